What follows belongs to an exercise in optimizing a design on an open flow for small area and a short achievable clock period; a production flow would make more cautious choices. Where RTL was checked, it was by simulation tests only, not by an equivalence proof against the original. Runs are listed by start time; runs that overlapped did not see each other's results, and the first one shown may already differ from the original design. The series may have gaps, and a smaller design here may also do less where the tests do not look. The RTL of runs 4 to 12, 18, 28 to 31, 38, 40 to 43 and 45 was laid out without a check of its function. In runs 35 to 45 and 47 the design's own scripts or RTL, not TritonCTS, make the clock network. No driver is modelled on the clock port, so clock power and skew are understated where the tree is cut down; a real chip needs a root buffer or a tree. Power and IR drop assume default switching activity.

==> design.v <==
module FSM_out
(
    input clk,
    input reset_n,
    input [63:0] fifo_data,
    input fifo_empty,
    input req,
    output reg data_end,
    output reg read_enable,
    output reg strobe_out,
    output reg [7:0] data_out
);
reg [3:0] state;
always @(posedge clk)
begin
    if(!reset_n)
    begin
      read_enable <= 0;
      state <= 0;
      strobe_out <= 0;
      data_out <= 0;
      data_end <= 0; 
    end
    else
    begin
        case(state)
            0: begin
                if(req && !fifo_empty)
                begin
                    state <= 1;
                    read_enable <= 1;
                end
                else state <= 0;
            end
            1: begin
               read_enable <= 0;
               state <= 2; 
            end
            2: begin
               strobe_out <= 1;
               data_out <= fifo_data[7:0];
               state <= 3; 
            end
            3: begin
                data_out <= fifo_data[15:8];
                state <= 4;
            end
            4: begin
                data_out <= fifo_data[23:16];
                state <= 5;
            end
            5: begin
                data_out <= fifo_data[31:24];
                state <= 6;
            end
            6: begin
               data_out <= fifo_data[39:32];
               state <= 7;
            end
            7: begin
                data_out <= fifo_data[47:40];
                state <= 8;
            end
            8: begin
                data_out <= fifo_data[55:48];
                state <= 9;
            end
            9: begin
                data_out <= fifo_data[63:56];
                data_end <= 1;
                state <= 10;
            end
            10: begin
                strobe_out <= 0;
                data_end <= 0;
                state <= 0;
            end
            default: state <= 0;
        endcase
    end
end
endmodule
module module_64_8
#(parameter width = 64, parameter depth = 8)
(
    input   clk,                                 
    input   reset_n,                             
    input   strobe_in,                           
    input   [width-1:0] input_data,              
    input   req_data,                            
    output  ready,                               
    output data_end,                             
    output  strobe_out,                          
    output  [7:0] data_out,                      
    output [$clog2(depth)-1:0]  write_counter
);
reg [width-1:0] mem [depth-1:0];
reg [$clog2(depth):0] wr_adr;
reg [$clog2(depth):0] rd_adr;
wire read_enable;
wire full = (wr_adr[$clog2(depth)-1:0] == rd_adr[$clog2(depth)-1:0]) && (wr_adr[$clog2(depth)]!= rd_adr[$clog2(depth)]);
wire empty = wr_adr == rd_adr;
assign write_counter = wr_adr - rd_adr;
assign ready = empty;
always @(posedge clk)
begin
    if(!reset_n)  
    begin
       wr_adr <= 0; 
    end
    else
    begin
        if(strobe_in && !full)
        begin
          wr_adr <= wr_adr + 1;  
        end
    end
end
always @(posedge clk)
begin
    if(strobe_in && !full)
    begin
        mem[wr_adr[$clog2(depth)-1:0]] <= input_data;  
    end
end
always @(posedge clk)
begin
    if(!reset_n)
    begin
       rd_adr <= 0; 
    end
    else
    begin
        if(read_enable)
        begin
           rd_adr <= rd_adr + 1;  
        end
    end
end
reg [width-1:0] data_out_fifo;
always @(posedge clk)
begin
    if(!reset_n)
    begin
        data_out_fifo <= 0;
    end
    else
    begin
        if(read_enable)
        begin
           data_out_fifo <=  mem[rd_adr[$clog2(depth)-1:0]];  
        end
    end
end
FSM_out FSM_out_1
(
    .clk            (clk),
    .reset_n        (reset_n),
    .fifo_data      (data_out_fifo),
    .fifo_empty     (empty),
    .req            (req_data),
    .data_end       (data_end),
    .read_enable    (read_enable),
    .strobe_out     (strobe_out),
    .data_out       (data_out)
);
endmodule
==> run.sh <==
#!/bin/bash
# synth_recipe.tcl (not shown) runs the flow's synth.tcl, then flattens the netlist and writes it again
# the make line also repeats each setting of config.mk as NAME=value (left out here)
make -C /OpenROAD-flow-scripts/flow DESIGN_CONFIG=/design/flow/config.mk WORK_HOME=/design/flow/orfs CLKGATE_MAP_FILE= SYNTH_SCRIPT=/design/flow/synth_recipe.tcl finish
==> config.mk <==
export PLATFORM = sky130hd
export DESIGN_NAME = module_64_8
export DESIGN_NICKNAME = module_64_8
export VERILOG_FILES = /design/flow/design.v
export SDC_FILE = /design/flow/constraint.sdc
export NUM_CORES = 4
export LEC_CHECK = 0
export CAP_MARGIN = 20
export CORE_MARGIN = 2
export CORE_UTILIZATION = 50
export SLEW_MARGIN = 20
==> constraint.sdc <==
create_clock -name core_clock -period 5.0 [get_ports {clk}]
set_input_delay 1.0000 -clock core_clock [delete_from_list [all_inputs] [get_ports {clk}]]
set_output_delay 1.0000 -clock core_clock [all_outputs]
set_load 0.01 [all_outputs]
==> flow_summary.json, run 1 <==
{
  "status": "finished clean",
  "synth_cell_type_count": 47,
  "first_iter_violations": 1020,
  "crit_type": "reg -> out",
  "die_h_um": 217,
  "rsz0062_at_grt": "no",
  "grt_usage_pct": 21.6,
  "htree_levels": 2,
  "use_met3_pct": 4.01,
  "synth_cells": 1230,
  "io-pin-count": 82,
  "diodes": 0,
  "num_rows": 78,
  "synth_edf_count": 512,
  "detail-route-antenna-nets": 0,
  "drive_gt1_share_pct": 19.1,
  "instances_no_fill": 1965,
  "synth-seq-cells": 599,
  "die-width_um": 217,
  "async_flop_share_pct": 0,
  "drc": 0,
  "max_cap_viol_count": 0,
  "required_ns": 4.00,
  "layout.nets": 1389,
  "critPathArrivalTime_ns": 2.90,
  "clk_latency_ns": 0.60,
  "yosysWarnings": 2,
  "netlist_area_um2": 22700,
  "fp.dieArea_um2": 47100,
  "crit_fanout": 57,
  "hold_viol_final": 0,
  "core_um2": 45100,
  "worstMarginPinSlew_ns": 1.00,
  "grt_pass1_vias": 11801,
  "cp_cell_sequence": "xnor2_1 > nand4_1 > inv_1 > clkdlybuf4s50_1",
  "gp_congestion": 0.770,
  "grt_most_used_layer": "met2",
  "grt_max_degree": 93,
  "hp-class": "reg -> reg",
  "drt-total-wl_mm": 49.5,
  "cts_max_path_buffers": 3,
  "met2_usage_pct": 34.0,
  "grt_pass1_wl_mm": 74.3,
  "wl_per_cell_um": 25.2,
  "setup_viol": 0,
  "worstSetupEndpointType": "output pin",
  "area_growth_pct": 14.8,
  "synthFlopType": "edfxtp_1",
  "yosysSeqAreaShare_pct": 75.4,
  "clock_sinks": 599,
  "clk_pin_slew_ns": 0.06,
  "finalClockSkew_ns": 0.0139,
  "fillCellCount": 3437,
  "cp_slowest_cell": "dfxtp_4",
  "cts_buffers": 59,
  "post_cts_buffers": 0,
  "cts_resized": 0,
  "worst_setup_path_start_kind": "register",
  "grt_overflow": 0,
  "drt-pass1-iter-count": 5,
  "start_util_pct": 50.3,
  "postCtsHoldBufs": 0,
  "hpwl_mm": 27.2,
  "antenna_found_initial": 1,
  "numPortBuffers": 81,
  "cts-root-buf": "clkbuf_16",
  "clock.fmax_ghz": 0.257,
  "slew_headroom_pct": 33.0,
  "tns_ns": 0,
  "p_per_area_nw_per_um2": 436,
  "vdd_drop_max_mv": 0.311,
  "dpl.cell_count": 1854,
  "use_met1_pct": 31.2,
  "syn_area_per_cell_um2": 18.5,
  "vias_per_cell": 5.88,
  "min_period_ns": 3.90,
  "p_leak_uw": 0.00818,
  "worst_path_largest_cell_delay_ns": 0.95,
  "final_max_slew_viol_count": 0,
  "vias": 11557,
  "period_share_pct": 77.9,
  "cts_tree": "yes"
}
final timing paths:
path | start | end | slack [ns] | cells past startpoint
min reg2reg | rd_adr[3] | rd_adr[3] | 0.55 | 2
min | rd_adr[3] | rd_adr[3] | 0.55 | 2
max reg2reg | rd_adr[2] | mem[7][22] | 1.44 | 4
max | rd_adr[2] | ready | 1.10 | 4
cell families after synthesis:
family,count (synthesis),share of synthesized area (%)
flops,599,75.4
compound gates,204,5.45
simple gates,187,3.39
mux,136,13.1
buf+inv,89,2.01
xor+xnor,10,0.386
fa+ha+maj,5,0.309
Yosys cell counts (2+ instances only):
cell type    n  share of area, %
edfxtp_1   512                68
nand2_1    142               2.3
mux4_2     128                13
dfxtp_1     87               7.7
o21ai_0     82               1.8
a31oi_1     67               1.8
clkbuf_1    38              0.63
a21oi_1     21              0.46
buf_2       20              0.44
nor2_1      19              0.31
buf_6       11              0.55
a22oi_1     10              0.33
inv_1        8              0.13
nand3_1      8              0.18
o221ai_1     8              0.31
xnor2_1      8              0.31
mux2i_1      7              0.31
buf_1        6             0.099
buf_4        4              0.13
ha_1         4              0.22
nor3_1       4             0.088
o221a_2      4              0.20
and2_1       2             0.055
inv_2        2             0.033
nand2b_1     2             0.055
nand4_1      2             0.055
o221a_1      2             0.099
o22ai_1      2             0.055
xor2_1       2             0.077
area by class of cell:
cell class | count | area, µm² | share of cell area [%]
sequential | 599 | 17100 | 65.7
multi-input combinational | 542 | 5190 | 19.9
clock buffer | 94 | 1760 | 6.76
timing repair buffer | 104 | 1010 | 3.87
tap | 600 | 751 | 2.88
clock inverter | 16 | 178 | 0.682
inverter | 10 | 37.5 | 0.144
stage by stage:
stage	hold slack [ns]	utilization, %	setup WS, ns	power [µW]	area, µm²
after floorplan	0.495	-	0.0419	6670	22700
after global placement	0.520	53.4	1.21	7080	24100
after detailed placement	0.528	53.4	1.15	7100	24100
after CTS	0.546	57.7	1.09	11500	26000
after global routing	0.585	57.8	0.997	11800	26100
final	0.545	57.8	1.10	11400	26100
placed cells by master (no fill, tap or decap), types with 7 or more instances in the layout:
master,instances
nor2_1,13
clkdlybuf4s50_1,80
xnor2_1,8
nand3_1,8
mux2i_1,7
dfxtp_1,83
clkbuf_8,11
edfxtp_1,512
o221ai_1,8
mux4_2,128
buf_4,21
a21oi_1,21
clkbuf_16,61
a31oi_1,67
clkinv_2,10
a22oi_1,10
o21ai_0,82
inv_1,8
nand2_1,142
clkbuf_1,22
power by group:
group | internal, µW | switching, µW
Combinational | 528 | 587
Sequential | 5660 | 209
Clock | 2600 | 1770
Total | 8790 | 2570
layer usage:
metal	up-vias	part of all wire, %
met2	343	48
met5	-	0.026
li1	5112	-
met1	6019	44
met4	2	2.3
met3	81	6.4
sequential cells by signal, summed over array words and instances, names as in the netlist:
name	flops
mem	512
data_out_fifo	64
FSM_out_1.data_out	8
FSM_out_1.state	4
rd_adr	4
wr_adr	4
FSM_out_1.data_end	1
FSM_out_1.read_enable	1
FSM_out_1.strobe_out	1
worst max-delay path, delay by kind of cell, from the launching register on:
family | cells | cell delay (ns)
flip-flops | 1 | 0.95
buffers and inverters | 2 | 0.68
AND/OR/NAND/NOR | 1 | 0.39
XOR/XNOR | 1 | 0.26
==> run 2: changes to the inputs <==
==> design.v (replaced) <==
module FSM_out
(
    input             clk,
    input             reset_n,
    input             req,
    input             fifo_empty,
    input      [63:0] fifo_data,    
    output            remove,       
    output            load,         
    output reg        strobe_out,
    output reg        data_end,
    output reg  [7:0] data_out
);
reg [3:0] state;
reg [55:0] buf_q;
wire idle  = (state == 4'd0);
assign remove = (state == 4'd1);
assign load   = (state == 4'd2);
wire shift = (state >= 4'd3) && (state <= 4'd9);
always @(posedge clk)
begin
    if (!reset_n)
        state <= 4'd0;
    else if (idle)
        state <= (req && !fifo_empty) ? 4'd1 : 4'd0;
    else if (state == 4'd10)
        state <= 4'd0;
    else
        state <= state + 4'd1;
end
always @(posedge clk)
    buf_q <= fifo_data[63:8] | ({56{!load}} & {8'd0, buf_q[55:8]});
always @(posedge clk)
begin
    if (!reset_n)
    begin
        strobe_out <= 1'b0;
        data_end   <= 1'b0;
        data_out   <= 8'd0;
    end
    else
    begin
        if (load)
        begin
            strobe_out <= 1'b1;
            data_out   <= fifo_data[7:0];
        end
        else if (shift)
            data_out <= buf_q[7:0];
        if (state == 4'd9)
            data_end <= 1'b1;
        else if (state == 4'd10)
        begin
            strobe_out <= 1'b0;
            data_end   <= 1'b0;
        end
    end
end
endmodule
module module_64_8
#(parameter width = 64, parameter depth = 8)
(
    input   clk,
    input   reset_n,
    input   strobe_in,
    input   [width-1:0] input_data,
    input   req_data,
    output  ready,
    output  data_end,
    output  strobe_out,
    output  [7:0] data_out,
    output  [$clog2(depth)-1:0] write_counter
);
reg [width-1:0] mem [depth-1:0];
reg [depth-1:0] wr_ptr;
reg [depth-1:0] rd_ptr;
reg [$clog2(depth):0] count;
reg                   empty;
wire full = count[$clog2(depth)];
wire write = strobe_in && !full;
wire remove;
wire load;
wire [$clog2(depth):0] count_next = count + {{$clog2(depth){1'b0}}, write} - {{$clog2(depth){1'b0}}, remove};
assign write_counter = count[$clog2(depth)-1:0];
assign ready = empty;
always @(posedge clk)
begin
    if (!reset_n)
    begin
        count <= 0;
        empty <= 1'b1;
        wr_ptr <= 1;
    end
    else
    begin
        count <= count_next;
        empty <= (count_next == 0);
        if (write)
            wr_ptr <= {wr_ptr[depth-2:0], wr_ptr[depth-1]};
    end
end
always @(posedge clk)
begin
    if (!reset_n)
        rd_ptr <= 1;
    else if (load)
        rd_ptr <= {rd_ptr[depth-2:0], rd_ptr[depth-1]};
end
integer i;
always @(posedge clk)
begin
    for (i = 0; i < depth; i = i + 1)
        if (write && wr_ptr[i])
            mem[i] <= input_data;
end
reg [width-1:0] rd_data;
always @*
begin
    rd_data = 0;
    for (i = 0; i < depth; i = i + 1)
        rd_data = rd_data | ({width{load && rd_ptr[i]}} & mem[i]);
end
FSM_out FSM_out_1
(
    .clk        (clk),
    .reset_n    (reset_n),
    .req        (req_data),
    .fifo_empty (empty),
    .fifo_data  (rd_data),
    .remove     (remove),
    .load       (load),
    .strobe_out (strobe_out),
    .data_end   (data_end),
    .data_out   (data_out)
);
endmodule
--- a/config.mk
+++ b/config.mk
@@ -10,2 +10,4 @@
 export CORE_UTILIZATION = 50
+export CTS_BUF_LIST = sky130_fd_sc_hd__clkbuf_4 sky130_fd_sc_hd__clkbuf_8
+export SETUP_SLACK_MARGIN = 2.5
 export SLEW_MARGIN = 20
==> run 2 against run 1 <==
Against the previous run: sequential cell count is 4 higher; non-clock buffer count rose by 9; first-iteration DRC count rose by 0.20%; cell count fell by 1.8%; die area is 6.6% lower; area after synthesis decreased by 6.8%; critical path depth increased by 5; sequential share of layout area is 4.2 points higher; highest routed layer is now met4.
==> flow_summary.json, run 2 <==
{
  "final_cell_mix": "edfxtp_1, clkbuf_8, a22o_1, a221oi_1, dfxtp_1",
  "synth_cell_type_count": 36,
  "power_frac_comb_pct": 7.3,
  "worstSetupEndpointType": "register",
  "timing.rr.start": "rd_ptr[4]",
  "slew_headroom_pct": 31.6,
  "crit_fanout": 9,
  "grt_pass1_wl_mm": 73.4,
  "largest_reg_flops": 512,
  "hold_viol_final": 0,
  "wl_per_cell_um": 25.7,
  "status": "finished clean",
  "p_leak_uw": 0.00798,
  "grt_max_degree": 74,
  "ys_top_cells_by_count": "edfxtp_1, a221oi_1, a22o_1",
  "finalClockSkew_ns": 0.0308,
  "cts_tree": "yes",
  "fp.dieArea_um2": 44000,
  "die_h_um": 210,
  "clk_latency_ns": 0.64,
  "clockPowerShare_pct": 38.6,
  "p_int_uw": 8430,
  "syn_area_per_cell_um2": 18.1,
  "async_flop_share_pct": 0,
  "htree_levels": 3,
  "die-width_um": 210,
  "yosysWarnings": 3,
  "num_rows": 75,
  "final_max_slew_viol_count": 0,
  "critPathArrivalTime_ns": 3.13,
  "grt_overflow": 0,
  "crit_type": "in -> reg",
  "min_period_ns": 2.60,
  "place_ws_ns": 1.68,
  "worst_setup_path_start_kind": "input port",
  "drc": 0,
  "rsz0062_at_grt": "yes",
  "p_switching_uw": 2410,
  "clock_sinks": 603,
  "power_frac_seq_pct": 54.0,
  "path_buf_inv": 3,
  "critPathMostFrequentCell": "ha_4",
  "final_common_cell": "edfxtp_1",
  "holdPathStages": 2,
  "cts_max_path_buffers": 3,
  "period_share_pct": 52.0,
  "first_iter_violations": 1022,
  "synth.most_common_cell": "edfxtp_1",
  "yosysTopAreaCellShare_pct": 72.6,
  "grt_usage_pct": 22.5,
  "hold_end": "FSM_out_1.buf_q[6]",
  "io-pin-count": 82,
  "detail-route-antenna-nets": 0,
  "hp-class": "reg -> reg",
  "p_per_area_nw_per_um2": 441,
  "min-delay-start": "FSM_out_1.buf_q[14]",
  "cp_cell_sequence": "clkdlybuf4s50_1 > nor2b_4 > inv_4 > ha_4 > inv_2 > ha_4 > fa_2 > xor2_1 > o41ai_2",
  "reg2reg_setup_slack_ns": 2.68,
  "synthFlopType": "edfxtp_1",
  "gp_congestion": 0.741,
  "antenna_found_initial": 0,
  "tns_ns": 0,
  "cts-root-buf": "clkbuf_8",
  "vias": 11519,
  "drt-total-wl_mm": 49.5,
  "synth_edf_count": 512,
  "start_util_pct": 50.6,
  "synth_top_area_cell": "edfxtp_1",
  "synth-seq-cells": 603,
  "area_growth_pct": 16.2,
  "cp_top_family": "adder cells",
  "grt_pass1_vias": 11893,
  "cts_buffers": 95,
  "layout.nets": 1387,
  "required_ns": 5.52,
  "vias_per_cell": 5.97,
  "setup_ws_ns": 2.40,
  "r2r_cells": 4,
  "worst_path_largest_cell_delay_ns": 0.45,
  "postCtsHoldBufs": 0,
  "yosysSeqAreaShare_pct": 81.3,
  "drt-pass1-iter-count": 4,
  "core_um2": 41900,
  "numPortBuffers": 81,
  "r2r_end": "FSM_out_1.buf_q[23]",
  "clk_pin_slew_ns": 0.06,
  "cp_slowest_cell": "clkdlybuf4s50_1",
  "worstMarginPinSlew_ns": 1.03,
  "setup_viol": 0,
  "diodes": 0,
  "clock.fmax_ghz": 0.384,
  "synth.area.top_cells": "edfxtp_1, dfxtp_1, a221oi_1, a22o_1, a22oi_1",
  "vdd_drop_max_mv": 0.245,
  "max_cap_viol_count": 0,
  "netlist_area_um2": 21200,
  "hpwl_mm": 25.5,
  "p_sw_share_pct": 22.2,
  "drive_gt1_share_pct": 16.8,
  "synth_cells": 1171
}
-- run 2: cell count changes after synthesis, sizes merged, moves of 19 or more --
cell and change:
mux4 -128, nand2 -122, a221oi +104, a22o +103, o21ai -73, a22oi +39, nor2 +34, and2 +19
-- run 2: area by class of cell --
cell class              count  area (µm²)
multi-input cells         488        3650
clock buffers             153        1820
well taps                 539         674
fillers                  3152       17300
inverters                   9        36.3
flip-flops and latches    603       17200
repair buffers            113        1050
clock inverters            24         148
-- run 2: cells by family (layout without fill, tap and decap cells) --
family,Yosys count,count (layout),share of synthesized area (%)
simple gates,112,115,2.46
mux,9,9,0.426
flops,603,603,81.3
compound gates,350,350,13.2
xor+xnor,5,5,0.207
buf+inv,83,299,1.89
fa+ha+maj,9,9,0.568
-- run 2: metal layers --
metal  track usage, %  routed length (µm)  vias to the layer above
li1                 -                   -                     5131
met4             6.60                 881                        0
met1             31.2               21900                     5956
met5                0                   0                        -
met3             3.56                2730                       77
met2             37.1               24000                      355
-- run 2: per-stage QoR --
step	area [µm²]	utilization (%)	power [µW]	hold slack [ns]	instances
after detailed placement	22600	53.9	6750	0.463	1746
after global routing	24600	58.7	11200	0.486	1929
after global placement	22600	53.9	6730	0.458	1746
after CTS	24500	58.6	10900	0.473	1925
final	24600	58.7	10800	0.469	1929
after floorplan	21200	-	6370	0.430	1171
-- run 2: worst max-delay path by stage --
| stage | slack (ns) | start | depth (start not counted) | endpoint |
|---|---|---|---|---|
| detailed placement | 1.68 | strobe_in | 9 | empty |
| global route | 2.31 | strobe_in | 4 | mem[3][30] |
| finish | 2.40 | strobe_in | 9 | empty |
| CTS | 2.38 | strobe_in | 9 | empty |
| global placement | 1.74 | strobe_in | 4 | mem[1][19] |
| floorplan | 2.43 | strobe_in | 8 | empty |
-- run 2: power groups by stage --
stage	registers [µW]	clock network (µW)	logic (µW)
final	5860	4190	795
after global routing	5880	4490	876
after CTS	5860	4270	775
after detailed placement	5960	0	781
after global placement	5960	0	767
after floorplan	5910	0	454
-- run 2: what timing repair did --
item                       4_1_cts  5_1_grt
setup endpoints to repair       58      146
pin swaps                        3        3
buffers inserted                 2        1
gates resized for setup         14        3
cloned                           0        3
-- run 2: worst register-to-register path, delay by kind of cell (launching register included) --
kind	cells	cell delay, ns
flip-flops	1	0.97
buffers and inverters	1	0.63
AO/OA/AOI/OAI	3	0.61
==> run 3: changes to the inputs <==
--- a/config.mk
+++ b/config.mk
@@ -10,4 +10,2 @@
 export CORE_UTILIZATION = 50
-export CTS_BUF_LIST = sky130_fd_sc_hd__clkbuf_4 sky130_fd_sc_hd__clkbuf_8
-export SETUP_SLACK_MARGIN = 2.5
 export SLEW_MARGIN = 20
==> run 3 against run 2 <==
Against the previous run: register-to-register slack got worse by 0.51 ns; cell count decreased by 3.8%; utilization decreased by 0.29 points; sequential cell count is the same; cell area fell by 0.49%; setup slack got worse by 0.77 ns; sequential share of layout area is 0.34 points higher; clock power increased by 4%; via count down 2.2%; fmax shrank 23%; area after synthesis is the same; critical endpoint unchanged.
==> flow_summary.json, run 3 <==
{
  "status": "finished clean",
  "largest_reg_flops": 512,
  "required_ns": 5.49,
  "post_cts_buffers": 0,
  "cts-root-buf": "clkbuf_16",
  "tns_ns": 0,
  "synth-seq-cells": 603,
  "clk_latency_ns": 0.61,
  "detail-route-antenna-nets": 0,
  "r2r_cells": 8,
  "synth.most_common_cell": "edfxtp_1",
  "setup_ws_ns": 1.63,
  "period_share_pct": 67.5,
  "cts_buffers": 58,
  "drt-total-wl_mm": 48.3,
  "vdd_drop_max_mv": 0.282,
  "timing.rr.start": "count[3]",
  "slew_headroom_pct": 29.6,
  "p_per_area_nw_per_um2": 448,
  "first_iter_violations": 1051,
  "cp_slowest_cell": "nor2b_1",
  "yosysWarnings": 3,
  "crit_fanout": 9,
  "drc": 0,
  "worstSetupEndpointType": "register",
  "grt_usage_pct": 22.4,
  "fp.dieArea_um2": 44000,
  "worst_setup_path_start_kind": "input port",
  "hold_viol_final": 0,
  "drt-pass1-iter-count": 7,
  "grt_pass1_vias": 11476,
  "rsz0062_at_grt": "no",
  "cts_tree": "yes",
  "ys_top_cells_by_count": "edfxtp_1, a221oi_1, a22o_1",
  "holdPathStages": 2,
  "synthFlopType": "edfxtp_1",
  "hp-class": "reg -> reg",
  "worstMarginPinSlew_ns": 1.06,
  "final_common_cell": "edfxtp_1",
  "numPortBuffers": 81,
  "layout.nets": 1343,
  "synth_top_area_cell": "edfxtp_1",
  "finalClockSkew_ns": 0.0196,
  "grt_pass1_wl_mm": 72.7,
  "place_ws_ns": 0.995,
  "wl_per_cell_um": 26.1,
  "hold_end": "FSM_out_1.buf_q[3]",
  "synth.area.top_cells": "edfxtp_1, dfxtp_1, a221oi_1, a22o_1, a22oi_1",
  "crit_type": "in -> reg",
  "cp_cell_sequence": "clkdlybuf4s50_1 > nor2b_1 > inv_1 > ha_1 > inv_1 > ha_1 > fa_1 > xor2_1 > o41ai_1",
  "final_max_slew_viol_count": 0,
  "syn_area_per_cell_um2": 18.1,
  "grt_max_degree": 54,
  "final_cell_mix": "edfxtp_1, a22o_1, a221oi_1, dfxtp_1, clkdlybuf4s50_1",
  "cts_resized": 0,
  "critPathArrivalTime_ns": 3.86,
  "die_h_um": 210,
  "clk_pin_slew_ns": 0.06,
  "async_flop_share_pct": 0,
  "min_period_ns": 3.37,
  "core_um2": 41900,
  "grt_overflow": 0,
  "start_util_pct": 50.6,
  "cp_top_family": "adder cells",
  "drive_gt1_share_pct": 9.89,
  "r2r_end": "empty",
  "yosysSeqAreaShare_pct": 81.3,
  "vias_per_cell": 6.08,
  "clock_sinks": 603,
  "min-delay-start": "FSM_out_1.buf_q[11]",
  "setup_viol": 0,
  "clock.fmax_ghz": 0.296,
  "max_cap_viol_count": 0,
  "io-pin-count": 82,
  "gp_congestion": 0.758,
  "synth_cell_type_count": 36,
  "path_buf_inv": 3,
  "netlist_area_um2": 21200,
  "die-width_um": 210,
  "postCtsHoldBufs": 0,
  "antenna_found_initial": 1,
  "synth_cells": 1171,
  "worst_path_largest_cell_delay_ns": 0.59,
  "cts_max_path_buffers": 3,
  "finalPower_uw": 11000,
  "p_leak_uw": 0.00777,
  "area_growth_pct": 15.6,
  "vias": 11271,
  "yosysTopAreaCellShare_pct": 72.6,
  "hpwl_mm": 26.2,
  "htree_levels": 2,
  "synth_edf_count": 512,
  "reg2reg_setup_slack_ns": 2.17,
  "num_rows": 75
}
-- run 3: worst reg2reg max path: stages (launching register included) --
cell     delay, ns
dfxtp_1       0.32
nor2b_1       0.57
inv_1         0.31
ha_1          0.36
inv_1         0.04
ha_1          0.20
fa_1          0.42
xor2_1        0.19
o41ai_1       0.32
-- run 3: per-stage QoR --
| step | std cells | hold WS, ns | util [%] | instance area [µm²] |
|---|---|---|---|---|
| floorplan | 1171 | 0.431 | - | 21200 |
| global placement | 1745 | 0.455 | 53.9 | 22500 |
| detailed placement | 1745 | 0.459 | 53.9 | 22500 |
| CTS | 1854 | 0.486 | 58.4 | 24500 |
| global route | 1854 | 0.483 | 58.4 | 24500 |
| finish | 1855 | 0.478 | 58.5 | 24500 |
-- run 3: cell type report --
cell class,count,area [µm²]
Tap cell,539,674
Clock buffer,81,1610
Timing Repair Buffer,109,1050
Fill cell,3177,17400
Inverter,9,33.8
Antenna cell,1,2.50
Sequential cell,603,17200
Multi-Input combinational cell,485,3590
Clock inverter,28,305
-- run 3: how the worst max path moves through the flow --
stage	from	endpoint	slack (ns)	cells past startpoint
4_1_cts	strobe_in	empty	1.62	9
3_3_place_gp	strobe_in	empty	1.10	9
5_1_grt	strobe_in	empty	1.43	9
3_5_place_dp	strobe_in	empty	0.99	9
2_1_floorplan	strobe_in	mem[0][0]	1.70	2
6_report	strobe_in	empty	1.63	9
-- run 3: cells by family (layout without fill, tap and decap cells) --
logic type | Yosys count | in the layout | share of synthesized area, %
fa+ha+maj | 9 | 9 | 0.568
flops | 603 | 603 | 81.3
other cells | 0 | 1 | 0
compound gates | 350 | 350 | 13.2
xor+xnor | 5 | 5 | 0.207
mux | 9 | 9 | 0.426
simple gates | 112 | 112 | 2.46
buf+inv | 83 | 227 | 1.89
-- run 3: report_power, final --
| group | switching [µW] | internal, µW | leakage [µW] |
|---|---|---|---|
| clock | 1780 | 2590 | 0.000939 |
| sequential | 102 | 5740 | 0.00538 |
| combinational | 436 | 319 | 0.00145 |
| total | 2320 | 8650 | 0.00777 |
-- run 3: layer usage --
metal / wire length, µm / GRT usage [%] / vias to the layer above / part of all wire [%]
met4: 903 / 5.65 / 0 / 1.9
li1: - / - / 5015 / -
met5: 0 / 0 / - / 0
met3: 2670 / 3.80 / 64 / 5.5
met2: 23500 / 36.8 / 326 / 49
met1: 21300 / 31.4 / 5866 / 44
==> run 4: changes to the inputs <==
--- a/design.v
+++ b/design.v
@@ -73,2 +73,3 @@
 );
+localparam aw = $clog2(depth);
 reg [width-1:0] mem [depth-1:0];
@@ -76,5 +77,6 @@
 reg [depth-1:0] rd_ptr;
-reg [$clog2(depth):0] count;
-reg                   empty;
-wire full = count[$clog2(depth)];
+reg [depth-1:0] wr_en;
+reg [aw:0] count;
+reg        empty;
+wire full = count[aw];
 wire write = strobe_in && !full;
@@ -82,4 +84,9 @@
 wire load;
-wire [$clog2(depth):0] count_next = count + {{$clog2(depth){1'b0}}, write} - {{$clog2(depth){1'b0}}, remove};
-assign write_counter = count[$clog2(depth)-1:0];
+wire [aw:0]    count_w  = remove ? count : count + 1'b1;
+wire [aw:0]    count_nw = remove ? count - 1'b1 : count;
+wire [depth-1:0] wr_ptr_w = {wr_ptr[depth-2:0], wr_ptr[depth-1]};
+wire           full_w   = (count_w == depth);
+wire           full_nw  = (count_nw == depth);
+wire           empty_nw = (count_nw == 0);
+assign write_counter = count[aw-1:0];
 assign ready = empty;
@@ -89,5 +96,13 @@
     begin
-        count <= 0;
-        empty <= 1'b1;
+        count  <= 0;
+        empty  <= 1'b1;
         wr_ptr <= 1;
+        wr_en  <= 1;
+    end
+    else if (write)
+    begin
+        count  <= count_w;
+        empty  <= 1'b0;
+        wr_ptr <= wr_ptr_w;
+        wr_en  <= full_w ? {depth{1'b0}} : wr_ptr_w;
     end
@@ -95,6 +110,5 @@
     begin
-        count <= count_next;
-        empty <= (count_next == 0);
-        if (write)
-            wr_ptr <= {wr_ptr[depth-2:0], wr_ptr[depth-1]};
+        count  <= count_nw;
+        empty  <= empty_nw;
+        wr_en  <= full_nw ? {depth{1'b0}} : wr_ptr;
     end
@@ -112,3 +126,3 @@
     for (i = 0; i < depth; i = i + 1)
-        if (write && wr_ptr[i])
+        if (wr_en[i])
             mem[i] <= input_data;
==> flow/run.sh (new file) <==
#!/bin/bash
# The standard ORFS layout, with the port buffers made of buf_2 cells (instead of the
# delay cells buffer_ports picks by default) and timing repair free to change a cell's
# footprint.
set -euo pipefail
bash standard.sh MATCH_CELL_FOOTPRINT=0 "BUFFER_PORTS_ARGS=-buffer_cell sky130_fd_sc_hd__buf_2" finish > standard_flow.log 2>&1
==> standard.sh (new file) <==
#!/bin/bash
# synth_recipe.tcl (not shown) runs the flow's synth.tcl, then flattens the netlist and writes it again
# the make line also repeats each setting of config.mk as NAME=value (left out here)
make -C /OpenROAD-flow-scripts/flow DESIGN_CONFIG=/design/flow/config.mk WORK_HOME=/design/flow/orfs CLKGATE_MAP_FILE= SYNTH_SCRIPT=/design/flow/synth_recipe.tcl "${@:-finish}"
--- a/config.mk
+++ b/config.mk
@@ -10,2 +10,4 @@
 export CORE_UTILIZATION = 50
+export CTS_BUF_LIST = sky130_fd_sc_hd__clkbuf_4 sky130_fd_sc_hd__clkbuf_8
+export SETUP_SLACK_MARGIN = 2.5
 export SLEW_MARGIN = 20
removed: run.sh
==> run 4 against run 3 <==
Against the previous run: synthesized cell count increased by 3.1%; non-clock buffer count shrank 7; total power down 5.3%; clock skew is 0.0069 ns higher; worst hold slack got worse by 0.0046 ns; area after synthesis rose by 0.84%; clock power decreased by 3%; register-to-register slack improved by 0.53 ns; combinational power down 52%; die area up 0.83%; sequential share of layout area up 1.3 points; critical path type is now reg -> reg; largest power group unchanged.
==> flow_summary.json, run 4 <==
{
  "status": "finished clean",
  "setup_viol": 0,
  "drt-total-wl_mm": 50.2,
  "htree_levels": 3,
  "grt_pass1_vias": 11735,
  "worst_path_largest_cell_delay_ns": 0.80,
  "setup_ws_ns": 2.70,
  "hold_viol_final": 0,
  "numPortBuffers": 81,
  "cp_slowest_cell": "and2_4",
  "r2r_end": "FSM_out_1.buf_q[45]",
  "start_util_pct": 50.8,
  "layout.nets": 1399,
  "holdPathStages": 2,
  "vias_per_cell": 6.06,
  "gp_congestion": 0.772,
  "min_period_ns": 2.30,
  "io-pin-count": 82,
  "drive_gt1_share_pct": 20.8,
  "post_cts_buffers": 0,
  "hp-class": "reg -> reg",
  "synth-seq-cells": 611,
  "synth.most_common_cell": "edfxtp_1",
  "async_flop_share_pct": 0,
  "cts_buffers": 94,
  "clk_latency_ns": 0.65,
  "synth.area.top_cells": "edfxtp_1, dfxtp_1, a221oi_1, a22o_1, a22oi_1",
  "cts_resized": 0,
  "final_max_slew_viol_count": 0,
  "finalCoreUtilization_pct": 57.7,
  "final_cell_mix": "edfxtp_1, clkbuf_8, a22o_1, a221oi_1, dfxtp_1",
  "fillCellCount": 3315,
  "crit_fanout": 83,
  "drc": 0,
  "yosysSeqAreaShare_pct": 81.3,
  "first_iter_violations": 983,
  "yosysTopAreaCellShare_pct": 72.0,
  "grt_max_degree": 84,
  "cts_max_path_buffers": 3,
  "worstMarginPinSlew_ns": 1.10,
  "area_growth_pct": 13.7,
  "yosysWarnings": 3,
  "cp_cell_sequence": "inv_1 > ha_1 > and2_4 > buf_4 > nor2_1 > a31oi_1",
  "worstSetupEndpointType": "register",
  "synth_top_area_cell": "edfxtp_1",
  "core_um2": 42000,
  "timing.rr.start": "FSM_out_1.state[0]",
  "p_per_area_nw_per_um2": 428,
  "num_rows": 75,
  "crit_type": "reg -> reg",
  "multi_input_area_um2": 3640,
  "tns_ns": 0,
  "period_share_pct": 46.0,
  "clock_sinks": 611,
  "largest_reg_flops": 512,
  "grt_pass1_wl_mm": 74.8,
  "syn_area_per_cell_um2": 17.7,
  "cts-root-buf": "clkbuf_8",
  "worst_setup_path_start_kind": "register",
  "ys_top_cells_by_count": "edfxtp_1, a221oi_1, a22o_1",
  "drt-pass1-iter-count": 4,
  "p_leak_uw": 0.00795,
  "clk_pin_slew_ns": 0.06,
  "hpwl_mm": 25.0,
  "rsz0062_at_grt": "no",
  "postCtsHoldBufs": 0,
  "clock.fmax_ghz": 0.434,
  "grt_usage_pct": 23.0,
  "r2r_cells": 6,
  "grt_overflow": 0,
  "detail-route-antenna-nets": 0,
  "min-delay-start": "FSM_out_1.buf_q[23]",
  "synth_cells": 1207,
  "finalPower_uw": 10400,
  "fp.dieArea_um2": 44400,
  "hold_end": "FSM_out_1.buf_q[15]",
  "netlist_area_um2": 21300,
  "max_cap_viol_count": 0,
  "reg2reg_setup_slack_ns": 2.70,
  "instances_no_fill": 1946,
  "finalClockSkew_ns": 0.0265,
  "required_ns": 5.57,
  "seqCellArea_um2": 17400,
  "vdd_drop_max_mv": 0.302,
  "synth_cell_type_count": 40,
  "final_common_cell": "edfxtp_1",
  "vias": 11801,
  "slew_headroom_pct": 26.9,
  "dpl.cell_count": 1768,
  "synthFlopType": "edfxtp_1",
  "die_h_um": 211,
  "place_ws_ns": 2.56,
  "synth_edf_count": 512,
  "antenna_found_initial": 6,
  "cts_tree": "yes",
  "wl_per_cell_um": 25.8,
  "die-width_um": 211,
  "critPathArrivalTime_ns": 2.87
}
-- run 4: cell count changes in the layout (fill, tap and decap cells not counted), moves of 8 or more --
cell,delta
clkbuf_8,+100
buf_2,+81
clkdlybuf4s50_1,-81
clkbuf_16,-59
clkbuf_4,+52
nand2_1,+18
clkbuf_1,-17
nor2_1,+13
and2_1,-11
a211oi_1,+8
and2_4,-8
dfxtp_4,+8
-- run 4: power breakdown --
part | total, µW | switching, µW | internal, µW
sequential | 5800 | 102 | 5700
combinational | 366 | 225 | 141
clock | 4220 | 1850 | 2370
-- run 4: routing by layer --
layer  track usage [%]  part of all wire, %
met5                 0                0.066
met3              4.31                  5.2
met2              37.2                   49
met1              32.2                   44
met4              6.73                  1.7
-- run 4: cells by family after synthesis --
logic type | share of synthesized area, %
AOI/OAI and AO/OA | 13.3
xor gates and xnor gates | 0.205
DFF | 81.3
muxes | 0.422
adders and majority gates | 0.352
and+or+nand+nor | 2.74
buffers and inverters | 1.64
-- run 4: worst max path at each step --
stage,start,end,slack (ns),cells past startpoint
floorplan,wr_en[0],mem[0][0],2.90,0
global placement,strobe_in,wr_en[6],2.59,4
detailed placement,strobe_in,wr_en[2],2.56,4
CTS,FSM_out_1.state[0],FSM_out_1.buf_q[45],2.67,6
global route,FSM_out_1.state[0],FSM_out_1.buf_q[37],2.55,6
finish,FSM_out_1.state[0],FSM_out_1.buf_q[45],2.70,6
-- run 4: cell type report --
class	count	share of cell area (%)
Timing Repair Buffer	102	2.32
Clock inverter	18	0.562
Clock buffer	157	7.56
Sequential cell	611	71.7
Inverter	6	0.0928
Multi-Input combinational cell	510	15.0
Antenna cell	3	0.0309
Tap cell	539	2.78
-- run 4: critical path: cells and delay by family, from the launching register on --
kind,cells,cell delay (ns)
AOI/OAI and AO/OA,1,0.16
adders and majority gates,1,0.26
buffers and inverters,2,0.50
DFF,1,0.34
and+or+nand+nor,2,0.87
-- run 4: through the flow --
step | hold WS (ns) | instance area (µm²)
finish | 0.474 | 24300
global route | 0.503 | 24300
CTS | 0.477 | 24300
detailed placement | 0.469 | 22300
global placement | 0.470 | 22300
floorplan | 0.445 | 21300
==> run 5: changes to the inputs <==
==> run.sh (new file) <==
#!/bin/bash
# synth_recipe.tcl (not shown) runs the flow's synth.tcl, then flattens the netlist and writes it again
# the make line also repeats each setting of config.mk as NAME=value (left out here)
make -C /OpenROAD-flow-scripts/flow DESIGN_CONFIG=/design/flow/config.mk WORK_HOME=/design/flow/orfs CLKGATE_MAP_FILE= SYNTH_SCRIPT=/design/flow/synth_recipe.tcl finish
removed: flow/run.sh
removed: standard.sh
==> run 5 against run 4 <==
Against the previous run: via count decreased by 0.10%; clock skew is 0.0011 ns lower; largest cell class unchanged; non-clock buffer count is 1 lower; sequential cell count did not move; combinational power rose by 7.1%; count of clock-buffer cells in the layout down 10; worst hold slack gained 0.0066 ns.
==> flow_summary.json, run 5 <==
{
  "required_ns": 4.00,
  "clock_sinks": 611,
  "grt_max_degree": 70,
  "die-width_um": 211,
  "first_iter_violations": 1186,
  "yosysTopAreaCellShare_pct": 72.0,
  "crit_fanout": 2,
  "max_cap_viol_count": 0,
  "area_growth_pct": 15.4,
  "final_common_cell": "edfxtp_1",
  "rsz0062_at_grt": "no",
  "synth.most_common_cell": "edfxtp_1",
  "synth.area.top_cells": "edfxtp_1, dfxtp_1, a221oi_1, a22o_1, a22oi_1",
  "core_um2": 42000,
  "syn_area_per_cell_um2": 17.7,
  "hold_viol_final": 0,
  "drt-total-wl_mm": 51.3,
  "p_leak_uw": 0.00797,
  "hpwl_mm": 24.5,
  "numPortBuffers": 81,
  "drc": 0,
  "cts_max_path_buffers": 3,
  "worstSetupEndpointType": "output pin",
  "wl_per_cell_um": 26.3,
  "gp_congestion": 0.764,
  "drt-pass1-iter-count": 5,
  "clk_latency_ns": 0.66,
  "yosysSeqAreaShare_pct": 81.3,
  "layout.nets": 1402,
  "vias": 11789,
  "yosysWarnings": 3,
  "grt_overflow": 0,
  "vias_per_cell": 6.05,
  "setup_viol": 0,
  "seqCellArea_um2": 17400,
  "path_depth": 1,
  "finalClockSkew_ns": 0.0253,
  "detail-route-antenna-nets": 0,
  "die_h_um": 211,
  "cp_slowest_cell": "dfxtp_1",
  "finalPower_uw": 10300,
  "crit_type": "reg -> out",
  "hp-class": "reg -> reg",
  "synth-seq-cells": 611,
  "critPathArrivalTime_ns": 1.32,
  "slew_headroom_pct": 30.0,
  "grt_pass1_wl_mm": 75.3,
  "fillCellCount": 3198,
  "synthFlopType": "edfxtp_1",
  "synth_cell_type_count": 40,
  "clk_pin_slew_ns": 0.06,
  "grt_pass1_vias": 11819,
  "io-pin-count": 82,
  "htree_levels": 3,
  "final_max_slew_viol_count": 0,
  "worstMarginPinSlew_ns": 1.05,
  "num_rows": 75,
  "async_flop_share_pct": 0,
  "worst_setup_path_start_kind": "register",
  "min_period_ns": 2.32,
  "period_share_pct": 46.3,
  "fp.dieArea_um2": 44400,
  "cp_cell_sequence": "dlygate4sd2_1",
  "tns_ns": 0,
  "synth_edf_count": 512,
  "path_buf_inv": 1,
  "cts_tree": "yes",
  "synth_top_area_cell": "edfxtp_1",
  "grt_usage_pct": 23.0,
  "ys_top_cells_by_count": "edfxtp_1, a221oi_1, a22o_1",
  "status": "finished clean",
  "drive_gt1_share_pct": 14.7,
  "r2r_cells": 5,
  "vdd_drop_max_mv": 0.227,
  "antenna_found_initial": 3,
  "cts-root-buf": "clkbuf_8",
  "start_util_pct": 50.8,
  "clock.fmax_ghz": 0.432,
  "final_cell_mix": "edfxtp_1, clkbuf_8, a22o_1, a221oi_1, dfxtp_1",
  "synth_cells": 1207,
  "worst_path_largest_cell_delay_ns": 0.37,
  "p_per_area_nw_per_um2": 419,
  "cts_buffers": 96,
  "finalCoreUtilization_pct": 58.6,
  "largest_reg_flops": 512,
  "multi_input_area_um2": 3650,
  "netlist_area_um2": 21300,
  "holdPathStages": 2,
  "cp_top_family": "flip-flops"
}
run 5: cell count changes in the layout (fill, tap and decap cells not counted), sizes merged:
| cell | previous run | this run |
|---|---|---|
| dlymetal6s2s | 0 | 1 |
| clkinv | 10 | 25 |
| buf | 102 | 20 |
| dlygate4sd2 | 0 | 13 |
| clkbuf | 157 | 147 |
| diode | 3 | 2 |
| clkdlybuf4s50 | 0 | 67 |
| clkinvlp | 4 | 3 |
| inv | 9 | 7 |
| and2 | 2 | 4 |
| bufinv | 1 | 0 |
run 5: what timing repair did:
action,4_1_cts,5_1_grt
cloned,0,2
setup endpoints to repair,14,19
pin swaps,0,1
gates resized for setup,16,1
hold buffers,0,0
setup buffers,0,0
run 5: cell type report:
| type | instances | share of cell area [%] |
|---|---|---|
| timing repair buffer | 101 | 3.85 |
| sequential | 611 | 70.7 |
| clock inverter | 29 | 0.554 |
| multi-input combinational | 512 | 14.8 |
| antenna | 2 | 0.0203 |
| inverter | 6 | 0.0915 |
| tap | 539 | 2.74 |
| clock buffer | 147 | 7.25 |
run 5: final timing paths:
check / startpoint / endpoint / slack (ns)
min reg2reg: FSM_out_1.buf_q[48] / FSM_out_1.buf_q[40] / 0.48
max: FSM_out_1.data_out[1] / data_out[1] / 2.68
max reg2reg: rd_ptr[0] / FSM_out_1.data_out[3] / 2.69
min: FSM_out_1.buf_q[48] / FSM_out_1.buf_q[40] / 0.48
run 5: power breakdown:
part           internal, µW  total [µW]  switching, µW  leakage [µW]
Sequential             5700        5810            112       0.00551
Combinational           171         392            220       0.00144
Clock                  2270        4120           1850       0.00102
Total                  8150       10300           2180       0.00797
run 5: kinds of logic after synthesis:
kind of cell             Yosys count  share of synthesized area, %
XOR/XNOR                           5                         0.205
flip-flops                       611                          81.3
multiplexers                       9                         0.422
AO/OA/AOI/OAI                    356                          13.3
buffers and inverters             86                          1.64
AND/OR/NAND/NOR                  134                          2.74
adder cells (fa/ha/maj)            6                         0.352
run 5: per-stage QoR:
stage	std cells	hold WS [ns]	area [µm²]	worst slack, ns
6_report	1947	0.480	24600	2.68
5_1_grt	1947	0.503	24600	2.53
4_1_cts	1943	0.482	24600	2.38
3_5_place_dp	1767	0.472	22700	2.14
3_3_place_gp	1767	0.468	22700	2.15
2_1_floorplan	1207	0.445	21300	2.90
run 5: layer usage:
| metal | vias up | GRT usage, % | routed length [µm] |
|---|---|---|---|
| met5 | - | 0 | 16 |
| met4 | 2 | 6.22 | 807 |
| met3 | 72 | 4.23 | 2720 |
| met2 | 340 | 37.0 | 24700 |
| met1 | 6128 | 32.8 | 23000 |
| li1 | 5247 | - | - |
==> run 6: changes to the inputs <==
--- a/design.v
+++ b/design.v
@@ -7,4 +7,4 @@
     input      [63:0] fifo_data,    
-    output            remove,       
-    output            load,         
+    output reg        remove,       
+    output reg        load,         
     output reg        strobe_out,
@@ -14,7 +14,6 @@
 reg [3:0] state;
+reg       shift;
 reg [55:0] buf_q;
-wire idle  = (state == 4'd0);
-assign remove = (state == 4'd1);
-assign load   = (state == 4'd2);
-wire shift = (state >= 4'd3) && (state <= 4'd9);
+wire idle = (state == 4'd0);
+wire start = idle && req && !fifo_empty;
 always @(posedge clk)
@@ -22,12 +21,23 @@
     if (!reset_n)
-        state <= 4'd0;
-    else if (idle)
-        state <= (req && !fifo_empty) ? 4'd1 : 4'd0;
-    else if (state == 4'd10)
-        state <= 4'd0;
+    begin
+        state  <= 4'd0;
+        remove <= 1'b0;
+        load   <= 1'b0;
+        shift  <= 1'b0;
+    end
     else
-        state <= state + 4'd1;
+    begin
+        if (idle)
+            state <= start ? 4'd1 : 4'd0;
+        else if (state == 4'd10)
+            state <= 4'd0;
+        else
+            state <= state + 4'd1;
+        remove <= start;
+        load   <= (state == 4'd1);
+        shift  <= (state >= 4'd2) && (state <= 4'd8);
+    end
 end
 always @(posedge clk)
-    buf_q <= fifo_data[63:8] | ({56{!load}} & {8'd0, buf_q[55:8]});
+    buf_q <= fifo_data[63:8] | ({56{shift}} & {8'd0, buf_q[55:8]});
 always @(posedge clk)
@@ -115,2 +125,3 @@
 end
+reg [depth-1:0] rd_sel;
 always @(posedge clk)
@@ -118,5 +129,12 @@
     if (!reset_n)
+    begin
         rd_ptr <= 1;
-    else if (load)
-        rd_ptr <= {rd_ptr[depth-2:0], rd_ptr[depth-1]};
+        rd_sel <= 0;
+    end
+    else
+    begin
+        if (load)
+            rd_ptr <= {rd_ptr[depth-2:0], rd_ptr[depth-1]};
+        rd_sel <= remove ? rd_ptr : {depth{1'b0}};
+    end
 end
@@ -134,3 +152,3 @@
     for (i = 0; i < depth; i = i + 1)
-        rd_data = rd_data | ({width{load && rd_ptr[i]}} & mem[i]);
+        rd_data = rd_data | ({width{rd_sel[i]}} & mem[i]);
 end
==> flow/run.sh (new file) <==
#!/bin/bash
# The standard ORFS layout, with the port buffers made of buf_2 cells (instead of the
# delay cells buffer_ports picks by default) and timing repair free to change a cell's
# footprint.
set -euo pipefail
bash standard.sh MATCH_CELL_FOOTPRINT=0 "BUFFER_PORTS_ARGS=-buffer_cell sky130_fd_sc_hd__buf_2" finish > standard_flow.log 2>&1
==> standard.sh (new file) <==
#!/bin/bash
# synth_recipe.tcl (not shown) runs the flow's synth.tcl, then flattens the netlist and writes it again
# the make line also repeats each setting of config.mk as NAME=value (left out here)
make -C /OpenROAD-flow-scripts/flow DESIGN_CONFIG=/design/flow/config.mk WORK_HOME=/design/flow/orfs CLKGATE_MAP_FILE= SYNTH_SCRIPT=/design/flow/synth_recipe.tcl "${@:-finish}"
--- a/config.mk
+++ b/config.mk
@@ -11,3 +11,3 @@
 export CTS_BUF_LIST = sky130_fd_sc_hd__clkbuf_4 sky130_fd_sc_hd__clkbuf_8
-export SETUP_SLACK_MARGIN = 2.5
+export SETUP_SLACK_MARGIN = 3.0
 export SLEW_MARGIN = 20
removed: run.sh
==> run 6 against run 5 <==
Against the previous run: still clean on timing, DRC and antenna; utilization is 0.32 points lower; area after synthesis is 0.59% higher; register-to-register slack better by 0.45 ns; combinational power is 32% lower; setup slack better by 0.21 ns; wire length is 4.0% lower; clock skew is 0.00088 ns lower; cell area is 0.33% lower; total power is 0.18% lower; die area is 0.58% higher; clock power is 2% higher; cell count is 2.3% lower; critical endpoint is now data_out[5]; largest cell class unchanged; largest power group unchanged.
==> flow_summary.json, run 6 <==
{
  "status": "finished clean",
  "reg2reg_setup_slack_ns": 3.14,
  "detail-route-antenna-nets": 0,
  "synth_top_area_cell": "edfxtp_1",
  "fp.dieArea_um2": 44600,
  "r2r_cells": 4,
  "finalPower_uw": 10300,
  "path_buf_inv": 1,
  "area_growth_pct": 14.3,
  "clk_latency_ns": 0.65,
  "synthFlopType": "edfxtp_1",
  "min_period_ns": 2.11,
  "start_util_pct": 51.0,
  "final_max_slew_viol_count": 0,
  "syn_area_per_cell_um2": 18.5,
  "drt-total-wl_mm": 49.2,
  "crit_fanout": 2,
  "min-delay-start": "empty",
  "postCtsHoldBufs": 0,
  "worst_setup_path_start_kind": "register",
  "required_ns": 4.00,
  "hpwl_mm": 24.2,
  "cp_slowest_cell": "dfxtp_2",
  "num_rows": 75,
  "yosysWarnings": 3,
  "period_share_pct": 42.1,
  "grt_usage_pct": 22.3,
  "hold_end": "FSM_out_1.remove",
  "io-pin-count": 82,
  "max_cap_viol_count": 0,
  "cts_buffers": 96,
  "vias_per_cell": 6.08,
  "tns_ns": 0,
  "grt_pass1_vias": 11680,
  "rsz0062_at_grt": "yes",
  "p_per_area_nw_per_um2": 420,
  "worst_path_largest_cell_delay_ns": 0.36,
  "vias": 11557,
  "hp-class": "reg -> reg",
  "critPathArrivalTime_ns": 1.11,
  "synth_cell_type_count": 47,
  "netlist_area_um2": 21500,
  "layout.nets": 1355,
  "vdd_drop_max_mv": 0.222,
  "r2r_end": "FSM_out_1.data_out[5]",
  "cts-root-buf": "clkbuf_8",
  "timing.rr.start": "rd_sel[6]",
  "synth.area.top_cells": "edfxtp_1, dfxtp_1, a22oi_1, a222oi_1, a22o_1",
  "yosysTopAreaCellShare_pct": 71.6,
  "final_cell_mix": "edfxtp_1, clkbuf_8, a22oi_1, dfxtp_1, buf_2",
  "grt_pass1_wl_mm": 73.2,
  "yosysSeqAreaShare_pct": 81.9,
  "p_leak_uw": 0.00820,
  "wl_per_cell_um": 25.9,
  "async_flop_share_pct": 0,
  "ys_top_cells_by_count": "edfxtp_1, dfxtp_1, a22oi_1",
  "first_iter_violations": 1156,
  "die_h_um": 211,
  "hold_viol_final": 0,
  "worstMarginPinSlew_ns": 1.05,
  "synth_cells": 1158,
  "synth_edf_count": 512,
  "cp_cell_sequence": "buf_6",
  "finalClockSkew_ns": 0.0245,
  "cp_top_family": "flip-flops",
  "setup_viol": 0,
  "numPortBuffers": 81,
  "cts_max_path_buffers": 3,
  "clk_pin_slew_ns": 0.06,
  "drive_gt1_share_pct": 22.8,
  "largest_reg_flops": 512,
  "cts_tree": "yes",
  "crit_type": "reg -> out",
  "htree_levels": 3,
  "die-width_um": 211,
  "drt-pass1-iter-count": 8,
  "worstSetupEndpointType": "output pin",
  "gp_congestion": 0.748,
  "holdPathStages": 1,
  "antenna_found_initial": 7,
  "clock_sinks": 622,
  "grt_max_degree": 56,
  "slew_headroom_pct": 29.8,
  "synth.most_common_cell": "edfxtp_1",
  "grt_overflow": 0,
  "clock.fmax_ghz": 0.475,
  "core_um2": 42100,
  "synth-seq-cells": 622,
  "drc": 0,
  "final_common_cell": "edfxtp_1"
}
run 6: metal layers:
metal  wire length, µm  global-route usage [%]  share of wire (%)
met2             23600                    35.5                 48
met4               569                    6.05                1.2
met3              3740                    4.48                7.6
met5                63                       0               0.13
met1             21200                    31.6                 43
run 6: kinds of logic after synthesis:
group,after synthesis,share of synthesized area (%)
buffers and inverters,83,1.70
and+or+nand+nor,130,3.35
DFF,622,81.9
xor gates and xnor gates,6,0.245
adders and majority gates,6,0.350
AOI/OAI and AO/OA,294,11.7
muxes,17,0.839
run 6: worst max path at each step:
stage | startpoint | to | slack (ns) | cells after the start
after floorplan | strobe_in | wr_en[7] | 3.18 | 5
after global placement | FSM_out_1.shift | FSM_out_1.data_out[1] | 2.73 | 4
after detailed placement | FSM_out_1.shift | FSM_out_1.data_out[6] | 2.72 | 4
after CTS | FSM_out_1.data_out[1] | data_out[1] | 2.84 | 1
after global routing | FSM_out_1.data_out[6] | data_out[6] | 2.84 | 1
final | FSM_out_1.data_out[5] | data_out[5] | 2.89 | 1
run 6: stage by stage:
step	hold slack [ns]	utilization, %	setup WS (ns)	instances	area (µm²)
final	0.440	58.2	2.89	1902	24500
after CTS	0.435	58.1	2.84	1899	24500
after global routing	0.466	58.2	2.84	1900	24500
after detailed placement	0.441	53.1	2.72	1718	22400
after floorplan	0.437	-	3.18	1158	21500
after global placement	0.431	53.1	2.73	1718	22400
run 6: area by class of cell:
class / instances / area [µm²]
inverters: 6 / 22.5
diodes: 2 / 5.00
flip-flops and latches: 622 / 17700
clock inverters: 36 / 191
repair buffers: 102 / 674
well taps: 539 / 674
fillers: 3141 / 17600
multi-input cells: 453 / 3530
clock buffers: 142 / 1780
run 6: repair_timing:
action                                  CTS  global route
endpoints found under the hold margin     0             0
endpoints found under the setup margin   67            21
buffers inserted                          3             1
pin swaps                                 0             0
resized for setup                        39             5
run 6: worst reg2reg max path, cell delays in order, from the launching register on:
cell      delay [ns]
dfxtp_2         0.72
buf_6           0.54
a22o_1          0.23
a221oi_1        0.06
a41oi_1         0.24
run 6: report_power, final:
group          leakage, µW  internal (µW)  switching [µW]
clock network      0.00104           2330            1870
logic              0.00154           94.5             173
registers          0.00561           5760            84.8
total              0.00820           8180            2130
==> run 7: changes to the inputs <==
==> flow/run.sh (replaced) <==
#!/bin/bash
# The standard ORFS layout, with the port buffers made of buf_1 cells (instead of the
# delay cells buffer_ports picks by default), timing repair free to change a cell's
# footprint, and a clock tree of fewer, larger leaf clusters.
set -euo pipefail
bash standard.sh MATCH_CELL_FOOTPRINT=0 \
  "BUFFER_PORTS_ARGS=-buffer_cell sky130_fd_sc_hd__buf_1" \
  "CTS_ARGS=-sink_clustering_enable -repair_clock_nets -buf_list {sky130_fd_sc_hd__clkbuf_8 sky130_fd_sc_hd__clkbuf_16} -sink_clustering_size 20 -sink_clustering_max_diameter 60" \
  finish > standard_flow.log 2>&1
--- a/config.mk
+++ b/config.mk
@@ -9,4 +9,3 @@
 export CORE_MARGIN = 2
-export CORE_UTILIZATION = 50
-export CTS_BUF_LIST = sky130_fd_sc_hd__clkbuf_4 sky130_fd_sc_hd__clkbuf_8
+export CORE_UTILIZATION = 60
 export SETUP_SLACK_MARGIN = 3.0
==> run 7 against run 6 <==
Against the previous run: still clean on timing, DRC and antenna; cell count down 9.7%; sequential cell count unchanged; combinational power down 2%; die area down 16%; worst hold slack worse by 0.032 ns; area after synthesis unchanged; count of clock-buffer cells in the layout down 99; via count down 3.1%; wire length down 4.5%; sequential power about the same; sequential share of layout area up 2.6 points; setup slack better by 0.086 ns.
==> flow_summary.json, run 7 <==
{
  "r2r_cells": 4,
  "grt_pass1_vias": 10954,
  "clock_sinks": 622,
  "period_share_pct": 40.4,
  "setup_viol": 0,
  "vdd_drop_max_mv": 0.347,
  "async_flop_share_pct": 0,
  "num_rows": 69,
  "crit_fanout": 2,
  "first_iter_violations": 1097,
  "cts_tree": "yes",
  "worst_path_largest_cell_delay_ns": 0.37,
  "synth_edf_count": 512,
  "ys_top_cells_by_count": "edfxtp_1, dfxtp_1, a22oi_1",
  "cts_buffers": 40,
  "detail-route-antenna-nets": 0,
  "numPortBuffers": 81,
  "worstSetupEndpointType": "output pin",
  "cp_top_family": "flip-flops",
  "synth.most_common_cell": "edfxtp_1",
  "gp_congestion": 0.746,
  "grt_usage_pct": 25.3,
  "netlist_area_um2": 21500,
  "critPathArrivalTime_ns": 1.02,
  "yosysTopAreaCellShare_pct": 71.6,
  "synth_cells": 1158,
  "path_buf_inv": 1,
  "min_period_ns": 2.02,
  "area_growth_pct": 10.2,
  "final_max_slew_viol_count": 0,
  "rsz0062_at_grt": "yes",
  "p_leak_uw": 0.00767,
  "htree_levels": 2,
  "tns_ns": 0,
  "fp.dieArea_um2": 37300,
  "yosysSeqAreaShare_pct": 81.9,
  "cts-root-buf": "clkbuf_16",
  "holdPathStages": 1,
  "synth_top_area_cell": "edfxtp_1",
  "finalClockSkew_ns": 0.0153,
  "max_cap_viol_count": 0,
  "wl_per_cell_um": 27.4,
  "reg2reg_setup_slack_ns": 3.02,
  "place_ws_ns": 2.74,
  "timing.rr.start": "rd_sel[3]",
  "yosysWarnings": 3,
  "syn_area_per_cell_um2": 18.5,
  "status": "finished clean",
  "io-pin-count": 82,
  "hp-class": "reg -> reg",
  "worstMarginPinSlew_ns": 1.04,
  "vias_per_cell": 6.52,
  "clock.fmax_ghz": 0.495,
  "required_ns": 4.00,
  "synth_cell_type_count": 47,
  "final_cell_mix": "edfxtp_1, a22oi_1, dfxtp_1, buf_1, a22o_1",
  "hold_viol_final": 0,
  "finalPower_uw": 9420,
  "die_h_um": 193,
  "cp_slowest_cell": "dfxtp_2",
  "largest_reg_flops": 512,
  "hold_end": "FSM_out_1.remove",
  "crit_type": "reg -> out",
  "worst_setup_path_start_kind": "register",
  "vias": 11201,
  "grt_max_degree": 55,
  "antenna_found_initial": 2,
  "fillCellCount": 2421,
  "die-width_um": 193,
  "drive_gt1_share_pct": 11.4,
  "synth.area.top_cells": "edfxtp_1, dfxtp_1, a22oi_1, a222oi_1, a22o_1",
  "slew_headroom_pct": 30.5,
  "min-delay-start": "empty",
  "drt-pass1-iter-count": 7,
  "clk_latency_ns": 0.54,
  "layout.nets": 1302,
  "setup_ws_ns": 2.98,
  "final_common_cell": "edfxtp_1",
  "multi_input_area_um2": 3530,
  "core_um2": 35400,
  "r2r_end": "FSM_out_1.buf_q[37]",
  "grt_pass1_wl_mm": 68.9,
  "finalCoreUtilization_pct": 66.9,
  "start_util_pct": 60.7,
  "synthFlopType": "edfxtp_1",
  "p_per_area_nw_per_um2": 398,
  "cp_cell_sequence": "buf_6",
  "clk_pin_slew_ns": 0.08,
  "whs_ns": 0.408,
  "synth-seq-cells": 622,
  "drc": 0,
  "seqCellArea_um2": 17700,
  "drt-total-wl_mm": 47.0,
  "hpwl_mm": 23.5,
  "cts_max_path_buffers": 3,
  "grt_overflow": 0
}
-- run 7: cell types whose count changed in the layout (fill, tap and decap cells not counted), sizes merged --
cell	previous run	this run
diode	2	1
clkbuf	142	44
inv	7	24
clkinvlp	3	0
buf	102	104
clkinv	31	6
bufinv	1	3
-- run 7: cell type report --
cell class                      instances  area share [%]
Antenna cell                            1          0.0106
Clock inverter                         27           0.973
Tap cell                              461            2.44
Timing Repair Buffer                  105            2.52
Clock buffer                           43            4.45
Inverter                                6          0.0952
Sequential cell                       622            74.6
Multi-Input combinational cell        453            14.9
-- run 7: kinds of logic (layout without fill, tap and decap cells) --
kind of cell / count (synthesis) / count (layout) / share of synthesized area [%]
flops: 622 / 622 / 81.9
compound gates: 294 / 294 / 11.7
simple gates: 130 / 130 / 3.35
buf+inv: 83 / 181 / 1.70
mux: 17 / 17 / 0.839
fa+ha+maj: 6 / 6 / 0.350
xor+xnor: 6 / 6 / 0.245
other cells: 0 / 1 / 0
-- run 7: routing by layer --
| layer | track usage (%) | up-vias | share of wire [%] |
|---|---|---|---|
| met5 | 0 | - | 0.028 |
| met3 | 3.40 | 57 | 6.4 |
| met2 | 41.1 | 368 | 48 |
| met1 | 37.4 | 5800 | 44 |
| li1 | - | 4974 | - |
| met4 | 4.95 | 2 | 1.6 |
-- run 7: report_power, final --
group / switching [µW] / total [µW] / internal (µW)
logic: 174 / 261 / 86.9
registers: 82.1 / 5830 / 5750
clock network: 1630 / 3330 / 1700
total: 1890 / 9420 / 7540
-- run 7: metrics by stage --
step	instance area, µm²	std cells
after CTS	23600	1714
after global placement	22200	1642
final	23700	1718
after global routing	23700	1717
after floorplan	21500	1158
after detailed placement	22200	1642
-- run 7: repair_timing --
item,CTS,global route
buffers inserted,2,3
gates resized for setup,64,5
hold endpoints to repair,0,0
hold buffers,0,0
endpoints found under the setup margin,65,22
-- run 7: worst max-delay path by stage --
stage	slack (ns)	depth (start not counted)	start	to
after CTS	2.86	1	count[0]	write_counter[0]
after global routing	2.96	1	count[0]	write_counter[0]
after floorplan	3.18	5	strobe_in	wr_en[7]
final	2.98	1	FSM_out_1.data_out[4]	data_out[4]
after detailed placement	2.74	5	strobe_in	count[1]
after global placement	2.78	5	strobe_in	count[1]
==> run 8: changes to the inputs <==
==> flow/run.sh (replaced) <==
#!/bin/bash
# The standard ORFS layout, with the port buffers made of buf_1 cells (instead of the
# delay cells buffer_ports picks by default), timing repair free to change a cell's
# footprint, and a clock tree with custom clustering.
set -euo pipefail
bash standard.sh MATCH_CELL_FOOTPRINT=0 \
  "BUFFER_PORTS_ARGS=-buffer_cell sky130_fd_sc_hd__buf_1" \
  "CTS_ARGS=-sink_clustering_enable -repair_clock_nets -buf_list {sky130_fd_sc_hd__clkbuf_8 sky130_fd_sc_hd__clkbuf_16} -sink_clustering_size 20 -sink_clustering_max_diameter 60 -dont_use_dummy_load" \
  finish > standard_flow.log 2>&1
==> run 8 against run 7 <==
Against the previous run: count of clock-buffer cells in the layout is 3 lower; first-iteration DRC count is 1.5% lower; largest cell class unchanged; combinational power hardly changed; critical path depth stayed put; synthesized cell count stayed put; highest routed layer unchanged.
==> flow_summary.json, run 8 <==
{
  "synth_cells": 1158,
  "drc": 0,
  "grt_usage_pct": 25.2,
  "p_switching_uw": 1760,
  "power_frac_comb_pct": 2.9,
  "worstSetupEndpointType": "output pin",
  "gp_congestion": 0.746,
  "drive_gt1_share_pct": 10.3,
  "reg2reg_setup_slack_ns": 3.05,
  "die-width_um": 193,
  "fin_area_um2": 23400,
  "worstMarginPinSlew_ns": 1.03,
  "synth.most_common_cell": "edfxtp_1",
  "wl_per_cell_um": 27.7,
  "synth_top_area_cell": "edfxtp_1",
  "r2r_end": "FSM_out_1.buf_q[37]",
  "synth_cell_type_count": 47,
  "grt_pass1_wl_mm": 68.7,
  "placed_area_um2": 22200,
  "power_frac_seq_pct": 64.7,
  "worst_setup_path_start_kind": "register",
  "r2r_cells": 4,
  "hpwl_mm": 23.5,
  "fillCellCount": 2452,
  "netlist_area_um2": 21500,
  "clockPowerShare_pct": 32.4,
  "clk_pin_slew_ns": 0.08,
  "p_sw_share_pct": 19.5,
  "max_cap_viol_count": 0,
  "critPathArrivalTime_ns": 1.01,
  "tns_ns": 0,
  "io-pin-count": 82,
  "layout.nets": 1302,
  "cts_buffers": 40,
  "endpoint": "data_out[4]",
  "final_cell_mix": "edfxtp_1, a22oi_1, dfxtp_1, buf_1, a22o_1",
  "yosysSeqAreaShare_pct": 81.9,
  "area_growth_pct": 8.86,
  "crit_path_start": "FSM_out_1.data_out[4]",
  "cts_max_path_buffers": 3,
  "fp.dieArea_um2": 37300,
  "slew_headroom_pct": 31.1,
  "status": "finished clean",
  "vias_per_cell": 6.56,
  "cp_cell_sequence": "buf_6",
  "hold_viol_final": 0,
  "grt_max_degree": 55,
  "clock_sinks": 622,
  "crit_type": "reg -> out",
  "clk_latency_ns": 0.53,
  "numPortBuffers": 81,
  "syn_area_per_cell_um2": 18.5,
  "rsz0062_at_grt": "yes",
  "p_leak_uw": 0.00747,
  "seqCellArea_um2": 17700,
  "cts-root-buf": "clkbuf_16",
  "yosysWarnings": 3,
  "drt-pass1-iter-count": 6,
  "setup_viol": 0,
  "drt-total-wl_mm": 46.8,
  "htree_levels": 2,
  "yosysTopAreaCellShare_pct": 71.6,
  "clock.fmax_ghz": 0.498,
  "grt_pass1_vias": 10891,
  "first_iter_violations": 1080,
  "crit_fanout": 2,
  "timing.rr.start": "rd_sel[3]",
  "synthFlopType": "edfxtp_1",
  "largest_reg_flops": 512,
  "ys_top_cells_by_count": "edfxtp_1, dfxtp_1, a22oi_1",
  "path_buf_inv": 1,
  "synth_edf_count": 512,
  "p_per_area_nw_per_um2": 386,
  "detail-route-antenna-nets": 0,
  "required_ns": 4.00,
  "cp_top_family": "flip-flops",
  "synth.area.top_cells": "edfxtp_1, dfxtp_1, a22oi_1, a222oi_1, a22o_1",
  "finalCoreUtilization_pct": 66.0,
  "finalClockSkew_ns": 0.0324,
  "postCtsHoldBufs": 0,
  "synth-seq-cells": 622,
  "final_common_cell": "edfxtp_1",
  "core_um2": 35400,
  "vdd_drop_max_mv": 0.343,
  "final_max_slew_viol_count": 0,
  "hp-class": "reg -> reg",
  "cp_slowest_cell": "dfxtp_2",
  "async_flop_share_pct": 0,
  "num_rows": 69,
  "die_h_um": 193,
  "p_int_uw": 7250,
  "antenna_found_initial": 3,
  "cts_tree": "yes",
  "worst_path_largest_cell_delay_ns": 0.37,
  "start_util_pct": 60.7,
  "grt_overflow": 0,
  "path_depth": 1,
  "whs_ns": 0.404,
  "period_share_pct": 40.2,
  "multi_input_area_um2": 3530,
  "vias": 11080,
  "min_period_ns": 2.01
}
## run 8: cell count changes in the layout (fill, tap and decap cells not counted), moves of 2 or more
cell / change
buf_6: -2
clkinv_4: -3
clkbuf_2: +2
clkbuf_8: -2
bufinv_16: -3
inv_1: -15
clkinv_2: -2
## run 8: layout make-up
cell class,count,share of cell area [%]
diodes,2,0.0214
clock buffers,40,4.28
inverters,6,0.0964
multi-input cells,453,15.1
flip-flops and latches,622,75.5
well taps,461,2.47
repair buffers,105,2.49
## run 8: cells by family after synthesis
| logic type | share of synthesized area [%] |
|---|---|
| buffers and inverters | 1.70 |
| adder cells (fa/ha/maj) | 0.350 |
| AND/OR/NAND/NOR | 3.35 |
| AO/OA/AOI/OAI | 11.7 |
| XOR/XNOR | 0.245 |
| flip-flops | 81.9 |
| multiplexers | 0.839 |
## run 8: worst min-delay path by stage
stage               slack (ns)                 end  cells after the start          startpoint
floorplan                 0.44  FSM_out_1.buf_q[0]                      2  FSM_out_1.buf_q[8]
global route              0.42    FSM_out_1.remove                      1               empty
detailed placement        0.43    FSM_out_1.remove                      1               empty
global placement          0.42    FSM_out_1.remove                      1               empty
CTS                       0.41    FSM_out_1.remove                      1               empty
finish                    0.40    FSM_out_1.remove                      1               empty
## run 8: repair_timing
| action | 4_1_cts | 5_1_grt |
|---|---|---|
| setup endpoints to repair | 54 | 18 |
| endpoints found under the hold margin | 0 | 0 |
| pin swaps | 0 | 0 |
| gates resized for setup | 55 | 7 |
| buffers inserted | 2 | 3 |
## run 8: power by group through the flow
stage | combinational, µW | clock (µW) | sequential [µW]
after floorplan | 105 | 0 | 5940
after global placement | 229 | 0 | 5950
after detailed placement | 236 | 0 | 5960
after CTS | 251 | 2990 | 5840
after global routing | 285 | 3140 | 5840
final | 259 | 2920 | 5830
## run 8: metal layers
layer / routed length [µm] / track usage (%) / up-vias
met5: 13 / 0 / -
li1: - / - / 4940
met1: 20200 / 37.3 / 5691
met4: 757 / 5.22 / 2
met3: 3260 / 3.40 / 58
met2: 22600 / 40.9 / 389
## run 8: stage by stage
stage | cells | worst slack [ns] | power (µW)
detailed placement | 1642 | 2.74 | 6190
floorplan | 1158 | 3.18 | 6050
finish | 1689 | 2.99 | 9010
CTS | 1684 | 2.85 | 9070
global route | 1688 | 2.97 | 9270
global placement | 1642 | 2.78 | 6180
==> run 9: changes to the inputs <==
--- a/flow/run.sh
+++ b/flow/run.sh
@@ -7,3 +7,3 @@
   "BUFFER_PORTS_ARGS=-buffer_cell sky130_fd_sc_hd__buf_1" \
-  "CTS_ARGS=-sink_clustering_enable -repair_clock_nets -buf_list {sky130_fd_sc_hd__clkbuf_8 sky130_fd_sc_hd__clkbuf_16} -sink_clustering_size 20 -sink_clustering_max_diameter 60 -dont_use_dummy_load" \
+  "CTS_ARGS=-sink_clustering_enable -repair_clock_nets -buf_list {sky130_fd_sc_hd__clkbuf_16} -sink_clustering_size 30 -sink_clustering_max_diameter 80 -dont_use_dummy_load" \
   finish > standard_flow.log 2>&1
==> run 9 against run 8 <==
Against the previous run: still clean on timing, DRC and antenna; cell area decreased by 1.5%; sequential power about the same; area after synthesis unchanged; via count decreased by 0.36%; cell count decreased by 0.89%; critical path type unchanged.
==> flow_summary.json, run 9 <==
{
  "status": "finished clean",
  "synth_top_area_cell": "edfxtp_1",
  "route.layer.met1.wl_mm": 20.4,
  "io-pin-count": 82,
  "max_cap_viol_count": 0,
  "cts-root-buf": "clkbuf_16",
  "worst_path_largest_cell_delay_ns": 0.37,
  "vias_per_cell": 6.59,
  "synth_cell_type_count": 47,
  "synthFlopType": "edfxtp_1",
  "vdd_drop_max_mv": 0.293,
  "cts_buffers": 25,
  "final_common_cell": "edfxtp_1",
  "p_int_uw": 6740,
  "p_sw_share_pct": 19.7,
  "clock.fmax_ghz": 0.485,
  "cp_top_family": "flip-flops",
  "drt-total-wl_mm": 46.5,
  "r2r_cells": 7,
  "drt-pass1-iter-count": 6,
  "antenna_found_initial": 3,
  "multi_input_area_um2": 3530,
  "finalClockSkew_ns": 0.0226,
  "min_period_ns": 2.06,
  "drc": 0,
  "holdPathStages": 1,
  "hpwl_mm": 23.5,
  "place_ws_ns": 2.74,
  "cp_cell_sequence": "buf_6",
  "path_depth": 1,
  "power_frac_comb_pct": 3.1,
  "setup_viol": 0,
  "critPathArrivalTime_ns": 1.06,
  "required_ns": 4.00,
  "async_flop_share_pct": 0,
  "p_leak_uw": 0.00729,
  "synth-seq-cells": 622,
  "cts_max_path_buffers": 3,
  "grt_max_degree": 55,
  "cts_tree": "yes",
  "hold_viol_final": 0,
  "core_um2": 35400,
  "slew_headroom_pct": 30.7,
  "synth.area.top_cells": "edfxtp_1, dfxtp_1, a22oi_1, a222oi_1, a22o_1",
  "synth_edf_count": 512,
  "grt_pass1_wl_mm": 68.3,
  "die-width_um": 193,
  "crit_type": "reg -> out",
  "setup_ws_ns": 2.94,
  "fp.dieArea_um2": 37300,
  "p_switching_uw": 1660,
  "period_share_pct": 41.2,
  "syn_area_per_cell_um2": 18.5,
  "yosysWarnings": 3,
  "clk_pin_slew_ns": 0.11,
  "fillCellCount": 2478,
  "worstMarginPinSlew_ns": 1.04,
  "htree_levels": 1,
  "clockPowerShare_pct": 27.4,
  "seqCellArea_um2": 17700,
  "final_cell_mix": "edfxtp_1, a22oi_1, dfxtp_1, buf_1, a22o_1",
  "grt_pass1_vias": 10797,
  "die_h_um": 193,
  "yosysTopAreaCellShare_pct": 71.6,
  "hp-class": "reg -> reg",
  "synth.most_common_cell": "edfxtp_1",
  "synth_cells": 1158,
  "grt_overflow": 0,
  "detail-route-antenna-nets": 0,
  "gp_congestion": 0.746,
  "numPortBuffers": 81,
  "tns_ns": 0,
  "final_max_slew_viol_count": 0,
  "yosysSeqAreaShare_pct": 81.9,
  "wl_per_cell_um": 27.8,
  "cp_slowest_cell": "dfxtp_4",
  "num_rows": 69,
  "ys_top_cells_by_count": "edfxtp_1, dfxtp_1, a22oi_1",
  "first_iter_violations": 1134,
  "grt_usage_pct": 25.0,
  "dr_wl_met3_mm": 2.93,
  "clock_sinks": 622,
  "met2_length_mm": 22.6,
  "crit_fanout": 2,
  "start_util_pct": 60.7,
  "p_per_area_nw_per_um2": 365,
  "area_growth_pct": 7.27,
  "clk_latency_ns": 0.58,
  "whs_ns": 0.440,
  "layout.nets": 1287,
  "highest_layer": "met5",
  "netlist_area_um2": 21500,
  "worst_setup_path_start_kind": "register",
  "path_buf_inv": 1,
  "worstSetupEndpointType": "output pin",
  "drive_gt1_share_pct": 9.33,
  "largest_reg_flops": 512,
  "postCtsHoldBufs": 0,
  "vias": 11040,
  "power_frac_seq_pct": 69.5,
  "rsz0062_at_grt": "yes"
}
run 9: cell counts after synthesis:
Identical to the previous run, type by type.
run 9: power groups by stage:
| stage | combinational (µW) | clock [µW] | sequential, µW |
|---|---|---|---|
| floorplan | 105 | 0 | 5940 |
| global placement | 229 | 0 | 5950 |
| detailed placement | 236 | 0 | 5960 |
| CTS | 254 | 2350 | 5840 |
| global route | 290 | 2490 | 5850 |
| finish | 264 | 2300 | 5830 |
run 9: kinds of logic after synthesis:
group                      after synthesis  synth area share [%]
adders and majority gates                6                 0.350
muxes                                   17                 0.839
DFF                                    622                  81.9
AOI/OAI and AO/OA                      294                  11.7
xor gates and xnor gates                 6                 0.245
buffers and inverters                   83                  1.70
and+or+nand+nor                        130                  3.35
run 9: metrics by stage:
step / utilization (%) / instances / power (µW) / instance area (µm²)
3_5_place_dp: 62.7 / 1642 / 6190 / 22200
4_1_cts: 64.9 / 1669 / 8440 / 23000
3_3_place_gp: 62.7 / 1642 / 6180 / 22200
6_report: 65.1 / 1674 / 8390 / 23000
5_1_grt: 65.1 / 1673 / 8630 / 23000
2_1_floorplan: - / 1158 / 6050 / 21500
run 9: path summary, 6_finish.rpt:
| kind | startpoint | to | slack, ns |
|---|---|---|---|
| max | FSM_out_1.data_out[7] | data_out[7] | 2.94 |
| min | empty | FSM_out_1.remove | 0.44 |
| max reg2reg | count[1] | wr_en[1] | 3.11 |
| min reg2reg | empty | FSM_out_1.remove | 0.44 |
run 9: cell type report:
type                    count  area share [%]
flip-flops and latches    622            76.7
multi-input cells         453            15.3
clock buffers              25            2.72
repair buffers            105            2.66
well taps                 461            2.50
inverters                   6          0.0978
diodes                      2          0.0217
run 9: timing repair:
item                       4_1_cts  5_1_grt
setup endpoints to repair       65       28
buffers inserted                 2        3
resized for setup               65        9
run 9: worst reg2reg max path, delay by kind of cell, from the launching register on:
family | cells | cell delay, ns
AOI/OAI and AO/OA | 1 | 0.23
DFF | 1 | 0.37
adders and majority gates | 1 | 0.33
buffers and inverters | 2 | 0.21
and+or+nand+nor | 3 | 0.64
run 9: per-layer routing:
metal	global-route usage, %	vias to the layer above
li1	-	4893
met1	37.4	5754
met2	40.9	352
met3	2.81	39
met4	4.31	2
met5	0	-
==> run 10: changes to the inputs <==
--- a/config.mk
+++ b/config.mk
@@ -10,3 +10,3 @@
 export CORE_UTILIZATION = 60
-export SETUP_SLACK_MARGIN = 3.0
+export SETUP_SLACK_MARGIN = 3.4
 export SLEW_MARGIN = 20
==> run 10 against run 9 <==
Against the previous run: sequential power hardly changed; via count increased by 1.5%; setup slack better by 0.0071 ns; non-clock buffer count up 18; synthesized cell count stayed put; cell count rose by 1.1%; combinational power grew 19%; sequential share of layout area down 1.4 points; die area unchanged; clock power hardly changed; sequential cell count unchanged; critical path type unchanged; largest power group unchanged.
==> flow_summary.json, run 10 <==
{
  "clk_latency_ns": 0.58,
  "tns_ns": 0,
  "p_per_area_nw_per_um2": 360,
  "final_cell_mix": "edfxtp_1, a22oi_1, dfxtp_1, buf_1, a22o_1",
  "synth-seq-cells": 622,
  "cts_buffers": 25,
  "yosysWarnings": 3,
  "syn_area_per_cell_um2": 18.5,
  "start_util_pct": 60.7,
  "area_growth_pct": 9.37,
  "min_period_ns": 2.05,
  "finalPower_uw": 8450,
  "ys_top_cells_by_count": "edfxtp_1, dfxtp_1, a22oi_1",
  "grt_pass1_vias": 10903,
  "fin_area_um2": 23500,
  "grt_overflow": 0,
  "drc": 0,
  "critPathArrivalTime_ns": 1.05,
  "vdd_drop_max_mv": 0.304,
  "max_cap_viol_count": 0,
  "vias_per_cell": 6.62,
  "cts-root-buf": "clkbuf_16",
  "worstSetupEndpointType": "output pin",
  "hold_viol_final": 0,
  "dpl.cell_count": 1642,
  "fillCellCount": 2466,
  "cts_max_path_buffers": 3,
  "setup_viol": 0,
  "met2_length_mm": 23.8,
  "crit_type": "reg -> out",
  "postCtsHoldBufs": 0,
  "cts_tree": "yes",
  "finalClockSkew_ns": 0.0451,
  "hpwl_mm": 23.2,
  "worst_setup_path_start_kind": "register",
  "die-width_um": 193,
  "rsz0062_at_grt": "yes",
  "synthFlopType": "edfxtp_1",
  "route.layer.met1.wl_mm": 20.6,
  "synth_cell_type_count": 47,
  "gp_congestion": 0.743,
  "fp.dieArea_um2": 37300,
  "clk_pin_slew_ns": 0.11,
  "slew_headroom_pct": 51.6,
  "grt_pass1_wl_mm": 69.6,
  "drt-pass1-iter-count": 8,
  "grt_max_degree": 56,
  "path_buf_inv": 1,
  "io-pin-count": 82,
  "cp_cell_sequence": "buf_6",
  "finalCoreUtilization_pct": 66.3,
  "synth_cells": 1158,
  "async_flop_share_pct": 0,
  "dr_wl_met3_mm": 3.51,
  "placed_area_um2": 22200,
  "hp-class": "reg -> reg",
  "drt-total-wl_mm": 48.5,
  "netlist_area_um2": 21500,
  "required_ns": 4.00,
  "clock_sinks": 622,
  "antenna_found_initial": 3,
  "synth_edf_count": 512,
  "numPortBuffers": 81,
  "wl_per_cell_um": 28.7,
  "cp_top_family": "flip-flops",
  "crit_fanout": 2,
  "detail-route-antenna-nets": 0,
  "grt_usage_pct": 25.6,
  "worst_path_largest_cell_delay_ns": 0.37,
  "highest_layer": "met5",
  "synth.area.top_cells": "edfxtp_1, dfxtp_1, a22oi_1, a222oi_1, a22o_1",
  "synth.most_common_cell": "edfxtp_1",
  "layout.nets": 1305,
  "yosysSeqAreaShare_pct": 81.9,
  "largest_reg_flops": 512,
  "period_share_pct": 41.1,
  "yosysTopAreaCellShare_pct": 71.6,
  "instances_no_fill": 1692,
  "vias": 11209,
  "first_iter_violations": 1317,
  "worstMarginPinSlew_ns": 0.725,
  "synth_top_area_cell": "edfxtp_1",
  "final_max_slew_viol_count": 0,
  "cp_slowest_cell": "dfxtp_4",
  "die_h_um": 193,
  "num_rows": 69,
  "drive_gt1_share_pct": 11.6,
  "final_common_cell": "edfxtp_1",
  "status": "finished clean",
  "core_um2": 35400,
  "p_leak_uw": 0.00746,
  "htree_levels": 1,
  "clock.fmax_ghz": 0.487
}
==> run 10: logic make-up (layout without fill, tap and decap cells) <==
kind of cell | count (synthesis) | in the layout | share of synthesized area [%]
flops | 622 | 622 | 81.9
compound gates | 294 | 294 | 11.7
simple gates | 130 | 130 | 3.35
buf+inv | 83 | 154 | 1.70
mux | 17 | 17 | 0.839
fa+ha+maj | 6 | 6 | 0.350
xor+xnor | 6 | 6 | 0.245
other cells | 0 | 2 | 0
==> run 10: repair_timing <==
item,CTS,global route
setup buffers,12,11
pin swaps,3,7
resized for setup,105,23
endpoints found under the setup margin,456,96
==> run 10: worst paths after layout <==
| path | startpoint | to | slack (ns) | depth (start not counted) |
|---|---|---|---|---|
| setup / recovery | FSM_out_1.data_out[7] | data_out[7] | 2.95 | 1 |
| setup reg to reg | count[1] | wr_en[2] | 3.25 | 8 |
| hold / removal | empty | FSM_out_1.remove | 0.44 | 1 |
| hold reg to reg | empty | FSM_out_1.remove | 0.44 | 1 |
==> run 10: layer usage <==
layer | global-route usage (%) | vias to the layer above
li1 | - | 4942
met1 | 37.3 | 5832
met2 | 42.5 | 390
met3 | 3.35 | 43
met4 | 4.75 | 2
met5 | 0 | -
==> run 10: cell type report <==
| cell class | instances | area (µm²) | share of cell area [%] |
|---|---|---|---|
| repair buffers | 123 | 977 | 4.16 |
| diodes | 2 | 5.00 | 0.0213 |
| well taps | 461 | 577 | 2.46 |
| clock buffers | 25 | 626 | 2.66 |
| multi-input cells | 453 | 3600 | 15.3 |
| flip-flops and latches | 622 | 17700 | 75.3 |
| inverters | 6 | 27.5 | 0.117 |
==> run 10: through the flow <==
stage          hold slack (ns)  worst slack, ns
2_1_floorplan            0.437             3.18
3_3_place_gp             0.418             2.42
3_5_place_dp             0.417             2.37
4_1_cts                  0.431             2.92
5_1_grt                  0.441             2.91
6_report                 0.435             2.95
==> run 10: report_power, final <==
| part | switching (µW) | leakage [µW] | internal [µW] | total (µW) |
|---|---|---|---|---|
| Combinational | 196 | 0.00154 | 119 | 315 |
| Clock | 1410 | 0.000308 | 901 | 2310 |
| Sequential | 75.9 | 0.00561 | 5750 | 5820 |
| Total | 1680 | 0.00746 | 6770 | 8450 |
==> run 11: changes to the inputs <==
--- a/flow/run.sh
+++ b/flow/run.sh
@@ -7,3 +7,3 @@
   "BUFFER_PORTS_ARGS=-buffer_cell sky130_fd_sc_hd__buf_1" \
-  "CTS_ARGS=-sink_clustering_enable -repair_clock_nets -buf_list {sky130_fd_sc_hd__clkbuf_16} -sink_clustering_size 30 -sink_clustering_max_diameter 80 -dont_use_dummy_load" \
+  "CTS_ARGS=-sink_clustering_enable -repair_clock_nets -buf_list {sky130_fd_sc_hd__clkbuf_8 sky130_fd_sc_hd__clkbuf_16} -sink_clustering_size 20 -sink_clustering_max_diameter 60 -dont_use_dummy_load" \
   finish > standard_flow.log 2>&1
==> run 11 against run 10 <==
Against the previous run: fmax increased by 1.4%; largest cell class unchanged; die area unchanged; worst hold slack got worse by 0.0072 ns; clock skew decreased by 0.0097 ns; total power increased by 6.4%; combinational power about the same; via count decreased by 0.17%; first-iteration DRC count increased by 2.9%; cell count increased by 0.71%.
==> flow_summary.json, run 11 <==
{
  "async_flop_share_pct": 0,
  "cts_tree": "yes",
  "hpwl_mm": 23.2,
  "yosysTopAreaCellShare_pct": 71.6,
  "synth.area.top_cells": "edfxtp_1, dfxtp_1, a22oi_1, a222oi_1, a22o_1",
  "detail-route-antenna-nets": 0,
  "max_cap_viol_count": 0,
  "slew_headroom_pct": 51.3,
  "syn_area_per_cell_um2": 18.5,
  "grt_usage_pct": 26.0,
  "placed_area_um2": 22200,
  "hold_viol_final": 0,
  "drt-pass1-iter-count": 5,
  "crit_type": "reg -> out",
  "p_leak_uw": 0.00761,
  "critPathArrivalTime_ns": 1.03,
  "netlist_area_um2": 21500,
  "core_um2": 35400,
  "grt_overflow": 0,
  "grt_max_degree": 56,
  "worst_setup_path_start_kind": "register",
  "drt-total-wl_mm": 48.3,
  "yosysSeqAreaShare_pct": 81.9,
  "clock_sinks": 622,
  "largest_reg_flops": 512,
  "status": "finished clean",
  "fillCellCount": 2435,
  "fp.dieArea_um2": 37300,
  "rsz0062_at_grt": "yes",
  "drc": 0,
  "post_synth_xor_area_fraction_pct": 0.245,
  "num_rows": 69,
  "vias": 11190,
  "synth_edf_count": 512,
  "vias_per_cell": 6.57,
  "worstSetupEndpointType": "output pin",
  "drive_gt1_share_pct": 12.7,
  "die_h_um": 193,
  "fin_area_um2": 23800,
  "path_buf_inv": 1,
  "layout.nets": 1317,
  "synth_cells": 1158,
  "required_ns": 4.00,
  "synth_cell_type_count": 47,
  "synth_mux_area_share_pct": 0.839,
  "cts_max_path_buffers": 3,
  "cp_top_family": "flip-flops",
  "first_iter_violations": 1355,
  "numPortBuffers": 81,
  "vdd_drop_max_mv": 0.296,
  "start_util_pct": 60.7,
  "synth_top_area_cell": "edfxtp_1",
  "grt_pass1_vias": 11005,
  "period_share_pct": 40.5,
  "area_growth_pct": 10.8,
  "final_cell_mix": "edfxtp_1, a22oi_1, dfxtp_1, buf_1, a22o_1",
  "clock.fmax_ghz": 0.493,
  "cts_buffers": 38,
  "yosysWarnings": 3,
  "grt_pass1_wl_mm": 70.2,
  "htree_levels": 2,
  "synth-seq-cells": 622,
  "yosys.area_share.simple_pct": 3.35,
  "synth.most_common_cell": "edfxtp_1",
  "setup_viol": 0,
  "final_max_slew_viol_count": 0,
  "die-width_um": 193,
  "synth_top_family_by_area": "compound AO/OA/AOI/OAI gates",
  "io-pin-count": 82,
  "antenna_found_initial": 3,
  "finalClockSkew_ns": 0.0355,
  "synth_compound_gate_area_share_pct": 11.7,
  "clk_latency_ns": 0.54,
  "gp_congestion": 0.743,
  "ys_top_cells_by_count": "edfxtp_1, dfxtp_1, a22oi_1",
  "p_per_area_nw_per_um2": 378,
  "cp_slowest_cell": "dfxtp_4",
  "crit_fanout": 2,
  "worstMarginPinSlew_ns": 0.731,
  "tns_ns": 0,
  "cp_cell_sequence": "buf_6",
  "worst_path_largest_cell_delay_ns": 0.36,
  "cts-root-buf": "clkbuf_16",
  "min_period_ns": 2.03,
  "hp-class": "reg -> reg",
  "finalPower_uw": 8980,
  "postCtsHoldBufs": 0,
  "synth_fa_ha_area_share_pct": 0.350,
  "clk_pin_slew_ns": 0.08,
  "final_common_cell": "edfxtp_1",
  "synthFlopType": "edfxtp_1",
  "wl_per_cell_um": 28.3
}
run 11: logic make-up after synthesis:
| group | count (synthesis) |
|---|---|
| AO/OA/AOI/OAI | 294 |
| XOR/XNOR | 6 |
| adder cells (fa/ha/maj) | 6 |
| buffers and inverters | 83 |
| flip-flops | 622 |
| multiplexers | 17 |
| AND/OR/NAND/NOR | 130 |
run 11: power breakdown:
| group | switching (µW) | internal, µW | total [µW] |
|---|---|---|---|
| logic | 195 | 119 | 314 |
| registers | 78.0 | 5750 | 5820 |
| clock network | 1490 | 1350 | 2850 |
| total | 1770 | 7220 | 8980 |
run 11: what timing repair did:
action,CTS,global route
gates resized for setup,108,27
pin swaps,6,12
setup endpoints to repair,458,90
setup buffers,16,6
run 11: cell type report:
| type | count | area, µm² | area share, % |
|---|---|---|---|
| Sequential cell | 622 | 17700 | 74.3 |
| Multi-Input combinational cell | 453 | 3610 | 15.2 |
| Timing Repair Buffer | 122 | 956 | 4.02 |
| Clock buffer | 38 | 951 | 4.00 |
| Tap cell | 461 | 577 | 2.42 |
| Inverter | 6 | 27.5 | 0.116 |
| Antenna cell | 2 | 5.00 | 0.0210 |
run 11: stage by stage:
| stage | instances | util (%) | worst slack [ns] | hold WS [ns] |
|---|---|---|---|---|
| 6_report | 1704 | 67.2 | 2.97 | 0.428 |
| 5_1_grt | 1703 | 67.2 | 2.95 | 0.435 |
| 4_1_cts | 1696 | 66.7 | 2.95 | 0.427 |
| 3_5_place_dp | 1642 | 62.7 | 2.37 | 0.417 |
| 3_3_place_gp | 1642 | 62.7 | 2.42 | 0.418 |
| 2_1_floorplan | 1158 | - | 3.18 | 0.437 |
run 11: final timing paths:
check / slack (ns) / depth (start not counted) / end / start
setup / recovery: 2.97 / 1 / data_out[4] / FSM_out_1.data_out[4]
hold reg to reg: 0.43 / 1 / FSM_out_1.remove / empty
hold / removal: 0.43 / 1 / FSM_out_1.remove / empty
setup reg to reg: 3.29 / 8 / wr_en[4] / count[1]
run 11: layer usage:
layer | share of wire, % | vias up | GRT usage, % | wire (µm)
met3 | 6.4 | 58 | 3.29 | 3090
met5 | 0.027 | - | 0 | 13
met4 | 1.7 | 2 | 5.33 | 813
met1 | 43 | 5769 | 37.5 | 20600
met2 | 49 | 396 | 43.2 | 23700
li1 | - | 4965 | - | -
==> run 12: changes to the inputs <==
==> flow/run.sh (replaced) <==
#!/bin/bash
# The standard ORFS layout, with the port buffers made of buf_1 cells (instead of the
# delay cells buffer_ports picks by default), timing repair free to change a cell's
# footprint, a clock tree of about 30 flip-flops per leaf buffer, and the clock
# tree's root buffer taken out after CTS (flow/bypass_root.tcl).
set -euo pipefail
W=$(pwd)
bash standard.sh MATCH_CELL_FOOTPRINT=0 \
  "BUFFER_PORTS_ARGS=-buffer_cell sky130_fd_sc_hd__buf_1" \
  "CTS_ARGS=-sink_clustering_enable -repair_clock_nets -buf_list {sky130_fd_sc_hd__clkbuf_16} -sink_clustering_size 30 -sink_clustering_max_diameter 80 -dont_use_dummy_load" \
  "POST_CTS_TCL=$W/flow/bypass_root.tcl" \
  finish > standard_flow.log 2>&1
==> flow/bypass_root.tcl (new file) <==
# After clock tree synthesis: take out the tree's root buffer, so that the clock port
# drives the root's few loads (the first level of clock buffers) directly.
set block [ord::get_db_block]
set clk_net [[$block findBTerm clk] getNet]
set roots {}
foreach it [$clk_net getITerms] {
  lappend roots [$it getInst]
}
if {[llength $roots] != 1} {
  puts "bypass_root: clock port drives [llength $roots] cells, leaving the tree as it is"
  return
}
set root [lindex $roots 0]
set out_net {}
foreach it [$root getITerms] {
  if {[$it isOutputSignal]} { set out_net [$it getNet] }
}
set loads {}
foreach it [$out_net getITerms] {
  if {[$it getInst] ne $root} { lappend loads $it }
}
if {[llength $loads] > 4 || [llength [$out_net getBTerms]] > 0} {
  puts "bypass_root: root drives [llength $loads] pins, leaving the tree as it is"
  return
}
puts "bypass_root: removing [$root getName] ([[$root getMaster] getName]), clock port now drives [llength $loads] pins"
foreach it $loads { $it disconnect }
foreach it [$root getITerms] { $it disconnect }
odb::dbInst_destroy $root
odb::dbNet_destroy $out_net
foreach it $loads { $it connect $clk_net }
--- a/config.mk
+++ b/config.mk
@@ -10,3 +10,3 @@
 export CORE_UTILIZATION = 60
-export SETUP_SLACK_MARGIN = 3.4
+export SETUP_SLACK_MARGIN = 3.0
 export SLEW_MARGIN = 20
==> run 12 against run 11 <==
Against the previous run: still clean on timing, DRC and antenna; sequential share of layout area increased by 2.5 points; global-route usage decreased by 1.0 points; count of clock-buffer cells in the layout decreased by 14; first-iteration DRC count decreased by 15%; worst hold slack improved by 0.012 ns; clock power decreased by 21%; area after synthesis unchanged; utilization decreased by 2.3 points; fmax increased by 3.8%; register-to-register slack got worse by 0.18 ns; sequential power about the same; critical path type unchanged; critical endpoint is now write_counter[0].
==> flow_summary.json, run 12 <==
{
  "grt_pass1_wl_mm": 68.2,
  "synth_top_area_cell": "edfxtp_1",
  "whs_ns": 0.440,
  "numPortBuffers": 81,
  "slew_headroom_pct": 31.1,
  "num_rows": 69,
  "syn_area_per_cell_um2": 18.5,
  "start_util_pct": 60.7,
  "grt_overflow": 0,
  "finalClockSkew_ns": 0.0235,
  "synth.most_common_cell": "edfxtp_1",
  "detail-route-antenna-nets": 0,
  "fillCellCount": 2480,
  "area_growth_pct": 7.13,
  "yosysWarnings": 3,
  "instances_no_fill": 1674,
  "dpl.cell_count": 1642,
  "synth.area.top_cells": "edfxtp_1, dfxtp_1, a22oi_1, a222oi_1, a22o_1",
  "grt_pass1_vias": 10794,
  "drc": 0,
  "cp_top_family": "flip-flops",
  "r2r_end": "wr_en[1]",
  "cp_slowest_cell": "dfxtp_4",
  "setup_viol": 0,
  "worst_path_largest_cell_delay_ns": 0.37,
  "min-delay-start": "empty",
  "hold_end": "FSM_out_1.remove",
  "status": "finished clean",
  "p_per_area_nw_per_um2": 363,
  "clock.fmax_ghz": 0.512,
  "clock_sinks": 622,
  "synth_cell_type_count": 47,
  "vias": 10968,
  "period_share_pct": 39.1,
  "final_max_slew_viol_count": 0,
  "final_cell_mix": "edfxtp_1, a22oi_1, dfxtp_1, buf_1, a22o_1",
  "gp_congestion": 0.746,
  "first_iter_violations": 1153,
  "io-pin-count": 82,
  "worstMarginPinSlew_ns": 1.03,
  "synth_edf_count": 512,
  "min_period_ns": 1.95,
  "worst_setup_path_start_kind": "register",
  "vias_per_cell": 6.55,
  "drive_gt1_share_pct": 9.25,
  "cp_cell_sequence": "buf_1",
  "p_leak_uw": 0.00728,
  "synthFlopType": "edfxtp_1",
  "clk_latency_ns": 0.45,
  "synth-seq-cells": 622,
  "die_h_um": 193,
  "r2r_cells": 7,
  "place_ws_ns": 2.74,
  "yosysTopAreaCellShare_pct": 71.6,
  "rsz0062_at_grt": "yes",
  "synth_cells": 1158,
  "layout.nets": 1287,
  "final_common_cell": "edfxtp_1",
  "netlist_area_um2": 21500,
  "drt-pass1-iter-count": 6,
  "crit_fanout": 4,
  "worstSetupEndpointType": "output pin",
  "crit_path_start": "count[0]",
  "yosysSeqAreaShare_pct": 81.9,
  "max_cap_viol_count": 0,
  "reg2reg_setup_slack_ns": 3.11,
  "timing.rr.start": "count[1]",
  "core_um2": 35400,
  "holdPathStages": 1,
  "hpwl_mm": 23.5,
  "ys_top_cells_by_count": "edfxtp_1, dfxtp_1, a22oi_1",
  "async_flop_share_pct": 0,
  "largest_reg_flops": 512,
  "critPathArrivalTime_ns": 0.95,
  "hp-class": "reg -> reg",
  "drt-total-wl_mm": 46.5,
  "clk_pin_slew_ns": 0.11,
  "hold_viol_final": 0,
  "required_ns": 4.00,
  "fp.dieArea_um2": 37300,
  "grt_max_degree": 55,
  "grt_usage_pct": 24.9,
  "antenna_found_initial": 3,
  "wl_per_cell_um": 27.8,
  "vdd_drop_max_mv": 0.294,
  "tns_ns": 0,
  "path_buf_inv": 1,
  "die-width_um": 193,
  "crit_type": "reg -> out",
  "setup_ws_ns": 3.05
}
## run 12: cell counts after synthesis
Identical to the previous run, type by type.
## run 12: worst max-delay path by stage
stage                       endpoint  cells past startpoint
2_1_floorplan               wr_en[7]                      5
3_3_place_gp                count[1]                      5
3_5_place_dp                count[1]                      5
5_1_grt        FSM_out_1.data_out[0]                      4
6_report            write_counter[0]                      1
## run 12: cells by family after synthesis
| family | count (synthesis) | synth area share, % |
|---|---|---|
| buf+inv | 83 | 1.70 |
| mux | 17 | 0.839 |
| flops | 622 | 81.9 |
| compound gates | 294 | 11.7 |
| fa+ha+maj | 6 | 0.350 |
| simple gates | 130 | 3.35 |
| xor+xnor | 6 | 0.245 |
## run 12: area by class of cell
class / instances / area, µm² / share of cell area [%]
Antenna cell: 2 / 5.00 / 0.0218
Clock buffer: 24 / 601 / 2.61
Inverter: 6 / 22.5 / 0.0979
Multi-Input combinational cell: 453 / 3530 / 15.3
Sequential cell: 622 / 17700 / 76.8
Tap cell: 461 / 577 / 2.51
Timing Repair Buffer: 106 / 612 / 2.66
## run 12: layer usage
metal | global-route usage (%) | up-vias | share of wire (%)
met3 | 2.64 | 42 | 6.2
met2 | 40.7 | 367 | 48
met4 | 4.52 | 2 | 1.5
li1 | - | 4891 | -
met5 | 0 | - | 0.024
met1 | 37.4 | 5666 | 44
## run 12: where the power goes
part	internal [µW]	switching [µW]
clock network	865	1380
registers	5750	82.9
logic	89.5	175
## run 12: per-stage QoR
stage | utilization (%) | total power [µW] | area, µm²
2_1_floorplan | - | 6050 | 21500
3_5_place_dp | 62.7 | 6190 | 22200
3_3_place_gp | 62.7 | 6180 | 22200
6_report | 65.0 | 8340 | 23000
5_1_grt | 65.0 | 8580 | 23000
==> run 13: changes to the inputs <==
--- a/design.v
+++ b/design.v
@@ -85,4 +85,4 @@
 reg [width-1:0] mem [depth-1:0];
-reg [depth-1:0] wr_ptr;
 reg [depth-1:0] rd_ptr;
+reg [depth-1:0] rd_sel;
 reg [depth-1:0] wr_en;
@@ -94,8 +94,9 @@
 wire load;
-wire [aw:0]    count_w  = remove ? count : count + 1'b1;
-wire [aw:0]    count_nw = remove ? count - 1'b1 : count;
+wire [depth-1:0] wr_ptr   = full ? rd_ptr : wr_en;
 wire [depth-1:0] wr_ptr_w = {wr_ptr[depth-2:0], wr_ptr[depth-1]};
-wire           full_w   = (count_w == depth);
-wire           full_nw  = (count_nw == depth);
-wire           empty_nw = (count_nw == 0);
+wire [aw:0] count_w  = remove ? count : count + 1'b1;
+wire [aw:0] count_nw = remove ? count - 1'b1 : count;
+wire        full_w   = (count_w == depth);
+wire        full_nw  = (count_nw == depth);
+wire        empty_nw = (count_nw == 0);
 assign write_counter = count[aw-1:0];
@@ -106,6 +107,5 @@
     begin
-        count  <= 0;
-        empty  <= 1'b1;
-        wr_ptr <= 1;
-        wr_en  <= 1;
+        count <= 0;
+        empty <= 1'b1;
+        wr_en <= 1;
     end
@@ -113,6 +113,5 @@
     begin
-        count  <= count_w;
-        empty  <= 1'b0;
-        wr_ptr <= wr_ptr_w;
-        wr_en  <= full_w ? {depth{1'b0}} : wr_ptr_w;
+        count <= count_w;
+        empty <= 1'b0;
+        wr_en <= full_w ? {depth{1'b0}} : wr_ptr_w;
     end
@@ -120,8 +119,7 @@
     begin
-        count  <= count_nw;
-        empty  <= empty_nw;
-        wr_en  <= full_nw ? {depth{1'b0}} : wr_ptr;
+        count <= count_nw;
+        empty <= empty_nw;
+        wr_en <= full_nw ? {depth{1'b0}} : wr_ptr;
     end
 end
-reg [depth-1:0] rd_sel;
 always @(posedge clk)
--- a/config.mk
+++ b/config.mk
@@ -10,3 +10,3 @@
 export CORE_UTILIZATION = 60
-export SETUP_SLACK_MARGIN = 3.0
+export SETUP_SLACK_MARGIN = 3.6
 export SLEW_MARGIN = 20
==> run 13 against run 12 <==
Against the previous run: die area down 1.3%; setup slack improved by 0.0018 ns; sequential power decreased by 1%; worst hold slack improved by 0.0012 ns; synthesized cell count fell by 2.3%; wire length increased by 10%.
==> flow_summary.json, run 13 <==
{
  "die_h_um": 192,
  "synth-seq-cells": 614,
  "yosysSeqAreaShare_pct": 82.2,
  "io-pin-count": 82,
  "synth_cells": 1131,
  "synth_edf_count": 512,
  "drt-total-wl_mm": 51.3,
  "worstMarginPinSlew_ns": 0.734,
  "met2_usage_pct": 45.5,
  "hp-class": "reg -> reg",
  "p_per_area_nw_per_um2": 350,
  "fin_area_um2": 24000,
  "grt_usage_pct": 27.8,
  "hpwl_mm": 23.3,
  "worst_path_largest_cell_delay_ns": 0.38,
  "worstSetupEndpointType": "output pin",
  "path_buf_inv": 1,
  "grt_pass1_wl_mm": 73.5,
  "syn_area_per_cell_um2": 18.7,
  "wl_per_cell_um": 30.2,
  "core_um2": 34600,
  "final_common_cell": "edfxtp_1",
  "antenna_found_initial": 6,
  "grt_max_degree": 65,
  "netlist_area_um2": 21200,
  "grt_overflow": 0,
  "drc": 0,
  "largest_reg_flops": 512,
  "area_growth_pct": 13.3,
  "cp_slowest_cell": "dfxtp_4",
  "vias": 11482,
  "clk_latency_ns": 0.45,
  "yosysWarnings": 3,
  "cp_cell_sequence": "buf_6",
  "placed_area_um2": 22000,
  "period_share_pct": 39.0,
  "required_ns": 4.00,
  "finalClockSkew_ns": 0.0535,
  "yosysTopAreaCellShare_pct": 72.6,
  "first_iter_violations": 1233,
  "final_cell_mix": "edfxtp_1, a22oi_1, dfxtp_1, buf_1, a222oi_1",
  "grt_pass1_vias": 11184,
  "p_leak_uw": 0.00768,
  "finalCoreUtilization_pct": 69.3,
  "fp.dieArea_um2": 36800,
  "crit_type": "reg -> out",
  "synth_top_area_cell": "edfxtp_1",
  "final_max_slew_viol_count": 0,
  "async_flop_share_pct": 0,
  "use_met1_pct": 40.7,
  "min_period_ns": 1.95,
  "clock_sinks": 614,
  "numPortBuffers": 81,
  "crit_fanout": 2,
  "num_rows": 68,
  "start_util_pct": 61.2,
  "hold_viol_final": 0,
  "clock.fmax_ghz": 0.513,
  "slew_headroom_pct": 51.1,
  "vdd_drop_max_mv": 0.306,
  "die-width_um": 192,
  "clk_pin_slew_ns": 0.11,
  "grt_most_used_layer": "met2",
  "use_met3_pct": 3.67,
  "tns_ns": 0,
  "layout.nets": 1313,
  "synthFlopType": "edfxtp_1",
  "setup_viol": 0,
  "cp_top_family": "flip-flops",
  "drive_gt1_share_pct": 16.5,
  "vias_per_cell": 6.77,
  "max_cap_viol_count": 0,
  "drt-pass1-iter-count": 7,
  "rsz0062_at_grt": "yes",
  "critPathArrivalTime_ns": 0.95,
  "synth_cell_type_count": 46,
  "gp_congestion": 0.736,
  "worst_setup_path_start_kind": "register",
  "status": "finished clean",
  "ys_top_cells_by_count": "edfxtp_1, dfxtp_1, a22oi_1",
  "detail-route-antenna-nets": 0,
  "synth.area.top_cells": "edfxtp_1, dfxtp_1, a22oi_1, a222oi_1, a221oi_1",
  "synth.most_common_cell": "edfxtp_1"
}
==> run 13: final timing paths <==
| path | startpoint | to | slack [ns] | cells past startpoint |
|---|---|---|---|---|
| max | FSM_out_1.data_out[7] | data_out[7] | 3.05 | 1 |
| min reg2reg | empty | FSM_out_1.remove | 0.44 | 1 |
| max reg2reg | count[1] | wr_en[7] | 3.22 | 9 |
| min | empty | FSM_out_1.remove | 0.44 | 1 |
==> run 13: area by class of cell <==
type | instances | area [µm²]
repair buffers | 156 | 1540
multi-input cells | 437 | 3720
diodes | 3 | 7.51
inverters | 5 | 21.3
fillers | 2222 | 10600
well taps | 455 | 569
clock buffers | 25 | 626
flip-flops and latches | 614 | 17500
==> run 13: logic make-up after synthesis <==
kind of cell	share of synthesized area, %
XOR/XNOR	0.289
multiplexers	0.850
adder cells (fa/ha/maj)	0.354
AO/OA/AOI/OAI	11.8
buffers and inverters	1.55
flip-flops	82.2
AND/OR/NAND/NOR	2.92
==> run 13: routing by layer <==
layer  up-vias  share of wire (%)
met3        58                7.4
li1       4953                  -
met5         -              0.080
met2       436                 49
met1      6029                 42
met4         6                1.9
==> run 13: through the flow <==
stage / cells / power [µW] / hold WS (ns) / setup WS, ns
2_1_floorplan: 1131 / 5980 / 0.437 / 3.30
5_1_grt: 1693 / 8620 / 0.449 / 3.03
3_5_place_dp: 1610 / 6120 / 0.447 / 2.66
6_report: 1695 / 8400 / 0.441 / 3.05
3_3_place_gp: 1610 / 6110 / 0.437 / 2.63
==> run 13: power by group <==
group	internal (µW)	leakage [µW]	switching, µW
registers	5680	0.00555	78.0
logic	142	0.00183	216
clock network	900	0.000308	1390
==> run 14: changes to the inputs <==
--- a/config.mk
+++ b/config.mk
@@ -10,3 +10,3 @@
 export CORE_UTILIZATION = 60
-export SETUP_SLACK_MARGIN = 3.6
+export SETUP_SLACK_MARGIN = 3.3
 export SLEW_MARGIN = 20
==> run 14 against run 13 <==
Against the previous run: still clean on timing, DRC and antenna; clock skew up 0.017 ns; critical path depth unchanged; sequential share of layout area up 3.3 points; critical endpoint is now data_out[1]; largest power group unchanged; highest routed layer unchanged.
==> flow_summary.json, run 14 <==
{
  "min_period_ns": 1.92,
  "async_flop_share_pct": 0,
  "final_max_slew_viol_count": 0,
  "power_frac_comb_pct": 3.2,
  "tns_ns": 0,
  "finalPower_uw": 8310,
  "grt_max_degree": 65,
  "required_ns": 4.00,
  "layout.nets": 1265,
  "hp-class": "reg -> reg",
  "clk_pin_slew_ns": 0.11,
  "numPortBuffers": 81,
  "synth.most_common_cell": "edfxtp_1",
  "synth.area.top_cells": "edfxtp_1, dfxtp_1, a22oi_1, a222oi_1, a221oi_1",
  "largest_reg_flops": 512,
  "fin_area_um2": 23000,
  "p_switching_uw": 1640,
  "grt_pass1_vias": 10792,
  "p_int_uw": 6670,
  "yosysTopAreaCellShare_pct": 72.6,
  "clockPowerShare_pct": 27.4,
  "finalClockSkew_ns": 0.0700,
  "die_h_um": 192,
  "power_frac_seq_pct": 69.4,
  "worst_setup_path_start_kind": "register",
  "p_leak_uw": 0.00723,
  "worstMarginPinSlew_ns": 0.744,
  "netlist_area_um2": 21200,
  "fp.dieArea_um2": 36800,
  "drt-pass1-iter-count": 7,
  "cp_slowest_cell": "dfxtp_4",
  "synth-seq-cells": 614,
  "gp_congestion": 0.744,
  "slew_headroom_pct": 50.4,
  "placed_area_um2": 21900,
  "vias_per_cell": 6.75,
  "cp_cell_sequence": "buf_6",
  "worstSetupEndpointType": "output pin",
  "path_buf_inv": 1,
  "ys_top_cells_by_count": "edfxtp_1, dfxtp_1, a22oi_1",
  "hold_viol_final": 0,
  "area_growth_pct": 8.32,
  "clock_sinks": 614,
  "grt_pass1_wl_mm": 70.0,
  "detail-route-antenna-nets": 0,
  "min-delay-start": "empty",
  "crit_fanout": 2,
  "drive_gt1_share_pct": 9.92,
  "clk_latency_ns": 0.46,
  "finalCoreUtilization_pct": 66.3,
  "first_iter_violations": 1280,
  "io-pin-count": 82,
  "grt_overflow": 0,
  "die-width_um": 192,
  "num_rows": 68,
  "syn_area_per_cell_um2": 18.7,
  "yosysWarnings": 3,
  "crit_type": "reg -> out",
  "grt_usage_pct": 26.0,
  "drc": 0,
  "setup_viol": 0,
  "synth_top_area_cell": "edfxtp_1",
  "antenna_found_initial": 5,
  "status": "finished clean",
  "hpwl_mm": 23.8,
  "clock.fmax_ghz": 0.520,
  "synth_edf_count": 512,
  "final_common_cell": "edfxtp_1",
  "vias": 11104,
  "start_util_pct": 61.2,
  "rsz0062_at_grt": "yes",
  "core_um2": 34600,
  "max_cap_viol_count": 0,
  "synth_cells": 1131,
  "timing.rr.start": "count[0]",
  "p_per_area_nw_per_um2": 362,
  "place_ws_ns": 2.90,
  "synth_cell_type_count": 46,
  "crit_path_start": "FSM_out_1.data_out[1]",
  "drt-total-wl_mm": 47.8,
  "period_share_pct": 38.5,
  "synthFlopType": "edfxtp_1",
  "worst_path_largest_cell_delay_ns": 0.38,
  "setup_ws_ns": 3.08,
  "wl_per_cell_um": 29.1,
  "critPathArrivalTime_ns": 0.92,
  "final_cell_mix": "edfxtp_1, a22oi_1, dfxtp_1, buf_1",
  "yosysSeqAreaShare_pct": 82.2,
  "vdd_drop_max_mv": 0.276,
  "cp_top_family": "flip-flops",
  "p_sw_share_pct": 19.7
}
-- run 14: final timing paths --
path,to,depth (start not counted),slack [ns]
max,data_out[1],1,3.08
min,FSM_out_1.remove,1,0.43
max reg2reg,wr_en[5],7,3.35
min reg2reg,FSM_out_1.remove,1,0.43
-- run 14: metrics by stage --
step | cells | hold slack (ns)
3_5_place_dp | 1611 | 0.423
3_3_place_gp | 1611 | 0.420
6_report | 1646 | 0.431
5_1_grt | 1645 | 0.462
2_1_floorplan | 1131 | 0.437
-- run 14: cell families (layout without fill, tap and decap cells) --
group | after synthesis | in the layout | share of synthesized area (%)
flops | 614 | 614 | 82.2
compound gates | 294 | 294 | 11.8
simple gates | 113 | 113 | 2.92
buf+inv | 80 | 138 | 1.55
mux | 17 | 17 | 0.850
xor+xnor | 7 | 7 | 0.289
fa+ha+maj | 6 | 6 | 0.354
other cells | 0 | 2 | 0
-- run 14: area by class of cell --
class | count | area, µm²
clock buffers | 25 | 626
diodes | 2 | 5.00
well taps | 455 | 569
multi-input cells | 437 | 3480
inverters | 5 | 18.8
flip-flops and latches | 614 | 17500
repair buffers | 108 | 743
fillers | 2350 | 11700
-- run 14: power groups by stage --
stage               clock network, µW  registers, µW  logic, µW
floorplan                           0           5870        100
global placement                    0           5880        223
detailed placement                  0           5890        227
global route                     2470           5780        294
finish                           2280           5760        268
-- run 14: layer usage --
layer | routed length, µm | part of all wire [%] | up-vias | GRT usage [%]
met5 | 35 | 0.073 | - | 0
met4 | 661 | 1.4 | 6 | 3.96
met3 | 3850 | 8.0 | 46 | 3.01
met2 | 22700 | 47 | 477 | 41.5
met1 | 20600 | 43 | 5734 | 39.9
li1 | - | - | 4841 | -
-- run 14: worst reg2reg max path: stages (launching register included) --
cell and delay (ns):
dfxtp_4 0.35, buf_6 0.14, inv_1 0.05, ha_1 0.24, xnor2_2 0.20, a41oi_4 0.17, o21ai_4 0.28, o2bb2ai_1 0.09
==> run 15: changes to the inputs <==
--- a/config.mk
+++ b/config.mk
@@ -9,3 +9,3 @@
 export CORE_MARGIN = 2
-export CORE_UTILIZATION = 60
+export CORE_UTILIZATION = 70
 export SETUP_SLACK_MARGIN = 3.3
==> run 15 against run 14 <==
Against the previous run: sequential power barely moved; cell area fell by 0.33%; global-route usage rose by 3.2 points; total power fell by 1.0%; synthesized cell count did not move; first-iteration DRC count rose by 41%; setup slack got worse by 0.0028 ns; critical path type unchanged; largest power group unchanged; highest routed layer unchanged.
==> flow_summary.json, run 15 <==
{
  "status": "finished clean",
  "worst_setup_path_start_kind": "register",
  "gp_congestion": 0.787,
  "core_um2": 29700,
  "final_max_slew_viol_count": 0,
  "netlist_area_um2": 21200,
  "cp_cell_sequence": "buf_6",
  "yosysSeqAreaShare_pct": 82.2,
  "finalClockSkew_ns": 0.0300,
  "hpwl_mm": 23.3,
  "syn_area_per_cell_um2": 18.7,
  "fin_area_um2": 22900,
  "numPortBuffers": 81,
  "min_period_ns": 1.93,
  "synthFlopType": "edfxtp_1",
  "drive_gt1_share_pct": 10.5,
  "slew_headroom_pct": 51.4,
  "layout.nets": 1268,
  "synth_top_area_cell": "edfxtp_1",
  "p_per_area_nw_per_um2": 359,
  "drt-pass1-iter-count": 5,
  "worstSetupEndpointType": "output pin",
  "num_rows": 63,
  "antenna_found_initial": 1,
  "cp_slowest_cell": "dfxtp_4",
  "vias_per_cell": 7.08,
  "critPathArrivalTime_ns": 0.93,
  "worst_path_largest_cell_delay_ns": 0.38,
  "vdd_drop_max_mv": 0.307,
  "dr_wl_met3_mm": 4.57,
  "required_ns": 4.00,
  "clock_sinks": 614,
  "period_share_pct": 38.5,
  "highest_layer": "met5",
  "clk_latency_ns": 0.43,
  "yosysWarnings": 3,
  "setup_viol": 0,
  "final_cell_mix": "edfxtp_1, a22oi_1, dfxtp_1, buf_1",
  "grt_max_degree": 58,
  "largest_reg_flops": 512,
  "p_leak_uw": 0.00724,
  "yosysTopAreaCellShare_pct": 72.6,
  "clk_pin_slew_ns": 0.10,
  "ys_top_cells_by_count": "edfxtp_1, dfxtp_1, a22oi_1",
  "die-width_um": 178,
  "diodes": 0,
  "whs_ns": 0.445,
  "synth-seq-cells": 614,
  "io-pin-count": 82,
  "rsz0062_at_grt": "yes",
  "placed_area_um2": 21900,
  "drt-total-wl_mm": 45.9,
  "synth_edf_count": 512,
  "vias": 11207,
  "final_common_cell": "edfxtp_1",
  "synth_cells": 1131,
  "die_h_um": 178,
  "max_cap_viol_count": 0,
  "detail-route-antenna-nets": 0,
  "grt_pass1_vias": 11058,
  "first_iter_violations": 1806,
  "fp.dieArea_um2": 31700,
  "clock.fmax_ghz": 0.519,
  "async_flop_share_pct": 0,
  "drc": 0,
  "synth_cell_type_count": 46,
  "area_growth_pct": 7.96,
  "wl_per_cell_um": 29.0,
  "hp-class": "reg -> reg",
  "crit_type": "reg -> out",
  "route.layer.met1.wl_mm": 18.4,
  "cp_top_family": "flip-flops",
  "synth.area.top_cells": "edfxtp_1, dfxtp_1, a22oi_1, a222oi_1, a221oi_1",
  "tns_ns": 0,
  "synth.most_common_cell": "edfxtp_1",
  "crit_fanout": 2,
  "start_util_pct": 71.3,
  "hold_viol_final": 0,
  "grt_usage_pct": 29.2,
  "grt_pass1_wl_mm": 67.6,
  "grt_overflow": 0,
  "met2_length_mm": 22.2,
  "path_buf_inv": 1,
  "worstMarginPinSlew_ns": 0.728
}
-- run 15: cell types whose count changed in the layout (fill, tap and decap cells not counted), moves of 2 or more --
cell	previous run	this run
buf_8	2	6
buf_12	4	1
o2bb2ai_1	6	3
o2bb2ai_2	1	4
buf_4	8	10
clkbuf_16	25	23
diode_2	2	0
-- run 15: area by class of cell --
| class | instances | area (µm²) |
|---|---|---|
| sequential | 614 | 17500 |
| fill | 1617 | 6840 |
| multi-input combinational | 437 | 3490 |
| timing repair buffer | 113 | 797 |
| clock buffer | 23 | 576 |
| tap | 390 | 488 |
| inverter | 5 | 18.8 |
-- run 15: through the flow --
| stage | std cells | total power [µW] | worst slack (ns) | util, % |
|---|---|---|---|---|
| after floorplan | 1131 | 5970 | 3.30 | - |
| after global placement | 1545 | 6100 | 2.92 | 73.6 |
| after detailed placement | 1545 | 6110 | 2.88 | 73.6 |
| after global routing | 1582 | 8440 | 3.05 | 77.0 |
| final | 1582 | 8220 | 3.07 | 77.0 |
-- run 15: path summary, 6_finish.rpt --
path                          from                to  slack, ns  cells after the start
max          FSM_out_1.data_out[1]       data_out[1]       3.07                      1
min reg2reg                  empty  FSM_out_1.remove       0.44                      1
min                          empty  FSM_out_1.remove       0.44                      1
max reg2reg               count[1]          wr_en[1]       3.32                      7
-- run 15: where the power goes --
part | switching, µW | total [µW] | internal [µW] | leakage [µW]
combinational | 182 | 284 | 102 | 0.00141
sequential | 79.2 | 5760 | 5680 | 0.00554
clock | 1350 | 2180 | 833 | 0.000283
total | 1610 | 8220 | 6610 | 0.00724
-- run 15: layer usage --
metal / global-route usage (%) / vias to the layer above
li1: - / 4849
met3: 4.13 / 46
met4: 6.32 / 2
met5: 0 / -
met2: 46.7 / 609
met1: 44.1 / 5701
-- run 15: cells by family after synthesis --
group | share of synthesized area [%]
flip-flops | 82.2
AO/OA/AOI/OAI | 11.8
multiplexers | 0.850
adder cells (fa/ha/maj) | 0.354
buffers and inverters | 1.55
AND/OR/NAND/NOR | 2.92
XOR/XNOR | 0.289
==> run 16: changes to the inputs <==
==> flow/run.sh (replaced) <==
#!/bin/bash
# The standard ORFS layout, with the port buffers made of buf_1 cells (instead of the
# delay cells buffer_ports picks by default), timing repair free to change a cell's
# footprint, a clock tree of about 20 flip-flops per leaf buffer, and the top of the
# clock tree reshaped after CTS (flow/clock_top.tcl).
set -euo pipefail
W=$(pwd)
bash standard.sh MATCH_CELL_FOOTPRINT=0 \
  "BUFFER_PORTS_ARGS=-buffer_cell sky130_fd_sc_hd__buf_1" \
  "CTS_ARGS=-sink_clustering_enable -repair_clock_nets -buf_list {sky130_fd_sc_hd__clkbuf_16} -sink_clustering_size 20 -sink_clustering_max_diameter 60 -dont_use_dummy_load" \
  "POST_CTS_TCL=$W/flow/clock_top.tcl" \
  finish > standard_flow.log 2>&1
==> flow/clock_top.tcl (new file) <==
set block [ord::get_db_block]
set clk_net [[$block findBTerm clk] getNet]

proc loads_of {net drv} {
  set loads {}
  foreach it [$net getITerms] {
    if {[$it getInst] ne $drv} { lappend loads $it }
  }
  return $loads
}
proc out_net_of {inst} {
  foreach it [$inst getITerms] {
    if {[$it isOutputSignal]} { return [$it getNet] }
  }
  return {}
}

set roots {}
foreach it [$clk_net getITerms] { lappend roots [$it getInst] }
if {[llength $roots] != 1} {
  puts "clock_top: clock port drives [llength $roots] cells, leaving the tree as it is"
  return
}
set root [lindex $roots 0]
set root_net [out_net_of $root]
set level1 [loads_of $root_net $root]
if {[llength $level1] > 4 || [llength [$root_net getBTerms]] > 0} {
  puts "clock_top: root drives [llength $level1] pins, leaving the tree as it is"
  return
}
puts "clock_top: removing root [$root getName], clock port now drives [llength $level1] pins"
foreach it $level1 { $it disconnect }
foreach it [$root getITerms] { $it disconnect }
odb::dbInst_destroy $root
odb::dbNet_destroy $root_net
foreach it $level1 { $it connect $clk_net }

# split first-level buffers while the clock port has room
set n_clk [llength $level1]
set k 0
foreach it $level1 {
  if {$n_clk >= 4} { break }
  set buf [$it getInst]
  set net [out_net_of $buf]
  set loads [loads_of $net $buf]
  if {[llength $loads] < 4} { continue }
  # positions of the loads
  set pts {}
  set xs {}
  set ys {}
  foreach l $loads {
    set b [[$l getInst] getBBox]
    set x [expr {([$b xMin] + [$b xMax]) / 2}]
    set y [expr {([$b yMin] + [$b yMax]) / 2}]
    lappend pts [list $l $x $y]
    lappend xs $x
    lappend ys $y
  }
  set dx [expr {[tcl::mathfunc::max {*}$xs] - [tcl::mathfunc::min {*}$xs]}]
  set dy [expr {[tcl::mathfunc::max {*}$ys] - [tcl::mathfunc::min {*}$ys]}]
  set idx [expr {$dx >= $dy ? 1 : 2}]
  set pts [lsort -integer -index $idx $pts]
  set half [expr {[llength $pts] / 2}]
  set keep [lrange $pts 0 [expr {$half - 1}]]
  set move [lrange $pts $half end]
  set master [$buf getMaster]
  set nb [odb::dbInst_create $block $master "clkbuf_split_${k}_clk"]
  set nn [odb::dbNet_create $block "clknet_split_${k}_clk"]
  $nn setSigType CLOCK
  foreach p $move {
    set l [lindex $p 0]
    $l disconnect
    $l connect $nn
  }
  # place each buffer at the centre of its loads
  foreach {b group} [list $buf $keep $nb $move] {
    set sx 0
    set sy 0
    foreach p $group {
      incr sx [lindex $p 1]
      incr sy [lindex $p 2]
    }
    set n [llength $group]
    $b setLocation [expr {$sx / $n}] [expr {$sy / $n}]
    $b setPlacementStatus PLACED
  }
  [$nb findITerm A] connect $clk_net
  [$nb findITerm X] connect $nn
  puts "clock_top: split [$buf getName]: [llength $keep] loads kept, [llength $move] moved to [$nb getName]"
  incr n_clk
  incr k
}
global_connect
detailed_placement
check_placement -verbose
--- a/config.mk
+++ b/config.mk
@@ -9,3 +9,3 @@
 export CORE_MARGIN = 2
-export CORE_UTILIZATION = 70
+export CORE_UTILIZATION = 60
 export SETUP_SLACK_MARGIN = 3.3
removed: flow/bypass_root.tcl
==> run 16 against run 15 <==
Against the previous run: still clean; critical path depth unchanged; area after synthesis stayed put; first-iteration DRC count is 32% lower; wire length grew 4.4%; critical endpoint unchanged; largest cell class unchanged; largest power group unchanged; highest routed layer unchanged.
==> flow_summary.json, run 16 <==
{
  "status": "finished clean",
  "r2r_cells": 6,
  "rsz0062_at_grt": "yes",
  "crit_type": "reg -> out",
  "vdd_drop_max_mv": 0.268,
  "synthFlopType": "edfxtp_1",
  "yosysSeqAreaShare_pct": 82.2,
  "r2r_end": "wr_en[1]",
  "clockPowerShare_pct": 31.3,
  "largest_reg_flops": 512,
  "finalCoreUtilization_pct": 67.1,
  "first_iter_violations": 1224,
  "p_int_uw": 7090,
  "hpwl_mm": 23.8,
  "layout.nets": 1277,
  "period_share_pct": 37.2,
  "io-pin-count": 82,
  "drt-pass1-iter-count": 5,
  "num_rows": 68,
  "final_common_cell": "edfxtp_1",
  "reg2reg_setup_slack_ns": 3.35,
  "core_um2": 34600,
  "synth_cell_type_count": 46,
  "vias": 11212,
  "path_depth": 1,
  "grt_pass1_wl_mm": 70.4,
  "tns_ns": 0,
  "drc": 0,
  "endpoint": "data_out[1]",
  "synth.most_common_cell": "edfxtp_1",
  "grt_usage_pct": 26.3,
  "yosysWarnings": 3,
  "clk_latency_ns": 0.37,
  "p_switching_uw": 1690,
  "worstSetupEndpointType": "output pin",
  "setup_ws_ns": 3.14,
  "async_flop_share_pct": 0,
  "fillCellCount": 2309,
  "ys_top_cells_by_count": "edfxtp_1, dfxtp_1, a22oi_1",
  "power_frac_comb_pct": 3.0,
  "antenna_found_initial": 5,
  "slew_headroom_pct": 51.9,
  "max_cap_viol_count": 0,
  "hp-class": "reg -> reg",
  "die-width_um": 192,
  "synth_top_area_cell": "edfxtp_1",
  "gp_congestion": 0.744,
  "setup_viol": 0,
  "finalClockSkew_ns": 0.0345,
  "clk_pin_slew_ns": 0.08,
  "worst_path_largest_cell_delay_ns": 0.37,
  "numPortBuffers": 81,
  "critPathArrivalTime_ns": 0.86,
  "worstMarginPinSlew_ns": 0.722,
  "required_ns": 4.00,
  "netlist_area_um2": 21200,
  "cp_top_family": "flip-flops",
  "crit_path_start": "FSM_out_1.data_out[1]",
  "path_buf_inv": 1,
  "placed_area_um2": 21900,
  "crit_fanout": 2,
  "cp_slowest_cell": "dfxtp_4",
  "area_growth_pct": 9.71,
  "hold_viol_final": 0,
  "die_h_um": 192,
  "p_leak_uw": 0.00737,
  "syn_area_per_cell_um2": 18.7,
  "fin_area_um2": 23200,
  "vias_per_cell": 6.76,
  "place_ws_ns": 2.90,
  "clock_sinks": 614,
  "synth_edf_count": 512,
  "grt_overflow": 0,
  "finalPower_uw": 8780,
  "synth.area.top_cells": "edfxtp_1, dfxtp_1, a22oi_1, a222oi_1, a221oi_1",
  "synth_cells": 1131,
  "fp.dieArea_um2": 36800,
  "grt_pass1_vias": 10873,
  "yosysTopAreaCellShare_pct": 72.6,
  "drive_gt1_share_pct": 10.9,
  "start_util_pct": 61.2,
  "cp_cell_sequence": "buf_6",
  "power_frac_seq_pct": 65.7,
  "detail-route-antenna-nets": 0,
  "synth-seq-cells": 614,
  "drt-total-wl_mm": 48.0,
  "p_per_area_nw_per_um2": 378,
  "p_sw_share_pct": 19.3,
  "grt_max_degree": 65,
  "min_period_ns": 1.86,
  "wl_per_cell_um": 28.9,
  "worst_setup_path_start_kind": "register",
  "clock.fmax_ghz": 0.538,
  "final_cell_mix": "edfxtp_1, a22oi_1, dfxtp_1, buf_1",
  "timing.rr.start": "count[0]",
  "final_max_slew_viol_count": 0
}
run 16: worst min-delay path by stage:
stage	cells past startpoint	slack, ns	to	from
floorplan	2	0.44	FSM_out_1.buf_q[0]	FSM_out_1.buf_q[8]
global placement	1	0.42	FSM_out_1.remove	empty
detailed placement	1	0.42	FSM_out_1.remove	empty
global route	1	0.40	FSM_out_1.remove	empty
finish	1	0.38	FSM_out_1.remove	empty
run 16: cell families (layout without fill, tap and decap cells):
family                     after synthesis  count (layout)  synth area share [%]
adders and majority gates                6               6                 0.354
other                                    0               2                     0
and+or+nand+nor                        113             113                  2.92
xor gates and xnor gates                 7               7                 0.289
AOI/OAI and AO/OA                      294             294                  11.8
buffers and inverters                   80             150                  1.55
muxes                                   17              17                 0.850
DFF                                    614             614                  82.2
run 16: power by group through the flow:
stage / Combinational [µW] / Sequential [µW] / Clock, µW
floorplan: 100 / 5870 / 0
detailed placement: 227 / 5890 / 0
global placement: 223 / 5880 / 0
finish: 267 / 5760 / 2750
global route: 293 / 5780 / 2960
run 16: final cells by class, without the clock buffers:
cell class	instances	area, µm²	share of cell area, %
diodes	2	5.00	0.0215
repair buffers	108	732	3.15
multi-input cells	437	3490	15.0
well taps	455	569	2.45
inverters	5	18.8	0.0807
flip-flops and latches	614	17500	75.3
run 16: stage by stage:
step                cells  hold WS, ns
finish               1658        0.382
detailed placement   1611        0.423
floorplan            1131        0.437
global placement     1611        0.420
global route         1657        0.403
run 16: metal layers:
layer	part of all wire [%]	global-route usage, %
met3	8.1	3.51
met1	43	40.2
met2	47	41.8
met5	0.069	0
met4	1.3	3.96
==> run 17: changes to the inputs <==
==> flow/run.sh (replaced) <==
#!/bin/bash
# The standard ORFS layout, with the port buffers made of buf_1 cells (instead of the
# delay cells buffer_ports picks by default), timing repair free to change a cell's
# footprint, a clock tree of about 30 flip-flops per leaf buffer, and the top of the
# clock tree reshaped after CTS (flow/clock_top.tcl).
set -euo pipefail
W=$(pwd)
bash standard.sh MATCH_CELL_FOOTPRINT=0 \
  "BUFFER_PORTS_ARGS=-buffer_cell sky130_fd_sc_hd__buf_1" \
  "CTS_ARGS=-sink_clustering_enable -repair_clock_nets -buf_list {sky130_fd_sc_hd__clkbuf_16} -sink_clustering_size 30 -sink_clustering_max_diameter 80 -dont_use_dummy_load" \
  "POST_CTS_TCL=$W/flow/clock_top.tcl" \
  finish > standard_flow.log 2>&1
==> run 17 against run 16 <==
Against the previous run: wire length up 0.20%; utilization down 0.70 points; cell count down 0.54%; area after synthesis unchanged; sequential power about the same; clock skew up 0.036 ns; total power down 4.5%; die area unchanged.
==> flow_summary.json, run 17 <==
{
  "yosysWarnings": 3,
  "synthFlopType": "edfxtp_1",
  "crit_path_start": "FSM_out_1.data_out[1]",
  "grt_usage_pct": 26.2,
  "netlist_area_um2": 21200,
  "place_ws_ns": 2.90,
  "num_rows": 68,
  "synth_edf_count": 512,
  "clock_sinks": 614,
  "use_met3_pct": 3.95,
  "finalCoreUtilization_pct": 66.4,
  "path_depth": 1,
  "min_period_ns": 1.84,
  "drt-total-wl_mm": 48.1,
  "tns_ns": 0,
  "status": "finished clean",
  "numPortBuffers": 81,
  "async_flop_share_pct": 0,
  "reg2reg_setup_slack_ns": 3.35,
  "final_cell_mix": "edfxtp_1, a22oi_1, dfxtp_1, buf_1",
  "detail-route-antenna-nets": 0,
  "cp_slowest_cell": "dfxtp_4",
  "drc": 0,
  "final_max_slew_viol_count": 0,
  "vias_per_cell": 6.74,
  "clk_pin_slew_ns": 0.11,
  "antenna_found_initial": 6,
  "timing.rr.start": "count[0]",
  "final_common_cell": "edfxtp_1",
  "grt_overflow": 0,
  "syn_area_per_cell_um2": 18.7,
  "layout.nets": 1267,
  "hp-class": "reg -> reg",
  "wl_per_cell_um": 29.1,
  "rsz0062_at_grt": "yes",
  "synth-seq-cells": 614,
  "die_h_um": 192,
  "vias": 11119,
  "clk_latency_ns": 0.37,
  "met2_usage_pct": 41.3,
  "hold_viol_final": 0,
  "grt_pass1_wl_mm": 70.0,
  "finalClockSkew_ns": 0.0701,
  "setup_viol": 0,
  "grt_pass1_vias": 10822,
  "first_iter_violations": 1332,
  "worstSetupEndpointType": "output pin",
  "clock.fmax_ghz": 0.543,
  "start_util_pct": 61.2,
  "finalPower_uw": 8380,
  "crit_type": "reg -> out",
  "p_leak_uw": 0.00725,
  "die-width_um": 192,
  "ys_top_cells_by_count": "edfxtp_1, dfxtp_1, a22oi_1",
  "p_per_area_nw_per_um2": 364,
  "worst_path_largest_cell_delay_ns": 0.38,
  "vdd_drop_max_mv": 0.279,
  "largest_reg_flops": 512,
  "use_met1_pct": 40.1,
  "endpoint": "data_out[1]",
  "synth_cell_type_count": 46,
  "grt_most_used_layer": "met2",
  "worst_setup_path_start_kind": "register",
  "period_share_pct": 36.8,
  "synth.area.top_cells": "edfxtp_1, dfxtp_1, a22oi_1, a222oi_1, a221oi_1",
  "path_buf_inv": 1,
  "area_growth_pct": 8.57,
  "r2r_end": "wr_en[5]",
  "cp_cell_sequence": "buf_6",
  "critPathArrivalTime_ns": 0.84,
  "crit_fanout": 2,
  "hpwl_mm": 23.8,
  "gp_congestion": 0.744,
  "io-pin-count": 82,
  "worstMarginPinSlew_ns": 0.732,
  "core_um2": 34600,
  "synth.most_common_cell": "edfxtp_1",
  "slew_headroom_pct": 51.2,
  "setup_ws_ns": 3.16,
  "fp.dieArea_um2": 36800,
  "r2r_cells": 7,
  "yosysTopAreaCellShare_pct": 72.6,
  "drive_gt1_share_pct": 10.1,
  "grt_max_degree": 65,
  "synth_cells": 1131,
  "required_ns": 4.00,
  "yosysSeqAreaShare_pct": 82.2,
  "cp_top_family": "flip-flops",
  "synth_top_area_cell": "edfxtp_1",
  "drt-pass1-iter-count": 5,
  "max_cap_viol_count": 0
}
==> run 17: stage by stage <==
stage | hold WS (ns) | cells | area, µm²
6_report | 0.431 | 1649 | 23000
5_1_grt | 0.462 | 1648 | 23000
2_1_floorplan | 0.437 | 1131 | 21200
3_5_place_dp | 0.423 | 1611 | 21900
3_3_place_gp | 0.420 | 1611 | 21900
==> run 17: cell type report, without the clock buffers <==
| type | instances | area, µm² |
|---|---|---|
| Fill cell | 2338 | 11600 |
| Inverter | 5 | 18.8 |
| Multi-Input combinational cell | 437 | 3480 |
| Sequential cell | 614 | 17500 |
| Antenna cell | 3 | 7.51 |
| Tap cell | 455 | 569 |
| Timing Repair Buffer | 108 | 743 |
| Buffer | 2 | 50.0 |
==> run 17: where the power goes <==
group | switching (µW) | leakage, µW | internal [µW]
Clock | 1370 | 0.000333 | 980
Combinational | 178 | 0.00138 | 91.7
Sequential | 84.0 | 0.00554 | 5680
==> run 17: worst min path at each step <==
stage                               to          startpoint  slack [ns]  cells past startpoint
floorplan           FSM_out_1.buf_q[0]  FSM_out_1.buf_q[8]        0.44                      2
global placement      FSM_out_1.remove               empty        0.42                      1
detailed placement    FSM_out_1.remove               empty        0.42                      1
global route          FSM_out_1.remove               empty        0.46                      1
finish                FSM_out_1.remove               empty        0.43                      1
==> run 17: kinds of logic after synthesis <==
family                   count (synthesis)  share of synthesized area, %
XOR/XNOR                                 7                         0.289
flip-flops                             614                          82.2
multiplexers                            17                         0.850
AO/OA/AOI/OAI                          294                          11.8
adder cells (fa/ha/maj)                  6                         0.354
buffers and inverters                   80                          1.55
AND/OR/NAND/NOR                        113                          2.92
==> run 17: per-layer routing <==
layer,wire [µm],part of all wire [%],vias up
li1,-,-,4847
met1,20900,43,5773
met2,22700,47,445
met3,3870,8.0,48
met4,591,1.2,6
met5,37,0.077,-
==> run 17: worst reg2reg max path: cells and delay by family, from the launching register on <==
family	cells	cell delay (ns)
DFF	1	0.35
xor gates and xnor gates	1	0.20
AOI/OAI and AO/OA	3	0.55
buffers and inverters	2	0.19
adders and majority gates	1	0.24
==> run 18: changes to the inputs <==
--- a/design.v
+++ b/design.v
@@ -16,2 +16,3 @@
 reg [55:0] buf_q;
+reg  [7:0] data_out_n;
 wire idle = (state == 4'd0);
@@ -22,6 +23,8 @@
     begin
-        state  <= 4'd0;
-        remove <= 1'b0;
-        load   <= 1'b0;
-        shift  <= 1'b0;
+        state      <= 4'd0;
+        remove     <= 1'b0;
+        load       <= 1'b0;
+        shift      <= 1'b0;
+        strobe_out <= 1'b0;
+        data_end   <= 1'b0;
     end
@@ -35,5 +38,7 @@
             state <= state + 4'd1;
-        remove <= start;
-        load   <= (state == 4'd1);
-        shift  <= (state >= 4'd2) && (state <= 4'd8);
+        remove     <= start;
+        load       <= (state == 4'd1);
+        shift      <= (state >= 4'd2) && (state <= 4'd8);
+        strobe_out <= (state >= 4'd2) && (state <= 4'd9);
+        data_end   <= (state == 4'd9);
     end
@@ -42,2 +47,5 @@
     buf_q <= fifo_data[63:8] | ({56{shift}} & {8'd0, buf_q[55:8]});
+wire [7:0] data_next = load  ? fifo_data[7:0] :
+                       shift ? buf_q[7:0] :
+                               ~data_out_n;
 always @(posedge clk)
@@ -46,5 +54,4 @@
     begin
-        strobe_out <= 1'b0;
-        data_end   <= 1'b0;
         data_out   <= 8'd0;
+        data_out_n <= 8'hff;
     end
@@ -52,16 +59,4 @@
     begin
-        if (load)
-        begin
-            strobe_out <= 1'b1;
-            data_out   <= fifo_data[7:0];
-        end
-        else if (shift)
-            data_out <= buf_q[7:0];
-        if (state == 4'd9)
-            data_end <= 1'b1;
-        else if (state == 4'd10)
-        begin
-            strobe_out <= 1'b0;
-            data_end   <= 1'b0;
-        end
+        data_out   <= data_next;
+        data_out_n <= ~data_next;
     end
@@ -88,4 +83,7 @@
 reg [depth-1:0] wr_en;
-reg [aw:0] count;
-reg        empty;
+reg [aw:0]   count_n;
+reg          nonempty;
+reg [aw-1:0] write_counter_q;
+reg          ready_q;
+wire [aw:0] count = ~count_n;
 wire full = count[aw];
@@ -101,4 +99,6 @@
 wire        empty_nw = (count_nw == 0);
-assign write_counter = count[aw-1:0];
-assign ready = empty;
+wire [aw:0] count_next = write ? count_w : count_nw;
+wire        empty_next = write ? 1'b0 : empty_nw;
+assign write_counter = write_counter_q;
+assign ready = ready_q;
 always @(posedge clk)
@@ -107,11 +107,7 @@
     begin
-        count <= 0;
-        empty <= 1'b1;
-        wr_en <= 1;
-    end
-    else if (write)
-    begin
-        count <= count_w;
-        empty <= 1'b0;
-        wr_en <= full_w ? {depth{1'b0}} : wr_ptr_w;
+        count_n         <= {(aw+1){1'b1}};
+        nonempty        <= 1'b0;
+        write_counter_q <= 0;
+        ready_q         <= 1'b1;
+        wr_en           <= 1;
     end
@@ -119,5 +115,10 @@
     begin
-        count <= count_nw;
-        empty <= empty_nw;
-        wr_en <= full_nw ? {depth{1'b0}} : wr_ptr;
+        count_n         <= ~count_next;
+        nonempty        <= !empty_next;
+        write_counter_q <= count_next[aw-1:0];
+        ready_q         <= empty_next;
+        if (write)
+            wr_en <= full_w ? {depth{1'b0}} : wr_ptr_w;
+        else
+            wr_en <= full_nw ? {depth{1'b0}} : wr_ptr;
     end
@@ -157,3 +158,3 @@
     .req        (req_data),
-    .fifo_empty (empty),
+    .fifo_empty (!nonempty),
     .fifo_data  (rd_data),
==> run 18 against run 17 <==
Against the previous run: sequential cell count rose by 12; first-iteration DRC count fell by 5.6%; utilization rose by 0.40 points; clock skew fell by 0.036 ns; sequential share of layout area fell by 1.3 points; register-to-register slack barely moved; die area rose by 1.8%; via count rose by 4.2%; cell area rose by 3.1%; synthesized cell count rose by 4.2%; combinational power rose by 33%; critical path type unchanged; critical endpoint is now write_counter[1]; largest cell class unchanged.
==> flow_summary.json, run 18 <==
{
  "synth.area.top_cells": "edfxtp_1, dfxtp_1, a22oi_1, a222oi_1, a221oi_1",
  "largest_reg_flops": 512,
  "start_util_pct": 60.8,
  "clk_latency_ns": 0.37,
  "netlist_area_um2": 21600,
  "syn_area_per_cell_um2": 18.3,
  "drt-pass1-iter-count": 8,
  "hold_viol_final": 0,
  "highest_layer": "met5",
  "synth.most_common_cell": "edfxtp_1",
  "hpwl_mm": 24.0,
  "vdd_drop_max_mv": 0.308,
  "grt_usage_pct": 26.7,
  "vias_per_cell": 6.74,
  "fillCellCount": 2373,
  "fp.dieArea_um2": 37500,
  "worstMarginPinSlew_ns": 1.12,
  "setup_viol": 0,
  "cp_slowest_cell": "dfxtp_2",
  "synth_cell_type_count": 49,
  "synth_fa_ha_area_share_pct": 0.452,
  "yosysWarnings": 3,
  "grt_pass1_vias": 11265,
  "grt_pass1_wl_mm": 74.1,
  "post_synth_xor_area_fraction_pct": 0.244,
  "clk_pin_slew_ns": 0.11,
  "clock_sinks": 626,
  "die-width_um": 194,
  "first_iter_violations": 1257,
  "hp-class": "reg -> reg",
  "cp_cell_sequence": "buf_6",
  "crit_fanout": 1,
  "worst_setup_path_start_kind": "register",
  "cp_top_family": "flip-flops",
  "path_buf_inv": 1,
  "yosys.area_share.simple_pct": 3.65,
  "tns_ns": 0,
  "grt_max_degree": 65,
  "layout.nets": 1333,
  "synth-seq-cells": 626,
  "wl_per_cell_um": 29.9,
  "ys_top_cells_by_count": "edfxtp_1, dfxtp_1, a22oi_1",
  "finalClockSkew_ns": 0.0345,
  "crit_type": "reg -> out",
  "p_per_area_nw_per_um2": 367,
  "worstSetupEndpointType": "output pin",
  "synth_cells": 1178,
  "instances_no_fill": 1719,
  "synth_top_area_cell": "edfxtp_1",
  "synth_compound_gate_area_share_pct": 10.9,
  "route.layer.met1.wl_mm": 22.3,
  "synthFlopType": "edfxtp_1",
  "final_max_slew_viol_count": 0,
  "antenna_found_initial": 6,
  "dpl.cell_count": 1663,
  "drc": 0,
  "core_um2": 35500,
  "detail-route-antenna-nets": 0,
  "required_ns": 4.00,
  "final_common_cell": "edfxtp_1",
  "yosysTopAreaCellShare_pct": 71.3,
  "clock.fmax_ghz": 0.550,
  "synth_mux_area_share_pct": 1.02,
  "slew_headroom_pct": 25.0,
  "num_rows": 69,
  "yosysSeqAreaShare_pct": 81.8,
  "p_leak_uw": 0.00763,
  "synth_edf_count": 512,
  "die_h_um": 194,
  "dr_wl_met3_mm": 4.30,
  "rsz0062_at_grt": "yes",
  "synth_top_family_by_area": "compound AO/OA/AOI/OAI gates",
  "max_cap_viol_count": 0,
  "worst_path_largest_cell_delay_ns": 0.34,
  "io-pin-count": 82,
  "area_growth_pct": 9.90,
  "met2_length_mm": 24.1,
  "vias": 11581,
  "drive_gt1_share_pct": 10.7,
  "status": "finished clean",
  "critPathArrivalTime_ns": 0.82,
  "grt_overflow": 0,
  "async_flop_share_pct": 0,
  "gp_congestion": 0.732,
  "final_cell_mix": "edfxtp_1, dfxtp_1, a22oi_1, buf_1",
  "min_period_ns": 1.82,
  "numPortBuffers": 81,
  "period_share_pct": 36.4,
  "drt-total-wl_mm": 51.5
}
==> run 18: final cells by class, without the clock buffers <==
| cell class | instances | area, µm² | area share, % |
|---|---|---|---|
| Sequential cell | 626 | 17700 | 74.8 |
| Multi-Input combinational cell | 459 | 3560 | 15.0 |
| Timing Repair Buffer | 125 | 1050 | 4.45 |
| Tap cell | 461 | 577 | 2.43 |
| Inverter | 17 | 67.6 | 0.285 |
| Buffer | 2 | 50.0 | 0.211 |
| Timing Repair inverter | 1 | 7.51 | 0.0317 |
| Antenna cell | 2 | 5.00 | 0.0211 |
==> run 18: routing by layer <==
layer	vias to the layer above	track usage, %
met5	-	0
met4	6	4.30
met3	55	4.52
met2	490	41.6
met1	6024	41.1
li1	5006	-
==> run 18: path summary, 6_finish.rpt <==
path                                          from             endpoint  slack [ns]  cells after the start
worst max-delay path            write_counter_q[1]     write_counter[1]        3.18                      1
worst min-delay path                    mem[6][63]  FSM_out_1.buf_q[55]        0.45                      2
worst max register to register            wr_en[2]            mem[2][1]        3.35                      1
worst min register to register          mem[6][63]  FSM_out_1.buf_q[55]        0.45                      2
==> run 18: cell families after synthesis <==
| logic type | count (synthesis) |
|---|---|
| adders and majority gates | 8 |
| DFF | 626 |
| xor gates and xnor gates | 6 |
| muxes | 22 |
| AOI/OAI and AO/OA | 276 |
| buffers and inverters | 93 |
| and+or+nand+nor | 147 |
==> run 18: power breakdown <==
part	switching (µW)	internal (µW)
sequential	101	5810
clock	1410	1020
combinational	234	126
==> run 18: through the flow <==
step	utilization [%]	hold WS, ns	total power, µW	instance area (µm²)	worst slack (ns)
final	66.8	0.454	8700	23700	3.18
after detailed placement	62.8	0.453	6330	22300	2.39
after global placement	62.8	0.442	6320	22300	2.41
after global routing	66.8	0.482	8950	23700	3.15
after floorplan	-	0.437	6160	21600	3.33
==> run 19: changes to the inputs <==
==> design.v: back to that of run 13 <==
--- a/config.mk
+++ b/config.mk
@@ -10,3 +10,3 @@
 export CORE_UTILIZATION = 60
-export SETUP_SLACK_MARGIN = 3.3
+export SETUP_SLACK_MARGIN = 3.1
 export SLEW_MARGIN = 20
==> run 19 against run 18 <==
Against the previous run: die area is 1.8% lower; sequential power is 3% lower; synthesized cell count is 4.0% lower; critical endpoint is now data_out[7]; via count is 4.4% lower; global-route usage is 0.12 points lower.
==> flow_summary.json, run 19 <==
{
  "synth_edf_count": 512,
  "async_flop_share_pct": 0,
  "vdd_drop_max_mv": 0.275,
  "timing.rr.start": "wr_en[4]",
  "max_cap_viol_count": 0,
  "p_per_area_nw_per_um2": 367,
  "finalClockSkew_ns": 0.0462,
  "drt-total-wl_mm": 47.8,
  "min-delay-start": "mem[1][19]",
  "final_max_slew_viol_count": 0,
  "grt_pass1_wl_mm": 70.7,
  "synth-seq-cells": 614,
  "rsz0062_at_grt": "no",
  "grt_usage_pct": 26.6,
  "worstSetupEndpointType": "output pin",
  "path_depth": 1,
  "fp.dieArea_um2": 36800,
  "start_util_pct": 61.2,
  "core_um2": 34600,
  "worst_path_largest_cell_delay_ns": 0.39,
  "grt_max_degree": 65,
  "clk_latency_ns": 0.37,
  "syn_area_per_cell_um2": 18.7,
  "slew_headroom_pct": 30.4,
  "synth.most_common_cell": "edfxtp_1",
  "io-pin-count": 82,
  "r2r_cells": 1,
  "cp_top_family": "flip-flops",
  "netlist_area_um2": 21200,
  "die_h_um": 192,
  "synthFlopType": "edfxtp_1",
  "holdPathStages": 2,
  "grt_pass1_vias": 10937,
  "wl_per_cell_um": 29.1,
  "drive_gt1_share_pct": 9.27,
  "clk_pin_slew_ns": 0.11,
  "crit_path_start": "FSM_out_1.data_out[7]",
  "place_ws_ns": 2.88,
  "setup_viol": 0,
  "min_period_ns": 1.85,
  "clock.fmax_ghz": 0.542,
  "synth_cell_type_count": 46,
  "ys_top_cells_by_count": "edfxtp_1, dfxtp_1, a22oi_1",
  "period_share_pct": 36.9,
  "fillCellCount": 2377,
  "clock_sinks": 614,
  "cp_slowest_cell": "dfxtp_2",
  "whs_ns": 0.431,
  "drc": 0,
  "final_common_cell": "edfxtp_1",
  "tns_ns": 0,
  "synth_cells": 1131,
  "detail-route-antenna-nets": 0,
  "hold_viol_final": 0,
  "synth.area.top_cells": "edfxtp_1, dfxtp_1, a22oi_1, a222oi_1, a221oi_1",
  "critPathArrivalTime_ns": 0.85,
  "hp-class": "reg -> reg",
  "die-width_um": 192,
  "worst_setup_path_start_kind": "register",
  "path_buf_inv": 1,
  "area_growth_pct": 7.72,
  "gp_congestion": 0.728,
  "cp_cell_sequence": "buf_6",
  "crit_type": "reg -> out",
  "required_ns": 4.00,
  "layout.nets": 1263,
  "synth_top_area_cell": "edfxtp_1",
  "crit_fanout": 2,
  "setup_ws_ns": 3.15,
  "yosysWarnings": 3,
  "hpwl_mm": 23.6,
  "vias": 11071,
  "status": "finished clean",
  "antenna_found_initial": 1,
  "numPortBuffers": 81,
  "first_iter_violations": 1202,
  "num_rows": 68,
  "yosysSeqAreaShare_pct": 82.2,
  "largest_reg_flops": 512,
  "yosysTopAreaCellShare_pct": 72.6,
  "worstMarginPinSlew_ns": 1.04,
  "final_cell_mix": "edfxtp_1, a22oi_1, dfxtp_1, buf_1",
  "p_leak_uw": 0.00719,
  "vias_per_cell": 6.73,
  "grt_overflow": 0,
  "drt-pass1-iter-count": 5
}
run 19: cell types whose count changed in the layout (fill, tap and decap cells not counted), sizes merged, moves of 9 or more:
| cell | previous run | this run |
|---|---|---|
| buf | 120 | 103 |
| inv | 16 | 5 |
| mux2i | 22 | 9 |
| nor2b | 1 | 13 |
| nor2 | 26 | 7 |
| dfxtp | 114 | 102 |
| nand4 | 17 | 8 |
run 19: power by group:
part           switching [µW]  total (µW)  internal (µW)
Sequential               82.3        5760           5680
Combinational             177         258           81.4
Clock                    1380        2360            980
run 19: worst paths after layout:
check | end | slack (ns)
min | FSM_out_1.buf_q[11] | 0.43
min reg2reg | FSM_out_1.buf_q[11] | 0.43
max reg2reg | mem[4][3] | 3.18
max | data_out[7] | 3.15
run 19: final cells by class, without the clock buffers:
class	instances	area, µm²	share of cell area [%]
diodes	2	5.00	0.0219
plain buffers	2	50.0	0.219
inverters	5	18.8	0.0822
multi-input cells	437	3440	15.1
flip-flops and latches	614	17500	76.7
well taps	455	569	2.49
repair buffers	104	614	2.69
run 19: metrics by stage:
stage | util (%) | power [µW] | instance area, µm² | cells
global route | 65.9 | 8620 | 22800 | 1643
floorplan | - | 5970 | 21200 | 1131
global placement | 63.3 | 6110 | 21900 | 1611
detailed placement | 63.3 | 6120 | 21900 | 1611
finish | 65.9 | 8380 | 22800 | 1644
run 19: kinds of logic (layout without fill, tap and decap cells):
group	Yosys count	in the layout	synth area share, %
xor+xnor	7	7	0.289
buf+inv	80	136	1.55
compound gates	294	294	11.8
flops	614	614	82.2
other cells	0	2	0
fa+ha+maj	6	6	0.354
mux	17	17	0.850
simple gates	113	113	2.92
run 19: routing by layer:
layer  track usage [%]  vias to the layer above  routed length, µm
met5                 0                        -                  0
met4              4.35                        0                655
met3              3.80                       46               3640
met2              43.3                      408              23200
met1              39.4                     5785              20400
li1                  -                     4832                  -
==> run 20: changes to the inputs <==
--- a/config.mk
+++ b/config.mk
@@ -10,3 +10,3 @@
 export CORE_UTILIZATION = 60
-export SETUP_SLACK_MARGIN = 3.1
+export SETUP_SLACK_MARGIN = 3.2
 export SLEW_MARGIN = 20
==> run 20 against run 19 <==
Against the previous run: highest routed layer unchanged; combinational power rose by 2%; sequential power barely moved; critical path type unchanged; global-route usage rose by 0.10 points; cell area rose by 0.36%; die area did not move; sequential cell count did not move; sequential share of layout area fell by 0.25 points; clock power barely moved; area after synthesis did not move; utilization rose by 0.23 points; still clean on timing, DRC and antenna.
==> flow_summary.json, run 20 <==
{
  "status": "finished clean",
  "synth_cells": 1131,
  "antenna_found_initial": 1,
  "setup_viol": 0,
  "placed_area_um2": 21900,
  "synth.area.top_cells": "edfxtp_1, dfxtp_1, a22oi_1, a222oi_1, a221oi_1",
  "max_cap_viol_count": 0,
  "async_flop_share_pct": 0,
  "worst_setup_path_start_kind": "register",
  "synthFlopType": "edfxtp_1",
  "whs_ns": 0.431,
  "cp_cell_sequence": "buf_6",
  "setup_ws_ns": 3.16,
  "rsz0062_at_grt": "yes",
  "grt_max_degree": 65,
  "vias_per_cell": 6.74,
  "p_per_area_nw_per_um2": 366,
  "vias": 11103,
  "gp_congestion": 0.728,
  "r2r_cells": 4,
  "grt_pass1_wl_mm": 70.9,
  "worstSetupEndpointType": "output pin",
  "grt_overflow": 0,
  "die_h_um": 192,
  "finalCoreUtilization_pct": 66.1,
  "crit_type": "reg -> out",
  "netlist_area_um2": 21200,
  "holdPathStages": 2,
  "place_ws_ns": 2.88,
  "synth_cell_type_count": 46,
  "synth_top_area_cell": "edfxtp_1",
  "min_period_ns": 1.84,
  "crit_fanout": 2,
  "period_share_pct": 36.8,
  "hp-class": "reg -> reg",
  "fillCellCount": 2371,
  "syn_area_per_cell_um2": 18.7,
  "clk_pin_slew_ns": 0.11,
  "tns_ns": 0,
  "worst_path_largest_cell_delay_ns": 0.38,
  "fin_area_um2": 22900,
  "cp_slowest_cell": "dfxtp_4",
  "cp_top_family": "flip-flops",
  "hpwl_mm": 23.6,
  "hold_viol_final": 0,
  "clock.fmax_ghz": 0.544,
  "worstMarginPinSlew_ns": 0.977,
  "io-pin-count": 82,
  "grt_usage_pct": 26.7,
  "yosysWarnings": 3,
  "drc": 0,
  "synth.most_common_cell": "edfxtp_1",
  "start_util_pct": 61.2,
  "reg2reg_setup_slack_ns": 3.27,
  "yosysTopAreaCellShare_pct": 72.6,
  "drt-pass1-iter-count": 5,
  "layout.nets": 1266,
  "area_growth_pct": 8.11,
  "core_um2": 34600,
  "final_common_cell": "edfxtp_1",
  "largest_reg_flops": 512,
  "clock_sinks": 614,
  "drt-total-wl_mm": 48.2,
  "fp.dieArea_um2": 36800,
  "final_max_slew_viol_count": 0,
  "drive_gt1_share_pct": 9.92,
  "grt_pass1_vias": 10966,
  "synth_edf_count": 512,
  "p_leak_uw": 0.00722,
  "clk_latency_ns": 0.37,
  "path_depth": 1,
  "slew_headroom_pct": 34.9,
  "die-width_um": 192,
  "vdd_drop_max_mv": 0.275,
  "yosysSeqAreaShare_pct": 82.2,
  "ys_top_cells_by_count": "edfxtp_1, dfxtp_1, a22oi_1",
  "first_iter_violations": 1170,
  "required_ns": 4.00,
  "wl_per_cell_um": 29.3,
  "finalClockSkew_ns": 0.0499,
  "detail-route-antenna-nets": 0,
  "numPortBuffers": 81,
  "synth-seq-cells": 614,
  "num_rows": 68,
  "critPathArrivalTime_ns": 0.84,
  "path_buf_inv": 1,
  "final_cell_mix": "edfxtp_1, a22oi_1, dfxtp_1, buf_1"
}
[run 20: area by class of cell, without the clock buffers]
class	count	area, µm²	share of cell area, %
Sequential cell	614	17500	76.4
Multi-Input combinational cell	437	3450	15.1
Timing Repair Buffer	107	679	2.97
Tap cell	455	569	2.49
Buffer	2	50.0	0.218
Inverter	5	18.8	0.0819
Antenna cell	2	5.00	0.0218
[run 20: path summary, 6_finish.rpt]
path                              start                     to
hold / removal               mem[1][19]    FSM_out_1.buf_q[11]
hold reg to reg              mem[1][19]    FSM_out_1.buf_q[11]
setup / recovery  FSM_out_1.data_out[7]            data_out[7]
setup reg to reg        FSM_out_1.shift  FSM_out_1.data_out[3]
[run 20: cell families after synthesis]
group / synth area share [%]
AOI/OAI and AO/OA: 11.8
xor gates and xnor gates: 0.289
adders and majority gates: 0.354
buffers and inverters: 1.55
DFF: 82.2
muxes: 0.850
and+or+nand+nor: 2.92
[run 20: report_power, final]
| part | switching (µW) | internal, µW | leakage (µW) |
|---|---|---|---|
| Clock | 1380 | 980 | 0.000333 |
| Sequential | 82.4 | 5680 | 0.00554 |
| Combinational | 177 | 85.0 | 0.00134 |
[run 20: routing by layer]
metal / global-route usage [%] / share of wire [%] / vias to the layer above
met2: 43.3 / 49 / 364
met5: 0 / 0 / -
met3: 3.86 / 6.3 / 51
li1: - / - / 4837
met4: 4.64 / 1.5 / 0
met1: 39.6 / 44 / 5851
[run 20: stage by stage]
step                      power [µW]  std cells
after floorplan                 5970       1131
after global placement          6110       1611
after detailed placement        6120       1611
after global routing            8630       1646
final                           8380       1647
==> run 21: changes to the inputs <==
--- a/design.v
+++ b/design.v
@@ -15,2 +15,3 @@
 reg       shift;
+reg       hold;
 reg [55:0] buf_q;
@@ -26,2 +27,3 @@
         shift  <= 1'b0;
+        hold   <= 1'b1;
     end
@@ -38,2 +40,3 @@
         shift  <= (state >= 4'd2) && (state <= 4'd8);
+        hold   <= !((state >= 4'd1) && (state <= 4'd8));
     end
@@ -42,2 +45,3 @@
     buf_q <= fifo_data[63:8] | ({56{shift}} & {8'd0, buf_q[55:8]});
+wire [7:0] data_next = fifo_data[7:0] | ({8{shift}} & buf_q[7:0]) | ({8{hold}} & data_out);
 always @(posedge clk)
@@ -52,9 +56,5 @@
     begin
+        data_out <= data_next;
         if (load)
-        begin
             strobe_out <= 1'b1;
-            data_out   <= fifo_data[7:0];
-        end
-        else if (shift)
-            data_out <= buf_q[7:0];
         if (state == 4'd9)
--- a/config.mk
+++ b/config.mk
@@ -10,2 +10,3 @@
 export CORE_UTILIZATION = 60
+export PLACE_DENSITY = 0.7
 export SETUP_SLACK_MARGIN = 3.2
==> run 21 against run 20 <==
Against the previous run: wire length down 4.4%; register-to-register slack worse by 0.05 ns; first-iteration DRC count up 12%; area after synthesis down 0.54%; setup slack worse by 0.014 ns; clock power down 5%; cell count about the same; via count down 0.54%; fmax down 0.74%; total power down 0.21%; sequential cell count up 1; critical path type unchanged.
==> flow_summary.json, run 21 <==
{
  "p_per_area_nw_per_um2": 367,
  "synth.most_common_cell": "edfxtp_1",
  "synth_edf_count": 512,
  "io-pin-count": 82,
  "gp_congestion": 0.733,
  "p_leak_uw": 0.00725,
  "largest_reg_flops": 512,
  "core_um2": 34500,
  "final_common_cell": "edfxtp_1",
  "final_cell_mix": "edfxtp_1, a22oi_1, dfxtp_1, buf_1",
  "tns_ns": 0,
  "finalPower_uw": 8360,
  "worst_setup_path_start_kind": "register",
  "path_buf_inv": 1,
  "p_int_uw": 6730,
  "vias_per_cell": 6.71,
  "vdd_drop_max_mv": 0.210,
  "crit_type": "reg -> out",
  "min_period_ns": 1.85,
  "hold_viol_final": 0,
  "drt-pass1-iter-count": 6,
  "synth_top_area_cell": "edfxtp_1",
  "whs_ns": 0.467,
  "grt_pass1_wl_mm": 67.8,
  "area_growth_pct": 8.23,
  "cp_top_family": "flip-flops",
  "die_h_um": 191,
  "r2r_end": "wr_en[2]",
  "p_sw_share_pct": 19.5,
  "period_share_pct": 37.0,
  "netlist_area_um2": 21100,
  "grt_usage_pct": 25.2,
  "hp-class": "reg -> reg",
  "worstMarginPinSlew_ns": 1.10,
  "num_rows": 68,
  "crit_fanout": 2,
  "p_switching_uw": 1630,
  "power_frac_seq_pct": 69.1,
  "grt_pass1_vias": 10842,
  "worst_path_largest_cell_delay_ns": 0.38,
  "fp.dieArea_um2": 36600,
  "critPathArrivalTime_ns": 0.85,
  "synth_cell_type_count": 40,
  "r2r_cells": 6,
  "yosysTopAreaCellShare_pct": 73.0,
  "first_iter_violations": 1310,
  "numPortBuffers": 81,
  "holdPathStages": 2,
  "async_flop_share_pct": 0,
  "required_ns": 4.00,
  "clk_pin_slew_ns": 0.11,
  "synth-seq-cells": 615,
  "ys_top_cells_by_count": "edfxtp_1, dfxtp_1, a22oi_1",
  "timing.rr.start": "count[0]",
  "reg2reg_setup_slack_ns": 3.22,
  "setup_viol": 0,
  "layout.nets": 1266,
  "cp_cell_sequence": "buf_6",
  "clockPowerShare_pct": 26.9,
  "yosysWarnings": 3,
  "clock_sinks": 615,
  "wl_per_cell_um": 28.0,
  "drc": 0,
  "slew_headroom_pct": 26.8,
  "clk_latency_ns": 0.36,
  "status": "finished clean",
  "cp_slowest_cell": "dfxtp_4",
  "synthFlopType": "edfxtp_1",
  "grt_overflow": 0,
  "antenna_found_initial": 2,
  "final_max_slew_viol_count": 0,
  "worstSetupEndpointType": "output pin",
  "start_util_pct": 61.0,
  "vias": 11043,
  "max_cap_viol_count": 0,
  "hpwl_mm": 23.1,
  "detail-route-antenna-nets": 0,
  "synth_cells": 1125,
  "syn_area_per_cell_um2": 18.7,
  "yosysSeqAreaShare_pct": 82.7,
  "drive_gt1_share_pct": 9.66,
  "clock.fmax_ghz": 0.540,
  "grt_max_degree": 65,
  "finalClockSkew_ns": 0.0353,
  "min-delay-start": "mem[1][17]",
  "die-width_um": 191,
  "hold_end": "FSM_out_1.buf_q[9]",
  "drt-total-wl_mm": 46.1,
  "rsz0062_at_grt": "yes",
  "synth.area.top_cells": "edfxtp_1, dfxtp_1, a22oi_1, a221oi_1, a22o_1",
  "power_frac_comb_pct": 3.9
}
-- run 21: cell count changes in the layout (fill, tap and decap cells not counted), sizes merged, moves of 9 or more --
cell / delta
a222oi: -9
nor2: +12
a31oi: +9
nor2b: -11
-- run 21: cells by family after synthesis --
kind of cell | synth area share [%]
xor+xnor | 0.249
compound gates | 11.9
flops | 82.7
mux | 0.427
simple gates | 2.78
buf+inv | 1.52
fa+ha+maj | 0.404
-- run 21: worst max path at each step --
stage                               start     endpoint  slack (ns)  cells after the start
global route                      reset_n     wr_en[0]        3.11                      5
global placement                  reset_n     wr_en[0]        2.78                      5
finish              FSM_out_1.data_out[0]  data_out[0]        3.15                      1
floorplan                       strobe_in     wr_en[1]        3.22                      5
detailed placement                reset_n     wr_en[0]        2.79                      5
-- run 21: power groups by stage --
| stage | sequential [µW] | clock, µW | combinational [µW] |
|---|---|---|---|
| 3_5_place_dp | 5910 | 0 | 256 |
| 3_3_place_gp | 5900 | 0 | 244 |
| 6_report | 5780 | 2250 | 330 |
| 5_1_grt | 5790 | 2430 | 359 |
| 2_1_floorplan | 5900 | 0 | 112 |
-- run 21: final cells by class, without the clock buffers --
type                       instances  area, µm²
sequential                       615      17500
fill                            2371      11700
multi-input combinational        430       3350
timing repair buffer             112        689
tap                              455        569
buffer                             2       50.0
inverter                           7       30.0
timing repair inverter             1       7.51
antenna                            1       2.50
-- run 21: per-stage QoR --
stage	util, %	worst slack, ns	cells	cell area (µm²)
after detailed placement	63.3	2.79	1607	21900
final	66.0	3.15	1646	22800
after global routing	66.0	3.11	1645	22800
after global placement	63.3	2.78	1607	21900
after floorplan	-	3.22	1125	21100
-- run 21: per-layer routing --
metal  share of wire (%)  global-route usage, %  up-vias
met2                  48                   40.9      482
li1                    -                      -     4823
met1                  42                   37.2     5682
met4                 1.5                   4.47        2
met3                 8.2                   3.93       54
met5               0.026                      0        -
==> run 22: changes to the inputs <==
--- a/config.mk
+++ b/config.mk
@@ -10,4 +10,4 @@
 export CORE_UTILIZATION = 60
-export PLACE_DENSITY = 0.7
 export SETUP_SLACK_MARGIN = 3.2
 export SLEW_MARGIN = 20
+export TNS_END_PERCENT = 5
==> run 22 against run 21 <==
Against the previous run: sequential power about the same; cell count unchanged; synthesized cell count unchanged; area after synthesis unchanged; fmax increased by 0.66%; critical path type unchanged; critical endpoint unchanged.
==> flow_summary.json, run 22 <==
{
  "drc": 0,
  "layout.nets": 1266,
  "use_met1_pct": 39.7,
  "area_growth_pct": 8.11,
  "first_iter_violations": 1275,
  "r2r_end": "FSM_out_1.data_out[7]",
  "worstSetupEndpointType": "output pin",
  "min-delay-start": "empty",
  "die_h_um": 191,
  "grt_pass1_vias": 10770,
  "path_buf_inv": 1,
  "numPortBuffers": 81,
  "synth.most_common_cell": "edfxtp_1",
  "vias": 11128,
  "critPathArrivalTime_ns": 0.84,
  "tns_ns": 0,
  "wl_per_cell_um": 29.1,
  "syn_area_per_cell_um2": 18.7,
  "clk_latency_ns": 0.36,
  "timing.rr.start": "rd_sel[0]",
  "clk_pin_slew_ns": 0.09,
  "cp_slowest_cell": "dfxtp_2",
  "worstMarginPinSlew_ns": 0.854,
  "cp_top_family": "flip-flops",
  "required_ns": 4.00,
  "reg2reg_setup_slack_ns": 3.19,
  "rsz0062_at_grt": "yes",
  "max_cap_viol_count": 0,
  "hp-class": "reg -> reg",
  "drt-pass1-iter-count": 5,
  "die-width_um": 191,
  "ys_top_cells_by_count": "edfxtp_1, dfxtp_1, a22oi_1",
  "num_rows": 68,
  "crit_path_start": "FSM_out_1.data_out[0]",
  "drt-total-wl_mm": 47.9,
  "yosysTopAreaCellShare_pct": 73.0,
  "start_util_pct": 61.0,
  "grt_max_degree": 55,
  "hold_viol_final": 0,
  "core_um2": 34500,
  "hold_end": "FSM_out_1.remove",
  "min_period_ns": 1.84,
  "detail-route-antenna-nets": 0,
  "holdPathStages": 1,
  "clock.fmax_ghz": 0.544,
  "final_common_cell": "edfxtp_1",
  "worst_path_largest_cell_delay_ns": 0.37,
  "grt_most_used_layer": "met2",
  "async_flop_share_pct": 0,
  "setup_viol": 0,
  "synth_cells": 1125,
  "period_share_pct": 36.8,
  "worst_setup_path_start_kind": "register",
  "p_leak_uw": 0.00725,
  "hpwl_mm": 23.7,
  "final_max_slew_viol_count": 0,
  "met2_usage_pct": 42.0,
  "drive_gt1_share_pct": 9.24,
  "largest_reg_flops": 512,
  "fp.dieArea_um2": 36600,
  "grt_overflow": 0,
  "vdd_drop_max_mv": 0.284,
  "clock_sinks": 615,
  "final_cell_mix": "edfxtp_1, a22oi_1, dfxtp_1, buf_1",
  "synth_cell_type_count": 40,
  "crit_type": "reg -> out",
  "synth.area.top_cells": "edfxtp_1, dfxtp_1, a22oi_1, a221oi_1, a22o_1",
  "netlist_area_um2": 21100,
  "status": "finished clean",
  "p_per_area_nw_per_um2": 371,
  "yosysWarnings": 3,
  "synth_edf_count": 512,
  "slew_headroom_pct": 43.0,
  "io-pin-count": 82,
  "antenna_found_initial": 2,
  "use_met3_pct": 3.69,
  "synth-seq-cells": 615,
  "grt_usage_pct": 26.2,
  "gp_congestion": 0.757,
  "r2r_cells": 4,
  "synthFlopType": "edfxtp_1",
  "grt_pass1_wl_mm": 69.5,
  "crit_fanout": 2,
  "vias_per_cell": 6.76,
  "synth_top_area_cell": "edfxtp_1",
  "cp_cell_sequence": "buf_2",
  "finalPower_uw": 8440,
  "finalClockSkew_ns": 0.0289,
  "yosysSeqAreaShare_pct": 82.7
}
run 22: cell types whose count changed in the layout (fill, tap and decap cells not counted), sizes merged:
cell	before	now
buf	111	102
clkbuf	26	35
run 22: layer usage:
metal | up-vias | part of all wire [%] | wire length [µm]
met4 | 0 | 1.1 | 546
met2 | 408 | 48 | 23000
met3 | 41 | 6.9 | 3330
li1 | 4839 | - | -
met1 | 5840 | 44 | 21000
met5 | - | 0 | 0
run 22: area by class of cell, without the clock buffers:
cell class	instances	area, µm²
antenna	1	2.50
buffer	2	50.0
tap	455	569
timing repair buffer	110	633
inverter	7	30.0
timing repair inverter	1	5.00
fill	2414	11800
sequential	615	17500
multi-input combinational	430	3350
run 22: cell families after synthesis:
group / after synthesis / share of synthesized area (%)
compound gates: 297 / 11.9
flops: 615 / 82.7
xor+xnor: 6 / 0.249
mux: 9 / 0.427
buf+inv: 80 / 1.52
simple gates: 111 / 2.78
fa+ha+maj: 7 / 0.404
run 22: worst max-delay path by stage:
stage                             end  slack, ns  cells after the start
after floorplan              wr_en[1]       3.22                      5
final                     data_out[0]       3.16                      1
after global routing       mem[7][17]       3.13                      1
after detailed placement     wr_en[0]       2.77                      5
after global placement       wr_en[0]       2.79                      5
run 22: power by group:
group | switching (µW) | internal [µW] | total, µW
Clock | 1370 | 980 | 2350
Sequential | 96.1 | 5700 | 5790
Combinational | 192 | 109 | 301
Total | 1660 | 6790 | 8440
run 22: metrics by stage:
stage	setup WS [ns]	cells	util, %	cell area (µm²)	hold WS [ns]
after floorplan	3.22	1125	-	21100	0.437
final	3.16	1646	66.0	22800	0.425
after detailed placement	2.77	1606	63.2	21800	0.447
after global routing	3.13	1645	65.9	22800	0.446
after global placement	2.79	1606	63.2	21800	0.442
==> run 23: changes to the inputs <==
--- a/config.mk
+++ b/config.mk
@@ -12,2 +12,2 @@
 export SLEW_MARGIN = 20
-export TNS_END_PERCENT = 5
+export TNS_END_PERCENT = 30
==> run 23 against run 22 <==
Against the previous run: utilization up 0.29 points; sequential cell count unchanged; clock power about the same; critical path depth unchanged; combinational power up 2%; total power up 0.11%; fmax up 0.40%; sequential power about the same; first-iteration DRC count down 1.8%; setup slack better by 0.0074 ns; highest routed layer unchanged.
==> flow_summary.json, run 23 <==
{
  "layout.nets": 1268,
  "synth-seq-cells": 615,
  "ys_top_cells_by_count": "edfxtp_1, dfxtp_1, a22oi_1",
  "p_sw_share_pct": 19.6,
  "hp-class": "reg -> reg",
  "period_share_pct": 36.6,
  "worst_path_largest_cell_delay_ns": 0.38,
  "clock_sinks": 615,
  "first_iter_violations": 1252,
  "drc": 0,
  "grt_pass1_wl_mm": 69.5,
  "crit_type": "reg -> out",
  "tns_ns": 0,
  "synth.most_common_cell": "edfxtp_1",
  "vias_per_cell": 6.70,
  "required_ns": 4.00,
  "instances_no_fill": 1648,
  "clockPowerShare_pct": 27.8,
  "finalClockSkew_ns": 0.0291,
  "synth.area.top_cells": "edfxtp_1, dfxtp_1, a22oi_1, a221oi_1, a22o_1",
  "clock.fmax_ghz": 0.546,
  "worstMarginPinSlew_ns": 0.850,
  "critPathArrivalTime_ns": 0.83,
  "netlist_area_um2": 21100,
  "max_cap_viol_count": 0,
  "largest_reg_flops": 512,
  "timing.rr.start": "wr_en[3]",
  "r2r_end": "mem[3][45]",
  "drive_gt1_share_pct": 9.65,
  "grt_usage_pct": 26.2,
  "vias": 11036,
  "reg2reg_setup_slack_ns": 3.22,
  "cp_cell_sequence": "buf_6",
  "syn_area_per_cell_um2": 18.7,
  "final_cell_mix": "edfxtp_1, a22oi_1, dfxtp_1, buf_1",
  "hold_end": "FSM_out_1.remove",
  "grt_overflow": 0,
  "grt_pass1_vias": 10771,
  "power_frac_seq_pct": 68.5,
  "area_growth_pct": 8.59,
  "worstSetupEndpointType": "output pin",
  "gp_congestion": 0.757,
  "fillCellCount": 2404,
  "final_common_cell": "edfxtp_1",
  "antenna_found_initial": 1,
  "wl_per_cell_um": 29.0,
  "min_period_ns": 1.83,
  "synth_cell_type_count": 40,
  "worst_setup_path_start_kind": "register",
  "io-pin-count": 82,
  "hpwl_mm": 23.7,
  "finalCoreUtilization_pct": 66.2,
  "r2r_cells": 1,
  "num_rows": 68,
  "die_h_um": 191,
  "holdPathStages": 1,
  "status": "finished clean",
  "power_frac_comb_pct": 3.6,
  "grt_max_degree": 55,
  "clk_pin_slew_ns": 0.10,
  "hold_viol_final": 0,
  "p_leak_uw": 0.00728,
  "drt-pass1-iter-count": 6,
  "core_um2": 34500,
  "path_buf_inv": 1,
  "cp_slowest_cell": "dfxtp_2",
  "p_switching_uw": 1660,
  "synth_top_area_cell": "edfxtp_1",
  "dpl.cell_count": 1606,
  "yosysWarnings": 3,
  "clk_latency_ns": 0.36,
  "min-delay-start": "empty",
  "rsz0062_at_grt": "yes",
  "synth_cells": 1125,
  "slew_headroom_pct": 43.3,
  "p_int_uw": 6790,
  "setup_viol": 0,
  "cp_top_family": "flip-flops",
  "yosysSeqAreaShare_pct": 82.7,
  "drt-total-wl_mm": 47.9,
  "crit_fanout": 2,
  "synth_edf_count": 512,
  "start_util_pct": 61.0,
  "async_flop_share_pct": 0,
  "synthFlopType": "edfxtp_1",
  "yosysTopAreaCellShare_pct": 73.0,
  "vdd_drop_max_mv": 0.284,
  "final_max_slew_viol_count": 0,
  "detail-route-antenna-nets": 0,
  "p_per_area_nw_per_um2": 369,
  "die-width_um": 191,
  "fp.dieArea_um2": 36600,
  "path_depth": 1,
  "numPortBuffers": 81
}
[run 23: cell types whose count changed in the layout (fill, tap and decap cells not counted)]
cell        change
dfxtp_1         -3
buf_2           -1
buf_6           +9
buf_12          +1
dfxtp_2         +2
clkinvlp_2      -1
buf_8           +1
dfxtp_4         +1
clkinvlp_4      +1
clkbuf_2        -8
[run 23: worst max path at each step]
| stage | endpoint | from | slack (ns) |
|---|---|---|---|
| floorplan | wr_en[1] | strobe_in | 3.22 |
| global placement | wr_en[0] | reset_n | 2.79 |
| detailed placement | wr_en[0] | reset_n | 2.77 |
| global route | data_out[4] | FSM_out_1.data_out[4] | 3.14 |
| finish | data_out[5] | FSM_out_1.data_out[5] | 3.17 |
[run 23: power by group through the flow]
stage	registers [µW]	clock network (µW)	logic [µW]
2_1_floorplan	5900	0	112
3_3_place_gp	5910	0	241
3_5_place_dp	5920	0	245
5_1_grt	5810	2550	337
6_report	5790	2350	308
[run 23: area by class of cell, without the clock buffers]
type | instances | area [µm²] | share of cell area (%)
Timing Repair Buffer | 112 | 724 | 3.17
Timing Repair inverter | 1 | 7.51 | 0.0328
Antenna cell | 1 | 2.50 | 0.0109
Sequential cell | 615 | 17500 | 76.6
Multi-Input combinational cell | 430 | 3350 | 14.7
Buffer | 2 | 50.0 | 0.219
Inverter | 7 | 30.0 | 0.131
Tap cell | 455 | 569 | 2.49
[run 23: cell families after synthesis]
group,after synthesis,synth area share (%)
DFF,615,82.7
AOI/OAI and AO/OA,297,11.9
and+or+nand+nor,111,2.78
buffers and inverters,80,1.52
muxes,9,0.427
adders and majority gates,7,0.404
xor gates and xnor gates,6,0.249
[run 23: through the flow]
step | area (µm²) | hold WS (ns) | total power [µW] | setup slack (ns)
finish | 22900 | 0.439 | 8450 | 3.17
global route | 22900 | 0.460 | 8700 | 3.14
detailed placement | 21800 | 0.447 | 6160 | 2.77
global placement | 21800 | 0.442 | 6150 | 2.79
floorplan | 21100 | 0.437 | 6010 | 3.22
[run 23: per-layer routing]
| metal | routed length, µm | up-vias | GRT usage, % |
|---|---|---|---|
| met5 | 0 | - | 0 |
| met2 | 23000 | 434 | 42.0 |
| met4 | 546 | 0 | 3.67 |
| met3 | 3550 | 40 | 3.71 |
| li1 | - | 4838 | - |
| met1 | 20800 | 5724 | 39.8 |
==> run 24: changes to the inputs <==
--- a/config.mk
+++ b/config.mk
@@ -12,2 +12 @@
 export SLEW_MARGIN = 20
-export TNS_END_PERCENT = 30
==> run 24 against run 23 <==
Against the previous run: clock power hardly changed; combinational power decreased by 1%; fmax barely moved; cell area decreased by 0.10%; sequential power is essentially flat; global-route usage grew 0.21 points; critical path depth is the same; setup slack is essentially flat; sequential cell count did not move; clock skew shrank 0.00087 ns; still clean; worst hold slack about the same; utilization decreased by 0.069 points.
==> flow_summary.json, run 24 <==
{
  "netlist_area_um2": 21100,
  "vdd_drop_max_mv": 0.283,
  "worst_path_largest_cell_delay_ns": 0.38,
  "die_h_um": 191,
  "power_frac_comb_pct": 3.6,
  "area_growth_pct": 8.47,
  "antenna_found_initial": 3,
  "grt_pass1_wl_mm": 69.8,
  "synthFlopType": "edfxtp_1",
  "gp_congestion": 0.757,
  "worstSetupEndpointType": "output pin",
  "max_cap_viol_count": 0,
  "critPathArrivalTime_ns": 0.83,
  "cp_cell_sequence": "buf_6",
  "yosysWarnings": 3,
  "drt-pass1-iter-count": 5,
  "layout.nets": 1265,
  "p_per_area_nw_per_um2": 369,
  "clk_pin_slew_ns": 0.10,
  "fp.dieArea_um2": 36600,
  "p_int_uw": 6790,
  "synth_edf_count": 512,
  "synth_cell_type_count": 40,
  "final_max_slew_viol_count": 0,
  "hpwl_mm": 23.7,
  "die-width_um": 191,
  "p_sw_share_pct": 19.6,
  "ys_top_cells_by_count": "edfxtp_1, dfxtp_1, a22oi_1",
  "numPortBuffers": 81,
  "p_leak_uw": 0.00726,
  "required_ns": 4.00,
  "p_switching_uw": 1650,
  "multi_input_area_um2": 3350,
  "synth_cells": 1125,
  "grt_overflow": 0,
  "yosysTopAreaCellShare_pct": 73.0,
  "grt_max_degree": 55,
  "synth.most_common_cell": "edfxtp_1",
  "syn_area_per_cell_um2": 18.7,
  "first_iter_violations": 1261,
  "core_um2": 34500,
  "clockPowerShare_pct": 27.8,
  "fillCellCount": 2409,
  "crit_fanout": 2,
  "yosysSeqAreaShare_pct": 82.7,
  "drt-total-wl_mm": 47.9,
  "worst_setup_path_start_kind": "register",
  "synth_top_area_cell": "edfxtp_1",
  "async_flop_share_pct": 0,
  "synth-seq-cells": 615,
  "final_common_cell": "edfxtp_1",
  "tns_ns": 0,
  "io-pin-count": 82,
  "vias_per_cell": 6.70,
  "period_share_pct": 36.7,
  "path_buf_inv": 1,
  "clock_sinks": 615,
  "finalPower_uw": 8440,
  "grt_pass1_vias": 10756,
  "drive_gt1_share_pct": 9.42,
  "num_rows": 68,
  "vias": 11029,
  "finalClockSkew_ns": 0.0283,
  "wl_per_cell_um": 29.1,
  "largest_reg_flops": 512,
  "final_cell_mix": "edfxtp_1, a22oi_1, dfxtp_1, buf_1",
  "setup_viol": 0,
  "worstMarginPinSlew_ns": 0.859,
  "start_util_pct": 61.0,
  "grt_usage_pct": 26.4,
  "synth.area.top_cells": "edfxtp_1, dfxtp_1, a22oi_1, a221oi_1, a22o_1",
  "hp-class": "reg -> reg",
  "finalCoreUtilization_pct": 66.2,
  "crit_type": "reg -> out",
  "drc": 0,
  "cp_top_family": "flip-flops",
  "min_period_ns": 1.83,
  "status": "finished clean",
  "clk_latency_ns": 0.36,
  "cp_slowest_cell": "dfxtp_2",
  "seqCellArea_um2": 17500,
  "detail-route-antenna-nets": 0,
  "hold_viol_final": 0,
  "clock.fmax_ghz": 0.546,
  "power_frac_seq_pct": 68.6,
  "slew_headroom_pct": 42.7,
  "rsz0062_at_grt": "yes"
}
-- run 24: cell counts after synthesis --
No cell type changed its count.
-- run 24: routing by layer --
layer | vias up | track usage (%) | share of wire, % | wire, µm
li1 | 4837 | - | - | -
met1 | 5723 | 40.1 | 44 | 20900
met2 | 430 | 42.2 | 48 | 23000
met3 | 39 | 3.71 | 7.3 | 3500
met4 | 0 | 3.88 | 1.2 | 557
met5 | - | 0 | 0 | 0
-- run 24: path summary, 6_finish.rpt --
path	slack [ns]	from	cells after the start	end
setup / recovery	3.17	FSM_out_1.data_out[5]	1	data_out[5]
hold / removal	0.44	empty	1	FSM_out_1.remove
setup reg to reg	3.23	rd_sel[4]	4	FSM_out_1.data_out[0]
hold reg to reg	0.44	empty	1	FSM_out_1.remove
-- run 24: kinds of logic (layout without fill, tap and decap cells) --
family	Yosys count	after routing	share of synthesized area (%)
buffers and inverters	80	144	1.52
other	0	2	0
adder cells (fa/ha/maj)	7	7	0.404
flip-flops	615	615	82.7
XOR/XNOR	6	6	0.249
AO/OA/AOI/OAI	297	297	11.9
multiplexers	9	9	0.427
AND/OR/NAND/NOR	111	111	2.78
-- run 24: power groups by stage --
stage	clock network, µW	logic [µW]	registers [µW]
3_5_place_dp	0	245	5920
2_1_floorplan	0	112	5900
3_3_place_gp	0	241	5910
6_report	2340	304	5790
5_1_grt	2550	333	5810
-- run 24: area by class of cell, without the clock buffers --
cell class                      instances  share of cell area, %
Antenna cell                            2                 0.0219
Buffer                                  2                  0.219
Inverter                                7                  0.131
Multi-Input combinational cell        430                   14.7
Sequential cell                       615                   76.6
Tap cell                              455                   2.49
Timing Repair Buffer                  109                   3.07
Timing Repair inverter                  1                 0.0219
-- run 24: per-stage QoR --
step | cells | hold WS, ns | cell area [µm²] | setup WS (ns)
2_1_floorplan | 1125 | 0.437 | 21100 | 3.22
3_3_place_gp | 1606 | 0.442 | 21800 | 2.79
3_5_place_dp | 1606 | 0.447 | 21800 | 2.77
5_1_grt | 1645 | 0.460 | 22900 | 3.13
6_report | 1646 | 0.439 | 22900 | 3.17
==> run 25: changes to the inputs <==
==> flow/run.sh (replaced) <==
#!/bin/bash
# The standard ORFS layout with these changes:
# - synthesis maps the logic with an area-oriented ABC script (flow/abc_area.script);
#   everything else in synthesis is the standard synthesis, so the registers are
#   the same cells with the same names;
# - the port buffers are buf_1 cells (instead of the delay cells buffer_ports picks),
#   and timing repair is free to change a cell's footprint;
# - a clock tree of about 30 flip-flops per leaf buffer, whose top is reshaped after
#   CTS (flow/clock_top.tcl) so the clock port drives four first-level buffers.
set -euo pipefail
W=$(pwd)
# ORFS's synth.tcl, with its ABC script replaced by flow/abc_area.script
sed '/^source \$::env(SCRIPTS_DIR)\/synth_preamble.tcl/a set abc_args [lreplace $abc_args 1 1 $::env(MY_ABC_SCRIPT)]\nputs "ABC script: $::env(MY_ABC_SCRIPT)"' \
  "$FLOW_HOME/scripts/synth.tcl" > "$W/area_synth.tcl"
grep -q MY_ABC_SCRIPT "$W/area_synth.tcl"
# The standard flow's synthesis script, sourcing that copy
sed "s#source \$::env(SCRIPTS_DIR)/synth.tcl#source $W/area_synth.tcl#" synth_recipe.tcl > "$W/area_synth_recipe.tcl"
grep -q area_synth.tcl "$W/area_synth_recipe.tcl"
export MY_ABC_SCRIPT="$W/flow/abc_area.script"
bash standard.sh "SYNTH_SCRIPT=$W/area_synth_recipe.tcl" MATCH_CELL_FOOTPRINT=0 \
  "BUFFER_PORTS_ARGS=-buffer_cell sky130_fd_sc_hd__buf_1" \
  "CTS_ARGS=-sink_clustering_enable -repair_clock_nets -buf_list {sky130_fd_sc_hd__clkbuf_16} -sink_clustering_size 30 -sink_clustering_max_diameter 80 -dont_use_dummy_load" \
  "POST_CTS_TCL=$W/flow/clock_top.tcl" \
  finish > standard_flow.log 2>&1
==> flow/abc_area.script (new file) <==
&get -n
&st
&dch
&nf -R 1000
&put
topo
stime -c
==> run 25 against run 24 <==
Against the previous run: fmax is 5.8% lower; utilization is 1.2 points higher; total power is 3.5% higher; still clean on timing, DRC and antenna; clock skew is 0.018 ns higher; global-route usage is 1.2 points lower; setup slack worse by 0.11 ns.
==> flow_summary.json, run 25 <==
{
  "grt_pass1_wl_mm": 66.5,
  "clock_sinks": 615,
  "hp-class": "reg -> reg",
  "netlist_area_um2": 20500,
  "die-width_um": 189,
  "synth_edf_count": 512,
  "synth_top_area_cell": "edfxtp_1",
  "fin_area_um2": 22700,
  "synth_fa_ha_area_share_pct": 0.366,
  "numPortBuffers": 81,
  "synth_cells": 1016,
  "worstMarginPinSlew_ns": 0.769,
  "instances_no_fill": 1602,
  "final_common_cell": "edfxtp_1",
  "synth-seq-cells": 615,
  "yosysSeqAreaShare_pct": 85.1,
  "clock.fmax_ghz": 0.514,
  "setup_viol": 0,
  "grt_max_degree": 52,
  "grt_usage_pct": 25.2,
  "antenna_found_initial": 4,
  "yosysTopAreaCellShare_pct": 75.0,
  "finalCoreUtilization_pct": 67.4,
  "drc": 0,
  "timing.rr.start": "count[0]",
  "final_max_slew_viol_count": 0,
  "fillCellCount": 2237,
  "worst_setup_path_start_kind": "register",
  "status": "finished clean",
  "clk_pin_slew_ns": 0.11,
  "largest_reg_flops": 512,
  "min_period_ns": 1.94,
  "slew_headroom_pct": 48.8,
  "area_growth_pct": 10.6,
  "first_iter_violations": 1602,
  "use_met3_pct": 3.99,
  "drt-pass1-iter-count": 9,
  "min-delay-start": "mem[6][46]",
  "post_synth_xor_area_fraction_pct": 0.256,
  "crit_fanout": 8,
  "synth_top_family_by_area": "compound AO/OA/AOI/OAI gates",
  "met2_usage_pct": 41.8,
  "vias_per_cell": 6.75,
  "dpl.cell_count": 1563,
  "final_cell_mix": "edfxtp_1, a222oi_1, dfxtp_1, buf_1, nand3_1",
  "finalPower_uw": 8740,
  "synth_compound_gate_area_share_pct": 10.9,
  "grt_most_used_layer": "met2",
  "period_share_pct": 38.9,
  "drt-total-wl_mm": 44.7,
  "layout.nets": 1229,
  "crit_path_start": "count[0]",
  "yosys.area_share.simple_pct": 2.94,
  "rsz0062_at_grt": "yes",
  "required_ns": 5.24,
  "start_util_pct": 61.0,
  "grt_overflow": 0,
  "synth.most_common_cell": "edfxtp_1",
  "fp.dieArea_um2": 35600,
  "synth_cell_type_count": 35,
  "detail-route-antenna-nets": 0,
  "p_per_area_nw_per_um2": 386,
  "num_rows": 67,
  "synth_mux_area_share_pct": 0.153,
  "drive_gt1_share_pct": 10.6,
  "crit_type": "reg -> reg",
  "p_leak_uw": 0.00722,
  "core_um2": 33600,
  "async_flop_share_pct": 0,
  "hold_viol_final": 0,
  "placed_area_um2": 21600,
  "ys_top_cells_by_count": "edfxtp_1, a222oi_1, dfxtp_1",
  "grt_pass1_vias": 10922,
  "die_h_um": 189,
  "vias": 10820,
  "synthFlopType": "edfxtp_1",
  "finalClockSkew_ns": 0.0464,
  "use_met1_pct": 36.3,
  "hpwl_mm": 21.8,
  "vdd_drop_max_mv": 0.292,
  "gp_congestion": 0.731,
  "synth.area.top_cells": "edfxtp_1, dfxtp_1, a222oi_1, nand3_1, and3_1",
  "clk_latency_ns": 0.36,
  "wl_per_cell_um": 27.9,
  "syn_area_per_cell_um2": 20.2,
  "critPathArrivalTime_ns": 2.18,
  "max_cap_viol_count": 0,
  "tns_ns": 0,
  "yosysWarnings": 3,
  "io-pin-count": 82,
  "worstSetupEndpointType": "register"
}
run 25: cell families (layout without fill, tap and decap cells):
kind of cell	after synthesis	count (layout)
xor gates and xnor gates	6	6
adders and majority gates	6	6
other	0	1
and+or+nand+nor	124	125
DFF	615	615
muxes	3	3
buffers and inverters	17	153
AOI/OAI and AO/OA	245	245
run 25: stage by stage:
stage / setup WS (ns) / hold WS [ns]
final: 3.06 / 0.447
after global routing: 2.96 / 0.475
after global placement: 2.57 / 0.433
after detailed placement: 2.53 / 0.437
after floorplan: 3.20 / 0.422
run 25: final timing paths:
kind / end / slack [ns] / cells after the start
max reg2reg: wr_en[0] / 3.06 / 9
min reg2reg: FSM_out_1.buf_q[38] / 0.45 / 2
max: wr_en[0] / 3.06 / 9
min: FSM_out_1.buf_q[38] / 0.45 / 2
run 25: final cells by class, without the clock buffers:
| class | count | area (µm²) | area share [%] |
|---|---|---|---|
| diodes | 1 | 2.50 | 0.0110 |
| plain buffers | 2 | 50.0 | 0.221 |
| inverters | 17 | 66.3 | 0.293 |
| multi-input cells | 385 | 3130 | 13.8 |
| flip-flops and latches | 615 | 17500 | 77.3 |
| well taps | 448 | 561 | 2.47 |
| repair buffers | 109 | 701 | 3.09 |
run 25: critical path, cell delays in order, from the launching register on:
cell       delay [ns]
dfxtp_4          0.36
buf_6            0.11
buf_6            0.12
inv_4            0.05
ha_4             0.12
mux2_4           0.30
nor3_2           0.13
and2_4           0.28
a2111oi_4        0.05
a311o_1          0.33
run 25: per-layer routing:
layer | part of all wire, % | wire, µm | vias to the layer above
li1 | - | - | 4782
met1 | 41 | 18400 | 5490
met2 | 49 | 21800 | 480
met3 | 8.4 | 3740 | 62
met4 | 1.6 | 693 | 6
met5 | 0.098 | 44 | -
run 25: power breakdown:
part,internal [µW],switching [µW],total [µW],leakage (µW)
logic,115,249,364,0.00131
clock network,979,1360,2340,0.000333
registers,5860,176,6030,0.00558
total,6950,1780,8740,0.00722
==> run 26: changes to the inputs <==
==> flow/abc_area.script (replaced) <==
&get -n
&st
&dch
&nf -R 0
&put
topo
stime -c
--- a/config.mk
+++ b/config.mk
@@ -10,3 +10,3 @@
 export CORE_UTILIZATION = 60
-export SETUP_SLACK_MARGIN = 3.2
+export SETUP_SLACK_MARGIN = 3.35
 export SLEW_MARGIN = 20
==> run 26 against run 25 <==
Against the previous run: clock power decreased by 2%; highest routed layer unchanged; sequential cell count unchanged; worst hold slack improved by 0.0020 ns; largest cell class unchanged; wire length increased by 2.9%.
==> flow_summary.json, run 26 <==
{
  "detail-route-antenna-nets": 0,
  "drt-total-wl_mm": 46.0,
  "grt_usage_pct": 25.3,
  "antenna_found_initial": 6,
  "grt_max_degree": 65,
  "slew_headroom_pct": 47.0,
  "dpl.cell_count": 1560,
  "hp-class": "reg -> reg",
  "gp_congestion": 0.728,
  "fp.dieArea_um2": 35800,
  "hold_viol_final": 0,
  "worst_setup_path_start_kind": "register",
  "synth.most_common_cell": "edfxtp_1",
  "synth.area.top_cells": "edfxtp_1, dfxtp_1, a222oi_1, nand3_1, a21boi_0",
  "p_per_area_nw_per_um2": 382,
  "clock_sinks": 615,
  "clock.fmax_ghz": 0.542,
  "vias": 11076,
  "async_flop_share_pct": 0,
  "yosysTopAreaCellShare_pct": 74.8,
  "status": "finished clean",
  "wl_per_cell_um": 28.5,
  "grt_pass1_wl_mm": 67.1,
  "synth_cells": 1016,
  "clk_pin_slew_ns": 0.10,
  "ys_top_cells_by_count": "edfxtp_1, a222oi_1, dfxtp_1",
  "finalClockSkew_ns": 0.0621,
  "crit_type": "reg -> out",
  "setup_viol": 0,
  "worstMarginPinSlew_ns": 0.795,
  "finalCoreUtilization_pct": 67.9,
  "cp_top_family": "flip-flops",
  "synth-seq-cells": 615,
  "largest_reg_flops": 512,
  "layout.nets": 1235,
  "synth_top_area_cell": "edfxtp_1",
  "synth_cell_type_count": 35,
  "final_common_cell": "edfxtp_1",
  "final_max_slew_viol_count": 0,
  "grt_pass1_vias": 10793,
  "max_cap_viol_count": 0,
  "vdd_drop_max_mv": 0.258,
  "synth_edf_count": 512,
  "critPathArrivalTime_ns": 0.84,
  "start_util_pct": 61.2,
  "clk_latency_ns": 0.36,
  "die-width_um": 189,
  "period_share_pct": 36.9,
  "cp_slowest_cell": "dfxtp_4",
  "rsz0062_at_grt": "yes",
  "worstSetupEndpointType": "output pin",
  "cp_cell_sequence": "buf_6",
  "drc": 0,
  "fillCellCount": 2248,
  "synthFlopType": "edfxtp_1",
  "finalPower_uw": 8720,
  "core_um2": 33600,
  "required_ns": 4.00,
  "worst_path_largest_cell_delay_ns": 0.37,
  "path_buf_inv": 1,
  "crit_fanout": 2,
  "whs_ns": 0.449,
  "yosysSeqAreaShare_pct": 84.8,
  "netlist_area_um2": 20600,
  "die_h_um": 189,
  "io-pin-count": 82,
  "vias_per_cell": 6.88,
  "hpwl_mm": 20.8,
  "tns_ns": 0,
  "numPortBuffers": 81,
  "grt_overflow": 0,
  "first_iter_violations": 1696,
  "instances_no_fill": 1611,
  "syn_area_per_cell_um2": 20.2,
  "final_cell_mix": "edfxtp_1, a222oi_1, dfxtp_1, buf_1, nand3_1",
  "area_growth_pct": 11.1,
  "yosysWarnings": 3,
  "p_leak_uw": 0.00730,
  "drive_gt1_share_pct": 10.3,
  "num_rows": 67,
  "drt-pass1-iter-count": 6,
  "min_period_ns": 1.84
}
run 26: changes by cell type after synthesis, sizes merged, moves of 2 or more:
cell,previous run,this run
a2111o,0,7
a2111oi,7,0
a21boi,3,18
a21oi,19,12
a31oi,7,0
clkinv,17,14
nand2,20,18
nand3,57,66
nor2,22,16
run 26: cell type report, without the clock buffers:
| class | instances | area, µm² | share of cell area, % |
|---|---|---|---|
| repair buffers | 117 | 893 | 3.91 |
| inverters | 14 | 55.1 | 0.241 |
| plain buffers | 2 | 50.0 | 0.219 |
| flip-flops and latches | 615 | 17500 | 76.7 |
| multi-input cells | 387 | 3140 | 13.8 |
| diodes | 4 | 10.0 | 0.0438 |
| well taps | 448 | 561 | 2.45 |
run 26: worst paths after layout:
path                    from             endpoint  slack [ns]  cells after the start
setup / recovery    count[1]     write_counter[1]        3.16                      1
hold / removal    mem[4][58]  FSM_out_1.buf_q[50]        0.45                      2
setup reg to reg    count[0]             wr_en[1]        3.23                      9
hold reg to reg   mem[4][58]  FSM_out_1.buf_q[50]        0.45                      2
run 26: metal layers:
| metal | GRT usage, % | wire length (µm) |
|---|---|---|
| met5 | 0 | 27 |
| met4 | 7.18 | 792 |
| met3 | 3.67 | 4080 |
| met2 | 39.6 | 21800 |
| met1 | 37.9 | 19300 |
run 26: logic make-up after synthesis:
group                      count (synthesis)  share of synthesized area (%)
buffers and inverters                     14                          0.256
DFF                                      615                           84.8
xor gates and xnor gates                   6                          0.256
adders and majority gates                  6                          0.365
and+or+nand+nor                          127                           3.09
muxes                                      3                          0.146
AOI/OAI and AO/OA                        245                           11.1
run 26: worst reg2reg max path, cell delays in order (launching register included):
cell and delay [ns]:
dfxtp_4 0.37, buf_6 0.13, inv_4 0.04, ha_4 0.23, and2_4 0.14, o21bai_4 0.14, nor3b_4 0.06, buf_6 0.14
a2111o_1 0.33, a21boi_1 0.12
run 26: power by group:
group	switching, µW	total, µW	internal (µW)
registers	142	6000	5860
logic	287	415	128
clock network	1350	2300	945
run 26: stage by stage:
stage | instance area [µm²] | setup WS (ns)
floorplan | 20600 | 3.23
global placement | 21600 | 3.04
detailed placement | 21600 | 3.02
global route | 22800 | 3.12
finish | 22800 | 3.16
==> run 27: changes to the inputs <==
--- a/config.mk
+++ b/config.mk
@@ -10,3 +10,3 @@
 export CORE_UTILIZATION = 60
-export SETUP_SLACK_MARGIN = 3.35
+export SETUP_SLACK_MARGIN = 3.2
 export SLEW_MARGIN = 20
==> run 27 against run 26 <==
Against the previous run: clock power barely moved; fmax rose by 0.38%; area after synthesis unchanged; clock skew decreased by 0.028 ns; register-to-register slack worse by 0.02 ns; setup slack improved by 0.0070 ns; largest cell class unchanged; critical endpoint is now data_out[2]; critical path depth unchanged; wire length is 1.3% lower; worst hold slack better by 0.0031 ns; largest power group unchanged; utilization is 0.12 points lower.
==> flow_summary.json, run 27 <==
{
  "tns_ns": 0,
  "grt_pass1_vias": 10749,
  "drc": 0,
  "period_share_pct": 36.7,
  "final_common_cell": "edfxtp_1",
  "min_period_ns": 1.84,
  "vias": 10969,
  "synthFlopType": "edfxtp_1",
  "clock.fmax_ghz": 0.544,
  "crit_type": "reg -> out",
  "worst_path_largest_cell_delay_ns": 0.38,
  "grt_max_degree": 47,
  "cp_slowest_cell": "dfxtp_4",
  "detail-route-antenna-nets": 0,
  "place_ws_ns": 2.70,
  "p_leak_uw": 0.00729,
  "clockPowerShare_pct": 26.3,
  "synth_cells": 1016,
  "crit_path_start": "FSM_out_1.data_out[2]",
  "fillCellCount": 2251,
  "final_max_slew_viol_count": 0,
  "clk_latency_ns": 0.36,
  "gp_congestion": 0.740,
  "synth_cell_type_count": 35,
  "crit_fanout": 2,
  "worstMarginPinSlew_ns": 0.727,
  "clk_pin_slew_ns": 0.11,
  "p_sw_share_pct": 20.4,
  "yosysTopAreaCellShare_pct": 74.8,
  "p_switching_uw": 1780,
  "setup_ws_ns": 3.16,
  "power_frac_comb_pct": 4.5,
  "endpoint": "data_out[2]",
  "path_buf_inv": 1,
  "timing.rr.start": "count[1]",
  "drive_gt1_share_pct": 10.4,
  "worst_setup_path_start_kind": "register",
  "synth.most_common_cell": "edfxtp_1",
  "die_h_um": 189,
  "worstSetupEndpointType": "output pin",
  "required_ns": 4.00,
  "instances_no_fill": 1609,
  "layout.nets": 1235,
  "wl_per_cell_um": 28.2,
  "critPathArrivalTime_ns": 0.84,
  "start_util_pct": 61.2,
  "hpwl_mm": 21.3,
  "die-width_um": 189,
  "max_cap_viol_count": 0,
  "slew_headroom_pct": 51.5,
  "r2r_cells": 9,
  "path_depth": 1,
  "grt_overflow": 0,
  "drt-pass1-iter-count": 9,
  "area_growth_pct": 10.9,
  "numPortBuffers": 81,
  "ys_top_cells_by_count": "edfxtp_1, a222oi_1, dfxtp_1",
  "async_flop_share_pct": 0,
  "r2r_end": "wr_en[0]",
  "dpl.cell_count": 1561,
  "first_iter_violations": 1509,
  "final_cell_mix": "edfxtp_1, a222oi_1, dfxtp_1, nand3_1, buf_1",
  "core_um2": 33600,
  "synth.area.top_cells": "edfxtp_1, dfxtp_1, a222oi_1, nand3_1, a21boi_0",
  "yosysSeqAreaShare_pct": 84.8,
  "finalClockSkew_ns": 0.0345,
  "reg2reg_setup_slack_ns": 3.21,
  "io-pin-count": 82,
  "cp_cell_sequence": "buf_6",
  "p_per_area_nw_per_um2": 382,
  "vias_per_cell": 6.82,
  "clock_sinks": 615,
  "grt_usage_pct": 25.2,
  "rsz0062_at_grt": "yes",
  "cp_top_family": "flip-flops",
  "hold_viol_final": 0,
  "netlist_area_um2": 20600,
  "largest_reg_flops": 512,
  "syn_area_per_cell_um2": 20.2,
  "synth-seq-cells": 615,
  "yosysWarnings": 3,
  "status": "finished clean",
  "p_int_uw": 6930,
  "vdd_drop_max_mv": 0.264,
  "setup_viol": 0,
  "power_frac_seq_pct": 69.2,
  "synth_edf_count": 512,
  "hp-class": "reg -> reg",
  "drt-total-wl_mm": 45.4,
  "fp.dieArea_um2": 35800,
  "antenna_found_initial": 3,
  "grt_pass1_wl_mm": 66.3,
  "num_rows": 67,
  "synth_top_area_cell": "edfxtp_1"
}
-- run 27: cell types whose count changed in the layout (fill, tap and decap cells not counted), moves of 2 or more --
cell     previous run  this run
dfxtp_4            19        21
o21ai_1             2         0
buf_12              7         3
buf_4              11        15
diode_2             4         2
dfxtp_2            14        12
buf_6              23        25
o21ai_0             9        11
buf_8               7         4
-- run 27: area by class of cell, without the clock buffers --
class / count / area [µm²] / share of cell area [%]
Buffer: 2 / 50.0 / 0.220
Sequential cell: 615 / 17500 / 76.9
Inverter: 14 / 55.1 / 0.241
Multi-Input combinational cell: 387 / 3140 / 13.8
Antenna cell: 2 / 5.00 / 0.0220
Timing Repair Buffer: 117 / 852 / 3.74
Tap cell: 448 / 561 / 2.46
-- run 27: worst min-delay path by stage --
| stage | start | end | slack [ns] | depth (start not counted) |
|---|---|---|---|---|
| global route | mem[2][19] | FSM_out_1.buf_q[11] | 0.47 | 2 |
| finish | mem[4][58] | FSM_out_1.buf_q[50] | 0.45 | 2 |
| detailed placement | mem[4][63] | FSM_out_1.buf_q[55] | 0.45 | 2 |
| global placement | mem[4][63] | FSM_out_1.buf_q[55] | 0.44 | 2 |
| floorplan | mem[4][58] | FSM_out_1.buf_q[50] | 0.42 | 2 |
-- run 27: logic make-up (layout without fill, tap and decap cells) --
kind of cell / count (synthesis) / count (layout) / synth area share [%]
flops: 615 / 615 / 84.8
compound gates: 245 / 245 / 11.1
simple gates: 127 / 127 / 3.09
buf+inv: 14 / 157 / 0.256
fa+ha+maj: 6 / 6 / 0.365
xor+xnor: 6 / 6 / 0.256
mux: 3 / 3 / 0.146
other cells: 0 / 2 / 0
-- run 27: metal layers --
metal / track usage (%) / vias up / wire length, µm
li1: - / 4789 / -
met1: 37.7 / 5613 / 18500
met2: 40.4 / 518 / 21800
met3: 4.26 / 47 / 4550
met4: 4.09 / 2 / 571
met5: 0 / - / 9
-- run 27: power groups by stage --
stage	registers [µW]	logic [µW]	clock network, µW
after floorplan	6150	94.5	0
after global placement	6160	292	0
after detailed placement	6180	299	0
after global routing	6050	430	2500
final	6030	394	2290
-- run 27: metrics by stage --
step                utilization, %  power (µW)  cell area [µm²]  hold slack, ns
floorplan                        -        6240            20600           0.422
global placement              64.3        6460            21600           0.440
detailed placement            64.3        6470            21600           0.447
global route                  67.8        8980            22800           0.470
finish                        67.8        8710            22800           0.452
==> run 28: changes to the inputs <==
--- a/design.v
+++ b/design.v
@@ -94,9 +94,11 @@
 wire load;
-wire [depth-1:0] wr_ptr   = full ? rd_ptr : wr_en;
-wire [depth-1:0] wr_ptr_w = {wr_ptr[depth-2:0], wr_ptr[depth-1]};
-wire [aw:0] count_w  = remove ? count : count + 1'b1;
-wire [aw:0] count_nw = remove ? count - 1'b1 : count;
-wire        full_w   = (count_w == depth);
-wire        full_nw  = (count_nw == depth);
-wire        empty_nw = (count_nw == 0);
+wire [aw:0] count_inc = count + 1'b1;
+wire [aw:0] count_dec = count - 1'b1;
+wire        count_is1 = (count == 1);
+wire        count_is7 = (count == depth - 1);
+wire [aw:0] count_w  = remove ? count : count_inc;
+wire [aw:0] count_nw = remove ? count_dec : count;
+wire        empty_nw = remove ? count_is1 : empty;
+wire [depth-1:0] wr_en_w  = (count_is7 && !remove) ? {depth{1'b0}} : {wr_en[depth-2:0], wr_en[depth-1]};
+wire [depth-1:0] wr_en_nw = wr_en | ({depth{full && remove}} & rd_ptr);
 assign write_counter = count[aw-1:0];
@@ -115,3 +117,3 @@
         empty <= 1'b0;
-        wr_en <= full_w ? {depth{1'b0}} : wr_ptr_w;
+        wr_en <= wr_en_w;
     end
@@ -121,3 +123,3 @@
         empty <= empty_nw;
-        wr_en <= full_nw ? {depth{1'b0}} : wr_ptr;
+        wr_en <= wr_en_nw;
     end
==> flow/run.sh (replaced) <==
#!/bin/bash
# The standard ORFS layout, with the port buffers made of buf_1 cells (instead of the
# delay cells buffer_ports picks by default), timing repair free to change a cell's
# footprint, a clock tree of about 30 flip-flops per leaf buffer, and the top of the
# clock tree reshaped after CTS (flow/clock_top.tcl).
set -euo pipefail
W=$(pwd)
bash standard.sh MATCH_CELL_FOOTPRINT=0 \
  "BUFFER_PORTS_ARGS=-buffer_cell sky130_fd_sc_hd__buf_1" \
  "CTS_ARGS=-sink_clustering_enable -repair_clock_nets -buf_list {sky130_fd_sc_hd__clkbuf_16} -sink_clustering_size 30 -sink_clustering_max_diameter 80 -dont_use_dummy_load" \
  "POST_CTS_TCL=$W/flow/clock_top.tcl" \
  finish > standard_flow.log 2>&1
removed: flow/abc_area.script
==> run 28 against run 27 <==
Against the previous run: still clean; sequential cell count unchanged; cell area increased by 1.0%; total power decreased by 1.3%; via count increased by 0.21%; clock skew increased by 0.012 ns; global-route usage increased by 0.57 points; cell count increased by 2.8%; critical path type unchanged.
==> flow_summary.json, run 28 <==
{
  "path_buf_inv": 1,
  "drt-total-wl_mm": 47.9,
  "p_leak_uw": 0.00738,
  "drt-pass1-iter-count": 6,
  "yosysTopAreaCellShare_pct": 71.9,
  "yosysWarnings": 3,
  "clock.fmax_ghz": 0.546,
  "area_growth_pct": 7.71,
  "final_common_cell": "edfxtp_1",
  "post_synth_xor_area_fraction_pct": 0.164,
  "grt_usage_pct": 25.8,
  "synth_top_area_cell": "edfxtp_1",
  "drc": 0,
  "final_cell_mix": "edfxtp_1, a22oi_1, dfxtp_1, a22o_1, buf_1",
  "tns_ns": 0,
  "die_h_um": 193,
  "async_flop_share_pct": 0,
  "synth_mux_area_share_pct": 0.568,
  "antenna_found_initial": 2,
  "syn_area_per_cell_um2": 19.0,
  "vias_per_cell": 6.65,
  "min-delay-start": "mem[7][52]",
  "final_max_slew_viol_count": 0,
  "core_um2": 35300,
  "cp_slowest_cell": "dfxtp_2",
  "yosysSeqAreaShare_pct": 81.5,
  "synth_fa_ha_area_share_pct": 0.468,
  "drive_gt1_share_pct": 10.9,
  "detail-route-antenna-nets": 0,
  "first_iter_violations": 1212,
  "period_share_pct": 36.6,
  "synth.area.top_cells": "edfxtp_1, dfxtp_1, a22oi_1, a22o_1, a222oi_1",
  "fillCellCount": 2409,
  "hpwl_mm": 22.9,
  "setup_viol": 0,
  "clk_pin_slew_ns": 0.10,
  "grt_overflow": 0,
  "whs_ns": 0.453,
  "synth_cells": 1128,
  "p_per_area_nw_per_um2": 373,
  "hold_viol_final": 0,
  "gp_congestion": 0.731,
  "ys_top_cells_by_count": "edfxtp_1, dfxtp_1, a22oi_1",
  "slew_headroom_pct": 22.5,
  "synth_edf_count": 512,
  "fp.dieArea_um2": 37200,
  "start_util_pct": 60.6,
  "worst_path_largest_cell_delay_ns": 0.37,
  "instances_no_fill": 1654,
  "finalClockSkew_ns": 0.0462,
  "vias": 10992,
  "timing.rr.start": "rd_sel[4]",
  "grt_pass1_wl_mm": 69.2,
  "num_rows": 69,
  "wl_per_cell_um": 28.9,
  "worstMarginPinSlew_ns": 1.16,
  "die-width_um": 193,
  "largest_reg_flops": 512,
  "crit_path_start": "FSM_out_1.data_out[1]",
  "synthFlopType": "edfxtp_1",
  "max_cap_viol_count": 0,
  "finalPower_uw": 8600,
  "worstSetupEndpointType": "output pin",
  "layout.nets": 1270,
  "crit_fanout": 2,
  "vdd_drop_max_mv": 0.366,
  "clk_latency_ns": 0.37,
  "required_ns": 4.00,
  "worst_setup_path_start_kind": "register",
  "cp_cell_sequence": "buf_6",
  "cp_top_family": "flip-flops",
  "synth_compound_gate_area_share_pct": 12.6,
  "grt_pass1_vias": 10760,
  "critPathArrivalTime_ns": 0.83,
  "synth-seq-cells": 615,
  "status": "finished clean",
  "synth_top_family_by_area": "compound AO/OA/AOI/OAI gates",
  "synth.most_common_cell": "edfxtp_1",
  "synth_cell_type_count": 41,
  "clock_sinks": 615,
  "rsz0062_at_grt": "yes",
  "crit_type": "reg -> out",
  "hp-class": "reg -> reg",
  "netlist_area_um2": 21400,
  "io-pin-count": 82,
  "yosys.area_share.simple_pct": 2.49,
  "min_period_ns": 1.83,
  "grt_max_degree": 65,
  "numPortBuffers": 81,
  "dpl.cell_count": 1613
}
run 28: layout make-up, without the clock buffers:
class	instances	area, µm²	share of cell area [%]
Sequential cell	615	17500	76.1
Multi-Input combinational cell	433	3500	15.2
Timing Repair Buffer	106	686	2.98
Tap cell	461	577	2.50
Buffer	2	50.0	0.217
Inverter	9	37.5	0.163
Timing Repair inverter	1	7.51	0.0326
Antenna cell	1	2.50	0.0109
run 28: where the power goes:
| part | switching (µW) | internal [µW] | total (µW) |
|---|---|---|---|
| registers | 124 | 5760 | 5880 |
| clock network | 1380 | 1010 | 2400 |
| logic | 212 | 106 | 318 |
| total | 1720 | 6880 | 8600 |
run 28: path summary, 6_finish.rpt:
check,to,slack (ns),cells past startpoint
max,data_out[1],3.17,1
min,FSM_out_1.buf_q[44],0.45,2
max reg2reg,FSM_out_1.data_out[1],3.26,3
min reg2reg,FSM_out_1.buf_q[44],0.45,2
run 28: metrics by stage:
step,util (%),cell area [µm²],setup WS [ns]
floorplan,-,21400,3.16
global placement,62.3,22000,2.02
detailed placement,62.3,22000,1.92
global route,65.2,23000,3.13
finish,65.2,23000,3.17
run 28: cells by family (layout without fill, tap and decap cells):
kind of cell	after synthesis	count (layout)
flops	615	615
compound gates	302	302
simple gates	107	107
buf+inv	80	144
mux	12	12
fa+ha+maj	8	8
xor+xnor	4	4
other cells	0	1
run 28: layer usage:
metal  track usage [%]  vias up  wire length, µm
met5                 0        -                9
met4              4.96        2              608
met3              2.89       36             3200
met2              42.3      364            23400
met1              38.1     5746            20600
li1                  -     4844                -
==> run 29: changes to the inputs <==
==> flow/run.sh (replaced) <==
#!/bin/bash
# The standard ORFS layout with these changes:
# - synthesis maps the logic with an area-oriented ABC script (flow/abc_area.script);
#   everything else in synthesis is the standard synthesis, so the registers are
#   the same cells with the same names;
# - the port buffers are buf_1 cells (instead of the delay cells buffer_ports picks),
#   and timing repair is free to change a cell's footprint;
# - a clock tree of about 30 flip-flops per leaf buffer, whose top is reshaped after
#   CTS (flow/clock_top.tcl) so the clock port drives four first-level buffers.
set -euo pipefail
W=$(pwd)
# ORFS's synth.tcl, with its ABC script replaced by flow/abc_area.script
sed '/^source \$::env(SCRIPTS_DIR)\/synth_preamble.tcl/a set abc_args [lreplace $abc_args 1 1 $::env(MY_ABC_SCRIPT)]\nputs "ABC script: $::env(MY_ABC_SCRIPT)"' \
  "$FLOW_HOME/scripts/synth.tcl" > "$W/area_synth.tcl"
grep -q MY_ABC_SCRIPT "$W/area_synth.tcl"
# The standard flow's synthesis script, sourcing that copy
sed "s#source \$::env(SCRIPTS_DIR)/synth.tcl#source $W/area_synth.tcl#" synth_recipe.tcl > "$W/area_synth_recipe.tcl"
grep -q area_synth.tcl "$W/area_synth_recipe.tcl"
export MY_ABC_SCRIPT="$W/flow/abc_area.script"
bash standard.sh "SYNTH_SCRIPT=$W/area_synth_recipe.tcl" MATCH_CELL_FOOTPRINT=0 \
  "BUFFER_PORTS_ARGS=-buffer_cell sky130_fd_sc_hd__buf_1" \
  "CTS_ARGS=-sink_clustering_enable -repair_clock_nets -buf_list {sky130_fd_sc_hd__clkbuf_16} -sink_clustering_size 30 -sink_clustering_max_diameter 80 -dont_use_dummy_load" \
  "POST_CTS_TCL=$W/flow/clock_top.tcl" \
  finish > standard_flow.log 2>&1
==> flow/abc_area.script (new file) <==
&get -n
&st
&dch
&nf -R 0
&put
topo
stime -c
==> run 29 against run 28 <==
Against the previous run: still clean on timing, DRC and antenna; register-to-register slack improved by 0.02 ns; utilization rose by 2.1 points; fmax fell by 1.4%; critical endpoint is now data_out[2]; largest cell class unchanged; highest routed layer unchanged.
==> flow_summary.json, run 29 <==
{
  "min_period_ns": 1.86,
  "finalCoreUtilization_pct": 67.4,
  "reg2reg_setup_slack_ns": 3.28,
  "rsz0062_at_grt": "yes",
  "worst_path_largest_cell_delay_ns": 0.37,
  "cp_cell_sequence": "buf_6",
  "slew_headroom_pct": 53.6,
  "instances_no_fill": 1603,
  "worst_setup_path_start_kind": "register",
  "status": "finished clean",
  "async_flop_share_pct": 0,
  "max_cap_viol_count": 0,
  "critPathArrivalTime_ns": 0.86,
  "start_util_pct": 61.0,
  "synth_cell_type_count": 33,
  "detail-route-antenna-nets": 0,
  "synthFlopType": "edfxtp_1",
  "hp-class": "reg -> reg",
  "min-delay-start": "mem[6][40]",
  "vdd_drop_max_mv": 0.424,
  "period_share_pct": 37.2,
  "yosysWarnings": 3,
  "finalClockSkew_ns": 0.0592,
  "vias": 10899,
  "p_leak_uw": 0.00732,
  "tns_ns": 0,
  "drt-total-wl_mm": 45.9,
  "hold_viol_final": 0,
  "worstMarginPinSlew_ns": 0.696,
  "layout.nets": 1233,
  "place_ws_ns": 2.59,
  "setup_ws_ns": 3.14,
  "num_rows": 67,
  "ys_top_cells_by_count": "edfxtp_1, a222oi_1, dfxtp_1",
  "path_buf_inv": 1,
  "grt_pass1_vias": 10808,
  "clock.fmax_ghz": 0.538,
  "timing.rr.start": "FSM_out_1.shift",
  "largest_reg_flops": 512,
  "grt_pass1_wl_mm": 67.8,
  "grt_overflow": 0,
  "gp_congestion": 0.736,
  "yosysTopAreaCellShare_pct": 75.0,
  "diodes": 0,
  "io-pin-count": 82,
  "highest_layer": "met5",
  "antenna_found_initial": 2,
  "synth.area.top_cells": "edfxtp_1, dfxtp_1, a222oi_1, nand3_1, and3_1",
  "met2_length_mm": 22.5,
  "route.layer.met1.wl_mm": 19.1,
  "final_cell_mix": "edfxtp_1, a222oi_1, dfxtp_1, buf_1, nand3_1",
  "crit_fanout": 2,
  "crit_type": "reg -> out",
  "grt_usage_pct": 25.7,
  "clk_pin_slew_ns": 0.11,
  "dr_wl_met3_mm": 3.69,
  "area_growth_pct": 10.5,
  "first_iter_violations": 1559,
  "drc": 0,
  "core_um2": 33600,
  "setup_viol": 0,
  "synth_edf_count": 512,
  "whs_ns": 0.448,
  "p_per_area_nw_per_um2": 398,
  "r2r_cells": 4,
  "clk_latency_ns": 0.38,
  "syn_area_per_cell_um2": 20.3,
  "synth_cells": 1012,
  "worstSetupEndpointType": "output pin",
  "die-width_um": 189,
  "hold_end": "FSM_out_1.buf_q[32]",
  "fp.dieArea_um2": 35600,
  "cp_slowest_cell": "dfxtp_4",
  "clock_sinks": 615,
  "hpwl_mm": 21.7,
  "netlist_area_um2": 20500,
  "r2r_end": "FSM_out_1.data_out[1]",
  "drive_gt1_share_pct": 9.61,
  "cp_top_family": "flip-flops",
  "grt_max_degree": 51,
  "dpl.cell_count": 1563,
  "vias_per_cell": 6.80,
  "required_ns": 4.00,
  "numPortBuffers": 81,
  "yosysSeqAreaShare_pct": 85.1,
  "synth-seq-cells": 615,
  "final_common_cell": "edfxtp_1",
  "holdPathStages": 2,
  "wl_per_cell_um": 28.6,
  "final_max_slew_viol_count": 0,
  "synth_top_area_cell": "edfxtp_1",
  "die_h_um": 189,
  "drt-pass1-iter-count": 7,
  "synth.most_common_cell": "edfxtp_1"
}
==> run 29: kinds of logic (layout without fill, tap and decap cells) <==
| logic type | after synthesis | after routing | share of synthesized area (%) |
|---|---|---|---|
| compound gates | 244 | 244 | 10.8 |
| xor+xnor | 3 | 3 | 0.128 |
| fa+ha+maj | 8 | 8 | 0.488 |
| buf+inv | 16 | 159 | 0.293 |
| flops | 615 | 615 | 85.1 |
| mux | 1 | 1 | 0.0488 |
| simple gates | 125 | 125 | 3.11 |
==> run 29: worst max-delay path by stage <==
stage / start / endpoint / slack, ns / depth (start not counted)
6_report: FSM_out_1.data_out[2] / data_out[2] / 3.14 / 1
5_1_grt: FSM_out_1.data_out[2] / data_out[2] / 3.12 / 1
3_5_place_dp: strobe_in / count[2] / 2.59 / 7
2_1_floorplan: strobe_in / count[2] / 2.87 / 6
3_3_place_gp: reset_n / rd_ptr[7] / 2.44 / 4
==> run 29: per-stage QoR <==
stage	power [µW]	instance area, µm²
floorplan	6420	20500
global placement	6680	21600
detailed placement	6700	21600
global route	9280	22600
finish	9000	22600
==> run 29: power by group <==
group	internal, µW	switching, µW
combinational	113	294
sequential	5990	220
clock	1010	1370
total	7120	1880
==> run 29: per-layer routing <==
metal,global-route usage (%),vias to the layer above
li1,-,4768
met1,37.3,5624
met2,42.7,461
met3,3.82,42
met4,4.48,4
met5,0,-
==> run 29: final cells by class, without the clock buffers <==
class / count / area, µm²
Timing Repair Buffer: 115 / 786
Fill cell: 2272 / 11000
Inverter: 16 / 62.6
Multi-Input combinational cell: 381 / 3020
Tap cell: 448 / 561
Sequential cell: 615 / 17500
Buffer: 2 / 50.0
==> run 30: changes to the inputs <==
--- a/config.mk
+++ b/config.mk
@@ -10,3 +10,3 @@
 export CORE_UTILIZATION = 60
-export SETUP_SLACK_MARGIN = 3.2
+export SETUP_SLACK_MARGIN = 3.0
 export SLEW_MARGIN = 20
==> run 30 against run 29 <==
Against the previous run: wire length fell by 3.4%; first-iteration DRC count fell by 3.8%; cell count rose by 0.12%; area after synthesis did not move; sequential cell count did not move; synthesized cell count did not move; largest power group unchanged; setup slack got worse by 0.023 ns.
==> flow_summary.json, run 30 <==
{
  "p_sw_share_pct": 20.7,
  "gp_congestion": 0.732,
  "grt_usage_pct": 25.1,
  "vias_per_cell": 6.81,
  "hpwl_mm": 21.8,
  "holdPathStages": 2,
  "synthFlopType": "edfxtp_1",
  "timing.rr.start": "FSM_out_1.shift",
  "synth_cells": 1012,
  "tns_ns": 0,
  "min_period_ns": 1.88,
  "max_cap_viol_count": 0,
  "required_ns": 5.26,
  "final_max_slew_viol_count": 0,
  "drive_gt1_share_pct": 9.69,
  "synth_cell_type_count": 33,
  "yosysWarnings": 3,
  "clk_pin_slew_ns": 0.10,
  "numPortBuffers": 81,
  "finalClockSkew_ns": 0.0738,
  "synth_top_area_cell": "edfxtp_1",
  "die_h_um": 189,
  "start_util_pct": 61.0,
  "die-width_um": 189,
  "fp.dieArea_um2": 35600,
  "worstSetupEndpointType": "register",
  "setup_viol": 0,
  "hp-class": "reg -> reg",
  "first_iter_violations": 1500,
  "synth.area.top_cells": "edfxtp_1, dfxtp_1, a222oi_1, nand3_1, and3_1",
  "power_frac_comb_pct": 4.3,
  "critPathArrivalTime_ns": 2.14,
  "worstMarginPinSlew_ns": 0.962,
  "hold_viol_final": 0,
  "endpoint": "count[2]",
  "p_switching_uw": 1850,
  "r2r_cells": 3,
  "detail-route-antenna-nets": 0,
  "core_um2": 33600,
  "reg2reg_setup_slack_ns": 3.15,
  "min-delay-start": "mem[7][40]",
  "slew_headroom_pct": 35.8,
  "drc": 0,
  "grt_pass1_vias": 10817,
  "antenna_found_initial": 4,
  "grt_pass1_wl_mm": 66.4,
  "power_frac_seq_pct": 69.6,
  "final_common_cell": "edfxtp_1",
  "clock_sinks": 615,
  "largest_reg_flops": 512,
  "async_flop_share_pct": 0,
  "vdd_drop_max_mv": 0.321,
  "ys_top_cells_by_count": "edfxtp_1, a222oi_1, dfxtp_1",
  "instances_no_fill": 1605,
  "placed_area_um2": 21600,
  "finalPower_uw": 8930,
  "num_rows": 67,
  "clk_latency_ns": 0.36,
  "yosysTopAreaCellShare_pct": 75.0,
  "grt_overflow": 0,
  "grt_max_degree": 49,
  "final_cell_mix": "edfxtp_1, a222oi_1, dfxtp_1, buf_1, nand3_1",
  "p_int_uw": 7080,
  "io-pin-count": 82,
  "r2r_end": "FSM_out_1.buf_q[16]",
  "finalCoreUtilization_pct": 67.0,
  "area_growth_pct": 9.88,
  "drt-total-wl_mm": 44.3,
  "yosysSeqAreaShare_pct": 85.1,
  "synth.most_common_cell": "edfxtp_1",
  "netlist_area_um2": 20500,
  "p_per_area_nw_per_um2": 397,
  "crit_type": "in -> reg",
  "syn_area_per_cell_um2": 20.3,
  "clock.fmax_ghz": 0.532,
  "status": "finished clean",
  "period_share_pct": 37.6,
  "fin_area_um2": 22500,
  "crit_path_start": "strobe_in",
  "clockPowerShare_pct": 26.0,
  "crit_fanout": 10,
  "synth_edf_count": 512,
  "worst_setup_path_start_kind": "input port",
  "drt-pass1-iter-count": 6,
  "synth-seq-cells": 615,
  "dpl.cell_count": 1563,
  "wl_per_cell_um": 27.6,
  "layout.nets": 1234,
  "rsz0062_at_grt": "no",
  "p_leak_uw": 0.00729,
  "vias": 10936
}
-- run 30: cell families (layout without fill, tap and decap cells) --
kind of cell / count (synthesis) / in the layout / synth area share, %
flops: 615 / 615 / 85.1
mux: 1 / 1 / 0.0488
compound gates: 244 / 244 / 10.8
fa+ha+maj: 8 / 8 / 0.488
buf+inv: 16 / 160 / 0.293
other cells: 0 / 1 / 0
xor+xnor: 3 / 3 / 0.128
simple gates: 125 / 125 / 3.11
-- run 30: layer usage --
layer | part of all wire [%] | global-route usage [%] | up-vias
met5 | 0.077 | 0 | -
met4 | 1.4 | 5.17 | 6
met3 | 8.3 | 3.82 | 45
met2 | 48 | 41.2 | 435
met1 | 42 | 36.4 | 5684
li1 | - | - | 4766
-- run 30: power by group through the flow --
stage / Sequential, µW / Combinational [µW] / Clock (µW)
after floorplan: 6330 / 91.0 / 0
after global placement: 6330 / 353 / 0
after detailed placement: 6340 / 359 / 0
after global routing: 6260 / 423 / 2540
final: 6220 / 386 / 2330
-- run 30: metrics by stage --
step	setup slack, ns	hold WS (ns)
after floorplan	2.87	0.422
after global placement	2.59	0.431
after detailed placement	2.55	0.433
after global routing	3.05	0.431
final	3.12	0.416
-- run 30: cell type report, without the clock buffers --
type | count | area, µm²
diodes | 1 | 2.50
well taps | 448 | 561
fillers | 2303 | 11100
flip-flops and latches | 615 | 17500
multi-input cells | 381 | 3020
repair buffers | 117 | 689
inverters | 16 | 62.6
plain buffers | 2 | 50.0
-- run 30: how the worst min path moves through the flow --
stage / end
2_1_floorplan: FSM_out_1.buf_q[48]
3_3_place_gp: FSM_out_1.buf_q[51]
3_5_place_dp: FSM_out_1.buf_q[52]
5_1_grt: FSM_out_1.buf_q[32]
6_report: FSM_out_1.buf_q[32]
-- run 30: worst max-delay path: stages --
cell and delay [ns]:
buf_1 0.09, nor2b_4 0.23, inv_4 0.10, ha_4 0.30, o21ai_0 0.11, nor3_1 0.13
and3b_1 0.19
==> run 31: changes to the inputs <==
--- a/config.mk
+++ b/config.mk
@@ -10,3 +10,3 @@
 export CORE_UTILIZATION = 60
-export SETUP_SLACK_MARGIN = 3.0
+export SETUP_SLACK_MARGIN = 3.1
 export SLEW_MARGIN = 20
==> run 31 against run 30 <==
Against the previous run: still clean on timing, DRC and antenna; cell count about the same; register-to-register slack about the same; critical path depth unchanged; critical endpoint unchanged; largest cell class unchanged.
==> flow_summary.json, run 31 <==
{
  "status": "finished clean",
  "clock_sinks": 615,
  "grt_overflow": 0,
  "yosysTopAreaCellShare_pct": 75.0,
  "drive_gt1_share_pct": 9.69,
  "synth.area.top_cells": "edfxtp_1, dfxtp_1, a222oi_1, nand3_1, and3_1",
  "drt-pass1-iter-count": 7,
  "worst_path_largest_cell_delay_ns": 0.29,
  "syn_area_per_cell_um2": 20.3,
  "final_max_slew_viol_count": 0,
  "async_flop_share_pct": 0,
  "drc": 0,
  "final_common_cell": "edfxtp_1",
  "worst_setup_path_start_kind": "input port",
  "io-pin-count": 82,
  "clk_latency_ns": 0.36,
  "min_period_ns": 1.94,
  "drt-total-wl_mm": 44.9,
  "ys_top_cells_by_count": "edfxtp_1, a222oi_1, dfxtp_1",
  "path_buf_inv": 2,
  "hpwl_mm": 21.8,
  "area_growth_pct": 10.0,
  "worstMarginPinSlew_ns": 0.929,
  "hold_viol_final": 0,
  "antenna_found_initial": 3,
  "synthFlopType": "edfxtp_1",
  "largest_reg_flops": 512,
  "crit_type": "in -> reg",
  "synth_cells": 1012,
  "instances_no_fill": 1606,
  "synth-seq-cells": 615,
  "numPortBuffers": 81,
  "grt_usage_pct": 25.3,
  "cp_top_family": "simple AND/OR/NAND/NOR gates",
  "fp.dieArea_um2": 35600,
  "grt_max_degree": 58,
  "grt_pass1_vias": 10555,
  "rsz0062_at_grt": "yes",
  "cp_cell_sequence": "clkbuf_2 > nor2b_4 > clkinv_4 > ha_4 > o21ai_1 > nor3_1 > and3b_1",
  "wl_per_cell_um": 27.9,
  "detail-route-antenna-nets": 0,
  "synth.most_common_cell": "edfxtp_1",
  "clock.fmax_ghz": 0.515,
  "yosysSeqAreaShare_pct": 85.1,
  "num_rows": 67,
  "required_ns": 5.26,
  "slew_headroom_pct": 38.1,
  "grt_pass1_wl_mm": 66.5,
  "die_h_um": 189,
  "crit_fanout": 8,
  "synth_cell_type_count": 33,
  "clk_pin_slew_ns": 0.10,
  "p_leak_uw": 0.00729,
  "p_per_area_nw_per_um2": 397,
  "setup_viol": 0,
  "final_cell_mix": "edfxtp_1, a222oi_1, dfxtp_1, buf_1, nand3_1",
  "core_um2": 33600,
  "first_iter_violations": 1460,
  "vdd_drop_max_mv": 0.340,
  "synth_top_area_cell": "edfxtp_1",
  "max_cap_viol_count": 0,
  "vias_per_cell": 6.70,
  "critPathArrivalTime_ns": 2.20,
  "synth_edf_count": 512,
  "dpl.cell_count": 1563,
  "netlist_area_um2": 20500,
  "worstSetupEndpointType": "register",
  "yosysWarnings": 3,
  "tns_ns": 0,
  "vias": 10758,
  "start_util_pct": 61.0,
  "gp_congestion": 0.741,
  "hp-class": "reg -> reg",
  "layout.nets": 1234,
  "die-width_um": 189,
  "period_share_pct": 38.8,
  "finalClockSkew_ns": 0.0328,
  "cp_slowest_cell": "ha_4"
}
-- run 31: changes by cell type in the layout (fill, tap and decap cells not counted) --
cell,previous run,this run
buf_4,32,28
buf_6,17,20
o21ai_0,12,10
o21ai_1,0,2
buf_12,0,1
clkinv_4,0,1
dfxtp_2,17,16
dfxtp_4,14,15
diode_2,1,2
inv_4,1,0
-- run 31: routing by layer --
layer	wire (µm)	part of all wire, %	GRT usage, %
met5	13	0.029	0
met4	576	1.3	3.97
met3	3560	7.9	3.87
met2	21800	48	42.3
met1	19000	42	36.6
-- run 31: logic make-up (layout without fill, tap and decap cells) --
logic type / after synthesis / after routing / synth area share (%)
other cells: 0 / 2 / 0
flops: 615 / 615 / 85.1
compound gates: 244 / 244 / 10.8
buf+inv: 16 / 160 / 0.293
fa+ha+maj: 8 / 8 / 0.488
simple gates: 125 / 125 / 3.11
xor+xnor: 3 / 3 / 0.128
mux: 1 / 1 / 0.0488
-- run 31: path summary, 6_finish.rpt --
kind                   start             endpoint  slack [ns]  cells past startpoint
setup reg to reg   rd_sel[0]  FSM_out_1.buf_q[51]        3.14                      4
hold reg to reg   mem[4][62]  FSM_out_1.buf_q[54]        0.45                      2
hold / removal    mem[4][62]  FSM_out_1.buf_q[54]        0.45                      2
setup / recovery   strobe_in             count[2]        3.06                      7
-- run 31: layout make-up, without the clock buffers --
type	count	area, µm²
Sequential cell	615	17500
Fill cell	2219	11100
Multi-Input combinational cell	381	3020
Timing Repair Buffer	117	713
Tap cell	448	561
Inverter	16	65.1
Buffer	2	50.0
Antenna cell	2	5.00
-- run 31: metrics by stage --
| stage | hold slack [ns] | utilization [%] | cell area [µm²] | setup slack, ns | power, µW |
|---|---|---|---|---|---|
| after global placement | 0.433 | 64.2 | 21600 | 2.63 | 6680 |
| after global routing | 0.457 | 67.1 | 22500 | 3.02 | 9220 |
| after floorplan | 0.422 | - | 20500 | 2.87 | 6420 |
| after detailed placement | 0.431 | 64.2 | 21600 | 2.58 | 6700 |
| final | 0.445 | 67.1 | 22500 | 3.06 | 8940 |
-- run 31: tightest hold or removal path, stage by stage, from the launching register on --
cell	delay, ns
edfxtp_1	0.33
nand2_1	0.05
nand3_1	0.05
-- run 31: power by group --
| group | leakage (µW) | total (µW) | switching [µW] | internal, µW |
|---|---|---|---|---|
| combinational | 0.00130 | 383 | 273 | 110 |
| clock | 0.000333 | 2340 | 1360 | 979 |
| sequential | 0.00566 | 6230 | 231 | 5990 |
==> run 32: changes to the inputs <==
--- a/design.v
+++ b/design.v
@@ -94,11 +94,9 @@
 wire load;
-wire [aw:0] count_inc = count + 1'b1;
-wire [aw:0] count_dec = count - 1'b1;
-wire        count_is1 = (count == 1);
-wire        count_is7 = (count == depth - 1);
-wire [aw:0] count_w  = remove ? count : count_inc;
-wire [aw:0] count_nw = remove ? count_dec : count;
-wire        empty_nw = remove ? count_is1 : empty;
-wire [depth-1:0] wr_en_w  = (count_is7 && !remove) ? {depth{1'b0}} : {wr_en[depth-2:0], wr_en[depth-1]};
-wire [depth-1:0] wr_en_nw = wr_en | ({depth{full && remove}} & rd_ptr);
+wire [depth-1:0] wr_ptr   = full ? rd_ptr : wr_en;
+wire [depth-1:0] wr_ptr_w = {wr_ptr[depth-2:0], wr_ptr[depth-1]};
+wire [aw:0] count_w  = remove ? count : count + 1'b1;
+wire [aw:0] count_nw = remove ? count - 1'b1 : count;
+wire        full_w   = (count_w == depth);
+wire        full_nw  = (count_nw == depth);
+wire        empty_nw = (count_nw == 0);
 assign write_counter = count[aw-1:0];
@@ -117,3 +115,3 @@
         empty <= 1'b0;
-        wr_en <= wr_en_w;
+        wr_en <= full_w ? {depth{1'b0}} : wr_ptr_w;
     end
@@ -123,3 +121,3 @@
         empty <= empty_nw;
-        wr_en <= wr_en_nw;
+        wr_en <= full_nw ? {depth{1'b0}} : wr_ptr;
     end
==> flow/run.sh (replaced) <==
#!/bin/bash
# The standard ORFS layout, with the port buffers made of buf_1 cells (instead of the
# delay cells buffer_ports picks by default), timing repair free to change a cell's
# footprint, a clock tree of about 30 flip-flops per leaf buffer, and the top of the
# clock tree reshaped after CTS (flow/clock_top.tcl).
set -euo pipefail
W=$(pwd)
bash standard.sh MATCH_CELL_FOOTPRINT=0 \
  "BUFFER_PORTS_ARGS=-buffer_cell sky130_fd_sc_hd__buf_1" \
  "CTS_ARGS=-sink_clustering_enable -repair_clock_nets -buf_list {sky130_fd_sc_hd__clkbuf_16} -sink_clustering_size 30 -sink_clustering_max_diameter 50 -dont_use_dummy_load" \
  "POST_CTS_TCL=$W/flow/clock_top.tcl" \
  finish > standard_flow.log 2>&1
--- a/config.mk
+++ b/config.mk
@@ -10,3 +10,3 @@
 export CORE_UTILIZATION = 60
-export SETUP_SLACK_MARGIN = 3.1
+export SETUP_SLACK_MARGIN = 3.2
 export SLEW_MARGIN = 20
removed: flow/abc_area.script
==> run 32 against run 31 <==
Against the previous run: sequential power decreased by 6.9%; die area grew 2.8%; worst hold slack got worse by 0.011 ns; total power grew 1.3%; via count up 3.9%; combinational power down 22%; wire length rose by 7.5%; synthesized cell count grew 11%; critical path type is now reg -> out.
==> flow_summary.json, run 32 <==
{
  "setup_viol": 0,
  "fp.dieArea_um2": 36600,
  "vdd_drop_max_mv": 0.275,
  "cp_cell_sequence": "buf_6",
  "critPathArrivalTime_ns": 0.88,
  "final_cell_mix": "edfxtp_1, a22oi_1, dfxtp_1, buf_1",
  "tns_ns": 0,
  "drt-total-wl_mm": 48.2,
  "grt_overflow": 0,
  "slew_headroom_pct": 55.9,
  "synth.most_common_cell": "edfxtp_1",
  "crit_path_start": "FSM_out_1.data_out[0]",
  "status": "finished clean",
  "gp_congestion": 0.757,
  "hpwl_mm": 23.7,
  "hold_viol_final": 0,
  "r2r_cells": 6,
  "synth_edf_count": 512,
  "seqCellArea_um2": 17500,
  "first_iter_violations": 1227,
  "path_depth": 1,
  "p_per_area_nw_per_um2": 390,
  "die_h_um": 191,
  "final_max_slew_viol_count": 0,
  "synth_cell_type_count": 40,
  "drc": 0,
  "wl_per_cell_um": 29.1,
  "rsz0062_at_grt": "yes",
  "io-pin-count": 82,
  "period_share_pct": 37.6,
  "r2r_end": "wr_en[5]",
  "antenna_found_initial": 3,
  "clock_sinks": 615,
  "required_ns": 4.00,
  "hp-class": "reg -> reg",
  "yosysWarnings": 3,
  "multi_input_area_um2": 3350,
  "worst_path_largest_cell_delay_ns": 0.37,
  "cp_slowest_cell": "dfxtp_4",
  "clk_pin_slew_ns": 0.08,
  "synth_cells": 1125,
  "crit_fanout": 2,
  "layout.nets": 1277,
  "whs_ns": 0.434,
  "netlist_area_um2": 21100,
  "grt_pass1_wl_mm": 70.5,
  "core_um2": 34500,
  "placed_area_um2": 21800,
  "cp_top_family": "flip-flops",
  "ys_top_cells_by_count": "edfxtp_1, dfxtp_1, a22oi_1",
  "worst_setup_path_start_kind": "register",
  "yosysTopAreaCellShare_pct": 73.0,
  "worstMarginPinSlew_ns": 0.662,
  "grt_max_degree": 55,
  "num_rows": 68,
  "start_util_pct": 61.0,
  "min_period_ns": 1.88,
  "synthFlopType": "edfxtp_1",
  "drive_gt1_share_pct": 10.2,
  "crit_type": "reg -> out",
  "vias": 11182,
  "numPortBuffers": 81,
  "synth-seq-cells": 615,
  "grt_pass1_vias": 10969,
  "detail-route-antenna-nets": 0,
  "path_buf_inv": 1,
  "timing.rr.start": "count[0]",
  "final_common_cell": "edfxtp_1",
  "vias_per_cell": 6.74,
  "clock.fmax_ghz": 0.532,
  "synth.area.top_cells": "edfxtp_1, dfxtp_1, a22oi_1, a221oi_1, a22o_1",
  "async_flop_share_pct": 0,
  "finalCoreUtilization_pct": 67.2,
  "die-width_um": 191,
  "max_cap_viol_count": 0,
  "endpoint": "data_out[0]",
  "reg2reg_setup_slack_ns": 3.26,
  "fillCellCount": 2363,
  "clk_latency_ns": 0.39,
  "grt_usage_pct": 26.6,
  "syn_area_per_cell_um2": 18.7,
  "synth_top_area_cell": "edfxtp_1",
  "area_growth_pct": 10.2,
  "worstSetupEndpointType": "output pin",
  "finalClockSkew_ns": 0.0402,
  "yosysSeqAreaShare_pct": 82.7,
  "fin_area_um2": 23200,
  "drt-pass1-iter-count": 6,
  "p_leak_uw": 0.00743,
  "largest_reg_flops": 512
}
[run 32: cell types whose count changed after synthesis, moves of 12 or more]
cell      previous run  this run
a21boi_0            12         0
a21oi_1             17         4
a221oi_1             1        64
a222oi_1           184        48
a22o_1               0        64
a22oi_1              3        89
buf_1                0        15
clkbuf_1             0        52
clkinv_1            16         0
nand2_1             20         5
[run 32: final cells by class, without the clock buffers]
class / instances / share of cell area, %
well taps: 455 / 2.45
repair buffers: 106 / 2.94
repair inverters: 1 / 0.0323
diodes: 2 / 0.0216
flip-flops and latches: 615 / 75.5
multi-input cells: 430 / 14.4
inverters: 7 / 0.129
[run 32: report_power, final]
group | internal, µW | leakage (µW) | total, µW | switching (µW)
combinational | 109 | 0.00136 | 298 | 189
sequential | 5700 | 0.00555 | 5800 | 96.6
clock | 1490 | 0.000518 | 2960 | 1480
[run 32: how the worst min path moves through the flow]
stage                     depth (start not counted)  slack, ns                   to                 from
after floorplan                                   2       0.44  FSM_out_1.buf_q[10]  FSM_out_1.buf_q[18]
after global placement                            1       0.44     FSM_out_1.remove                empty
after detailed placement                          1       0.45     FSM_out_1.remove                empty
after global routing                              1       0.45     FSM_out_1.remove                empty
final                                             1       0.43     FSM_out_1.remove                empty
[run 32: routing by layer]
layer,part of all wire [%],vias to the layer above,GRT usage [%]
met5,0,-,0
met4,1.4,0,4.88
met3,7.9,57,4.02
met2,48,459,42.4
met1,43,5801,40.1
li1,-,4865,-
[run 32: cell families (layout without fill, tap and decap cells)]
family,Yosys count,in the layout,synth area share [%]
flip-flops,615,615,82.7
XOR/XNOR,6,6,0.249
AND/OR/NAND/NOR,111,111,2.78
AO/OA/AOI/OAI,297,297,11.9
adder cells (fa/ha/maj),7,7,0.404
multiplexers,9,9,0.427
buffers and inverters,80,156,1.52
other,0,2,0
[run 32: per-stage QoR]
stage / std cells / setup WS (ns) / power (µW)
2_1_floorplan: 1125 / 3.22 / 6010
5_1_grt: 1657 / 3.10 / 9310
6_report: 1658 / 3.12 / 9060
3_3_place_gp: 1606 / 2.79 / 6150
3_5_place_dp: 1606 / 2.77 / 6160
==> run 33: changes to the inputs <==
==> flow/run.sh (replaced) <==
#!/bin/bash
# The standard ORFS layout, with the port buffers made of buf_1 cells (instead of the
# delay cells buffer_ports picks by default), timing repair free to change a cell's
# footprint, a clock tree of about 25 flip-flops per leaf buffer, and the top of the
# clock tree reshaped after CTS (flow/clock_top.tcl).
set -euo pipefail
W=$(pwd)
bash standard.sh MATCH_CELL_FOOTPRINT=0 \
  "BUFFER_PORTS_ARGS=-buffer_cell sky130_fd_sc_hd__buf_1" \
  "CTS_ARGS=-sink_clustering_enable -repair_clock_nets -buf_list {sky130_fd_sc_hd__clkbuf_16} -sink_clustering_size 25 -sink_clustering_max_diameter 60 -dont_use_dummy_load" \
  "POST_CTS_TCL=$W/flow/clock_top.tcl" \
  finish > standard_flow.log 2>&1
==> run 33 against run 32 <==
Against the previous run: still clean on timing, DRC and antenna; via count is 1.4% lower; worst hold slack improved by 0.011 ns; setup slack better by 0.026 ns; combinational power about the same; first-iteration DRC count rose by 10%; total power shrank 2.6%; critical path depth did not move; fmax grew 1.4%; sequential power about the same; sequential share of layout area grew 0.56 points; utilization down 0.50 points; die area did not move; largest power group unchanged.
==> flow_summary.json, run 33 <==
{
  "synth_edf_count": 512,
  "worstMarginPinSlew_ns": 0.852,
  "netlist_area_um2": 21100,
  "synth-seq-cells": 615,
  "first_iter_violations": 1353,
  "final_common_cell": "edfxtp_1",
  "clk_pin_slew_ns": 0.09,
  "wl_per_cell_um": 29.2,
  "hpwl_mm": 23.7,
  "reg2reg_setup_slack_ns": 3.24,
  "holdPathStages": 1,
  "critPathArrivalTime_ns": 0.85,
  "area_growth_pct": 9.34,
  "fp.dieArea_um2": 36600,
  "grt_overflow": 0,
  "crit_fanout": 2,
  "timing.rr.start": "count[1]",
  "r2r_cells": 6,
  "detail-route-antenna-nets": 0,
  "vdd_drop_max_mv": 0.398,
  "synth_cells": 1125,
  "clock.fmax_ghz": 0.540,
  "grt_pass1_vias": 10850,
  "clk_latency_ns": 0.37,
  "worst_path_largest_cell_delay_ns": 0.37,
  "vias": 11031,
  "grt_pass1_wl_mm": 70.1,
  "start_util_pct": 61.0,
  "grt_max_degree": 55,
  "core_um2": 34500,
  "tns_ns": 0,
  "cp_slowest_cell": "dfxtp_2",
  "async_flop_share_pct": 0,
  "synth.area.top_cells": "edfxtp_1, dfxtp_1, a22oi_1, a221oi_1, a22o_1",
  "drc": 0,
  "p_per_area_nw_per_um2": 383,
  "die-width_um": 191,
  "synth_top_area_cell": "edfxtp_1",
  "drt-pass1-iter-count": 5,
  "yosysSeqAreaShare_pct": 82.7,
  "slew_headroom_pct": 43.2,
  "worst_setup_path_start_kind": "register",
  "period_share_pct": 37.0,
  "ys_top_cells_by_count": "edfxtp_1, dfxtp_1, a22oi_1",
  "largest_reg_flops": 512,
  "whs_ns": 0.445,
  "max_cap_viol_count": 0,
  "cp_cell_sequence": "buf_6",
  "vias_per_cell": 6.69,
  "min-delay-start": "empty",
  "hold_end": "FSM_out_1.remove",
  "rsz0062_at_grt": "yes",
  "yosysTopAreaCellShare_pct": 73.0,
  "required_ns": 4.00,
  "layout.nets": 1270,
  "finalCoreUtilization_pct": 66.7,
  "worstSetupEndpointType": "output pin",
  "yosysWarnings": 3,
  "drive_gt1_share_pct": 9.80,
  "crit_type": "reg -> out",
  "die_h_um": 191,
  "status": "finished clean",
  "clock_sinks": 615,
  "p_leak_uw": 0.00735,
  "hp-class": "reg -> reg",
  "antenna_found_initial": 1,
  "hold_viol_final": 0,
  "setup_viol": 0,
  "numPortBuffers": 81,
  "grt_usage_pct": 26.5,
  "cp_top_family": "flip-flops",
  "gp_congestion": 0.757,
  "min_period_ns": 1.85,
  "synth.most_common_cell": "edfxtp_1",
  "finalClockSkew_ns": 0.0393,
  "io-pin-count": 82,
  "num_rows": 68,
  "r2r_end": "wr_en[7]",
  "final_cell_mix": "edfxtp_1, a22oi_1, dfxtp_1, buf_1",
  "path_buf_inv": 1,
  "synthFlopType": "edfxtp_1",
  "drt-total-wl_mm": 48.2,
  "synth_cell_type_count": 40,
  "syn_area_per_cell_um2": 18.7,
  "final_max_slew_viol_count": 0
}
==> run 33: cell types whose count changed in the layout (fill, tap and decap cells not counted) <==
cell | previous run | this run
buf_12 | 2 | 1
buf_4 | 8 | 9
buf_6 | 28 | 27
clkbuf_16 | 42 | 36
diode_2 | 2 | 1
or3_1 | 1 | 0
or3_4 | 0 | 1
==> run 33: cell type report, without the clock buffers <==
cell class | count | area, µm²
Timing Repair inverter | 1 | 7.51
Tap cell | 455 | 569
Timing Repair Buffer | 105 | 658
Antenna cell | 1 | 2.50
Fill cell | 2386 | 11500
Multi-Input combinational cell | 430 | 3350
Sequential cell | 615 | 17500
Inverter | 7 | 30.0
==> run 33: worst max-delay path by stage <==
stage                                     start           to  slack [ns]  cells after the start
after floorplan                       strobe_in     wr_en[1]        3.22                      5
after global placement                  reset_n     wr_en[0]        2.79                      5
after detailed placement                reset_n     wr_en[0]        2.77                      5
after global routing                    reset_n     wr_en[0]        3.12                      5
final                     FSM_out_1.data_out[5]  data_out[5]        3.15                      1
==> run 33: logic make-up after synthesis <==
logic type | Yosys count | share of synthesized area (%)
AO/OA/AOI/OAI | 297 | 11.9
XOR/XNOR | 6 | 0.249
adder cells (fa/ha/maj) | 7 | 0.404
buffers and inverters | 80 | 1.52
flip-flops | 615 | 82.7
multiplexers | 9 | 0.427
AND/OR/NAND/NOR | 111 | 2.78
==> run 33: routing by layer <==
metal  GRT usage [%]  up-vias  part of all wire (%)
li1                -     4852                     -
met1            40.1     5692                    43
met2            42.0      436                    48
met3            3.52       51                   7.8
met4            5.09        0                   1.5
met5               0        -                     0
==> run 33: through the flow <==
step,worst slack [ns],instance area (µm²),power [µW],cells
finish,3.15,23000,8820,1650
floorplan,3.22,21100,6010,1125
global route,3.12,23000,9080,1649
detailed placement,2.77,21800,6160,1606
global placement,2.79,21800,6150,1606
==> run 33: power by group <==
group,switching [µW],internal (µW)
Sequential,97.6,5700
Combinational,189,109
Clock,1440,1290
==> run 34: changes to the inputs <==
==> flow/run.sh (replaced) <==
#!/bin/bash
# The standard ORFS layout, with the port buffers made of buf_1 cells (instead of the
# delay cells buffer_ports picks by default), timing repair free to change a cell's
# footprint, a clock tree of about 30 flip-flops per leaf buffer, and the top of the
# clock tree reshaped after CTS (flow/clock_top.tcl).
set -euo pipefail
W=$(pwd)
bash standard.sh MATCH_CELL_FOOTPRINT=0 \
  "BUFFER_PORTS_ARGS=-buffer_cell sky130_fd_sc_hd__buf_1" \
  "CTS_ARGS=-sink_clustering_enable -repair_clock_nets -buf_list {sky130_fd_sc_hd__clkbuf_16} -sink_clustering_size 30 -sink_clustering_max_diameter 80 -dont_use_dummy_load" \
  "PRE_DETAIL_PLACE_TCL=$W/flow/output_flops.tcl" \
  "POST_CTS_TCL=$W/flow/clock_top.tcl" \
  finish > standard_flow.log 2>&1
==> flow/output_flops.tcl (new file) <==
# Before detailed placement: put each flip-flop that drives an output port's buffer
# right next to that buffer, so the wire between them is short. Detailed placement
# then legalizes the moved cells.
set block [ord::get_db_block]
set moved 0
foreach bt [$block getBTerms] {
  if {[$bt getIoType] ne "OUTPUT"} { continue }
  foreach it [[$bt getNet] getITerms] {
    set buf [$it getInst]
    foreach in [$buf getITerms] {
      if {![$in isInputSignal] || [$in getNet] eq "NULL"} { continue }
      foreach drv [[$in getNet] getITerms] {
        if {![$drv isOutputSignal]} { continue }
        set ff [$drv getInst]
        if {![string match "*__df*" [[$ff getMaster] getName]]} { continue }
        set bb [$buf getBBox]
        set ffb [$ff getBBox]
        # step from the buffer towards the flip-flop's current place by one buffer width
        set bx [$bb xMin]
        set by [$bb yMin]
        set dx [expr {[$ffb xMin] - $bx}]
        set dy [expr {[$ffb yMin] - $by}]
        set len [expr {sqrt(double($dx) * $dx + double($dy) * $dy)}]
        set step [expr {2.0 * ([$bb xMax] - [$bb xMin])}]
        if {$len > $step} {
          set nx [expr {int($bx + $dx * $step / $len)}]
          set ny [expr {int($by + $dy * $step / $len)}]
          $ff setLocation $nx $ny
          incr moved
        }
      }
    }
  }
}
puts "output_flops: moved $moved flip-flops next to their output buffers"
==> run 34 against run 33 <==
Against the previous run: combinational power up 8.7%; worst hold slack worse by 0.0071 ns; setup slack improved by 0.022 ns; largest power group unchanged.
==> flow_summary.json, run 34 <==
{
  "hpwl_mm": 23.8,
  "synth_edf_count": 512,
  "tns_ns": 0,
  "yosysWarnings": 3,
  "synth_top_area_cell": "edfxtp_1",
  "finalCoreUtilization_pct": 66.5,
  "async_flop_share_pct": 0,
  "slew_headroom_pct": 56.4,
  "clock.fmax_ghz": 0.546,
  "grt_pass1_vias": 11057,
  "whs_ns": 0.438,
  "first_iter_violations": 1064,
  "drc": 0,
  "crit_fanout": 2,
  "grt_max_degree": 55,
  "period_share_pct": 36.6,
  "clock_sinks": 615,
  "gp_congestion": 0.757,
  "cp_cell_sequence": "buf_6",
  "min_period_ns": 1.83,
  "num_rows": 68,
  "largest_reg_flops": 512,
  "vias": 11156,
  "clk_latency_ns": 0.36,
  "yosysTopAreaCellShare_pct": 73.0,
  "final_max_slew_viol_count": 0,
  "setup_viol": 0,
  "numPortBuffers": 81,
  "synth_top_family_by_area": "compound AO/OA/AOI/OAI gates",
  "drive_gt1_share_pct": 10.4,
  "cp_top_family": "flip-flops",
  "vias_per_cell": 6.73,
  "io-pin-count": 82,
  "netlist_area_um2": 21100,
  "path_buf_inv": 1,
  "die_h_um": 191,
  "grt_usage_pct": 27.1,
  "yosysSeqAreaShare_pct": 82.7,
  "fin_area_um2": 23000,
  "worstSetupEndpointType": "output pin",
  "fillCellCount": 2381,
  "synthFlopType": "edfxtp_1",
  "synth_fa_ha_area_share_pct": 0.404,
  "synth_cell_type_count": 40,
  "start_util_pct": 61.0,
  "post_synth_xor_area_fraction_pct": 0.249,
  "synth_mux_area_share_pct": 0.427,
  "grt_overflow": 0,
  "area_growth_pct": 9.08,
  "synth.most_common_cell": "edfxtp_1",
  "final_common_cell": "edfxtp_1",
  "finalClockSkew_ns": 0.0469,
  "vdd_drop_max_mv": 0.313,
  "ys_top_cells_by_count": "edfxtp_1, dfxtp_1, a22oi_1",
  "hp-class": "reg -> reg",
  "synth_compound_gate_area_share_pct": 11.9,
  "reg2reg_setup_slack_ns": 3.22,
  "drt-total-wl_mm": 49.2,
  "detail-route-antenna-nets": 0,
  "p_per_area_nw_per_um2": 367,
  "synth_cells": 1125,
  "crit_type": "reg -> out",
  "hold_viol_final": 0,
  "p_leak_uw": 0.00733,
  "core_um2": 34500,
  "die-width_um": 191,
  "cp_slowest_cell": "dfxtp_4",
  "required_ns": 4.00,
  "layout.nets": 1276,
  "worst_path_largest_cell_delay_ns": 0.37,
  "final_cell_mix": "edfxtp_1, a22oi_1, dfxtp_1, buf_1",
  "critPathArrivalTime_ns": 0.83,
  "max_cap_viol_count": 0,
  "antenna_found_initial": 2,
  "drt-pass1-iter-count": 8,
  "status": "finished clean",
  "worst_setup_path_start_kind": "register",
  "synth-seq-cells": 615,
  "wl_per_cell_um": 29.7,
  "clk_pin_slew_ns": 0.11,
  "rsz0062_at_grt": "yes",
  "fp.dieArea_um2": 36600,
  "worstMarginPinSlew_ns": 0.653,
  "syn_area_per_cell_um2": 18.7,
  "grt_pass1_wl_mm": 71.8,
  "yosys.area_share.simple_pct": 2.78,
  "synth.area.top_cells": "edfxtp_1, dfxtp_1, a22oi_1, a221oi_1, a22o_1",
  "placed_area_um2": 21800
}
## run 34: final cells by class, without the clock buffers
| cell class | count | area (µm²) | area share [%] |
|---|---|---|---|
| diodes | 2 | 5.00 | 0.0218 |
| repair buffers | 121 | 846 | 3.68 |
| multi-input cells | 430 | 3360 | 14.6 |
| repair inverters | 1 | 7.51 | 0.0327 |
| inverters | 7 | 30.0 | 0.131 |
| flip-flops and latches | 615 | 17500 | 76.2 |
| plain buffers | 2 | 50.0 | 0.218 |
| well taps | 455 | 569 | 2.48 |
## run 34: through the flow
stage               worst slack, ns  instances  power, µW
floorplan                      3.22       1125       6010
global placement               2.79       1606       6150
detailed placement             2.72       1606       6160
global route                   3.13       1656       8680
finish                         3.17       1657       8440
## run 34: cells by family (layout without fill, tap and decap cells)
family,Yosys count,after routing
multiplexers,9,9
flip-flops,615,615
AND/OR/NAND/NOR,111,111
buffers and inverters,80,155
XOR/XNOR,6,6
AO/OA/AOI/OAI,297,297
other,0,2
adder cells (fa/ha/maj),7,7
## run 34: path summary, 6_finish.rpt
check / from / end / cells after the start
min reg2reg: empty / FSM_out_1.remove / 1
max reg2reg: count[1] / wr_en[4] / 7
min: empty / FSM_out_1.remove / 1
max: count[2] / write_counter[2] / 1
## run 34: power by group
group          internal [µW]  switching, µW
logic                    124            199
registers               5700           95.9
clock network            946           1380
## run 34: routing by layer
layer	GRT usage, %	up-vias	share of wire (%)
met5	0	-	0
met4	4.88	0	1.3
met3	4.64	46	7.7
met2	43.4	446	48
met1	40.1	5801	43
li1	-	4863	-
==> run 35: changes to the inputs <==
--- a/flow/run.sh
+++ b/flow/run.sh
@@ -10,3 +10,2 @@
   "CTS_ARGS=-sink_clustering_enable -repair_clock_nets -buf_list {sky130_fd_sc_hd__clkbuf_16} -sink_clustering_size 30 -sink_clustering_max_diameter 80 -dont_use_dummy_load" \
-  "PRE_DETAIL_PLACE_TCL=$W/flow/output_flops.tcl" \
   "POST_CTS_TCL=$W/flow/clock_top.tcl" \
--- a/flow/clock_top.tcl
+++ b/flow/clock_top.tcl
@@ -92,2 +92,45 @@
 }
+# Make every buffer of the tree (two levels: first level and leaves) an inverter:
+# two inversions on every path keep the flip-flops' clock polarity, and an inverter
+# is one stage where a buffer is two.
+set inv_master [[ord::get_db] findMaster sky130_fd_sc_hd__clkinv_16]
+set tree {}
+foreach it [$clk_net getITerms] { lappend tree [$it getInst] }
+set level1 $tree
+foreach b $level1 {
+  foreach it [loads_of [out_net_of $b] $b] { lappend tree [$it getInst] }
+}
+set n_inv 0
+set all_bufs 1
+foreach b $tree {
+  if {![string match "sky130_fd_sc_hd__clkbuf_*" [[$b getMaster] getName]]} { set all_bufs 0 }
+}
+# every path must go through exactly two tree cells
+foreach b $level1 {
+  foreach it [loads_of [out_net_of $b] $b] {
+    set leaf [$it getInst]
+    foreach it2 [loads_of [out_net_of $leaf] $leaf] {
+      if {[string match "sky130_fd_sc_hd__clkbuf_*" [[[$it2 getInst] getMaster] getName]]} { set all_bufs 0 }
+    }
+  }
+}
+if {$all_bufs} {
+  foreach b $tree {
+    set in_net [[$b findITerm A] getNet]
+    set out_net [out_net_of $b]
+    set loc [$b getLocation]
+    set name [$b getName]
+    foreach it [$b getITerms] { $it disconnect }
+    odb::dbInst_destroy $b
+    set inv [odb::dbInst_create $block $inv_master $name]
+    $inv setLocation [lindex $loc 0] [lindex $loc 1]
+    $inv setPlacementStatus PLACED
+    [$inv findITerm A] connect $in_net
+    [$inv findITerm Y] connect $out_net
+    incr n_inv
+  }
+  puts "clock_top: made $n_inv clock tree cells inverters"
+} else {
+  puts "clock_top: the tree is not two levels of buffers, leaving its cells as they are"
+}
 global_connect
removed: flow/output_flops.tcl
==> run 35 against run 34 <==
Against the previous run: still clean; clock skew down 0.0087 ns; die area unchanged; combinational power down 5%; register-to-register slack better by 0.03 ns; total power down 1.2%; sequential power about the same; first-iteration DRC count up 17%; setup slack better by 0.079 ns; sequential share of layout area down 0.14 points; sequential cell count unchanged; critical endpoint is now wr_en[4].
==> flow_summary.json, run 35 <==
{
  "status": "finished clean",
  "r2r_end": "wr_en[4]",
  "p_sw_share_pct": 25.5,
  "syn_area_per_cell_um2": 18.7,
  "min_period_ns": 1.75,
  "instances_no_fill": 1649,
  "first_iter_violations": 1242,
  "clock_sinks": 615,
  "layout.nets": 1268,
  "start_util_pct": 61.0,
  "cp_cell_sequence": "buf_1 > buf_4 > and3_4 > a221o_1",
  "worstMarginPinSlew_ns": 0.840,
  "drc": 0,
  "final_common_cell": "edfxtp_1",
  "cp_slowest_cell": "a221o_1",
  "ys_top_cells_by_count": "edfxtp_1, dfxtp_1, a22oi_1",
  "gp_congestion": 0.757,
  "synth_top_area_cell": "edfxtp_1",
  "p_leak_uw": 0.00726,
  "final_cell_mix": "edfxtp_1, a22oi_1, dfxtp_1, buf_1",
  "worst_path_largest_cell_delay_ns": 0.35,
  "r2r_cells": 6,
  "io-pin-count": 82,
  "placed_area_um2": 21800,
  "period_share_pct": 35.0,
  "grt_overflow": 0,
  "p_int_uw": 6210,
  "worstSetupEndpointType": "register",
  "yosysTopAreaCellShare_pct": 73.0,
  "crit_fanout": 26,
  "hp-class": "reg -> reg",
  "antenna_found_initial": 3,
  "rsz0062_at_grt": "no",
  "largest_reg_flops": 512,
  "yosysSeqAreaShare_pct": 82.7,
  "synth_cell_type_count": 40,
  "vdd_drop_max_mv": 0.319,
  "critPathArrivalTime_ns": 1.87,
  "vias_per_cell": 6.71,
  "wl_per_cell_um": 29.1,
  "crit_type": "in -> reg",
  "p_per_area_nw_per_um2": 362,
  "crit_path_start": "reset_n",
  "endpoint": "wr_en[4]",
  "slew_headroom_pct": 44.0,
  "synth_cells": 1125,
  "grt_max_degree": 55,
  "netlist_area_um2": 21100,
  "die_h_um": 191,
  "timing.rr.start": "count[1]",
  "synth-seq-cells": 615,
  "synth_edf_count": 512,
  "die-width_um": 191,
  "tns_ns": 0,
  "synth.area.top_cells": "edfxtp_1, dfxtp_1, a22oi_1, a221oi_1, a22o_1",
  "detail-route-antenna-nets": 0,
  "worst_setup_path_start_kind": "input port",
  "fp.dieArea_um2": 36600,
  "clk_latency_ns": 0.27,
  "hold_viol_final": 0,
  "max_cap_viol_count": 0,
  "numPortBuffers": 81,
  "final_max_slew_viol_count": 0,
  "area_growth_pct": 9.28,
  "power_frac_seq_pct": 69.5,
  "required_ns": 5.12,
  "power_frac_comb_pct": 3.7,
  "synthFlopType": "edfxtp_1",
  "grt_pass1_wl_mm": 70.2,
  "drive_gt1_share_pct": 9.73,
  "reg2reg_setup_slack_ns": 3.25,
  "finalPower_uw": 8340,
  "yosysWarnings": 3,
  "grt_usage_pct": 26.5,
  "dpl.cell_count": 1606,
  "core_um2": 34500,
  "p_switching_uw": 2130,
  "drt-total-wl_mm": 47.9,
  "synth.most_common_cell": "edfxtp_1",
  "vias": 11073,
  "clock.fmax_ghz": 0.571,
  "finalClockSkew_ns": 0.0382,
  "clk_pin_slew_ns": 0.07,
  "fin_area_um2": 23000,
  "setup_viol": 0,
  "clockPowerShare_pct": 26.8,
  "hpwl_mm": 23.7,
  "drt-pass1-iter-count": 8,
  "async_flop_share_pct": 0,
  "grt_pass1_vias": 10757,
  "num_rows": 68
}
## run 35: final cells by class
class,instances,area (µm²)
diodes,2,5.00
fillers,2393,11500
inverters,34,841
multi-input cells,430,3350
flip-flops and latches,615,17500
well taps,455,569
repair buffers,112,733
repair inverters,1,7.51
## run 35: through the flow
stage / setup WS, ns / hold WS [ns] / util, %
2_1_floorplan: 3.22 / 0.437 / -
3_3_place_gp: 2.79 / 0.442 / 63.2
3_5_place_dp: 2.77 / 0.447 / 63.2
5_1_grt: 3.20 / 0.456 / 66.7
6_report: 3.25 / 0.436 / 66.7
## run 35: power groups by stage
stage,Combinational (µW),Sequential (µW),Clock [µW]
final,309,5790,2230
after global routing,337,5810,2490
after detailed placement,245,5920,0
after global placement,241,5910,0
after floorplan,112,5900,0
## run 35: worst min-delay path by stage
stage / from / endpoint / cells after the start
2_1_floorplan: FSM_out_1.buf_q[18] / FSM_out_1.buf_q[10] / 2
3_3_place_gp: empty / FSM_out_1.remove / 1
3_5_place_dp: empty / FSM_out_1.remove / 1
5_1_grt: empty / FSM_out_1.remove / 1
6_report: empty / FSM_out_1.remove / 1
## run 35: worst max-delay path: cells and delay by family
family / cells / cell delay (ns)
AOI/OAI and AO/OA: 1 / 0.35
and+or+nand+nor: 1 / 0.24
buffers and inverters: 2 / 0.28
## run 35: per-layer routing
| layer | routed length, µm | global-route usage, % |
|---|---|---|
| met1 | 21200 | 40.3 |
| met2 | 23300 | 42.6 |
| met4 | 565 | 4.62 |
| met3 | 2830 | 3.05 |
| met5 | 0 | 0 |
## run 35: cell families after synthesis
kind of cell,count (synthesis),share of synthesized area (%)
flops,615,82.7
compound gates,297,11.9
simple gates,111,2.78
buf+inv,80,1.52
mux,9,0.427
fa+ha+maj,7,0.404
xor+xnor,6,0.249
==> run 36: changes to the inputs <==
--- a/config.mk
+++ b/config.mk
@@ -10,3 +10,3 @@
 export CORE_UTILIZATION = 60
-export SETUP_SLACK_MARGIN = 3.2
+export SETUP_SLACK_MARGIN = 3.4
 export SLEW_MARGIN = 20
==> run 36 against run 35 <==
Against the previous run: setup slack lost 0.0016 ns; highest routed layer unchanged; still clean; global-route usage up 0.45 points; via count grew 0.91%; combinational power increased by 6.8%.
==> flow_summary.json, run 36 <==
{
  "vias": 11174,
  "vdd_drop_max_mv": 0.334,
  "die-width_um": 191,
  "antenna_found_initial": 4,
  "hp-class": "reg -> reg",
  "netlist_area_um2": 21100,
  "yosysSeqAreaShare_pct": 82.7,
  "place_ws_ns": 2.81,
  "grt_pass1_wl_mm": 71.0,
  "drt-pass1-iter-count": 9,
  "ys_top_cells_by_count": "edfxtp_1, dfxtp_1, a22oi_1",
  "setup_viol": 0,
  "numPortBuffers": 81,
  "required_ns": 5.14,
  "gp_congestion": 0.712,
  "clock.fmax_ghz": 0.570,
  "synth_edf_count": 512,
  "grt_usage_pct": 27.0,
  "hpwl_mm": 23.6,
  "num_rows": 68,
  "drc": 0,
  "layout.nets": 1268,
  "p_leak_uw": 0.00729,
  "worst_setup_path_start_kind": "register",
  "clk_pin_slew_ns": 0.08,
  "use_met3_pct": 3.95,
  "fin_area_um2": 23200,
  "use_met1_pct": 41.2,
  "tns_ns": 0,
  "setup_ws_ns": 3.25,
  "p_per_area_nw_per_um2": 360,
  "detail-route-antenna-nets": 0,
  "grt_pass1_vias": 10960,
  "min_period_ns": 1.75,
  "synth-seq-cells": 615,
  "start_util_pct": 61.0,
  "status": "finished clean",
  "synth.most_common_cell": "edfxtp_1",
  "clk_latency_ns": 0.27,
  "finalPower_uw": 8350,
  "placed_area_um2": 21900,
  "drive_gt1_share_pct": 10.2,
  "period_share_pct": 35.1,
  "io-pin-count": 82,
  "final_cell_mix": "edfxtp_1, a22oi_1, dfxtp_1, buf_1",
  "final_common_cell": "edfxtp_1",
  "synthFlopType": "edfxtp_1",
  "hold_viol_final": 0,
  "core_um2": 34500,
  "synth.area.top_cells": "edfxtp_1, dfxtp_1, a22oi_1, a221oi_1, a22o_1",
  "max_cap_viol_count": 0,
  "vias_per_cell": 6.77,
  "clock_sinks": 615,
  "synth_cell_type_count": 40,
  "synth_top_area_cell": "edfxtp_1",
  "met2_usage_pct": 42.4,
  "cp_top_family": "simple AND/OR/NAND/NOR gates",
  "worst_path_largest_cell_delay_ns": 0.37,
  "grt_max_degree": 65,
  "slew_headroom_pct": 50.6,
  "path_buf_inv": 2,
  "grt_most_used_layer": "met2",
  "die_h_um": 191,
  "async_flop_share_pct": 0,
  "worstSetupEndpointType": "register",
  "crit_type": "reg -> reg",
  "grt_overflow": 0,
  "final_max_slew_viol_count": 0,
  "largest_reg_flops": 512,
  "worstMarginPinSlew_ns": 0.741,
  "rsz0062_at_grt": "yes",
  "fp.dieArea_um2": 36600,
  "syn_area_per_cell_um2": 18.7,
  "first_iter_violations": 1126,
  "critPathArrivalTime_ns": 1.89,
  "wl_per_cell_um": 29.2,
  "yosysWarnings": 3,
  "finalClockSkew_ns": 0.0428,
  "crit_fanout": 8,
  "cp_slowest_cell": "dfxtp_4",
  "yosysTopAreaCellShare_pct": 73.0,
  "synth_cells": 1125,
  "drt-total-wl_mm": 48.2,
  "area_growth_pct": 10.0,
  "cp_cell_sequence": "buf_8 > inv_2 > ha_4 > or3_4 > and3_4 > a221o_1"
}
==> run 36: changes by cell type in the layout (fill, tap and decap cells not counted), moves of 2 or more <==
cell	before	now
buf_8	1	5
buf_6	26	22
dfxtp_4	17	21
inv_1	5	3
diode_2	2	4
buf_4	15	8
dfxtp_2	15	11
buf_12	3	9
==> run 36: path summary, 6_finish.rpt <==
path / start / endpoint / slack (ns) / cells after the start
setup / recovery: count[0] / wr_en[1] / 3.25 / 6
hold / removal: empty / FSM_out_1.remove / 0.43 / 1
setup reg to reg: count[0] / wr_en[1] / 3.25 / 6
hold reg to reg: empty / FSM_out_1.remove / 0.43 / 1
==> run 36: per-stage QoR <==
stage | util [%] | hold WS [ns] | cells
2_1_floorplan | - | 0.437 | 1125
3_3_place_gp | 63.3 | 0.420 | 1606
3_5_place_dp | 63.3 | 0.424 | 1606
5_1_grt | 67.1 | 0.441 | 1650
6_report | 67.1 | 0.425 | 1651
==> run 36: power by group <==
part / switching (µW) / internal, µW
clock: 1840 / 397
sequential: 89.1 / 5690
combinational: 207 / 124
total: 2130 / 6210
==> run 36: final cells by class <==
cell class              instances  area (µm²)
inverters                      34         843
fillers                      2362       11400
multi-input cells             430        3370
diodes                          4        10.0
flip-flops and latches        615       17500
well taps                     455         569
repair inverters                1        7.51
repair buffers                112         852
==> run 36: logic make-up (layout without fill, tap and decap cells) <==
| kind of cell | Yosys count | count (layout) | synth area share (%) |
|---|---|---|---|
| AND/OR/NAND/NOR | 111 | 111 | 2.78 |
| AO/OA/AOI/OAI | 297 | 297 | 11.9 |
| flip-flops | 615 | 615 | 82.7 |
| buffers and inverters | 80 | 147 | 1.52 |
| other | 0 | 4 | 0 |
| adder cells (fa/ha/maj) | 7 | 7 | 0.404 |
| multiplexers | 9 | 9 | 0.427 |
| XOR/XNOR | 6 | 6 | 0.249 |
==> run 36: metal layers <==
layer | up-vias | wire [µm]
met3 | 38 | 3770
li1 | 4831 | -
met4 | 0 | 525
met1 | 5862 | 20700
met5 | - | 0
met2 | 443 | 23200
==> run 37: changes to the inputs <==
--- a/config.mk
+++ b/config.mk
@@ -10,3 +10,3 @@
 export CORE_UTILIZATION = 60
-export SETUP_SLACK_MARGIN = 3.4
+export SETUP_SLACK_MARGIN = 3.5
 export SLEW_MARGIN = 20
==> run 37 against run 36 <==
Against the previous run: still clean on timing, DRC and antenna; via count is 0.56% higher; sequential share of layout area fell by 0.80 points; die area unchanged; synthesized cell count did not move; largest cell class unchanged.
==> flow_summary.json, run 37 <==
{
  "status": "finished clean",
  "vias_per_cell": 6.77,
  "max_cap_viol_count": 0,
  "grt_usage_pct": 26.9,
  "final_cell_mix": "edfxtp_1, a22oi_1, dfxtp_1, buf_1, a22o_1",
  "gp_congestion": 0.761,
  "use_met3_pct": 4.30,
  "worstMarginPinSlew_ns": 0.659,
  "core_um2": 34500,
  "clk_pin_slew_ns": 0.07,
  "met2_usage_pct": 43.5,
  "place_ws_ns": 2.84,
  "largest_reg_flops": 512,
  "crit_type": "reg -> reg",
  "period_share_pct": 35.8,
  "drive_gt1_share_pct": 11.6,
  "ys_top_cells_by_count": "edfxtp_1, dfxtp_1, a22oi_1",
  "yosysTopAreaCellShare_pct": 73.0,
  "yosysSeqAreaShare_pct": 82.7,
  "grt_overflow": 0,
  "critPathArrivalTime_ns": 1.94,
  "synthFlopType": "edfxtp_1",
  "tns_ns": 0,
  "min_period_ns": 1.79,
  "finalClockSkew_ns": 0.0664,
  "clock.fmax_ghz": 0.558,
  "reg2reg_setup_slack_ns": 3.21,
  "async_flop_share_pct": 0,
  "rsz0062_at_grt": "yes",
  "crit_fanout": 7,
  "vias": 11237,
  "setup_viol": 0,
  "hp-class": "reg -> reg",
  "drt-pass1-iter-count": 6,
  "layout.nets": 1280,
  "drt-total-wl_mm": 49.3,
  "num_rows": 68,
  "hold_viol_final": 0,
  "slew_headroom_pct": 56.1,
  "grt_pass1_wl_mm": 71.2,
  "p_per_area_nw_per_um2": 359,
  "numPortBuffers": 81,
  "wl_per_cell_um": 29.7,
  "grt_most_used_layer": "met2",
  "worstSetupEndpointType": "register",
  "area_growth_pct": 11.1,
  "final_max_slew_viol_count": 0,
  "start_util_pct": 61.0,
  "die-width_um": 191,
  "syn_area_per_cell_um2": 18.7,
  "hpwl_mm": 23.1,
  "antenna_found_initial": 1,
  "required_ns": 5.15,
  "vdd_drop_max_mv": 0.280,
  "detail-route-antenna-nets": 0,
  "yosysWarnings": 3,
  "io-pin-count": 82,
  "grt_max_degree": 65,
  "synth_cell_type_count": 40,
  "synth_cells": 1125,
  "netlist_area_um2": 21100,
  "grt_pass1_vias": 11059,
  "fillCellCount": 2308,
  "synth.most_common_cell": "edfxtp_1",
  "synth_top_area_cell": "edfxtp_1",
  "die_h_um": 191,
  "p_leak_uw": 0.00741,
  "clk_latency_ns": 0.28,
  "fp.dieArea_um2": 36600,
  "use_met1_pct": 39.8,
  "synth-seq-cells": 615,
  "worst_setup_path_start_kind": "register",
  "first_iter_violations": 1242,
  "synth_edf_count": 512,
  "setup_ws_ns": 3.21,
  "synth.area.top_cells": "edfxtp_1, dfxtp_1, a22oi_1, a221oi_1, a22o_1",
  "drc": 0,
  "final_common_cell": "edfxtp_1",
  "clock_sinks": 615
}
run 37: cell counts after synthesis:
No cell type changed its count.
run 37: routing by layer:
metal | vias to the layer above | wire length, µm
met5 | - | 0
met4 | 0 | 624
met3 | 48 | 3990
met2 | 490 | 23900
met1 | 5842 | 20800
li1 | 4857 | -
run 37: logic make-up (layout without fill, tap and decap cells):
family | Yosys count | in the layout | share of synthesized area [%]
compound gates | 297 | 297 | 11.9
xor+xnor | 6 | 6 | 0.249
fa+ha+maj | 7 | 7 | 0.404
buf+inv | 80 | 159 | 1.52
flops | 615 | 615 | 82.7
mux | 9 | 9 | 0.427
other cells | 0 | 1 | 0
simple gates | 111 | 111 | 2.78
run 37: final cells by class:
class,count,area (µm²),area share (%)
Timing Repair Buffer,125,1070,4.56
Sequential cell,615,17500,74.8
Antenna cell,1,2.50,0.0107
Tap cell,455,569,2.43
Inverter,34,847,3.62
Multi-Input combinational cell,430,3410,14.6
run 37: per-stage QoR:
stage / instance area (µm²) / utilization, % / power (µW) / hold slack [ns] / cells
floorplan: 21200 / - / 6020 / 0.437 / 1125
global placement: 21900 / 63.4 / 6170 / 0.423 / 1606
detailed placement: 21900 / 63.4 / 6180 / 0.429 / 1606
global route: 23400 / 67.8 / 8700 / 0.439 / 1659
finish: 23400 / 67.8 / 8400 / 0.425 / 1660
run 37: path summary, 6_finish.rpt:
| path | cells past startpoint | to | from |
|---|---|---|---|
| min reg2reg | 1 | FSM_out_1.remove | empty |
| max | 7 | wr_en[5] | count[1] |
| max reg2reg | 7 | wr_en[5] | count[1] |
| min | 1 | FSM_out_1.remove | empty |
run 37: power by group:
group          switching, µW  leakage [µW]  internal, µW
clock network           1840      0.000308           396
logic                    233       0.00155           157
registers               80.0       0.00555          5700
run 37: critical path, cell delays in order, from the launching register on:
cell     delay (ns)
dfxtp_4        0.36
buf_6          0.11
buf_6          0.13
inv_4          0.06
ha_4           0.20
or3_4          0.33
and3_4         0.20
a221o_1        0.29
==> run 38: changes to the inputs <==
--- a/design.v
+++ b/design.v
@@ -90,2 +90,4 @@
 reg        empty;
+reg        count_is1;
+reg        count_is7;
 wire full = count[aw];
@@ -94,9 +96,13 @@
 wire load;
-wire [depth-1:0] wr_ptr   = full ? rd_ptr : wr_en;
-wire [depth-1:0] wr_ptr_w = {wr_ptr[depth-2:0], wr_ptr[depth-1]};
+wire count_is6 = (count == depth - 2);
+wire count_is2 = (count == 2);
 wire [aw:0] count_w  = remove ? count : count + 1'b1;
 wire [aw:0] count_nw = remove ? count - 1'b1 : count;
-wire        full_w   = (count_w == depth);
-wire        full_nw  = (count_nw == depth);
-wire        empty_nw = (count_nw == 0);
+wire        empty_nw = remove ? count_is1 : empty;
+wire        is1_w    = remove ? count_is1 : empty;
+wire        is1_nw   = remove ? count_is2 : count_is1;
+wire        is7_w    = remove ? count_is7 : count_is6;
+wire        is7_nw   = remove ? full : count_is7;
+wire [depth-1:0] wr_en_w  = (count_is7 && !remove) ? {depth{1'b0}} : {wr_en[depth-2:0], wr_en[depth-1]};
+wire [depth-1:0] wr_en_nw = wr_en | ({depth{full && remove}} & rd_ptr);
 assign write_counter = count[aw-1:0];
@@ -107,5 +113,7 @@
     begin
-        count <= 0;
-        empty <= 1'b1;
-        wr_en <= 1;
+        count     <= 0;
+        empty     <= 1'b1;
+        count_is1 <= 1'b0;
+        count_is7 <= 1'b0;
+        wr_en     <= 1;
     end
@@ -113,5 +121,7 @@
     begin
-        count <= count_w;
-        empty <= 1'b0;
-        wr_en <= full_w ? {depth{1'b0}} : wr_ptr_w;
+        count     <= count_w;
+        empty     <= 1'b0;
+        count_is1 <= is1_w;
+        count_is7 <= is7_w;
+        wr_en     <= wr_en_w;
     end
@@ -119,5 +129,7 @@
     begin
-        count <= count_nw;
-        empty <= empty_nw;
-        wr_en <= full_nw ? {depth{1'b0}} : wr_ptr;
+        count     <= count_nw;
+        empty     <= empty_nw;
+        count_is1 <= is1_nw;
+        count_is7 <= is7_nw;
+        wr_en     <= wr_en_nw;
     end
--- a/config.mk
+++ b/config.mk
@@ -10,3 +10,3 @@
 export CORE_UTILIZATION = 60
-export SETUP_SLACK_MARGIN = 3.5
+export SETUP_SLACK_MARGIN = 3.4
 export SLEW_MARGIN = 20
==> run 38 against run 37 <==
Against the previous run: still clean; cell area up 0.83%; cell count up 1.0%; first-iteration DRC count up 9.4%; synthesized cell count up 1.4%; utilization down 1.1 points; clock power down 2%; sequential cell count up 2; combinational power up 4%; setup slack worse by 0.092 ns; die area up 1.8%; largest cell class unchanged.
==> flow_summary.json, run 38 <==
{
  "synth.area.top_cells": "edfxtp_1, dfxtp_1, a22oi_1, a22o_1, a222oi_1",
  "multi_input_area_um2": 3570,
  "drt-pass1-iter-count": 8,
  "worstSetupEndpointType": "register",
  "ys_top_cells_by_count": "edfxtp_1, dfxtp_1, a22oi_1",
  "io-pin-count": 82,
  "p_per_area_nw_per_um2": 360,
  "clockPowerShare_pct": 25.9,
  "p_sw_share_pct": 25.8,
  "grt_overflow": 0,
  "final_common_cell": "edfxtp_1",
  "synthFlopType": "edfxtp_1",
  "crit_path_start": "strobe_in",
  "required_ns": 5.18,
  "core_um2": 35400,
  "max_cap_viol_count": 0,
  "numPortBuffers": 81,
  "gp_congestion": 0.725,
  "grt_max_degree": 57,
  "synth_edf_count": 512,
  "drive_gt1_share_pct": 12.3,
  "clk_latency_ns": 0.27,
  "crit_fanout": 5,
  "first_iter_violations": 1359,
  "grt_pass1_wl_mm": 72.8,
  "clock.fmax_ghz": 0.531,
  "rsz0062_at_grt": "yes",
  "syn_area_per_cell_um2": 18.8,
  "yosysTopAreaCellShare_pct": 71.6,
  "finalPower_uw": 8510,
  "antenna_found_initial": 3,
  "synth.most_common_cell": "edfxtp_1",
  "detail-route-antenna-nets": 0,
  "yosysWarnings": 3,
  "num_rows": 69,
  "worst_path_largest_cell_delay_ns": 0.28,
  "clk_pin_slew_ns": 0.08,
  "layout.nets": 1293,
  "status": "finished clean",
  "p_leak_uw": 0.00748,
  "fillCellCount": 2366,
  "critPathArrivalTime_ns": 2.06,
  "worstMarginPinSlew_ns": 0.685,
  "slew_headroom_pct": 54.4,
  "synth_top_area_cell": "edfxtp_1",
  "clock_sinks": 617,
  "worst_setup_path_start_kind": "input port",
  "final_cell_mix": "edfxtp_1, a22oi_1, dfxtp_1, buf_1, a22o_1",
  "cp_cell_sequence": "buf_8 > nor2b_4 > inv_4 > ha_4 > nand3_1 > and3b_1 > nor4_1",
  "power_frac_comb_pct": 4.8,
  "setup_ws_ns": 3.12,
  "vias_per_cell": 6.74,
  "synth-seq-cells": 617,
  "netlist_area_um2": 21500,
  "yosysSeqAreaShare_pct": 81.4,
  "grt_usage_pct": 27.2,
  "largest_reg_flops": 512,
  "drt-total-wl_mm": 50.6,
  "vdd_drop_max_mv": 0.350,
  "wl_per_cell_um": 30.2,
  "hp-class": "reg -> reg",
  "finalCoreUtilization_pct": 66.7,
  "synth_cell_type_count": 45,
  "final_max_slew_viol_count": 0,
  "power_frac_seq_pct": 69.4,
  "seqCellArea_um2": 17600,
  "min-delay-start": "mem[7][37]",
  "grt_pass1_vias": 11307,
  "cp_slowest_cell": "ha_4",
  "async_flop_share_pct": 0,
  "fp.dieArea_um2": 37300,
  "p_int_uw": 6310,
  "period_share_pct": 37.7,
  "area_growth_pct": 10.0,
  "timing.rr.start": "count[3]",
  "place_ws_ns": 2.09,
  "hpwl_mm": 23.7,
  "die_h_um": 193,
  "hold_viol_final": 0,
  "finalClockSkew_ns": 0.0422,
  "min_period_ns": 1.88,
  "drc": 0,
  "tns_ns": 0,
  "vias": 11301,
  "synth_cells": 1141,
  "setup_viol": 0,
  "start_util_pct": 60.7,
  "p_switching_uw": 2190,
  "die-width_um": 193,
  "crit_type": "in -> reg"
}
## run 38: cell count changes after synthesis, moves of 7 or more
cell and change:
buf_2 +28, clkbuf_1 -27, a221oi_1 -24, a221oi_2 +24
buf_6 +11, buf_1 -10, and3_1 -9, a21oi_1 +8
a32oi_1 +8, a21o_1 +7, a221o_1 -7
## run 38: metrics by stage
| step | cell area (µm²) | hold slack (ns) | instances |
|---|---|---|---|
| 3_5_place_dp | 22100 | 0.454 | 1622 |
| 5_1_grt | 23600 | 0.477 | 1676 |
| 3_3_place_gp | 22100 | 0.445 | 1622 |
| 2_1_floorplan | 21500 | 0.438 | 1141 |
| 6_report | 23600 | 0.448 | 1677 |
## run 38: metal layers
layer | routed length, µm | GRT usage, % | up-vias
met3 | 3450 | 3.80 | 45
met4 | 833 | 5.97 | 4
li1 | - | - | 4900
met1 | 21600 | 40.1 | 5914
met2 | 24600 | 44.2 | 438
met5 | 27 | 0 | -
## run 38: final timing paths
path	endpoint	slack (ns)	cells after the start
worst max-delay path	count[3]	3.12	7
worst min register to register	FSM_out_1.buf_q[29]	0.45	2
worst max register to register	count[3]	3.33	6
worst min-delay path	FSM_out_1.buf_q[29]	0.45	2
## run 38: logic make-up after synthesis
group | count (synthesis) | synth area share, %
AOI/OAI and AO/OA | 315 | 12.8
xor gates and xnor gates | 4 | 0.163
adders and majority gates | 8 | 0.501
buffers and inverters | 86 | 2.16
DFF | 617 | 81.4
muxes | 11 | 0.513
and+or+nand+nor | 100 | 2.41
## run 38: layout make-up
type	count	share of cell area, %
timing repair buffer	124	4.55
antenna	1	0.0106
sequential	617	74.4
multi-input combinational	438	15.1
tap	461	2.44
inverter	36	3.50
## run 38: worst max-delay path, delay by kind of cell
family / cells / cell delay [ns]
simple gates: 4 / 0.63
fa+ha+maj: 1 / 0.28
buf+inv: 2 / 0.16
## run 38: power groups by stage
stage	logic [µW]	clock network [µW]	registers, µW
floorplan	139	0	6020
global placement	279	0	6040
detailed placement	286	0	6050
global route	439	2450	5920
finish	405	2200	5900
==> run 39: changes to the inputs <==
--- a/design.v
+++ b/design.v
@@ -90,4 +90,2 @@
 reg        empty;
-reg        count_is1;
-reg        count_is7;
 wire full = count[aw];
@@ -96,13 +94,9 @@
 wire load;
-wire count_is6 = (count == depth - 2);
-wire count_is2 = (count == 2);
+wire [depth-1:0] wr_ptr   = full ? rd_ptr : wr_en;
+wire [depth-1:0] wr_ptr_w = {wr_ptr[depth-2:0], wr_ptr[depth-1]};
 wire [aw:0] count_w  = remove ? count : count + 1'b1;
 wire [aw:0] count_nw = remove ? count - 1'b1 : count;
-wire        empty_nw = remove ? count_is1 : empty;
-wire        is1_w    = remove ? count_is1 : empty;
-wire        is1_nw   = remove ? count_is2 : count_is1;
-wire        is7_w    = remove ? count_is7 : count_is6;
-wire        is7_nw   = remove ? full : count_is7;
-wire [depth-1:0] wr_en_w  = (count_is7 && !remove) ? {depth{1'b0}} : {wr_en[depth-2:0], wr_en[depth-1]};
-wire [depth-1:0] wr_en_nw = wr_en | ({depth{full && remove}} & rd_ptr);
+wire        full_w   = (count_w == depth);
+wire        full_nw  = (count_nw == depth);
+wire        empty_nw = (count_nw == 0);
 assign write_counter = count[aw-1:0];
@@ -113,7 +107,5 @@
     begin
-        count     <= 0;
-        empty     <= 1'b1;
-        count_is1 <= 1'b0;
-        count_is7 <= 1'b0;
-        wr_en     <= 1;
+        count <= 0;
+        empty <= 1'b1;
+        wr_en <= 1;
     end
@@ -121,7 +113,5 @@
     begin
-        count     <= count_w;
-        empty     <= 1'b0;
-        count_is1 <= is1_w;
-        count_is7 <= is7_w;
-        wr_en     <= wr_en_w;
+        count <= count_w;
+        empty <= 1'b0;
+        wr_en <= full_w ? {depth{1'b0}} : wr_ptr_w;
     end
@@ -129,7 +119,5 @@
     begin
-        count     <= count_nw;
-        empty     <= empty_nw;
-        count_is1 <= is1_nw;
-        count_is7 <= is7_nw;
-        wr_en     <= wr_en_nw;
+        count <= count_nw;
+        empty <= empty_nw;
+        wr_en <= full_nw ? {depth{1'b0}} : wr_ptr;
     end
==> flow/run.sh (replaced) <==
#!/bin/bash
# The standard ORFS layout, with the port buffers made of buf_1 cells (instead of the
# delay cells buffer_ports picks by default), timing repair free to change a cell's
# footprint, a clock tree of about 20 flip-flops per leaf buffer, and the top of the
# clock tree reshaped after CTS (flow/clock_top.tcl).
set -euo pipefail
W=$(pwd)
bash standard.sh MATCH_CELL_FOOTPRINT=0 \
  "BUFFER_PORTS_ARGS=-buffer_cell sky130_fd_sc_hd__buf_1" \
  "CTS_ARGS=-sink_clustering_enable -repair_clock_nets -buf_list {sky130_fd_sc_hd__clkbuf_16} -sink_clustering_size 20 -sink_clustering_max_diameter 60 -dont_use_dummy_load" \
  "POST_CTS_TCL=$W/flow/clock_top.tcl" \
  finish > standard_flow.log 2>&1
--- a/flow/clock_top.tcl
+++ b/flow/clock_top.tcl
@@ -96,2 +96,3 @@
 set inv_master [[ord::get_db] findMaster sky130_fd_sc_hd__clkinv_16]
+set leaf_master [[ord::get_db] findMaster sky130_fd_sc_hd__clkinv_8]
 set tree {}
@@ -124,3 +125,4 @@
     odb::dbInst_destroy $b
-    set inv [odb::dbInst_create $block $inv_master $name]
+    set m [expr {[lsearch -exact $level1 $b] >= 0 ? $inv_master : $leaf_master}]
+    set inv [odb::dbInst_create $block $m $name]
     $inv setLocation [lindex $loc 0] [lindex $loc 1]
==> run 39 against run 38 <==
Against the previous run: sequential power decreased by 2%; first-iteration DRC count decreased by 11%; fmax increased by 9.1%; cell count decreased by 0.30%; area after synthesis decreased by 1.8%; total power decreased by 3.4%; via count decreased by 0.39%; highest routed layer is now met4; register-to-register slack got worse by 0.03 ns; clock skew increased by 0.0016 ns; clock power decreased by 6%; wire length decreased by 2.7%.
==> flow_summary.json, run 39 <==
{
  "status": "finished clean",
  "hold_end": "FSM_out_1.remove",
  "r2r_end": "wr_en[6]",
  "drt-pass1-iter-count": 8,
  "clk_pin_slew_ns": 0.08,
  "synth_cells": 1125,
  "drt-total-wl_mm": 49.2,
  "holdPathStages": 1,
  "timing.rr.start": "count[1]",
  "hpwl_mm": 23.6,
  "period_share_pct": 34.5,
  "grt_overflow": 0,
  "tns_ns": 0,
  "cp_slowest_cell": "dfxtp_4",
  "area_growth_pct": 10.2,
  "worst_path_largest_cell_delay_ns": 0.37,
  "reg2reg_setup_slack_ns": 3.30,
  "detail-route-antenna-nets": 0,
  "p_leak_uw": 0.00735,
  "cp_cell_sequence": "buf_6",
  "crit_fanout": 2,
  "syn_area_per_cell_um2": 18.7,
  "worstMarginPinSlew_ns": 0.741,
  "drc": 0,
  "final_max_slew_viol_count": 0,
  "crit_type": "reg -> out",
  "yosysWarnings": 3,
  "synth.most_common_cell": "edfxtp_1",
  "grt_pass1_wl_mm": 71.1,
  "io-pin-count": 82,
  "required_ns": 4.00,
  "wl_per_cell_um": 29.4,
  "grt_pass1_vias": 11123,
  "hp-class": "reg -> reg",
  "worstSetupEndpointType": "output pin",
  "yosysSeqAreaShare_pct": 82.7,
  "netlist_area_um2": 21100,
  "slew_headroom_pct": 50.6,
  "path_buf_inv": 1,
  "p_per_area_nw_per_um2": 354,
  "ys_top_cells_by_count": "edfxtp_1, dfxtp_1, a22oi_1",
  "rsz0062_at_grt": "yes",
  "synth_top_area_cell": "edfxtp_1",
  "largest_reg_flops": 512,
  "synthFlopType": "edfxtp_1",
  "antenna_found_initial": 3,
  "first_iter_violations": 1212,
  "layout.nets": 1290,
  "grt_max_degree": 65,
  "final_common_cell": "edfxtp_1",
  "finalPower_uw": 8220,
  "multi_input_area_um2": 3400,
  "vdd_drop_max_mv": 0.279,
  "worst_setup_path_start_kind": "register",
  "start_util_pct": 61.0,
  "finalClockSkew_ns": 0.0438,
  "synth-seq-cells": 615,
  "synth_cell_type_count": 40,
  "fillCellCount": 2386,
  "clock_sinks": 615,
  "die_h_um": 191,
  "clk_latency_ns": 0.25,
  "async_flop_share_pct": 0,
  "gp_congestion": 0.712,
  "vias_per_cell": 6.73,
  "vias": 11257,
  "max_cap_viol_count": 0,
  "fp.dieArea_um2": 36600,
  "setup_viol": 0,
  "core_um2": 34500,
  "final_cell_mix": "edfxtp_1, a22oi_1, dfxtp_1, buf_1",
  "hold_viol_final": 0,
  "die-width_um": 191,
  "critPathArrivalTime_ns": 0.73,
  "r2r_cells": 6,
  "grt_usage_pct": 26.9,
  "min_period_ns": 1.73,
  "synth_edf_count": 512,
  "synth.area.top_cells": "edfxtp_1, dfxtp_1, a22oi_1, a221oi_1, a22o_1",
  "whs_ns": 0.423,
  "clock.fmax_ghz": 0.579,
  "drive_gt1_share_pct": 12.4,
  "cp_top_family": "flip-flops",
  "num_rows": 68,
  "yosysTopAreaCellShare_pct": 73.0,
  "min-delay-start": "empty",
  "numPortBuffers": 81,
  "seqCellArea_um2": 17500
}
[run 39: per-layer routing]
| layer | global-route usage [%] | routed length (µm) | vias to the layer above |
|---|---|---|---|
| met2 | 42.8 | 23700 | 466 |
| met5 | 0 | 0 | - |
| met1 | 40.6 | 21200 | 5856 |
| li1 | - | - | 4889 |
| met3 | 3.82 | 3670 | 46 |
| met4 | 5.36 | 675 | 0 |
[run 39: through the flow]
step | instances | utilization, % | area (µm²) | worst slack, ns
6_report | 1672 | 67.2 | 23200 | 3.27
3_3_place_gp | 1606 | 63.3 | 21900 | 2.79
5_1_grt | 1671 | 67.2 | 23200 | 3.25
2_1_floorplan | 1125 | - | 21100 | 3.27
3_5_place_dp | 1606 | 63.3 | 21900 | 2.81
[run 39: cell type report]
| cell class | instances | share of cell area (%) |
|---|---|---|
| inverters | 45 | 3.05 |
| repair buffers | 122 | 4.32 |
| diodes | 3 | 0.0323 |
| multi-input cells | 430 | 14.6 |
| well taps | 455 | 2.45 |
| repair inverters | 2 | 0.0539 |
| flip-flops and latches | 615 | 75.5 |
[run 39: worst max-delay path by stage]
stage	slack [ns]	from	depth (start not counted)	to
final	3.27	FSM_out_1.data_out[3]	1	data_out[3]
after global routing	3.25	FSM_out_1.data_out[3]	1	data_out[3]
after detailed placement	2.81	reset_n	5	wr_en[0]
after global placement	2.79	reset_n	5	wr_en[0]
after floorplan	3.27	count[0]	7	wr_en[1]
[run 39: logic make-up after synthesis]
family | Yosys count | share of synthesized area, %
flip-flops | 615 | 82.7
AO/OA/AOI/OAI | 297 | 11.9
AND/OR/NAND/NOR | 111 | 2.78
buffers and inverters | 80 | 1.52
multiplexers | 9 | 0.427
adder cells (fa/ha/maj) | 7 | 0.404
XOR/XNOR | 6 | 0.249
[run 39: report_power, final]
group / switching, µW / internal, µW / total, µW
Clock: 1730 / 331 / 2070
Combinational: 223 / 149 / 372
Sequential: 90.0 / 5690 / 5780
==> run 40: changes to the inputs <==
--- a/design.v
+++ b/design.v
@@ -90,2 +90,3 @@
 reg        empty;
+reg        count_is7;
 wire full = count[aw];
@@ -98,5 +99,7 @@
 wire [aw:0] count_nw = remove ? count - 1'b1 : count;
-wire        full_w   = (count_w == depth);
 wire        full_nw  = (count_nw == depth);
 wire        empty_nw = (count_nw == 0);
+wire        count_is6 = (count == depth - 2);
+wire        is7_w    = remove ? count_is7 : count_is6;
+wire        is7_nw   = remove ? full : count_is7;
 assign write_counter = count[aw-1:0];
@@ -109,2 +112,3 @@
         empty <= 1'b1;
+        count_is7 <= 1'b0;
         wr_en <= 1;
@@ -115,3 +119,4 @@
         empty <= 1'b0;
-        wr_en <= full_w ? {depth{1'b0}} : wr_ptr_w;
+        count_is7 <= is7_w;
+        wr_en <= (count_is7 && !remove) ? {depth{1'b0}} : wr_ptr_w;
     end
@@ -121,2 +126,3 @@
         empty <= empty_nw;
+        count_is7 <= is7_nw;
         wr_en <= full_nw ? {depth{1'b0}} : wr_ptr;
==> run 40 against run 39 <==
Against the previous run: still clean on timing, DRC and antenna; wire length decreased by 0.20%; die area increased by 0.33%; setup slack got worse by 0.14 ns; highest routed layer is now met5.
==> flow_summary.json, run 40 <==
{
  "layout.nets": 1304,
  "netlist_area_um2": 21100,
  "area_growth_pct": 10.5,
  "synthFlopType": "edfxtp_1",
  "clock.fmax_ghz": 0.536,
  "grt_pass1_wl_mm": 71.3,
  "yosysTopAreaCellShare_pct": 72.7,
  "start_util_pct": 61.1,
  "grt_max_degree": 65,
  "antenna_found_initial": 2,
  "drt-pass1-iter-count": 8,
  "p_per_area_nw_per_um2": 351,
  "yosysSeqAreaShare_pct": 82.6,
  "clockPowerShare_pct": 25.2,
  "drc": 0,
  "worstSetupEndpointType": "register",
  "vdd_drop_max_mv": 0.280,
  "rsz0062_at_grt": "yes",
  "syn_area_per_cell_um2": 18.7,
  "hp-class": "reg -> reg",
  "power_frac_comb_pct": 3.8,
  "wl_per_cell_um": 29.2,
  "place_ws_ns": 2.68,
  "drive_gt1_share_pct": 13.5,
  "period_share_pct": 37.3,
  "worst_setup_path_start_kind": "register",
  "tns_ns": 0,
  "core_um2": 34600,
  "synth_cell_type_count": 41,
  "clk_latency_ns": 0.25,
  "numPortBuffers": 81,
  "hpwl_mm": 23.1,
  "synth.most_common_cell": "edfxtp_1",
  "status": "finished clean",
  "vias": 11294,
  "final_cell_mix": "edfxtp_1, a22oi_1, dfxtp_1, buf_1, a22o_1",
  "cp_cell_sequence": "buf_6 > or4b_4 > a221o_2 > a221o_1",
  "vias_per_cell": 6.71,
  "fp.dieArea_um2": 36800,
  "clock_sinks": 616,
  "worst_path_largest_cell_delay_ns": 0.54,
  "grt_overflow": 0,
  "max_cap_viol_count": 0,
  "min_period_ns": 1.87,
  "p_int_uw": 6160,
  "setup_ws_ns": 3.13,
  "required_ns": 5.13,
  "p_switching_uw": 2030,
  "synth_top_area_cell": "edfxtp_1",
  "yosysWarnings": 3,
  "async_flop_share_pct": 0,
  "p_leak_uw": 0.00740,
  "grt_usage_pct": 26.7,
  "finalCoreUtilization_pct": 67.5,
  "finalClockSkew_ns": 0.0338,
  "detail-route-antenna-nets": 0,
  "crit_fanout": 8,
  "largest_reg_flops": 512,
  "drt-total-wl_mm": 49.1,
  "first_iter_violations": 1213,
  "synth_cells": 1130,
  "setup_viol": 0,
  "worstMarginPinSlew_ns": 0.756,
  "die-width_um": 192,
  "synth_edf_count": 512,
  "ys_top_cells_by_count": "edfxtp_1, dfxtp_1, a22oi_1",
  "power_frac_seq_pct": 70.9,
  "critPathArrivalTime_ns": 2.00,
  "gp_congestion": 0.789,
  "slew_headroom_pct": 49.6,
  "cp_slowest_cell": "or4b_4",
  "fillCellCount": 2301,
  "synth-seq-cells": 616,
  "p_sw_share_pct": 24.7,
  "crit_type": "reg -> reg",
  "grt_pass1_vias": 11289,
  "num_rows": 68,
  "final_common_cell": "edfxtp_1",
  "io-pin-count": 82,
  "die_h_um": 192,
  "finalPower_uw": 8190,
  "hold_viol_final": 0,
  "synth.area.top_cells": "edfxtp_1, dfxtp_1, a22oi_1, a221oi_1, a22o_1",
  "clk_pin_slew_ns": 0.08,
  "final_max_slew_viol_count": 0
}
==> run 40: critical path: cells and delay by family, from the launching register on <==
family	cells	cell delay (ns)
AND/OR/NAND/NOR	1	0.54
buffers and inverters	1	0.13
flip-flops	1	0.35
AO/OA/AOI/OAI	2	0.73
==> run 40: metrics by stage <==
step	cell area [µm²]	std cells	hold WS, ns
2_1_floorplan	21200	1130	0.438
3_3_place_gp	21900	1612	0.446
3_5_place_dp	21900	1612	0.450
5_1_grt	23400	1682	0.472
6_report	23400	1682	0.448
==> run 40: logic make-up after synthesis <==
family,Yosys count,share of synthesized area (%)
adder cells (fa/ha/maj),8,0.473
XOR/XNOR,4,0.166
AO/OA/AOI/OAI,301,12.0
AND/OR/NAND/NOR,103,2.53
flip-flops,616,82.6
buffers and inverters,81,1.44
multiplexers,17,0.852
==> run 40: path summary, 6_finish.rpt <==
| kind | startpoint | end | slack [ns] | cells past startpoint |
|---|---|---|---|---|
| setup / recovery | count[1] | wr_en[0] | 3.13 | 4 |
| setup reg to reg | count[1] | wr_en[0] | 3.13 | 4 |
| hold reg to reg | mem[7][51] | FSM_out_1.buf_q[43] | 0.45 | 2 |
| hold / removal | mem[7][51] | FSM_out_1.buf_q[43] | 0.45 | 2 |
==> run 40: area by class of cell <==
type	count	area (µm²)	area share [%]
diodes	1	2.50	0.0107
repair inverters	1	7.51	0.0321
flip-flops and latches	616	17500	75.1
well taps	455	569	2.44
inverters	47	713	3.05
multi-input cells	433	3480	14.9
repair buffers	129	1050	4.50
==> run 40: power by group through the flow <==
stage	clock network, µW	logic [µW]	registers (µW)
after detailed placement	0	232	5940
after floorplan	0	84.9	5930
after global placement	0	228	5930
final	2070	313	5810
after global routing	2290	338	5830
==> run 40: routing by layer <==
| metal | up-vias | GRT usage [%] | wire, µm |
|---|---|---|---|
| li1 | 4932 | - | - |
| met1 | 5860 | 39.3 | 21000 |
| met2 | 446 | 43.2 | 23900 |
| met3 | 54 | 3.89 | 3410 |
| met4 | 2 | 5.56 | 820 |
| met5 | - | 0 | 13 |
==> run 41: changes to the inputs <==
--- a/design.v
+++ b/design.v
@@ -90,2 +90,3 @@
 reg        empty;
+reg        count_is1;
 reg        count_is7;
@@ -95,11 +96,30 @@
 wire load;
-wire [depth-1:0] wr_ptr   = full ? rd_ptr : wr_en;
-wire [depth-1:0] wr_ptr_w = {wr_ptr[depth-2:0], wr_ptr[depth-1]};
-wire [aw:0] count_w  = remove ? count : count + 1'b1;
-wire [aw:0] count_nw = remove ? count - 1'b1 : count;
-wire        full_nw  = (count_nw == depth);
-wire        empty_nw = (count_nw == 0);
-wire        count_is6 = (count == depth - 2);
+wire count_is6 = (count == depth - 2);
+wire count_is2 = (count == 2);
+reg [aw:0] count_inc;
+reg [aw:0] count_dec;
+reg        carry;
+reg        borrow;
+integer k;
+always @*
+begin
+    carry  = 1'b1;
+    borrow = 1'b1;
+    for (k = 0; k <= aw; k = k + 1)
+    begin
+        count_inc[k] = count[k] ^ carry;
+        count_dec[k] = count[k] ^ borrow;
+        carry  = carry & count[k];
+        borrow = borrow & ~count[k];
+    end
+end
+wire [aw:0] count_w  = remove ? count : count_inc;
+wire [aw:0] count_nw = remove ? count_dec : count;
+wire        empty_nw = remove ? count_is1 : empty;
+wire        is1_w    = remove ? count_is1 : empty;
+wire        is1_nw   = remove ? count_is2 : count_is1;
 wire        is7_w    = remove ? count_is7 : count_is6;
 wire        is7_nw   = remove ? full : count_is7;
+wire [depth-1:0] wr_en_w  = (count_is7 && !remove) ? {depth{1'b0}} : {wr_en[depth-2:0], wr_en[depth-1]};
+wire [depth-1:0] wr_en_nw = wr_en | ({depth{full && remove}} & rd_ptr);
 assign write_counter = count[aw-1:0];
@@ -110,6 +130,7 @@
     begin
-        count <= 0;
-        empty <= 1'b1;
+        count     <= 0;
+        empty     <= 1'b1;
+        count_is1 <= 1'b0;
         count_is7 <= 1'b0;
-        wr_en <= 1;
+        wr_en     <= 1;
     end
@@ -117,6 +138,7 @@
     begin
-        count <= count_w;
-        empty <= 1'b0;
+        count     <= count_w;
+        empty     <= 1'b0;
+        count_is1 <= is1_w;
         count_is7 <= is7_w;
-        wr_en <= (count_is7 && !remove) ? {depth{1'b0}} : wr_ptr_w;
+        wr_en     <= wr_en_w;
     end
@@ -124,6 +146,7 @@
     begin
-        count <= count_nw;
-        empty <= empty_nw;
+        count     <= count_nw;
+        empty     <= empty_nw;
+        count_is1 <= is1_nw;
         count_is7 <= is7_nw;
-        wr_en <= full_nw ? {depth{1'b0}} : wr_ptr;
+        wr_en     <= wr_en_nw;
     end
==> run 41 against run 40 <==
Against the previous run: combinational power grew 6%; clock power about the same; die area up 0.55%.
==> flow_summary.json, run 41 <==
{
  "core_um2": 34700,
  "hold_viol_final": 0,
  "num_rows": 68,
  "clk_latency_ns": 0.26,
  "period_share_pct": 36.9,
  "syn_area_per_cell_um2": 18.7,
  "drc": 0,
  "clock.fmax_ghz": 0.541,
  "vias": 11320,
  "p_leak_uw": 0.00744,
  "drt-total-wl_mm": 49.3,
  "grt_max_degree": 48,
  "drt-pass1-iter-count": 7,
  "tns_ns": 0,
  "crit_path_start": "strobe_in",
  "setup_viol": 0,
  "required_ns": 5.17,
  "async_flop_share_pct": 0,
  "vias_per_cell": 6.70,
  "place_ws_ns": 2.27,
  "gp_congestion": 0.730,
  "area_growth_pct": 9.82,
  "synth_cells": 1138,
  "hp-class": "reg -> reg",
  "worst_path_largest_cell_delay_ns": 0.24,
  "vdd_drop_max_mv": 0.301,
  "ys_top_cells_by_count": "edfxtp_1, dfxtp_1, a22oi_1",
  "grt_pass1_vias": 11207,
  "start_util_pct": 61.3,
  "yosysTopAreaCellShare_pct": 72.3,
  "die_h_um": 192,
  "synth-seq-cells": 617,
  "crit_type": "in -> reg",
  "synth.area.top_cells": "edfxtp_1, dfxtp_1, a22oi_1, a22o_1, a221oi_1",
  "grt_pass1_wl_mm": 72.1,
  "critPathArrivalTime_ns": 2.02,
  "synth_top_area_cell": "edfxtp_1",
  "die-width_um": 192,
  "hpwl_mm": 24.0,
  "clk_pin_slew_ns": 0.08,
  "first_iter_violations": 1274,
  "numPortBuffers": 81,
  "fp.dieArea_um2": 37000,
  "detail-route-antenna-nets": 0,
  "wl_per_cell_um": 29.2,
  "max_cap_viol_count": 0,
  "fillCellCount": 2401,
  "layout.nets": 1308,
  "synth_edf_count": 512,
  "synthFlopType": "edfxtp_1",
  "cp_cell_sequence": "buf_8 > nor2b_4 > inv_4 > ha_4 > buf_4 > buf_6 > nand2_2 > nand3_1 > o21ai_1",
  "final_max_slew_viol_count": 0,
  "p_per_area_nw_per_um2": 354,
  "setup_ws_ns": 3.15,
  "worstSetupEndpointType": "register",
  "status": "finished clean",
  "synth_cell_type_count": 42,
  "crit_fanout": 5,
  "io-pin-count": 82,
  "final_cell_mix": "edfxtp_1, a22oi_1, dfxtp_1, buf_1, a22o_1",
  "cp_slowest_cell": "ha_4",
  "antenna_found_initial": 3,
  "worst_setup_path_start_kind": "input port",
  "netlist_area_um2": 21300,
  "yosysSeqAreaShare_pct": 82.2,
  "rsz0062_at_grt": "yes",
  "min_period_ns": 1.85,
  "synth.most_common_cell": "edfxtp_1",
  "grt_overflow": 0,
  "worstMarginPinSlew_ns": 0.612,
  "grt_usage_pct": 27.0,
  "clock_sinks": 617,
  "finalClockSkew_ns": 0.0485,
  "reg2reg_setup_slack_ns": 3.44,
  "min-delay-start": "mem[7][29]",
  "slew_headroom_pct": 59.2,
  "drive_gt1_share_pct": 12.5,
  "largest_reg_flops": 512,
  "yosysWarnings": 3,
  "final_common_cell": "edfxtp_1",
  "timing.rr.start": "count[3]"
}
run 41: cell type report:
class	count	area [µm²]	area share (%)
antenna	1	2.50	0.0107
inverter	46	709	3.04
multi-input combinational	440	3430	14.7
sequential	617	17600	75.3
tap	455	569	2.44
timing repair buffer	129	1060	4.55
timing repair inverter	1	7.51	0.0322
run 41: critical path: cells and delay by family:
family,cells,cell delay (ns)
fa+ha+maj,1,0.24
simple gates,3,0.29
compound gates,1,0.10
buf+inv,4,0.38
run 41: where the power goes:
group          internal [µW]  total (µW)  switching [µW]
Sequential              5740        5840             101
Clock                    331        2100            1770
Combinational            124         331             207
Total                   6190        8260            2070
run 41: metal layers:
layer  track usage [%]  share of wire (%)
met4              6.14                2.1
met5                 0              0.055
met1              39.5                 42
met3              4.33                7.3
met2              43.6                 48
run 41: worst paths after layout:
kind	to	cells after the start
setup / recovery	count[3]	9
hold / removal	FSM_out_1.buf_q[21]	2
setup reg to reg	count[3]	8
hold reg to reg	FSM_out_1.buf_q[21]	2
run 41: logic make-up (layout without fill, tap and decap cells):
| logic type | Yosys count | in the layout | synth area share, % |
|---|---|---|---|
| DFF | 617 | 617 | 82.2 |
| AOI/OAI and AO/OA | 303 | 303 | 12.1 |
| and+or+nand+nor | 116 | 116 | 2.71 |
| buffers and inverters | 81 | 176 | 1.96 |
| muxes | 12 | 12 | 0.571 |
| adders and majority gates | 5 | 5 | 0.294 |
| xor gates and xnor gates | 4 | 4 | 0.165 |
| other | 0 | 1 | 0 |
run 41: per-stage QoR:
stage               utilization (%)  hold WS [ns]  cell area (µm²)  power (µW)  cells
floorplan                         -         0.435            21300        6060   1138
global placement               63.2         0.446            21900        6210   1619
finish                         67.3         0.453            23300        8260   1689
global route                   67.3         0.471            23300        8540   1689
detailed placement             63.2         0.450            21900        6220   1619
==> run 42: changes to the inputs <==
--- a/design.v
+++ b/design.v
@@ -90,3 +90,2 @@
 reg        empty;
-reg        count_is1;
 reg        count_is7;
@@ -96,30 +95,11 @@
 wire load;
-wire count_is6 = (count == depth - 2);
-wire count_is2 = (count == 2);
-reg [aw:0] count_inc;
-reg [aw:0] count_dec;
-reg        carry;
-reg        borrow;
-integer k;
-always @*
-begin
-    carry  = 1'b1;
-    borrow = 1'b1;
-    for (k = 0; k <= aw; k = k + 1)
-    begin
-        count_inc[k] = count[k] ^ carry;
-        count_dec[k] = count[k] ^ borrow;
-        carry  = carry & count[k];
-        borrow = borrow & ~count[k];
-    end
-end
-wire [aw:0] count_w  = remove ? count : count_inc;
-wire [aw:0] count_nw = remove ? count_dec : count;
-wire        empty_nw = remove ? count_is1 : empty;
-wire        is1_w    = remove ? count_is1 : empty;
-wire        is1_nw   = remove ? count_is2 : count_is1;
+wire [depth-1:0] wr_ptr   = full ? rd_ptr : wr_en;
+wire [depth-1:0] wr_ptr_w = {wr_ptr[depth-2:0], wr_ptr[depth-1]};
+wire [aw:0] count_w  = remove ? count : count + 1'b1;
+wire [aw:0] count_nw = remove ? count - 1'b1 : count;
+wire        full_nw  = (count_nw == depth);
+wire        empty_nw = (count_nw == 0);
+wire        count_is6 = (count == depth - 2);
 wire        is7_w    = remove ? count_is7 : count_is6;
 wire        is7_nw   = remove ? full : count_is7;
-wire [depth-1:0] wr_en_w  = (count_is7 && !remove) ? {depth{1'b0}} : {wr_en[depth-2:0], wr_en[depth-1]};
-wire [depth-1:0] wr_en_nw = wr_en | ({depth{full && remove}} & rd_ptr);
 assign write_counter = count[aw-1:0];
@@ -130,7 +110,6 @@
     begin
-        count     <= 0;
-        empty     <= 1'b1;
-        count_is1 <= 1'b0;
+        count <= 0;
+        empty <= 1'b1;
         count_is7 <= 1'b0;
-        wr_en     <= 1;
+        wr_en <= 1;
     end
@@ -138,7 +117,6 @@
     begin
-        count     <= count_w;
-        empty     <= 1'b0;
-        count_is1 <= is1_w;
+        count <= count_w;
+        empty <= 1'b0;
         count_is7 <= is7_w;
-        wr_en     <= wr_en_w;
+        wr_en <= (count_is7 && !remove) ? {depth{1'b0}} : wr_ptr_w;
     end
@@ -146,7 +124,6 @@
     begin
-        count     <= count_nw;
-        empty     <= empty_nw;
-        count_is1 <= is1_nw;
+        count <= count_nw;
+        empty <= empty_nw;
         count_is7 <= is7_nw;
-        wr_en     <= wr_en_nw;
+        wr_en <= wr_en | ({depth{full && remove}} & rd_ptr);
     end
==> run 42 against run 41 <==
Against the previous run: critical path depth fell by 1; sequential share of layout area fell by 0.12 points; synthesized cell count fell by 0.26%; first-iteration DRC count rose by 17%; global-route usage rose by 0.44 points; worst hold slack improved by 0.0037 ns; critical path type unchanged; largest cell class unchanged.
==> flow_summary.json, run 42 <==
{
  "min_period_ns": 1.94,
  "critPathArrivalTime_ns": 2.05,
  "first_iter_violations": 1496,
  "die_h_um": 192,
  "grt_pass1_vias": 11203,
  "clock_sinks": 616,
  "holdPathStages": 2,
  "vias": 11331,
  "r2r_end": "count[1]",
  "max_cap_viol_count": 0,
  "finalClockSkew_ns": 0.0427,
  "antenna_found_initial": 3,
  "gp_congestion": 0.733,
  "clk_latency_ns": 0.26,
  "synth-seq-cells": 616,
  "syn_area_per_cell_um2": 18.7,
  "p_leak_uw": 0.00744,
  "detail-route-antenna-nets": 0,
  "hold_end": "FSM_out_1.buf_q[29]",
  "die-width_um": 192,
  "worst_path_largest_cell_delay_ns": 0.40,
  "min-delay-start": "FSM_out_1.buf_q[37]",
  "synthFlopType": "edfxtp_1",
  "fp.dieArea_um2": 37000,
  "hpwl_mm": 23.5,
  "grt_overflow": 0,
  "ys_top_cells_by_count": "edfxtp_1, dfxtp_1, a22oi_1",
  "area_growth_pct": 9.82,
  "rsz0062_at_grt": "yes",
  "layout.nets": 1306,
  "period_share_pct": 38.8,
  "final_max_slew_viol_count": 0,
  "timing.rr.start": "count[0]",
  "io-pin-count": 82,
  "tns_ns": 0,
  "final_common_cell": "edfxtp_1",
  "required_ns": 5.11,
  "hold_viol_final": 0,
  "grt_pass1_wl_mm": 72.9,
  "synth_cell_type_count": 47,
  "cp_slowest_cell": "a2111oi_1",
  "crit_fanout": 4,
  "worst_setup_path_start_kind": "input port",
  "worstMarginPinSlew_ns": 0.729,
  "hp-class": "reg -> reg",
  "vdd_drop_max_mv": 0.323,
  "drt-total-wl_mm": 49.8,
  "vias_per_cell": 6.72,
  "status": "finished clean",
  "drc": 0,
  "synth.most_common_cell": "edfxtp_1",
  "r2r_cells": 6,
  "num_rows": 68,
  "drive_gt1_share_pct": 12.8,
  "grt_usage_pct": 27.5,
  "largest_reg_flops": 512,
  "final_cell_mix": "edfxtp_1, a22oi_1, dfxtp_1, buf_1, a22o_1",
  "drt-pass1-iter-count": 8,
  "synth_top_area_cell": "edfxtp_1",
  "yosysTopAreaCellShare_pct": 72.3,
  "netlist_area_um2": 21300,
  "core_um2": 34700,
  "crit_type": "in -> reg",
  "clk_pin_slew_ns": 0.08,
  "start_util_pct": 61.3,
  "synth_cells": 1135,
  "slew_headroom_pct": 51.4,
  "numPortBuffers": 81,
  "critPathMostFrequentCell": "nand2b_4",
  "instances_no_fill": 1685,
  "yosysSeqAreaShare_pct": 82.1,
  "wl_per_cell_um": 29.5,
  "p_per_area_nw_per_um2": 347,
  "synth.area.top_cells": "edfxtp_1, dfxtp_1, a22oi_1, a22o_1, a222oi_1",
  "dpl.cell_count": 1618,
  "synth_edf_count": 512,
  "async_flop_share_pct": 0,
  "reg2reg_setup_slack_ns": 3.36,
  "grt_max_degree": 65,
  "setup_viol": 0,
  "clock.fmax_ghz": 0.515,
  "worstSetupEndpointType": "register",
  "cp_cell_sequence": "buf_12 > nand2b_4 > inv_4 > ha_4 > nand2b_4 > nor3_1 > a2111oi_1 > nor2_1",
  "yosysWarnings": 3
}
run 42: cell count changes after synthesis, moves of 3 or more:
cell,previous run,this run
buf_2,24,31
a221oi_2,2,7
a221oi_1,63,57
clkbuf_1,34,31
ha_1,5,8
buf_6,10,3
o21ai_0,3,0
nand2_1,13,7
run 42: area by class of cell:
type / instances / area (µm²)
Antenna cell: 2 / 5.00
Fill cell: 2361 / 11400
Inverter: 47 / 722
Multi-Input combinational cell: 439 / 3500
Sequential cell: 616 / 17600
Tap cell: 455 / 569
Timing Repair Buffer: 126 / 1020
run 42: power breakdown:
part	internal, µW	leakage, µW	switching, µW
combinational	92.9	0.00161	174
sequential	5670	0.00555	77.4
clock	331	0.000280	1750
run 42: logic make-up (layout without fill, tap and decap cells):
| kind of cell | after synthesis | in the layout | synth area share (%) |
|---|---|---|---|
| DFF | 616 | 616 | 82.1 |
| xor gates and xnor gates | 4 | 4 | 0.165 |
| buffers and inverters | 80 | 173 | 1.79 |
| and+or+nand+nor | 112 | 112 | 2.70 |
| adders and majority gates | 8 | 8 | 0.471 |
| muxes | 10 | 10 | 0.471 |
| AOI/OAI and AO/OA | 305 | 305 | 12.3 |
| other | 0 | 2 | 0 |
run 42: metrics by stage:
step	utilization (%)	area [µm²]	power (µW)	hold slack, ns	setup slack (ns)
floorplan	-	21300	5950	0.438	3.03
global placement	63.4	22000	6080	0.435	2.44
detailed placement	63.4	22000	6090	0.434	2.42
global route	67.3	23400	8370	0.492	3.01
finish	67.3	23400	8100	0.457	3.06
run 42: worst max-delay path by stage:
stage,startpoint,to,slack (ns),depth (start not counted)
2_1_floorplan,strobe_in,count[1],3.03,7
3_3_place_gp,strobe_in,count[1],2.44,8
3_5_place_dp,strobe_in,count[1],2.42,8
5_1_grt,strobe_in,count[1],3.01,8
6_report,strobe_in,count[1],3.06,8
run 42: worst max-delay path: cells and delay by family:
family | cells | cell delay, ns
adder cells (fa/ha/maj) | 1 | 0.14
AO/OA/AOI/OAI | 1 | 0.40
buffers and inverters | 2 | 0.18
AND/OR/NAND/NOR | 4 | 0.33
run 42: layer usage:
layer	GRT usage [%]	wire length (µm)	vias to the layer above
li1	-	-	4939
met1	41.2	21100	5821
met2	43.0	23400	510
met3	4.31	4300	59
met4	6.84	904	2
met5	0	18	-
==> run 43: changes to the inputs <==
--- a/design.v
+++ b/design.v
@@ -88,6 +88,6 @@
 reg [depth-1:0] wr_en;
-reg [aw:0] count;
-reg        empty;
-reg        count_is7;
-wire full = count[aw];
+reg [depth:0]  level;
+reg [aw-1:0]   count_q;
+wire full  = level[depth];
+wire empty = level[0];
 wire write = strobe_in && !full;
@@ -95,12 +95,16 @@
 wire load;
-wire [depth-1:0] wr_ptr   = full ? rd_ptr : wr_en;
-wire [depth-1:0] wr_ptr_w = {wr_ptr[depth-2:0], wr_ptr[depth-1]};
-wire [aw:0] count_w  = remove ? count : count + 1'b1;
-wire [aw:0] count_nw = remove ? count - 1'b1 : count;
-wire        full_nw  = (count_nw == depth);
-wire        empty_nw = (count_nw == 0);
-wire        count_is6 = (count == depth - 2);
-wire        is7_w    = remove ? count_is7 : count_is6;
-wire        is7_nw   = remove ? full : count_is7;
-assign write_counter = count[aw-1:0];
+function [aw-1:0] level_count;
+    input [depth:0] l;
+    integer k;
+    begin
+        level_count = 0;
+        for (k = 0; k <= depth; k = k + 1)
+            level_count = level_count | ({aw{l[k]}} & k[aw-1:0]);
+    end
+endfunction
+wire [depth:0] level_w  = remove ? level : {level[depth-1:0], 1'b0};
+wire [depth:0] level_nw = remove ? {1'b0, level[depth:1]} : level;
+wire [depth-1:0] wr_en_w  = (level[depth-1] && !remove) ? {depth{1'b0}} : {wr_en[depth-2:0], wr_en[depth-1]};
+wire [depth-1:0] wr_en_nw = wr_en | ({depth{full && remove}} & rd_ptr);
+assign write_counter = count_q;
 assign ready = empty;
@@ -110,6 +114,5 @@
     begin
-        count <= 0;
-        empty <= 1'b1;
-        count_is7 <= 1'b0;
-        wr_en <= 1;
+        level   <= 1;
+        count_q <= 0;
+        wr_en   <= 1;
     end
@@ -117,6 +120,5 @@
     begin
-        count <= count_w;
-        empty <= 1'b0;
-        count_is7 <= is7_w;
-        wr_en <= (count_is7 && !remove) ? {depth{1'b0}} : wr_ptr_w;
+        level   <= level_w;
+        count_q <= level_count(level_w);
+        wr_en   <= wr_en_w;
     end
@@ -124,6 +126,5 @@
     begin
-        count <= count_nw;
-        empty <= empty_nw;
-        count_is7 <= is7_nw;
-        wr_en <= wr_en | ({depth{full && remove}} & rd_ptr);
+        level   <= level_nw;
+        count_q <= level_count(level_nw);
+        wr_en   <= wr_en_nw;
     end
==> run 43 against run 42 <==
Against the previous run: area after synthesis grew 0.68%; setup slack gained 0.10 ns; die area increased by 0.67%; sequential share of layout area shrank 0.22 points; sequential cell count up 6; still clean; critical endpoint is now count_q[2]; largest cell class unchanged.
==> flow_summary.json, run 43 <==
{
  "status": "finished clean",
  "clk_pin_slew_ns": 0.08,
  "yosysWarnings": 3,
  "cp_cell_sequence": "buf_8 > nor2b_4 > buf_6 > a221oi_2 > a21oi_1 > o41a_1",
  "wl_per_cell_um": 29.2,
  "yosysTopAreaCellShare_pct": 71.8,
  "r2r_cells": 4,
  "period_share_pct": 36.8,
  "synthFlopType": "edfxtp_1",
  "fin_area_um2": 23600,
  "timing.rr.start": "rd_sel[5]",
  "grt_usage_pct": 27.3,
  "crit_type": "in -> reg",
  "drc": 0,
  "io-pin-count": 82,
  "fillCellCount": 2450,
  "hpwl_mm": 23.5,
  "crit_fanout": 6,
  "crit_path_start": "strobe_in",
  "worst_path_largest_cell_delay_ns": 0.31,
  "r2r_end": "FSM_out_1.data_out[1]",
  "synth.most_common_cell": "edfxtp_1",
  "vdd_drop_max_mv": 0.323,
  "async_flop_share_pct": 0,
  "antenna_found_initial": 2,
  "required_ns": 5.11,
  "grt_overflow": 0,
  "numPortBuffers": 81,
  "rsz0062_at_grt": "yes",
  "cp_slowest_cell": "o41a_1",
  "tns_ns": 0,
  "max_cap_viol_count": 0,
  "synth_cell_type_count": 46,
  "placed_area_um2": 22200,
  "seqCellArea_um2": 17700,
  "finalCoreUtilization_pct": 66.6,
  "path_buf_inv": 2,
  "area_growth_pct": 10.1,
  "synth_edf_count": 512,
  "min-delay-start": "mem[2][38]",
  "reg2reg_setup_slack_ns": 3.42,
  "setup_ws_ns": 3.16,
  "worst_setup_path_start_kind": "input port",
  "min_period_ns": 1.84,
  "start_util_pct": 60.5,
  "synth_cells": 1173,
  "place_ws_ns": 2.55,
  "synth-seq-cells": 622,
  "detail-route-antenna-nets": 0,
  "final_max_slew_viol_count": 0,
  "grt_pass1_vias": 11168,
  "yosysSeqAreaShare_pct": 82.1,
  "final_cell_mix": "edfxtp_1, a22oi_1, dfxtp_1, buf_1, a22o_1",
  "hold_end": "FSM_out_1.buf_q[30]",
  "syn_area_per_cell_um2": 18.3,
  "die_h_um": 193,
  "clk_latency_ns": 0.25,
  "netlist_area_um2": 21400,
  "layout.nets": 1340,
  "largest_reg_flops": 512,
  "setup_viol": 0,
  "num_rows": 69,
  "critPathArrivalTime_ns": 1.95,
  "finalClockSkew_ns": 0.0243,
  "core_um2": 35400,
  "holdPathStages": 2,
  "worstSetupEndpointType": "register",
  "die-width_um": 193,
  "worstMarginPinSlew_ns": 0.715,
  "ys_top_cells_by_count": "edfxtp_1, dfxtp_1, a22oi_1",
  "fp.dieArea_um2": 37200,
  "multi_input_area_um2": 3610,
  "vias_per_cell": 6.68,
  "drive_gt1_share_pct": 12.2,
  "synth_top_area_cell": "edfxtp_1",
  "clock_sinks": 622,
  "hold_viol_final": 0,
  "drt-total-wl_mm": 50.5,
  "cp_top_family": "compound AO/OA/AOI/OAI gates",
  "slew_headroom_pct": 52.3,
  "p_leak_uw": 0.00760,
  "hp-class": "reg -> reg",
  "drt-pass1-iter-count": 6,
  "vias": 11555,
  "grt_pass1_wl_mm": 72.6,
  "synth.area.top_cells": "edfxtp_1, dfxtp_1, a22oi_1, a221oi_1, a22o_1",
  "p_per_area_nw_per_um2": 357,
  "first_iter_violations": 1244,
  "grt_max_degree": 56,
  "final_common_cell": "edfxtp_1",
  "gp_congestion": 0.758,
  "clock.fmax_ghz": 0.543
}
-- run 43: per-stage QoR --
step	hold WS (ns)	std cells	power, µW
6_report	0.463	1729	8420
5_1_grt	0.478	1727	8700
3_5_place_dp	0.456	1657	6390
3_3_place_gp	0.445	1657	6380
2_1_floorplan	0.437	1173	6210
-- run 43: per-layer routing --
| metal | track usage (%) | vias to the layer above | share of wire (%) |
|---|---|---|---|
| met5 | 0 | - | 0.028 |
| met4 | 5.36 | 2 | 1.6 |
| met3 | 4.47 | 52 | 8.3 |
| met2 | 44.0 | 462 | 48 |
| met1 | 40.2 | 5978 | 43 |
| li1 | - | 5061 | - |
-- run 43: kinds of logic after synthesis --
family	count (synthesis)	synth area share, %
flops	622	82.1
compound gates	310	12.1
simple gates	136	3.17
buf+inv	83	1.59
mux	14	0.684
xor+xnor	4	0.164
fa+ha+maj	4	0.234
-- run 43: worst register-to-register path, delay by kind of cell, from the launching register on --
family | cells | cell delay, ns
AOI/OAI and AO/OA | 3 | 0.48
DFF | 1 | 0.62
buffers and inverters | 1 | 0.41
-- run 43: how the worst max path moves through the flow --
stage,slack [ns],cells past startpoint,to
final,3.16,6,count_q[2]
after global routing,3.13,6,count_q[2]
after detailed placement,2.55,5,level[1]
after global placement,2.57,5,level[3]
after floorplan,3.08,5,count_q[2]
-- run 43: power breakdown --
group          internal, µW  switching (µW)  leakage [µW]  total, µW
logic                  88.7             231       0.00160        320
registers              5880             126       0.00572       6000
clock network           331            1770      0.000280       2100
-- run 43: cell type report --
class	instances	area share, %
Antenna cell	2	0.0212
Timing Repair inverter	1	0.0318
Timing Repair Buffer	130	4.30
Inverter	44	2.97
Multi-Input combinational cell	469	15.3
Sequential cell	622	74.9
Tap cell	461	2.45
==> run 44: changes to the inputs <==
--- a/design.v
+++ b/design.v
@@ -88,6 +88,5 @@
 reg [depth-1:0] wr_en;
-reg [depth:0]  level;
-reg [aw-1:0]   count_q;
-wire full  = level[depth];
-wire empty = level[0];
+reg [aw:0] count;
+reg        empty;
+wire full = count[aw];
 wire write = strobe_in && !full;
@@ -95,16 +94,10 @@
 wire load;
-function [aw-1:0] level_count;
-    input [depth:0] l;
-    integer k;
-    begin
-        level_count = 0;
-        for (k = 0; k <= depth; k = k + 1)
-            level_count = level_count | ({aw{l[k]}} & k[aw-1:0]);
-    end
-endfunction
-wire [depth:0] level_w  = remove ? level : {level[depth-1:0], 1'b0};
-wire [depth:0] level_nw = remove ? {1'b0, level[depth:1]} : level;
-wire [depth-1:0] wr_en_w  = (level[depth-1] && !remove) ? {depth{1'b0}} : {wr_en[depth-2:0], wr_en[depth-1]};
-wire [depth-1:0] wr_en_nw = wr_en | ({depth{full && remove}} & rd_ptr);
-assign write_counter = count_q;
+wire [depth-1:0] wr_ptr   = full ? rd_ptr : wr_en;
+wire [depth-1:0] wr_ptr_w = {wr_ptr[depth-2:0], wr_ptr[depth-1]};
+wire [aw:0] count_w  = remove ? count : count + 1'b1;
+wire [aw:0] count_nw = remove ? count - 1'b1 : count;
+wire        full_w   = (count_w == depth);
+wire        full_nw  = (count_nw == depth);
+wire        empty_nw = (count_nw == 0);
+assign write_counter = count[aw-1:0];
 assign ready = empty;
@@ -114,5 +107,5 @@
     begin
-        level   <= 1;
-        count_q <= 0;
-        wr_en   <= 1;
+        count <= 0;
+        empty <= 1'b1;
+        wr_en <= 1;
     end
@@ -120,5 +113,5 @@
     begin
-        level   <= level_w;
-        count_q <= level_count(level_w);
-        wr_en   <= wr_en_w;
+        count <= count_w;
+        empty <= 1'b0;
+        wr_en <= full_w ? {depth{1'b0}} : wr_ptr_w;
     end
@@ -126,5 +119,5 @@
     begin
-        level   <= level_nw;
-        count_q <= level_count(level_nw);
-        wr_en   <= wr_en_nw;
+        count <= count_nw;
+        empty <= empty_nw;
+        wr_en <= full_nw ? {depth{1'b0}} : wr_ptr;
     end
--- a/config.mk
+++ b/config.mk
@@ -10,3 +10,3 @@
 export CORE_UTILIZATION = 60
-export SETUP_SLACK_MARGIN = 3.4
+export SETUP_SLACK_MARGIN = 3.3
 export SLEW_MARGIN = 20
==> run 44 against run 43 <==
Against the previous run: setup slack gained 0.12 ns; register-to-register slack got worse by 0.11 ns; worst hold slack got worse by 0.042 ns; highest routed layer is now met4; synthesized cell count shrank 4.1%; cell count fell by 3.8%; combinational power rose by 5%; wire length fell by 3.0%; area after synthesis decreased by 1.6%; cell area down 2.2%; largest cell class unchanged; global-route usage down 0.60 points; total power decreased by 2.9%.
==> flow_summary.json, run 44 <==
{
  "gp_congestion": 0.766,
  "first_iter_violations": 1153,
  "status": "finished clean",
  "worst_path_largest_cell_delay_ns": 0.37,
  "ys_top_cells_by_count": "edfxtp_1, dfxtp_1, a22oi_1",
  "path_depth": 1,
  "largest_reg_flops": 512,
  "vias_per_cell": 6.70,
  "hold_viol_final": 0,
  "fillCellCount": 2370,
  "netlist_area_um2": 21100,
  "rsz0062_at_grt": "yes",
  "crit_type": "reg -> out",
  "grt_usage_pct": 26.7,
  "power_frac_seq_pct": 70.7,
  "synth_edf_count": 512,
  "start_util_pct": 61.0,
  "grt_max_degree": 57,
  "worst_setup_path_start_kind": "register",
  "required_ns": 4.00,
  "reg2reg_setup_slack_ns": 3.31,
  "yosys.area_share.simple_pct": 2.78,
  "grt_pass1_vias": 11069,
  "yosysTopAreaCellShare_pct": 73.0,
  "r2r_end": "wr_en[1]",
  "p_per_area_nw_per_um2": 355,
  "synth_fa_ha_area_share_pct": 0.404,
  "synth_mux_area_share_pct": 0.427,
  "post_synth_xor_area_fraction_pct": 0.249,
  "num_rows": 68,
  "r2r_cells": 6,
  "synth-seq-cells": 615,
  "numPortBuffers": 81,
  "synth_top_family_by_area": "compound AO/OA/AOI/OAI gates",
  "die-width_um": 191,
  "hp-class": "reg -> reg",
  "synthFlopType": "edfxtp_1",
  "clock_sinks": 615,
  "layout.nets": 1284,
  "timing.rr.start": "count[1]",
  "slew_headroom_pct": 40.9,
  "grt_overflow": 0,
  "async_flop_share_pct": 0,
  "syn_area_per_cell_um2": 18.7,
  "drive_gt1_share_pct": 11.5,
  "path_buf_inv": 1,
  "fp.dieArea_um2": 36600,
  "tns_ns": 0,
  "detail-route-antenna-nets": 0,
  "place_ws_ns": 2.81,
  "p_switching_uw": 2030,
  "antenna_found_initial": 1,
  "critPathArrivalTime_ns": 0.72,
  "io-pin-count": 82,
  "final_cell_mix": "edfxtp_1, a22oi_1, dfxtp_1, buf_1",
  "vias": 11153,
  "endpoint": "data_out[5]",
  "synth.area.top_cells": "edfxtp_1, dfxtp_1, a22oi_1, a221oi_1, a22o_1",
  "drc": 0,
  "max_cap_viol_count": 0,
  "synth.most_common_cell": "edfxtp_1",
  "worstMarginPinSlew_ns": 0.886,
  "p_int_uw": 6150,
  "crit_fanout": 2,
  "yosysWarnings": 3,
  "clockPowerShare_pct": 25.2,
  "finalCoreUtilization_pct": 66.8,
  "clock.fmax_ghz": 0.580,
  "synth_cell_type_count": 40,
  "drt-total-wl_mm": 49.0,
  "final_common_cell": "edfxtp_1",
  "clk_latency_ns": 0.24,
  "synth_top_area_cell": "edfxtp_1",
  "area_growth_pct": 9.45,
  "hpwl_mm": 23.8,
  "clk_pin_slew_ns": 0.08,
  "die_h_um": 191,
  "min_period_ns": 1.72,
  "period_share_pct": 34.5,
  "synth_cells": 1125,
  "vdd_drop_max_mv": 0.274,
  "core_um2": 34500,
  "cp_slowest_cell": "dfxtp_2",
  "synth_compound_gate_area_share_pct": 11.9,
  "setup_viol": 0,
  "cp_cell_sequence": "buf_6",
  "drt-pass1-iter-count": 8,
  "worstSetupEndpointType": "output pin",
  "crit_path_start": "FSM_out_1.data_out[5]",
  "power_frac_comb_pct": 4.1,
  "cp_top_family": "flip-flops",
  "final_max_slew_viol_count": 0,
  "wl_per_cell_um": 29.4,
  "yosysSeqAreaShare_pct": 82.7,
  "setup_ws_ns": 3.28,
  "grt_pass1_wl_mm": 70.9,
  "p_leak_uw": 0.00730,
  "p_sw_share_pct": 24.9,
  "finalClockSkew_ns": 0.0375
}
[run 44: power by group through the flow]
| stage | combinational (µW) | clock, µW | sequential (µW) |
|---|---|---|---|
| 2_1_floorplan | 122 | 0 | 5900 |
| 3_3_place_gp | 258 | 0 | 5910 |
| 3_5_place_dp | 263 | 0 | 5920 |
| 5_1_grt | 365 | 2280 | 5800 |
| 6_report | 337 | 2060 | 5790 |
[run 44: area by class of cell]
class | instances | area, µm² | area share, %
flip-flops and latches | 615 | 17500 | 76.0
inverters | 44 | 689 | 2.99
multi-input cells | 430 | 3370 | 14.6
diodes | 1 | 2.50 | 0.0108
repair buffers | 118 | 902 | 3.91
repair inverters | 1 | 7.51 | 0.0325
well taps | 455 | 569 | 2.47
[run 44: metrics by stage]
step           hold WS, ns  power (µW)  cell area, µm²  std cells
2_1_floorplan        0.437        6020           21100       1125
3_3_place_gp         0.424        6170           21900       1607
3_5_place_dp         0.424        6180           21900       1608
5_1_grt              0.436        8450           23100       1663
6_report             0.421        8180           23100       1664
[run 44: logic make-up after synthesis]
| logic type | count (synthesis) |
|---|---|
| AND/OR/NAND/NOR | 111 |
| XOR/XNOR | 6 |
| multiplexers | 9 |
| flip-flops | 615 |
| AO/OA/AOI/OAI | 297 |
| adder cells (fa/ha/maj) | 7 |
| buffers and inverters | 80 |
[run 44: worst min-delay path by stage]
stage	endpoint	startpoint	cells after the start	slack (ns)
finish	FSM_out_1.remove	empty	1	0.42
global route	FSM_out_1.remove	empty	1	0.44
detailed placement	FSM_out_1.remove	empty	1	0.42
global placement	FSM_out_1.remove	empty	1	0.42
floorplan	FSM_out_1.buf_q[10]	FSM_out_1.buf_q[18]	2	0.44
[run 44: layer usage]
layer	GRT usage [%]	vias to the layer above	wire length, µm
met3	3.76	64	3270
met1	40.0	5801	21500
met4	6.33	0	1030
li1	-	4885	-
met2	42.1	403	23200
met5	0	-	0
[run 44: worst register-to-register path, cell delays in order, from the launching register on]
cell     delay (ns)
dfxtp_4        0.36
buf_6          0.11
inv_2          0.05
ha_4           0.25
or3_4          0.33
and3_4         0.21
a221o_1        0.30
==> run 45: changes to the inputs <==
==> design.v (replaced) <==
module FSM_out
#(parameter W = 1)
(
    input          reset_n,
    input          strobe_in,
    input          full,
    input  [W-1:0] reset_value,
    input  [W-1:0] with_write,
    input  [W-1:0] without_write,
    output [W-1:0] next
);
assign next = !reset_n              ? reset_value :
              (strobe_in && !full)  ? with_write  :
                                      without_write;
endmodule
module module_64_8
#(parameter width = 64, parameter depth = 8)
(
    input   clk,
    input   reset_n,
    input   strobe_in,
    input   [width-1:0] input_data,
    input   req_data,
    output  ready,
    output  reg data_end,
    output  reg strobe_out,
    output  reg [7:0] data_out,
    output  [$clog2(depth)-1:0] write_counter
);
localparam aw = $clog2(depth);
reg [width-1:0] mem [depth-1:0];
reg [depth-1:0] rd_ptr;
reg [depth-1:0] rd_sel;
reg [depth-1:0] wr_en;
reg [aw:0] count;
reg        empty;
wire full = count[aw];
wire write = strobe_in && !full;
reg  remove;       
reg  load;         
wire [depth-1:0] wr_ptr   = full ? rd_ptr : wr_en;
wire [depth-1:0] wr_ptr_w = {wr_ptr[depth-2:0], wr_ptr[depth-1]};
wire [aw:0] count_w  = remove ? count : count + 1'b1;
wire [aw:0] count_nw = remove ? count - 1'b1 : count;
wire        full_w   = (count_w == depth);
wire        full_nw  = (count_nw == depth);
wire        empty_nw = (count_nw == 0);
assign write_counter = count[aw-1:0];
assign ready = empty;
wire [aw:0]       count_next;
wire              empty_next;
wire [depth-1:0]  wr_en_next;
FSM_out #(.W(aw + 2 + depth)) write_select
(
    .reset_n       (reset_n),
    .strobe_in     (strobe_in),
    .full          (full),
    .reset_value   ({{(aw+1){1'b0}}, 1'b1, {{(depth-1){1'b0}}, 1'b1}}),
    .with_write    ({count_w, 1'b0, full_w ? {depth{1'b0}} : wr_ptr_w}),
    .without_write ({count_nw, empty_nw, full_nw ? {depth{1'b0}} : wr_ptr}),
    .next          ({count_next, empty_next, wr_en_next})
);
always @(posedge clk)
begin
    count <= count_next;
    empty <= empty_next;
    wr_en <= wr_en_next;
end
always @(posedge clk)
begin
    if (!reset_n)
    begin
        rd_ptr <= 1;
        rd_sel <= 0;
    end
    else
    begin
        if (load)
            rd_ptr <= {rd_ptr[depth-2:0], rd_ptr[depth-1]};
        rd_sel <= remove ? rd_ptr : {depth{1'b0}};
    end
end
integer i;
always @(posedge clk)
begin
    for (i = 0; i < depth; i = i + 1)
        if (wr_en[i])
            mem[i] <= input_data;
end
reg [width-1:0] rd_data;
always @*
begin
    rd_data = 0;
    for (i = 0; i < depth; i = i + 1)
        rd_data = rd_data | ({width{rd_sel[i]}} & mem[i]);
end
reg [3:0] state;
reg       shift;
reg       hold;
reg [55:0] buf_q;
wire idle = (state == 4'd0);
wire start = idle && req_data && !empty;
always @(posedge clk)
begin
    if (!reset_n)
    begin
        state  <= 4'd0;
        remove <= 1'b0;
        load   <= 1'b0;
        shift  <= 1'b0;
        hold   <= 1'b1;
    end
    else
    begin
        if (idle)
            state <= start ? 4'd1 : 4'd0;
        else if (state == 4'd10)
            state <= 4'd0;
        else
            state <= state + 4'd1;
        remove <= start;
        load   <= (state == 4'd1);
        shift  <= (state >= 4'd2) && (state <= 4'd8);
        hold   <= !((state >= 4'd1) && (state <= 4'd8));
    end
end
always @(posedge clk)
    buf_q <= rd_data[63:8] | ({56{shift}} & {8'd0, buf_q[55:8]});
wire [7:0] data_next = rd_data[7:0] | ({8{shift}} & buf_q[7:0]) | ({8{hold}} & data_out);
always @(posedge clk)
begin
    if (!reset_n)
    begin
        strobe_out <= 1'b0;
        data_end   <= 1'b0;
        data_out   <= 8'd0;
    end
    else
    begin
        data_out <= data_next;
        if (load)
            strobe_out <= 1'b1;
        if (state == 4'd9)
            data_end <= 1'b1;
        else if (state == 4'd10)
        begin
            strobe_out <= 1'b0;
            data_end   <= 1'b0;
        end
    end
end
endmodule
--- a/config.mk
+++ b/config.mk
@@ -12 +12,3 @@
 export SLEW_MARGIN = 20
+export SYNTH_HIERARCHICAL = 1
+export SYNTH_MINIMUM_KEEP_SIZE = 0
==> run 45 against run 44 <==
Against the previous run: still clean on timing, DRC and antenna; critical path depth increased by 1; sequential power increased by 8.8%; fmax decreased by 3.9%; total power increased by 11%; combinational power increased by 110%; critical path type unchanged; largest cell class unchanged.
==> flow_summary.json, run 45 <==
{
  "status": "finished clean",
  "gp_congestion": 0.739,
  "vdd_drop_max_mv": 0.330,
  "p_int_uw": 6650,
  "async_flop_share_pct": 0,
  "drc": 0,
  "min_period_ns": 1.79,
  "area_growth_pct": 9.78,
  "yosysSeqAreaShare_pct": 80.6,
  "vias": 11552,
  "synth_top_area_cell": "edfxtp_1",
  "r2r_end": "wr_en[2]",
  "min-delay-start": "buf_q[47]",
  "fp.dieArea_um2": 37600,
  "drt-total-wl_mm": 48.6,
  "num_rows": 69,
  "largest_reg_flops": 512,
  "clock.fmax_ghz": 0.558,
  "holdPathStages": 2,
  "wl_per_cell_um": 27.9,
  "start_util_pct": 60.9,
  "grt_max_degree": 65,
  "detail-route-antenna-nets": 0,
  "clockPowerShare_pct": 22.8,
  "layout.nets": 1359,
  "clk_latency_ns": 0.26,
  "synth.area.top_cells": "edfxtp_1, dfxtp_1, a22oi_1, a221oi_1, a22o_1",
  "grt_usage_pct": 25.7,
  "r2r_cells": 9,
  "synth_cells": 1186,
  "antenna_found_initial": 2,
  "power_frac_comb_pct": 7.8,
  "critPathArrivalTime_ns": 0.79,
  "die_h_um": 194,
  "clock_sinks": 615,
  "setup_ws_ns": 3.21,
  "final_common_cell": "edfxtp_1",
  "final_max_slew_viol_count": 0,
  "syn_area_per_cell_um2": 18.3,
  "grt_pass1_vias": 11522,
  "core_um2": 35600,
  "hold_end": "buf_q[39]",
  "tns_ns": 0,
  "io-pin-count": 82,
  "synth_cell_type_count": 49,
  "fin_area_um2": 23800,
  "netlist_area_um2": 21600,
  "slew_headroom_pct": 32.2,
  "rsz0062_at_grt": "yes",
  "placed_area_um2": 22400,
  "yosysTopAreaCellShare_pct": 71.0,
  "synth_edf_count": 512,
  "finalClockSkew_ns": 0.0737,
  "power_frac_seq_pct": 69.4,
  "worstMarginPinSlew_ns": 1.02,
  "p_sw_share_pct": 26.8,
  "clk_pin_slew_ns": 0.08,
  "grt_overflow": 0,
  "worst_setup_path_start_kind": "register",
  "crit_fanout": 2,
  "max_cap_viol_count": 0,
  "yosysWarnings": 8,
  "timing.rr.start": "count[0]",
  "first_iter_violations": 1116,
  "die-width_um": 194,
  "ys_top_cells_by_count": "edfxtp_1, dfxtp_1, a22oi_1",
  "p_leak_uw": 0.00774,
  "setup_viol": 0,
  "reg2reg_setup_slack_ns": 3.22,
  "hold_viol_final": 0,
  "p_per_area_nw_per_um2": 382,
  "vias_per_cell": 6.62,
  "drt-pass1-iter-count": 5,
  "required_ns": 4.00,
  "crit_type": "reg -> out",
  "hpwl_mm": 23.2,
  "synthFlopType": "edfxtp_1",
  "hp-class": "reg -> reg",
  "period_share_pct": 35.9,
  "p_switching_uw": 2430,
  "drive_gt1_share_pct": 12.9,
  "final_cell_mix": "edfxtp_1, a22oi_1, dfxtp_1, buf_1",
  "synth.most_common_cell": "edfxtp_1",
  "worstSetupEndpointType": "output pin",
  "grt_pass1_wl_mm": 72.3,
  "numPortBuffers": 81,
  "synth-seq-cells": 615,
  "place_ws_ns": 1.87
}
-- run 45: layout make-up --
cell class | instances | area [µm²]
timing repair buffer | 126 | 941
multi-input combinational | 494 | 4000
tap | 461 | 577
antenna | 2 | 5.00
fill | 2473 | 11800
sequential | 615 | 17500
inverter | 47 | 716
-- run 45: logic make-up after synthesis --
group                    Yosys count  synth area share [%]
buffers and inverters             90                  1.88
multiplexers                      19                 0.884
XOR/XNOR                           8                 0.358
AND/OR/NAND/NOR                  134                  3.60
flip-flops                       615                  80.6
other                              2                0.0347
AO/OA/AOI/OAI                    311                  12.3
adder cells (fa/ha/maj)            7                 0.405
-- run 45: worst max path at each step --
| stage | from | endpoint | slack [ns] |
|---|---|---|---|
| floorplan | count[0] | wr_en[5] | 3.33 |
| detailed placement | reset_n | hold | 1.87 |
| global route | count[0] | wr_en[5] | 3.15 |
| global placement | reset_n | hold | 1.94 |
| finish | count[0] | write_counter[0] | 3.21 |
-- run 45: power groups by stage --
stage	Combinational (µW)	Clock, µW	Sequential, µW
after floorplan	241	0	6430
final	707	2070	6300
after detailed placement	555	0	6430
after global routing	763	2290	6340
after global placement	548	0	6420
-- run 45: metrics by stage --
step	cells	util (%)	total power [µW]	hold WS [ns]
2_1_floorplan	1198	-	6670	0.438
3_3_place_gp	1677	63.0	6960	0.445
3_5_place_dp	1677	63.0	6990	0.449
5_1_grt	1744	66.8	9400	0.484
6_report	1745	66.8	9080	0.462
-- run 45: critical path, cell delays in order (launching register included) --
cell and delay (ns):
dfxtp_4 0.34, buf_4 0.14, buf_6 0.11
-- run 45: metal layers --
layer / wire length, µm / global-route usage (%)
met5: 0 / 0
met4: 779 / 5.22
met3: 3100 / 2.92
met2: 23800 / 42.3
met1: 21000 / 37.8
==> run 46: changes to the inputs <==
==> design.v: back to that of run 21 <==
==> flow/run.sh (replaced) <==
#!/bin/bash
# The standard ORFS layout, with the port buffers made of buf_1 cells (instead of the
# delay cells buffer_ports picks by default), timing repair free to change a cell's
# footprint, a clock tree of about 10 flip-flops per leaf buffer, and the top of the
# clock tree reshaped after CTS (flow/clock_top.tcl).
set -euo pipefail
W=$(pwd)
bash standard.sh MATCH_CELL_FOOTPRINT=0 \
  "BUFFER_PORTS_ARGS=-buffer_cell sky130_fd_sc_hd__buf_1" \
  "CTS_ARGS=-sink_clustering_enable -repair_clock_nets -buf_list {sky130_fd_sc_hd__clkbuf_16} -sink_clustering_size 10 -sink_clustering_max_diameter 40 -dont_use_dummy_load" \
  "POST_CTS_TCL=$W/flow/clock_top.tcl" \
  finish > standard_flow.log 2>&1
--- a/flow/clock_top.tcl
+++ b/flow/clock_top.tcl
@@ -96,3 +96,3 @@
 set inv_master [[ord::get_db] findMaster sky130_fd_sc_hd__clkinv_16]
-set leaf_master [[ord::get_db] findMaster sky130_fd_sc_hd__clkinv_8]
+set leaf_master [[ord::get_db] findMaster sky130_fd_sc_hd__clkinv_4]
 set tree {}
--- a/config.mk
+++ b/config.mk
@@ -12,3 +12 @@
 export SLEW_MARGIN = 20
-export SYNTH_HIERARCHICAL = 1
-export SYNTH_MINIMUM_KEEP_SIZE = 0
==> run 46 against run 45 <==
Against the previous run: still clean on timing, DRC and antenna; global-route usage is 1.4 points higher; synthesized cell count is 5.1% lower; sequential power is 7.8% lower; first-iteration DRC count decreased by 0.72%; worst hold slack got worse by 0.037 ns; total power grew 16%; critical path type unchanged; largest cell class unchanged.
==> flow_summary.json, run 46 <==
{
  "tns_ns": 0,
  "synth_cells": 1125,
  "setup_viol": 0,
  "cp_slowest_cell": "dfxtp_4",
  "dpl.cell_count": 1608,
  "core_um2": 34500,
  "io-pin-count": 82,
  "antenna_found_initial": 2,
  "synth.area.top_cells": "edfxtp_1, dfxtp_1, a22oi_1, a221oi_1, a22o_1",
  "worst_setup_path_start_kind": "register",
  "grt_overflow": 0,
  "gp_congestion": 0.766,
  "clock.fmax_ghz": 0.490,
  "yosysTopAreaCellShare_pct": 73.0,
  "critPathArrivalTime_ns": 1.04,
  "synth_mux_area_share_pct": 0.427,
  "synth.most_common_cell": "edfxtp_1",
  "grt_pass1_vias": 11422,
  "synthFlopType": "edfxtp_1",
  "crit_fanout": 2,
  "cp_top_family": "flip-flops",
  "drt-total-wl_mm": 49.1,
  "hpwl_mm": 23.8,
  "worstSetupEndpointType": "output pin",
  "vias": 11339,
  "wl_per_cell_um": 28.9,
  "required_ns": 4.00,
  "first_iter_violations": 1108,
  "fp.dieArea_um2": 36600,
  "synth-seq-cells": 615,
  "clk_latency_ns": 0.56,
  "worst_path_largest_cell_delay_ns": 0.36,
  "min_period_ns": 2.04,
  "drc": 0,
  "grt_max_degree": 57,
  "start_util_pct": 61.0,
  "crit_type": "reg -> out",
  "yosys.area_share.simple_pct": 2.78,
  "finalClockSkew_ns": 0.0280,
  "async_flop_share_pct": 0,
  "vdd_drop_max_mv": 0.325,
  "fillCellCount": 2210,
  "rsz0062_at_grt": "yes",
  "status": "finished clean",
  "synth_fa_ha_area_share_pct": 0.404,
  "vias_per_cell": 6.66,
  "cts_tree": "yes",
  "finalCoreUtilization_pct": 70.1,
  "grt_usage_pct": 27.0,
  "synth_top_family_by_area": "compound AO/OA/AOI/OAI gates",
  "drive_gt1_share_pct": 14.0,
  "syn_area_per_cell_um2": 18.7,
  "slew_headroom_pct": 39.9,
  "layout.nets": 1321,
  "clock_sinks": 615,
  "ys_top_cells_by_count": "edfxtp_1, dfxtp_1, a22oi_1",
  "instances_no_fill": 1702,
  "clk_pin_slew_ns": 0.05,
  "largest_reg_flops": 512,
  "die_h_um": 191,
  "p_leak_uw": 0.00792,
  "numPortBuffers": 81,
  "final_max_slew_viol_count": 0,
  "hp-class": "reg -> reg",
  "grt_pass1_wl_mm": 71.8,
  "drt-pass1-iter-count": 8,
  "num_rows": 68,
  "synth_cell_type_count": 40,
  "detail-route-antenna-nets": 0,
  "die-width_um": 191,
  "p_per_area_nw_per_um2": 433,
  "netlist_area_um2": 21100,
  "yosysSeqAreaShare_pct": 82.7,
  "cp_cell_sequence": "buf_6",
  "final_common_cell": "edfxtp_1",
  "yosysWarnings": 3,
  "final_cell_mix": "edfxtp_1, a22oi_1, clkbuf_16, dfxtp_1, buf_1",
  "synth_top_area_cell": "edfxtp_1",
  "post_synth_xor_area_fraction_pct": 0.249,
  "worstMarginPinSlew_ns": 0.901,
  "area_growth_pct": 15.0,
  "path_buf_inv": 1,
  "synth_edf_count": 512,
  "max_cap_viol_count": 0,
  "hold_viol_final": 0,
  "synth_compound_gate_area_share_pct": 11.9,
  "period_share_pct": 40.8
}
run 46: changes by cell type after synthesis, sizes merged, moves of 8 or more:
cell    before  now
a311oi       8    0
and3         9   18
buf         41   21
clkbuf      40   52
mux2i       18    9
nand2       17    5
nand2b      15    1
nand4b      14    0
o211ai      13    0
run 46: power breakdown:
group / switching, µW / total (µW) / internal (µW)
Combinational: 210 / 349 / 139
Sequential: 94.3 / 5810 / 5710
Clock: 1730 / 4340 / 2620
Total: 2030 / 10500 / 8470
run 46: final timing paths:
kind	start	to	slack (ns)	cells after the start
max	FSM_out_1.data_out[7]	data_out[7]	2.96	1
min	empty	FSM_out_1.remove	0.42	1
max reg2reg	count[1]	wr_en[3]	3.19	7
min reg2reg	empty	FSM_out_1.remove	0.42	1
run 46: kinds of logic (layout without fill, tap and decap cells):
| logic type | after synthesis | after routing |
|---|---|---|
| mux | 9 | 9 |
| xor+xnor | 6 | 6 |
| compound gates | 297 | 297 |
| fa+ha+maj | 7 | 7 |
| flops | 615 | 615 |
| other cells | 0 | 2 |
| simple gates | 111 | 111 |
| buf+inv | 80 | 200 |
run 46: layout make-up, without the clock buffers:
cell class	instances	area [µm²]	area share (%)
timing repair buffer	117	837	3.45
inverter	7	37.5	0.155
tap	455	569	2.35
timing repair inverter	1	5.00	0.0207
antenna	2	5.00	0.0207
multi-input combinational	430	3380	13.9
sequential	615	17500	72.3
run 46: per-stage QoR:
| step | setup WS, ns | hold slack [ns] | total power [µW] | area [µm²] |
|---|---|---|---|---|
| floorplan | 3.27 | 0.437 | 6020 | 21100 |
| global placement | 2.79 | 0.424 | 6170 | 21900 |
| detailed placement | 2.81 | 0.424 | 6180 | 21900 |
| global route | 2.93 | 0.437 | 10800 | 24200 |
| finish | 2.96 | 0.425 | 10500 | 24200 |
run 46: metal layers:
metal,up-vias,wire (µm),global-route usage (%)
li1,4967,-,-
met1,5803,21000,39.8
met2,497,23400,41.9
met3,72,3780,4.81
met4,0,969,7.96
met5,-,0,0
==> run 47: changes to the inputs <==
==> flow/run.sh (replaced) <==
#!/bin/bash
# The standard ORFS layout with these changes:
# - synthesis maps the logic with an area-oriented ABC script (flow/abc_area.script);
#   everything else in synthesis is the standard synthesis, so the registers are
#   the same cells with the same names;
# - the port buffers are buf_1 cells (instead of the delay cells buffer_ports picks),
#   and timing repair is free to change a cell's footprint;
# - a clock tree of about 20 flip-flops per leaf, whose top is reshaped after
#   CTS (flow/clock_top.tcl) so the clock port drives four first-level buffers.
set -euo pipefail
W=$(pwd)
# ORFS's synth.tcl, with its ABC script replaced by flow/abc_area.script
sed '/^source \$::env(SCRIPTS_DIR)\/synth_preamble.tcl/a set abc_args [lreplace $abc_args 1 1 $::env(MY_ABC_SCRIPT)]\nputs "ABC script: $::env(MY_ABC_SCRIPT)"' \
  "$FLOW_HOME/scripts/synth.tcl" > "$W/area_synth.tcl"
grep -q MY_ABC_SCRIPT "$W/area_synth.tcl"
# The standard flow's synthesis script, sourcing that copy
sed "s#source \$::env(SCRIPTS_DIR)/synth.tcl#source $W/area_synth.tcl#" synth_recipe.tcl > "$W/area_synth_recipe.tcl"
grep -q area_synth.tcl "$W/area_synth_recipe.tcl"
export MY_ABC_SCRIPT="$W/flow/abc_area.script"
bash standard.sh "SYNTH_SCRIPT=$W/area_synth_recipe.tcl" MATCH_CELL_FOOTPRINT=0 \
  "BUFFER_PORTS_ARGS=-buffer_cell sky130_fd_sc_hd__buf_1" \
  "CTS_ARGS=-sink_clustering_enable -repair_clock_nets -buf_list {sky130_fd_sc_hd__clkbuf_16} -sink_clustering_size 20 -sink_clustering_max_diameter 60 -dont_use_dummy_load" \
  "POST_CTS_TCL=$W/flow/clock_top.tcl" \
  finish > standard_flow.log 2>&1
==> flow/abc_area.script (new file) <==
&get -n
&st
&dch
&nf -R 0
&put
topo
stime -c
--- a/flow/clock_top.tcl
+++ b/flow/clock_top.tcl
@@ -96,3 +96,3 @@
 set inv_master [[ord::get_db] findMaster sky130_fd_sc_hd__clkinv_16]
-set leaf_master [[ord::get_db] findMaster sky130_fd_sc_hd__clkinv_4]
+set leaf_master [[ord::get_db] findMaster sky130_fd_sc_hd__clkinv_8]
 set tree {}
==> run 47 against run 46 <==
Against the previous run: area after synthesis down 2.4%; setup slack better by 0.23 ns; die area down 2.4%; utilization down 2.3 points; cell area down 5.8%; synthesized cell count down 9.7%; fmax up 13%; total power down 20%; clock power down 53%; critical path depth up 1; first-iteration DRC count up 33%; sequential share of layout area up 4.5 points; critical endpoint is now write_counter[1]; highest routed layer is now met5.
==> flow_summary.json, run 47 <==
{
  "final_common_cell": "edfxtp_1",
  "yosysWarnings": 3,
  "rsz0062_at_grt": "yes",
  "clk_latency_ns": 0.24,
  "synth_cell_type_count": 35,
  "hpwl_mm": 21.3,
  "met2_length_mm": 22.0,
  "crit_type": "reg -> out",
  "slew_headroom_pct": 49.5,
  "highest_layer": "met5",
  "reg2reg_setup_slack_ns": 3.21,
  "synth_compound_gate_area_share_pct": 11.1,
  "syn_area_per_cell_um2": 20.2,
  "clockPowerShare_pct": 24.0,
  "drt-pass1-iter-count": 6,
  "timing.rr.start": "count[0]",
  "tns_ns": 0,
  "async_flop_share_pct": 0,
  "final_cell_mix": "edfxtp_1, a222oi_1, dfxtp_1, nand3_1, buf_1",
  "p_switching_uw": 2130,
  "p_sw_share_pct": 25.2,
  "whs_ns": 0.438,
  "drive_gt1_share_pct": 11.2,
  "period_share_pct": 36.2,
  "hold_viol_final": 0,
  "setup_viol": 0,
  "largest_reg_flops": 512,
  "drt-total-wl_mm": 45.4,
  "gp_congestion": 0.724,
  "grt_max_degree": 65,
  "worst_setup_path_start_kind": "register",
  "yosysSeqAreaShare_pct": 84.8,
  "grt_usage_pct": 25.2,
  "p_int_uw": 6310,
  "layout.nets": 1250,
  "antenna_found_initial": 3,
  "synth_edf_count": 512,
  "cp_slowest_cell": "dfxtp_4",
  "netlist_area_um2": 20600,
  "route.layer.met1.wl_mm": 18.3,
  "grt_overflow": 0,
  "cp_cell_sequence": "buf_4 > buf_6",
  "clock_sinks": 615,
  "finalClockSkew_ns": 0.0295,
  "fillCellCount": 2194,
  "p_per_area_nw_per_um2": 370,
  "area_growth_pct": 11.0,
  "max_cap_viol_count": 0,
  "multi_input_area_um2": 3140,
  "synth_top_area_cell": "edfxtp_1",
  "synth.most_common_cell": "edfxtp_1",
  "power_frac_comb_pct": 4.7,
  "die_h_um": 189,
  "vias": 10994,
  "start_util_pct": 61.2,
  "hp-class": "reg -> reg",
  "path_buf_inv": 2,
  "r2r_end": "wr_en[4]",
  "r2r_cells": 8,
  "clock.fmax_ghz": 0.552,
  "detail-route-antenna-nets": 0,
  "yosys.area_share.simple_pct": 3.09,
  "numPortBuffers": 81,
  "required_ns": 4.00,
  "crit_fanout": 2,
  "clk_pin_slew_ns": 0.08,
  "power_frac_seq_pct": 71.3,
  "path_depth": 2,
  "io-pin-count": 82,
  "endpoint": "write_counter[1]",
  "critPathArrivalTime_ns": 0.81,
  "p_leak_uw": 0.00725,
  "synth_top_family_by_area": "compound AO/OA/AOI/OAI gates",
  "vdd_drop_max_mv": 0.270,
  "die-width_um": 189,
  "dr_wl_met3_mm": 4.39,
  "fp.dieArea_um2": 35800,
  "setup_ws_ns": 3.19,
  "core_um2": 33600,
  "seqCellArea_um2": 17500,
  "worstMarginPinSlew_ns": 0.757,
  "num_rows": 67,
  "yosysTopAreaCellShare_pct": 74.8,
  "worst_path_largest_cell_delay_ns": 0.35,
  "cp_top_family": "flip-flops",
  "first_iter_violations": 1479,
  "vias_per_cell": 6.77,
  "min_period_ns": 1.81,
  "grt_pass1_vias": 10912,
  "wl_per_cell_um": 27.9,
  "final_max_slew_viol_count": 0,
  "grt_pass1_wl_mm": 66.7,
  "place_ws_ns": 2.74,
  "post_synth_xor_area_fraction_pct": 0.256,
  "synth-seq-cells": 615,
  "worstSetupEndpointType": "output pin",
  "synth_fa_ha_area_share_pct": 0.365,
  "synth_cells": 1016,
  "synthFlopType": "edfxtp_1",
  "ys_top_cells_by_count": "edfxtp_1, a222oi_1, dfxtp_1",
  "crit_path_start": "count[1]",
  "synth_mux_area_share_pct": 0.146,
  "status": "finished clean",
  "synth.area.top_cells": "edfxtp_1, dfxtp_1, a222oi_1, nand3_1, a21boi_0",
  "drc": 0
}
==> run 47: changes by cell type in the layout (fill, tap and decap cells not counted), sizes merged, moves of 11 or more <==
cell,delta
a22o,-64
a21boi,+18
nand3,+16
a31oi,-11
clkbuf,-76
a221oi,-62
a22oi,-86
a222oi,+136
clkinv,+51
nand2,+13
==> run 47: how the worst min path moves through the flow <==
stage | end | slack (ns) | depth (start not counted) | startpoint
after floorplan | FSM_out_1.buf_q[50] | 0.42 | 2 | mem[4][58]
after global placement | FSM_out_1.buf_q[50] | 0.44 | 2 | mem[4][58]
after detailed placement | FSM_out_1.buf_q[50] | 0.44 | 2 | mem[4][58]
after global routing | FSM_out_1.buf_q[45] | 0.47 | 2 | FSM_out_1.buf_q[53]
final | FSM_out_1.buf_q[50] | 0.44 | 2 | mem[4][58]
==> run 47: layout make-up <==
class | count | share of cell area, %
inverter | 51 | 3.11
tap | 448 | 2.46
timing repair buffer | 120 | 3.83
sequential | 615 | 76.8
antenna | 2 | 0.0219
multi-input combinational | 388 | 13.8
==> run 47: cells by family (layout without fill, tap and decap cells) <==
group | count (synthesis) | after routing
AOI/OAI and AO/OA | 245 | 245
xor gates and xnor gates | 6 | 6
adders and majority gates | 6 | 6
buffers and inverters | 14 | 171
DFF | 615 | 615
muxes | 3 | 3
other | 0 | 2
and+or+nand+nor | 127 | 128
==> run 47: metal layers <==
layer  up-vias  global-route usage, %
li1       4836                      -
met1      5588                   36.8
met2       510                   41.2
met3        58                   4.32
met4         2                   4.63
met5         -                      0
==> run 47: power groups by stage <==
stage          registers [µW]  clock network, µW  logic [µW]
5_1_grt                  6050               2280         431
2_1_floorplan            6140                  0        98.9
6_report                 6020               2030         394
3_5_place_dp             6150                  0         325
3_3_place_gp             6140                  0         320
==> run 47: through the flow <==
step                      std cells  power (µW)  util, %  cell area, µm²
after floorplan                1016        6240        -           20600
after detailed placement       1563        6480     64.3           21600
after global routing           1622        8760     67.9           22800
final                          1624        8440     67.9           22800
after global placement         1563        6460     64.3           21600
==> run 47: worst reg2reg max path: stages, from the launching register on <==
cell and delay (ns):
dfxtp_4 0.36, buf_6 0.12, clkinv_1 0.10, ha_4 0.25, and2_4 0.14, o21bai_4 0.14, nor3b_4 0.09, a2111o_1 0.40
a21boi_1 0.12

what the ideal ports hide:
How much do the figures lean on ideal ports? The routed layouts below were timed once more, with nothing changed but the port constraints. Step 1 (the two cells are an assumption about what drives the block):
set clk [get_ports {clk}]
set_driving_cell -lib_cell sky130_fd_sc_hd__clkbuf_16 $clk
set_driving_cell -lib_cell sky130_fd_sc_hd__buf_2 [delete_from_list [all_inputs] $clk]
Step 2 also shifts input and output timing later by t, the mid clock arrival at the registers, as if the neighbouring blocks saw the same clock. Slacks: ideal / step 1 / step 2; pairs: ideal / step 1.
run	t, ns	setup slack, ns	worst hold slack (ns)	worst setup path at the end	latest minus earliest clock arrival (ns)
run 1	0.653	1.103 / 1.047 / 1.122	0.545 / 0.545 / 0.545	input to register	0.016 / 0.015
run 2	0.682	2.398 / 2.421 / 1.738	0.469 / 0.469 / 0.469	input to register	0.035 / 0.035
run 3	0.655	1.627 / 1.653 / 0.998	0.478 / 0.478 / 0.478	input to register	0.020 / 0.020
run 4	0.689	2.698 / 2.698 / 2.557	0.474 / 0.474 / 0.474	input to register	0.027 / 0.027
run 5	0.695	2.685 / 2.634 / 2.070	0.480 / 0.480 / 0.480	input to register	0.026 / 0.025
run 6	0.683	2.893 / 2.842 / 2.764	0.440 / 0.440 / 0.440	input to register	0.027 / 0.027
run 7	0.587	2.978 / 2.924 / 2.707	0.408 / 0.408 / 0.408	input to register	0.017 / 0.017
run 8	0.569	2.990 / 2.937 / 2.680	0.404 / 0.404 / 0.404	input to register	0.043 / 0.043
run 9	0.623	2.938 / 2.878 / 2.716	0.440 / 0.440 / 0.440	input to register	0.026 / 0.025
run 10	0.610	2.945 / 2.890 / 2.878	0.435 / 0.435 / 0.435	input to register	0.048 / 0.048
run 11	0.571	2.973 / 2.917 / 2.885	0.428 / 0.428 / 0.428	input to register	0.055 / 0.054
run 12	0.504	3.047 / 2.977 / 2.745	0.440 / 0.440 / 0.440	input to register	0.027 / 0.027
run 13	0.495	3.049 / 2.979 / 2.994	0.441 / 0.441 / 0.441	input to register	0.055 / 0.055
run 14	0.485	3.076 / 3.011 / 3.009	0.431 / 0.431 / 0.431	input to register	0.071 / 0.070
run 15	0.486	3.073 / 3.003 / 2.965	0.445 / 0.445 / 0.445	input to register	0.031 / 0.030
run 16	0.448	3.142 / 3.047 / 3.005	0.382 / 0.382 / 0.382	input to register	0.035 / 0.036
run 17	0.448	3.159 / 3.045 / 3.009	0.431 / 0.431 / 0.431	input to register	0.071 / 0.071
run 18	0.465	3.181 / 3.068 / 2.875	0.454 / 0.454 / 0.454	input to register	0.035 / 0.035
run 19	0.459	3.154 / 3.042 / 2.891	0.431 / 0.431 / 0.431	input to register	0.050 / 0.050
run 20	0.458	3.162 / 3.049 / 3.000	0.431 / 0.431 / 0.431	input to register	0.050 / 0.050
run 21	0.456	3.148 / 3.036 / 2.861	0.467 / 0.467 / 0.467	input to register	0.036 / 0.035
run 22	0.460	3.160 / 3.044 / 2.873	0.425 / 0.425 / 0.425	input to register	0.031 / 0.030
run 23	0.461	3.168 / 3.051 / 2.890	0.439 / 0.439 / 0.439	input to register	0.031 / 0.031
run 24	0.461	3.167 / 3.049 / 2.843	0.439 / 0.439 / 0.439	input to register	0.029 / 0.029
run 25	0.453	3.055 / 3.046 / 2.878	0.447 / 0.447 / 0.447	input to register	0.050 / 0.050
run 26	0.447	3.156 / 3.043 / 3.075	0.449 / 0.449 / 0.449	input to register	0.068 / 0.067
run 27	0.457	3.163 / 3.052 / 3.010	0.452 / 0.452 / 0.452	input to register	0.037 / 0.036
run 28	0.460	3.168 / 3.054 / 2.897	0.453 / 0.453 / 0.453	input to register	0.050 / 0.051
run 29	0.466	3.142 / 3.025 / 2.851	0.448 / 0.448 / 0.448	input to register	0.061 / 0.061
run 30	0.444	3.119 / 3.058 / 2.766	0.416 / 0.416 / 0.416	input to register	0.087 / 0.087
run 31	0.458	3.060 / 3.061 / 2.691	0.445 / 0.445 / 0.445	input to register	0.034 / 0.034
run 32	0.472	3.122 / 3.022 / 2.869	0.434 / 0.434 / 0.434	input to register	0.045 / 0.045
run 33	0.458	3.148 / 3.044 / 2.812	0.445 / 0.445 / 0.445	input to register	0.041 / 0.042
run 34	0.453	3.170 / 3.058 / 2.859	0.438 / 0.438 / 0.438	input to register	0.047 / 0.046
run 35	0.494	3.248 / 3.021 / 2.981	0.436 / 0.437 / 0.437	input to register	0.039 / 0.039
run 36	0.488	3.247 / 3.013 / 3.069	0.425 / 0.426 / 0.426	input to register	0.045 / 0.045
run 37	0.482	3.208 / 3.005 / 3.073	0.425 / 0.425 / 0.425	input to register	0.066 / 0.070
run 38	0.493	3.116 / 3.006 / 2.815	0.448 / 0.449 / 0.449	input to register	0.043 / 0.044
run 39	0.461	3.273 / 3.036 / 3.079	0.423 / 0.423 / 0.423	input to register	0.049 / 0.051
run 40	0.461	3.135 / 2.925 / 2.892	0.448 / 0.449 / 0.449	input to register	0.037 / 0.037
run 41	0.450	3.153 / 3.039 / 2.886	0.453 / 0.454 / 0.454	input to register	0.076 / 0.079
run 42	0.485	3.058 / 3.019 / 2.762	0.457 / 0.457 / 0.457	input to register	0.043 / 0.044
run 43	0.470	3.158 / 3.028 / 2.885	0.463 / 0.463 / 0.463	input to register	0.033 / 0.033
run 44	0.457	3.276 / 3.042 / 3.043	0.421 / 0.421 / 0.421	input to register	0.044 / 0.046
run 45	0.449	3.207 / 2.974 / 3.065	0.462 / 0.463 / 0.463	input to register	0.073 / 0.076
run 46	0.604	2.958 / 2.905 / 2.852	0.425 / 0.425 / 0.425	input to register	0.029 / 0.030
run 47	0.460	3.190 / 2.960 / 3.023	0.438 / 0.439 / 0.439	input to register	0.033 / 0.034
After both steps setup and hold are still met in every run listed. For run 2, which loses most, drivers alone change the setup slack by +0.023 ns; drivers and shift together by -0.660 ns.
